Source: an optimization exercise on an open RTL-to-GDS flow (aim: small area). Production flows keep margins and buffers that such runs may drop. Where RTL was checked, it was by simulation tests only, not by an equivalence proof against the original. Order is by start time. A run may have started before the one above it ended, and the first run may already hold edits. Not every run is shown, and edits may drop behaviour that the tests do not exercise. Function not checked in runs 6 to 10: the RTL went through the layout flow alone. No activity file was given, so power comes from the tool's default toggle rates.

==> design/flow/design.v <==
`timescale 1ns / 1ps
module fma_pipeline #(
    parameter FP = 32,
    parameter FPexp = 8,
    parameter FPfrac = 23
    )(
    input   wire                    clk,
    input   wire                    rst_n,
    input   wire                    valid_in,
    input   wire    [FP - 1 : 0]    A_in, 
    input   wire    [FP - 1 : 0]    B_in,
    input   wire    [FP - 1 : 0]    C_in,
    output  wire                    valid_out,
    output  wire    [FP - 1 : 0]    F_out
    );
    reg valid_s1;
    reg                     signA_s1, signB_s1, signC_s1;
    reg [FPexp - 1 : 0]     expA_s1, expB_s1, expC_s1;
    reg [FPfrac : 0]        fracA_s1, fracB_s1, fracC_s1;    
    wire                        signA_in = A_in[FP - 1];
    wire    [FPexp - 1 : 0]     expA_in = A_in[FPfrac + FPexp - 1 : FPfrac];
    wire    [FPfrac - 1 : 0]    fracA_in = A_in[FPfrac - 1 : 0];
    wire                        signB_in = B_in[FP - 1];
    wire    [FPexp - 1 : 0]     expB_in = B_in[FPfrac + FPexp - 1 : FPfrac];
    wire    [FPfrac - 1 : 0]    fracB_in = B_in[FPfrac - 1 : 0];
    wire                        signC_in = C_in[FP - 1];
    wire    [FPexp - 1 : 0]     expC_in = C_in[FPfrac + FPexp - 1 : FPfrac];
    wire    [FPfrac - 1 : 0]    fracC_in = C_in[FPfrac - 1 : 0];
    always @(posedge clk) begin
        if(!rst_n) begin
            valid_s1 <= 1'b0;
            signA_s1 <= 1'b0; expA_s1 <= {(FPexp){1'b0}}; fracA_s1 <= {(FPfrac + 1){1'b0}};
            signB_s1 <= 1'b0; expB_s1 <= {(FPexp){1'b0}}; fracB_s1 <= {(FPfrac + 1){1'b0}};
            signC_s1 <= 1'b0; expC_s1 <= {(FPexp){1'b0}}; fracC_s1 <= {(FPfrac + 1){1'b0}};
        end
        else begin
            valid_s1 <= valid_in;
            signA_s1 <= signA_in;
            expA_s1 <= expA_in;
            fracA_s1 <= (expA_in == 0) ? {1'b0, fracA_in} : {1'b1, fracA_in};
            signB_s1 <= signB_in;
            expB_s1 <= expB_in;
            fracB_s1 <= (expB_in == 0) ? {1'b0, fracB_in} : {1'b1, fracB_in};
            signC_s1 <= signC_in;
            expC_s1 <= expC_in;
            fracC_s1 <= (expC_in == 0) ? {1'b0, fracC_in} : {1'b1, fracC_in};
        end
    end
    reg valid_s2;
    reg                                 signAB_s2;
    reg [FPexp + 1 : 0]                 expAB_s2;    
    reg [((FPfrac + 1) << 1) - 1 : 0]   prodAB_s2;   
    reg                                 signC_s2;
    reg [FPexp - 1 : 0]                 expC_s2;
    reg [FPfrac : 0]                    fracC_s2;
    always @(posedge clk) begin
        if(!rst_n) begin
            valid_s2 <= 1'b0;
            signAB_s2 <= 1'b0;
            expAB_s2 <= {(FPexp + 2){1'b0}}; prodAB_s2 <= {((FPfrac + 1) << 1){1'b0}};
            signC_s2 <= 1'b0;
            expC_s2 <= {(FPexp){1'b0}};
            fracC_s2 <= {(FPfrac + 1){1'b0}};
        end 
        else begin
            valid_s2 <= valid_s1;
            signAB_s2 <= signA_s1 ^ signB_s1;
            expAB_s2 <= ((&expA_s1) | (&expB_s1)) ? ({(FPexp){1'b1}}) : ({{2'b0}, expA_s1} + {{2'b0}, expB_s1}) - ((1 << (FPexp - 1)) - 1);
            prodAB_s2 <= {{(FPfrac + 1){1'b0}}, fracA_s1} * {{(FPfrac + 1){1'b0}}, fracB_s1};
            signC_s2 <= signC_s1;
            expC_s2 <= expC_s1;
            fracC_s2 <= fracC_s1;
        end
    end
    reg valid_s3;
    reg                                 signAB_s3;
    reg [FPexp + 1 : 0]                 expAB_s3;
    reg [((FPfrac + 1) << 1) - 1 : 0]   prodAB_s3;
    reg                                 signC_s3;
    reg [FPexp + 1 : 0]                 expC_s3;
    reg [((FPfrac + 1) << 1) - 1 : 0]   fracC_s3;
    reg [FPexp + 1 : 0]                 expAB_norm;
    reg [((FPfrac + 1) << 1) - 1 : 0]   prodAB_norm;
    always @(*) begin
        if(prodAB_s2 == 0) begin
            expAB_norm = {(FPexp + 2){1'b0}};
            prodAB_norm = {((FPfrac + 1) << 1){1'b0}};
        end
        else begin
            if(prodAB_s2[((FPfrac + 1) << 1) - 1] == 1'b1) begin
                expAB_norm = expAB_s2 + 1;
                prodAB_norm = prodAB_s2 >> 1;
            end
            else begin
                expAB_norm = expAB_s2;
                prodAB_norm = prodAB_s2;
            end
        end
    end
    always @(posedge clk) begin
        if(!rst_n) begin
            valid_s3 <= 1'b0;
            signAB_s3 <= 1'b0;
            expAB_s3 <= {(FPexp + 2){1'b0}};
            prodAB_s3 <= {((FPfrac + 1) << 1){1'b0}};
        end
        else begin
            valid_s3 <= valid_s2;
            signAB_s3 <= signAB_s2;
            expAB_s3 <= expAB_norm;
            prodAB_s3 <= prodAB_norm;
        end
    end
    reg valid_s4;
    reg                                 sign_s4;
    reg [FPexp + 1 : 0]                 exp_s4;
    reg [((FPfrac + 1) << 1) - 1 : 0]   frac_s4;
    reg                                 sign_big, sign_small;
    reg [FPexp + 1 : 0]                 exp_big, exp_small;
    reg [((FPfrac + 1) << 1) - 1 : 0]   frac_big, frac_small;
    always @(*) begin
        if($signed(expAB_s3) > $signed(expC_s3)) begin
            sign_big = signAB_s3;
            exp_big = expAB_s3;
            frac_big = prodAB_s3;
            sign_small = signC_s3;
            exp_small = expC_s3;
            frac_small = fracC_s3;
        end
        else begin
            sign_big = signC_s3;
            exp_big = expC_s3;
            frac_big = fracC_s3;
            sign_small = signAB_s3;
            exp_small = expAB_s3;
            frac_small = prodAB_s3;
        end
    end
    wire [FPexp + 1 : 0]    exp_diff = exp_big - exp_small;
    wire [((FPfrac + 1) << 1) - 1 : 0]  frac_aligned = frac_small >> exp_diff;
    reg                                 sign_sum;
    reg [((FPfrac + 1) << 1) - 1 : 0]   frac_sum;
    always @(*) begin
        if(sign_big ^ sign_small) begin
            if(frac_big >= frac_aligned) begin
                sign_sum = sign_big;
                frac_sum = frac_big - frac_aligned;
            end
            else begin
                sign_sum = ~sign_big;
                frac_sum = frac_aligned - frac_big;
            end
        end
        else begin
            sign_sum = sign_big;
            frac_sum = frac_big + frac_aligned;
        end
    end
    reg [FPexp + 1 : 0]                 exp_norm;
    reg [((FPfrac + 1) << 1) - 1 : 0]   frac_norm;
    always @(*) begin
        if(frac_sum[((FPfrac + 1) << 1) - 1] == 1'b1) begin
            exp_norm = exp_big + 1;
            frac_norm = frac_sum >> 1;
        end
        else begin
            exp_norm = exp_big;
            frac_norm = frac_sum;
        end
    end
    always @(posedge clk) begin
        if(!rst_n) begin
            valid_s4 <= 1'b0;
            sign_s4 <= 1'b0;
            exp_s4 <= {(FPexp + 2){1'b0}};
            frac_s4 <= {((FPfrac + 1) << 1){1'b0}};
            signC_s3 <= 1'b0;
            expC_s3 <= {(FPexp + 2){1'b0}};
            fracC_s3 <= {((FPfrac + 1) << 1){1'b0}};
        end
        else begin
            valid_s4 <= valid_s3;
            sign_s4 <= sign_sum;
            exp_s4 <= exp_norm;
            frac_s4 <= frac_norm;
            if(valid_s3) begin
                signC_s3 <= sign_sum;
                expC_s3 <= exp_norm;
                fracC_s3 <= frac_norm;
            end
            else begin
                signC_s3 <= signC_s2;
                expC_s3 <= {{2'b0}, expC_s2};
                fracC_s3 <= {{1'b0}, fracC_s2, {(FPfrac){1'b0}}};
            end
        end
    end
    reg                 valid_s5;
    reg [FP - 1 : 0]    out_s5;
    reg [FPexp - 1 : 0]     exp_final;
    reg [FPfrac - 1 : 0]    frac_final;
    always @(*) begin
        if(exp_s4[FPexp + 1]) begin
            exp_final = {(FPexp){1'b0}};
            frac_final = {(FPfrac){1'b0}};
        end
        else if(exp_s4[FPexp] | (&exp_s4[FPexp - 1 : 0])) begin
            exp_final = {(FPexp){1'b1}};
            frac_final = {(FPfrac){1'b0}};
        end
        else begin
            exp_final = exp_s4[FPexp - 1 : 0];
            frac_final = frac_s4[(FPfrac << 1) - 1 : FPfrac];
        end
    end
    always @(posedge clk) begin
        if(!rst_n) begin
            valid_s5 <= 1'b0;
            out_s5 <= {(FP){1'b0}};
        end
        else begin
            valid_s5 <= valid_s4;
            out_s5 <= {sign_s4, exp_final, frac_final};
        end
    end
    assign valid_out = valid_s5;
    assign F_out = out_s5;
endmodule
==> design/flow/run.sh <==
#!/bin/bash
# synth_recipe.tcl (not shown) runs the flow's synth.tcl, then flattens the netlist and writes it again
# the make line also repeats each setting of config.mk as NAME=value (left out here)
make -C /OpenROAD-flow-scripts/flow DESIGN_CONFIG=/design/flow/config.mk WORK_HOME=/design/flow/orfs CLKGATE_MAP_FILE= SYNTH_SCRIPT=/design/flow/synth_recipe.tcl finish
==> design/flow/config.mk <==
export PLATFORM = sky130hd
export DESIGN_NAME = fma_pipeline
export DESIGN_NICKNAME = fma_pipeline
export VERILOG_FILES = /design/flow/design.v
export SDC_FILE = /design/flow/constraint.sdc
export NUM_CORES = 4
export LEC_CHECK = 0
export CAP_MARGIN = 20
export CORE_MARGIN = 2
export CORE_UTILIZATION = 40
export SLEW_MARGIN = 20
==> design/flow/constraint.sdc <==
create_clock -name core_clock -period 10.5 [get_ports {clk}]
set_input_delay 2.1000 -clock core_clock [delete_from_list [all_inputs] [get_ports {clk}]]
set_output_delay 2.1000 -clock core_clock [all_outputs]
set_load 0.01 [all_outputs]
==> results by group, run 1 <==
Status
  – Status: complete, no violations

Worst setup path
  – Worst EP arrival: 10.26 ns
  – WS Path Type: reg2reg
  – Critical Path Fanout Max: 91
  – Worst Setup End Kind: register
  – WP data required: 11.01 ns
  – Worst setup SP type: register

Global routing
  – Global-route wire length before repair: 215 mm
  – Total grt overflow: 0
  – Initial antenna violation count: 1
  – Vias in the first global route: 36.8k
  – Largest net degree at the start of global routing: 102
  – GRT Overall Usage: 24.8%

Power
  – Max VDD drop: 124 uV
  – P_int: 0.00461 W
  – Clock share of power: 17.2%
  – Sw Share: 49.1%
  – Pwr Density: 191 nW/um^2
  – Combinational share of power: 63.4%
  – Net Switching: 0.00444 W
  – Leakage: 21.4 nW
  – Power, Total: 0.00905 W
  – Reg power frac: 19.5%

Logic synthesis
  – Asr flop ratio synth: 0%
  – Yosys warns: 1
  – Sequential area share after synthesis: 17.5%
  – Mapped Avg Cell Area: 8.40 um^2
  – Number of synthesized register bits: 378
  – Commonest register cell after synthesis: dfxtp_1
  – Post-synth EDFFs: 0
  – Post-Syn Nets: 6082
  – Cells after Synth: 5154
  – Unique masters post-synth: 93
  – Mapped Area: 43300 um^2

Clock tree
  – Cts hold-fix bufs: 0
  – H-tree depth: 2
  – CTS Buf Count: 45
  – CTS tree: yes
  – Clock transition at the registers of the reported paths: 0.06 ns
  – Root buf cell: clkbuf_16
  – Clock Latency Late Sink: 0.61 ns
  – Clk sink count: 378
  – Clock Tree Buf Depth: 3

Placement
  – Dpl ws: 0.922 ns
  – DP HPWL: 112 mm
  – IO Port Bufs: 131
  – GP Congestion: 1.02

Layout
  – Most common cell after layout, fill and taps aside: inv_1
  – Layout cells sized above 1: 5.73%
  – Area growth syn-to-layout: 9.75%
  – Antenna Cells: 0
  – Final core occ: 44.3%
  – Commonest cells after routing, fill and taps aside: inv_1 (639), nand2_1 (593), fa_1 (486), and2_1 (397), dfxtp_1 (373)
  – Fin nets: 6065

Route
  – Post-Route WL: 137 mm
  – Routed via count: 36.3k
  – Initial DRT Pass Iterations: 6
  – # DRC: 0
  – DR WL/cell: 20.9 um
  – Post-detailed-route count of antenna-violating nets: 0
  – Vias per cell: 5.52
  – DR iter-0 viols: 3119

Timing
  – Hold Violations, Final: 0
  – Slew headroom: 26.9%
  – Fin. max-slew vios: 0
  – Minimum clock period: 9.76 ns
  – Period utilization: 92.9%
  – RSZ-0062 raised after global routing: false
  – Endpoints failing setup: 0
  – Worst-margin pin slew: 1.10 ns
  – FMAX: 102 MHz
  – Clk_skew: 0.0382 ns
  – Final TNS setup: 0 ns
  – Final WS setup: 0.744 ns

Floorplan
  – Die W: 333 um
  – Initial Util: 40.4%
  – Chip height: 333 um
  – Site Rows: 120
  – Top-Level Pins: 132
  – Die area: 111000 um^2
  – Core Area: 107000 um^2

Worst hold path
  – HP Class: reg2reg

Flow run
  – Total of max-cap violations: 0
-- what timing repair did --
| item | in CTS | in global routing |
|---|---|---|
| setup buffers | 0 | 0 |
| setup endpoints to repair | 0 | 10 |
| gates resized for setup | 0 | 2 |
-- worst paths after layout --
kind,startpoint,endpoint,slack [ns],cells past startpoint
hold / removal,fracC_s1[17],fracC_s2[17],0.43,1
setup reg to reg,expC_s3[9],fracC_s3[33],0.74,27
hold reg to reg,fracC_s1[17],fracC_s2[17],0.43,1
setup / recovery,expC_s3[9],fracC_s3[33],0.74,27
-- final cells by class --
class                   count  area, um^2
well taps                1403        1760
clock inverters            18         181
flip-flops and latches    378        7570
multi-input cells        3843       32200
fillers                 10822       59700
clock buffers              62        1300
inverters                 642        2410
repair buffers            227        2080
-- cell families (layout without fill, tap and decap cells) --
group	Yosys count	after routing	share of synthesized area, %
adders and majority gates	829	829	32.4
buffers and inverters	933	949	8.33
and+or+nand+nor	1725	1725	19.3
xor gates and xnor gates	123	123	2.51
muxes	249	249	6.22
AOI/OAI and AO/OA	917	917	13.8
DFF	378	378	17.5
-- critical path: stages (launching register included) --
cell and delay (ns):
dfxtp_1 0.31, inv_1 0.05, ha_1 0.75, o21ai_0 0.26
o21ba_2 0.29, o211a_1 0.26, o22ai_4 0.56, buf_12 0.46
mux2i_1 0.29, a22oi_1 0.29, a21oi_1 0.12, a21oi_1 0.76
mux2i_1 0.41, nor2_1 0.29, o21ai_0 0.18, ha_1 0.58
and4_1 0.31, nor4b_2 0.34, nand4_1 0.17, a211o_1 0.38
nand3_2 0.17, or2_2 0.52, buf_12 0.26, mux2i_1 0.41
o211ai_1 0.36, xnor2_1 0.41, o211ai_1 0.16, a21oi_1 0.19
-- per-layer routing --
| metal | up-vias | share of wire [%] | global-route usage [%] | wire (um) |
|---|---|---|---|---|
| met5 | - | 0 | 0 | 0 |
| met4 | 0 | 3.9 | 9.11 | 5420 |
| met2 | 1316 | 45 | 39.9 | 61700 |
| li1 | 16903 | - | - | - |
| met1 | 17826 | 44 | 33.3 | 60400 |
| met3 | 223 | 7.3 | 4.36 | 9970 |
-- stage by stage --
step	area (um^2)	hold slack [ns]	instances
floorplan	43300	0.406	5154
global placement	46000	0.415	6493
detailed placement	46000	0.419	6493
CTS	47500	0.433	6573
global route	47500	0.442	6573
finish	47500	0.428	6573
-- cells in the mapped netlist, types with 56 or more instances --
| cell | n | area [um^2] |
|---|---|---|
| mux2_2 | 58 | 653 |
| a21oi_1 | 307 | 1540 |
| xnor2_1 | 87 | 762 |
| clkbuf_1 | 220 | 826 |
| ha_1 | 343 | 4290 |
| o21ai_0 | 141 | 706 |
| nor3_1 | 59 | 295 |
| a21o_1 | 56 | 420 |
| and2_1 | 398 | 2490 |
| nand3_1 | 69 | 345 |
| dfxtp_1 | 378 | 7570 |
| fa_1 | 486 | 9730 |
| nor2_1 | 357 | 1340 |
| inv_1 | 640 | 2400 |
| mux2i_1 | 181 | 1810 |
| nand2_1 | 593 | 2230 |
-- flip-flops by register name, summed over array words and instances (netlist names), 8 cells and up --
| signal | cells |
|---|---|
| expAB_s2 | 10 |
| expAB_s3 | 10 |
| expA_s1 | 8 |
| expB_s1 | 8 |
| expC_s1 | 8 |
| expC_s2 | 8 |
| expC_s3 | 10 |
| exp_s4 | 10 |
| fracA_s1 | 24 |
| fracB_s1 | 24 |
| fracC_s1 | 24 |
| fracC_s2 | 24 |
| fracC_s3 | 47 |
| frac_s4 | 23 |
| out_s5 | 32 |
| prodAB_s2 | 48 |
| prodAB_s3 | 47 |
-- power groups by stage --
stage / Clock, W / Sequential (W) / Combinational (W)
2_1_floorplan: 0 / 0.00171 / 0.00395
3_3_place_gp: 0 / 0.00179 / 0.00561
3_5_place_dp: 0 / 0.00179 / 0.00560
4_1_cts: 0.00161 / 0.00176 / 0.00563
5_1_grt: 0.00166 / 0.00178 / 0.00627
6_report: 0.00156 / 0.00176 / 0.00573
==> run 2: changes to the inputs <==
==> design/flow/design.v (replaced) <==
`timescale 1ns / 1ps
module fma_pipeline #(
    parameter FP = 32,
    parameter FPexp = 8,
    parameter FPfrac = 23
    )(
    input   wire                    clk,
    input   wire                    rst_n,
    input   wire                    valid_in,
    input   wire    [FP - 1 : 0]    A_in,
    input   wire    [FP - 1 : 0]    B_in,
    input   wire    [FP - 1 : 0]    C_in,
    output  wire                    valid_out,
    output  wire    [FP - 1 : 0]    F_out
    );
    wire [7:0]  eA = A_in[30:23];
    wire [7:0]  eB = B_in[30:23];
    wire [23:0] mA = {|eA, A_in[22:0]};
    wire [23:0] mB = {|eB, B_in[22:0]};
    wire [47:0] prod = mA * mB;
    wire        pzero = ~(|A_in[30:0]) | ~(|B_in[30:0]);
    wire        inf   = (&eA) | (&eB);
    wire [9:0]  esum  = {2'b0, eA} + {2'b0, eB} - 10'd127;
    wire [9:0]  e_raw = inf ? 10'd255 : esum;
    wire [9:0]  e_n   = pzero ? 10'd0 : (prod[47] ? e_raw + 10'd1 : e_raw);
    wire [46:0] p_n   = prod[47] ? prod[47:1] : prod[46:0];
    reg         v1;
    reg         s1;
    reg  [9:0]  e1;
    reg  [46:0] p1;
    reg         v2;
    reg         acc_s;
    reg  [9:0]  acc_e;
    reg  [46:0] acc_f;
    wire        ab_big  = $signed(e1) > $signed(acc_e);
    wire        s_big   = ab_big ? s1 : acc_s;
    wire [9:0]  e_big   = ab_big ? e1 : acc_e;
    wire [46:0] f_big   = ab_big ? p1 : acc_f;
    wire [9:0]  e_small = ab_big ? acc_e : e1;
    wire [46:0] f_small = ab_big ? acc_f : p1;
    wire        sub     = s1 ^ acc_s;
    wire [9:0]  diff    = e_big - e_small;
    wire [46:0] f_al    = f_small >> diff;
    wire [47:0] t       = {1'b0, f_big} + ({1'b0, f_al} ^ {48{sub}}) + {47'd0, sub};
    wire        neg     = sub & t[47];
    wire [47:0] mag     = neg ? (~t + 48'd1) : t;
    wire        s_sum   = s_big ^ neg;
    wire        ovf     = ~sub & t[47];
    wire [9:0]  e_sum   = ovf ? e_big + 10'd1 : e_big;
    wire [46:0] f_sum   = ovf ? mag[47:1] : mag[46:0];
    wire [7:0]  e_out = acc_e[9] ? 8'd0 : ((acc_e[8] | (&acc_e[7:0])) ? 8'hff : acc_e[7:0]);
    wire [22:0] f_out = (acc_e[9] | acc_e[8] | (&acc_e[7:0])) ? 23'd0 : acc_f[45:23];
    reg         v3, v4, v5;
    reg  [31:0] o3, o4, o5;
    always @(posedge clk) begin
        if (!rst_n) begin
            v1 <= 1'b0;
            v2 <= 1'b0;
            v3 <= 1'b0;
            v4 <= 1'b0;
            v5 <= 1'b0;
        end
        else begin
            v1 <= valid_in;
            v2 <= v1;
            v3 <= v2;
            v4 <= v3;
            v5 <= v4;
        end
    end
    always @(posedge clk) begin
        s1 <= A_in[31] ^ B_in[31];
        e1 <= e_n;
        p1 <= p_n;
        if (v1) begin
            acc_s <= s_sum;
            acc_e <= e_sum;
            acc_f <= f_sum;
        end
        else begin
            acc_s <= C_in[31];
            acc_e <= {2'b0, C_in[30:23]};
            acc_f <= {|C_in[30:23], C_in[22:0], 23'd0};
        end
        o3 <= {acc_s, e_out, f_out};
        o4 <= o3;
        o5 <= o4;
    end
    assign valid_out = v5;
    assign F_out = o5;
endmodule
==> run 2 against run 1 <==
Count of clock-buffer cells in the layout down 36. Setup slack got worse by 0.24 ns. Flip-flop and latch count is 161 lower. Critical endpoint is now acc_f[44]. Cell area fell by 17%. Global-route usage is 2.4 points lower. Final cell count is 15% lower.
==> results by group, run 2 <==
Worst setup path
  – Worst EP arrival: 10.40 ns
  – Worst setup SP type: register
  – Slowest-stage cell, CP: or3_1
  – Reg-to-Reg Start: acc_e[5]
  – Crit-path most repeated cell: a21o_1
  – WS Path Type: reg2reg
  – Reg2reg path depth: 42
  – WP data required: 10.90 ns
  – Critical Path Fanout Max: 6
  – Slowest Stage Delay on Critical Path: 0.47 ns
  – Worst Setup End Kind: register
  – Reg2reg setup slack: 0.50 ns
  – Reg-to-reg critical path endpoint: acc_f[44]

Worst hold path
  – Beginning of the worst hold path: o4[8]
  – Hold path depth: 0
  – Hold endpoint: o5[8]
  – HP Class: reg2reg

Clock tree
  – H-tree depth: 1
  – Clock Latency Late Sink: 0.55 ns
  – Clk sink count: 217
  – Cts hold-fix bufs: 0
  – CTS Buf Count: 22
  – CTS tree: yes
  – Clock transition at the registers of the reported paths: 0.06 ns
  – Root buf cell: clkbuf_16
  – Clock Tree Buf Depth: 3

Floorplan
  – Die area: 90800 um^2
  – Initial Util: 40.2%
  – Die W: 301 um
  – Chip height: 301 um
  – Site Rows: 109
  – Core Area: 88000 um^2
  – Top-Level Pins: 132

Flow run
  – Total of max-cap violations: 0

Placement
  – IO Port Bufs: 131
  – GP Congestion: 0.977
  – DP HPWL: 86.1 mm
  – Dpl ws: 0.0410 ns

Timing
  – Worst hold slack: 0.310 ns
  – Slew headroom: 30.0%
  – Worst-margin pin slew: 1.05 ns
  – Final WS setup: 0.500 ns
  – FMAX: 100 MHz
  – Clk_skew: 0.0243 ns
  – Period utilization: 95.2%
  – Minimum clock period: 10.00 ns
  – RSZ-0062 raised after global routing: true
  – Endpoints failing setup: 0
  – Hold Violations, Final: 0
  – Fin. max-slew vios: 0

Layout
  – Most common cell after layout, fill and taps aside: nand2_1
  – Multi-input logic area: 28000 um^2
  – Antenna Cells: 0
  – Layout cells sized above 1: 8.07%
  – Seq. cell area: 4350 um^2
  – Fin nets: 5246
  – Commonest cells after routing, fill and taps aside: nand2_1 (718), inv_1 (557), fa_1 (484), nor2_1 (262), ha_1 (250)
  – Fillers: 8798
  – Area growth syn-to-layout: 11.6%
  – Top flop regs: acc_f x47, p1 x47

Status
  – Status: complete, no violations

Global routing
  – GRT Overall Usage: 22.4%
  – Global-route wire length before repair: 163 mm
  – Largest net degree at the start of global routing: 70
  – Total grt overflow: 0
  – Vias in the first global route: 29.5k
  – Initial antenna violation count: 1

Logic synthesis
  – Post-synth EDFFs: 0
  – Asr flop ratio synth: 0%
  – Synth area leaders: fa_1 (27%), dfxtp_1 (12%), ha_1 (8.9%)
  – Top post-synthesis cells by count: nand2_1 (718), inv_1 (557), fa_1 (484)
  – Commonest register cell after synthesis: dfxtp_1
  – Yosys warns: 1
  – Mapped Area: 35400 um^2
  – Yosys top cell area share: 27.4%
  – Unique masters post-synth: 104
  – Mapped Avg Cell Area: 8.22 um^2
  – Sequential area share after synthesis: 12.3%
  – Number of synthesized register bits: 217
  – Post-Syn Nets: 5137
  – Dominant cell type by area after synthesis: fa_1
  – Cells after Synth: 4303
  – Count leader, synth: nand2_1

Route
  – # DRC: 0
  – Post-Route WL: 101 mm
  – Vias per cell: 5.28
  – Routed via count: 29.5k
  – DR WL/cell: 18.1 um
  – DR iter-0 viols: 2084
  – Post-detailed-route count of antenna-violating nets: 0
  – Initial DRT Pass Iterations: 5
[run 2: kinds of logic after synthesis]
kind of cell	after synthesis	synth area share, %
AO/OA/AOI/OAI	616	11.6
XOR/XNOR	192	4.78
adder cells (fa/ha/maj)	735	36.3
AND/OR/NAND/NOR	1554	20.5
multiplexers	184	5.83
flip-flops	217	12.3
buffers and inverters	805	8.77
[run 2: worst max path at each step]
stage          slack [ns]  startpoint  cells past startpoint         to
2_1_floorplan        0.21    acc_e[8]                     47  acc_f[44]
6_report             0.50    acc_e[5]                     42  acc_f[44]
3_5_place_dp         0.04     B_in[0]                     29      e1[9]
4_1_cts              0.45    acc_e[5]                     46  acc_f[34]
5_1_grt             -0.08    acc_e[3]                     44  acc_f[44]
3_3_place_gp         0.13     B_in[0]                     29      e1[9]
[run 2: area by class of cell]
cell class                 instances  area share (%)
clock buffer                      26            1.51
clock inverter                    11           0.291
inverter                         566            5.38
multi-input combinational       3281            70.9
sequential                       217            11.0
tap                             1165            3.69
timing repair buffer             324            7.24
[run 2: what timing repair did]
action	in CTS	in global routing
setup buffers	0	0
resized for setup	0	3
setup endpoints to repair	0	27
[run 2: through the flow]
step | cell area (um^2) | instances | util, % | setup TNS [ns]
after floorplan | 35400 | 4303 | - | 0
after global placement | 38800 | 5553 | 44.1 | 0
after detailed placement | 38800 | 5553 | 44.1 | 0
after CTS | 39500 | 5590 | 44.9 | 0
after global routing | 39500 | 5590 | 44.9 | -0.0819
final | 39500 | 5590 | 44.9 | 0
[run 2: routing by layer]
layer | share of wire (%) | wire length, um | track usage [%]
met2 | 44 | 44800 | 35.8
met1 | 48 | 48400 | 32.7
met5 | 0 | 0 | 0
met4 | 2.3 | 2350 | 5.25
met3 | 5.7 | 5730 | 1.79
[run 2: worst max-delay path, delay by kind of cell, from the launching register on]
kind / cells / cell delay, ns
AOI/OAI and AO/OA: 24 / 4.64
and+or+nand+nor: 9 / 2.85
adders and majority gates: 3 / 0.89
buffers and inverters: 4 / 0.60
DFF: 1 / 0.36
muxes: 1 / 0.30
xor gates and xnor gates: 1 / 0.21
Power of run 2 is left out: the tool's default activity adds up to more than one toggle a clock period on the data nets, which glitch-free logic cannot reach.
--- run 3: outline of the changes from run 2 ---
design/flow/design.v: 91 -> 1686 lines; modules unchanged: 0
  fma_fa: new, 4 lines
  fma_pipeline: edited, 90 -> 1681 lines, shown in part
==> module fma_fa as of run 3 <==
module fma_fa(input a, input b, input c, output s, output co);
    assign s = a ^ b ^ c;
    assign co = (a & b) | (a & c) | (b & c);
endmodule
==> module fma_pipeline, changes in run 3, first 48 of 1596 lines <==
@@ -18,3 +18,1594 @@
     wire [23:0] mB = {|eB, B_in[22:0]};
-    wire [47:0] prod = mA * mB;
+    wire [47:0] nx, ny;
+    wire pp_0_0 = ~(mA[0] & mB[0]);
+    wire pp_0_1 = ~(mA[0] & mB[1]);
+    wire pp_0_2 = ~(mA[0] & mB[2]);
+    wire pp_0_3 = ~(mA[0] & mB[3]);
+    wire pp_0_4 = ~(mA[0] & mB[4]);
+    wire pp_0_5 = ~(mA[0] & mB[5]);
+    wire pp_0_6 = ~(mA[0] & mB[6]);
+    wire pp_0_7 = ~(mA[0] & mB[7]);
+    wire pp_0_8 = ~(mA[0] & mB[8]);
+    wire pp_0_9 = ~(mA[0] & mB[9]);
+    wire pp_0_10 = ~(mA[0] & mB[10]);
+    wire pp_0_11 = ~(mA[0] & mB[11]);
+    wire pp_0_12 = ~(mA[0] & mB[12]);
+    wire pp_0_13 = ~(mA[0] & mB[13]);
+    wire pp_0_14 = ~(mA[0] & mB[14]);
+    wire pp_0_15 = ~(mA[0] & mB[15]);
+    wire pp_0_16 = ~(mA[0] & mB[16]);
+    wire pp_0_17 = ~(mA[0] & mB[17]);
+    wire pp_0_18 = ~(mA[0] & mB[18]);
+    wire pp_0_19 = ~(mA[0] & mB[19]);
+    wire pp_0_20 = ~(mA[0] & mB[20]);
+    wire pp_0_21 = ~(mA[0] & mB[21]);
+    wire pp_0_22 = ~(mA[0] & mB[22]);
+    wire pp_0_23 = ~(mA[0] & mB[23]);
+    wire pp_1_0 = ~(mA[1] & mB[0]);
+    wire pp_1_1 = ~(mA[1] & mB[1]);
+    wire pp_1_2 = ~(mA[1] & mB[2]);
+    wire pp_1_3 = ~(mA[1] & mB[3]);
+    wire pp_1_4 = ~(mA[1] & mB[4]);
+    wire pp_1_5 = ~(mA[1] & mB[5]);
+    wire pp_1_6 = ~(mA[1] & mB[6]);
+    wire pp_1_7 = ~(mA[1] & mB[7]);
+    wire pp_1_8 = ~(mA[1] & mB[8]);
+    wire pp_1_9 = ~(mA[1] & mB[9]);
+    wire pp_1_10 = ~(mA[1] & mB[10]);
+    wire pp_1_11 = ~(mA[1] & mB[11]);
+    wire pp_1_12 = ~(mA[1] & mB[12]);
+    wire pp_1_13 = ~(mA[1] & mB[13]);
+    wire pp_1_14 = ~(mA[1] & mB[14]);
+    wire pp_1_15 = ~(mA[1] & mB[15]);
+    wire pp_1_16 = ~(mA[1] & mB[16]);
+    wire pp_1_17 = ~(mA[1] & mB[17]);
+    wire pp_1_18 = ~(mA[1] & mB[18]);
+    wire pp_1_19 = ~(mA[1] & mB[19]);
--- a/design/flow/config.mk
+++ b/design/flow/config.mk
@@ -11 +11,2 @@
 export SLEW_MARGIN = 20
+export SYNTH_HIERARCHICAL = 1
==> run 3 against run 2 <==
Setup slack improved by 0.33 ns. Cell area fell by 9.9%. Fmax rose by 3.4%. Highest routed layer unchanged. First-iteration DRC count rose by 4.6%. Still clean. Flip-flop and latch count did not move. Global-route usage rose by 2.2 points. Wire length fell by 0.77%.
==> results by group, run 3 <==
Global routing
  – Global-route wire length before repair: 158 mm
  – GRT Overall Usage: 24.6%
  – Largest net degree at the start of global routing: 51
  – Vias in the first global route: 27.5k
  – Initial antenna violation count: 1
  – Total grt overflow: 0

Layout
  – Fillers: 7883
  – Area growth syn-to-layout: 12.4%
  – Commonest cells after routing, fill and taps aside: nand2_1 (1031), fa_1 (486), dfxtp_1 (216), nor2_1 (191), buf_4 (172)
  – Most common cell after layout, fill and taps aside: nand2_1
  – Fin nets: 4537
  – Top flop regs: acc_f x47, p1 x47
  – Layout cells sized above 1: 8.92%

Logic synthesis
  – Unique masters post-synth: 101
  – XOR/XNOR Fraction of Synth Area: 5.65%
  – Synth area leaders: fa_1 (31%), dfxtp_1 (14%), nand2_1 (12%)
  – Mapped Avg Cell Area: 8.50 um^2
  – Post-synth EDFFs: 0
  – Largest family of logic cells by synthesized area: adder cells
  – Asr flop ratio synth: 0%
  – Yosys warns: 7
  – Synth Area in Simple Gates: 20.8%
  – Number of synthesized register bits: 217
  – Mux cell area share after synthesis: 7.65%
  – Cells after Synth: 3722
  – Post-Syn Nets: 4453
  – Yosys top cell area share: 30.7%
  – Mapped Area: 31600 um^2
  – Post-synthesis adder-cell area fraction: 36.5%
  – Synth Area in Compound Gates: 10.6%
  – Commonest register cell after synthesis: dfxtp_1
  – Top post-synthesis cells by count: nand2_1 (1031), fa_1 (486), clkbuf_1 (230)
  – Dominant cell type by area after synthesis: fa_1
  – Sequential area share after synthesis: 13.7%
  – Count leader, synth: nand2_1

Timing
  – Hold Violations, Final: 0
  – Fin. max-slew vios: 0
  – Clk_skew: 0.0276 ns
  – Minimum clock period: 9.67 ns
  – Final TNS setup: 0 ns
  – FMAX: 103 MHz
  – RSZ-0062 raised after global routing: false
  – Period utilization: 92.1%
  – Final WS setup: 0.831 ns
  – Worst hold slack: 0.325 ns
  – Endpoints failing setup: 0
  – Worst-margin pin slew: 1.05 ns
  – Slew headroom: 29.2%

Clock tree
  – Clock Latency Late Sink: 0.55 ns
  – Clock Tree Buf Depth: 3
  – H-tree depth: 1
  – CTS tree: yes
  – Clock transition at the registers of the reported paths: 0.06 ns
  – Clk sink count: 217
  – CTS Buf Count: 22
  – Root buf cell: clkbuf_16

Placement
  – GP Congestion: 0.984
  – IO Port Bufs: 131
  – DP HPWL: 81.5 mm
  – Dpl ws: 0.213 ns

Floorplan
  – Die W: 285 um
  – Core Area: 78600 um^2
  – Site Rows: 103
  – Top-Level Pins: 132
  – Die area: 81400 um^2
  – Initial Util: 40.3%
  – Chip height: 285 um

Worst setup path
  – Worst setup SP type: register
  – Slowest Stage Delay on Critical Path: 0.60 ns
  – Slowest-stage cell, CP: or4_1
  – Worst Setup End Kind: register
  – Worst EP arrival: 10.10 ns
  – WS Path Type: reg2reg
  – WP data required: 10.93 ns
  – Critical Path Fanout Max: 15

Flow run
  – Total of max-cap violations: 0

Route
  – DRT met1 WL: 42.2 mm
  – Vias per cell: 5.53
  – Post-detailed-route count of antenna-violating nets: 0
  – Initial DRT Pass Iterations: 5
  – DR WL/cell: 20.6 um
  – Met3 WL: 6.94 mm
  – Routed via count: 27.0k
  – Top Layer Used: met4
  – DR iter-0 viols: 2179
  – # DRC: 0
  – Post-Route WL: 100 mm
  – DR WL met2: 47.6 mm

Status
  – Status: complete, no violations

Worst hold path
  – HP Class: reg2reg
## run 3: cell count changes after synthesis, sizes merged, moves of 14 or more
cell | previous run | this run
inv | 564 | 158
clkbuf | 201 | 230
ha | 251 | 146
mux4 | 12 | 36
nor2 | 264 | 194
buf | 38 | 21
xnor2 | 146 | 160
o21ai | 158 | 112
nand2b | 44 | 20
mux2 | 52 | 33
and2 | 225 | 43
nand2 | 720 | 1032
## run 3: what timing repair did
item / CTS / global route
resized for setup: 0 / 7
endpoints found under the setup margin: 0 / 21
buffers inserted: 0 / 5
hold buffers: 0 / 0
## run 3: modules after synthesis, one instance, submodules excluded
module | cells inside | times used | flops+latches
fma_pipeline | 3239 | 1 | 217
fma_fa | 1 | 483 | 0
## run 3: area by class of cell
| class | count | area, um^2 | share of cell area (%) |
|---|---|---|---|
| Multi-Input combinational cell | 3094 | 25800 | 72.6 |
| Sequential cell | 217 | 4350 | 12.2 |
| Timing Repair Buffer | 311 | 2760 | 7.76 |
| Tap cell | 1050 | 1310 | 3.69 |
| Inverter | 160 | 601 | 1.69 |
| Clock buffer | 26 | 586 | 1.65 |
| Clock inverter | 14 | 151 | 0.425 |
| Antenna cell | 1 | 2.50 | 0.00703 |
## run 3: cell families (layout without fill, tap and decap cells)
kind of cell	Yosys count	after routing
other	0	1
DFF	217	217
buffers and inverters	411	511
adders and majority gates	632	632
xor gates and xnor gates	202	202
muxes	192	192
and+or+nand+nor	1551	1551
AOI/OAI and AO/OA	517	517
## run 3: metrics by stage
step,util [%],cell area (um^2),cells
after floorplan,-,31600,3722
after global placement,44.2,34800,4827
after detailed placement,44.2,34800,4827
after CTS,45.2,35500,4867
after global routing,45.3,35600,4873
final,45.3,35600,4873
## run 3: final timing paths
kind,depth (start not counted),to,startpoint,slack [ns]
setup reg to reg,38,acc_f[42],acc_e[6],0.83
hold reg to reg,0,o5[25],o4[25],0.33
hold / removal,0,o5[25],o4[25],0.33
setup / recovery,38,acc_f[42],acc_e[6],0.83
## run 3: critical path: cells and delay by family, from the launching register on
kind / cells / cell delay, ns
buf+inv: 5 / 0.93
xor+xnor: 3 / 0.48
mux: 2 / 0.46
fa+ha+maj: 2 / 0.65
simple gates: 9 / 2.63
compound gates: 17 / 4.03
flops: 1 / 0.39
## run 3: layer usage
layer / up-vias / track usage [%]
met2: 1099 / 41.6
met4: 0 / 8.49
met1: 13255 / 32.4
met5: - / 0
li1: 12443 / -
met3: 167 / 3.16
Power of run 3 is left out for the same reason.
==> run 4: changes to the inputs <==
--- a/design/flow/config.mk
+++ b/design/flow/config.mk
@@ -10,2 +10,3 @@
 export CORE_UTILIZATION = 40
+export GPL_TIMING_DRIVEN = 0
 export SLEW_MARGIN = 20
==> run 4 against run 3 <==
Still clean on timing, DRC and antenna. Flip-flop and latch count unchanged. Hold slack worse by 0.0049 ns. Final cell count up 0.60%. Synthesized cell count unchanged. Count of clock-buffer cells in the layout unchanged. Critical path depth up 8. Critical path type unchanged.
==> results by group, run 4 <==
Floorplan
  – Initial Util: 40.3%
  – Die W: 285 um
  – Chip height: 285 um
  – Top-Level Pins: 132
  – Core Area: 78600 um^2
  – Site Rows: 103
  – Die area: 81400 um^2

Layout
  – Fin nets: 4569
  – Top flop regs: acc_f x47, p1 x47
  – Antenna Cells: 0
  – Fin cells: 4902
  – Most common cell after layout, fill and taps aside: nand2_1
  – Area growth syn-to-layout: 10.9%
  – Commonest cells after routing, fill and taps aside: nand2_1 (1029), fa_1 (486), dfxtp_1 (216), clkbuf_1 (199), nor2_1 (189)
  – Layout cells sized above 1: 6.52%
  – Fillers: 7886
  – Final instance area: 35100 um^2

Worst setup path
  – Worst Setup End Kind: register
  – WS Path Type: reg2reg
  – Slowest Stage Delay on Critical Path: 0.42 ns
  – Reg2reg setup slack: 0.46 ns
  – Critical Path Fanout Max: 10
  – Worst EP arrival: 10.47 ns
  – WP data required: 10.93 ns
  – Slowest-stage cell, CP: o41a_1
  – Worst setup SP type: register

Logic synthesis
  – Post-synth EDFFs: 0
  – Count leader, synth: nand2_1
  – Number of synthesized register bits: 217
  – Mapped Area: 31600 um^2
  – Post-Syn Nets: 4453
  – Top post-synthesis cells by count: nand2_1 (1031), fa_1 (486), clkbuf_1 (230)
  – Asr flop ratio synth: 0%
  – Yosys warns: 7
  – Yosys top cell area share: 30.7%
  – Dominant cell type by area after synthesis: fa_1
  – Sequential area share after synthesis: 13.7%
  – Commonest register cell after synthesis: dfxtp_1
  – Mapped Avg Cell Area: 8.50 um^2
  – Cells after Synth: 3722
  – Unique masters post-synth: 101
  – Synth area leaders: fa_1 (31%), dfxtp_1 (14%), nand2_1 (12%)

Status
  – Status: complete, no violations

Global routing
  – Largest net degree at the start of global routing: 17
  – GRT Overall Usage: 27.0%
  – Total grt overflow: 0
  – Vias in the first global route: 28.1k
  – Global-route wire length before repair: 170 mm
  – Initial antenna violation count: 1

Timing
  – Endpoints failing setup: 0
  – Fin. max-slew vios: 0
  – Final TNS setup: 0 ns
  – Hold Violations, Final: 0
  – Slew headroom: 22.5%
  – Worst-margin pin slew: 1.13 ns
  – FMAX: 99.6 MHz
  – Period utilization: 95.6%
  – Clk_skew: 0.0163 ns
  – Minimum clock period: 10.04 ns

Worst hold path
  – HP Class: reg2reg

Flow run
  – Total of max-cap violations: 0

Clock tree
  – Root buf cell: clkbuf_16
  – H-tree depth: 1
  – Cts hold-fix bufs: 0
  – CTS tree: yes
  – Clock transition at the registers of the reported paths: 0.07 ns
  – Clock Tree Buf Depth: 3
  – Clk sink count: 217
  – Clock Latency Late Sink: 0.55 ns
  – CTS Buf Count: 22

Route
  – # DRC: 0
  – Post-Route WL: 111 mm
  – Vias per cell: 5.59
  – Post-detailed-route count of antenna-violating nets: 0
  – Routed via count: 27.4k
  – DR iter-0 viols: 2142
  – DR WL/cell: 22.5 um
  – Initial DRT Pass Iterations: 6

Placement
  – DP HPWL: 91.3 mm
  – Cell Area, Placed: 33800 um^2
  – Placed Cells: 4859
  – IO Port Bufs: 86
  – GP Congestion: 0.995
run 4: worst max-delay path: cells and delay by family (launching register included):
kind,cells,cell delay [ns]
compound gates,20,4.06
buf+inv,10,1.78
fa+ha+maj,4,1.15
mux,3,1.02
simple gates,7,0.96
xor+xnor,2,0.49
flops,1,0.41
run 4: layout make-up:
class                   instances  area, um^2  area share, %
multi-input cells            3094       26100           74.4
flip-flops and latches        217        4350           12.4
well taps                    1050        1310           3.74
plain buffers                 246        1050           2.98
repair buffers                 97         943           2.69
clock buffers                  26         607           1.73
inverters                     160         602           1.72
clock inverters                12         128          0.364
run 4: what timing repair did:
item | CTS | global route
setup buffers | 3 | 7
pin swaps | 4 | 9
resized for setup | 83 | 58
setup endpoints to repair | 114 | 113
endpoints found under the hold margin | 0 | 0
run 4: kinds of logic after synthesis:
kind of cell / Yosys count / synth area share (%)
compound gates: 517 / 10.6
mux: 192 / 7.65
simple gates: 1551 / 20.8
flops: 217 / 13.7
buf+inv: 411 / 5.01
xor+xnor: 202 / 5.65
fa+ha+maj: 632 / 36.5
run 4: metrics by stage:
stage          hold WS (ns)  utilization, %  worst slack [ns]
6_report              0.320            44.6             0.457
5_1_grt               0.329            44.6          -0.00312
4_1_cts               0.323            44.4           0.00808
3_5_place_dp          0.312            43.0             -3.08
3_3_place_gp          0.311            43.0             -3.17
2_1_floorplan         0.310               -             0.773
run 4: per-module statistics from Yosys, one instance, submodules excluded:
module        flip-flops and latches  cells inside  cell area, um^2  copies in the design
fma_pipeline                     217          3239            22000                     1
fma_fa                             0             1             20.0                   483
run 4: path summary, 6_finish.rpt:
path	endpoint	cells past startpoint	from
worst min-delay path	o5[31]	0	o4[31]
worst max register to register	acc_f[26]	46	acc_e[8]
worst max-delay path	acc_f[26]	46	acc_e[8]
worst min register to register	o5[31]	0	o4[31]
run 4: per-layer routing:
metal  vias up  global-route usage (%)  share of wire [%]
met5         -                       0             0.0081
met4         2                    10.6                4.5
met3       212                    3.86                7.4
met2      1138                    44.7                 46
met1     13526                    35.8                 42
li1      12529                       -                  -
Power of run 4 is left out for the same reason.
==> run 5: changes to the inputs <==
--- a/design/flow/config.mk
+++ b/design/flow/config.mk
@@ -7,7 +7,6 @@
 export LEC_CHECK = 0
-export CAP_MARGIN = 20
+export CAP_MARGIN = 0
 export CORE_MARGIN = 2
 export CORE_UTILIZATION = 40
-export GPL_TIMING_DRIVEN = 0
-export SLEW_MARGIN = 20
+export SLEW_MARGIN = 0
 export SYNTH_HIERARCHICAL = 1
==> run 5 against run 4 <==
Critical path depth down 8. Global-route usage down 2.5 points. Area after synthesis unchanged. Synthesized cell count unchanged. Count of clock-buffer cells in the layout unchanged. First-iteration DRC count up 1.7%. Setup slack better by 0.37 ns. Clock skew up 0.011 ns. Non-clock buffer count down 32. Register-to-register slack better by 0.37 ns.
==> results by group, run 5 <==
Status
  – Status: complete, no violations

Clock tree
  – Clock transition at the registers of the reported paths: 0.06 ns
  – Clock Latency Late Sink: 0.55 ns
  – Clock Tree Buf Depth: 3
  – H-tree depth: 1
  – Clk sink count: 217
  – CTS Buf Count: 22
  – Root buf cell: clkbuf_16
  – CTS tree: yes

Route
  – DR WL/cell: 20.6 um
  – Post-Route WL: 100 mm
  – DRT met1 WL: 42.2 mm
  – Met3 WL: 6.94 mm
  – Initial DRT Pass Iterations: 5
  – # DRC: 0
  – Routed via count: 27.0k
  – DR iter-0 viols: 2179
  – Post-detailed-route count of antenna-violating nets: 0
  – DR WL met2: 47.6 mm
  – Top Layer Used: met4
  – Vias per cell: 5.53

Global routing
  – Global-route wire length before repair: 158 mm
  – Largest net degree at the start of global routing: 51
  – Vias in the first global route: 27.5k
  – Initial antenna violation count: 1
  – Total grt overflow: 0
  – GRT Overall Usage: 24.6%

Timing
  – Hold Violations, Final: 0
  – Final TNS setup: 0 ns
  – Worst-margin pin slew: 1.05 ns
  – Period utilization: 92.1%
  – FMAX: 103 MHz
  – Clk_skew: 0.0276 ns
  – Endpoints failing setup: 0
  – Minimum clock period: 9.67 ns
  – Slew headroom: 29.2%
  – RSZ-0062 raised after global routing: false
  – Fin. max-slew vios: 0

Worst setup path
  – WP data required: 10.93 ns
  – Worst Setup End Kind: register
  – WS Path Type: reg2reg
  – Crit path from: acc_e[6]
  – Slowest-stage cell, CP: or4_1
  – Critical Path Sink: acc_f[42]
  – Slowest Stage Delay on Critical Path: 0.60 ns
  – Worst EP arrival: 10.10 ns
  – Reg2reg path depth: 38
  – Reg2reg setup slack: 0.83 ns
  – Worst setup SP type: register
  – Reg-to-Reg Start: acc_e[6]
  – Critical Path Fanout Max: 15
  – Reg-to-reg critical path endpoint: acc_f[42]

Floorplan
  – Die W: 285 um
  – Top-Level Pins: 132
  – Site Rows: 103
  – Core Area: 78600 um^2
  – Initial Util: 40.3%
  – Chip height: 285 um
  – Die area: 81400 um^2

Flow run
  – Total of max-cap violations: 0

Logic synthesis
  – Mapped Area: 31600 um^2
  – Asr flop ratio synth: 0%
  – Yosys top cell area share: 30.7%
  – Count leader, synth: nand2_1
  – Post-synth EDFFs: 0
  – Yosys warns: 7
  – Commonest register cell after synthesis: dfxtp_1
  – Number of synthesized register bits: 217
  – Dominant cell type by area after synthesis: fa_1
  – Top post-synthesis cells by count: nand2_1 (1031), fa_1 (486), clkbuf_1 (230)
  – Unique masters post-synth: 101
  – Mapped Avg Cell Area: 8.50 um^2
  – Synth area leaders: fa_1 (31%), dfxtp_1 (14%), nand2_1 (12%)
  – Cells after Synth: 3722
  – Sequential area share after synthesis: 13.7%
  – Post-Syn Nets: 4453

Placement
  – IO Port Bufs: 131
  – GP Congestion: 0.984
  – DP HPWL: 81.5 mm

Layout
  – Area growth syn-to-layout: 12.4%
  – Most common cell after layout, fill and taps aside: nand2_1
  – Commonest cells after routing, fill and taps aside: nand2_1 (1031), fa_1 (486), dfxtp_1 (216), nor2_1 (191), buf_4 (172)
  – Top flop regs: acc_f x47, p1 x47
  – Layout cells sized above 1: 8.92%
  – Fin nets: 4537

Worst hold path
  – HP Class: reg2reg
  – Hold path depth: 0
-- run 5: logic make-up after synthesis --
| kind of cell | after synthesis | synth area share, % |
|---|---|---|
| buf+inv | 411 | 5.01 |
| simple gates | 1551 | 20.8 |
| compound gates | 517 | 10.6 |
| mux | 192 | 7.65 |
| flops | 217 | 13.7 |
| xor+xnor | 202 | 5.65 |
| fa+ha+maj | 632 | 36.5 |
-- run 5: how the worst min path moves through the flow --
stage               startpoint     end  slack (ns)
global placement        o4[31]  o5[31]        0.31
global route            o4[24]  o5[24]        0.33
CTS                      o3[1]   o4[1]        0.33
floorplan                o3[0]   o4[0]        0.31
detailed placement      o4[14]  o5[14]        0.31
finish                  o4[25]  o5[25]        0.33
-- run 5: timing repair --
item	4_1_cts	5_1_grt
setup buffers	0	5
hold buffers	0	0
resized for setup	0	7
setup endpoints to repair	0	21
-- run 5: per-stage QoR --
stage / util (%) / setup slack (ns) / instance area (um^2) / std cells / hold WS, ns
floorplan: - / 0.773 / 31600 / 3722 / 0.310
global placement: 44.2 / 0.287 / 34800 / 4827 / 0.310
detailed placement: 44.2 / 0.213 / 34800 / 4827 / 0.312
CTS: 45.2 / 0.716 / 35500 / 4867 / 0.327
global route: 45.3 / 0.0319 / 35600 / 4873 / 0.331
finish: 45.3 / 0.831 / 35600 / 4873 / 0.325
-- run 5: modules after synthesis, one instance, submodules excluded --
module,cells inside,cell area (um^2),flip-flops and latches
fma_fa,1,20.0,0
fma_pipeline,3239,22000,217
-- run 5: layout make-up --
class                   instances  area [um^2]
flip-flops and latches        217         4350
inverters                     160          601
repair buffers                311         2760
fillers                      7883        43000
clock buffers                  26          586
diodes                          1         2.50
clock inverters                14          151
well taps                    1050         1310
multi-input cells            3094        25800
-- run 5: per-layer routing --
metal,up-vias,global-route usage [%]
met1,13255,32.4
li1,12443,-
met4,0,8.49
met5,-,0
met2,1099,41.6
met3,167,3.16
-- run 5: worst max-delay path, delay by kind of cell, from the launching register on --
family | cells | cell delay, ns
AOI/OAI and AO/OA | 17 | 4.03
xor gates and xnor gates | 3 | 0.48
adders and majority gates | 2 | 0.65
buffers and inverters | 5 | 0.93
DFF | 1 | 0.39
muxes | 2 | 0.46
and+or+nand+nor | 9 | 2.63
Power of run 5 is left out for the same reason.
==> run 6: changes to the inputs <==
--- a/design/flow/design.v
+++ b/design/flow/design.v
@@ -23,3 +23,2 @@
     wire [23:0] mB = {|eB, B_in[22:0]};
-    wire [47:0] nx, ny;
     wire pp_0_0 = ~(mA[0] & mB[0]);
@@ -1612,5 +1611,137 @@
     fma_fa u_fa482 (.a(pp_22_23), .b(pp_23_22), .c(fc_480), .s(fs_482), .co(fc_482));
-    assign nx = {1'b1, pp_23_23, fs_482, fs_481, fc_476, fs_476, fc_467, fc_461, fs_461, fs_454, fs_446, fc_427, fc_416, fc_404, fc_391, fs_391, fs_377, fc_346, fc_329, fc_311, fc_292, fs_292, hc_22, hc_21, fs_230, hc_19, hc_18, hc_17, hc_16, hc_15, hc_14, fs_104, hc_12, hc_11, hc_10, hc_9, fs_44, hc_7, fs_27, fs_20, fs_14, fs_9, fs_5, hs_2, fs_0, pp_2_0, pp_0_1, pp_0_0};
-    assign ny = {1'b1, fc_482, fc_481, fc_479, fs_479, fc_472, fs_472, fs_467, fc_454, fc_446, fc_437, fs_437, fs_427, fs_416, fs_404, fc_377, fc_362, fs_362, fs_346, fs_329, fs_311, fc_272, fs_272, hs_22, hs_21, hs_20, hs_19, hs_18, hs_17, hs_16, hs_15, hs_14, hs_13, hs_12, hs_11, hs_10, hs_9, hs_8, hs_7, hs_6, hs_5, hs_4, hs_3, fs_2, hs_1, hs_0, pp_1_0, 1'b1};
-    wire [47:0] prod = ~nx + ~ny;
+    wire [47:0] nx = {1'b1, pp_23_23, fs_482, fs_481, fc_476, fs_476, fc_467, fc_461, fs_461, fs_454, fs_446, fc_427, fc_416, fc_404, fc_391, fs_391, fs_377, fc_346, fc_329, fc_311, fc_292, fs_292, hc_22, hc_21, fs_230, hc_19, hc_18, hc_17, hc_16, hc_15, hc_14, fs_104, hc_12, hc_11, hc_10, hc_9, fs_44, hc_7, fs_27, fs_20, fs_14, fs_9, fs_5, hs_2, fs_0, pp_2_0, pp_0_1, pp_0_0};
+    wire [47:0] ny = {1'b1, fc_482, fc_481, fc_479, fs_479, fc_472, fs_472, fs_467, fc_454, fc_446, fc_437, fs_437, fs_427, fs_416, fs_404, fc_377, fc_362, fs_362, fs_346, fs_329, fs_311, fc_272, fs_272, hs_22, hs_21, hs_20, hs_19, hs_18, hs_17, hs_16, hs_15, hs_14, hs_13, hs_12, hs_11, hs_10, hs_9, hs_8, hs_7, hs_6, hs_5, hs_4, hs_3, fs_2, hs_1, hs_0, pp_1_0, 1'b1};
+    wire [47:0] mg = ~(nx | ny);
+    wire [47:0] mp = nx ^ ny;
+    wire mc_g0 = mg[1] | (mp[1] & mg[0]);
+    wire mc_g1 = mg[3] | (mp[3] & mg[2]);
+    wire mc_p1 = mp[3] & mp[2];
+    wire mc_g2 = mg[5] | (mp[5] & mg[4]);
+    wire mc_p2 = mp[5] & mp[4];
+    wire mc_g3 = mg[7] | (mp[7] & mg[6]);
+    wire mc_p3 = mp[7] & mp[6];
+    wire mc_g4 = mg[9] | (mp[9] & mg[8]);
+    wire mc_p4 = mp[9] & mp[8];
+    wire mc_g5 = mg[11] | (mp[11] & mg[10]);
+    wire mc_p5 = mp[11] & mp[10];
+    wire mc_g6 = mg[13] | (mp[13] & mg[12]);
+    wire mc_p6 = mp[13] & mp[12];
+    wire mc_g7 = mg[15] | (mp[15] & mg[14]);
+    wire mc_p7 = mp[15] & mp[14];
+    wire mc_g8 = mg[17] | (mp[17] & mg[16]);
+    wire mc_p8 = mp[17] & mp[16];
+    wire mc_g9 = mg[19] | (mp[19] & mg[18]);
+    wire mc_p9 = mp[19] & mp[18];
+    wire mc_g10 = mg[21] | (mp[21] & mg[20]);
+    wire mc_p10 = mp[21] & mp[20];
+    wire mc_g11 = mg[23] | (mp[23] & mg[22]);
+    wire mc_p11 = mp[23] & mp[22];
+    wire mc_g12 = mg[25] | (mp[25] & mg[24]);
+    wire mc_p12 = mp[25] & mp[24];
+    wire mc_g13 = mg[27] | (mp[27] & mg[26]);
+    wire mc_p13 = mp[27] & mp[26];
+    wire mc_g14 = mg[29] | (mp[29] & mg[28]);
+    wire mc_p14 = mp[29] & mp[28];
+    wire mc_g15 = mg[31] | (mp[31] & mg[30]);
+    wire mc_p15 = mp[31] & mp[30];
+    wire mc_g16 = mg[33] | (mp[33] & mg[32]);
+    wire mc_p16 = mp[33] & mp[32];
+    wire mc_g17 = mg[35] | (mp[35] & mg[34]);
+    wire mc_p17 = mp[35] & mp[34];
+    wire mc_g18 = mg[37] | (mp[37] & mg[36]);
+    wire mc_p18 = mp[37] & mp[36];
+    wire mc_g19 = mg[39] | (mp[39] & mg[38]);
+    wire mc_p19 = mp[39] & mp[38];
+    wire mc_g20 = mg[41] | (mp[41] & mg[40]);
+    wire mc_p20 = mp[41] & mp[40];
+    wire mc_g21 = mg[43] | (mp[43] & mg[42]);
+    wire mc_p21 = mp[43] & mp[42];
+    wire mc_g22 = mg[45] | (mp[45] & mg[44]);
+    wire mc_p22 = mp[45] & mp[44];
+    wire mc_g23 = mg[47] | (mp[47] & mg[46]);
+    wire mc_p23 = mp[47] & mp[46];
+    wire mc_g24 = mc_g1 | (mc_p1 & mc_g0);
+    wire mc_g25 = mc_g3 | (mc_p3 & mc_g2);
+    wire mc_p25 = mc_p3 & mc_p2;
+    wire mc_g26 = mc_g5 | (mc_p5 & mc_g4);
+    wire mc_p26 = mc_p5 & mc_p4;
+    wire mc_g27 = mc_g7 | (mc_p7 & mc_g6);
+    wire mc_p27 = mc_p7 & mc_p6;
+    wire mc_g28 = mc_g9 | (mc_p9 & mc_g8);
+    wire mc_p28 = mc_p9 & mc_p8;
+    wire mc_g29 = mc_g11 | (mc_p11 & mc_g10);
+    wire mc_p29 = mc_p11 & mc_p10;
+    wire mc_g30 = mc_g13 | (mc_p13 & mc_g12);
+    wire mc_p30 = mc_p13 & mc_p12;
+    wire mc_g31 = mc_g15 | (mc_p15 & mc_g14);
+    wire mc_p31 = mc_p15 & mc_p14;
+    wire mc_g32 = mc_g17 | (mc_p17 & mc_g16);
+    wire mc_p32 = mc_p17 & mc_p16;
+    wire mc_g33 = mc_g19 | (mc_p19 & mc_g18);
+    wire mc_p33 = mc_p19 & mc_p18;
+    wire mc_g34 = mc_g21 | (mc_p21 & mc_g20);
+    wire mc_p34 = mc_p21 & mc_p20;
+    wire mc_g35 = mc_g23 | (mc_p23 & mc_g22);
+    wire mc_p35 = mc_p23 & mc_p22;
+    wire mc_g36 = mc_g25 | (mc_p25 & mc_g24);
+    wire mc_g37 = mc_g27 | (mc_p27 & mc_g26);
+    wire mc_p37 = mc_p27 & mc_p26;
+    wire mc_g38 = mc_g29 | (mc_p29 & mc_g28);
+    wire mc_p38 = mc_p29 & mc_p28;
+    wire mc_g39 = mc_g31 | (mc_p31 & mc_g30);
+    wire mc_p39 = mc_p31 & mc_p30;
+    wire mc_g40 = mc_g33 | (mc_p33 & mc_g32);
+    wire mc_p40 = mc_p33 & mc_p32;
+    wire mc_g41 = mc_g35 | (mc_p35 & mc_g34);
+    wire mc_p41 = mc_p35 & mc_p34;
+    wire mc_g42 = mc_g37 | (mc_p37 & mc_g36);
+    wire mc_g43 = mc_g39 | (mc_p39 & mc_g38);
+    wire mc_p43 = mc_p39 & mc_p38;
+    wire mc_g44 = mc_g41 | (mc_p41 & mc_g40);
+    wire mc_p44 = mc_p41 & mc_p40;
+    wire mc_g45 = mc_g43 | (mc_p43 & mc_g42);
+    wire mc_g46 = mc_g44 | (mc_p44 & mc_g45);
+    wire mc_g47 = mc_g38 | (mc_p38 & mc_g42);
+    wire mc_g48 = mc_g40 | (mc_p40 & mc_g45);
+    wire mc_g49 = mc_g26 | (mc_p26 & mc_g36);
+    wire mc_g50 = mc_g28 | (mc_p28 & mc_g42);
+    wire mc_g51 = mc_g30 | (mc_p30 & mc_g47);
+    wire mc_g52 = mc_g32 | (mc_p32 & mc_g45);
+    wire mc_g53 = mc_g34 | (mc_p34 & mc_g48);
+    wire mc_g54 = mc_g2 | (mc_p2 & mc_g24);
+    wire mc_g55 = mc_g4 | (mc_p4 & mc_g36);
+    wire mc_g56 = mc_g6 | (mc_p6 & mc_g49);
+    wire mc_g57 = mc_g8 | (mc_p8 & mc_g42);
+    wire mc_g58 = mc_g10 | (mc_p10 & mc_g50);
+    wire mc_g59 = mc_g12 | (mc_p12 & mc_g47);
+    wire mc_g60 = mc_g14 | (mc_p14 & mc_g51);
+    wire mc_g61 = mc_g16 | (mc_p16 & mc_g45);
+    wire mc_g62 = mc_g18 | (mc_p18 & mc_g52);
+    wire mc_g63 = mc_g20 | (mc_p20 & mc_g48);
+    wire mc_g64 = mc_g22 | (mc_p22 & mc_g53);
+    wire mc_g65 = mg[2] | (mp[2] & mc_g0);
+    wire mc_g66 = mg[4] | (mp[4] & mc_g24);
+    wire mc_g67 = mg[6] | (mp[6] & mc_g54);
+    wire mc_g68 = mg[8] | (mp[8] & mc_g36);
+    wire mc_g69 = mg[10] | (mp[10] & mc_g55);
+    wire mc_g70 = mg[12] | (mp[12] & mc_g49);
+    wire mc_g71 = mg[14] | (mp[14] & mc_g56);
+    wire mc_g72 = mg[16] | (mp[16] & mc_g42);
+    wire mc_g73 = mg[18] | (mp[18] & mc_g57);
+    wire mc_g74 = mg[20] | (mp[20] & mc_g50);
+    wire mc_g75 = mg[22] | (mp[22] & mc_g58);
+    wire mc_g76 = mg[24] | (mp[24] & mc_g47);
+    wire mc_g77 = mg[26] | (mp[26] & mc_g59);
+    wire mc_g78 = mg[28] | (mp[28] & mc_g51);
+    wire mc_g79 = mg[30] | (mp[30] & mc_g60);
+    wire mc_g80 = mg[32] | (mp[32] & mc_g45);
+    wire mc_g81 = mg[34] | (mp[34] & mc_g61);
+    wire mc_g82 = mg[36] | (mp[36] & mc_g52);
+    wire mc_g83 = mg[38] | (mp[38] & mc_g62);
+    wire mc_g84 = mg[40] | (mp[40] & mc_g48);
+    wire mc_g85 = mg[42] | (mp[42] & mc_g63);
+    wire mc_g86 = mg[44] | (mp[44] & mc_g53);
+    wire mc_g87 = mg[46] | (mp[46] & mc_g64);
+    wire [47:0] mcy = {mc_g87, mc_g64, mc_g86, mc_g53, mc_g85, mc_g63, mc_g84, mc_g48, mc_g83, mc_g62, mc_g82, mc_g52, mc_g81, mc_g61, mc_g80, mc_g45, mc_g79, mc_g60, mc_g78, mc_g51, mc_g77, mc_g59, mc_g76, mc_g47, mc_g75, mc_g58, mc_g74, mc_g50, mc_g73, mc_g57, mc_g72, mc_g42, mc_g71, mc_g56, mc_g70, mc_g49, mc_g69, mc_g55, mc_g68, mc_g36, mc_g67, mc_g54, mc_g66, mc_g24, mc_g65, mc_g0, mg[0], 1'b0};
+    wire [47:0] prod = mp ^ mcy;
     wire        pzero = ~(|A_in[30:0]) | ~(|B_in[30:0]);
@@ -1629,3 +1760,6 @@
     reg  [46:0] acc_f;
-    wire        ab_big  = $signed(e1) > $signed(acc_e);
+    wire [10:0] d_ab  = {e1[9], e1} - {acc_e[9], acc_e};
+    wire [10:0] d_acc = {acc_e[9], acc_e} - {e1[9], e1};
+    wire        ab_big = ~d_ab[10] & (|d_ab[9:0]);       
+    wire [9:0]  sh     = ab_big ? d_ab[9:0] : d_acc[9:0];
     wire        s_big   = ab_big ? s1 : acc_s;
@@ -1633,16 +1767,196 @@
     wire [46:0] f_big   = ab_big ? p1 : acc_f;
-    wire [9:0]  e_small = ab_big ? acc_e : e1;
     wire [46:0] f_small = ab_big ? acc_f : p1;
     wire        sub     = s1 ^ acc_s;
-    wire [9:0]  diff    = e_big - e_small;
-    wire [46:0] f_al    = f_small >> diff;
-    wire [47:0] t       = {1'b0, f_big} + ({1'b0, f_al} ^ {48{sub}}) + {47'd0, sub};
-    wire        neg     = sub & t[47];
-    wire [47:0] mag     = neg ? (~t + 48'd1) : t;
-    wire        s_sum   = s_big ^ neg;
-    wire        ovf     = ~sub & t[47];
-    wire [9:0]  e_sum   = ovf ? e_big + 10'd1 : e_big;
-    wire [46:0] f_sum   = ovf ? mag[47:1] : mag[46:0];
-    wire [7:0]  e_out = acc_e[9] ? 8'd0 : ((acc_e[8] | (&acc_e[7:0])) ? 8'hff : acc_e[7:0]);
-    wire [22:0] f_out = (acc_e[9] | acc_e[8] | (&acc_e[7:0])) ? 23'd0 : acc_f[45:23];
+    wire [46:0] al0 = f_small;
+    wire [46:0] al1 = sh[0] ? {1'b0,  al0[46:1]}  : al0;
+    wire [46:0] al2 = sh[1] ? {2'b0,  al1[46:2]}  : al1;
+    wire [46:0] al3 = sh[2] ? {4'b0,  al2[46:4]}  : al2;
+    wire [46:0] al4 = sh[3] ? {8'b0,  al3[46:8]}  : al3;
+    wire [46:0] al5 = sh[4] ? {16'b0, al4[46:16]} : al4;
+    wire [46:0] al6 = sh[5] ? {32'b0, al5[46:32]} : al5;
+    wire [46:0] f_al = (|sh[9:6]) ? 47'd0 : al6;
+    wire [46:0] ab = f_al ^ {47{sub}};
+    wire [46:0] lg = f_big & ab;
+    wire [46:0] lp = f_big ^ ab;
+    wire lc_g0 = lg[1] | (lp[1] & lg[0]);
+    wire lc_p0 = lp[1] & lp[0];
+    wire lc_g1 = lg[3] | (lp[3] & lg[2]);
+    wire lc_p1 = lp[3] & lp[2];
+    wire lc_g2 = lg[5] | (lp[5] & lg[4]);
+    wire lc_p2 = lp[5] & lp[4];
+    wire lc_g3 = lg[7] | (lp[7] & lg[6]);
+    wire lc_p3 = lp[7] & lp[6];
+    wire lc_g4 = lg[9] | (lp[9] & lg[8]);
+    wire lc_p4 = lp[9] & lp[8];
+    wire lc_g5 = lg[11] | (lp[11] & lg[10]);
+    wire lc_p5 = lp[11] & lp[10];
+    wire lc_g6 = lg[13] | (lp[13] & lg[12]);
+    wire lc_p6 = lp[13] & lp[12];
+    wire lc_g7 = lg[15] | (lp[15] & lg[14]);
+    wire lc_p7 = lp[15] & lp[14];
+    wire lc_g8 = lg[17] | (lp[17] & lg[16]);
+    wire lc_p8 = lp[17] & lp[16];
+    wire lc_g9 = lg[19] | (lp[19] & lg[18]);
+    wire lc_p9 = lp[19] & lp[18];
+    wire lc_g10 = lg[21] | (lp[21] & lg[20]);
+    wire lc_p10 = lp[21] & lp[20];
+    wire lc_g11 = lg[23] | (lp[23] & lg[22]);
+    wire lc_p11 = lp[23] & lp[22];
+    wire lc_g12 = lg[25] | (lp[25] & lg[24]);
+    wire lc_p12 = lp[25] & lp[24];
+    wire lc_g13 = lg[27] | (lp[27] & lg[26]);
+    wire lc_p13 = lp[27] & lp[26];
+    wire lc_g14 = lg[29] | (lp[29] & lg[28]);
+    wire lc_p14 = lp[29] & lp[28];
+    wire lc_g15 = lg[31] | (lp[31] & lg[30]);
+    wire lc_p15 = lp[31] & lp[30];
+    wire lc_g16 = lg[33] | (lp[33] & lg[32]);
+    wire lc_p16 = lp[33] & lp[32];
+    wire lc_g17 = lg[35] | (lp[35] & lg[34]);
+    wire lc_p17 = lp[35] & lp[34];
+    wire lc_g18 = lg[37] | (lp[37] & lg[36]);
+    wire lc_p18 = lp[37] & lp[36];
+    wire lc_g19 = lg[39] | (lp[39] & lg[38]);
+    wire lc_p19 = lp[39] & lp[38];
+    wire lc_g20 = lg[41] | (lp[41] & lg[40]);
+    wire lc_p20 = lp[41] & lp[40];
+    wire lc_g21 = lg[43] | (lp[43] & lg[42]);
+    wire lc_p21 = lp[43] & lp[42];
+    wire lc_g22 = lg[45] | (lp[45] & lg[44]);
+    wire lc_p22 = lp[45] & lp[44];
+    wire lc_g23 = lc_g1 | (lc_p1 & lc_g0);
+    wire lc_p23 = lc_p1 & lc_p0;
+    wire lc_g24 = lc_g3 | (lc_p3 & lc_g2);
+    wire lc_p24 = lc_p3 & lc_p2;
+    wire lc_g25 = lc_g5 | (lc_p5 & lc_g4);
+    wire lc_p25 = lc_p5 & lc_p4;
+    wire lc_g26 = lc_g7 | (lc_p7 & lc_g6);
+    wire lc_p26 = lc_p7 & lc_p6;
+    wire lc_g27 = lc_g9 | (lc_p9 & lc_g8);
+    wire lc_p27 = lc_p9 & lc_p8;
+    wire lc_g28 = lc_g11 | (lc_p11 & lc_g10);
+    wire lc_p28 = lc_p11 & lc_p10;
+    wire lc_g29 = lc_g13 | (lc_p13 & lc_g12);
+    wire lc_p29 = lc_p13 & lc_p12;
+    wire lc_g30 = lc_g15 | (lc_p15 & lc_g14);
+    wire lc_p30 = lc_p15 & lc_p14;
+    wire lc_g31 = lc_g17 | (lc_p17 & lc_g16);
+    wire lc_p31 = lc_p17 & lc_p16;
+    wire lc_g32 = lc_g19 | (lc_p19 & lc_g18);
+    wire lc_p32 = lc_p19 & lc_p18;
+    wire lc_g33 = lc_g21 | (lc_p21 & lc_g20);
+    wire lc_p33 = lc_p21 & lc_p20;
+    wire lc_g34 = lc_g24 | (lc_p24 & lc_g23);
+    wire lc_p34 = lc_p24 & lc_p23;
+    wire lc_g35 = lc_g26 | (lc_p26 & lc_g25);
+    wire lc_p35 = lc_p26 & lc_p25;
+    wire lc_g36 = lc_g28 | (lc_p28 & lc_g27);
+    wire lc_p36 = lc_p28 & lc_p27;
+    wire lc_g37 = lc_g30 | (lc_p30 & lc_g29);
+    wire lc_p37 = lc_p30 & lc_p29;
+    wire lc_g38 = lc_g32 | (lc_p32 & lc_g31);
+    wire lc_p38 = lc_p32 & lc_p31;
+    wire lc_g39 = lc_g35 | (lc_p35 & lc_g34);
+    wire lc_p39 = lc_p35 & lc_p34;
+    wire lc_g40 = lc_g37 | (lc_p37 & lc_g36);
+    wire lc_p40 = lc_p37 & lc_p36;
+    wire lc_g41 = lc_g40 | (lc_p40 & lc_g39);
+    wire lc_p41 = lc_p40 & lc_p39;
+    wire lc_g42 = lc_g36 | (lc_p36 & lc_g39);
+    wire lc_p42 = lc_p36 & lc_p39;
+    wire lc_g43 = lc_g38 | (lc_p38 & lc_g41);
+    wire lc_p43 = lc_p38 & lc_p41;
+    wire lc_g44 = lc_g25 | (lc_p25 & lc_g34);
+    wire lc_p44 = lc_p25 & lc_p34;
+    wire lc_g45 = lc_g27 | (lc_p27 & lc_g39);
+    wire lc_p45 = lc_p27 & lc_p39;
+    wire lc_g46 = lc_g29 | (lc_p29 & lc_g42);
+    wire lc_p46 = lc_p29 & lc_p42;
+    wire lc_g47 = lc_g31 | (lc_p31 & lc_g41);
+    wire lc_p47 = lc_p31 & lc_p41;
+    wire lc_g48 = lc_g33 | (lc_p33 & lc_g43);
+    wire lc_p48 = lc_p33 & lc_p43;
+    wire lc_g49 = lc_g2 | (lc_p2 & lc_g23);
+    wire lc_p49 = lc_p2 & lc_p23;
+    wire lc_g50 = lc_g4 | (lc_p4 & lc_g34);
+    wire lc_p50 = lc_p4 & lc_p34;
+    wire lc_g51 = lc_g6 | (lc_p6 & lc_g44);
+    wire lc_p51 = lc_p6 & lc_p44;
+    wire lc_g52 = lc_g8 | (lc_p8 & lc_g39);
+    wire lc_p52 = lc_p8 & lc_p39;
+    wire lc_g53 = lc_g10 | (lc_p10 & lc_g45);
+    wire lc_p53 = lc_p10 & lc_p45;
+    wire lc_g54 = lc_g12 | (lc_p12 & lc_g42);
+    wire lc_p54 = lc_p12 & lc_p42;
+    wire lc_g55 = lc_g14 | (lc_p14 & lc_g46);
+    wire lc_p55 = lc_p14 & lc_p46;
+    wire lc_g56 = lc_g16 | (lc_p16 & lc_g41);
+    wire lc_p56 = lc_p16 & lc_p41;
+    wire lc_g57 = lc_g18 | (lc_p18 & lc_g47);
+    wire lc_p57 = lc_p18 & lc_p47;
+    wire lc_g58 = lc_g20 | (lc_p20 & lc_g43);
+    wire lc_p58 = lc_p20 & lc_p43;
+    wire lc_g59 = lc_g22 | (lc_p22 & lc_g48);
+    wire lc_p59 = lc_p22 & lc_p48;
+    wire lc_g60 = lg[2] | (lp[2] & lc_g0);
+    wire lc_p60 = lp[2] & lc_p0;
+    wire lc_g61 = lg[4] | (lp[4] & lc_g23);
+    wire lc_p61 = lp[4] & lc_p23;
+    wire lc_g62 = lg[6] | (lp[6] & lc_g49);
+    wire lc_p62 = lp[6] & lc_p49;
+    wire lc_g63 = lg[8] | (lp[8] & lc_g34);
+    wire lc_p63 = lp[8] & lc_p34;
+    wire lc_g64 = lg[10] | (lp[10] & lc_g50);
+    wire lc_p64 = lp[10] & lc_p50;
+    wire lc_g65 = lg[12] | (lp[12] & lc_g44);
+    wire lc_p65 = lp[12] & lc_p44;
+    wire lc_g66 = lg[14] | (lp[14] & lc_g51);
+    wire lc_p66 = lp[14] & lc_p51;
+    wire lc_g67 = lg[16] | (lp[16] & lc_g39);
+    wire lc_p67 = lp[16] & lc_p39;
+    wire lc_g68 = lg[18] | (lp[18] & lc_g52);
+    wire lc_p68 = lp[18] & lc_p52;
+    wire lc_g69 = lg[20] | (lp[20] & lc_g45);
+    wire lc_p69 = lp[20] & lc_p45;
+    wire lc_g70 = lg[22] | (lp[22] & lc_g53);
+    wire lc_p70 = lp[22] & lc_p53;
+    wire lc_g71 = lg[24] | (lp[24] & lc_g42);
+    wire lc_p71 = lp[24] & lc_p42;
+    wire lc_g72 = lg[26] | (lp[26] & lc_g54);
+    wire lc_p72 = lp[26] & lc_p54;
+    wire lc_g73 = lg[28] | (lp[28] & lc_g46);
+    wire lc_p73 = lp[28] & lc_p46;
+    wire lc_g74 = lg[30] | (lp[30] & lc_g55);
+    wire lc_p74 = lp[30] & lc_p55;
+    wire lc_g75 = lg[32] | (lp[32] & lc_g41);
+    wire lc_p75 = lp[32] & lc_p41;
+    wire lc_g76 = lg[34] | (lp[34] & lc_g56);
+    wire lc_p76 = lp[34] & lc_p56;
+    wire lc_g77 = lg[36] | (lp[36] & lc_g47);
+    wire lc_p77 = lp[36] & lc_p47;
+    wire lc_g78 = lg[38] | (lp[38] & lc_g57);
+    wire lc_p78 = lp[38] & lc_p57;
+    wire lc_g79 = lg[40] | (lp[40] & lc_g43);
+    wire lc_p79 = lp[40] & lc_p43;
+    wire lc_g80 = lg[42] | (lp[42] & lc_g58);
+    wire lc_p80 = lp[42] & lc_p58;
+    wire lc_g81 = lg[44] | (lp[44] & lc_g48);
+    wire lc_p81 = lp[44] & lc_p48;
+    wire lc_g82 = lg[46] | (lp[46] & lc_g59);
+    wire lc_p82 = lp[46] & lc_p59;
+    wire [46:0] c0 = {lc_g59, lc_g81, lc_g48, lc_g80, lc_g58, lc_g79, lc_g43, lc_g78, lc_g57, lc_g77, lc_g47, lc_g76, lc_g56, lc_g75, lc_g41, lc_g74, lc_g55, lc_g73, lc_g46, lc_g72, lc_g54, lc_g71, lc_g42, lc_g70, lc_g53, lc_g69, lc_g45, lc_g68, lc_g52, lc_g67, lc_g39, lc_g66, lc_g51, lc_g65, lc_g44, lc_g64, lc_g50, lc_g63, lc_g34, lc_g62, lc_g49, lc_g61, lc_g23, lc_g60, lc_g0, lg[0], 1'b0};
+    wire [46:0] c1 = {(lc_g59 | lc_p59), (lc_g81 | lc_p81), (lc_g48 | lc_p48), (lc_g80 | lc_p80), (lc_g58 | lc_p58), (lc_g79 | lc_p79), (lc_g43 | lc_p43), (lc_g78 | lc_p78), (lc_g57 | lc_p57), (lc_g77 | lc_p77), (lc_g47 | lc_p47), (lc_g76 | lc_p76), (lc_g56 | lc_p56), (lc_g75 | lc_p75), (lc_g41 | lc_p41), (lc_g74 | lc_p74), (lc_g55 | lc_p55), (lc_g73 | lc_p73), (lc_g46 | lc_p46), (lc_g72 | lc_p72), (lc_g54 | lc_p54), (lc_g71 | lc_p71), (lc_g42 | lc_p42), (lc_g70 | lc_p70), (lc_g53 | lc_p53), (lc_g69 | lc_p69), (lc_g45 | lc_p45), (lc_g68 | lc_p68), (lc_g52 | lc_p52), (lc_g67 | lc_p67), (lc_g39 | lc_p39), (lc_g66 | lc_p66), (lc_g51 | lc_p51), (lc_g65 | lc_p65), (lc_g44 | lc_p44), (lc_g64 | lc_p64), (lc_g50 | lc_p50), (lc_g63 | lc_p63), (lc_g34 | lc_p34), (lc_g62 | lc_p62), (lc_g49 | lc_p49), (lc_g61 | lc_p61), (lc_g23 | lc_p23), (lc_g60 | lc_p60), (lc_g0 | lc_p0), (lg[0] | lp[0]), 1'b1};
+    wire        cout0 = lc_g82;
+    wire        ge    = lc_g82 | lc_p82;
+    wire [46:0] csel  = sub ? (ge ? c1 : ~c0) : c0;
+    wire [46:0] mag   = lp ^ csel;
+    wire        neg   = sub & ~ge;
+    wire        ovf   = ~sub & cout0;
+    wire        s_sum = s_big ^ neg;
+    wire [9:0]  e_sum = ovf ? e_big + 10'd1 : e_big;
+    wire [46:0] f_sum = ovf ? {1'b1, mag[46:1]} : mag;
+    wire        o_zero = acc_e[9];
+    wire        o_inf  = acc_e[8] | (&acc_e[7:0]);
+    wire [7:0]  e_out = o_zero ? 8'd0 : (o_inf ? 8'hff : acc_e[7:0]);
+    wire [22:0] f_out = (o_zero | o_inf) ? 23'd0 : acc_f[45:23];
     reg         v3, v4, v5;
==> design/flow/flow/run.sh (new file) <==
#!/bin/bash
# Own layout flow: the standard flow, except that the final technology
# mapping in synthesis uses an area-oriented ABC script (area.abc) with a delay
# target. Everything else (synthesis passes, register names, floorplan, power
# grid, placement, CTS, routing) is the standard flow.
set -uo pipefail
HERE=$(pwd)
FLOWDIR=$HERE/flow
ABC_D=$(cat $FLOWDIR/abc_delay_ps)

# synthesis script: the standard flow's, with yosys' abc command wrapped to use our script
cat > $HERE/my_synth.tcl <<EOT
proc abc {args} {
  set out {}
  set i 0
  while {\$i < [llength \$args]} {
    set a [lindex \$args \$i]
    if {\$a eq "-script"} {
      incr i
      lappend out -script $FLOWDIR/area.abc
    } elseif {\$a eq "-D"} {
      incr i
      lappend out -D $ABC_D
    } else {
      lappend out \$a
    }
    incr i
  }
  if {[lsearch -exact \$out -D] < 0} { lappend out -D $ABC_D }
  yosys abc {*}\$out
}
source $HERE/synth_recipe.tcl
EOT

sed -e "s#SYNTH_SCRIPT=[^ ]*#SYNTH_SCRIPT=$HERE/my_synth.tcl#" standard.sh > $HERE/my_standard.sh
bash $HERE/my_standard.sh synth > $HERE/synth.log 2>&1 || { echo "synthesis failed"; tail -20 $HERE/synth.log; exit 1; }
bash standard.sh > $HERE/layout.log 2>&1 || { echo "layout failed"; tail -20 $HERE/layout.log; exit 1; }
==> design/flow/flow/abc_delay_ps (new file) <==
7000
==> design/flow/flow/area.abc (new file) <==
strash
dch
map -D {D}
topo
buffer -c
upsize -c -D {D}
dnsize -c -D {D}
==> design/flow/standard.sh (new file) <==
#!/bin/bash
# synth_recipe.tcl (not shown) runs the flow's synth.tcl, then flattens the netlist and writes it again
# the make line also repeats each setting of config.mk as NAME=value (left out here)
make -C /OpenROAD-flow-scripts/flow DESIGN_CONFIG=/design/flow/config.mk WORK_HOME=/design/flow/orfs CLKGATE_MAP_FILE= SYNTH_SCRIPT=/design/flow/synth_recipe.tcl "${@:-finish}"
--- a/design/flow/config.mk
+++ b/design/flow/config.mk
@@ -7,6 +7,6 @@
 export LEC_CHECK = 0
-export CAP_MARGIN = 0
+export CAP_MARGIN = 20
 export CORE_MARGIN = 2
 export CORE_UTILIZATION = 40
-export SLEW_MARGIN = 0
+export SLEW_MARGIN = 20
 export SYNTH_HIERARCHICAL = 1
removed: design/flow/run.sh
==> run 6 against run 5 <==
The flow now stops in 1_2_yosys.
==> results by group, run 6 <==
Status
  – Last stage: 1_2_yosys
  – Status: aborted with a tool error
  – Run Error: ERROR: ABC script did not complete successfully

Logic synthesis
  – Yosys warns: 1
==> run 7: changes to the inputs <==
==> design/flow/flow/abc_delay_ps (replaced) <==
9000
==> run 7 against run 6 <==
The flow again stops in 1_2_yosys.
==> results by group, run 7 <==
Logic synthesis
  – Yosys warns: 1

Status
  – Last stage: 1_2_yosys
  – Run Error: ERROR: ABC script did not complete successfully
  – Status: aborted with a tool error
==> run 8: changes to the inputs <==
--- a/design/flow/flow/run.sh
+++ b/design/flow/flow/run.sh
@@ -9,2 +9,3 @@
 ABC_D=$(cat $FLOWDIR/abc_delay_ps)
+sed -e "s/{D}/$ABC_D/g" $FLOWDIR/area.abc > $HERE/area_d.abc
 
@@ -19,3 +20,3 @@
       incr i
-      lappend out -script $FLOWDIR/area.abc
+      lappend out -script $HERE/area_d.abc
     } elseif {\$a eq "-D"} {
==> run 8 against run 7 <==
The run now finishes clean.
==> results by group, run 8 <==
Logic synthesis
  – Asr flop ratio synth: 0%
  – Unique masters post-synth: 44
  – Top post-synthesis cells by count: nand2_1 (1013), fa_1 (509), inv_1 (355)
  – Number of synthesized register bits: 217
  – Yosys top cell area share: 35.0%
  – Count leader, synth: nand2_1
  – Yosys warns: 7
  – Commonest register cell after synthesis: dfxtp_1
  – Synth area leaders: fa_1 (35%), dfxtp_1 (15%), nand2_1 (13%)
  – Sequential area share after synthesis: 14.9%
  – Mapped Area: 29100 um^2
  – Post-synth EDFFs: 0
  – Dominant cell type by area after synthesis: fa_1
  – Post-Syn Nets: 4432
  – Cells after Synth: 3671
  – Mapped Avg Cell Area: 7.93 um^2

Worst setup path
  – Slowest Stage Delay on Critical Path: 0.81 ns
  – Worst EP arrival: 10.25 ns
  – Slowest-stage cell, CP: clkdlybuf4s50_1
  – Reg-to-reg critical path endpoint: acc_f[46]
  – Reg2reg setup slack: 0.75 ns
  – WP data required: 10.86 ns
  – Worst setup SP type: primary input
  – WS Path Type: in2reg
  – CP delay by family, top: adder cells
  – Crit-path most repeated cell: fa_1
  – Worst Setup End Kind: register
  – Reg2reg path depth: 47
  – Critical Path Fanout Max: 6
  – Crit path from: A_in[17]
  – Reg-to-Reg Start: e1[0]
  – Crit path buf inv count: 5

Clock tree
  – Clock Tree Buf Depth: 3
  – Root buf cell: clkbuf_16
  – CTS tree: yes
  – CTS Buf Count: 21
  – Clock Latency Late Sink: 0.53 ns
  – Clk sink count: 217
  – H-tree depth: 1
  – Clock transition at the registers of the reported paths: 0.07 ns

Global routing
  – Grt peak-use layer: met2
  – Grt met1 use: 33.0%
  – GRT met3 Usage: 3.62%
  – GRT Overall Usage: 24.4%
  – Initial antenna violation count: 0
  – Vias in the first global route: 25.8k
  – Global Route met2 Usage: 40.8%
  – Global-route wire length before repair: 144 mm
  – Largest net degree at the start of global routing: 51
  – Total grt overflow: 0

Floorplan
  – Core Area: 71700 um^2
  – Site Rows: 98
  – Initial Util: 40.6%
  – Die area: 74900 um^2
  – Top-Level Pins: 132
  – Die W: 274 um
  – Chip height: 274 um

Timing
  – FMAX: 101 MHz
  – Endpoints failing setup: 0
  – Clk_skew: 0.0240 ns
  – Fin. max-slew vios: 0
  – Slew headroom: 35.6%
  – Hold Violations, Final: 0
  – Minimum clock period: 9.89 ns
  – Period utilization: 94.1%
  – Worst-margin pin slew: 0.963 ns

Route
  – DR iter-0 viols: 2106
  – Post-Route WL: 91.2 mm
  – DR WL/cell: 19.3 um
  – # DRC: 0
  – Post-detailed-route count of antenna-violating nets: 0
  – Routed via count: 25.1k
  – Vias per cell: 5.32
  – Initial DRT Pass Iterations: 7

Layout
  – Seq. cell area: 4340 um^2
  – Layout cells sized above 1: 6.56%
  – Commonest cells after routing, fill and taps aside: nand2_1 (1012), fa_1 (508), inv_1 (353), o21ai_0 (285), nor2_1 (242)
  – Antenna Cells: 0
  – Fin nets: 4513
  – Top flop regs: acc_f x47, p1 x47
  – Final core occ: 46.3%
  – Most common cell after layout, fill and taps aside: nand2_1
  – Area growth syn-to-layout: 14.2%
  – Multi-input logic area: 22500 um^2
  – Fillers: 7076

Placement
  – GP Congestion: 1.00
  – DP HPWL: 72.7 mm
  – IO Port Bufs: 131

Worst hold path
  – Beginning of the worst hold path: o4[13]
  – Hold endpoint: o5[13]
  – Hold path depth: 0
  – HP Class: reg2reg

Status
  – Status: complete, no violations

Flow run
  – Total of max-cap violations: 0
-- run 8: kinds of logic after synthesis --
family | Yosys count | synth area share, %
DFF | 217 | 14.9
AOI/OAI and AO/OA | 647 | 12.4
xor gates and xnor gates | 136 | 4.09
and+or+nand+nor | 1383 | 18.6
adders and majority gates | 662 | 41.6
muxes | 13 | 0.447
buffers and inverters | 613 | 7.91
-- run 8: worst register-to-register path, delay by kind of cell (launching register included) --
family | cells | cell delay [ns]
flops | 1 | 0.36
fa+ha+maj | 3 | 1.03
compound gates | 16 | 3.90
xor+xnor | 3 | 1.03
simple gates | 16 | 1.95
buf+inv | 9 | 1.30
-- run 8: final cells by class --
cell class                      instances  area share, %
Sequential cell                       217           13.1
Clock buffer                           25           1.72
Clock inverter                         12          0.414
Inverter                              361           4.10
Timing Repair Buffer                  310           9.24
Multi-Input combinational cell       2841           67.9
Tap cell                              950           3.58
-- run 8: metrics by stage --
stage	worst slack [ns]	instances	area [um^2]	TNS, ns	hold WS [ns]
finish	0.615	4716	33200	0	0.314
global route	-0.0203	4716	33200	-0.0203	0.323
floorplan	0.728	3671	29100	0	0.310
detailed placement	-0.171	4673	32400	-0.495	0.312
CTS	0.265	4714	33100	0	0.318
global placement	-0.117	4673	32400	-0.230	0.311
-- run 8: how the worst max path moves through the flow --
stage | endpoint | slack (ns) | cells past startpoint
final | e1[8] | 0.61 | 37
after global routing | e1[8] | -0.02 | 40
after CTS | acc_f[19] | 0.26 | 50
after detailed placement | e1[8] | -0.17 | 40
after global placement | e1[9] | -0.12 | 38
after floorplan | e1[9] | 0.73 | 37
-- run 8: metal layers --
metal / share of wire (%) / up-vias / wire length (um)
met5: 0 / - / 0
met4: 3.0 / 0 / 2720
met3: 7.6 / 140 / 6940
met2: 47 / 1053 / 42600
met1: 43 / 12122 / 38900
li1: - / 11778 / -
-- run 8: modules after synthesis, one instance, submodules excluded --
module | cell area, um^2 | flip-flops and latches
fma_fa | 20.0 | 0
fma_pipeline | 19400 | 217
-- run 8: what timing repair did --
action                     CTS  global route
hold buffers                 0             0
buffers inserted             4             2
gates resized for setup      0            22
setup endpoints to repair    6            80
pin swaps                    1             2
cloned                       0             0
Power of run 8 is left out for the same reason.
==> run 9: changes to the inputs <==
==> design/flow/flow/abc_delay_ps (replaced) <==
7000
==> run 9 against run 8 <==
Register-to-register slack hardly changed. Via count stayed put. Hold slack stayed put. Global-route usage stayed put. Cell area stayed put. Largest cell class unchanged. Highest routed layer unchanged. Die area stayed put. Area after synthesis stayed put. Clock skew stayed put. Count of clock-buffer cells in the layout stayed put. Final cell count stayed put. Fmax stayed put.
==> results by group, run 9 <==
Logic synthesis
  – Cells after Synth: 3671
  – Number of synthesized register bits: 217
  – Post-synth EDFFs: 0
  – Sequential area share after synthesis: 14.9%
  – Count leader, synth: nand2_1
  – Asr flop ratio synth: 0%
  – Post-synthesis adder-cell area fraction: 41.6%
  – Unique masters post-synth: 44
  – Top post-synthesis cells by count: nand2_1 (1013), fa_1 (509), inv_1 (355)
  – Mux cell area share after synthesis: 0.447%
  – Commonest register cell after synthesis: dfxtp_1
  – XOR/XNOR Fraction of Synth Area: 4.09%
  – Post-Syn Nets: 4432
  – Mapped Avg Cell Area: 7.93 um^2
  – Yosys top cell area share: 35.0%
  – Dominant cell type by area after synthesis: fa_1
  – Synth area leaders: fa_1 (35%), dfxtp_1 (15%), nand2_1 (13%)
  – Synth Area in Simple Gates: 18.6%
  – Yosys warns: 7
  – Largest family of logic cells by synthesized area: adder cells
  – Mapped Area: 29100 um^2
  – Synth Area in Compound Gates: 12.4%

Placement
  – GP Congestion: 1.00
  – DP HPWL: 72.7 mm
  – IO Port Bufs: 131

Worst hold path
  – HP Class: reg2reg

Floorplan
  – Die W: 274 um
  – Die area: 74900 um^2
  – Core Area: 71700 um^2
  – Chip height: 274 um
  – Initial Util: 40.6%
  – Site Rows: 98
  – Top-Level Pins: 132

Route
  – Initial DRT Pass Iterations: 7
  – DR WL/cell: 19.3 um
  – Post-detailed-route count of antenna-violating nets: 0
  – Routed via count: 25.1k
  – Vias per cell: 5.32
  – # DRC: 0
  – DR iter-0 viols: 2106
  – Post-Route WL: 91.2 mm

Clock tree
  – CTS tree: yes
  – Clock Tree Buf Depth: 3
  – H-tree depth: 1
  – CTS Buf Count: 21
  – Clock transition at the registers of the reported paths: 0.07 ns
  – Root buf cell: clkbuf_16
  – Clock Latency Late Sink: 0.53 ns
  – Clk sink count: 217

Worst setup path
  – Worst setup SP type: primary input
  – WP data required: 10.86 ns
  – CP delay by family, top: adder cells
  – Worst EP arrival: 10.25 ns
  – Crit-path most repeated cell: fa_1
  – Slowest Stage Delay on Critical Path: 0.81 ns
  – Crit path buf inv count: 5
  – Critical Path Fanout Max: 6
  – Worst Setup End Kind: register
  – Slowest-stage cell, CP: clkdlybuf4s50_1
  – WS Path Type: in2reg

Layout
  – Fillers: 7076
  – Layout cells sized above 1: 6.56%
  – Top flop regs: acc_f x47, p1 x47
  – Most common cell after layout, fill and taps aside: nand2_1
  – Commonest cells after routing, fill and taps aside: nand2_1 (1012), fa_1 (508), inv_1 (353), o21ai_0 (285), nor2_1 (242)
  – Area growth syn-to-layout: 14.2%
  – Fin nets: 4513
  – Antenna Cells: 0

Global routing
  – Largest net degree at the start of global routing: 51
  – Initial antenna violation count: 0
  – Global-route wire length before repair: 144 mm
  – GRT Overall Usage: 24.4%
  – Total grt overflow: 0
  – Vias in the first global route: 25.8k

Flow run
  – Total of max-cap violations: 0

Timing
  – Worst-margin pin slew: 0.963 ns
  – Clk_skew: 0.0240 ns
  – FMAX: 101 MHz
  – Hold Violations, Final: 0
  – Final TNS setup: 0 ns
  – Fin. max-slew vios: 0
  – Period utilization: 94.1%
  – Minimum clock period: 9.89 ns
  – Endpoints failing setup: 0
  – Slew headroom: 35.6%

Status
  – Status: complete, no violations
-- run 9: cell counts in the layout (fill, tap and decap cells not counted) --
Identical to the previous run, type by type.
-- run 9: path summary, 6_finish.rpt --
path | from | to | slack (ns) | cells after the start
max | A_in[17] | e1[8] | 0.61 | 37
min | o4[13] | o5[13] | 0.31 | 0
max reg2reg | e1[0] | acc_f[46] | 0.75 | 47
min reg2reg | o4[13] | o5[13] | 0.31 | 0
-- run 9: layout make-up --
class / count / area [um^2] / area share, %
inverter: 361 / 1360 / 4.10
multi-input combinational: 2841 / 22500 / 67.9
sequential: 217 / 4340 / 13.1
clock buffer: 25 / 571 / 1.72
tap: 950 / 1190 / 3.58
clock inverter: 12 / 138 / 0.414
timing repair buffer: 310 / 3070 / 9.24
-- run 9: timing repair --
| item | in CTS | in global routing |
|---|---|---|
| hold buffers | 0 | 0 |
| endpoints found under the setup margin | 6 | 80 |
| pin swaps | 1 | 2 |
| setup buffers | 4 | 2 |
| gates resized for setup | 0 | 22 |
-- run 9: per-module statistics from Yosys, one instance, submodules excluded --
module | flops+latches | copies in the design | cell area (um^2)
fma_pipeline | 217 | 1 | 19400
fma_fa | 0 | 483 | 20.0
-- run 9: kinds of logic (layout without fill, tap and decap cells) --
| group | count (synthesis) | in the layout |
|---|---|---|
| simple gates | 1383 | 1383 |
| fa+ha+maj | 662 | 662 |
| compound gates | 647 | 647 |
| buf+inv | 613 | 708 |
| flops | 217 | 217 |
| xor+xnor | 136 | 136 |
| mux | 13 | 13 |
-- run 9: per-layer routing --
layer  global-route usage (%)  part of all wire [%]  routed length [um]  vias to the layer above
li1                         -                     -                   -                    11778
met1                     33.0                    43               38900                    12122
met2                     40.8                    47               42600                     1053
met3                     3.62                   7.6                6940                      140
met4                     6.79                   3.0                2720                        0
met5                        0                     0                   0                        -
-- run 9: metrics by stage --
step	cell area, um^2	worst slack [ns]	std cells	hold slack (ns)	utilization [%]
after global placement	32400	-0.117	4673	0.311	45.1
after global routing	33200	-0.0203	4716	0.323	46.3
after detailed placement	32400	-0.171	4673	0.312	45.1
after CTS	33100	0.265	4714	0.318	46.2
final	33200	0.615	4716	0.314	46.3
after floorplan	29100	0.728	3671	0.310	-
Power of run 9 is left out for the same reason.
==> run 10: changes to the inputs <==
--- a/design/flow/config.mk
+++ b/design/flow/config.mk
@@ -10,2 +10,3 @@
 export CORE_UTILIZATION = 40
+export GPL_TIMING_DRIVEN = 0
 export SLEW_MARGIN = 20
==> run 10 against run 9 <==
Clock skew grew 0.0040 ns. Via count rose by 3.6%. Highest routed layer unchanged. Synthesized cell count did not move. Critical path type unchanged.
==> results by group, run 10 <==
Status
  – Status: complete, no violations

Worst setup path
  – Crit-path most repeated cell: fa_1
  – WS Path Type: in2reg
  – Reg2reg setup slack: 0.69 ns
  – Critical Path Fanout Max: 10
  – Reg-to-Reg Start: e1[0]
  – Reg2reg path depth: 43
  – Slowest-stage cell, CP: clkdlybuf4s50_1
  – Critical Path Sink: e1[8]
  – Slowest Stage Delay on Critical Path: 0.74 ns
  – Crit path from: A_in[1]
  – Worst EP arrival: 10.47 ns
  – WP data required: 10.86 ns
  – Worst setup SP type: primary input
  – Reg-to-reg critical path endpoint: acc_f[9]
  – Worst Setup End Kind: register

Logic synthesis
  – Number of synthesized register bits: 217
  – Unique masters post-synth: 44
  – Sequential area share after synthesis: 14.9%
  – Post-Syn Nets: 4432
  – Commonest register cell after synthesis: dfxtp_1
  – Cells after Synth: 3671
  – Mapped Area: 29100 um^2
  – Dominant cell type by area after synthesis: fa_1
  – Mapped Avg Cell Area: 7.93 um^2
  – Top post-synthesis cells by count: nand2_1 (1013), fa_1 (509), inv_1 (355)
  – Asr flop ratio synth: 0%
  – Yosys warns: 7
  – Post-synth EDFFs: 0
  – Synth area leaders: fa_1 (35%), dfxtp_1 (15%), nand2_1 (13%)
  – Yosys top cell area share: 35.0%
  – Count leader, synth: nand2_1

Layout
  – Fillers: 7313
  – Area growth syn-to-layout: 11.4%
  – Top flop regs: acc_f x47, p1 x47
  – Commonest cells after routing, fill and taps aside: nand2_1 (1010), fa_1 (501), inv_1 (352), o21ai_0 (278), nor2_1 (239)
  – Layout cells sized above 1: 4.91%
  – Multi-input logic area: 22600 um^2
  – Most common cell after layout, fill and taps aside: nand2_1
  – Fin nets: 4555
  – Seq. cell area: 4340 um^2

Global routing
  – Vias in the first global route: 26.4k
  – Initial antenna violation count: 1
  – GRT Overall Usage: 28.2%
  – Total grt overflow: 0
  – Global-route wire length before repair: 160 mm
  – Largest net degree at the start of global routing: 17

Route
  – Routed via count: 26.0k
  – DR iter-0 viols: 2747
  – Post-Route WL: 106 mm
  – Post-detailed-route count of antenna-violating nets: 0
  – Initial DRT Pass Iterations: 6
  – # DRC: 0
  – Vias per cell: 5.46
  – DR WL/cell: 22.3 um

Placement
  – DP HPWL: 87.5 mm
  – IO Port Bufs: 89
  – Dpl ws: -2.08 ns
  – GP Congestion: 1.00

Clock tree
  – CTS Buf Count: 22
  – Root buf cell: clkbuf_16
  – Clock transition at the registers of the reported paths: 0.08 ns
  – CTS tree: yes
  – Clk sink count: 217
  – H-tree depth: 1
  – Clock Tree Buf Depth: 3
  – Clock Latency Late Sink: 0.54 ns

Timing
  – FMAX: 98.9 MHz
  – Worst-margin pin slew: 0.882 ns
  – Slew headroom: 40.8%
  – RSZ-0062 raised after global routing: true
  – Period utilization: 96.3%
  – Final WS setup: 0.389 ns
  – Hold Violations, Final: 0
  – Minimum clock period: 10.11 ns
  – Endpoints failing setup: 0
  – Fin. max-slew vios: 0
  – Clk_skew: 0.0280 ns

Floorplan
  – Chip height: 274 um
  – Core Area: 71700 um^2
  – Die W: 274 um
  – Initial Util: 40.6%
  – Top-Level Pins: 132
  – Site Rows: 98
  – Die area: 74900 um^2

Worst hold path
  – HP Class: reg2reg
  – Beginning of the worst hold path: o4[25]

Flow run
  – Total of max-cap violations: 0
-- run 10: per-stage QoR --
| stage | hold slack, ns | utilization, % | instances | cell area, um^2 | TNS, ns |
|---|---|---|---|---|---|
| floorplan | 0.310 | - | 3671 | 29100 | 0 |
| global placement | 0.310 | 43.5 | 4710 | 31200 | -156.22 |
| detailed placement | 0.312 | 43.5 | 4710 | 31200 | -162.76 |
| CTS | 0.305 | 44.8 | 4754 | 32100 | 0 |
| global route | 0.329 | 45.2 | 4761 | 32400 | -0.0337 |
| finish | 0.315 | 45.2 | 4761 | 32400 | 0 |
-- run 10: final cells by class --
cell class	instances	share of cell area (%)
buffer	250	3.27
clock inverter	11	0.413
clock buffer	29	2.03
multi-input combinational	2841	69.9
antenna	1	0.00772
sequential	217	13.4
inverter	361	4.21
tap	950	3.67
timing repair buffer	101	3.12
-- run 10: routing by layer --
metal	vias up	GRT usage [%]	share of wire, %
met5	-	0	0
met1	12616	37.9	41
li1	11863	-	-
met2	1318	46.6	46
met3	207	3.46	8.7
met4	0	10.6	4.1
-- run 10: cell families after synthesis --
kind of cell               after synthesis  synth area share, %
DFF                                    217                 14.9
and+or+nand+nor                       1383                 18.6
buffers and inverters                  613                 7.91
AOI/OAI and AO/OA                      647                 12.4
adders and majority gates              662                 41.6
xor gates and xnor gates               136                 4.09
muxes                                   13                0.447
-- run 10: how the worst min path moves through the flow --
| stage | to | depth (start not counted) |
|---|---|---|
| after detailed placement | o4[18] | 0 |
| after floorplan | o4[0] | 0 |
| after global routing | o5[31] | 0 |
| final | o5[25] | 0 |
| after global placement | o4[22] | 0 |
| after CTS | o5[25] | 0 |
-- run 10: modules after synthesis (local to each module, per instance) --
module,flops+latches,cells inside,cell area (um^2),copies in the design
fma_pipeline,217,3188,19400,1
fma_fa,0,1,20.0,483
-- run 10: repair_timing --
action / in CTS / in global routing
endpoints found under the hold margin: 0 / 0
setup endpoints to repair: 115 / 101
cloned: 0 / 0
hold buffers: 0 / 0
pin swaps: 3 / 16
setup buffers: 6 / 6
resized for setup: 67 / 144
-- run 10: worst max-delay path: cells and delay by family --
kind / cells / cell delay (ns)
compound gates: 5 / 0.77
fa+ha+maj: 10 / 4.42
buf+inv: 6 / 1.43
simple gates: 17 / 1.72
Power of run 10 is left out for the same reason.
==> run 11: too many edits to list; what changed since run 10 <==
design/flow/design.v: 2000 -> 1380 lines; modules unchanged: 1
  fma_pipeline: edited, 1995 -> 1375 lines, shown in part
==> module fma_pipeline as of run 11, first 38 of 1375 lines <==
module fma_pipeline #(
    parameter FP = 32,
    parameter FPexp = 8,
    parameter FPfrac = 23
    )(
    input   wire                    clk,
    input   wire                    rst_n,
    input   wire                    valid_in,
    input   wire    [FP - 1 : 0]    A_in,
    input   wire    [FP - 1 : 0]    B_in,
    input   wire    [FP - 1 : 0]    C_in,
    output  wire                    valid_out,
    output  wire    [FP - 1 : 0]    F_out
    );
    wire [7:0]  eA = A_in[30:23];
    wire [7:0]  eB = B_in[30:23];
    wire [23:0] mA = {|eA, A_in[22:0]};
    wire [23:0] mB = {|eB, B_in[22:0]};
    wire bo_0 = mB[0] ^ 1'b0;
    wire bt_0 = mB[1] ? ~(mB[0] | 1'b0) : (mB[0] & 1'b0);
    wire bn_0 = mB[1];
    wire pp_0_0 = ~(((bo_0 & mA[0])) ^ bn_0);
    wire pp_0_1 = ~(((bo_0 & mA[1]) | (bt_0 & mA[0])) ^ bn_0);
    wire pp_0_2 = ~(((bo_0 & mA[2]) | (bt_0 & mA[1])) ^ bn_0);
    wire pp_0_3 = ~(((bo_0 & mA[3]) | (bt_0 & mA[2])) ^ bn_0);
    wire pp_0_4 = ~(((bo_0 & mA[4]) | (bt_0 & mA[3])) ^ bn_0);
    wire pp_0_5 = ~(((bo_0 & mA[5]) | (bt_0 & mA[4])) ^ bn_0);
    wire pp_0_6 = ~(((bo_0 & mA[6]) | (bt_0 & mA[5])) ^ bn_0);
    wire pp_0_7 = ~(((bo_0 & mA[7]) | (bt_0 & mA[6])) ^ bn_0);
    wire pp_0_8 = ~(((bo_0 & mA[8]) | (bt_0 & mA[7])) ^ bn_0);
    wire pp_0_9 = ~(((bo_0 & mA[9]) | (bt_0 & mA[8])) ^ bn_0);
    wire pp_0_10 = ~(((bo_0 & mA[10]) | (bt_0 & mA[9])) ^ bn_0);
    wire pp_0_11 = ~(((bo_0 & mA[11]) | (bt_0 & mA[10])) ^ bn_0);
    wire pp_0_12 = ~(((bo_0 & mA[12]) | (bt_0 & mA[11])) ^ bn_0);
    wire pp_0_13 = ~(((bo_0 & mA[13]) | (bt_0 & mA[12])) ^ bn_0);
    wire pp_0_14 = ~(((bo_0 & mA[14]) | (bt_0 & mA[13])) ^ bn_0);
    wire pp_0_15 = ~(((bo_0 & mA[15]) | (bt_0 & mA[14])) ^ bn_0);
    wire pp_0_16 = ~(((bo_0 & mA[16]) | (bt_0 & mA[15])) ^ bn_0);
--- a/design/flow/config.mk
+++ b/design/flow/config.mk
@@ -10,3 +10,2 @@
 export CORE_UTILIZATION = 40
-export GPL_TIMING_DRIVEN = 0
 export SLEW_MARGIN = 20
==> run 11 against run 10 <==
Still clean. Cell area is 1.5% lower. Synthesized cell count is 1.9% lower. Wire length shrank 11%. Clock skew is 0.015 ns lower. Area after synthesis decreased by 4.8%. Critical path type unchanged.
==> results by group, run 11 <==
Status
  – Status: complete, no violations

Worst setup path
  – Reg2reg path depth: 46
  – Slowest Stage Delay on Critical Path: 0.57 ns
  – Worst Setup End Kind: register
  – WP data required: 10.94 ns
  – Slowest-stage cell, CP: clkdlybuf4s50_1
  – Critical Path Fanout Max: 6
  – Crit-path most repeated cell: fa_1
  – WS Path Type: in2reg
  – Worst EP arrival: 10.43 ns
  – Worst setup SP type: primary input
  – Reg2reg setup slack: 0.78 ns

Logic synthesis
  – Sequential area share after synthesis: 15.7%
  – Synth area leaders: fa_1 (21%), dfxtp_1 (16%), xor2_1 (13%)
  – Post-Syn Nets: 4167
  – Mapped Avg Cell Area: 7.69 um^2
  – Synth Area in Compound Gates: 19.5%
  – Yosys warns: 7
  – Largest family of logic cells by synthesized area: adder cells
  – Post-synth EDFFs: 0
  – XOR/XNOR Fraction of Synth Area: 13.6%
  – Synth Area in Simple Gates: 12.5%
  – Cells after Synth: 3603
  – Count leader, synth: nand2_1
  – Dominant cell type by area after synthesis: fa_1
  – Asr flop ratio synth: 0%
  – Post-synthesis adder-cell area fraction: 28.9%
  – Mapped Area: 27700 um^2
  – Commonest register cell after synthesis: dfxtp_1
  – Mux cell area share after synthesis: 0.759%
  – Unique masters post-synth: 40
  – Top post-synthesis cells by count: nand2_1 (481), inv_1 (411), xor2_1 (404)
  – Yosys top cell area share: 21.0%
  – Number of synthesized register bits: 217

Layout
  – Layout cells sized above 1: 7.79%
  – Top flop regs: acc_f x47, p1 x47
  – Commonest cells after routing, fill and taps aside: nand2_1 (478), inv_1 (410), xor2_1 (404), o22ai_1 (329), fa_1 (290)
  – Antenna Cells: 0
  – Most common cell after layout, fill and taps aside: nand2_1
  – Fin nets: 4301
  – Area growth syn-to-layout: 15.3%
  – Final core occ: 46.5%

Timing
  – Endpoints failing setup: 0
  – Hold Violations, Final: 0
  – Period utilization: 95.2%
  – Minimum clock period: 9.99 ns
  – Fin. max-slew vios: 0
  – FMAX: 100 MHz
  – Clk_skew: 0.0129 ns
  – Slew headroom: 35.4%
  – Worst-margin pin slew: 0.959 ns

Global routing
  – GRT Overall Usage: 26.4%
  – Vias in the first global route: 25.4k
  – GRT met3 Usage: 2.39%
  – Largest net degree at the start of global routing: 100
  – Total grt overflow: 0
  – Grt met1 use: 33.1%
  – Global-route wire length before repair: 146 mm
  – Global Route met2 Usage: 45.5%
  – Grt peak-use layer: met2
  – Initial antenna violation count: 0

Floorplan
  – Site Rows: 96
  – Initial Util: 40.4%
  – Die area: 71300 um^2
  – Core Area: 68600 um^2
  – Die W: 267 um
  – Top-Level Pins: 132
  – Chip height: 267 um

Clock tree
  – Clock Tree Buf Depth: 3
  – Clock transition at the registers of the reported paths: 0.07 ns
  – Clk sink count: 217
  – CTS tree: yes
  – Cts hold-fix bufs: 0
  – Clock Latency Late Sink: 0.53 ns
  – CTS Buf Count: 21
  – Root buf cell: clkbuf_16
  – H-tree depth: 1

Route
  – DR iter-0 viols: 1961
  – # DRC: 0
  – Vias per cell: 5.53
  – Initial DRT Pass Iterations: 6
  – Routed via count: 25.9k
  – Post-detailed-route count of antenna-violating nets: 0
  – DR WL/cell: 20.3 um
  – Post-Route WL: 95.0 mm

Placement
  – GP Congestion: 1.01
  – IO Port Bufs: 131
  – DP HPWL: 75.6 mm

Worst hold path
  – HP Class: reg2reg
  – Hold path depth: 0

Flow run
  – Total of max-cap violations: 0
-- run 11: changes by cell type after synthesis, moves of 23 or more --
| cell | previous run | this run |
|---|---|---|
| nand2_1 | 1013 | 481 |
| xor2_1 | 113 | 404 |
| o22ai_1 | 48 | 329 |
| fa_1 | 509 | 290 |
| inv_1 | 355 | 411 |
| clkbuf_1 | 243 | 199 |
| a21oi_1 | 186 | 216 |
| buf_1 | 9 | 38 |
| o21ai_0 | 290 | 263 |
| nor2_1 | 247 | 270 |
-- run 11: critical path: cells and delay by family --
kind                     cells  cell delay [ns]
buffers and inverters        9             1.45
AO/OA/AOI/OAI               11             1.63
XOR/XNOR                     1             0.19
adder cells (fa/ha/maj)      9             3.65
AND/OR/NAND/NOR             14             1.41
-- run 11: routing by layer --
layer	vias up	routed length [um]
li1	12253	-
met1	12331	39000
met2	1059	45100
met3	244	5520
met4	0	5280
met5	-	0
-- run 11: path summary, 6_finish.rpt --
path / startpoint / end
max: B_in[6] / e1[9]
min reg2reg: o3[16] / o4[16]
min: o3[16] / o4[16]
max reg2reg: e1[0] / acc_f[10]
-- run 11: cells by family (layout without fill, tap and decap cells) --
kind of cell,Yosys count,count (layout)
and+or+nand+nor,870,870
DFF,217,217
xor gates and xnor gates,429,429
muxes,21,21
AOI/OAI and AO/OA,934,934
buffers and inverters,667,813
adders and majority gates,465,465
-- run 11: layout make-up --
class / count / area (um^2)
fill: 6970 / 36700
multi-input combinational: 2719 / 21000
sequential: 217 / 4340
timing repair buffer: 348 / 3150
inverter: 430 / 1620
tap: 931 / 1160
clock buffer: 26 / 564
clock inverter: 9 / 113
-- run 11: metrics by stage --
step | instance area, um^2 | setup slack (ns) | std cells | TNS, ns | hold WS (ns)
6_report | 31900 | 0.508 | 4680 | 0 | 0.323
5_1_grt | 31900 | -0.0682 | 4680 | -0.113 | 0.331
4_1_cts | 31800 | 0.411 | 4673 | 0 | 0.326
3_5_place_dp | 31100 | -0.105 | 4638 | -0.205 | 0.312
3_3_place_gp | 31100 | 0.0702 | 4638 | 0 | 0.310
2_1_floorplan | 27700 | 0.143 | 3603 | 0 | 0.310
-- run 11: what timing repair did --
action,CTS,global route
resized for setup,0,13
setup buffers,0,6
setup endpoints to repair,0,56
-- run 11: Yosys stat by module (local to each module, per instance) --
module / times used / cell area, um^2 / cells / flip-flops and latches
fma_fa: 264 / 20.0 / 1 / 0
fma_pipeline: 1 / 22400 / 3339 / 217
Power of run 11 is left out for the same reason.
==> run 12: changes to the inputs <==
--- a/design/flow/config.mk
+++ b/design/flow/config.mk
@@ -10,2 +10,3 @@
 export CORE_UTILIZATION = 40
+export GPL_TIMING_DRIVEN = 0
 export SLEW_MARGIN = 20
==> run 12 against run 11 <==
Still clean on timing, DRC and antenna. Die area unchanged. Setup slack worse by 0.13 ns. Global-route usage up 7.4 points. First-iteration DRC count up 22%. Synthesized cell count unchanged. Wire length up 28%. Flip-flop and latch count unchanged. Register-to-register slack worse by 0.17 ns. Core utilization up 0.46 points. Critical endpoint is now p1[31]. Largest cell class unchanged.
==> results by group, run 12 <==
Timing
  – Period utilization: 96.4%
  – Endpoints failing setup: 0
  – Minimum clock period: 10.12 ns
  – FMAX: 98.8 MHz
  – Fin. max-slew vios: 0
  – Worst-margin pin slew: 1.04 ns
  – Clk_skew: 0.0163 ns
  – Final WS setup: 0.376 ns
  – Slew headroom: 30.1%
  – Hold Violations, Final: 0

Clock tree
  – Clk sink count: 217
  – Cts hold-fix bufs: 0
  – Root buf cell: clkbuf_16
  – Clock transition at the registers of the reported paths: 0.07 ns
  – CTS Buf Count: 23
  – Clock Latency Late Sink: 0.55 ns
  – H-tree depth: 1
  – Clock Tree Buf Depth: 3
  – CTS tree: yes

Route
  – Post-Route WL: 122 mm
  – Vias per cell: 5.66
  – # DRC: 0
  – Post-detailed-route count of antenna-violating nets: 0
  – Routed via count: 26.8k
  – DR WL/cell: 25.7 um
  – Initial DRT Pass Iterations: 6
  – DR iter-0 viols: 2386

Logic synthesis
  – Top post-synthesis cells by count: nand2_1 (481), inv_1 (411), xor2_1 (404)
  – Asr flop ratio synth: 0%
  – Post-Syn Nets: 4167
  – Number of synthesized register bits: 217
  – Commonest register cell after synthesis: dfxtp_1
  – Yosys top cell area share: 21.0%
  – Post-synth EDFFs: 0
  – Count leader, synth: nand2_1
  – Sequential area share after synthesis: 15.7%
  – Cells after Synth: 3603
  – Mapped Avg Cell Area: 7.69 um^2
  – Yosys warns: 7
  – Mapped Area: 27700 um^2
  – Synth area leaders: fa_1 (21%), dfxtp_1 (16%), xor2_1 (13%)
  – Dominant cell type by area after synthesis: fa_1
  – Unique masters post-synth: 40

Floorplan
  – Die area: 71300 um^2
  – Chip height: 267 um
  – Site Rows: 96
  – Die W: 267 um
  – Core Area: 68600 um^2
  – Top-Level Pins: 132
  – Initial Util: 40.4%

Placement
  – IO Port Bufs: 131
  – Placed Cells: 4665
  – Dpl ws: -3.25 ns
  – DP HPWL: 101 mm
  – GP Congestion: 1.08

Global routing
  – Largest net degree at the start of global routing: 17
  – GRT Overall Usage: 33.8%
  – Total grt overflow: 0
  – Initial antenna violation count: 1
  – Vias in the first global route: 27.0k
  – Global-route wire length before repair: 178 mm

Layout
  – Most common cell after layout, fill and taps aside: nand2_1
  – Layout cells sized above 1: 8.50%
  – Fin cells: 4735
  – Final core occ: 47.0%
  – Commonest cells after routing, fill and taps aside: nand2_1 (477), inv_1 (397), xor2_1 (397), o22ai_1 (322), fa_1 (284)
  – Fin nets: 4349
  – Area growth syn-to-layout: 16.4%
  – Top flop regs: acc_f x47, p1 x47

Worst setup path
  – Slowest-stage cell, CP: fa_1
  – WP data required: 10.87 ns
  – WS Path Type: in2reg
  – Slowest Stage Delay on Critical Path: 0.52 ns
  – Worst EP arrival: 10.50 ns
  – Critical Path Fanout Max: 10
  – Crit-path most repeated cell: fa_1
  – Worst setup SP type: primary input
  – Worst Setup End Kind: register

Flow run
  – Total of max-cap violations: 0

Status
  – Status: complete, no violations

Worst hold path
  – HP Class: reg2reg
## run 12: cell type report
| type | count | area (um^2) |
|---|---|---|
| fill | 7046 | 36400 |
| multi-input combinational | 2719 | 21400 |
| sequential | 217 | 4340 |
| inverter | 430 | 1670 |
| timing repair buffer | 164 | 1560 |
| buffer | 230 | 1330 |
| tap | 931 | 1160 |
| clock buffer | 31 | 666 |
| clock inverter | 11 | 123 |
| antenna | 2 | 5.00 |
## run 12: kinds of logic after synthesis
group	synth area share (%)
compound gates	19.5
mux	0.759
fa+ha+maj	28.9
buf+inv	9.04
xor+xnor	13.6
flops	15.7
simple gates	12.5
## run 12: final timing paths
| kind | slack, ns | startpoint | depth (start not counted) | end |
|---|---|---|---|---|
| setup / recovery | 0.38 | A_in[18] | 34 | p1[31] |
| hold / removal | 0.32 | o4[25] | 0 | o5[25] |
| setup reg to reg | 0.61 | e1[2] | 49 | acc_f[10] |
| hold reg to reg | 0.32 | o4[25] | 0 | o5[25] |
## run 12: per-stage QoR
stage	setup TNS [ns]	instance area, um^2	hold WS, ns
CTS	0	31600	0.323
global placement	-256.31	30200	0.310
global route	-0.00740	32200	0.330
finish	0	32200	0.316
detailed placement	-243.33	30200	0.312
floorplan	0	27700	0.310
## run 12: per-module statistics from Yosys, one instance, submodules excluded
module / cells / area [um^2] / flops+latches
fma_fa: 1 / 20.0 / 0
fma_pipeline: 3339 / 22400 / 217
## run 12: timing repair
item,4_1_cts,5_1_grt
pin swaps,6,19
setup buffers,11,21
gates cloned,0,1
gates resized for setup,281,272
setup endpoints to repair,115,113
## run 12: critical path, delay by kind of cell
kind                     cells  cell delay (ns)
adder cells (fa/ha/maj)      8             3.16
buffers and inverters        8             2.00
AND/OR/NAND/NOR             10             1.60
AO/OA/AOI/OAI                7             1.31
XOR/XNOR                     1             0.31
## run 12: metal layers
metal / vias up / routed length [um] / global-route usage (%)
met2: 1310 / 56900 / 57.0
li1: 12347 / - / -
met5: - / 0 / 0
met1: 12781 / 48000 / 40.7
met3: 381 / 7730 / 4.60
met4: 0 / 9240 / 21.3
Power of run 12 is left out for the same reason.
==> run 13: changes to the inputs <==
--- a/design/flow/design.v
+++ b/design/flow/design.v
@@ -5,2 +5,5 @@
 endmodule
+module fma_bpp(input one, input two, input a, input a1, input neg, output npp);
+    assign npp = ~(((one & a) | (two & a1)) ^ neg);
+endmodule
 module fma_pipeline #(
@@ -27,25 +30,48 @@
     wire pp_0_0 = ~(((bo_0 & mA[0])) ^ bn_0);
-    wire pp_0_1 = ~(((bo_0 & mA[1]) | (bt_0 & mA[0])) ^ bn_0);
-    wire pp_0_2 = ~(((bo_0 & mA[2]) | (bt_0 & mA[1])) ^ bn_0);
-    wire pp_0_3 = ~(((bo_0 & mA[3]) | (bt_0 & mA[2])) ^ bn_0);
-    wire pp_0_4 = ~(((bo_0 & mA[4]) | (bt_0 & mA[3])) ^ bn_0);
-    wire pp_0_5 = ~(((bo_0 & mA[5]) | (bt_0 & mA[4])) ^ bn_0);
-    wire pp_0_6 = ~(((bo_0 & mA[6]) | (bt_0 & mA[5])) ^ bn_0);
-    wire pp_0_7 = ~(((bo_0 & mA[7]) | (bt_0 & mA[6])) ^ bn_0);
-    wire pp_0_8 = ~(((bo_0 & mA[8]) | (bt_0 & mA[7])) ^ bn_0);
-    wire pp_0_9 = ~(((bo_0 & mA[9]) | (bt_0 & mA[8])) ^ bn_0);
-    wire pp_0_10 = ~(((bo_0 & mA[10]) | (bt_0 & mA[9])) ^ bn_0);
-    wire pp_0_11 = ~(((bo_0 & mA[11]) | (bt_0 & mA[10])) ^ bn_0);
-    wire pp_0_12 = ~(((bo_0 & mA[12]) | (bt_0 & mA[11])) ^ bn_0);
-    wire pp_0_13 = ~(((bo_0 & mA[13]) | (bt_0 & mA[12])) ^ bn_0);
-    wire pp_0_14 = ~(((bo_0 & mA[14]) | (bt_0 & mA[13])) ^ bn_0);
-    wire pp_0_15 = ~(((bo_0 & mA[15]) | (bt_0 & mA[14])) ^ bn_0);
-    wire pp_0_16 = ~(((bo_0 & mA[16]) | (bt_0 & mA[15])) ^ bn_0);
-    wire pp_0_17 = ~(((bo_0 & mA[17]) | (bt_0 & mA[16])) ^ bn_0);
-    wire pp_0_18 = ~(((bo_0 & mA[18]) | (bt_0 & mA[17])) ^ bn_0);
-    wire pp_0_19 = ~(((bo_0 & mA[19]) | (bt_0 & mA[18])) ^ bn_0);
-    wire pp_0_20 = ~(((bo_0 & mA[20]) | (bt_0 & mA[19])) ^ bn_0);
-    wire pp_0_21 = ~(((bo_0 & mA[21]) | (bt_0 & mA[20])) ^ bn_0);
-    wire pp_0_22 = ~(((bo_0 & mA[22]) | (bt_0 & mA[21])) ^ bn_0);
-    wire pp_0_23 = ~(((bo_0 & mA[23]) | (bt_0 & mA[22])) ^ bn_0);
+    wire pp_0_1;
+    fma_bpp u_bpp0_1 (.one(bo_0), .two(bt_0), .a(mA[1]), .a1(mA[0]), .neg(bn_0), .npp(pp_0_1));
+    wire pp_0_2;
+    fma_bpp u_bpp0_2 (.one(bo_0), .two(bt_0), .a(mA[2]), .a1(mA[1]), .neg(bn_0), .npp(pp_0_2));
+    wire pp_0_3;
+    fma_bpp u_bpp0_3 (.one(bo_0), .two(bt_0), .a(mA[3]), .a1(mA[2]), .neg(bn_0), .npp(pp_0_3));
+    wire pp_0_4;
+    fma_bpp u_bpp0_4 (.one(bo_0), .two(bt_0), .a(mA[4]), .a1(mA[3]), .neg(bn_0), .npp(pp_0_4));
+    wire pp_0_5;
+    fma_bpp u_bpp0_5 (.one(bo_0), .two(bt_0), .a(mA[5]), .a1(mA[4]), .neg(bn_0), .npp(pp_0_5));
+    wire pp_0_6;
+    fma_bpp u_bpp0_6 (.one(bo_0), .two(bt_0), .a(mA[6]), .a1(mA[5]), .neg(bn_0), .npp(pp_0_6));
+    wire pp_0_7;
+    fma_bpp u_bpp0_7 (.one(bo_0), .two(bt_0), .a(mA[7]), .a1(mA[6]), .neg(bn_0), .npp(pp_0_7));
+    wire pp_0_8;
+    fma_bpp u_bpp0_8 (.one(bo_0), .two(bt_0), .a(mA[8]), .a1(mA[7]), .neg(bn_0), .npp(pp_0_8));
+    wire pp_0_9;
+    fma_bpp u_bpp0_9 (.one(bo_0), .two(bt_0), .a(mA[9]), .a1(mA[8]), .neg(bn_0), .npp(pp_0_9));
+    wire pp_0_10;
+    fma_bpp u_bpp0_10 (.one(bo_0), .two(bt_0), .a(mA[10]), .a1(mA[9]), .neg(bn_0), .npp(pp_0_10));
+    wire pp_0_11;
+    fma_bpp u_bpp0_11 (.one(bo_0), .two(bt_0), .a(mA[11]), .a1(mA[10]), .neg(bn_0), .npp(pp_0_11));
+    wire pp_0_12;
+    fma_bpp u_bpp0_12 (.one(bo_0), .two(bt_0), .a(mA[12]), .a1(mA[11]), .neg(bn_0), .npp(pp_0_12));
+    wire pp_0_13;
+    fma_bpp u_bpp0_13 (.one(bo_0), .two(bt_0), .a(mA[13]), .a1(mA[12]), .neg(bn_0), .npp(pp_0_13));
+    wire pp_0_14;
+    fma_bpp u_bpp0_14 (.one(bo_0), .two(bt_0), .a(mA[14]), .a1(mA[13]), .neg(bn_0), .npp(pp_0_14));
+    wire pp_0_15;
+    fma_bpp u_bpp0_15 (.one(bo_0), .two(bt_0), .a(mA[15]), .a1(mA[14]), .neg(bn_0), .npp(pp_0_15));
+    wire pp_0_16;
+    fma_bpp u_bpp0_16 (.one(bo_0), .two(bt_0), .a(mA[16]), .a1(mA[15]), .neg(bn_0), .npp(pp_0_16));
+    wire pp_0_17;
+    fma_bpp u_bpp0_17 (.one(bo_0), .two(bt_0), .a(mA[17]), .a1(mA[16]), .neg(bn_0), .npp(pp_0_17));
+    wire pp_0_18;
+    fma_bpp u_bpp0_18 (.one(bo_0), .two(bt_0), .a(mA[18]), .a1(mA[17]), .neg(bn_0), .npp(pp_0_18));
+    wire pp_0_19;
+    fma_bpp u_bpp0_19 (.one(bo_0), .two(bt_0), .a(mA[19]), .a1(mA[18]), .neg(bn_0), .npp(pp_0_19));
+    wire pp_0_20;
+    fma_bpp u_bpp0_20 (.one(bo_0), .two(bt_0), .a(mA[20]), .a1(mA[19]), .neg(bn_0), .npp(pp_0_20));
+    wire pp_0_21;
+    fma_bpp u_bpp0_21 (.one(bo_0), .two(bt_0), .a(mA[21]), .a1(mA[20]), .neg(bn_0), .npp(pp_0_21));
+    wire pp_0_22;
+    fma_bpp u_bpp0_22 (.one(bo_0), .two(bt_0), .a(mA[22]), .a1(mA[21]), .neg(bn_0), .npp(pp_0_22));
+    wire pp_0_23;
+    fma_bpp u_bpp0_23 (.one(bo_0), .two(bt_0), .a(mA[23]), .a1(mA[22]), .neg(bn_0), .npp(pp_0_23));
     wire pp_0_24 = ~(((bt_0 & mA[23])) ^ bn_0);
@@ -57,25 +83,48 @@
     wire pp_1_0 = ~(((bo_1 & mA[0])) ^ bn_1);
-    wire pp_1_1 = ~(((bo_1 & mA[1]) | (bt_1 & mA[0])) ^ bn_1);
-    wire pp_1_2 = ~(((bo_1 & mA[2]) | (bt_1 & mA[1])) ^ bn_1);
-    wire pp_1_3 = ~(((bo_1 & mA[3]) | (bt_1 & mA[2])) ^ bn_1);
-    wire pp_1_4 = ~(((bo_1 & mA[4]) | (bt_1 & mA[3])) ^ bn_1);
-    wire pp_1_5 = ~(((bo_1 & mA[5]) | (bt_1 & mA[4])) ^ bn_1);
-    wire pp_1_6 = ~(((bo_1 & mA[6]) | (bt_1 & mA[5])) ^ bn_1);
-    wire pp_1_7 = ~(((bo_1 & mA[7]) | (bt_1 & mA[6])) ^ bn_1);
-    wire pp_1_8 = ~(((bo_1 & mA[8]) | (bt_1 & mA[7])) ^ bn_1);
-    wire pp_1_9 = ~(((bo_1 & mA[9]) | (bt_1 & mA[8])) ^ bn_1);
-    wire pp_1_10 = ~(((bo_1 & mA[10]) | (bt_1 & mA[9])) ^ bn_1);
-    wire pp_1_11 = ~(((bo_1 & mA[11]) | (bt_1 & mA[10])) ^ bn_1);
-    wire pp_1_12 = ~(((bo_1 & mA[12]) | (bt_1 & mA[11])) ^ bn_1);
-    wire pp_1_13 = ~(((bo_1 & mA[13]) | (bt_1 & mA[12])) ^ bn_1);
-    wire pp_1_14 = ~(((bo_1 & mA[14]) | (bt_1 & mA[13])) ^ bn_1);
-    wire pp_1_15 = ~(((bo_1 & mA[15]) | (bt_1 & mA[14])) ^ bn_1);
-    wire pp_1_16 = ~(((bo_1 & mA[16]) | (bt_1 & mA[15])) ^ bn_1);
-    wire pp_1_17 = ~(((bo_1 & mA[17]) | (bt_1 & mA[16])) ^ bn_1);
-    wire pp_1_18 = ~(((bo_1 & mA[18]) | (bt_1 & mA[17])) ^ bn_1);
-    wire pp_1_19 = ~(((bo_1 & mA[19]) | (bt_1 & mA[18])) ^ bn_1);
-    wire pp_1_20 = ~(((bo_1 & mA[20]) | (bt_1 & mA[19])) ^ bn_1);
-    wire pp_1_21 = ~(((bo_1 & mA[21]) | (bt_1 & mA[20])) ^ bn_1);
-    wire pp_1_22 = ~(((bo_1 & mA[22]) | (bt_1 & mA[21])) ^ bn_1);
-    wire pp_1_23 = ~(((bo_1 & mA[23]) | (bt_1 & mA[22])) ^ bn_1);
+    wire pp_1_1;
+    fma_bpp u_bpp1_1 (.one(bo_1), .two(bt_1), .a(mA[1]), .a1(mA[0]), .neg(bn_1), .npp(pp_1_1));
+    wire pp_1_2;
+    fma_bpp u_bpp1_2 (.one(bo_1), .two(bt_1), .a(mA[2]), .a1(mA[1]), .neg(bn_1), .npp(pp_1_2));
+    wire pp_1_3;
+    fma_bpp u_bpp1_3 (.one(bo_1), .two(bt_1), .a(mA[3]), .a1(mA[2]), .neg(bn_1), .npp(pp_1_3));
+    wire pp_1_4;
+    fma_bpp u_bpp1_4 (.one(bo_1), .two(bt_1), .a(mA[4]), .a1(mA[3]), .neg(bn_1), .npp(pp_1_4));
+    wire pp_1_5;
+    fma_bpp u_bpp1_5 (.one(bo_1), .two(bt_1), .a(mA[5]), .a1(mA[4]), .neg(bn_1), .npp(pp_1_5));
+    wire pp_1_6;
+    fma_bpp u_bpp1_6 (.one(bo_1), .two(bt_1), .a(mA[6]), .a1(mA[5]), .neg(bn_1), .npp(pp_1_6));
+    wire pp_1_7;
+    fma_bpp u_bpp1_7 (.one(bo_1), .two(bt_1), .a(mA[7]), .a1(mA[6]), .neg(bn_1), .npp(pp_1_7));
+    wire pp_1_8;
+    fma_bpp u_bpp1_8 (.one(bo_1), .two(bt_1), .a(mA[8]), .a1(mA[7]), .neg(bn_1), .npp(pp_1_8));
+    wire pp_1_9;
+    fma_bpp u_bpp1_9 (.one(bo_1), .two(bt_1), .a(mA[9]), .a1(mA[8]), .neg(bn_1), .npp(pp_1_9));
+    wire pp_1_10;
+    fma_bpp u_bpp1_10 (.one(bo_1), .two(bt_1), .a(mA[10]), .a1(mA[9]), .neg(bn_1), .npp(pp_1_10));
+    wire pp_1_11;
+    fma_bpp u_bpp1_11 (.one(bo_1), .two(bt_1), .a(mA[11]), .a1(mA[10]), .neg(bn_1), .npp(pp_1_11));
+    wire pp_1_12;
+    fma_bpp u_bpp1_12 (.one(bo_1), .two(bt_1), .a(mA[12]), .a1(mA[11]), .neg(bn_1), .npp(pp_1_12));
+    wire pp_1_13;
+    fma_bpp u_bpp1_13 (.one(bo_1), .two(bt_1), .a(mA[13]), .a1(mA[12]), .neg(bn_1), .npp(pp_1_13));
+    wire pp_1_14;
+    fma_bpp u_bpp1_14 (.one(bo_1), .two(bt_1), .a(mA[14]), .a1(mA[13]), .neg(bn_1), .npp(pp_1_14));
+    wire pp_1_15;
+    fma_bpp u_bpp1_15 (.one(bo_1), .two(bt_1), .a(mA[15]), .a1(mA[14]), .neg(bn_1), .npp(pp_1_15));
+    wire pp_1_16;
+    fma_bpp u_bpp1_16 (.one(bo_1), .two(bt_1), .a(mA[16]), .a1(mA[15]), .neg(bn_1), .npp(pp_1_16));
+    wire pp_1_17;
+    fma_bpp u_bpp1_17 (.one(bo_1), .two(bt_1), .a(mA[17]), .a1(mA[16]), .neg(bn_1), .npp(pp_1_17));
+    wire pp_1_18;
+    fma_bpp u_bpp1_18 (.one(bo_1), .two(bt_1), .a(mA[18]), .a1(mA[17]), .neg(bn_1), .npp(pp_1_18));
+    wire pp_1_19;
+    fma_bpp u_bpp1_19 (.one(bo_1), .two(bt_1), .a(mA[19]), .a1(mA[18]), .neg(bn_1), .npp(pp_1_19));
+    wire pp_1_20;
+    fma_bpp u_bpp1_20 (.one(bo_1), .two(bt_1), .a(mA[20]), .a1(mA[19]), .neg(bn_1), .npp(pp_1_20));
+    wire pp_1_21;
+    fma_bpp u_bpp1_21 (.one(bo_1), .two(bt_1), .a(mA[21]), .a1(mA[20]), .neg(bn_1), .npp(pp_1_21));
+    wire pp_1_22;
+    fma_bpp u_bpp1_22 (.one(bo_1), .two(bt_1), .a(mA[22]), .a1(mA[21]), .neg(bn_1), .npp(pp_1_22));
+    wire pp_1_23;
+    fma_bpp u_bpp1_23 (.one(bo_1), .two(bt_1), .a(mA[23]), .a1(mA[22]), .neg(bn_1), .npp(pp_1_23));
     wire pp_1_24 = ~(((bt_1 & mA[23])) ^ bn_1);
@@ -87,25 +136,48 @@
     wire pp_2_0 = ~(((bo_2 & mA[0])) ^ bn_2);
-    wire pp_2_1 = ~(((bo_2 & mA[1]) | (bt_2 & mA[0])) ^ bn_2);
-    wire pp_2_2 = ~(((bo_2 & mA[2]) | (bt_2 & mA[1])) ^ bn_2);
-    wire pp_2_3 = ~(((bo_2 & mA[3]) | (bt_2 & mA[2])) ^ bn_2);
-    wire pp_2_4 = ~(((bo_2 & mA[4]) | (bt_2 & mA[3])) ^ bn_2);
-    wire pp_2_5 = ~(((bo_2 & mA[5]) | (bt_2 & mA[4])) ^ bn_2);
-    wire pp_2_6 = ~(((bo_2 & mA[6]) | (bt_2 & mA[5])) ^ bn_2);
-    wire pp_2_7 = ~(((bo_2 & mA[7]) | (bt_2 & mA[6])) ^ bn_2);
-    wire pp_2_8 = ~(((bo_2 & mA[8]) | (bt_2 & mA[7])) ^ bn_2);
-    wire pp_2_9 = ~(((bo_2 & mA[9]) | (bt_2 & mA[8])) ^ bn_2);
-    wire pp_2_10 = ~(((bo_2 & mA[10]) | (bt_2 & mA[9])) ^ bn_2);
-    wire pp_2_11 = ~(((bo_2 & mA[11]) | (bt_2 & mA[10])) ^ bn_2);
-    wire pp_2_12 = ~(((bo_2 & mA[12]) | (bt_2 & mA[11])) ^ bn_2);
-    wire pp_2_13 = ~(((bo_2 & mA[13]) | (bt_2 & mA[12])) ^ bn_2);
-    wire pp_2_14 = ~(((bo_2 & mA[14]) | (bt_2 & mA[13])) ^ bn_2);
-    wire pp_2_15 = ~(((bo_2 & mA[15]) | (bt_2 & mA[14])) ^ bn_2);
-    wire pp_2_16 = ~(((bo_2 & mA[16]) | (bt_2 & mA[15])) ^ bn_2);
-    wire pp_2_17 = ~(((bo_2 & mA[17]) | (bt_2 & mA[16])) ^ bn_2);
-    wire pp_2_18 = ~(((bo_2 & mA[18]) | (bt_2 & mA[17])) ^ bn_2);
-    wire pp_2_19 = ~(((bo_2 & mA[19]) | (bt_2 & mA[18])) ^ bn_2);
-    wire pp_2_20 = ~(((bo_2 & mA[20]) | (bt_2 & mA[19])) ^ bn_2);
-    wire pp_2_21 = ~(((bo_2 & mA[21]) | (bt_2 & mA[20])) ^ bn_2);
-    wire pp_2_22 = ~(((bo_2 & mA[22]) | (bt_2 & mA[21])) ^ bn_2);
-    wire pp_2_23 = ~(((bo_2 & mA[23]) | (bt_2 & mA[22])) ^ bn_2);
+    wire pp_2_1;
+    fma_bpp u_bpp2_1 (.one(bo_2), .two(bt_2), .a(mA[1]), .a1(mA[0]), .neg(bn_2), .npp(pp_2_1));
+    wire pp_2_2;
+    fma_bpp u_bpp2_2 (.one(bo_2), .two(bt_2), .a(mA[2]), .a1(mA[1]), .neg(bn_2), .npp(pp_2_2));
+    wire pp_2_3;
+    fma_bpp u_bpp2_3 (.one(bo_2), .two(bt_2), .a(mA[3]), .a1(mA[2]), .neg(bn_2), .npp(pp_2_3));
+    wire pp_2_4;
+    fma_bpp u_bpp2_4 (.one(bo_2), .two(bt_2), .a(mA[4]), .a1(mA[3]), .neg(bn_2), .npp(pp_2_4));
+    wire pp_2_5;
+    fma_bpp u_bpp2_5 (.one(bo_2), .two(bt_2), .a(mA[5]), .a1(mA[4]), .neg(bn_2), .npp(pp_2_5));
+    wire pp_2_6;
+    fma_bpp u_bpp2_6 (.one(bo_2), .two(bt_2), .a(mA[6]), .a1(mA[5]), .neg(bn_2), .npp(pp_2_6));
+    wire pp_2_7;
+    fma_bpp u_bpp2_7 (.one(bo_2), .two(bt_2), .a(mA[7]), .a1(mA[6]), .neg(bn_2), .npp(pp_2_7));
+    wire pp_2_8;
+    fma_bpp u_bpp2_8 (.one(bo_2), .two(bt_2), .a(mA[8]), .a1(mA[7]), .neg(bn_2), .npp(pp_2_8));
+    wire pp_2_9;
+    fma_bpp u_bpp2_9 (.one(bo_2), .two(bt_2), .a(mA[9]), .a1(mA[8]), .neg(bn_2), .npp(pp_2_9));
+    wire pp_2_10;
+    fma_bpp u_bpp2_10 (.one(bo_2), .two(bt_2), .a(mA[10]), .a1(mA[9]), .neg(bn_2), .npp(pp_2_10));
+    wire pp_2_11;
+    fma_bpp u_bpp2_11 (.one(bo_2), .two(bt_2), .a(mA[11]), .a1(mA[10]), .neg(bn_2), .npp(pp_2_11));
+    wire pp_2_12;
+    fma_bpp u_bpp2_12 (.one(bo_2), .two(bt_2), .a(mA[12]), .a1(mA[11]), .neg(bn_2), .npp(pp_2_12));
+    wire pp_2_13;
+    fma_bpp u_bpp2_13 (.one(bo_2), .two(bt_2), .a(mA[13]), .a1(mA[12]), .neg(bn_2), .npp(pp_2_13));
+    wire pp_2_14;
+    fma_bpp u_bpp2_14 (.one(bo_2), .two(bt_2), .a(mA[14]), .a1(mA[13]), .neg(bn_2), .npp(pp_2_14));
+    wire pp_2_15;
+    fma_bpp u_bpp2_15 (.one(bo_2), .two(bt_2), .a(mA[15]), .a1(mA[14]), .neg(bn_2), .npp(pp_2_15));
+    wire pp_2_16;
+    fma_bpp u_bpp2_16 (.one(bo_2), .two(bt_2), .a(mA[16]), .a1(mA[15]), .neg(bn_2), .npp(pp_2_16));
+    wire pp_2_17;
+    fma_bpp u_bpp2_17 (.one(bo_2), .two(bt_2), .a(mA[17]), .a1(mA[16]), .neg(bn_2), .npp(pp_2_17));
+    wire pp_2_18;
+    fma_bpp u_bpp2_18 (.one(bo_2), .two(bt_2), .a(mA[18]), .a1(mA[17]), .neg(bn_2), .npp(pp_2_18));
+    wire pp_2_19;
+    fma_bpp u_bpp2_19 (.one(bo_2), .two(bt_2), .a(mA[19]), .a1(mA[18]), .neg(bn_2), .npp(pp_2_19));
+    wire pp_2_20;
+    fma_bpp u_bpp2_20 (.one(bo_2), .two(bt_2), .a(mA[20]), .a1(mA[19]), .neg(bn_2), .npp(pp_2_20));
+    wire pp_2_21;
+    fma_bpp u_bpp2_21 (.one(bo_2), .two(bt_2), .a(mA[21]), .a1(mA[20]), .neg(bn_2), .npp(pp_2_21));
+    wire pp_2_22;
+    fma_bpp u_bpp2_22 (.one(bo_2), .two(bt_2), .a(mA[22]), .a1(mA[21]), .neg(bn_2), .npp(pp_2_22));
+    wire pp_2_23;
+    fma_bpp u_bpp2_23 (.one(bo_2), .two(bt_2), .a(mA[23]), .a1(mA[22]), .neg(bn_2), .npp(pp_2_23));
     wire pp_2_24 = ~(((bt_2 & mA[23])) ^ bn_2);
@@ -117,25 +189,48 @@
     wire pp_3_0 = ~(((bo_3 & mA[0])) ^ bn_3);
-    wire pp_3_1 = ~(((bo_3 & mA[1]) | (bt_3 & mA[0])) ^ bn_3);
-    wire pp_3_2 = ~(((bo_3 & mA[2]) | (bt_3 & mA[1])) ^ bn_3);
-    wire pp_3_3 = ~(((bo_3 & mA[3]) | (bt_3 & mA[2])) ^ bn_3);
-    wire pp_3_4 = ~(((bo_3 & mA[4]) | (bt_3 & mA[3])) ^ bn_3);
-    wire pp_3_5 = ~(((bo_3 & mA[5]) | (bt_3 & mA[4])) ^ bn_3);
-    wire pp_3_6 = ~(((bo_3 & mA[6]) | (bt_3 & mA[5])) ^ bn_3);
-    wire pp_3_7 = ~(((bo_3 & mA[7]) | (bt_3 & mA[6])) ^ bn_3);
-    wire pp_3_8 = ~(((bo_3 & mA[8]) | (bt_3 & mA[7])) ^ bn_3);
-    wire pp_3_9 = ~(((bo_3 & mA[9]) | (bt_3 & mA[8])) ^ bn_3);
-    wire pp_3_10 = ~(((bo_3 & mA[10]) | (bt_3 & mA[9])) ^ bn_3);
-    wire pp_3_11 = ~(((bo_3 & mA[11]) | (bt_3 & mA[10])) ^ bn_3);
-    wire pp_3_12 = ~(((bo_3 & mA[12]) | (bt_3 & mA[11])) ^ bn_3);
-    wire pp_3_13 = ~(((bo_3 & mA[13]) | (bt_3 & mA[12])) ^ bn_3);
-    wire pp_3_14 = ~(((bo_3 & mA[14]) | (bt_3 & mA[13])) ^ bn_3);
-    wire pp_3_15 = ~(((bo_3 & mA[15]) | (bt_3 & mA[14])) ^ bn_3);
-    wire pp_3_16 = ~(((bo_3 & mA[16]) | (bt_3 & mA[15])) ^ bn_3);
-    wire pp_3_17 = ~(((bo_3 & mA[17]) | (bt_3 & mA[16])) ^ bn_3);
-    wire pp_3_18 = ~(((bo_3 & mA[18]) | (bt_3 & mA[17])) ^ bn_3);
-    wire pp_3_19 = ~(((bo_3 & mA[19]) | (bt_3 & mA[18])) ^ bn_3);
-    wire pp_3_20 = ~(((bo_3 & mA[20]) | (bt_3 & mA[19])) ^ bn_3);
-    wire pp_3_21 = ~(((bo_3 & mA[21]) | (bt_3 & mA[20])) ^ bn_3);
-    wire pp_3_22 = ~(((bo_3 & mA[22]) | (bt_3 & mA[21])) ^ bn_3);
-    wire pp_3_23 = ~(((bo_3 & mA[23]) | (bt_3 & mA[22])) ^ bn_3);
+    wire pp_3_1;
+    fma_bpp u_bpp3_1 (.one(bo_3), .two(bt_3), .a(mA[1]), .a1(mA[0]), .neg(bn_3), .npp(pp_3_1));
+    wire pp_3_2;
+    fma_bpp u_bpp3_2 (.one(bo_3), .two(bt_3), .a(mA[2]), .a1(mA[1]), .neg(bn_3), .npp(pp_3_2));
+    wire pp_3_3;
+    fma_bpp u_bpp3_3 (.one(bo_3), .two(bt_3), .a(mA[3]), .a1(mA[2]), .neg(bn_3), .npp(pp_3_3));
+    wire pp_3_4;
+    fma_bpp u_bpp3_4 (.one(bo_3), .two(bt_3), .a(mA[4]), .a1(mA[3]), .neg(bn_3), .npp(pp_3_4));
+    wire pp_3_5;
+    fma_bpp u_bpp3_5 (.one(bo_3), .two(bt_3), .a(mA[5]), .a1(mA[4]), .neg(bn_3), .npp(pp_3_5));
+    wire pp_3_6;
+    fma_bpp u_bpp3_6 (.one(bo_3), .two(bt_3), .a(mA[6]), .a1(mA[5]), .neg(bn_3), .npp(pp_3_6));
+    wire pp_3_7;
+    fma_bpp u_bpp3_7 (.one(bo_3), .two(bt_3), .a(mA[7]), .a1(mA[6]), .neg(bn_3), .npp(pp_3_7));
+    wire pp_3_8;
+    fma_bpp u_bpp3_8 (.one(bo_3), .two(bt_3), .a(mA[8]), .a1(mA[7]), .neg(bn_3), .npp(pp_3_8));
+    wire pp_3_9;
+    fma_bpp u_bpp3_9 (.one(bo_3), .two(bt_3), .a(mA[9]), .a1(mA[8]), .neg(bn_3), .npp(pp_3_9));
+    wire pp_3_10;
+    fma_bpp u_bpp3_10 (.one(bo_3), .two(bt_3), .a(mA[10]), .a1(mA[9]), .neg(bn_3), .npp(pp_3_10));
+    wire pp_3_11;
+    fma_bpp u_bpp3_11 (.one(bo_3), .two(bt_3), .a(mA[11]), .a1(mA[10]), .neg(bn_3), .npp(pp_3_11));
+    wire pp_3_12;
+    fma_bpp u_bpp3_12 (.one(bo_3), .two(bt_3), .a(mA[12]), .a1(mA[11]), .neg(bn_3), .npp(pp_3_12));
+    wire pp_3_13;
+    fma_bpp u_bpp3_13 (.one(bo_3), .two(bt_3), .a(mA[13]), .a1(mA[12]), .neg(bn_3), .npp(pp_3_13));
+    wire pp_3_14;
+    fma_bpp u_bpp3_14 (.one(bo_3), .two(bt_3), .a(mA[14]), .a1(mA[13]), .neg(bn_3), .npp(pp_3_14));
+    wire pp_3_15;
+    fma_bpp u_bpp3_15 (.one(bo_3), .two(bt_3), .a(mA[15]), .a1(mA[14]), .neg(bn_3), .npp(pp_3_15));
+    wire pp_3_16;
+    fma_bpp u_bpp3_16 (.one(bo_3), .two(bt_3), .a(mA[16]), .a1(mA[15]), .neg(bn_3), .npp(pp_3_16));
+    wire pp_3_17;
+    fma_bpp u_bpp3_17 (.one(bo_3), .two(bt_3), .a(mA[17]), .a1(mA[16]), .neg(bn_3), .npp(pp_3_17));
+    wire pp_3_18;
+    fma_bpp u_bpp3_18 (.one(bo_3), .two(bt_3), .a(mA[18]), .a1(mA[17]), .neg(bn_3), .npp(pp_3_18));
+    wire pp_3_19;
+    fma_bpp u_bpp3_19 (.one(bo_3), .two(bt_3), .a(mA[19]), .a1(mA[18]), .neg(bn_3), .npp(pp_3_19));
+    wire pp_3_20;
+    fma_bpp u_bpp3_20 (.one(bo_3), .two(bt_3), .a(mA[20]), .a1(mA[19]), .neg(bn_3), .npp(pp_3_20));
+    wire pp_3_21;
+    fma_bpp u_bpp3_21 (.one(bo_3), .two(bt_3), .a(mA[21]), .a1(mA[20]), .neg(bn_3), .npp(pp_3_21));
+    wire pp_3_22;
+    fma_bpp u_bpp3_22 (.one(bo_3), .two(bt_3), .a(mA[22]), .a1(mA[21]), .neg(bn_3), .npp(pp_3_22));
+    wire pp_3_23;
+    fma_bpp u_bpp3_23 (.one(bo_3), .two(bt_3), .a(mA[23]), .a1(mA[22]), .neg(bn_3), .npp(pp_3_23));
     wire pp_3_24 = ~(((bt_3 & mA[23])) ^ bn_3);
@@ -147,25 +242,48 @@
     wire pp_4_0 = ~(((bo_4 & mA[0])) ^ bn_4);
-    wire pp_4_1 = ~(((bo_4 & mA[1]) | (bt_4 & mA[0])) ^ bn_4);
-    wire pp_4_2 = ~(((bo_4 & mA[2]) | (bt_4 & mA[1])) ^ bn_4);
-    wire pp_4_3 = ~(((bo_4 & mA[3]) | (bt_4 & mA[2])) ^ bn_4);
-    wire pp_4_4 = ~(((bo_4 & mA[4]) | (bt_4 & mA[3])) ^ bn_4);
-    wire pp_4_5 = ~(((bo_4 & mA[5]) | (bt_4 & mA[4])) ^ bn_4);
-    wire pp_4_6 = ~(((bo_4 & mA[6]) | (bt_4 & mA[5])) ^ bn_4);
-    wire pp_4_7 = ~(((bo_4 & mA[7]) | (bt_4 & mA[6])) ^ bn_4);
-    wire pp_4_8 = ~(((bo_4 & mA[8]) | (bt_4 & mA[7])) ^ bn_4);
-    wire pp_4_9 = ~(((bo_4 & mA[9]) | (bt_4 & mA[8])) ^ bn_4);
-    wire pp_4_10 = ~(((bo_4 & mA[10]) | (bt_4 & mA[9])) ^ bn_4);
-    wire pp_4_11 = ~(((bo_4 & mA[11]) | (bt_4 & mA[10])) ^ bn_4);
-    wire pp_4_12 = ~(((bo_4 & mA[12]) | (bt_4 & mA[11])) ^ bn_4);
-    wire pp_4_13 = ~(((bo_4 & mA[13]) | (bt_4 & mA[12])) ^ bn_4);
-    wire pp_4_14 = ~(((bo_4 & mA[14]) | (bt_4 & mA[13])) ^ bn_4);
-    wire pp_4_15 = ~(((bo_4 & mA[15]) | (bt_4 & mA[14])) ^ bn_4);
-    wire pp_4_16 = ~(((bo_4 & mA[16]) | (bt_4 & mA[15])) ^ bn_4);
-    wire pp_4_17 = ~(((bo_4 & mA[17]) | (bt_4 & mA[16])) ^ bn_4);
-    wire pp_4_18 = ~(((bo_4 & mA[18]) | (bt_4 & mA[17])) ^ bn_4);
-    wire pp_4_19 = ~(((bo_4 & mA[19]) | (bt_4 & mA[18])) ^ bn_4);
-    wire pp_4_20 = ~(((bo_4 & mA[20]) | (bt_4 & mA[19])) ^ bn_4);
-    wire pp_4_21 = ~(((bo_4 & mA[21]) | (bt_4 & mA[20])) ^ bn_4);
-    wire pp_4_22 = ~(((bo_4 & mA[22]) | (bt_4 & mA[21])) ^ bn_4);
-    wire pp_4_23 = ~(((bo_4 & mA[23]) | (bt_4 & mA[22])) ^ bn_4);
+    wire pp_4_1;
+    fma_bpp u_bpp4_1 (.one(bo_4), .two(bt_4), .a(mA[1]), .a1(mA[0]), .neg(bn_4), .npp(pp_4_1));
+    wire pp_4_2;
+    fma_bpp u_bpp4_2 (.one(bo_4), .two(bt_4), .a(mA[2]), .a1(mA[1]), .neg(bn_4), .npp(pp_4_2));
+    wire pp_4_3;
+    fma_bpp u_bpp4_3 (.one(bo_4), .two(bt_4), .a(mA[3]), .a1(mA[2]), .neg(bn_4), .npp(pp_4_3));
+    wire pp_4_4;
+    fma_bpp u_bpp4_4 (.one(bo_4), .two(bt_4), .a(mA[4]), .a1(mA[3]), .neg(bn_4), .npp(pp_4_4));
+    wire pp_4_5;
+    fma_bpp u_bpp4_5 (.one(bo_4), .two(bt_4), .a(mA[5]), .a1(mA[4]), .neg(bn_4), .npp(pp_4_5));
+    wire pp_4_6;
+    fma_bpp u_bpp4_6 (.one(bo_4), .two(bt_4), .a(mA[6]), .a1(mA[5]), .neg(bn_4), .npp(pp_4_6));
+    wire pp_4_7;
+    fma_bpp u_bpp4_7 (.one(bo_4), .two(bt_4), .a(mA[7]), .a1(mA[6]), .neg(bn_4), .npp(pp_4_7));
+    wire pp_4_8;
+    fma_bpp u_bpp4_8 (.one(bo_4), .two(bt_4), .a(mA[8]), .a1(mA[7]), .neg(bn_4), .npp(pp_4_8));
+    wire pp_4_9;
+    fma_bpp u_bpp4_9 (.one(bo_4), .two(bt_4), .a(mA[9]), .a1(mA[8]), .neg(bn_4), .npp(pp_4_9));
+    wire pp_4_10;
+    fma_bpp u_bpp4_10 (.one(bo_4), .two(bt_4), .a(mA[10]), .a1(mA[9]), .neg(bn_4), .npp(pp_4_10));
+    wire pp_4_11;
+    fma_bpp u_bpp4_11 (.one(bo_4), .two(bt_4), .a(mA[11]), .a1(mA[10]), .neg(bn_4), .npp(pp_4_11));
+    wire pp_4_12;
+    fma_bpp u_bpp4_12 (.one(bo_4), .two(bt_4), .a(mA[12]), .a1(mA[11]), .neg(bn_4), .npp(pp_4_12));
+    wire pp_4_13;
+    fma_bpp u_bpp4_13 (.one(bo_4), .two(bt_4), .a(mA[13]), .a1(mA[12]), .neg(bn_4), .npp(pp_4_13));
+    wire pp_4_14;
+    fma_bpp u_bpp4_14 (.one(bo_4), .two(bt_4), .a(mA[14]), .a1(mA[13]), .neg(bn_4), .npp(pp_4_14));
+    wire pp_4_15;
+    fma_bpp u_bpp4_15 (.one(bo_4), .two(bt_4), .a(mA[15]), .a1(mA[14]), .neg(bn_4), .npp(pp_4_15));
+    wire pp_4_16;
+    fma_bpp u_bpp4_16 (.one(bo_4), .two(bt_4), .a(mA[16]), .a1(mA[15]), .neg(bn_4), .npp(pp_4_16));
+    wire pp_4_17;
+    fma_bpp u_bpp4_17 (.one(bo_4), .two(bt_4), .a(mA[17]), .a1(mA[16]), .neg(bn_4), .npp(pp_4_17));
+    wire pp_4_18;
+    fma_bpp u_bpp4_18 (.one(bo_4), .two(bt_4), .a(mA[18]), .a1(mA[17]), .neg(bn_4), .npp(pp_4_18));
+    wire pp_4_19;
+    fma_bpp u_bpp4_19 (.one(bo_4), .two(bt_4), .a(mA[19]), .a1(mA[18]), .neg(bn_4), .npp(pp_4_19));
+    wire pp_4_20;
+    fma_bpp u_bpp4_20 (.one(bo_4), .two(bt_4), .a(mA[20]), .a1(mA[19]), .neg(bn_4), .npp(pp_4_20));
+    wire pp_4_21;
+    fma_bpp u_bpp4_21 (.one(bo_4), .two(bt_4), .a(mA[21]), .a1(mA[20]), .neg(bn_4), .npp(pp_4_21));
+    wire pp_4_22;
+    fma_bpp u_bpp4_22 (.one(bo_4), .two(bt_4), .a(mA[22]), .a1(mA[21]), .neg(bn_4), .npp(pp_4_22));
+    wire pp_4_23;
+    fma_bpp u_bpp4_23 (.one(bo_4), .two(bt_4), .a(mA[23]), .a1(mA[22]), .neg(bn_4), .npp(pp_4_23));
     wire pp_4_24 = ~(((bt_4 & mA[23])) ^ bn_4);
@@ -177,25 +295,48 @@
     wire pp_5_0 = ~(((bo_5 & mA[0])) ^ bn_5);
-    wire pp_5_1 = ~(((bo_5 & mA[1]) | (bt_5 & mA[0])) ^ bn_5);
-    wire pp_5_2 = ~(((bo_5 & mA[2]) | (bt_5 & mA[1])) ^ bn_5);
-    wire pp_5_3 = ~(((bo_5 & mA[3]) | (bt_5 & mA[2])) ^ bn_5);
-    wire pp_5_4 = ~(((bo_5 & mA[4]) | (bt_5 & mA[3])) ^ bn_5);
-    wire pp_5_5 = ~(((bo_5 & mA[5]) | (bt_5 & mA[4])) ^ bn_5);
-    wire pp_5_6 = ~(((bo_5 & mA[6]) | (bt_5 & mA[5])) ^ bn_5);
-    wire pp_5_7 = ~(((bo_5 & mA[7]) | (bt_5 & mA[6])) ^ bn_5);
-    wire pp_5_8 = ~(((bo_5 & mA[8]) | (bt_5 & mA[7])) ^ bn_5);
-    wire pp_5_9 = ~(((bo_5 & mA[9]) | (bt_5 & mA[8])) ^ bn_5);
-    wire pp_5_10 = ~(((bo_5 & mA[10]) | (bt_5 & mA[9])) ^ bn_5);
-    wire pp_5_11 = ~(((bo_5 & mA[11]) | (bt_5 & mA[10])) ^ bn_5);
-    wire pp_5_12 = ~(((bo_5 & mA[12]) | (bt_5 & mA[11])) ^ bn_5);
-    wire pp_5_13 = ~(((bo_5 & mA[13]) | (bt_5 & mA[12])) ^ bn_5);
-    wire pp_5_14 = ~(((bo_5 & mA[14]) | (bt_5 & mA[13])) ^ bn_5);
-    wire pp_5_15 = ~(((bo_5 & mA[15]) | (bt_5 & mA[14])) ^ bn_5);
-    wire pp_5_16 = ~(((bo_5 & mA[16]) | (bt_5 & mA[15])) ^ bn_5);
-    wire pp_5_17 = ~(((bo_5 & mA[17]) | (bt_5 & mA[16])) ^ bn_5);
-    wire pp_5_18 = ~(((bo_5 & mA[18]) | (bt_5 & mA[17])) ^ bn_5);
-    wire pp_5_19 = ~(((bo_5 & mA[19]) | (bt_5 & mA[18])) ^ bn_5);
-    wire pp_5_20 = ~(((bo_5 & mA[20]) | (bt_5 & mA[19])) ^ bn_5);
-    wire pp_5_21 = ~(((bo_5 & mA[21]) | (bt_5 & mA[20])) ^ bn_5);
-    wire pp_5_22 = ~(((bo_5 & mA[22]) | (bt_5 & mA[21])) ^ bn_5);
-    wire pp_5_23 = ~(((bo_5 & mA[23]) | (bt_5 & mA[22])) ^ bn_5);
+    wire pp_5_1;
+    fma_bpp u_bpp5_1 (.one(bo_5), .two(bt_5), .a(mA[1]), .a1(mA[0]), .neg(bn_5), .npp(pp_5_1));
+    wire pp_5_2;
+    fma_bpp u_bpp5_2 (.one(bo_5), .two(bt_5), .a(mA[2]), .a1(mA[1]), .neg(bn_5), .npp(pp_5_2));
+    wire pp_5_3;
+    fma_bpp u_bpp5_3 (.one(bo_5), .two(bt_5), .a(mA[3]), .a1(mA[2]), .neg(bn_5), .npp(pp_5_3));
+    wire pp_5_4;
+    fma_bpp u_bpp5_4 (.one(bo_5), .two(bt_5), .a(mA[4]), .a1(mA[3]), .neg(bn_5), .npp(pp_5_4));
+    wire pp_5_5;
+    fma_bpp u_bpp5_5 (.one(bo_5), .two(bt_5), .a(mA[5]), .a1(mA[4]), .neg(bn_5), .npp(pp_5_5));
+    wire pp_5_6;
+    fma_bpp u_bpp5_6 (.one(bo_5), .two(bt_5), .a(mA[6]), .a1(mA[5]), .neg(bn_5), .npp(pp_5_6));
+    wire pp_5_7;
+    fma_bpp u_bpp5_7 (.one(bo_5), .two(bt_5), .a(mA[7]), .a1(mA[6]), .neg(bn_5), .npp(pp_5_7));
+    wire pp_5_8;
+    fma_bpp u_bpp5_8 (.one(bo_5), .two(bt_5), .a(mA[8]), .a1(mA[7]), .neg(bn_5), .npp(pp_5_8));
+    wire pp_5_9;
+    fma_bpp u_bpp5_9 (.one(bo_5), .two(bt_5), .a(mA[9]), .a1(mA[8]), .neg(bn_5), .npp(pp_5_9));
+    wire pp_5_10;
+    fma_bpp u_bpp5_10 (.one(bo_5), .two(bt_5), .a(mA[10]), .a1(mA[9]), .neg(bn_5), .npp(pp_5_10));
+    wire pp_5_11;
+    fma_bpp u_bpp5_11 (.one(bo_5), .two(bt_5), .a(mA[11]), .a1(mA[10]), .neg(bn_5), .npp(pp_5_11));
+    wire pp_5_12;
+    fma_bpp u_bpp5_12 (.one(bo_5), .two(bt_5), .a(mA[12]), .a1(mA[11]), .neg(bn_5), .npp(pp_5_12));
+    wire pp_5_13;
+    fma_bpp u_bpp5_13 (.one(bo_5), .two(bt_5), .a(mA[13]), .a1(mA[12]), .neg(bn_5), .npp(pp_5_13));
+    wire pp_5_14;
+    fma_bpp u_bpp5_14 (.one(bo_5), .two(bt_5), .a(mA[14]), .a1(mA[13]), .neg(bn_5), .npp(pp_5_14));
+    wire pp_5_15;
+    fma_bpp u_bpp5_15 (.one(bo_5), .two(bt_5), .a(mA[15]), .a1(mA[14]), .neg(bn_5), .npp(pp_5_15));
+    wire pp_5_16;
+    fma_bpp u_bpp5_16 (.one(bo_5), .two(bt_5), .a(mA[16]), .a1(mA[15]), .neg(bn_5), .npp(pp_5_16));
+    wire pp_5_17;
+    fma_bpp u_bpp5_17 (.one(bo_5), .two(bt_5), .a(mA[17]), .a1(mA[16]), .neg(bn_5), .npp(pp_5_17));
+    wire pp_5_18;
+    fma_bpp u_bpp5_18 (.one(bo_5), .two(bt_5), .a(mA[18]), .a1(mA[17]), .neg(bn_5), .npp(pp_5_18));
+    wire pp_5_19;
+    fma_bpp u_bpp5_19 (.one(bo_5), .two(bt_5), .a(mA[19]), .a1(mA[18]), .neg(bn_5), .npp(pp_5_19));
+    wire pp_5_20;
+    fma_bpp u_bpp5_20 (.one(bo_5), .two(bt_5), .a(mA[20]), .a1(mA[19]), .neg(bn_5), .npp(pp_5_20));
+    wire pp_5_21;
+    fma_bpp u_bpp5_21 (.one(bo_5), .two(bt_5), .a(mA[21]), .a1(mA[20]), .neg(bn_5), .npp(pp_5_21));
+    wire pp_5_22;
+    fma_bpp u_bpp5_22 (.one(bo_5), .two(bt_5), .a(mA[22]), .a1(mA[21]), .neg(bn_5), .npp(pp_5_22));
+    wire pp_5_23;
+    fma_bpp u_bpp5_23 (.one(bo_5), .two(bt_5), .a(mA[23]), .a1(mA[22]), .neg(bn_5), .npp(pp_5_23));
     wire pp_5_24 = ~(((bt_5 & mA[23])) ^ bn_5);
@@ -207,25 +348,48 @@
     wire pp_6_0 = ~(((bo_6 & mA[0])) ^ bn_6);
-    wire pp_6_1 = ~(((bo_6 & mA[1]) | (bt_6 & mA[0])) ^ bn_6);
-    wire pp_6_2 = ~(((bo_6 & mA[2]) | (bt_6 & mA[1])) ^ bn_6);
-    wire pp_6_3 = ~(((bo_6 & mA[3]) | (bt_6 & mA[2])) ^ bn_6);
-    wire pp_6_4 = ~(((bo_6 & mA[4]) | (bt_6 & mA[3])) ^ bn_6);
-    wire pp_6_5 = ~(((bo_6 & mA[5]) | (bt_6 & mA[4])) ^ bn_6);
-    wire pp_6_6 = ~(((bo_6 & mA[6]) | (bt_6 & mA[5])) ^ bn_6);
-    wire pp_6_7 = ~(((bo_6 & mA[7]) | (bt_6 & mA[6])) ^ bn_6);
-    wire pp_6_8 = ~(((bo_6 & mA[8]) | (bt_6 & mA[7])) ^ bn_6);
-    wire pp_6_9 = ~(((bo_6 & mA[9]) | (bt_6 & mA[8])) ^ bn_6);
-    wire pp_6_10 = ~(((bo_6 & mA[10]) | (bt_6 & mA[9])) ^ bn_6);
-    wire pp_6_11 = ~(((bo_6 & mA[11]) | (bt_6 & mA[10])) ^ bn_6);
-    wire pp_6_12 = ~(((bo_6 & mA[12]) | (bt_6 & mA[11])) ^ bn_6);
-    wire pp_6_13 = ~(((bo_6 & mA[13]) | (bt_6 & mA[12])) ^ bn_6);
-    wire pp_6_14 = ~(((bo_6 & mA[14]) | (bt_6 & mA[13])) ^ bn_6);
-    wire pp_6_15 = ~(((bo_6 & mA[15]) | (bt_6 & mA[14])) ^ bn_6);
-    wire pp_6_16 = ~(((bo_6 & mA[16]) | (bt_6 & mA[15])) ^ bn_6);
-    wire pp_6_17 = ~(((bo_6 & mA[17]) | (bt_6 & mA[16])) ^ bn_6);
-    wire pp_6_18 = ~(((bo_6 & mA[18]) | (bt_6 & mA[17])) ^ bn_6);
-    wire pp_6_19 = ~(((bo_6 & mA[19]) | (bt_6 & mA[18])) ^ bn_6);
-    wire pp_6_20 = ~(((bo_6 & mA[20]) | (bt_6 & mA[19])) ^ bn_6);
-    wire pp_6_21 = ~(((bo_6 & mA[21]) | (bt_6 & mA[20])) ^ bn_6);
-    wire pp_6_22 = ~(((bo_6 & mA[22]) | (bt_6 & mA[21])) ^ bn_6);
-    wire pp_6_23 = ~(((bo_6 & mA[23]) | (bt_6 & mA[22])) ^ bn_6);
+    wire pp_6_1;
+    fma_bpp u_bpp6_1 (.one(bo_6), .two(bt_6), .a(mA[1]), .a1(mA[0]), .neg(bn_6), .npp(pp_6_1));
+    wire pp_6_2;
+    fma_bpp u_bpp6_2 (.one(bo_6), .two(bt_6), .a(mA[2]), .a1(mA[1]), .neg(bn_6), .npp(pp_6_2));
+    wire pp_6_3;
+    fma_bpp u_bpp6_3 (.one(bo_6), .two(bt_6), .a(mA[3]), .a1(mA[2]), .neg(bn_6), .npp(pp_6_3));
+    wire pp_6_4;
+    fma_bpp u_bpp6_4 (.one(bo_6), .two(bt_6), .a(mA[4]), .a1(mA[3]), .neg(bn_6), .npp(pp_6_4));
+    wire pp_6_5;
+    fma_bpp u_bpp6_5 (.one(bo_6), .two(bt_6), .a(mA[5]), .a1(mA[4]), .neg(bn_6), .npp(pp_6_5));
+    wire pp_6_6;
+    fma_bpp u_bpp6_6 (.one(bo_6), .two(bt_6), .a(mA[6]), .a1(mA[5]), .neg(bn_6), .npp(pp_6_6));
+    wire pp_6_7;
+    fma_bpp u_bpp6_7 (.one(bo_6), .two(bt_6), .a(mA[7]), .a1(mA[6]), .neg(bn_6), .npp(pp_6_7));
+    wire pp_6_8;
+    fma_bpp u_bpp6_8 (.one(bo_6), .two(bt_6), .a(mA[8]), .a1(mA[7]), .neg(bn_6), .npp(pp_6_8));
+    wire pp_6_9;
+    fma_bpp u_bpp6_9 (.one(bo_6), .two(bt_6), .a(mA[9]), .a1(mA[8]), .neg(bn_6), .npp(pp_6_9));
+    wire pp_6_10;
+    fma_bpp u_bpp6_10 (.one(bo_6), .two(bt_6), .a(mA[10]), .a1(mA[9]), .neg(bn_6), .npp(pp_6_10));
+    wire pp_6_11;
+    fma_bpp u_bpp6_11 (.one(bo_6), .two(bt_6), .a(mA[11]), .a1(mA[10]), .neg(bn_6), .npp(pp_6_11));
+    wire pp_6_12;
+    fma_bpp u_bpp6_12 (.one(bo_6), .two(bt_6), .a(mA[12]), .a1(mA[11]), .neg(bn_6), .npp(pp_6_12));
+    wire pp_6_13;
+    fma_bpp u_bpp6_13 (.one(bo_6), .two(bt_6), .a(mA[13]), .a1(mA[12]), .neg(bn_6), .npp(pp_6_13));
+    wire pp_6_14;
+    fma_bpp u_bpp6_14 (.one(bo_6), .two(bt_6), .a(mA[14]), .a1(mA[13]), .neg(bn_6), .npp(pp_6_14));
+    wire pp_6_15;
+    fma_bpp u_bpp6_15 (.one(bo_6), .two(bt_6), .a(mA[15]), .a1(mA[14]), .neg(bn_6), .npp(pp_6_15));
+    wire pp_6_16;
+    fma_bpp u_bpp6_16 (.one(bo_6), .two(bt_6), .a(mA[16]), .a1(mA[15]), .neg(bn_6), .npp(pp_6_16));
+    wire pp_6_17;
+    fma_bpp u_bpp6_17 (.one(bo_6), .two(bt_6), .a(mA[17]), .a1(mA[16]), .neg(bn_6), .npp(pp_6_17));
+    wire pp_6_18;
+    fma_bpp u_bpp6_18 (.one(bo_6), .two(bt_6), .a(mA[18]), .a1(mA[17]), .neg(bn_6), .npp(pp_6_18));
+    wire pp_6_19;
+    fma_bpp u_bpp6_19 (.one(bo_6), .two(bt_6), .a(mA[19]), .a1(mA[18]), .neg(bn_6), .npp(pp_6_19));
+    wire pp_6_20;
+    fma_bpp u_bpp6_20 (.one(bo_6), .two(bt_6), .a(mA[20]), .a1(mA[19]), .neg(bn_6), .npp(pp_6_20));
+    wire pp_6_21;
+    fma_bpp u_bpp6_21 (.one(bo_6), .two(bt_6), .a(mA[21]), .a1(mA[20]), .neg(bn_6), .npp(pp_6_21));
+    wire pp_6_22;
+    fma_bpp u_bpp6_22 (.one(bo_6), .two(bt_6), .a(mA[22]), .a1(mA[21]), .neg(bn_6), .npp(pp_6_22));
+    wire pp_6_23;
+    fma_bpp u_bpp6_23 (.one(bo_6), .two(bt_6), .a(mA[23]), .a1(mA[22]), .neg(bn_6), .npp(pp_6_23));
     wire pp_6_24 = ~(((bt_6 & mA[23])) ^ bn_6);
@@ -237,25 +401,48 @@
     wire pp_7_0 = ~(((bo_7 & mA[0])) ^ bn_7);
-    wire pp_7_1 = ~(((bo_7 & mA[1]) | (bt_7 & mA[0])) ^ bn_7);
-    wire pp_7_2 = ~(((bo_7 & mA[2]) | (bt_7 & mA[1])) ^ bn_7);
-    wire pp_7_3 = ~(((bo_7 & mA[3]) | (bt_7 & mA[2])) ^ bn_7);
-    wire pp_7_4 = ~(((bo_7 & mA[4]) | (bt_7 & mA[3])) ^ bn_7);
-    wire pp_7_5 = ~(((bo_7 & mA[5]) | (bt_7 & mA[4])) ^ bn_7);
-    wire pp_7_6 = ~(((bo_7 & mA[6]) | (bt_7 & mA[5])) ^ bn_7);
-    wire pp_7_7 = ~(((bo_7 & mA[7]) | (bt_7 & mA[6])) ^ bn_7);
-    wire pp_7_8 = ~(((bo_7 & mA[8]) | (bt_7 & mA[7])) ^ bn_7);
-    wire pp_7_9 = ~(((bo_7 & mA[9]) | (bt_7 & mA[8])) ^ bn_7);
-    wire pp_7_10 = ~(((bo_7 & mA[10]) | (bt_7 & mA[9])) ^ bn_7);
-    wire pp_7_11 = ~(((bo_7 & mA[11]) | (bt_7 & mA[10])) ^ bn_7);
-    wire pp_7_12 = ~(((bo_7 & mA[12]) | (bt_7 & mA[11])) ^ bn_7);
-    wire pp_7_13 = ~(((bo_7 & mA[13]) | (bt_7 & mA[12])) ^ bn_7);
-    wire pp_7_14 = ~(((bo_7 & mA[14]) | (bt_7 & mA[13])) ^ bn_7);
-    wire pp_7_15 = ~(((bo_7 & mA[15]) | (bt_7 & mA[14])) ^ bn_7);
-    wire pp_7_16 = ~(((bo_7 & mA[16]) | (bt_7 & mA[15])) ^ bn_7);
-    wire pp_7_17 = ~(((bo_7 & mA[17]) | (bt_7 & mA[16])) ^ bn_7);
-    wire pp_7_18 = ~(((bo_7 & mA[18]) | (bt_7 & mA[17])) ^ bn_7);
-    wire pp_7_19 = ~(((bo_7 & mA[19]) | (bt_7 & mA[18])) ^ bn_7);
-    wire pp_7_20 = ~(((bo_7 & mA[20]) | (bt_7 & mA[19])) ^ bn_7);
-    wire pp_7_21 = ~(((bo_7 & mA[21]) | (bt_7 & mA[20])) ^ bn_7);
-    wire pp_7_22 = ~(((bo_7 & mA[22]) | (bt_7 & mA[21])) ^ bn_7);
-    wire pp_7_23 = ~(((bo_7 & mA[23]) | (bt_7 & mA[22])) ^ bn_7);
+    wire pp_7_1;
+    fma_bpp u_bpp7_1 (.one(bo_7), .two(bt_7), .a(mA[1]), .a1(mA[0]), .neg(bn_7), .npp(pp_7_1));
+    wire pp_7_2;
+    fma_bpp u_bpp7_2 (.one(bo_7), .two(bt_7), .a(mA[2]), .a1(mA[1]), .neg(bn_7), .npp(pp_7_2));
+    wire pp_7_3;
+    fma_bpp u_bpp7_3 (.one(bo_7), .two(bt_7), .a(mA[3]), .a1(mA[2]), .neg(bn_7), .npp(pp_7_3));
+    wire pp_7_4;
+    fma_bpp u_bpp7_4 (.one(bo_7), .two(bt_7), .a(mA[4]), .a1(mA[3]), .neg(bn_7), .npp(pp_7_4));
+    wire pp_7_5;
+    fma_bpp u_bpp7_5 (.one(bo_7), .two(bt_7), .a(mA[5]), .a1(mA[4]), .neg(bn_7), .npp(pp_7_5));
+    wire pp_7_6;
+    fma_bpp u_bpp7_6 (.one(bo_7), .two(bt_7), .a(mA[6]), .a1(mA[5]), .neg(bn_7), .npp(pp_7_6));
+    wire pp_7_7;
+    fma_bpp u_bpp7_7 (.one(bo_7), .two(bt_7), .a(mA[7]), .a1(mA[6]), .neg(bn_7), .npp(pp_7_7));
+    wire pp_7_8;
+    fma_bpp u_bpp7_8 (.one(bo_7), .two(bt_7), .a(mA[8]), .a1(mA[7]), .neg(bn_7), .npp(pp_7_8));
+    wire pp_7_9;
+    fma_bpp u_bpp7_9 (.one(bo_7), .two(bt_7), .a(mA[9]), .a1(mA[8]), .neg(bn_7), .npp(pp_7_9));
+    wire pp_7_10;
+    fma_bpp u_bpp7_10 (.one(bo_7), .two(bt_7), .a(mA[10]), .a1(mA[9]), .neg(bn_7), .npp(pp_7_10));
+    wire pp_7_11;
+    fma_bpp u_bpp7_11 (.one(bo_7), .two(bt_7), .a(mA[11]), .a1(mA[10]), .neg(bn_7), .npp(pp_7_11));
+    wire pp_7_12;
+    fma_bpp u_bpp7_12 (.one(bo_7), .two(bt_7), .a(mA[12]), .a1(mA[11]), .neg(bn_7), .npp(pp_7_12));
+    wire pp_7_13;
+    fma_bpp u_bpp7_13 (.one(bo_7), .two(bt_7), .a(mA[13]), .a1(mA[12]), .neg(bn_7), .npp(pp_7_13));
+    wire pp_7_14;
+    fma_bpp u_bpp7_14 (.one(bo_7), .two(bt_7), .a(mA[14]), .a1(mA[13]), .neg(bn_7), .npp(pp_7_14));
+    wire pp_7_15;
+    fma_bpp u_bpp7_15 (.one(bo_7), .two(bt_7), .a(mA[15]), .a1(mA[14]), .neg(bn_7), .npp(pp_7_15));
+    wire pp_7_16;
+    fma_bpp u_bpp7_16 (.one(bo_7), .two(bt_7), .a(mA[16]), .a1(mA[15]), .neg(bn_7), .npp(pp_7_16));
+    wire pp_7_17;
+    fma_bpp u_bpp7_17 (.one(bo_7), .two(bt_7), .a(mA[17]), .a1(mA[16]), .neg(bn_7), .npp(pp_7_17));
+    wire pp_7_18;
+    fma_bpp u_bpp7_18 (.one(bo_7), .two(bt_7), .a(mA[18]), .a1(mA[17]), .neg(bn_7), .npp(pp_7_18));
+    wire pp_7_19;
+    fma_bpp u_bpp7_19 (.one(bo_7), .two(bt_7), .a(mA[19]), .a1(mA[18]), .neg(bn_7), .npp(pp_7_19));
+    wire pp_7_20;
+    fma_bpp u_bpp7_20 (.one(bo_7), .two(bt_7), .a(mA[20]), .a1(mA[19]), .neg(bn_7), .npp(pp_7_20));
+    wire pp_7_21;
+    fma_bpp u_bpp7_21 (.one(bo_7), .two(bt_7), .a(mA[21]), .a1(mA[20]), .neg(bn_7), .npp(pp_7_21));
+    wire pp_7_22;
+    fma_bpp u_bpp7_22 (.one(bo_7), .two(bt_7), .a(mA[22]), .a1(mA[21]), .neg(bn_7), .npp(pp_7_22));
+    wire pp_7_23;
+    fma_bpp u_bpp7_23 (.one(bo_7), .two(bt_7), .a(mA[23]), .a1(mA[22]), .neg(bn_7), .npp(pp_7_23));
     wire pp_7_24 = ~(((bt_7 & mA[23])) ^ bn_7);
@@ -267,25 +454,48 @@
     wire pp_8_0 = ~(((bo_8 & mA[0])) ^ bn_8);
-    wire pp_8_1 = ~(((bo_8 & mA[1]) | (bt_8 & mA[0])) ^ bn_8);
-    wire pp_8_2 = ~(((bo_8 & mA[2]) | (bt_8 & mA[1])) ^ bn_8);
-    wire pp_8_3 = ~(((bo_8 & mA[3]) | (bt_8 & mA[2])) ^ bn_8);
-    wire pp_8_4 = ~(((bo_8 & mA[4]) | (bt_8 & mA[3])) ^ bn_8);
-    wire pp_8_5 = ~(((bo_8 & mA[5]) | (bt_8 & mA[4])) ^ bn_8);
-    wire pp_8_6 = ~(((bo_8 & mA[6]) | (bt_8 & mA[5])) ^ bn_8);
-    wire pp_8_7 = ~(((bo_8 & mA[7]) | (bt_8 & mA[6])) ^ bn_8);
-    wire pp_8_8 = ~(((bo_8 & mA[8]) | (bt_8 & mA[7])) ^ bn_8);
-    wire pp_8_9 = ~(((bo_8 & mA[9]) | (bt_8 & mA[8])) ^ bn_8);
-    wire pp_8_10 = ~(((bo_8 & mA[10]) | (bt_8 & mA[9])) ^ bn_8);
-    wire pp_8_11 = ~(((bo_8 & mA[11]) | (bt_8 & mA[10])) ^ bn_8);
-    wire pp_8_12 = ~(((bo_8 & mA[12]) | (bt_8 & mA[11])) ^ bn_8);
-    wire pp_8_13 = ~(((bo_8 & mA[13]) | (bt_8 & mA[12])) ^ bn_8);
-    wire pp_8_14 = ~(((bo_8 & mA[14]) | (bt_8 & mA[13])) ^ bn_8);
-    wire pp_8_15 = ~(((bo_8 & mA[15]) | (bt_8 & mA[14])) ^ bn_8);
-    wire pp_8_16 = ~(((bo_8 & mA[16]) | (bt_8 & mA[15])) ^ bn_8);
-    wire pp_8_17 = ~(((bo_8 & mA[17]) | (bt_8 & mA[16])) ^ bn_8);
-    wire pp_8_18 = ~(((bo_8 & mA[18]) | (bt_8 & mA[17])) ^ bn_8);
-    wire pp_8_19 = ~(((bo_8 & mA[19]) | (bt_8 & mA[18])) ^ bn_8);
-    wire pp_8_20 = ~(((bo_8 & mA[20]) | (bt_8 & mA[19])) ^ bn_8);
-    wire pp_8_21 = ~(((bo_8 & mA[21]) | (bt_8 & mA[20])) ^ bn_8);
-    wire pp_8_22 = ~(((bo_8 & mA[22]) | (bt_8 & mA[21])) ^ bn_8);
-    wire pp_8_23 = ~(((bo_8 & mA[23]) | (bt_8 & mA[22])) ^ bn_8);
+    wire pp_8_1;
+    fma_bpp u_bpp8_1 (.one(bo_8), .two(bt_8), .a(mA[1]), .a1(mA[0]), .neg(bn_8), .npp(pp_8_1));
+    wire pp_8_2;
+    fma_bpp u_bpp8_2 (.one(bo_8), .two(bt_8), .a(mA[2]), .a1(mA[1]), .neg(bn_8), .npp(pp_8_2));
+    wire pp_8_3;
+    fma_bpp u_bpp8_3 (.one(bo_8), .two(bt_8), .a(mA[3]), .a1(mA[2]), .neg(bn_8), .npp(pp_8_3));
+    wire pp_8_4;
+    fma_bpp u_bpp8_4 (.one(bo_8), .two(bt_8), .a(mA[4]), .a1(mA[3]), .neg(bn_8), .npp(pp_8_4));
+    wire pp_8_5;
+    fma_bpp u_bpp8_5 (.one(bo_8), .two(bt_8), .a(mA[5]), .a1(mA[4]), .neg(bn_8), .npp(pp_8_5));
+    wire pp_8_6;
+    fma_bpp u_bpp8_6 (.one(bo_8), .two(bt_8), .a(mA[6]), .a1(mA[5]), .neg(bn_8), .npp(pp_8_6));
+    wire pp_8_7;
+    fma_bpp u_bpp8_7 (.one(bo_8), .two(bt_8), .a(mA[7]), .a1(mA[6]), .neg(bn_8), .npp(pp_8_7));
+    wire pp_8_8;
+    fma_bpp u_bpp8_8 (.one(bo_8), .two(bt_8), .a(mA[8]), .a1(mA[7]), .neg(bn_8), .npp(pp_8_8));
+    wire pp_8_9;
+    fma_bpp u_bpp8_9 (.one(bo_8), .two(bt_8), .a(mA[9]), .a1(mA[8]), .neg(bn_8), .npp(pp_8_9));
+    wire pp_8_10;
+    fma_bpp u_bpp8_10 (.one(bo_8), .two(bt_8), .a(mA[10]), .a1(mA[9]), .neg(bn_8), .npp(pp_8_10));
+    wire pp_8_11;
+    fma_bpp u_bpp8_11 (.one(bo_8), .two(bt_8), .a(mA[11]), .a1(mA[10]), .neg(bn_8), .npp(pp_8_11));
+    wire pp_8_12;
+    fma_bpp u_bpp8_12 (.one(bo_8), .two(bt_8), .a(mA[12]), .a1(mA[11]), .neg(bn_8), .npp(pp_8_12));
+    wire pp_8_13;
+    fma_bpp u_bpp8_13 (.one(bo_8), .two(bt_8), .a(mA[13]), .a1(mA[12]), .neg(bn_8), .npp(pp_8_13));
+    wire pp_8_14;
+    fma_bpp u_bpp8_14 (.one(bo_8), .two(bt_8), .a(mA[14]), .a1(mA[13]), .neg(bn_8), .npp(pp_8_14));
+    wire pp_8_15;
+    fma_bpp u_bpp8_15 (.one(bo_8), .two(bt_8), .a(mA[15]), .a1(mA[14]), .neg(bn_8), .npp(pp_8_15));
+    wire pp_8_16;
+    fma_bpp u_bpp8_16 (.one(bo_8), .two(bt_8), .a(mA[16]), .a1(mA[15]), .neg(bn_8), .npp(pp_8_16));
+    wire pp_8_17;
+    fma_bpp u_bpp8_17 (.one(bo_8), .two(bt_8), .a(mA[17]), .a1(mA[16]), .neg(bn_8), .npp(pp_8_17));
+    wire pp_8_18;
+    fma_bpp u_bpp8_18 (.one(bo_8), .two(bt_8), .a(mA[18]), .a1(mA[17]), .neg(bn_8), .npp(pp_8_18));
+    wire pp_8_19;
+    fma_bpp u_bpp8_19 (.one(bo_8), .two(bt_8), .a(mA[19]), .a1(mA[18]), .neg(bn_8), .npp(pp_8_19));
+    wire pp_8_20;
+    fma_bpp u_bpp8_20 (.one(bo_8), .two(bt_8), .a(mA[20]), .a1(mA[19]), .neg(bn_8), .npp(pp_8_20));
+    wire pp_8_21;
+    fma_bpp u_bpp8_21 (.one(bo_8), .two(bt_8), .a(mA[21]), .a1(mA[20]), .neg(bn_8), .npp(pp_8_21));
+    wire pp_8_22;
+    fma_bpp u_bpp8_22 (.one(bo_8), .two(bt_8), .a(mA[22]), .a1(mA[21]), .neg(bn_8), .npp(pp_8_22));
+    wire pp_8_23;
+    fma_bpp u_bpp8_23 (.one(bo_8), .two(bt_8), .a(mA[23]), .a1(mA[22]), .neg(bn_8), .npp(pp_8_23));
     wire pp_8_24 = ~(((bt_8 & mA[23])) ^ bn_8);
@@ -297,25 +507,48 @@
     wire pp_9_0 = ~(((bo_9 & mA[0])) ^ bn_9);
-    wire pp_9_1 = ~(((bo_9 & mA[1]) | (bt_9 & mA[0])) ^ bn_9);
-    wire pp_9_2 = ~(((bo_9 & mA[2]) | (bt_9 & mA[1])) ^ bn_9);
-    wire pp_9_3 = ~(((bo_9 & mA[3]) | (bt_9 & mA[2])) ^ bn_9);
-    wire pp_9_4 = ~(((bo_9 & mA[4]) | (bt_9 & mA[3])) ^ bn_9);
-    wire pp_9_5 = ~(((bo_9 & mA[5]) | (bt_9 & mA[4])) ^ bn_9);
-    wire pp_9_6 = ~(((bo_9 & mA[6]) | (bt_9 & mA[5])) ^ bn_9);
-    wire pp_9_7 = ~(((bo_9 & mA[7]) | (bt_9 & mA[6])) ^ bn_9);
-    wire pp_9_8 = ~(((bo_9 & mA[8]) | (bt_9 & mA[7])) ^ bn_9);
-    wire pp_9_9 = ~(((bo_9 & mA[9]) | (bt_9 & mA[8])) ^ bn_9);
-    wire pp_9_10 = ~(((bo_9 & mA[10]) | (bt_9 & mA[9])) ^ bn_9);
-    wire pp_9_11 = ~(((bo_9 & mA[11]) | (bt_9 & mA[10])) ^ bn_9);
-    wire pp_9_12 = ~(((bo_9 & mA[12]) | (bt_9 & mA[11])) ^ bn_9);
-    wire pp_9_13 = ~(((bo_9 & mA[13]) | (bt_9 & mA[12])) ^ bn_9);
-    wire pp_9_14 = ~(((bo_9 & mA[14]) | (bt_9 & mA[13])) ^ bn_9);
-    wire pp_9_15 = ~(((bo_9 & mA[15]) | (bt_9 & mA[14])) ^ bn_9);
-    wire pp_9_16 = ~(((bo_9 & mA[16]) | (bt_9 & mA[15])) ^ bn_9);
-    wire pp_9_17 = ~(((bo_9 & mA[17]) | (bt_9 & mA[16])) ^ bn_9);
-    wire pp_9_18 = ~(((bo_9 & mA[18]) | (bt_9 & mA[17])) ^ bn_9);
-    wire pp_9_19 = ~(((bo_9 & mA[19]) | (bt_9 & mA[18])) ^ bn_9);
-    wire pp_9_20 = ~(((bo_9 & mA[20]) | (bt_9 & mA[19])) ^ bn_9);
-    wire pp_9_21 = ~(((bo_9 & mA[21]) | (bt_9 & mA[20])) ^ bn_9);
-    wire pp_9_22 = ~(((bo_9 & mA[22]) | (bt_9 & mA[21])) ^ bn_9);
-    wire pp_9_23 = ~(((bo_9 & mA[23]) | (bt_9 & mA[22])) ^ bn_9);
+    wire pp_9_1;
+    fma_bpp u_bpp9_1 (.one(bo_9), .two(bt_9), .a(mA[1]), .a1(mA[0]), .neg(bn_9), .npp(pp_9_1));
+    wire pp_9_2;
+    fma_bpp u_bpp9_2 (.one(bo_9), .two(bt_9), .a(mA[2]), .a1(mA[1]), .neg(bn_9), .npp(pp_9_2));
+    wire pp_9_3;
+    fma_bpp u_bpp9_3 (.one(bo_9), .two(bt_9), .a(mA[3]), .a1(mA[2]), .neg(bn_9), .npp(pp_9_3));
+    wire pp_9_4;
+    fma_bpp u_bpp9_4 (.one(bo_9), .two(bt_9), .a(mA[4]), .a1(mA[3]), .neg(bn_9), .npp(pp_9_4));
+    wire pp_9_5;
+    fma_bpp u_bpp9_5 (.one(bo_9), .two(bt_9), .a(mA[5]), .a1(mA[4]), .neg(bn_9), .npp(pp_9_5));
+    wire pp_9_6;
+    fma_bpp u_bpp9_6 (.one(bo_9), .two(bt_9), .a(mA[6]), .a1(mA[5]), .neg(bn_9), .npp(pp_9_6));
+    wire pp_9_7;
+    fma_bpp u_bpp9_7 (.one(bo_9), .two(bt_9), .a(mA[7]), .a1(mA[6]), .neg(bn_9), .npp(pp_9_7));
+    wire pp_9_8;
+    fma_bpp u_bpp9_8 (.one(bo_9), .two(bt_9), .a(mA[8]), .a1(mA[7]), .neg(bn_9), .npp(pp_9_8));
+    wire pp_9_9;
+    fma_bpp u_bpp9_9 (.one(bo_9), .two(bt_9), .a(mA[9]), .a1(mA[8]), .neg(bn_9), .npp(pp_9_9));
+    wire pp_9_10;
+    fma_bpp u_bpp9_10 (.one(bo_9), .two(bt_9), .a(mA[10]), .a1(mA[9]), .neg(bn_9), .npp(pp_9_10));
+    wire pp_9_11;
+    fma_bpp u_bpp9_11 (.one(bo_9), .two(bt_9), .a(mA[11]), .a1(mA[10]), .neg(bn_9), .npp(pp_9_11));
+    wire pp_9_12;
+    fma_bpp u_bpp9_12 (.one(bo_9), .two(bt_9), .a(mA[12]), .a1(mA[11]), .neg(bn_9), .npp(pp_9_12));
+    wire pp_9_13;
+    fma_bpp u_bpp9_13 (.one(bo_9), .two(bt_9), .a(mA[13]), .a1(mA[12]), .neg(bn_9), .npp(pp_9_13));
+    wire pp_9_14;
+    fma_bpp u_bpp9_14 (.one(bo_9), .two(bt_9), .a(mA[14]), .a1(mA[13]), .neg(bn_9), .npp(pp_9_14));
+    wire pp_9_15;
+    fma_bpp u_bpp9_15 (.one(bo_9), .two(bt_9), .a(mA[15]), .a1(mA[14]), .neg(bn_9), .npp(pp_9_15));
+    wire pp_9_16;
+    fma_bpp u_bpp9_16 (.one(bo_9), .two(bt_9), .a(mA[16]), .a1(mA[15]), .neg(bn_9), .npp(pp_9_16));
+    wire pp_9_17;
+    fma_bpp u_bpp9_17 (.one(bo_9), .two(bt_9), .a(mA[17]), .a1(mA[16]), .neg(bn_9), .npp(pp_9_17));
+    wire pp_9_18;
+    fma_bpp u_bpp9_18 (.one(bo_9), .two(bt_9), .a(mA[18]), .a1(mA[17]), .neg(bn_9), .npp(pp_9_18));
+    wire pp_9_19;
+    fma_bpp u_bpp9_19 (.one(bo_9), .two(bt_9), .a(mA[19]), .a1(mA[18]), .neg(bn_9), .npp(pp_9_19));
+    wire pp_9_20;
+    fma_bpp u_bpp9_20 (.one(bo_9), .two(bt_9), .a(mA[20]), .a1(mA[19]), .neg(bn_9), .npp(pp_9_20));
+    wire pp_9_21;
+    fma_bpp u_bpp9_21 (.one(bo_9), .two(bt_9), .a(mA[21]), .a1(mA[20]), .neg(bn_9), .npp(pp_9_21));
+    wire pp_9_22;
+    fma_bpp u_bpp9_22 (.one(bo_9), .two(bt_9), .a(mA[22]), .a1(mA[21]), .neg(bn_9), .npp(pp_9_22));
+    wire pp_9_23;
+    fma_bpp u_bpp9_23 (.one(bo_9), .two(bt_9), .a(mA[23]), .a1(mA[22]), .neg(bn_9), .npp(pp_9_23));
     wire pp_9_24 = ~(((bt_9 & mA[23])) ^ bn_9);
@@ -327,25 +560,48 @@
     wire pp_10_0 = ~(((bo_10 & mA[0])) ^ bn_10);
-    wire pp_10_1 = ~(((bo_10 & mA[1]) | (bt_10 & mA[0])) ^ bn_10);
-    wire pp_10_2 = ~(((bo_10 & mA[2]) | (bt_10 & mA[1])) ^ bn_10);
-    wire pp_10_3 = ~(((bo_10 & mA[3]) | (bt_10 & mA[2])) ^ bn_10);
-    wire pp_10_4 = ~(((bo_10 & mA[4]) | (bt_10 & mA[3])) ^ bn_10);
-    wire pp_10_5 = ~(((bo_10 & mA[5]) | (bt_10 & mA[4])) ^ bn_10);
-    wire pp_10_6 = ~(((bo_10 & mA[6]) | (bt_10 & mA[5])) ^ bn_10);
-    wire pp_10_7 = ~(((bo_10 & mA[7]) | (bt_10 & mA[6])) ^ bn_10);
-    wire pp_10_8 = ~(((bo_10 & mA[8]) | (bt_10 & mA[7])) ^ bn_10);
-    wire pp_10_9 = ~(((bo_10 & mA[9]) | (bt_10 & mA[8])) ^ bn_10);
-    wire pp_10_10 = ~(((bo_10 & mA[10]) | (bt_10 & mA[9])) ^ bn_10);
-    wire pp_10_11 = ~(((bo_10 & mA[11]) | (bt_10 & mA[10])) ^ bn_10);
-    wire pp_10_12 = ~(((bo_10 & mA[12]) | (bt_10 & mA[11])) ^ bn_10);
-    wire pp_10_13 = ~(((bo_10 & mA[13]) | (bt_10 & mA[12])) ^ bn_10);
-    wire pp_10_14 = ~(((bo_10 & mA[14]) | (bt_10 & mA[13])) ^ bn_10);
-    wire pp_10_15 = ~(((bo_10 & mA[15]) | (bt_10 & mA[14])) ^ bn_10);
-    wire pp_10_16 = ~(((bo_10 & mA[16]) | (bt_10 & mA[15])) ^ bn_10);
-    wire pp_10_17 = ~(((bo_10 & mA[17]) | (bt_10 & mA[16])) ^ bn_10);
-    wire pp_10_18 = ~(((bo_10 & mA[18]) | (bt_10 & mA[17])) ^ bn_10);
-    wire pp_10_19 = ~(((bo_10 & mA[19]) | (bt_10 & mA[18])) ^ bn_10);
-    wire pp_10_20 = ~(((bo_10 & mA[20]) | (bt_10 & mA[19])) ^ bn_10);
-    wire pp_10_21 = ~(((bo_10 & mA[21]) | (bt_10 & mA[20])) ^ bn_10);
-    wire pp_10_22 = ~(((bo_10 & mA[22]) | (bt_10 & mA[21])) ^ bn_10);
-    wire pp_10_23 = ~(((bo_10 & mA[23]) | (bt_10 & mA[22])) ^ bn_10);
+    wire pp_10_1;
+    fma_bpp u_bpp10_1 (.one(bo_10), .two(bt_10), .a(mA[1]), .a1(mA[0]), .neg(bn_10), .npp(pp_10_1));
+    wire pp_10_2;
+    fma_bpp u_bpp10_2 (.one(bo_10), .two(bt_10), .a(mA[2]), .a1(mA[1]), .neg(bn_10), .npp(pp_10_2));
+    wire pp_10_3;
+    fma_bpp u_bpp10_3 (.one(bo_10), .two(bt_10), .a(mA[3]), .a1(mA[2]), .neg(bn_10), .npp(pp_10_3));
+    wire pp_10_4;
+    fma_bpp u_bpp10_4 (.one(bo_10), .two(bt_10), .a(mA[4]), .a1(mA[3]), .neg(bn_10), .npp(pp_10_4));
+    wire pp_10_5;
+    fma_bpp u_bpp10_5 (.one(bo_10), .two(bt_10), .a(mA[5]), .a1(mA[4]), .neg(bn_10), .npp(pp_10_5));
+    wire pp_10_6;
+    fma_bpp u_bpp10_6 (.one(bo_10), .two(bt_10), .a(mA[6]), .a1(mA[5]), .neg(bn_10), .npp(pp_10_6));
+    wire pp_10_7;
+    fma_bpp u_bpp10_7 (.one(bo_10), .two(bt_10), .a(mA[7]), .a1(mA[6]), .neg(bn_10), .npp(pp_10_7));
+    wire pp_10_8;
+    fma_bpp u_bpp10_8 (.one(bo_10), .two(bt_10), .a(mA[8]), .a1(mA[7]), .neg(bn_10), .npp(pp_10_8));
+    wire pp_10_9;
+    fma_bpp u_bpp10_9 (.one(bo_10), .two(bt_10), .a(mA[9]), .a1(mA[8]), .neg(bn_10), .npp(pp_10_9));
+    wire pp_10_10;
+    fma_bpp u_bpp10_10 (.one(bo_10), .two(bt_10), .a(mA[10]), .a1(mA[9]), .neg(bn_10), .npp(pp_10_10));
+    wire pp_10_11;
+    fma_bpp u_bpp10_11 (.one(bo_10), .two(bt_10), .a(mA[11]), .a1(mA[10]), .neg(bn_10), .npp(pp_10_11));
+    wire pp_10_12;
+    fma_bpp u_bpp10_12 (.one(bo_10), .two(bt_10), .a(mA[12]), .a1(mA[11]), .neg(bn_10), .npp(pp_10_12));
+    wire pp_10_13;
+    fma_bpp u_bpp10_13 (.one(bo_10), .two(bt_10), .a(mA[13]), .a1(mA[12]), .neg(bn_10), .npp(pp_10_13));
+    wire pp_10_14;
+    fma_bpp u_bpp10_14 (.one(bo_10), .two(bt_10), .a(mA[14]), .a1(mA[13]), .neg(bn_10), .npp(pp_10_14));
+    wire pp_10_15;
+    fma_bpp u_bpp10_15 (.one(bo_10), .two(bt_10), .a(mA[15]), .a1(mA[14]), .neg(bn_10), .npp(pp_10_15));
+    wire pp_10_16;
+    fma_bpp u_bpp10_16 (.one(bo_10), .two(bt_10), .a(mA[16]), .a1(mA[15]), .neg(bn_10), .npp(pp_10_16));
+    wire pp_10_17;
+    fma_bpp u_bpp10_17 (.one(bo_10), .two(bt_10), .a(mA[17]), .a1(mA[16]), .neg(bn_10), .npp(pp_10_17));
+    wire pp_10_18;
+    fma_bpp u_bpp10_18 (.one(bo_10), .two(bt_10), .a(mA[18]), .a1(mA[17]), .neg(bn_10), .npp(pp_10_18));
+    wire pp_10_19;
+    fma_bpp u_bpp10_19 (.one(bo_10), .two(bt_10), .a(mA[19]), .a1(mA[18]), .neg(bn_10), .npp(pp_10_19));
+    wire pp_10_20;
+    fma_bpp u_bpp10_20 (.one(bo_10), .two(bt_10), .a(mA[20]), .a1(mA[19]), .neg(bn_10), .npp(pp_10_20));
+    wire pp_10_21;
+    fma_bpp u_bpp10_21 (.one(bo_10), .two(bt_10), .a(mA[21]), .a1(mA[20]), .neg(bn_10), .npp(pp_10_21));
+    wire pp_10_22;
+    fma_bpp u_bpp10_22 (.one(bo_10), .two(bt_10), .a(mA[22]), .a1(mA[21]), .neg(bn_10), .npp(pp_10_22));
+    wire pp_10_23;
+    fma_bpp u_bpp10_23 (.one(bo_10), .two(bt_10), .a(mA[23]), .a1(mA[22]), .neg(bn_10), .npp(pp_10_23));
     wire pp_10_24 = ~(((bt_10 & mA[23])) ^ bn_10);
@@ -357,25 +613,48 @@
     wire pp_11_0 = ~(((bo_11 & mA[0])) ^ bn_11);
-    wire pp_11_1 = ~(((bo_11 & mA[1]) | (bt_11 & mA[0])) ^ bn_11);
-    wire pp_11_2 = ~(((bo_11 & mA[2]) | (bt_11 & mA[1])) ^ bn_11);
-    wire pp_11_3 = ~(((bo_11 & mA[3]) | (bt_11 & mA[2])) ^ bn_11);
-    wire pp_11_4 = ~(((bo_11 & mA[4]) | (bt_11 & mA[3])) ^ bn_11);
-    wire pp_11_5 = ~(((bo_11 & mA[5]) | (bt_11 & mA[4])) ^ bn_11);
-    wire pp_11_6 = ~(((bo_11 & mA[6]) | (bt_11 & mA[5])) ^ bn_11);
-    wire pp_11_7 = ~(((bo_11 & mA[7]) | (bt_11 & mA[6])) ^ bn_11);
-    wire pp_11_8 = ~(((bo_11 & mA[8]) | (bt_11 & mA[7])) ^ bn_11);
-    wire pp_11_9 = ~(((bo_11 & mA[9]) | (bt_11 & mA[8])) ^ bn_11);
-    wire pp_11_10 = ~(((bo_11 & mA[10]) | (bt_11 & mA[9])) ^ bn_11);
-    wire pp_11_11 = ~(((bo_11 & mA[11]) | (bt_11 & mA[10])) ^ bn_11);
-    wire pp_11_12 = ~(((bo_11 & mA[12]) | (bt_11 & mA[11])) ^ bn_11);
-    wire pp_11_13 = ~(((bo_11 & mA[13]) | (bt_11 & mA[12])) ^ bn_11);
-    wire pp_11_14 = ~(((bo_11 & mA[14]) | (bt_11 & mA[13])) ^ bn_11);
-    wire pp_11_15 = ~(((bo_11 & mA[15]) | (bt_11 & mA[14])) ^ bn_11);
-    wire pp_11_16 = ~(((bo_11 & mA[16]) | (bt_11 & mA[15])) ^ bn_11);
-    wire pp_11_17 = ~(((bo_11 & mA[17]) | (bt_11 & mA[16])) ^ bn_11);
-    wire pp_11_18 = ~(((bo_11 & mA[18]) | (bt_11 & mA[17])) ^ bn_11);
-    wire pp_11_19 = ~(((bo_11 & mA[19]) | (bt_11 & mA[18])) ^ bn_11);
-    wire pp_11_20 = ~(((bo_11 & mA[20]) | (bt_11 & mA[19])) ^ bn_11);
-    wire pp_11_21 = ~(((bo_11 & mA[21]) | (bt_11 & mA[20])) ^ bn_11);
-    wire pp_11_22 = ~(((bo_11 & mA[22]) | (bt_11 & mA[21])) ^ bn_11);
-    wire pp_11_23 = ~(((bo_11 & mA[23]) | (bt_11 & mA[22])) ^ bn_11);
+    wire pp_11_1;
+    fma_bpp u_bpp11_1 (.one(bo_11), .two(bt_11), .a(mA[1]), .a1(mA[0]), .neg(bn_11), .npp(pp_11_1));
+    wire pp_11_2;
+    fma_bpp u_bpp11_2 (.one(bo_11), .two(bt_11), .a(mA[2]), .a1(mA[1]), .neg(bn_11), .npp(pp_11_2));
+    wire pp_11_3;
+    fma_bpp u_bpp11_3 (.one(bo_11), .two(bt_11), .a(mA[3]), .a1(mA[2]), .neg(bn_11), .npp(pp_11_3));
+    wire pp_11_4;
+    fma_bpp u_bpp11_4 (.one(bo_11), .two(bt_11), .a(mA[4]), .a1(mA[3]), .neg(bn_11), .npp(pp_11_4));
+    wire pp_11_5;
+    fma_bpp u_bpp11_5 (.one(bo_11), .two(bt_11), .a(mA[5]), .a1(mA[4]), .neg(bn_11), .npp(pp_11_5));
+    wire pp_11_6;
+    fma_bpp u_bpp11_6 (.one(bo_11), .two(bt_11), .a(mA[6]), .a1(mA[5]), .neg(bn_11), .npp(pp_11_6));
+    wire pp_11_7;
+    fma_bpp u_bpp11_7 (.one(bo_11), .two(bt_11), .a(mA[7]), .a1(mA[6]), .neg(bn_11), .npp(pp_11_7));
+    wire pp_11_8;
+    fma_bpp u_bpp11_8 (.one(bo_11), .two(bt_11), .a(mA[8]), .a1(mA[7]), .neg(bn_11), .npp(pp_11_8));
+    wire pp_11_9;
+    fma_bpp u_bpp11_9 (.one(bo_11), .two(bt_11), .a(mA[9]), .a1(mA[8]), .neg(bn_11), .npp(pp_11_9));
+    wire pp_11_10;
+    fma_bpp u_bpp11_10 (.one(bo_11), .two(bt_11), .a(mA[10]), .a1(mA[9]), .neg(bn_11), .npp(pp_11_10));
+    wire pp_11_11;
+    fma_bpp u_bpp11_11 (.one(bo_11), .two(bt_11), .a(mA[11]), .a1(mA[10]), .neg(bn_11), .npp(pp_11_11));
+    wire pp_11_12;
+    fma_bpp u_bpp11_12 (.one(bo_11), .two(bt_11), .a(mA[12]), .a1(mA[11]), .neg(bn_11), .npp(pp_11_12));
+    wire pp_11_13;
+    fma_bpp u_bpp11_13 (.one(bo_11), .two(bt_11), .a(mA[13]), .a1(mA[12]), .neg(bn_11), .npp(pp_11_13));
+    wire pp_11_14;
+    fma_bpp u_bpp11_14 (.one(bo_11), .two(bt_11), .a(mA[14]), .a1(mA[13]), .neg(bn_11), .npp(pp_11_14));
+    wire pp_11_15;
+    fma_bpp u_bpp11_15 (.one(bo_11), .two(bt_11), .a(mA[15]), .a1(mA[14]), .neg(bn_11), .npp(pp_11_15));
+    wire pp_11_16;
+    fma_bpp u_bpp11_16 (.one(bo_11), .two(bt_11), .a(mA[16]), .a1(mA[15]), .neg(bn_11), .npp(pp_11_16));
+    wire pp_11_17;
+    fma_bpp u_bpp11_17 (.one(bo_11), .two(bt_11), .a(mA[17]), .a1(mA[16]), .neg(bn_11), .npp(pp_11_17));
+    wire pp_11_18;
+    fma_bpp u_bpp11_18 (.one(bo_11), .two(bt_11), .a(mA[18]), .a1(mA[17]), .neg(bn_11), .npp(pp_11_18));
+    wire pp_11_19;
+    fma_bpp u_bpp11_19 (.one(bo_11), .two(bt_11), .a(mA[19]), .a1(mA[18]), .neg(bn_11), .npp(pp_11_19));
+    wire pp_11_20;
+    fma_bpp u_bpp11_20 (.one(bo_11), .two(bt_11), .a(mA[20]), .a1(mA[19]), .neg(bn_11), .npp(pp_11_20));
+    wire pp_11_21;
+    fma_bpp u_bpp11_21 (.one(bo_11), .two(bt_11), .a(mA[21]), .a1(mA[20]), .neg(bn_11), .npp(pp_11_21));
+    wire pp_11_22;
+    fma_bpp u_bpp11_22 (.one(bo_11), .two(bt_11), .a(mA[22]), .a1(mA[21]), .neg(bn_11), .npp(pp_11_22));
+    wire pp_11_23;
+    fma_bpp u_bpp11_23 (.one(bo_11), .two(bt_11), .a(mA[23]), .a1(mA[22]), .neg(bn_11), .npp(pp_11_23));
     wire pp_11_24 = ~(((bt_11 & mA[23])) ^ bn_11);
@@ -993,5 +1272,6 @@
     wire [47:0] ny = {fc_262, fc_261, fc_259, fc_257, fs_257, fc_251, fc_247, fs_247, fs_243, fs_238, fc_227, fc_221, fs_221, fs_214, fs_207, fs_199, fs_191, fs_182, fs_173, fs_163, fs_153, fc_131, fs_131, fs_120, hs_21, hs_20, hs_19, hs_18, hs_17, hs_16, hs_15, hs_14, hs_13, hs_12, hs_11, hs_10, hs_9, hs_8, hs_7, hs_6, hs_5, hs_4, hs_3, hs_2, hs_1, hs_0, 1'b1, pp_0_0};
-    wire [47:0] mg = ~(nx | ny);
+    wire [47:0] mg = nx & ny;
     wire [47:0] mp = nx ^ ny;
     wire mc_g0 = mg[1] | (mp[1] & mg[0]);
+    wire mc_p0 = mp[1] & mp[0];
     wire mc_g1 = mg[3] | (mp[3] & mg[2]);
@@ -1043,2 +1323,3 @@
     wire mc_g24 = mc_g1 | (mc_p1 & mc_g0);
+    wire mc_p24 = mc_p1 & mc_p0;
     wire mc_g25 = mc_g3 | (mc_p3 & mc_g2);
@@ -1066,2 +1347,3 @@
     wire mc_g36 = mc_g25 | (mc_p25 & mc_g24);
+    wire mc_p36 = mc_p25 & mc_p24;
     wire mc_g37 = mc_g27 | (mc_p27 & mc_g26);
@@ -1077,2 +1359,3 @@
     wire mc_g42 = mc_g37 | (mc_p37 & mc_g36);
+    wire mc_p42 = mc_p37 & mc_p36;
     wire mc_g43 = mc_g39 | (mc_p39 & mc_g38);
@@ -1082,46 +1365,89 @@
     wire mc_g45 = mc_g43 | (mc_p43 & mc_g42);
+    wire mc_p45 = mc_p43 & mc_p42;
     wire mc_g46 = mc_g44 | (mc_p44 & mc_g45);
+    wire mc_p46 = mc_p44 & mc_p45;
     wire mc_g47 = mc_g38 | (mc_p38 & mc_g42);
+    wire mc_p47 = mc_p38 & mc_p42;
     wire mc_g48 = mc_g40 | (mc_p40 & mc_g45);
+    wire mc_p48 = mc_p40 & mc_p45;
     wire mc_g49 = mc_g26 | (mc_p26 & mc_g36);
+    wire mc_p49 = mc_p26 & mc_p36;
     wire mc_g50 = mc_g28 | (mc_p28 & mc_g42);
+    wire mc_p50 = mc_p28 & mc_p42;
     wire mc_g51 = mc_g30 | (mc_p30 & mc_g47);
+    wire mc_p51 = mc_p30 & mc_p47;
     wire mc_g52 = mc_g32 | (mc_p32 & mc_g45);
+    wire mc_p52 = mc_p32 & mc_p45;
     wire mc_g53 = mc_g34 | (mc_p34 & mc_g48);
+    wire mc_p53 = mc_p34 & mc_p48;
     wire mc_g54 = mc_g2 | (mc_p2 & mc_g24);
+    wire mc_p54 = mc_p2 & mc_p24;
     wire mc_g55 = mc_g4 | (mc_p4 & mc_g36);
+    wire mc_p55 = mc_p4 & mc_p36;
     wire mc_g56 = mc_g6 | (mc_p6 & mc_g49);
+    wire mc_p56 = mc_p6 & mc_p49;
     wire mc_g57 = mc_g8 | (mc_p8 & mc_g42);
+    wire mc_p57 = mc_p8 & mc_p42;
     wire mc_g58 = mc_g10 | (mc_p10 & mc_g50);
+    wire mc_p58 = mc_p10 & mc_p50;
     wire mc_g59 = mc_g12 | (mc_p12 & mc_g47);
+    wire mc_p59 = mc_p12 & mc_p47;
     wire mc_g60 = mc_g14 | (mc_p14 & mc_g51);
+    wire mc_p60 = mc_p14 & mc_p51;
     wire mc_g61 = mc_g16 | (mc_p16 & mc_g45);
+    wire mc_p61 = mc_p16 & mc_p45;
     wire mc_g62 = mc_g18 | (mc_p18 & mc_g52);
+    wire mc_p62 = mc_p18 & mc_p52;
     wire mc_g63 = mc_g20 | (mc_p20 & mc_g48);
+    wire mc_p63 = mc_p20 & mc_p48;
     wire mc_g64 = mc_g22 | (mc_p22 & mc_g53);
+    wire mc_p64 = mc_p22 & mc_p53;
     wire mc_g65 = mg[2] | (mp[2] & mc_g0);
+    wire mc_p65 = mp[2] & mc_p0;
     wire mc_g66 = mg[4] | (mp[4] & mc_g24);
+    wire mc_p66 = mp[4] & mc_p24;
     wire mc_g67 = mg[6] | (mp[6] & mc_g54);
+    wire mc_p67 = mp[6] & mc_p54;
     wire mc_g68 = mg[8] | (mp[8] & mc_g36);
+    wire mc_p68 = mp[8] & mc_p36;
     wire mc_g69 = mg[10] | (mp[10] & mc_g55);
+    wire mc_p69 = mp[10] & mc_p55;
     wire mc_g70 = mg[12] | (mp[12] & mc_g49);
+    wire mc_p70 = mp[12] & mc_p49;
     wire mc_g71 = mg[14] | (mp[14] & mc_g56);
+    wire mc_p71 = mp[14] & mc_p56;
     wire mc_g72 = mg[16] | (mp[16] & mc_g42);
+    wire mc_p72 = mp[16] & mc_p42;
     wire mc_g73 = mg[18] | (mp[18] & mc_g57);
+    wire mc_p73 = mp[18] & mc_p57;
     wire mc_g74 = mg[20] | (mp[20] & mc_g50);
+    wire mc_p74 = mp[20] & mc_p50;
     wire mc_g75 = mg[22] | (mp[22] & mc_g58);
+    wire mc_p75 = mp[22] & mc_p58;
     wire mc_g76 = mg[24] | (mp[24] & mc_g47);
+    wire mc_p76 = mp[24] & mc_p47;
     wire mc_g77 = mg[26] | (mp[26] & mc_g59);
+    wire mc_p77 = mp[26] & mc_p59;
     wire mc_g78 = mg[28] | (mp[28] & mc_g51);
+    wire mc_p78 = mp[28] & mc_p51;
     wire mc_g79 = mg[30] | (mp[30] & mc_g60);
+    wire mc_p79 = mp[30] & mc_p60;
     wire mc_g80 = mg[32] | (mp[32] & mc_g45);
+    wire mc_p80 = mp[32] & mc_p45;
     wire mc_g81 = mg[34] | (mp[34] & mc_g61);
+    wire mc_p81 = mp[34] & mc_p61;
     wire mc_g82 = mg[36] | (mp[36] & mc_g52);
+    wire mc_p82 = mp[36] & mc_p52;
     wire mc_g83 = mg[38] | (mp[38] & mc_g62);
+    wire mc_p83 = mp[38] & mc_p62;
     wire mc_g84 = mg[40] | (mp[40] & mc_g48);
+    wire mc_p84 = mp[40] & mc_p48;
     wire mc_g85 = mg[42] | (mp[42] & mc_g63);
+    wire mc_p85 = mp[42] & mc_p63;
     wire mc_g86 = mg[44] | (mp[44] & mc_g53);
+    wire mc_p86 = mp[44] & mc_p53;
     wire mc_g87 = mg[46] | (mp[46] & mc_g64);
-    wire [47:0] mcy = {mc_g87, mc_g64, mc_g86, mc_g53, mc_g85, mc_g63, mc_g84, mc_g48, mc_g83, mc_g62, mc_g82, mc_g52, mc_g81, mc_g61, mc_g80, mc_g45, mc_g79, mc_g60, mc_g78, mc_g51, mc_g77, mc_g59, mc_g76, mc_g47, mc_g75, mc_g58, mc_g74, mc_g50, mc_g73, mc_g57, mc_g72, mc_g42, mc_g71, mc_g56, mc_g70, mc_g49, mc_g69, mc_g55, mc_g68, mc_g36, mc_g67, mc_g54, mc_g66, mc_g24, mc_g65, mc_g0, mg[0], 1'b0};
-    wire [47:0] prod = mp ^ mcy;
+    wire mc_p87 = mp[46] & mc_p64;
+    wire [47:0] mcy = {(mc_g87 | mc_p87), (mc_g64 | mc_p64), (mc_g86 | mc_p86), (mc_g53 | mc_p53), (mc_g85 | mc_p85), (mc_g63 | mc_p63), (mc_g84 | mc_p84), (mc_g48 | mc_p48), (mc_g83 | mc_p83), (mc_g62 | mc_p62), (mc_g82 | mc_p82), (mc_g52 | mc_p52), (mc_g81 | mc_p81), (mc_g61 | mc_p61), (mc_g80 | mc_p80), (mc_g45 | mc_p45), (mc_g79 | mc_p79), (mc_g60 | mc_p60), (mc_g78 | mc_p78), (mc_g51 | mc_p51), (mc_g77 | mc_p77), (mc_g59 | mc_p59), (mc_g76 | mc_p76), (mc_g47 | mc_p47), (mc_g75 | mc_p75), (mc_g58 | mc_p58), (mc_g74 | mc_p74), (mc_g50 | mc_p50), (mc_g73 | mc_p73), (mc_g57 | mc_p57), (mc_g72 | mc_p72), (mc_g42 | mc_p42), (mc_g71 | mc_p71), (mc_g56 | mc_p56), (mc_g70 | mc_p70), (mc_g49 | mc_p49), (mc_g69 | mc_p69), (mc_g55 | mc_p55), (mc_g68 | mc_p68), (mc_g36 | mc_p36), (mc_g67 | mc_p67), (mc_g54 | mc_p54), (mc_g66 | mc_p66), (mc_g24 | mc_p24), (mc_g65 | mc_p65), (mc_g0 | mc_p0), (mg[0] | mp[0]), 1'b1};
+    wire [47:0] prod = ~(mp ^ mcy);
     wire        pzero = ~(|A_in[30:0]) | ~(|B_in[30:0]);
--- a/design/flow/config.mk
+++ b/design/flow/config.mk
@@ -10,3 +10,2 @@
 export CORE_UTILIZATION = 40
-export GPL_TIMING_DRIVEN = 0
 export SLEW_MARGIN = 20
==> run 13 against run 12 <==
Sequential share of layout area is 0.36 points higher. Final cell count is 3.0% lower. Critical path type unchanged. Still clean. Area after synthesis is 0.68% lower. Clock skew is 0.0019 ns lower. Via count is 4.4% lower. Critical path depth stayed put.
==> results by group, run 13 <==
Layout
  – Antenna Cells: 0
  – Layout cells sized above 1: 5.69%
  – Area growth syn-to-layout: 14.2%
  – Commonest cells after routing, fill and taps aside: nand2_1 (523), xor2_1 (415), inv_1 (383), a22oi_1 (280), nor2_1 (270)
  – Fin nets: 4236
  – Top flop regs: acc_f x47, p1 x47
  – Most common cell after layout, fill and taps aside: nand2_1
  – Final instance area: 31400 um^2

Clock tree
  – CTS Buf Count: 22
  – CTS tree: yes
  – Clock Tree Buf Depth: 3
  – H-tree depth: 1
  – Root buf cell: clkbuf_16
  – Clk sink count: 217
  – Clock transition at the registers of the reported paths: 0.07 ns
  – Clock Latency Late Sink: 0.54 ns

Logic synthesis
  – Number of synthesized register bits: 217
  – Post-synth EDFFs: 0
  – Dominant cell type by area after synthesis: fa_1
  – Count leader, synth: nand2_1
  – Mapped Area: 27500 um^2
  – Mapped Avg Cell Area: 7.83 um^2
  – Unique masters post-synth: 46
  – Synth area leaders: fa_1 (19%), dfxtp_1 (16%), xor2_1 (13%)
  – Yosys top cell area share: 19.4%
  – Cells after Synth: 3511
  – Asr flop ratio synth: 0%
  – Yosys warns: 7
  – Top post-synthesis cells by count: nand2_1 (524), xor2_1 (415), inv_1 (384)
  – Commonest register cell after synthesis: dfxtp_1
  – Post-Syn Nets: 4053
  – Sequential area share after synthesis: 15.8%

Route
  – Routed via count: 25.6k
  – Initial DRT Pass Iterations: 6
  – Post-detailed-route count of antenna-violating nets: 0
  – Vias per cell: 5.58
  – # DRC: 0
  – Post-Route WL: 93.6 mm
  – DR iter-0 viols: 2368
  – DR WL/cell: 20.4 um

Timing
  – Worst-margin pin slew: 0.986 ns
  – RSZ-0062 raised after global routing: false
  – Clk_skew: 0.0144 ns
  – FMAX: 103 MHz
  – Slew headroom: 34.1%
  – Hold Violations, Final: 0
  – Worst hold slack: 0.323 ns
  – Fin. max-slew vios: 0
  – Endpoints failing setup: 0
  – Final WS setup: 0.819 ns
  – Final TNS setup: 0 ns
  – Period utilization: 92.2%
  – Minimum clock period: 9.68 ns

Floorplan
  – Site Rows: 96
  – Die area: 70900 um^2
  – Core Area: 68300 um^2
  – Die W: 266 um
  – Initial Util: 40.2%
  – Chip height: 266 um
  – Top-Level Pins: 132

Worst setup path
  – Reg-to-Reg Start: e1[0]
  – Reg2reg path depth: 51
  – Worst EP arrival: 10.11 ns
  – CP delay by family, top: adder cells
  – Crit-path most repeated cell: nand2_1
  – WP data required: 10.93 ns
  – Crit path buf inv count: 6
  – WS Path Type: in2reg
  – Reg-to-reg critical path endpoint: acc_e[9]
  – Critical Path Fanout Max: 19
  – Reg2reg setup slack: 1.03 ns
  – Slowest Stage Delay on Critical Path: 0.61 ns
  – Worst setup SP type: primary input
  – Worst Setup End Kind: register
  – Slowest-stage cell, CP: or4_1

Global routing
  – Initial antenna violation count: 1
  – Total grt overflow: 0
  – Vias in the first global route: 25.0k
  – Largest net degree at the start of global routing: 65
  – GRT Overall Usage: 26.1%
  – Global-route wire length before repair: 145 mm

Status
  – Status: complete, no violations

Worst hold path
  – Hold endpoint: o5[24]
  – HP Class: reg2reg
  – Beginning of the worst hold path: o4[24]
  – Hold path depth: 0

Flow run
  – Total of max-cap violations: 0

Placement
  – GP Congestion: 0.969
  – IO Port Bufs: 131
  – DP HPWL: 73.9 mm
  – Dpl ws: 0.218 ns
  – Cell Area, Placed: 30600 um^2
## run 13: changes by cell type after synthesis, moves of 7 or more
cell / before / now
clkbuf_1: 199 / 95
inv_1: 411 / 384
buf_1: 38 / 18
xor2_1: 404 / 415
inv_2: 14 / 2
a21o_1: 4 / 18
fa_1: 290 / 267
nor3_1: 30 / 37
a22oi_1: 2 / 280
nand2_1: 481 / 524
a31oi_1: 37 / 29
o22ai_1: 329 / 52
## run 13: routing by layer
metal | wire [um] | GRT usage (%) | vias to the layer above
li1 | - | - | 12220
met3 | 7760 | 3.51 | 173
met5 | 0 | 0 | -
met2 | 42300 | 42.3 | 1055
met1 | 40100 | 35.6 | 12192
met4 | 3390 | 8.82 | 0
## run 13: stage by stage
step / cells / utilization [%]
6_report: 4591 / 45.9
5_1_grt: 4591 / 45.9
4_1_cts: 4588 / 45.9
3_5_place_dp: 4549 / 44.8
3_3_place_gp: 4549 / 44.8
2_1_floorplan: 3511 / -
## run 13: area by class of cell
class / instances / area [um^2]
multi-input cells: 2792 / 21300
well taps: 882 / 1100
repair buffers: 273 / 2420
clock inverters: 11 / 121
flip-flops and latches: 217 / 4340
inverters: 388 / 1460
clock buffers: 28 / 634
fillers: 6927 / 37000
## run 13: modules after synthesis, one instance, submodules excluded
module	area, um^2	times used
fma_fa	20.0	264
fma_bpp	16.3	276
fma_pipeline	17700	1
## run 13: what timing repair did
item                       4_1_cts  5_1_grt
setup buffers                    0        2
setup endpoints to repair        0       48
gates resized for setup          0        1
hold buffers                     0        0
## run 13: kinds of logic after synthesis
kind of cell,synth area share (%)
buffers and inverters,6.86
adder cells (fa/ha/maj),27.4
flip-flops,15.8
XOR/XNOR,14.0
AND/OR/NAND/NOR,13.5
AO/OA/AOI/OAI,21.6
multiplexers,0.764
## run 13: worst max-delay path by stage
| stage | start | endpoint | depth (start not counted) |
|---|---|---|---|
| floorplan | B_in[30] | p1[16] | 29 |
| global placement | B_in[30] | e1[0] | 34 |
| detailed placement | B_in[30] | e1[0] | 34 |
| CTS | B_in[30] | e1[0] | 34 |
| global route | e1[0] | acc_e[9] | 53 |
| finish | B_in[28] | e1[0] | 34 |
Power of run 13 is left out for the same reason.
==> run 14: changes to the inputs <==
==> design/flow/flow/area.abc (replaced) <==
strash
dch
amap
topo
==> run 14 against run 13 <==
Still clean. Sequential share of layout area shrank 0.41 points. Flip-flop and latch count unchanged. Hold slack better by 0.0022 ns. Setup slack got worse by 0.36 ns. Critical endpoint is now e1[9]. Largest cell class unchanged.
==> results by group, run 14 <==
Worst setup path
  – Worst Setup End Kind: register
  – Critical Path Fanout Max: 4
  – Slowest Stage Delay on Critical Path: 0.60 ns
  – Reg2reg path depth: 47
  – WP data required: 10.93 ns
  – Reg-to-reg critical path endpoint: acc_f[4]
  – Worst EP arrival: 10.47 ns
  – WS Path Type: in2reg
  – Critical Path Sink: e1[9]
  – Worst setup SP type: primary input
  – Slowest-stage cell, CP: clkdlybuf4s50_1
  – Crit path from: B_in[20]
  – Reg2reg setup slack: 0.62 ns
  – Crit-path most repeated cell: fa_1
  – Reg-to-Reg Start: e1[0]

Layout
  – Fin cells: 4662
  – Seq. cell area: 4350 um^2
  – Fillers: 6396
  – Most common cell after layout, fill and taps aside: nor2_1
  – Fin nets: 4334
  – Antenna Cells: 0
  – Commonest cells after routing, fill and taps aside: nor2_1 (589), a21oi_1 (508), buf_4 (300), clkinv_1 (280), a22oi_1 (270)
  – Multi-input logic area: 21400 um^2
  – Layout cells sized above 1: 12.9%
  – Top flop regs: acc_f x47, p1 x47
  – Area growth syn-to-layout: 23.8%

Global routing
  – Initial antenna violation count: 4
  – GRT met3 Usage: 3.80%
  – Total grt overflow: 0
  – Global Route met2 Usage: 46.1%
  – GRT Overall Usage: 28.2%
  – Vias in the first global route: 25.7k
  – Grt peak-use layer: met2
  – Global-route wire length before repair: 150 mm
  – Largest net degree at the start of global routing: 76
  – Grt met1 use: 38.3%

Logic synthesis
  – Synth Area in Simple Gates: 14.0%
  – Post-Syn Nets: 3869
  – XOR/XNOR Fraction of Synth Area: 0.100%
  – Mapped Avg Cell Area: 7.86 um^2
  – Mapped Area: 26200 um^2
  – Top post-synthesis cells by count: nor2_1 (597), a21oi_1 (531), clkinv_1 (295)
  – Post-synthesis adder-cell area fraction: 28.9%
  – Count leader, synth: nor2_1
  – Synth Area in Compound Gates: 36.2%
  – Yosys warns: 7
  – Unique masters post-synth: 44
  – Largest family of logic cells by synthesized area: compound AO/OA/AOI/OAI gates
  – Cells after Synth: 3327
  – Commonest register cell after synthesis: dfxtp_1
  – Sequential area share after synthesis: 16.6%
  – Asr flop ratio synth: 0%
  – Post-synth EDFFs: 0
  – Number of synthesized register bits: 217
  – Synth area leaders: fa_1 (20%), dfxtp_1 (17%), a21oi_1 (10%)
  – Yosys top cell area share: 20.4%
  – Dominant cell type by area after synthesis: fa_1
  – Mux cell area share after synthesis: 0%

Status
  – Status: complete, no violations

Placement
  – DP HPWL: 76.9 mm
  – Placed Cells: 4613
  – GP Congestion: 0.966
  – IO Port Bufs: 131

Floorplan
  – Top-Level Pins: 132
  – Site Rows: 93
  – Initial Util: 40.5%
  – Die area: 67500 um^2
  – Die W: 260 um
  – Core Area: 64600 um^2
  – Chip height: 260 um

Timing
  – Endpoints failing setup: 0
  – Slew headroom: 25.6%
  – Minimum clock period: 10.04 ns
  – Clk_skew: 0.0122 ns
  – Worst-margin pin slew: 1.11 ns
  – Period utilization: 95.6%
  – Hold Violations, Final: 0
  – Fin. max-slew vios: 0
  – FMAX: 99.6 MHz

Clock tree
  – Clk sink count: 217
  – Clock Latency Late Sink: 0.52 ns
  – Clock transition at the registers of the reported paths: 0.07 ns
  – Root buf cell: clkbuf_16
  – CTS Buf Count: 21
  – H-tree depth: 1
  – Clock Tree Buf Depth: 3
  – CTS tree: yes
  – Cts hold-fix bufs: 0

Route
  – DR iter-0 viols: 2665
  – DR WL/cell: 20.8 um
  – Routed via count: 27.3k
  – Initial DRT Pass Iterations: 8
  – Vias per cell: 5.87
  – Post-detailed-route count of antenna-violating nets: 0
  – Post-Route WL: 97.1 mm
  – # DRC: 0

Flow run
  – Total of max-cap violations: 0

Worst hold path
  – HP Class: reg2reg
## run 14: cell types whose count changed in the layout (fill, tap and decap cells not counted), sizes merged, moves of 30 or more
cell / previous run / this run
buf: 152 / 320
xor2: 415 / 3
o22ai: 52 / 140
a21oi: 214 / 531
nor2: 272 / 598
nand3: 43 / 13
clkinv: 9 / 300
nand2: 524 / 178
o21ai: 275 / 139
o22a: 0 / 159
inv: 386 / 3
## run 14: layout make-up
type                            instances  area share [%]
Clock inverter                         13           0.417
Clock buffer                           25            1.76
Inverter                              295            3.57
Multi-Input combinational cell       2816            66.1
Tap cell                              855            3.30
Timing Repair Buffer                  441            11.4
Sequential cell                       217            13.4
## run 14: timing repair
action                     CTS  global route
gates resized for setup      0            63
buffers inserted             0             9
setup endpoints to repair    0            96
## run 14: critical path: cells and delay by family
kind / cells / cell delay (ns)
AO/OA/AOI/OAI: 14 / 2.90
AND/OR/NAND/NOR: 9 / 1.31
adder cells (fa/ha/maj): 8 / 3.25
buffers and inverters: 4 / 0.91
## run 14: modules after synthesis, one instance, submodules excluded
module        times used  cells inside  flip-flops and latches
fma_fa               264             1                       0
fma_bpp              276             3                       0
fma_pipeline           1          2235                     217
## run 14: per-stage QoR
stage,instance area (um^2),TNS (ns),setup slack (ns),hold WS [ns],utilization [%]
final,32400,0,0.462,0.325,50.2
after global routing,32400,-0.0679,-0.0679,0.330,50.2
after detailed placement,31400,-8.60,-0.368,0.312,48.5
after CTS,32100,0,0.0911,0.327,49.6
after global placement,31400,-2.19,-0.207,0.310,48.5
after floorplan,26600,-365.61,-6.40,0.310,-
## run 14: cell families after synthesis
family | count (synthesis)
and+or+nand+nor | 901
adders and majority gates | 443
DFF | 217
AOI/OAI and AO/OA | 1468
xor gates and xnor gates | 3
buffers and inverters | 295
## run 14: how the worst min path moves through the flow
stage / slack [ns] / startpoint / end / depth (start not counted)
2_1_floorplan: 0.31 / o3[0] / o4[0] / 0
3_3_place_gp: 0.31 / o3[11] / o4[11] / 0
3_5_place_dp: 0.31 / o4[10] / o5[10] / 0
4_1_cts: 0.33 / o4[31] / o5[31] / 0
5_1_grt: 0.33 / o4[6] / o5[6] / 0
6_report: 0.33 / o4[17] / o5[17] / 0
## run 14: layer usage
metal | routed length, um | up-vias
met5 | 0 | -
met4 | 3910 | 0
met3 | 7120 | 175
met2 | 43800 | 1142
met1 | 42300 | 12611
li1 | - | 13418
Power of run 14 is left out for the same reason.
==> run 15: changes to the inputs <==
==> design/flow/flow/area.abc (replaced) <==
strash
dch
map -a
topo
dnsize -c -D {D}
==> run 15 against run 14 <==
Still clean on timing, DRC and antenna. Area after synthesis up 3.5%. Non-clock buffer count decreased by 121. Synthesized cell count rose by 2.1%. Via count is 5.4% lower. Fmax is 3.0% higher. Cell area decreased by 1.5%. Core utilization is 2.5 points lower. Critical path depth is 4 lower. Final cell count is 0.71% lower. First-iteration DRC count down 7.2%.
==> results by group, run 15 <==
Status
  – Status: complete, no violations

Worst setup path
  – Worst EP arrival: 10.20 ns
  – Slowest-stage cell, CP: or4_1
  – Reg2reg setup slack: 1.12 ns
  – CP delay by family, top: adder cells
  – Worst Setup End Kind: register
  – Crit path buf inv count: 6
  – Critical Path Fanout Max: 80
  – Worst setup SP type: primary input
  – WS Path Type: in2reg
  – Slowest Stage Delay on Critical Path: 0.64 ns
  – WP data required: 10.96 ns
  – Crit-path most repeated cell: fa_1

Layout
  – Multi-input logic area: 21400 um^2
  – Top flop regs: acc_f x47, p1 x47
  – Most common cell after layout, fill and taps aside: nand2_1
  – Seq. cell area: 4350 um^2
  – Antenna Cells: 0
  – Layout cells sized above 1: 7.32%
  – Fin nets: 4283
  – Final instance area: 31900 um^2
  – Fillers: 6673
  – Commonest cells after routing, fill and taps aside: nand2_1 (522), xor2_1 (415), clkinv_1 (379), a22oi_1 (280), nor2_1 (267)
  – Area growth syn-to-layout: 17.9%

Clock tree
  – Post_cts resized: 0
  – Clock Latency Late Sink: 0.54 ns
  – Setup bufs post-CTS: 0
  – Clk sink count: 217
  – Clock transition at the registers of the reported paths: 0.07 ns
  – Root buf cell: clkbuf_16
  – Clock Tree Buf Depth: 3
  – Cts hold-fix bufs: 0
  – CTS tree: yes
  – H-tree depth: 1
  – CTS Buf Count: 22

Logic synthesis
  – Unique masters post-synth: 40
  – Post-Syn Nets: 3939
  – Yosys top cell area share: 19.7%
  – Top post-synthesis cells by count: nand2_1 (524), xor2_1 (415), clkinv_1 (388)
  – Number of synthesized register bits: 217
  – Mapped Area: 27100 um^2
  – Yosys warns: 7
  – Asr flop ratio synth: 0%
  – Sequential area share after synthesis: 16.0%
  – Commonest register cell after synthesis: dfxtp_1
  – Synth area leaders: fa_1 (20%), dfxtp_1 (16%), xor2_1 (13%)
  – Mapped Avg Cell Area: 7.97 um^2
  – Cells after Synth: 3397
  – Post-synth EDFFs: 0
  – Dominant cell type by area after synthesis: fa_1
  – Count leader, synth: nand2_1

Route
  – Routed via count: 25.9k
  – Initial DRT Pass Iterations: 6
  – # DRC: 0
  – Post-detailed-route count of antenna-violating nets: 0
  – DR WL/cell: 19.9 um
  – DR iter-0 viols: 2473
  – Vias per cell: 5.59
  – Post-Route WL: 92.0 mm

Global routing
  – Grt met1 use: 36.4%
  – GRT met3 Usage: 4.07%
  – GRT Overall Usage: 26.0%
  – Grt peak-use layer: met2
  – Global Route met2 Usage: 41.0%
  – Total grt overflow: 0
  – Vias in the first global route: 25.0k
  – Largest net degree at the start of global routing: 151
  – Initial antenna violation count: 0
  – Global-route wire length before repair: 144 mm

Placement
  – DP HPWL: 72.0 mm
  – GP Congestion: 0.954
  – Cell Area, Placed: 31100 um^2
  – Dpl ws: 0.248 ns
  – IO Port Bufs: 131

Timing
  – Hold Violations, Final: 0
  – Period utilization: 92.8%
  – RSZ-0062 raised after global routing: false
  – Minimum clock period: 9.74 ns
  – FMAX: 103 MHz
  – Worst-margin pin slew: 0.960 ns
  – Slew headroom: 35.8%
  – Final WS setup: 0.758 ns
  – Endpoints failing setup: 0
  – Fin. max-slew vios: 0
  – Clk_skew: 0.0354 ns

Floorplan
  – Chip height: 264 um
  – Site Rows: 95
  – Die W: 264 um
  – Top-Level Pins: 132
  – Initial Util: 40.4%
  – Die area: 69800 um^2
  – Core Area: 67000 um^2

Flow run
  – Total of max-cap violations: 0

Worst hold path
  – HP Class: reg2reg
-- run 15: cell count changes after synthesis, moves of 136 or more --
cell	delta
o21ai_0	+136
o22a_1	-159
nor2_1	-325
nand2_1	+346
xor2_1	+412
a21oi_1	-317
-- run 15: per-layer routing --
metal,up-vias,wire [um]
li1,12369,-
met1,12242,41100
met2,1085,40500
met3,168,7370
met4,0,2950
met5,-,0
-- run 15: cell type report --
class | count | share of cell area (%)
Timing Repair Buffer | 320 | 8.80
Tap cell | 873 | 3.42
Multi-Input combinational cell | 2792 | 67.1
Sequential cell | 217 | 13.6
Clock inverter | 10 | 0.463
Inverter | 388 | 4.62
Clock buffer | 29 | 1.93
-- run 15: final timing paths --
path,startpoint,to,depth (start not counted)
worst max-delay path,B_in[30],p1[6],31
worst max register to register,e1[2],acc_f[5],55
worst min register to register,o4[31],o5[31],0
worst min-delay path,o4[31],o5[31],0
-- run 15: metrics by stage --
step | setup TNS [ns] | hold WS, ns | std cells | utilization [%]
2_1_floorplan | -149.28 | 0.310 | 3397 | -
3_3_place_gp | 0 | 0.310 | 4589 | 46.4
3_5_place_dp | 0 | 0.312 | 4589 | 46.4
4_1_cts | 0 | 0.317 | 4628 | 47.6
5_1_grt | 0 | 0.314 | 4629 | 47.6
6_report | 0 | 0.306 | 4629 | 47.6
-- run 15: cells by family (layout without fill, tap and decap cells) --
kind of cell	count (synthesis)	count (layout)	synth area share, %
xor+xnor	441	441	14.3
buf+inv	388	747	5.38
compound gates	959	959	21.9
mux	21	21	0.776
simple gates	928	928	13.7
flops	217	217	16.0
fa+ha+maj	443	443	27.9
-- run 15: worst reg2reg max path: cells and delay by family (launching register included) --
| kind | cells | cell delay, ns |
|---|---|---|
| xor+xnor | 3 | 0.54 |
| fa+ha+maj | 2 | 0.78 |
| flops | 1 | 0.41 |
| simple gates | 23 | 3.09 |
| compound gates | 11 | 2.27 |
| buf+inv | 16 | 2.20 |
-- run 15: per-module statistics from Yosys, one instance, submodules excluded --
| module | copies in the design | cells |
|---|---|---|
| fma_bpp | 276 | 2 |
| fma_pipeline | 1 | 2581 |
| fma_fa | 264 | 1 |
Power of run 15 is left out for the same reason.
==> run 16: changes to the inputs <==
--- a/design/flow/flow/run.sh
+++ b/design/flow/flow/run.sh
@@ -37,2 +37,3 @@
 bash $HERE/my_standard.sh synth > $HERE/synth.log 2>&1 || { echo "synthesis failed"; tail -20 $HERE/synth.log; exit 1; }
+export BUFFER_PORTS_ARGS="-buffer_cell sky130_fd_sc_hd__buf_1"
 bash standard.sh > $HERE/layout.log 2>&1 || { echo "layout failed"; tail -20 $HERE/layout.log; exit 1; }
==> design/flow/flow/area.abc (replaced) <==
strash
dch
map -D {D}
topo
buffer -c
upsize -c -D {D}
dnsize -c -D {D}
==> run 16 against run 15 <==
Clock skew decreased by 0.014 ns. Critical endpoint is now acc_e[8]. Register-to-register slack got worse by 0.30 ns. Die area increased by 1.6%. Global-route usage about the same. Core utilization decreased by 3.1 points. Cell area decreased by 4.7%. Sequential share of layout area increased by 0.67 points.
==> results by group, run 16 <==
Status
  – Status: complete, no violations

Layout
  – Layout cells sized above 1: 5.27%
  – Area growth syn-to-layout: 10.6%
  – Top flop regs: acc_f x47, p1 x47
  – Fillers: 6987
  – Fin nets: 4226
  – Commonest cells after routing, fill and taps aside: nand2_1 (523), xor2_1 (415), inv_1 (383), a22oi_1 (280), nor2_1 (270)
  – Most common cell after layout, fill and taps aside: nand2_1

Clock tree
  – Setup bufs post-CTS: 0
  – Clock transition at the registers of the reported paths: 0.06 ns
  – Clock Latency Late Sink: 0.53 ns
  – CTS Buf Count: 21
  – Clk sink count: 217
  – CTS tree: yes
  – H-tree depth: 1
  – Cts hold-fix bufs: 0
  – Post_cts resized: 0
  – Root buf cell: clkbuf_16
  – Clock Tree Buf Depth: 3

Timing
  – Endpoints failing setup: 0
  – Hold Violations, Final: 0
  – Period utilization: 92.2%
  – Fin. max-slew vios: 0
  – Worst-margin pin slew: 1.12 ns
  – Final WS setup: 0.816 ns
  – FMAX: 103 MHz
  – Slew headroom: 25.1%
  – RSZ-0062 raised after global routing: false
  – Final TNS setup: 0 ns
  – Minimum clock period: 9.68 ns
  – Clk_skew: 0.0219 ns

Worst setup path
  – WS Path Type: reg2reg
  – Critical Path Fanout Max: 75
  – Slowest-stage cell, CP: o21ai_4
  – Worst setup SP type: register
  – Crit path buf inv count: 10
  – Worst Setup End Kind: register
  – Worst EP arrival: 10.11 ns
  – Slowest Stage Delay on Critical Path: 0.51 ns
  – WP data required: 10.93 ns
  – Reg-to-Reg Start: e1[0]
  – CP delay by family, top: compound AO/OA/AOI/OAI gates
  – Crit-path most repeated cell: o21ai_0
  – Crit path from: e1[0]

Logic synthesis
  – Synth Area in Compound Gates: 21.6%
  – Unique masters post-synth: 46
  – Post-synthesis adder-cell area fraction: 27.4%
  – Sequential area share after synthesis: 15.8%
  – Post-Syn Nets: 4053
  – Number of synthesized register bits: 217
  – Post-synth EDFFs: 0
  – Mux cell area share after synthesis: 0.764%
  – Cells after Synth: 3511
  – Yosys warns: 7
  – Mapped Area: 27500 um^2
  – XOR/XNOR Fraction of Synth Area: 14.0%
  – Top post-synthesis cells by count: nand2_1 (524), xor2_1 (415), inv_1 (384)
  – Synth Area in Simple Gates: 13.5%
  – Count leader, synth: nand2_1
  – Synth area leaders: fa_1 (19%), dfxtp_1 (16%), xor2_1 (13%)
  – Largest family of logic cells by synthesized area: adder cells
  – Mapped Avg Cell Area: 7.83 um^2
  – Commonest register cell after synthesis: dfxtp_1
  – Asr flop ratio synth: 0%
  – Yosys top cell area share: 19.4%
  – Dominant cell type by area after synthesis: fa_1

Global routing
  – GRT Overall Usage: 26.0%
  – Largest net degree at the start of global routing: 76
  – Initial antenna violation count: 1
  – Vias in the first global route: 25.0k
  – Global-route wire length before repair: 144 mm
  – Total grt overflow: 0

Floorplan
  – Die area: 70900 um^2
  – Core Area: 68300 um^2
  – Chip height: 266 um
  – Initial Util: 40.2%
  – Die W: 266 um
  – Top-Level Pins: 132
  – Site Rows: 96

Placement
  – IO Port Bufs: 131
  – GP Congestion: 1.00
  – Dpl ws: 0.680 ns
  – DP HPWL: 73.8 mm

Route
  – # DRC: 0
  – Post-Route WL: 93.5 mm
  – Met3 WL: 7.97 mm
  – DR WL/cell: 20.4 um
  – Post-detailed-route count of antenna-violating nets: 0
  – Initial DRT Pass Iterations: 8
  – Vias per cell: 5.59
  – DR WL met2: 43.7 mm
  – DRT met1 WL: 38.9 mm
  – Routed via count: 25.6k
  – Top Layer Used: met4
  – DR iter-0 viols: 2671

Worst hold path
  – Beginning of the worst hold path: o4[29]
  – HP Class: reg2reg

Flow run
  – Total of max-cap violations: 0
run 16: cells by family after synthesis:
kind of cell    after synthesis
compound gates              959
flops                       217
buf+inv                     502
simple gates                928
mux                          21
xor+xnor                    441
fa+ha+maj                   443
run 16: layer usage:
metal  vias to the layer above  track usage, %
li1                      12228               -
met1                     12095            34.2
met2                      1131            43.6
met3                       159            4.22
met4                         0            8.15
met5                         -               0
run 16: area by class of cell:
type	instances	area [um^2]	area share [%]
antenna	2	5.00	0.0165
clock buffer	30	589	1.94
clock inverter	7	72.6	0.239
inverter	388	1460	4.79
multi-input combinational	2792	21300	70.1
sequential	217	4340	14.3
tap	882	1100	3.63
timing repair buffer	264	1530	5.03
run 16: worst paths after layout:
check | cells past startpoint | slack, ns | end
setup reg to reg | 46 | 0.82 | acc_e[8]
hold / removal | 0 | 0.32 | o5[29]
hold reg to reg | 0 | 0.32 | o5[29]
setup / recovery | 46 | 0.82 | acc_e[8]
run 16: Yosys stat by module (local to each module, per instance):
module | flops+latches | cell area (um^2) | cells
fma_fa | 0 | 20.0 | 1
fma_bpp | 0 | 16.3 | 2
fma_pipeline | 217 | 17700 | 2695
run 16: per-stage QoR:
stage / hold slack [ns] / util [%] / cell area [um^2] / std cells
5_1_grt: 0.326 / 44.5 / 30400 / 4581
3_5_place_dp: 0.312 / 43.5 / 29700 / 4543
4_1_cts: 0.324 / 44.5 / 30400 / 4580
3_3_place_gp: 0.310 / 43.5 / 29700 / 4543
2_1_floorplan: 0.310 / - / 27500 / 3511
6_report: 0.322 / 44.5 / 30400 / 4582
Power of run 16 is left out for the same reason.
==> run 17: changes to the inputs <==
--- a/design/flow/config.mk
+++ b/design/flow/config.mk
@@ -10,2 +10,3 @@
 export CORE_UTILIZATION = 40
+export CTS_BUF_LIST = sky130_fd_sc_hd__clkbuf_8
 export SLEW_MARGIN = 20
==> run 17 against run 16 <==
Still clean on timing, DRC and antenna. Register-to-register slack about the same. Core utilization barely moved. Clock skew rose by 0.0095 ns. Flip-flop and latch count did not move. Synthesized cell count unchanged. Wire length is 0.40% higher. Critical path depth unchanged. Final cell count rose by 0.44%. Largest cell class unchanged. Highest routed layer unchanged.
==> results by group, run 17 <==
Status
  – Status: complete, no violations

Route
  – Post-detailed-route count of antenna-violating nets: 0
  – Post-Route WL: 93.9 mm
  – Routed via count: 25.6k
  – DR iter-0 viols: 2613
  – Vias per cell: 5.57
  – DR WL/cell: 20.4 um
  – Initial DRT Pass Iterations: 6
  – # DRC: 0

Logic synthesis
  – Synth Area in Compound Gates: 21.6%
  – Count leader, synth: nand2_1
  – Post-synth EDFFs: 0
  – Mapped Area: 27500 um^2
  – Mapped Avg Cell Area: 7.83 um^2
  – Mux cell area share after synthesis: 0.764%
  – Unique masters post-synth: 46
  – Post-synthesis adder-cell area fraction: 27.4%
  – Number of synthesized register bits: 217
  – Commonest register cell after synthesis: dfxtp_1
  – Asr flop ratio synth: 0%
  – Largest family of logic cells by synthesized area: adder cells
  – Sequential area share after synthesis: 15.8%
  – Synth area leaders: fa_1 (19%), dfxtp_1 (16%), xor2_1 (13%)
  – Top post-synthesis cells by count: nand2_1 (524), xor2_1 (415), inv_1 (384)
  – Yosys top cell area share: 19.4%
  – Dominant cell type by area after synthesis: fa_1
  – Yosys warns: 7
  – Post-Syn Nets: 4053
  – Cells after Synth: 3511
  – XOR/XNOR Fraction of Synth Area: 14.0%
  – Synth Area in Simple Gates: 13.5%

Worst setup path
  – WS Path Type: reg2reg
  – Slowest-stage cell, CP: o21ai_4
  – Crit path buf inv count: 10
  – WP data required: 10.96 ns
  – Worst Setup End Kind: register
  – Crit-path most repeated cell: o21ai_0
  – Worst setup SP type: register
  – Worst EP arrival: 10.14 ns
  – Critical Path Fanout Max: 75
  – CP delay by family, top: compound AO/OA/AOI/OAI gates
  – Slowest Stage Delay on Critical Path: 0.53 ns

Clock tree
  – Clock Latency Late Sink: 0.56 ns
  – Clk sink count: 217
  – Clock Tree Buf Depth: 3
  – CTS tree: yes
  – Setup bufs post-CTS: 0
  – Root buf cell: clkbuf_8
  – H-tree depth: 2
  – Post_cts resized: 0
  – CTS Buf Count: 34
  – Clock transition at the registers of the reported paths: 0.06 ns
  – Cts hold-fix bufs: 0

Global routing
  – Largest net degree at the start of global routing: 76
  – Global-route wire length before repair: 145 mm
  – Vias in the first global route: 25.1k
  – Initial antenna violation count: 2
  – GRT Overall Usage: 26.1%
  – Total grt overflow: 0

Layout
  – Fin cells: 4602
  – Final core occ: 44.5%
  – Area growth syn-to-layout: 10.5%
  – Fin nets: 4239
  – Most common cell after layout, fill and taps aside: nand2_1
  – Layout cells sized above 1: 5.76%
  – Top flop regs: acc_f x47, p1 x47
  – Commonest cells after routing, fill and taps aside: nand2_1 (523), xor2_1 (415), inv_1 (390), a22oi_1 (280), nor2_1 (270)

Timing
  – Minimum clock period: 9.68 ns
  – Fin. max-slew vios: 0
  – Final TNS setup: 0 ns
  – RSZ-0062 raised after global routing: false
  – Slew headroom: 25.9%
  – Endpoints failing setup: 0
  – FMAX: 103 MHz
  – Worst-margin pin slew: 1.11 ns
  – Period utilization: 92.2%
  – Hold Violations, Final: 0
  – Clk_skew: 0.0314 ns

Placement
  – GP Congestion: 1.00
  – DP HPWL: 73.8 mm
  – Placed Cells: 4543
  – IO Port Bufs: 131

Floorplan
  – Initial Util: 40.2%
  – Core Area: 68300 um^2
  – Die W: 266 um
  – Chip height: 266 um
  – Site Rows: 96
  – Top-Level Pins: 132
  – Die area: 70900 um^2

Worst hold path
  – HP Class: reg2reg

Flow run
  – Total of max-cap violations: 0
run 17: cell types whose count changed in the layout (fill, tap and decap cells not counted), sizes merged:
cell | before | now
clkinvlp | 5 | 2
bufinv | 1 | 0
clkinv | 3 | 8
inv | 386 | 393
clkbuf | 41 | 53
run 17: per-stage QoR:
step | setup WS (ns) | hold slack, ns | area [um^2]
CTS | 0.949 | 0.325 | 30400
floorplan | 0.901 | 0.310 | 27500
global placement | 0.711 | 0.310 | 29700
global route | 0.0297 | 0.332 | 30400
detailed placement | 0.680 | 0.312 | 29700
finish | 0.818 | 0.323 | 30400
run 17: path summary, 6_finish.rpt:
| check | from | endpoint | slack, ns | cells past startpoint |
|---|---|---|---|---|
| setup / recovery | e1[0] | acc_e[8] | 0.82 | 46 |
| hold / removal | o4[28] | o5[28] | 0.32 | 0 |
| setup reg to reg | e1[0] | acc_e[8] | 0.82 | 46 |
| hold reg to reg | o4[28] | o5[28] | 0.32 | 0 |
run 17: final cells by class:
cell class,instances,area (um^2)
diodes,2,5.00
fillers,7010,38000
inverters,388,1460
repair buffers,264,1530
well taps,882,1100
multi-input cells,2792,21300
clock buffers,42,578
clock inverters,15,71.3
flip-flops and latches,217,4340
run 17: cells by family (layout without fill, tap and decap cells):
logic type | count (synthesis) | count (layout)
xor+xnor | 441 | 441
buf+inv | 502 | 709
compound gates | 959 | 959
simple gates | 928 | 928
other cells | 0 | 2
fa+ha+maj | 443 | 443
mux | 21 | 21
flops | 217 | 217
run 17: per-module statistics from Yosys, one instance, submodules excluded:
module | flip-flops and latches | times used | area (um^2)
fma_bpp | 0 | 276 | 16.3
fma_fa | 0 | 264 | 20.0
fma_pipeline | 217 | 1 | 17700
run 17: routing by layer:
layer / GRT usage [%] / routed length, um / up-vias
met4: 7.67 / 2760 / 0
li1: - / - / 12265
met1: 34.4 / 39400 / 12122
met5: 0 / 0 / -
met3: 4.24 / 7650 / 146
met2: 44.0 / 44100 / 1115
run 17: worst register-to-register path, delay by kind of cell, from the launching register on:
family / cells / cell delay [ns]
AO/OA/AOI/OAI: 17 / 4.31
AND/OR/NAND/NOR: 15 / 2.42
buffers and inverters: 10 / 1.40
adder cells (fa/ha/maj): 3 / 0.96
flip-flops: 1 / 0.35
XOR/XNOR: 1 / 0.12
Power of run 17 is left out for the same reason.
==> run 18: changes to the inputs <==
--- a/design/flow/config.mk
+++ b/design/flow/config.mk
@@ -9,4 +9,4 @@
 export CORE_MARGIN = 2
-export CORE_UTILIZATION = 40
-export CTS_BUF_LIST = sky130_fd_sc_hd__clkbuf_8
+export CORE_UTILIZATION = 60
+export PLACE_DENSITY = 0.72
 export SLEW_MARGIN = 20
==> run 18 against run 17 <==
Highest routed layer unchanged. Area after synthesis unchanged. Core utilization increased by 22 points. Critical path depth decreased by 13. Flip-flop and latch count unchanged. Global-route usage increased by 13 points. Critical endpoint is now e1[4]. Setup slack got worse by 0.30 ns. Hold slack got worse by 0.0065 ns. Synthesized cell count unchanged. Register-to-register slack improved by 0.03 ns. Still clean on timing, DRC and antenna. Via count increased by 4.2%.
==> results by group, run 18 <==
Worst setup path
  – Worst Setup End Kind: register
  – Slowest-stage cell, CP: or4_1
  – Slowest Stage Delay on Critical Path: 0.63 ns
  – Worst setup SP type: primary input
  – WP data required: 10.88 ns
  – Reg-to-Reg Start: e1[0]
  – WS Path Type: in2reg
  – Crit path from: B_in[30]
  – Worst EP arrival: 10.36 ns
  – Critical Path Fanout Max: 21

Status
  – Status: complete, no violations

Timing
  – Slew headroom: 26.5%
  – Final TNS setup: 0 ns
  – RSZ-0062 raised after global routing: false
  – FMAX: 100 MHz
  – Clk_skew: 0.0323 ns
  – Fin. max-slew vios: 0
  – Endpoints failing setup: 0
  – Minimum clock period: 9.98 ns
  – Hold Violations, Final: 0
  – Worst-margin pin slew: 1.10 ns
  – Period utilization: 95.0%

Layout
  – Top flop regs: acc_f x47, p1 x47
  – Commonest cells after routing, fill and taps aside: nand2_1 (523), xor2_1 (415), inv_1 (382), a22oi_1 (280), nor2_1 (268)
  – Fin nets: 4205
  – Area growth syn-to-layout: 8.90%
  – Most common cell after layout, fill and taps aside: nand2_1
  – Layout cells sized above 1: 4.95%

Logic synthesis
  – Mapped Area: 27500 um^2
  – Commonest register cell after synthesis: dfxtp_1
  – Post-synth EDFFs: 0
  – Sequential area share after synthesis: 15.8%
  – Yosys top cell area share: 19.4%
  – Yosys warns: 7
  – Unique masters post-synth: 46
  – Synth area leaders: fa_1 (19%), dfxtp_1 (16%), xor2_1 (13%)
  – Dominant cell type by area after synthesis: fa_1
  – Count leader, synth: nand2_1
  – Number of synthesized register bits: 217
  – Asr flop ratio synth: 0%
  – Top post-synthesis cells by count: nand2_1 (524), xor2_1 (415), inv_1 (384)
  – Post-Syn Nets: 4053
  – Mapped Avg Cell Area: 7.83 um^2
  – Cells after Synth: 3511

Route
  – Post-Route WL: 93.0 mm
  – Vias per cell: 6.24
  – # DRC: 0
  – Routed via count: 26.7k
  – Initial DRT Pass Iterations: 6
  – DR WL/cell: 21.7 um
  – Post-detailed-route count of antenna-violating nets: 0
  – DR iter-0 viols: 2988

Clock tree
  – CTS Buf Count: 19
  – Root buf cell: clkbuf_16
  – Clock Tree Buf Depth: 3
  – Clock Latency Late Sink: 0.53 ns
  – Clock transition at the registers of the reported paths: 0.08 ns
  – CTS tree: yes
  – H-tree depth: 1
  – Clk sink count: 217

Placement
  – DP HPWL: 71.8 mm
  – IO Port Bufs: 131
  – GP Congestion: 1.05

Floorplan
  – Core Area: 45300 um^2
  – Chip height: 218 um
  – Die W: 218 um
  – Initial Util: 60.7%
  – Top-Level Pins: 132
  – Die area: 47600 um^2
  – Site Rows: 78

Global routing
  – Initial antenna violation count: 3
  – Vias in the first global route: 26.6k
  – Total grt overflow: 0
  – Global-route wire length before repair: 145 mm
  – Largest net degree at the start of global routing: 57
  – GRT Overall Usage: 38.8%

Flow run
  – Total of max-cap violations: 0

Worst hold path
  – HP Class: reg2reg
  – Beginning of the worst hold path: o3[25]
[run 18: logic make-up (layout without fill, tap and decap cells)]
logic type	count (synthesis)	count (layout)	synth area share [%]
adders and majority gates	443	443	27.4
AOI/OAI and AO/OA	959	959	21.6
xor gates and xnor gates	441	441	14.0
other	0	3	0
and+or+nand+nor	928	928	13.5
muxes	21	21	0.764
buffers and inverters	502	667	6.86
DFF	217	217	15.8
[run 18: final timing paths]
kind                to  slack [ns]  cells after the start
max              e1[4]        0.52                     33
min             o4[25]        0.32                      0
max reg2reg  acc_f[42]        0.85                     51
min reg2reg     o4[25]        0.32                      0
[run 18: modules after synthesis (local to each module, per instance)]
| module | copies in the design | flops+latches | cells inside |
|---|---|---|---|
| fma_pipeline | 1 | 217 | 2695 |
| fma_bpp | 276 | 0 | 2 |
| fma_fa | 264 | 0 | 1 |
[run 18: routing by layer]
metal / wire length [um] / vias up / GRT usage, % / share of wire, %
li1: - / 12182 / - / -
met1: 35500 / 12536 / 49.4 / 38
met2: 42300 / 1665 / 62.6 / 45
met3: 9450 / 333 / 6.43 / 10
met4: 5790 / 0 / 22.5 / 6.2
met5: 0 / - / 0 / 0
[run 18: cell type report]
| cell class | instances | area (um^2) |
|---|---|---|
| Inverter | 388 | 1460 |
| Antenna cell | 3 | 7.51 |
| Sequential cell | 217 | 4340 |
| Clock inverter | 8 | 108 |
| Clock buffer | 26 | 562 |
| Timing Repair inverter | 1 | 7.51 |
| Fill cell | 4064 | 15300 |
| Timing Repair Buffer | 244 | 1390 |
| Multi-Input combinational cell | 2792 | 21300 |
| Tap cell | 600 | 751 |
[run 18: critical path: cells and delay by family]
family	cells	cell delay (ns)
buffers and inverters	6	0.89
AO/OA/AOI/OAI	5	1.07
adder cells (fa/ha/maj)	6	2.69
AND/OR/NAND/NOR	15	3.35
XOR/XNOR	1	0.22
[run 18: stage by stage]
step / worst slack (ns) / utilization [%] / area, um^2 / hold WS (ns) / instances
global placement: 0.116 / 64.5 / 29200 / 0.310 / 4236
detailed placement: -0.0389 / 64.5 / 29200 / 0.312 / 4236
floorplan: 0.901 / - / 27500 / 0.310 / 3511
global route: 0.0257 / 66.1 / 30000 / 0.326 / 4279
finish: 0.520 / 66.1 / 30000 / 0.316 / 4279
CTS: 0.478 / 66.0 / 29900 / 0.320 / 4270
[run 18: timing repair]
item / 4_1_cts / 5_1_grt
setup buffers: 0 / 5
hold buffers: 0 / 0
setup endpoints to repair: 0 / 55
resized for setup: 0 / 7
Power of run 18 is left out for the same reason.
==> run 19: changes to the inputs <==
--- a/design/flow/design.v
+++ b/design/flow/design.v
@@ -1466,6 +1466,8 @@
     reg  [46:0] acc_f;
-    wire [10:0] d_ab  = {e1[9], e1} - {acc_e[9], acc_e};
-    wire [10:0] d_acc = {acc_e[9], acc_e} - {e1[9], e1};
+    wire [10:0] d_ab   = {e1[9], e1} - {acc_e[9], acc_e};
     wire        ab_big = ~d_ab[10] & (|d_ab[9:0]);       
-    wire [9:0]  sh     = ab_big ? d_ab[9:0] : d_acc[9:0];
+    wire [5:0]  d_neg  = ~d_ab[5:0] + 6'd1;
+    wire [5:0]  sh     = ab_big ? d_ab[5:0] : d_neg;
+    wire        sh_big = ab_big ? (|d_ab[9:6])
+                                : (d_ab[10] & ~((&d_ab[9:6]) & (|d_ab[5:0])));    
     wire        s_big   = ab_big ? s1 : acc_s;
@@ -1482,3 +1484,3 @@
     wire [46:0] al6 = sh[5] ? {32'b0, al5[46:32]} : al5;
-    wire [46:0] f_al = (|sh[9:6]) ? 47'd0 : al6;
+    wire [46:0] f_al = sh_big ? 47'd0 : al6;
     wire [46:0] ab = f_al ^ {47{sub}};
--- a/design/flow/flow/run.sh
+++ b/design/flow/flow/run.sh
@@ -1,6 +1,8 @@
 #!/bin/bash
-# Own layout flow: the standard flow, except that the final technology
-# mapping in synthesis uses an area-oriented ABC script (area.abc) with a delay
-# target. Everything else (synthesis passes, register names, floorplan, power
-# grid, placement, CTS, routing) is the standard flow.
+# Own layout flow: the standard flow, except that
+#  - the final technology mapping in synthesis uses an area-oriented ABC script
+#    (area.abc) with a delay target, and
+#  - the port buffers that placement inserts are sky130_fd_sc_hd__buf_1.
+# Everything else (synthesis passes, register names, floorplan, power grid,
+# placement, CTS, routing) is the standard flow.
 set -uo pipefail
==> design/flow/flow/area.abc (replaced) <==
strash
&get -n
&dch -f
&nf -R 1000
&put
topo
buffer -c
upsize -c -D {D}
dnsize -c -D {D}
--- a/design/flow/config.mk
+++ b/design/flow/config.mk
@@ -9,4 +9,3 @@
 export CORE_MARGIN = 2
-export CORE_UTILIZATION = 60
-export PLACE_DENSITY = 0.72
+export CORE_UTILIZATION = 40
 export SLEW_MARGIN = 20
==> run 19 against run 18 <==
Non-clock buffer count is 51 higher. Hold slack worse by 0.011 ns. Still clean. Cell area is 1.5% higher. Fmax is 2.4% higher. Register-to-register slack better by 0.14 ns. Area after synthesis is 1.7% lower. Highest routed layer unchanged. Via count is 12% lower.
==> results by group, run 19 <==
Status
  – Status: complete, no violations

Route
  – DRT met1 WL: 39.3 mm
  – DR iter-0 viols: 2190
  – # DRC: 0
  – Post-detailed-route count of antenna-violating nets: 0
  – Met3 WL: 6.75 mm
  – DR WL met2: 39.4 mm
  – Initial DRT Pass Iterations: 6
  – Top Layer Used: met4
  – Routed via count: 23.6k
  – Vias per cell: 5.73
  – DR WL/cell: 21.4 um
  – Post-Route WL: 88.2 mm

Layout
  – Final core occ: 45.3%
  – Top flop regs: acc_f x47, p1 x47
  – Fillers: 6640
  – Seq. cell area: 4350 um^2
  – Area growth syn-to-layout: 12.5%
  – Fin nets: 3764
  – Commonest cells after routing, fill and taps aside: xor2_1 (321), a22oi_1 (289), fa_1 (266), nand2_1 (230), dfxtp_1 (216)
  – Multi-input logic area: 21800 um^2
  – Most common cell after layout, fill and taps aside: xor2_1
  – Layout cells sized above 1: 10.1%

Worst setup path
  – Crit path buf inv count: 3
  – Slowest-stage cell, CP: fa_1
  – Crit path from: B_in[7]
  – Worst Setup End Kind: register
  – Slowest Stage Delay on Critical Path: 0.50 ns
  – CP delay by family, top: adder cells
  – Worst setup SP type: primary input
  – WS Path Type: in2reg
  – Worst EP arrival: 10.18 ns
  – Crit-path most repeated cell: fa_1
  – Reg2reg path depth: 43
  – Critical path depth: 30
  – Critical Path Fanout Max: 23
  – WP data required: 10.94 ns
  – Reg-to-Reg Start: acc_e[0]

Timing
  – Hold Violations, Final: 0
  – Clk_skew: 0.0322 ns
  – Worst-margin pin slew: 1.06 ns
  – Fin. max-slew vios: 0
  – Worst hold slack: 0.306 ns
  – FMAX: 103 MHz
  – Slew headroom: 28.7%
  – RSZ-0062 raised after global routing: false
  – Final TNS setup: 0 ns
  – Period utilization: 92.8%
  – Endpoints failing setup: 0
  – Minimum clock period: 9.75 ns

Placement
  – GP Congestion: 0.966
  – DP HPWL: 68.8 mm
  – IO Port Bufs: 131

Floorplan
  – Chip height: 264 um
  – Core Area: 67000 um^2
  – Top-Level Pins: 132
  – Die area: 69700 um^2
  – Die W: 264 um
  – Initial Util: 40.3%
  – Site Rows: 95

Logic synthesis
  – Synth area leaders: fa_1 (20%), dfxtp_1 (16%), xor2_1 (10%)
  – Mapped Avg Cell Area: 8.97 um^2
  – Synth Area in Compound Gates: 19.3%
  – Top post-synthesis cells by count: xor2_1 (324), a22oi_1 (289), fa_1 (266)
  – Post-synthesis adder-cell area fraction: 27.5%
  – Commonest register cell after synthesis: dfxtp_1
  – Asr flop ratio synth: 0%
  – Sequential area share after synthesis: 16.1%
  – Count leader, synth: xor2_1
  – Mux cell area share after synthesis: 8.69%
  – Largest family of logic cells by synthesized area: adder cells
  – XOR/XNOR Fraction of Synth Area: 14.6%
  – Dominant cell type by area after synthesis: fa_1
  – Number of synthesized register bits: 217
  – Yosys warns: 7
  – Synth Area in Simple Gates: 10.0%
  – Post-synth EDFFs: 0
  – Cells after Synth: 3013
  – Yosys top cell area share: 19.7%
  – Post-Syn Nets: 3546
  – Mapped Area: 27000 um^2
  – Unique masters post-synth: 50

Clock tree
  – Root buf cell: clkbuf_16
  – CTS Buf Count: 22
  – CTS tree: yes
  – Clk sink count: 217
  – H-tree depth: 1
  – Clock transition at the registers of the reported paths: 0.06 ns
  – Clock Latency Late Sink: 0.54 ns
  – Cts hold-fix bufs: 0
  – Clock Tree Buf Depth: 3

Worst hold path
  – Hold path depth: 0
  – HP Class: reg2reg
  – Beginning of the worst hold path: o4[22]

Global routing
  – Largest net degree at the start of global routing: 77
  – Total grt overflow: 0
  – GRT Overall Usage: 24.9%
  – Initial antenna violation count: 1
  – Global-route wire length before repair: 137 mm
  – Vias in the first global route: 23.5k

Flow run
  – Total of max-cap violations: 0
## run 19: cell types whose count changed after synthesis, sizes merged, moves of 21 or more
| cell | change |
|---|---|
| nand2 | -293 |
| mux2 | +67 |
| xor2 | -91 |
| nor2 | -70 |
| o21ai | -140 |
| inv | -208 |
| o221ai | -28 |
| a21oi | -21 |
| xnor2 | +101 |
| and2 | +33 |
| mux2i | +100 |
## run 19: worst reg2reg max path, delay by kind of cell (launching register included)
kind / cells / cell delay (ns)
AO/OA/AOI/OAI: 17 / 3.88
XOR/XNOR: 3 / 0.43
adder cells (fa/ha/maj): 3 / 1.00
buffers and inverters: 7 / 1.35
flip-flops: 1 / 0.44
multiplexers: 2 / 0.89
AND/OR/NAND/NOR: 11 / 1.34
## run 19: final timing paths
check                           slack [ns]         to
worst max-delay path                  0.75     p1[36]
worst min-delay path                  0.31     o5[22]
worst max register to register        0.99  acc_f[23]
worst min register to register        0.31     o5[22]
## run 19: through the flow
| stage | setup slack (ns) | cell area (um^2) | instances |
|---|---|---|---|
| final | 0.752 | 30400 | 4118 |
| after global routing | 0.0729 | 30400 | 4117 |
| after CTS | 0.446 | 30300 | 4111 |
| after detailed placement | 0.157 | 29600 | 4074 |
| after global placement | 0.200 | 29600 | 4074 |
| after floorplan | 0.527 | 27000 | 3013 |
## run 19: final cells by class
type	instances	share of cell area, %
well taps	873	3.59
repair buffers	295	5.96
diodes	1	0.00823
clock inverters	8	0.268
multi-input cells	2516	71.6
clock buffers	29	2.07
flip-flops and latches	217	14.3
inverters	179	2.21
## run 19: cell families (layout without fill, tap and decap cells)
kind of cell,after synthesis,after routing
buffers and inverters,280,511
and+or+nand+nor,616,616
AOI/OAI and AO/OA,810,810
DFF,217,217
other,0,1
xor gates and xnor gates,451,451
muxes,205,205
adders and majority gates,434,434
## run 19: routing by layer
metal,GRT usage (%),vias up
met2,40.0,1000
li1,-,11130
met5,0,-
met1,34.5,11328
met4,7.66,0
met3,3.79,147
## run 19: what timing repair did
item                                    CTS  global route
buffers inserted                          0             6
endpoints found under the setup margin    0            53
resized for setup                         0             3
## run 19: Yosys stat by module (local to each module, per instance)
module,cells,area [um^2],flip-flops and latches,copies in the design
fma_pipeline,2197,17300,217,1
fma_fa,1,20.0,0,264
fma_bpp,2,16.3,0,276
Power of run 19 is left out for the same reason.
==> run 20: changes to the inputs <==
==> design/flow/flow/area.abc (replaced) <==
strash
dch
map -D {D}
topo
buffer -c
upsize -c -D {D}
dnsize -c -D {D}
==> run 20 against run 19 <==
Largest cell class unchanged. Final cell count up 8.4%. Non-clock buffer count down 50. Count of clock-buffer cells in the layout down 1. Core utilization down 0.67 points. Wire length up 2.4%.
==> results by group, run 20 <==
Timing
  – RSZ-0062 raised after global routing: false
  – Hold Violations, Final: 0
  – Fin. max-slew vios: 0
  – Endpoints failing setup: 0
  – FMAX: 103 MHz
  – Slew headroom: 19.6%
  – Final TNS setup: 0 ns
  – Worst-margin pin slew: 1.21 ns
  – Period utilization: 92.1%
  – Clk_skew: 0.0150 ns
  – Minimum clock period: 9.67 ns

Logic synthesis
  – Asr flop ratio synth: 0%
  – Cells after Synth: 3428
  – Mux cell area share after synthesis: 1.25%
  – Synth area leaders: fa_1 (20%), dfxtp_1 (16%), xor2_1 (13%)
  – Post-Syn Nets: 3961
  – Largest family of logic cells by synthesized area: adder cells
  – Yosys top cell area share: 19.6%
  – Number of synthesized register bits: 217
  – Yosys warns: 7
  – Synth Area in Simple Gates: 12.7%
  – Unique masters post-synth: 45
  – Top post-synthesis cells by count: nand2_1 (469), xor2_1 (416), inv_1 (359)
  – Commonest register cell after synthesis: dfxtp_1
  – Post-synthesis adder-cell area fraction: 27.4%
  – Mapped Avg Cell Area: 7.92 um^2
  – Synth Area in Compound Gates: 21.6%
  – Dominant cell type by area after synthesis: fa_1
  – Post-synth EDFFs: 0
  – Mapped Area: 27100 um^2
  – XOR/XNOR Fraction of Synth Area: 14.4%
  – Sequential area share after synthesis: 16.0%
  – Count leader, synth: nand2_1

Clock tree
  – Cts hold-fix bufs: 0
  – Clock Tree Buf Depth: 3
  – Root buf cell: clkbuf_16
  – Clk sink count: 217
  – CTS tree: yes
  – Post_cts resized: 0
  – Setup bufs post-CTS: 0
  – Clock transition at the registers of the reported paths: 0.08 ns
  – CTS Buf Count: 21
  – H-tree depth: 1
  – Clock Latency Late Sink: 0.53 ns

Layout
  – Antenna Cells: 0
  – Layout cells sized above 1: 5.23%
  – Commonest cells after routing, fill and taps aside: nand2_1 (466), xor2_1 (414), inv_1 (358), a22oi_1 (276), fa_1 (266)
  – Top flop regs: acc_f x47, p1 x47
  – Most common cell after layout, fill and taps aside: nand2_1
  – Fin nets: 4111
  – Area growth syn-to-layout: 10.5%
  – Fin cells: 4465

Route
  – Post-Route WL: 90.3 mm
  – DR WL/cell: 20.2 um
  – Vias per cell: 5.56
  – Routed via count: 24.8k
  – Post-detailed-route count of antenna-violating nets: 0
  – # DRC: 0
  – Initial DRT Pass Iterations: 6
  – DR iter-0 viols: 2042

Worst setup path
  – WP data required: 10.91 ns
  – WS Path Type: in2reg
  – CP delay by family, top: adder cells
  – Slowest-stage cell, CP: fa_1
  – Crit-path most repeated cell: inv_1
  – Worst EP arrival: 10.08 ns
  – Crit path buf inv count: 10
  – Slowest Stage Delay on Critical Path: 0.58 ns
  – Reg2reg setup slack: 1.00 ns
  – Worst Setup End Kind: register
  – Worst setup SP type: primary input
  – Critical Path Fanout Max: 18

Floorplan
  – Core Area: 67200 um^2
  – Die W: 264 um
  – Die area: 70000 um^2
  – Site Rows: 95
  – Top-Level Pins: 132
  – Initial Util: 40.4%
  – Chip height: 264 um

Flow run
  – Total of max-cap violations: 0

Global routing
  – GRT Overall Usage: 25.5%
  – Initial antenna violation count: 0
  – Global-route wire length before repair: 141 mm
  – Vias in the first global route: 24.3k
  – Total grt overflow: 0
  – Largest net degree at the start of global routing: 143

Worst hold path
  – HP Class: reg2reg

Placement
  – DP HPWL: 69.6 mm
  – Placed Cells: 4428
  – IO Port Bufs: 131
  – GP Congestion: 0.982

Status
  – Status: complete, no violations
## run 20: cell types whose count changed in the layout (fill, tap and decap cells not counted), moves of 17 or more
cell and change:
nand2_1 +236, inv_1 +180, o21ai_0 +117, xnor2_1 -94, xor2_1 +93, mux2i_1 -87
a21oi_1 +70, mux2_2 -67, nor2_1 +51, buf_4 -48, and2_1 -33, o221ai_1 +26
nand3_1 +20, mux4_2 -17
## run 20: cell type report
| class | instances | area, um^2 |
|---|---|---|
| flip-flops and latches | 217 | 4340 |
| repair buffers | 245 | 1420 |
| multi-input cells | 2728 | 21000 |
| well taps | 873 | 1090 |
| clock buffers | 28 | 602 |
| fillers | 6760 | 37200 |
| inverters | 365 | 1370 |
| clock inverters | 9 | 133 |
## run 20: metrics by stage
stage | area [um^2] | hold slack (ns) | util [%] | worst slack (ns)
final | 30000 | 0.319 | 44.7 | 0.829
after global routing | 30000 | 0.327 | 44.7 | 0.0678
after CTS | 30000 | 0.316 | 44.6 | 0.751
after detailed placement | 29200 | 0.312 | 43.5 | 0.230
after global placement | 29200 | 0.311 | 43.5 | 0.228
after floorplan | 27100 | 0.310 | - | 0.684
## run 20: cells by family after synthesis
logic type                 count (synthesis)
DFF                                      217
xor gates and xnor gates                 445
AOI/OAI and AO/OA                        956
buffers and inverters                    483
and+or+nand+nor                          859
adders and majority gates                434
muxes                                     34
## run 20: final timing paths
| check | cells after the start | end | start |
|---|---|---|---|
| max | 37 | e1[5] | A_in[30] |
| min | 0 | o4[14] | o3[14] |
| max reg2reg | 52 | acc_f[42] | e1[0] |
| min reg2reg | 0 | o4[14] | o3[14] |
## run 20: worst reg2reg max path, delay by kind of cell, from the launching register on
kind / cells / cell delay (ns)
XOR/XNOR: 3 / 0.69
AO/OA/AOI/OAI: 9 / 1.60
flip-flops: 1 / 0.31
buffers and inverters: 12 / 1.59
AND/OR/NAND/NOR: 25 / 4.41
adder cells (fa/ha/maj): 3 / 0.74
## run 20: metal layers
| metal | global-route usage, % | up-vias | part of all wire [%] |
|---|---|---|---|
| met4 | 8.60 | 0 | 3.5 |
| met1 | 35.1 | 11682 | 43 |
| met5 | 0 | - | 0 |
| met3 | 3.77 | 153 | 8.0 |
| met2 | 40.9 | 1066 | 45 |
| li1 | - | 11908 | - |
## run 20: modules after synthesis, one instance, submodules excluded
module	flip-flops and latches	copies in the design	cells	area (um^2)
fma_fa	0	264	1	20.0
fma_bpp	0	276	2	16.3
fma_pipeline	217	1	2612	17400
Power of run 20 is left out for the same reason.
==> run 21: changes to the inputs <==
--- a/design/flow/config.mk
+++ b/design/flow/config.mk
@@ -10,2 +10,4 @@
 export CORE_UTILIZATION = 40
+export CTS_CLUSTER_DIAMETER = 100
+export CTS_CLUSTER_SIZE = 28
 export SLEW_MARGIN = 20
==> run 21 against run 20 <==
Cell area decreased by 1.5%. Flip-flop and latch count unchanged. Fmax about the same. Non-clock buffer count unchanged. Final cell count decreased by 0.56%. Area after synthesis unchanged. Highest routed layer unchanged. Wire length decreased by 0.38%. Sequential share of layout area increased by 0.22 points. Still clean on timing, DRC and antenna. Critical path depth unchanged. Count of clock-buffer cells in the layout decreased by 17. Die area unchanged. Core utilization decreased by 0.67 points.
==> results by group, run 21 <==
Status
  – Status: complete, no violations

Clock tree
  – Cts hold-fix bufs: 0
  – CTS tree: yes
  – H-tree depth: 1
  – Clk sink count: 217
  – Clock Latency Late Sink: 0.50 ns
  – Clock Tree Buf Depth: 3
  – Root buf cell: clkbuf_16
  – CTS Buf Count: 11
  – Clock transition at the registers of the reported paths: 0.11 ns

Floorplan
  – Die area: 70000 um^2
  – Top-Level Pins: 132
  – Chip height: 264 um
  – Initial Util: 40.4%
  – Site Rows: 95
  – Core Area: 67200 um^2
  – Die W: 264 um

Layout
  – Area growth syn-to-layout: 8.87%
  – Layout cells sized above 1: 4.63%
  – Fin nets: 4101
  – Fillers: 6803
  – Most common cell after layout, fill and taps aside: nand2_1
  – Fin cells: 4440
  – Top flop regs: acc_f x47, p1 x47
  – Antenna Cells: 0
  – Commonest cells after routing, fill and taps aside: nand2_1 (466), xor2_1 (414), inv_1 (358), a22oi_1 (276), fa_1 (266)

Placement
  – IO Port Bufs: 131
  – Placed Cells: 4428
  – GP Congestion: 0.982
  – DP HPWL: 69.6 mm

Worst setup path
  – WP data required: 10.86 ns
  – Reg2reg setup slack: 1.02 ns
  – Slowest-stage cell, CP: fa_1
  – Reg2reg path depth: 52
  – Critical Path Fanout Max: 18
  – Crit-path most repeated cell: inv_1
  – Reg-to-reg critical path endpoint: acc_e[8]
  – Worst EP arrival: 10.03 ns
  – Slowest Stage Delay on Critical Path: 0.58 ns
  – Worst setup SP type: primary input
  – Reg-to-Reg Start: e1[0]
  – WS Path Type: in2reg
  – Worst Setup End Kind: register

Flow run
  – Total of max-cap violations: 0

Logic synthesis
  – Asr flop ratio synth: 0%
  – Post-Syn Nets: 3961
  – Sequential area share after synthesis: 16.0%
  – Commonest register cell after synthesis: dfxtp_1
  – Dominant cell type by area after synthesis: fa_1
  – Count leader, synth: nand2_1
  – Unique masters post-synth: 45
  – Top post-synthesis cells by count: nand2_1 (469), xor2_1 (416), inv_1 (359)
  – Number of synthesized register bits: 217
  – Mapped Avg Cell Area: 7.92 um^2
  – Synth area leaders: fa_1 (20%), dfxtp_1 (16%), xor2_1 (13%)
  – Mapped Area: 27100 um^2
  – Yosys warns: 7
  – Yosys top cell area share: 19.6%
  – Cells after Synth: 3428
  – Post-synth EDFFs: 0

Global routing
  – Initial antenna violation count: 0
  – Total grt overflow: 0
  – Vias in the first global route: 24.1k
  – Global-route wire length before repair: 141 mm
  – GRT Overall Usage: 25.5%
  – Largest net degree at the start of global routing: 143

Timing
  – FMAX: 103 MHz
  – Period utilization: 92.2%
  – Worst-margin pin slew: 1.19 ns
  – Fin. max-slew vios: 0
  – Minimum clock period: 9.68 ns
  – Hold Violations, Final: 0
  – Clk_skew: 0.0217 ns
  – Final TNS setup: 0 ns
  – RSZ-0062 raised after global routing: false
  – Slew headroom: 20.6%
  – Endpoints failing setup: 0

Worst hold path
  – Beginning of the worst hold path: o4[5]
  – HP Class: reg2reg
  – Hold path depth: 0
  – Hold endpoint: o5[5]

Route
  – Routed via count: 24.7k
  – Post-Route WL: 89.9 mm
  – DR iter-0 viols: 2070
  – Post-detailed-route count of antenna-violating nets: 0
  – Vias per cell: 5.57
  – # DRC: 0
  – DR WL/cell: 20.3 um
  – Initial DRT Pass Iterations: 8
## run 21: per-layer routing
metal	part of all wire [%]	wire, um	up-vias	GRT usage [%]
met1	44	39500	11653	35.2
met3	7.7	6950	156	3.59
met2	45	40300	1031	40.8
met4	3.5	3170	0	8.60
met5	0	0	-	0
li1	-	-	11886	-
## run 21: per-module statistics from Yosys (local to each module, per instance)
module        flip-flops and latches  cells inside  cell area [um^2]  times used
fma_fa                             0             1              20.0         264
fma_bpp                            0             2              16.3         276
fma_pipeline                     217          2612             17400           1
## run 21: cells by family (layout without fill, tap and decap cells)
kind of cell / count (synthesis) / after routing / share of synthesized area, %
AO/OA/AOI/OAI: 956 / 956 / 21.6
XOR/XNOR: 445 / 445 / 14.4
adder cells (fa/ha/maj): 434 / 434 / 27.4
buffers and inverters: 483 / 622 / 6.68
flip-flops: 217 / 217 / 16.0
multiplexers: 34 / 34 / 1.25
AND/OR/NAND/NOR: 859 / 859 / 12.7
## run 21: worst max-delay path: cells and delay by family
kind	cells	cell delay, ns
adder cells (fa/ha/maj)	6	2.83
AND/OR/NAND/NOR	15	2.51
buffers and inverters	10	1.46
AO/OA/AOI/OAI	6	1.09
## run 21: worst max path at each step
stage	from	end	slack [ns]	cells after the start
2_1_floorplan	B_in[24]	p1[19]	0.68	33
3_3_place_gp	A_in[30]	e1[5]	0.23	37
3_5_place_dp	A_in[30]	e1[3]	0.23	36
4_1_cts	A_in[30]	e1[3]	0.73	36
5_1_grt	e1[0]	acc_e[8]	0.06	51
6_report	A_in[30]	e1[3]	0.82	37
## run 21: cell type report
type,count,area (um^2),share of cell area [%]
multi-input combinational,2728,21000,71.2
clock buffer,11,275,0.931
inverter,365,1370,4.64
sequential,217,4340,14.7
clock inverter,1,8.76,0.0296
timing repair buffer,245,1420,4.80
tap,873,1090,3.70
## run 21: timing repair
item / CTS / global route
buffers inserted: 0 / 0
gates resized for setup: 0 / 8
endpoints found under the setup margin: 0 / 33
## run 21: stage by stage
stage	utilization, %	area (um^2)	hold WS, ns	setup slack (ns)
floorplan	-	27100	0.310	0.684
global placement	43.5	29200	0.311	0.228
detailed placement	43.5	29200	0.312	0.230
CTS	44.0	29500	0.316	0.734
global route	44.0	29600	0.319	0.0573
finish	44.0	29600	0.319	0.824
Power of run 21 is left out for the same reason.
==> run 22: changes to the inputs <==
--- a/design/flow/config.mk
+++ b/design/flow/config.mk
@@ -9,5 +9,6 @@
 export CORE_MARGIN = 2
-export CORE_UTILIZATION = 40
+export CORE_UTILIZATION = 60
 export CTS_CLUSTER_DIAMETER = 100
 export CTS_CLUSTER_SIZE = 28
+export PLACE_DENSITY = 0.72
 export SLEW_MARGIN = 20
==> run 22 against run 21 <==
Still clean. Critical endpoint is now p1[39]. Final cell count shrank 6.4%. Fmax shrank 1.9%. Sequential share of layout area grew 0.17 points. Flip-flop and latch count is the same. Global-route usage grew 13 points. Non-clock buffer count shrank 3.
==> results by group, run 22 <==
Status
  – Status: complete, no violations

Timing
  – Minimum clock period: 9.87 ns
  – Fin. max-slew vios: 0
  – Worst-margin pin slew: 1.27 ns
  – Slew headroom: 15.1%
  – Hold Violations, Final: 0
  – Clk_skew: 0.0195 ns
  – Period utilization: 94.0%
  – Endpoints failing setup: 0
  – FMAX: 101 MHz

Worst setup path
  – Reg-to-Reg Start: e1[0]
  – Slowest-stage cell, CP: ha_1
  – Reg2reg setup slack: 0.78 ns
  – Worst Setup End Kind: register
  – Worst EP arrival: 10.26 ns
  – WS Path Type: in2reg
  – Critical Path Fanout Max: 39
  – Reg-to-reg critical path endpoint: acc_f[43]
  – Crit-path most repeated cell: fa_1
  – Critical Path Sink: p1[39]
  – Slowest Stage Delay on Critical Path: 0.70 ns
  – Worst setup SP type: primary input
  – Reg2reg path depth: 57
  – WP data required: 10.89 ns
  – Crit path from: B_in[9]

Route
  – DR WL/cell: 22.1 um
  – DR iter-0 viols: 3073
  – Post-Route WL: 92.0 mm
  – # DRC: 0
  – Initial DRT Pass Iterations: 7
  – Vias per cell: 6.30
  – Routed via count: 26.2k
  – Post-detailed-route count of antenna-violating nets: 0

Logic synthesis
  – Unique masters post-synth: 45
  – Sequential area share after synthesis: 16.0%
  – Number of synthesized register bits: 217
  – Post-synth EDFFs: 0
  – Post-Syn Nets: 3961
  – Yosys warns: 7
  – Dominant cell type by area after synthesis: fa_1
  – Synth area leaders: fa_1 (20%), dfxtp_1 (16%), xor2_1 (13%)
  – Asr flop ratio synth: 0%
  – Top post-synthesis cells by count: nand2_1 (469), xor2_1 (416), inv_1 (359)
  – Cells after Synth: 3428
  – Yosys top cell area share: 19.6%
  – Commonest register cell after synthesis: dfxtp_1
  – Mapped Area: 27100 um^2
  – Count leader, synth: nand2_1
  – Mapped Avg Cell Area: 7.92 um^2

Floorplan
  – Die W: 217 um
  – Die area: 47000 um^2
  – Chip height: 217 um
  – Top-Level Pins: 132
  – Initial Util: 61.1%
  – Site Rows: 77
  – Core Area: 44400 um^2

Global routing
  – Largest net degree at the start of global routing: 107
  – Total grt overflow: 0
  – Global-route wire length before repair: 144 mm
  – Initial antenna violation count: 0
  – Vias in the first global route: 26.3k
  – GRT Overall Usage: 38.9%

Clock tree
  – Clock Latency Late Sink: 0.49 ns
  – CTS tree: yes
  – Clk sink count: 217
  – H-tree depth: 1
  – Clock Tree Buf Depth: 3
  – Cts hold-fix bufs: 0
  – Clock transition at the registers of the reported paths: 0.11 ns
  – Root buf cell: clkbuf_16
  – CTS Buf Count: 11

Layout
  – Multi-input logic area: 21000 um^2
  – Top flop regs: acc_f x47, p1 x47
  – Area growth syn-to-layout: 7.62%
  – Fillers: 3947
  – Seq. cell area: 4340 um^2
  – Layout cells sized above 1: 4.54%
  – Most common cell after layout, fill and taps aside: nand2_1
  – Commonest cells after routing, fill and taps aside: nand2_1 (467), xor2_1 (415), inv_1 (357), a22oi_1 (276), fa_1 (266)
  – Final instance area: 29200 um^2
  – Antenna Cells: 0
  – Fin nets: 4099

Worst hold path
  – Hold path depth: 0
  – HP Class: reg2reg

Placement
  – DP HPWL: 70.0 mm
  – IO Port Bufs: 131
  – Cell Area, Placed: 28900 um^2
  – GP Congestion: 1.01

Flow run
  – Total of max-cap violations: 0
==> run 22: cell counts after synthesis <==
Identical to the previous run, type by type.
==> run 22: cells by family after synthesis <==
group / Yosys count / synth area share [%]
AO/OA/AOI/OAI: 956 / 21.6
XOR/XNOR: 445 / 14.4
adder cells (fa/ha/maj): 434 / 27.4
buffers and inverters: 483 / 6.68
flip-flops: 217 / 16.0
multiplexers: 34 / 1.25
AND/OR/NAND/NOR: 859 / 12.7
==> run 22: metrics by stage <==
stage               worst slack, ns  setup TNS [ns]  hold slack [ns]  instances  util, %
finish                        0.634               0            0.325       4157     65.8
floorplan                     0.684               0            0.310       3428        -
detailed placement            0.219               0            0.312       4142     65.0
global route                -0.0119         -0.0119            0.335       4157     65.8
global placement              0.367               0            0.310       4142     65.0
CTS                           0.690               0            0.335       4154     65.6
==> run 22: worst min-delay path by stage <==
| stage | to | startpoint | slack [ns] |
|---|---|---|---|
| 4_1_cts | o5[22] | o4[22] | 0.33 |
| 5_1_grt | o5[9] | o4[9] | 0.34 |
| 6_report | o5[9] | o4[9] | 0.32 |
| 3_3_place_gp | o5[6] | o4[6] | 0.31 |
| 2_1_floorplan | o4[0] | o3[0] | 0.31 |
| 3_5_place_dp | o5[22] | o4[22] | 0.31 |
==> run 22: critical path, delay by kind of cell <==
kind	cells	cell delay, ns
XOR/XNOR	1	0.24
adder cells (fa/ha/maj)	8	3.82
AO/OA/AOI/OAI	3	0.85
buffers and inverters	7	1.39
multiplexers	1	0.29
AND/OR/NAND/NOR	12	1.53
==> run 22: cell type report <==
class	count	area share [%]
inverters	365	4.72
clock inverters	1	0.0300
flip-flops and latches	217	14.9
multi-input cells	2728	72.0
repair inverters	1	0.0257
clock buffers	11	0.942
well taps	592	2.54
repair buffers	242	4.89
==> run 22: what timing repair did <==
item                                   4_1_cts  5_1_grt
gates resized for setup                      0        9
endpoints found under the hold margin        0        0
setup endpoints to repair                    0       49
buffers inserted                             0        1
==> run 22: per-module statistics from Yosys (local to each module, per instance) <==
module	times used	flops+latches	cells inside
fma_pipeline	1	217	2612
fma_fa	264	0	1
fma_bpp	276	0	2
==> run 22: layer usage <==
metal  vias up  global-route usage, %  share of wire (%)
li1      11873                      -                  -
met1     12396                   47.8                 38
met2      1538                   64.8                 46
met3       363                   6.92                9.6
met4         0                   21.3                6.1
met5         -                      0                  0
Power of run 22 is left out for the same reason.
==> run 23: changes to the inputs <==
--- a/design/flow/config.mk
+++ b/design/flow/config.mk
@@ -9,6 +9,6 @@
 export CORE_MARGIN = 2
-export CORE_UTILIZATION = 60
+export CORE_UTILIZATION = 40
 export CTS_CLUSTER_DIAMETER = 100
 export CTS_CLUSTER_SIZE = 28
-export PLACE_DENSITY = 0.72
+export GPL_TIMING_DRIVEN = 0
 export SLEW_MARGIN = 20
==> run 23 against run 22 <==
Sequential share of layout area down 0.22 points. Cell area up 1.5%. Count of clock-buffer cells in the layout stayed put. Fmax down 2.0%. Clock skew rose by 0.00082 ns. Critical path depth grew 3. Still clean on timing, DRC and antenna. Global-route usage decreased by 10 points. Synthesized cell count unchanged. Hold slack worse by 0.0019 ns. Final cell count grew 7.3%. Core utilization shrank 22 points. Die area grew 49%.
==> results by group, run 23 <==
Logic synthesis
  – Top post-synthesis cells by count: nand2_1 (469), xor2_1 (416), inv_1 (359)
  – Sequential area share after synthesis: 16.0%
  – Count leader, synth: nand2_1
  – Post-Syn Nets: 3961
  – Cells after Synth: 3428
  – Mapped Avg Cell Area: 7.92 um^2
  – Number of synthesized register bits: 217
  – Synth Area in Compound Gates: 21.6%
  – Mapped Area: 27100 um^2
  – Asr flop ratio synth: 0%
  – Dominant cell type by area after synthesis: fa_1
  – Post-synthesis adder-cell area fraction: 27.4%
  – Mux cell area share after synthesis: 1.25%
  – Synth Area in Simple Gates: 12.7%
  – Largest family of logic cells by synthesized area: adder cells
  – Synth area leaders: fa_1 (20%), dfxtp_1 (16%), xor2_1 (13%)
  – Unique masters post-synth: 45
  – Yosys top cell area share: 19.6%
  – XOR/XNOR Fraction of Synth Area: 14.4%
  – Commonest register cell after synthesis: dfxtp_1
  – Post-synth EDFFs: 0
  – Yosys warns: 7

Route
  – Post-Route WL: 102 mm
  – Post-detailed-route count of antenna-violating nets: 0
  – # DRC: 0
  – Routed via count: 25.5k
  – Vias per cell: 5.73
  – DR WL/cell: 22.8 um
  – Initial DRT Pass Iterations: 8
  – DR iter-0 viols: 2198

Floorplan
  – Die W: 264 um
  – Initial Util: 40.4%
  – Site Rows: 95
  – Die area: 70000 um^2
  – Top-Level Pins: 132
  – Chip height: 264 um
  – Core Area: 67200 um^2

Timing
  – Endpoints failing setup: 0
  – Hold Violations, Final: 0
  – Period utilization: 95.9%
  – Clk_skew: 0.0203 ns
  – FMAX: 99.3 MHz
  – Final TNS setup: 0 ns
  – RSZ-0062 raised after global routing: false
  – Worst-margin pin slew: 1.11 ns
  – Slew headroom: 25.3%
  – Minimum clock period: 10.07 ns
  – Fin. max-slew vios: 0

Worst setup path
  – WS Path Type: in2reg
  – WP data required: 10.91 ns
  – Slowest-stage cell, CP: ha_2
  – Worst EP arrival: 10.47 ns
  – Worst setup SP type: primary input
  – Reg2reg setup slack: 0.67 ns
  – Reg-to-Reg Start: acc_e[3]
  – Reg-to-reg critical path endpoint: acc_f[12]
  – Crit path from: B_in[9]
  – Slowest Stage Delay on Critical Path: 0.82 ns
  – Reg2reg path depth: 49
  – Critical Path Fanout Max: 24
  – Worst Setup End Kind: register

Layout
  – Area growth syn-to-layout: 9.25%
  – Top flop regs: acc_f x47, p1 x47
  – Most common cell after layout, fill and taps aside: nand2_1
  – Final instance area: 29700 um^2
  – Fin cells: 4459
  – Fillers: 6875
  – Seq. cell area: 4340 um^2
  – Multi-input logic area: 21200 um^2
  – Layout cells sized above 1: 4.68%
  – Commonest cells after routing, fill and taps aside: nand2_1 (459), xor2_1 (413), inv_1 (357), a22oi_1 (276), fa_1 (266)
  – Fin nets: 4119
  – Antenna Cells: 0
  – Final core occ: 44.2%

Placement
  – DP HPWL: 77.7 mm
  – Placed Cells: 4447
  – GP Congestion: 1.02
  – IO Port Bufs: 131
  – Cell Area, Placed: 29100 um^2

Clock tree
  – Clk sink count: 217
  – CTS Buf Count: 11
  – Root buf cell: clkbuf_16
  – Clock Latency Late Sink: 0.50 ns
  – Clock Tree Buf Depth: 3
  – CTS tree: yes
  – H-tree depth: 1
  – Clock transition at the registers of the reported paths: 0.11 ns

Flow run
  – Total of max-cap violations: 0

Worst hold path
  – Beginning of the worst hold path: o4[22]
  – Hold path depth: 0
  – Hold endpoint: o5[22]
  – HP Class: reg2reg

Status
  – Status: complete, no violations

Global routing
  – Largest net degree at the start of global routing: 29
  – Initial antenna violation count: 0
  – Vias in the first global route: 25.4k
  – Total grt overflow: 0
  – GRT Overall Usage: 28.8%
  – Global-route wire length before repair: 156 mm
==> run 23: cell counts after synthesis <==
No cell type changed its count.
==> run 23: kinds of logic after synthesis <==
family,Yosys count
compound gates,956
xor+xnor,445
fa+ha+maj,434
buf+inv,483
flops,217
mux,34
simple gates,859
==> run 23: layout make-up <==
type | count | share of cell area, %
sequential | 217 | 14.6
multi-input combinational | 2728 | 71.5
clock buffer | 11 | 0.928
clock inverter | 2 | 0.118
timing repair buffer | 147 | 2.82
inverter | 365 | 4.62
tap | 873 | 3.68
buffer | 116 | 1.73
==> run 23: worst max-delay path by stage <==
| stage | endpoint | depth (start not counted) |
|---|---|---|
| floorplan | p1[19] | 33 |
| global placement | p1[39] | 34 |
| detailed placement | acc_f[45] | 55 |
| CTS | p1[9] | 36 |
| global route | p1[1] | 37 |
| finish | p1[3] | 35 |
==> run 23: metal layers <==
layer,share of wire [%],vias to the layer above,global-route usage (%)
met5,0,-,0
met4,4.6,0,12.6
met3,7.9,239,3.78
met2,45,1293,46.8
met1,42,12080,38.2
li1,-,11926,-
==> run 23: worst max-delay path, delay by kind of cell <==
kind	cells	cell delay, ns
compound gates	4	0.85
xor+xnor	1	0.21
fa+ha+maj	8	3.94
buf+inv	9	1.80
simple gates	13	1.53
==> run 23: per-module statistics from Yosys (local to each module, per instance) <==
module	flops+latches	copies in the design	cell area [um^2]
fma_pipeline	217	1	17400
fma_fa	0	264	20.0
fma_bpp	0	276	16.3
==> run 23: stage by stage <==
stage          hold slack, ns  setup slack, ns
2_1_floorplan           0.310            0.684
3_3_place_gp            0.310            -3.22
3_5_place_dp            0.312            -1.68
4_1_cts                 0.324           0.0162
5_1_grt                 0.335          0.00194
6_report                0.323            0.434
==> run 23: timing repair <==
| action | 4_1_cts | 5_1_grt |
|---|---|---|
| resized for setup | 66 | 66 |
| endpoints found under the setup margin | 112 | 114 |
| pin swaps | 0 | 2 |
| hold endpoints to repair | 0 | 0 |
| hold buffers | 0 | 0 |
| setup buffers | 0 | 1 |
Power of run 23 is left out for the same reason.
==> run 24: changes to the inputs <==
==> design/flow/flow/area.abc (replaced) <==
strash
dch
map -D {D}
topo
upsize -c -D {D}
dnsize -c -D {D}
==> run 24 against run 23 <==
Still clean on timing, DRC and antenna. First-iteration DRC count grew 13%. Flip-flop and latch count did not move. Highest routed layer unchanged. Global-route usage decreased by 3.1 points.
==> results by group, run 24 <==
Status
  – Status: complete, no violations

Floorplan
  – Core Area: 66000 um^2
  – Chip height: 262 um
  – Die W: 262 um
  – Initial Util: 40.5%
  – Die area: 68900 um^2
  – Top-Level Pins: 132
  – Site Rows: 94

Worst hold path
  – Beginning of the worst hold path: o3[1]
  – Hold endpoint: o4[1]
  – Hold path depth: 0
  – HP Class: reg2reg

Flow run
  – Total of max-cap violations: 0

Worst setup path
  – Crit-path most repeated cell: fa_1
  – Reg2reg path depth: 46
  – Slowest Stage Delay on Critical Path: 0.51 ns
  – Critical Path Fanout Max: 23
  – Worst Setup End Kind: register
  – Reg-to-Reg Start: acc_e[0]
  – Reg2reg setup slack: 0.62 ns
  – Worst EP arrival: 10.27 ns
  – Worst setup SP type: primary input
  – Slowest-stage cell, CP: fa_1
  – Reg-to-reg critical path endpoint: acc_f[11]
  – WP data required: 10.88 ns
  – WS Path Type: in2reg

Layout
  – Most common cell after layout, fill and taps aside: nand2_1
  – Fin nets: 4032
  – Layout cells sized above 1: 5.95%
  – Top flop regs: acc_f x47, p1 x47
  – Commonest cells after routing, fill and taps aside: nand2_1 (452), xor2_1 (413), clkinv_1 (331), a22oi_1 (276), fa_1 (265)
  – Area growth syn-to-layout: 12.1%
  – Antenna Cells: 0

Logic synthesis
  – Cells after Synth: 3310
  – Post-synth EDFFs: 0
  – Synth area leaders: fa_1 (20%), dfxtp_1 (16%), xor2_1 (14%)
  – Unique masters post-synth: 45
  – Mapped Avg Cell Area: 8.07 um^2
  – Yosys top cell area share: 19.9%
  – Count leader, synth: nand2_1
  – Top post-synthesis cells by count: nand2_1 (468), xor2_1 (416), clkinv_1 (364)
  – Post-Syn Nets: 3843
  – Asr flop ratio synth: 0%
  – Yosys warns: 7
  – Commonest register cell after synthesis: dfxtp_1
  – Number of synthesized register bits: 217
  – Sequential area share after synthesis: 16.3%
  – Mapped Area: 26700 um^2
  – Dominant cell type by area after synthesis: fa_1

Route
  – # DRC: 0
  – Initial DRT Pass Iterations: 6
  – Vias per cell: 5.66
  – Post-detailed-route count of antenna-violating nets: 0
  – DR WL/cell: 21.1 um
  – Routed via count: 24.7k
  – DR iter-0 viols: 2491
  – Post-Route WL: 92.1 mm

Clock tree
  – Clk sink count: 217
  – Clock Tree Buf Depth: 3
  – H-tree depth: 1
  – Root buf cell: clkbuf_16
  – Clock transition at the registers of the reported paths: 0.12 ns
  – CTS tree: yes
  – CTS Buf Count: 11
  – Cts hold-fix bufs: 0
  – Clock Latency Late Sink: 0.50 ns

Timing
  – Period utilization: 94.2%
  – Endpoints failing setup: 0
  – Clk_skew: 0.0237 ns
  – Minimum clock period: 9.89 ns
  – Fin. max-slew vios: 0
  – Slew headroom: 29.5%
  – Hold Violations, Final: 0
  – FMAX: 101 MHz
  – Worst-margin pin slew: 1.06 ns
  – Final TNS setup: 0 ns
  – Final WS setup: 0.609 ns

Global routing
  – Global-route wire length before repair: 140 mm
  – GRT Overall Usage: 25.6%
  – Initial antenna violation count: 0
  – Largest net degree at the start of global routing: 105
  – Total grt overflow: 0
  – Vias in the first global route: 23.9k

Placement
  – Dpl ws: -1.94 ns
  – GP Congestion: 0.960
  – IO Port Bufs: 131
  – DP HPWL: 62.7 mm
[run 24: cell types whose count changed after synthesis, sizes merged]
cell / previous run / this run
inv: 363 / 1
clkinv: 2 / 364
clkbuf: 108 / 0
buf: 10 / 0
[run 24: stage by stage]
stage / hold WS, ns / utilization, % / instance area (um^2) / std cells
finish: 0.316 / 45.4 / 29900 / 4362
global route: 0.329 / 45.4 / 29900 / 4362
CTS: 0.324 / 44.8 / 29600 / 4344
detailed placement: 0.312 / 43.9 / 29000 / 4321
global placement: 0.310 / 43.2 / 28500 / 4305
floorplan: 0.310 / - / 26900 / 3310
[run 24: timing repair]
action | CTS | global route
cloned | 7 | 4
pin swaps | 4 | 4
setup endpoints to repair | 115 | 85
endpoints found under the hold margin | 0 | 0
buffers inserted | 4 | 14
gates resized for setup | 50 | 56
[run 24: worst max-delay path, delay by kind of cell]
| kind | cells | cell delay (ns) |
|---|---|---|
| AOI/OAI and AO/OA | 3 | 0.74 |
| xor gates and xnor gates | 1 | 0.23 |
| adders and majority gates | 8 | 3.29 |
| buffers and inverters | 9 | 1.46 |
| and+or+nand+nor | 17 | 2.38 |
[run 24: logic make-up after synthesis]
logic type      synth area share [%]
compound gates                  21.9
xor+xnor                        14.7
fa+ha+maj                       27.8
buf+inv                         5.13
flops                           16.3
mux                             1.27
simple gates                    13.0
[run 24: Yosys stat by module, one instance, submodules excluded]
module,cells,area (um^2)
fma_pipeline,2494,17000
fma_fa,1,20.0
fma_bpp,2,16.3
[run 24: worst max-delay path by stage]
| stage | cells past startpoint | end | start |
|---|---|---|---|
| floorplan | 53 | acc_f[18] | e1[0] |
| global placement | 33 | acc_f[46] | acc_s |
| detailed placement | 52 | acc_f[46] | acc_e[2] |
| CTS | 37 | e1[5] | B_in[7] |
| global route | 38 | e1[5] | B_in[3] |
| finish | 38 | e1[5] | B_in[9] |
[run 24: area by class of cell]
class,count,area [um^2]
Inverter,365,1500
Timing Repair Buffer,165,1060
Multi-Input combinational cell,2739,21700
Tap cell,864,1080
Clock buffer,11,275
Fill cell,6634,36000
Sequential cell,217,4350
Clock inverter,1,8.76
[run 24: per-layer routing]
layer | part of all wire, % | GRT usage [%] | wire [um]
met5 | 0 | 0 | 0
met1 | 42 | 34.3 | 39100
met3 | 8.3 | 4.15 | 7610
met4 | 3.2 | 8.43 | 2980
met2 | 46 | 42.2 | 42400
Power of run 24 is left out for the same reason.
==> run 25: changes to the inputs <==
==> design/flow/flow/abc_delay_ps (replaced) <==
5000
==> design/flow/flow/area.abc (replaced) <==
strash
dch
map -D {D}
topo
buffer -c
upsize -c -D {D}
dnsize -c -D {D}
--- a/design/flow/config.mk
+++ b/design/flow/config.mk
@@ -12,3 +12,2 @@
 export CTS_CLUSTER_SIZE = 28
-export GPL_TIMING_DRIVEN = 0
 export SLEW_MARGIN = 20
==> run 25 against run 24 <==
Register-to-register slack better by 0.40 ns. Non-clock buffer count rose by 80. Setup slack better by 0.22 ns. Highest routed layer unchanged. Flip-flop and latch count stayed put. Die area up 1.5%. Global-route usage down 0.18 points. Largest cell class unchanged. Wire length shrank 2.4%. Cell area fell by 1.3%. First-iteration DRC count fell by 17%. Fmax is 2.2% higher. Area after synthesis is 1.6% higher.
==> results by group, run 25 <==
Logic synthesis
  – Yosys top cell area share: 19.6%
  – Synth area leaders: fa_1 (20%), dfxtp_1 (16%), xor2_1 (13%)
  – Post-Syn Nets: 3961
  – Top post-synthesis cells by count: nand2_1 (469), xor2_1 (416), inv_1 (359)
  – Mapped Avg Cell Area: 7.92 um^2
  – Commonest register cell after synthesis: dfxtp_1
  – Cells after Synth: 3428
  – Unique masters post-synth: 45
  – Mapped Area: 27100 um^2
  – Sequential area share after synthesis: 16.0%
  – Count leader, synth: nand2_1
  – Post-synth EDFFs: 0
  – Yosys warns: 7
  – Dominant cell type by area after synthesis: fa_1
  – Asr flop ratio synth: 0%
  – Number of synthesized register bits: 217

Floorplan
  – Die area: 70000 um^2
  – Site Rows: 95
  – Chip height: 264 um
  – Core Area: 67200 um^2
  – Die W: 264 um
  – Top-Level Pins: 132
  – Initial Util: 40.4%

Layout
  – Multi-input logic area: 21000 um^2
  – Fillers: 6803
  – Seq. cell area: 4340 um^2
  – Commonest cells after routing, fill and taps aside: nand2_1 (466), xor2_1 (414), inv_1 (358), a22oi_1 (276), fa_1 (266)
  – Antenna Cells: 0
  – Layout cells sized above 1: 4.63%
  – Final core occ: 44.0%
  – Area growth syn-to-layout: 8.87%
  – Fin nets: 4101
  – Most common cell after layout, fill and taps aside: nand2_1
  – Top flop regs: acc_f x47, p1 x47

Route
  – DR WL/cell: 20.3 um
  – DR iter-0 viols: 2070
  – # DRC: 0
  – Initial DRT Pass Iterations: 8
  – Routed via count: 24.7k
  – Post-detailed-route count of antenna-violating nets: 0
  – Post-Route WL: 89.9 mm
  – Vias per cell: 5.57

Placement
  – DP HPWL: 69.6 mm
  – Dpl ws: 0.230 ns
  – IO Port Bufs: 131
  – GP Congestion: 0.982

Worst setup path
  – Worst setup SP type: primary input
  – WS Path Type: in2reg
  – Slowest-stage cell, CP: fa_1
  – Slowest Stage Delay on Critical Path: 0.58 ns
  – Crit-path most repeated cell: inv_1
  – WP data required: 10.86 ns
  – Worst EP arrival: 10.03 ns
  – Worst Setup End Kind: register
  – Critical Path Fanout Max: 18

Status
  – Status: complete, no violations

Timing
  – Period utilization: 92.2%
  – RSZ-0062 raised after global routing: false
  – Fin. max-slew vios: 0
  – Slew headroom: 20.6%
  – Minimum clock period: 9.68 ns
  – Hold Violations, Final: 0
  – Worst-margin pin slew: 1.19 ns
  – Endpoints failing setup: 0
  – Final TNS setup: 0 ns
  – FMAX: 103 MHz
  – Clk_skew: 0.0217 ns
  – Worst hold slack: 0.319 ns
  – Final WS setup: 0.824 ns

Clock tree
  – Post_cts resized: 0
  – Clock Tree Buf Depth: 3
  – Clock transition at the registers of the reported paths: 0.11 ns
  – H-tree depth: 1
  – CTS tree: yes
  – Clk sink count: 217
  – CTS Buf Count: 11
  – Cts hold-fix bufs: 0
  – Setup bufs post-CTS: 0
  – Clock Latency Late Sink: 0.50 ns
  – Root buf cell: clkbuf_16

Global routing
  – Largest net degree at the start of global routing: 143
  – Global-route wire length before repair: 141 mm
  – Vias in the first global route: 24.1k
  – Total grt overflow: 0
  – GRT Overall Usage: 25.5%
  – Initial antenna violation count: 0

Worst hold path
  – HP Class: reg2reg

Flow run
  – Total of max-cap violations: 0
-- run 25: layer usage --
| metal | up-vias | share of wire (%) | track usage, % |
|---|---|---|---|
| met3 | 156 | 7.7 | 3.59 |
| met1 | 11653 | 44 | 35.2 |
| li1 | 11886 | - | - |
| met5 | - | 0 | 0 |
| met4 | 0 | 3.5 | 8.60 |
| met2 | 1031 | 45 | 40.8 |
-- run 25: cell type report --
cell class / instances / share of cell area [%]
inverter: 365 / 4.64
clock inverter: 1 / 0.0296
sequential: 217 / 14.7
clock buffer: 11 / 0.931
multi-input combinational: 2728 / 71.2
timing repair buffer: 245 / 4.80
tap: 873 / 3.70
-- run 25: Yosys stat by module (local to each module, per instance) --
| module | times used | flops+latches |
|---|---|---|
| fma_fa | 264 | 0 |
| fma_bpp | 276 | 0 |
| fma_pipeline | 1 | 217 |
-- run 25: cells by family after synthesis --
| family | synth area share [%] |
|---|---|
| AOI/OAI and AO/OA | 21.6 |
| xor gates and xnor gates | 14.4 |
| adders and majority gates | 27.4 |
| buffers and inverters | 6.68 |
| DFF | 16.0 |
| muxes | 1.25 |
| and+or+nand+nor | 12.7 |
-- run 25: worst max-delay path: cells and delay by family --
family,cells,cell delay (ns)
compound gates,6,1.09
buf+inv,10,1.46
simple gates,15,2.51
fa+ha+maj,6,2.83
-- run 25: path summary, 6_finish.rpt --
| check | startpoint | endpoint | slack [ns] | depth (start not counted) |
|---|---|---|---|---|
| setup / recovery | A_in[30] | e1[3] | 0.82 | 37 |
| hold / removal | o4[5] | o5[5] | 0.32 | 0 |
| setup reg to reg | e1[0] | acc_e[8] | 1.02 | 52 |
| hold reg to reg | o4[5] | o5[5] | 0.32 | 0 |
-- run 25: stage by stage --
| step | std cells | cell area [um^2] |
|---|---|---|
| 2_1_floorplan | 3428 | 27100 |
| 3_3_place_gp | 4428 | 29200 |
| 3_5_place_dp | 4428 | 29200 |
| 4_1_cts | 4440 | 29500 |
| 5_1_grt | 4440 | 29600 |
| 6_report | 4440 | 29600 |
Power of run 25 is left out for the same reason.
==> run 26: changes to the inputs <==
==> design/flow/flow/abc_delay_ps (replaced) <==
6000
==> run 26 against run 25 <==
Still clean on timing, DRC and antenna. Core utilization unchanged. Synthesized cell count unchanged. Setup slack unchanged. Critical endpoint unchanged.
==> results by group, run 26 <==
Logic synthesis
  – Top post-synthesis cells by count: nand2_1 (469), xor2_1 (416), inv_1 (359)
  – Post-synth EDFFs: 0
  – Yosys warns: 7
  – Synth area leaders: fa_1 (20%), dfxtp_1 (16%), xor2_1 (13%)
  – Sequential area share after synthesis: 16.0%
  – Mapped Avg Cell Area: 7.92 um^2
  – Count leader, synth: nand2_1
  – Unique masters post-synth: 45
  – Asr flop ratio synth: 0%
  – Dominant cell type by area after synthesis: fa_1
  – Yosys top cell area share: 19.6%
  – Cells after Synth: 3428
  – Post-Syn Nets: 3961
  – Mapped Area: 27100 um^2
  – Commonest register cell after synthesis: dfxtp_1
  – Number of synthesized register bits: 217

Route
  – DR WL/cell: 20.3 um
  – Routed via count: 24.7k
  – # DRC: 0
  – Initial DRT Pass Iterations: 8
  – DR iter-0 viols: 2070
  – Vias per cell: 5.57
  – Post-detailed-route count of antenna-violating nets: 0
  – Post-Route WL: 89.9 mm

Timing
  – Endpoints failing setup: 0
  – Final TNS setup: 0 ns
  – Slew headroom: 20.6%
  – Minimum clock period: 9.68 ns
  – Hold Violations, Final: 0
  – RSZ-0062 raised after global routing: false
  – Clk_skew: 0.0217 ns
  – Worst-margin pin slew: 1.19 ns
  – Fin. max-slew vios: 0
  – FMAX: 103 MHz
  – Period utilization: 92.2%

Layout
  – Layout cells sized above 1: 4.63%
  – Most common cell after layout, fill and taps aside: nand2_1
  – Area growth syn-to-layout: 8.87%
  – Antenna Cells: 0
  – Top flop regs: acc_f x47, p1 x47
  – Fin nets: 4101
  – Commonest cells after routing, fill and taps aside: nand2_1 (466), xor2_1 (414), inv_1 (358), a22oi_1 (276), fa_1 (266)

Worst setup path
  – Slowest Stage Delay on Critical Path: 0.58 ns
  – Worst Setup End Kind: register
  – WP data required: 10.86 ns
  – WS Path Type: in2reg
  – Worst EP arrival: 10.03 ns
  – Critical Path Fanout Max: 18
  – Crit-path most repeated cell: inv_1
  – Reg-to-Reg Start: e1[0]
  – Worst setup SP type: primary input
  – Crit path from: A_in[30]
  – Slowest-stage cell, CP: fa_1

Global routing
  – Total grt overflow: 0
  – GRT met3 Usage: 3.59%
  – Largest net degree at the start of global routing: 143
  – Global-route wire length before repair: 141 mm
  – Grt peak-use layer: met2
  – Vias in the first global route: 24.1k
  – GRT Overall Usage: 25.5%
  – Grt met1 use: 35.2%
  – Initial antenna violation count: 0
  – Global Route met2 Usage: 40.8%

Floorplan
  – Chip height: 264 um
  – Site Rows: 95
  – Die W: 264 um
  – Initial Util: 40.4%
  – Die area: 70000 um^2
  – Top-Level Pins: 132
  – Core Area: 67200 um^2

Clock tree
  – Root buf cell: clkbuf_16
  – H-tree depth: 1
  – Clock Latency Late Sink: 0.50 ns
  – Clk sink count: 217
  – CTS tree: yes
  – Setup bufs post-CTS: 0
  – CTS Buf Count: 11
  – Clock Tree Buf Depth: 3
  – Clock transition at the registers of the reported paths: 0.11 ns

Worst hold path
  – HP Class: reg2reg
  – Beginning of the worst hold path: o4[5]

Status
  – Status: complete, no violations

Placement
  – IO Port Bufs: 131
  – DP HPWL: 69.6 mm
  – GP Congestion: 0.982

Flow run
  – Total of max-cap violations: 0
-- run 26: modules after synthesis, one instance, submodules excluded --
module        times used  area [um^2]
fma_bpp              276         16.3
fma_fa               264         20.0
fma_pipeline           1        17400
-- run 26: cell families (layout without fill, tap and decap cells) --
family | Yosys count | after routing | synth area share [%]
XOR/XNOR | 445 | 445 | 14.4
AND/OR/NAND/NOR | 859 | 859 | 12.7
buffers and inverters | 483 | 622 | 6.68
AO/OA/AOI/OAI | 956 | 956 | 21.6
flip-flops | 217 | 217 | 16.0
adder cells (fa/ha/maj) | 434 | 434 | 27.4
multiplexers | 34 | 34 | 1.25
-- run 26: critical path: cells and delay by family --
kind | cells | cell delay [ns]
fa+ha+maj | 6 | 2.83
simple gates | 15 | 2.51
buf+inv | 10 | 1.46
compound gates | 6 | 1.09
-- run 26: worst paths after layout --
| kind | end | slack, ns | depth (start not counted) |
|---|---|---|---|
| max | e1[3] | 0.82 | 37 |
| min | o5[5] | 0.32 | 0 |
| max reg2reg | acc_e[8] | 1.02 | 52 |
| min reg2reg | o5[5] | 0.32 | 0 |
-- run 26: through the flow --
stage | cells | worst slack, ns | instance area [um^2] | hold slack (ns) | utilization (%)
3_5_place_dp | 4428 | 0.230 | 29200 | 0.312 | 43.5
6_report | 4440 | 0.824 | 29600 | 0.319 | 44.0
4_1_cts | 4440 | 0.734 | 29500 | 0.316 | 44.0
5_1_grt | 4440 | 0.0573 | 29600 | 0.319 | 44.0
2_1_floorplan | 3428 | 0.684 | 27100 | 0.310 | -
3_3_place_gp | 4428 | 0.228 | 29200 | 0.311 | 43.5
-- run 26: layer usage --
layer / vias to the layer above / wire, um
met5: - / 0
met4: 0 / 3170
met3: 156 / 6950
met2: 1031 / 40300
met1: 11653 / 39500
li1: 11886 / -
-- run 26: area by class of cell --
class | count | area [um^2]
inverter | 365 | 1370
fill | 6803 | 37600
timing repair buffer | 245 | 1420
tap | 873 | 1090
multi-input combinational | 2728 | 21000
clock inverter | 1 | 8.76
clock buffer | 11 | 275
sequential | 217 | 4340
-- run 26: repair_timing --
item | in CTS | in global routing
gates resized for setup | 0 | 8
setup endpoints to repair | 0 | 33
hold buffers | 0 | 0
Power of run 26 is left out for the same reason.
==> run 27: changes to the inputs <==
==> design/flow/flow/abc_delay_ps (replaced) <==
7000
==> design/flow/flow/area.abc (replaced) <==
strash
dc2
balance
rewrite
refactor
balance
rewrite
rewrite -z
balance
refactor -z
rewrite -z
balance
dc2
dch
map -D {D}
topo
buffer -c
upsize -c -D {D}
dnsize -c -D {D}
==> run 27 against run 26 <==
The layout now fails its checks (setup timing). Non-clock buffer count increased by 727. Final cell count increased by 12%. Clock skew decreased by 0.0020 ns. Flip-flop and latch count unchanged. Synthesized cell count decreased by 5.4%. Global-route usage increased by 1.5 points.
==> results by group, run 27 <==
Timing
  – Hold Violations, Final: 0
  – Slew headroom: 31.6%
  – FMAX: 80.0 MHz
  – Worst hold slack: 0.331 ns
  – Fin. max-slew vios: 0
  – Final TNS setup: -125.01 ns
  – Clk_skew: 0.0197 ns
  – Period utilization: 119%
  – Minimum clock period: 12.50 ns
  – Worst-margin pin slew: 1.03 ns
  – Final WS setup: -2.00 ns
  – RSZ-0062 raised after global routing: true
  – Endpoints failing setup: 115

Route
  – Routed via count: 27.0k
  – Vias per cell: 5.42
  – Post-detailed-route count of antenna-violating nets: 0
  – Initial DRT Pass Iterations: 7
  – DR WL/cell: 19.7 um
  – Post-Route WL: 98.5 mm
  – # DRC: 0
  – DR iter-0 viols: 2426

Placement
  – GP Congestion: 0.966
  – IO Port Bufs: 131
  – DP HPWL: 72.2 mm

Floorplan
  – Chip height: 261 um
  – Site Rows: 94
  – Top-Level Pins: 132
  – Initial Util: 40.4%
  – Core Area: 65600 um^2
  – Die area: 68300 um^2
  – Die W: 261 um

Worst setup path
  – Critical Path Fanout Max: 7
  – WS Path Type: reg2reg
  – Worst Setup End Kind: register
  – Slowest-stage cell, CP: ha_1
  – Reg2reg setup slack: -2.00 ns
  – Worst setup SP type: register
  – Crit path buf inv count: 61
  – Reg-to-reg critical path endpoint: acc_f[6]
  – Reg-to-Reg Start: e1[0]
  – Worst EP arrival: 12.91 ns
  – Slowest Stage Delay on Critical Path: 0.34 ns
  – Reg2reg path depth: 97
  – CP delay by family, top: buffers and inverters
  – Crit-path most repeated cell: buf_4
  – WP data required: 10.91 ns

Clock tree
  – CTS Buf Count: 12
  – Clock Latency Late Sink: 0.52 ns
  – Clock transition at the registers of the reported paths: 0.11 ns
  – Clk sink count: 217
  – Clock Tree Buf Depth: 3
  – H-tree depth: 1
  – Root buf cell: clkbuf_16
  – CTS tree: yes

Global routing
  – GRT Overall Usage: 26.9%
  – Vias in the first global route: 25.5k
  – Global-route wire length before repair: 145 mm
  – Total grt overflow: 0
  – Largest net degree at the start of global routing: 57
  – Initial antenna violation count: 1

Worst hold path
  – Hold endpoint: o4[28]
  – Hold path depth: 0
  – Beginning of the worst hold path: o3[28]
  – HP Class: reg2reg

Logic synthesis
  – Mapped Area: 26500 um^2
  – Post-synth EDFFs: 0
  – Top post-synthesis cells by count: nand2_1 (453), xor2_1 (411), a22oi_1 (302)
  – Number of synthesized register bits: 217
  – Cells after Synth: 3243
  – Unique masters post-synth: 55
  – Sequential area share after synthesis: 16.4%
  – Post-Syn Nets: 3776
  – Yosys warns: 7
  – Count leader, synth: nand2_1
  – Yosys top cell area share: 20.1%
  – Synth area leaders: fa_1 (20%), dfxtp_1 (16%), xor2_1 (14%)
  – Dominant cell type by area after synthesis: fa_1
  – Commonest register cell after synthesis: dfxtp_1
  – Mapped Avg Cell Area: 8.17 um^2
  – Asr flop ratio synth: 0%

Status
  – Status: failed layout checks
  – Failed Checks: setup timing

Flow run
  – Total of max-cap violations: 0

Layout
  – Layout cells sized above 1: 29.1%
  – Antenna Cells: 0
  – Top flop regs: acc_f x47, p1 x47
  – Most common cell after layout, fill and taps aside: buf_4
  – Commonest cells after routing, fill and taps aside: buf_4 (750), nand2_1 (417), xor2_1 (398), a22oi_1 (289), inv_1 (285)
  – Area growth syn-to-layout: 39.2%
  – Fin nets: 4658
run 27: cell count changes after synthesis, sizes merged, moves of 14 or more:
| cell | previous run | this run |
|---|---|---|
| a21oi | 260 | 206 |
| mux2i | 34 | 17 |
| a21o | 16 | 35 |
| o221ai | 26 | 2 |
| a22oi | 276 | 302 |
| nor2 | 255 | 240 |
| clkbuf | 108 | 79 |
| nand3 | 48 | 29 |
| inv | 363 | 305 |
| buf | 10 | 32 |
| o21ai | 254 | 240 |
run 27: worst register-to-register path: cells and delay by family (launching register included):
kind | cells | cell delay (ns)
AOI/OAI and AO/OA | 11 | 1.31
buffers and inverters | 61 | 7.36
and+or+nand+nor | 19 | 2.06
DFF | 1 | 0.33
adders and majority gates | 3 | 0.80
xor gates and xnor gates | 3 | 0.52
run 27: per-stage QoR:
step	cell area [um^2]	util [%]	cells	setup WS [ns]
floorplan	26900	-	3243	-1.02
global placement	33000	50.3	4762	-1.35
detailed placement	33000	50.3	4762	-1.51
CTS	34600	52.7	4903	-1.26
global route	36900	56.2	4990	-2.53
finish	36900	56.2	4990	-2.00
run 27: kinds of logic after synthesis:
family          synth area share (%)
compound gates                  21.8
simple gates                    12.3
xor+xnor                        14.7
fa+ha+maj                       28.0
buf+inv                         6.15
flops                           16.4
mux                            0.642
run 27: metal layers:
metal  vias to the layer above  track usage (%)  wire length, um
met5                         -                0               13
met2                      1065             45.4            46800
met1                     13003             36.2            41400
li1                      12788                -                -
met4                         2             7.51             3430
met3                       186             3.54             6830
run 27: cell type report:
cell class	count	area (um^2)
inverter	307	1200
fill	6002	28700
timing repair buffer	972	7690
sequential	217	4350
clock buffer	12	300
timing repair inverter	1	11.3
multi-input combinational	2614	22200
tap	864	1080
clock inverter	3	56.3
run 27: worst max-delay path by stage:
stage / start / end / slack [ns] / cells after the start
final: e1[0] / acc_f[6] / -2.00 / 97
after detailed placement: e1[0] / acc_f[22] / -1.51 / 86
after floorplan: e1[0] / acc_f[23] / -1.02 / 89
after global placement: e1[0] / acc_f[14] / -1.35 / 86
after global routing: e1[0] / acc_f[7] / -2.53 / 87
after CTS: e1[0] / acc_f[12] / -1.26 / 86
run 27: per-module statistics from Yosys, one instance, submodules excluded:
module	times used	area, um^2
fma_bpp	276	16.3
fma_fa	264	20.0
fma_pipeline	1	16700
run 27: what timing repair did:
item | 4_1_cts | 5_1_grt
buffers inserted | 122 | 77
pin swaps | 17 | 113
hold endpoints to repair | 0 | 0
cloned | 4 | 19
gates resized for setup | 94 | 341
endpoints found under the setup margin | 115 | 115
hold buffers | 0 | 0
Power of run 27 is left out for the same reason.
==> run 28: changes to the inputs <==
==> design/flow/flow/area.abc (replaced) <==
strash
dc2
dch
map -D {D}
topo
buffer -c
upsize -c -D {D}
dnsize -c -D {D}
==> run 28 against run 27 <==
Still fails the layout checks on setup timing. Flip-flop and latch count did not move. Core utilization rose by 1.8 points. Non-clock buffer count rose by 89. Hold slack improved by 0.0016 ns. Setup slack improved by 0.32 ns. Count of clock-buffer cells in the layout did not move. Sequential share of layout area fell by 0.40 points. Area after synthesis rose by 0.74%. First-iteration DRC count fell by 6.7%. Final cell count rose by 2.6%. Global-route usage rose by 0.17 points. Fmax rose by 2.6%. Critical path type unchanged.
==> results by group, run 28 <==
Worst setup path
  – Worst EP arrival: 12.57 ns
  – Crit-path most repeated cell: a21oi_2
  – Worst Setup End Kind: register
  – Worst setup SP type: register
  – Critical Path Fanout Max: 8
  – WP data required: 10.89 ns
  – Slowest-stage cell, CP: dfxtp_2
  – WS Path Type: reg2reg
  – Slowest Stage Delay on Critical Path: 0.34 ns

Clock tree
  – H-tree depth: 1
  – CTS tree: yes
  – Root buf cell: clkbuf_16
  – Clk sink count: 217
  – Clock transition at the registers of the reported paths: 0.12 ns
  – Clock Latency Late Sink: 0.50 ns
  – Clock Tree Buf Depth: 3
  – CTS Buf Count: 11

Timing
  – RSZ-0062 raised after global routing: true
  – Minimum clock period: 12.18 ns
  – Worst-margin pin slew: 0.853 ns
  – Hold Violations, Final: 0
  – FMAX: 82.1 MHz
  – Slew headroom: 42.5%
  – Clk_skew: 0.0281 ns
  – Endpoints failing setup: 115
  – Final WS setup: -1.68 ns
  – Fin. max-slew vios: 0
  – Final TNS setup: -106.62 ns
  – Period utilization: 116%

Layout
  – Commonest cells after routing, fill and taps aside: buf_4 (835), nand2_1 (468), xor2_1 (396), inv_1 (309), a22oi_1 (274)
  – Area growth syn-to-layout: 43.1%
  – Top flop regs: acc_f x47, p1 x47
  – Final core occ: 58.0%
  – Antenna Cells: 0
  – Fin nets: 4790
  – Fillers: 5861
  – Final instance area: 38200 um^2
  – Most common cell after layout, fill and taps aside: buf_4
  – Layout cells sized above 1: 31.7%

Logic synthesis
  – Commonest register cell after synthesis: dfxtp_1
  – Post-Syn Nets: 3825
  – XOR/XNOR Fraction of Synth Area: 14.5%
  – Synth Area in Simple Gates: 12.5%
  – Asr flop ratio synth: 0%
  – Synth Area in Compound Gates: 21.6%
  – Post-synthesis adder-cell area fraction: 27.8%
  – Cells after Synth: 3292
  – Post-synth EDFFs: 0
  – Largest family of logic cells by synthesized area: adder cells
  – Mapped Area: 26700 um^2
  – Count leader, synth: nand2_1
  – Unique masters post-synth: 57
  – Sequential area share after synthesis: 16.3%
  – Yosys warns: 7
  – Yosys top cell area share: 20.0%
  – Number of synthesized register bits: 217
  – Mux cell area share after synthesis: 0.675%
  – Dominant cell type by area after synthesis: fa_1
  – Top post-synthesis cells by count: nand2_1 (509), xor2_1 (415), inv_1 (324)
  – Mapped Avg Cell Area: 8.11 um^2
  – Synth area leaders: fa_1 (20%), dfxtp_1 (16%), xor2_1 (14%)

Floorplan
  – Chip height: 262 um
  – Core Area: 65900 um^2
  – Die W: 262 um
  – Top-Level Pins: 132
  – Site Rows: 94
  – Die area: 68800 um^2
  – Initial Util: 40.5%

Worst hold path
  – HP Class: reg2reg

Route
  – Post-detailed-route count of antenna-violating nets: 0
  – Routed via count: 27.8k
  – DR WL/cell: 19.6 um
  – # DRC: 0
  – Vias per cell: 5.43
  – Post-Route WL: 100 mm
  – Initial DRT Pass Iterations: 7
  – DR iter-0 viols: 2264

Flow run
  – Total of max-cap violations: 0

Placement
  – DP HPWL: 72.7 mm
  – GP Congestion: 0.949
  – Cell Area, Placed: 33300 um^2
  – IO Port Bufs: 131

Status
  – Status: failed layout checks
  – Failed Checks: setup timing

Global routing
  – Largest net degree at the start of global routing: 50
  – Total grt overflow: 0
  – Global-route wire length before repair: 150 mm
  – Initial antenna violation count: 0
  – GRT Overall Usage: 27.1%
  – Vias in the first global route: 26.5k
run 28: what timing repair did:
item,4_1_cts,5_1_grt
buffers inserted,204,60
hold buffers,0,0
gates cloned,11,13
setup endpoints to repair,115,115
pin swaps,44,124
resized for setup,180,365
run 28: modules after synthesis (local to each module, per instance):
| module | flip-flops and latches | cell area, um^2 | times used |
|---|---|---|---|
| fma_fa | 0 | 20.0 | 264 |
| fma_bpp | 0 | 16.3 | 276 |
| fma_pipeline | 217 | 16900 | 1 |
run 28: layout make-up:
type | count | area (um^2) | area share [%]
Clock inverter | 1 | 7.51 | 0.0197
Multi-Input combinational cell | 2628 | 22600 | 59.1
Sequential cell | 217 | 4350 | 11.4
Clock buffer | 12 | 289 | 0.757
Timing Repair Buffer | 1061 | 8550 | 22.4
Tap cell | 864 | 1080 | 2.83
Timing Repair inverter | 2 | 31.3 | 0.0819
Inverter | 336 | 1310 | 3.42
run 28: worst max-delay path, delay by kind of cell, from the launching register on:
family / cells / cell delay (ns)
simple gates: 28 / 2.72
fa+ha+maj: 3 / 0.63
flops: 1 / 0.34
buf+inv: 19 / 2.07
xor+xnor: 3 / 0.73
compound gates: 38 / 5.57
run 28: logic make-up (layout without fill, tap and decap cells):
logic type / after synthesis / count (layout)
multiplexers: 18 / 18
buffers and inverters: 449 / 1412
adder cells (fa/ha/maj): 434 / 434
AO/OA/AOI/OAI: 913 / 913
AND/OR/NAND/NOR: 818 / 820
XOR/XNOR: 443 / 443
flip-flops: 217 / 217
run 28: layer usage:
metal  track usage (%)  share of wire, %  vias up
met5                 0                 0        -
li1                  -                 -    13085
met3              3.31               7.2      198
met4              7.57               3.4        0
met1              37.6                43    13340
met2              44.3                46     1204
run 28: worst paths after layout:
check        cells past startpoint  slack, ns    from        end
min reg2reg                      0       0.33  o3[13]     o4[13]
max reg2reg                     91      -1.68   e1[0]  acc_f[12]
max                             91      -1.68   e1[0]  acc_f[12]
min                              0       0.33  o3[13]     o4[13]
run 28: per-stage QoR:
step	setup WS (ns)	hold WS (ns)	instances
3_5_place_dp	-1.42	0.312	4823
4_1_cts	-0.857	0.335	5051
5_1_grt	-2.51	0.336	5121
3_3_place_gp	-1.06	0.310	4823
6_report	-1.68	0.333	5121
2_1_floorplan	-0.733	0.310	3292
Power of run 28 is left out for the same reason.
==> run 29: changes to the inputs <==
--- a/design/flow/design.v
+++ b/design/flow/design.v
@@ -22,2 +22,30 @@
     );
+    function automatic [9:0] inc10(input [9:0] x);
+        integer i;
+        reg c;
+        begin
+            c = 1'b1;
+            for (i = 0; i < 10; i = i + 1) begin
+                inc10[i] = x[i] ^ c;
+                c = c & x[i];
+            end
+        end
+    endfunction
+    function automatic [9:0] ebias(input [7:0] a, input [7:0] b);
+        integer i;
+        reg c;
+        reg [8:0] s;
+        begin
+            c = 1'b1;
+            for (i = 0; i < 8; i = i + 1) begin
+                s[i] = a[i] ^ b[i] ^ c;
+                c = (a[i] & b[i]) | (a[i] & c) | (b[i] & c);
+            end
+            s[8] = c;
+            ebias[6:0] = s[6:0];
+            ebias[7]   = ~s[7];
+            ebias[8]   = s[8] ^ ~s[7];
+            ebias[9]   = ~s[8] & ~s[7];
+        end
+    endfunction
     wire [7:0]  eA = A_in[30:23];
@@ -1454,5 +1482,5 @@
     wire        inf   = (&eA) | (&eB);
-    wire [9:0]  esum  = {2'b0, eA} + {2'b0, eB} - 10'd127;
+    wire [9:0]  esum  = ebias(eA, eB);
     wire [9:0]  e_raw = inf ? 10'd255 : esum;
-    wire [9:0]  e_n   = pzero ? 10'd0 : (prod[47] ? e_raw + 10'd1 : e_raw);
+    wire [9:0]  e_n   = pzero ? 10'd0 : (prod[47] ? inc10(e_raw) : e_raw);
     wire [46:0] p_n   = prod[47] ? prod[47:1] : prod[46:0];
@@ -1663,3 +1691,3 @@
     wire        s_sum = s_big ^ neg;
-    wire [9:0]  e_sum = ovf ? e_big + 10'd1 : e_big;
+    wire [9:0]  e_sum = ovf ? inc10(e_big) : e_big;
     wire [46:0] f_sum = ovf ? {1'b1, mag[46:1]} : mag;
==> design/flow/flow/area.abc (replaced) <==
strash
dch
map -D {D}
topo
buffer -c
upsize -c -D {D}
dnsize -c -D {D}
==> run 29 against run 28 <==
Now clean on timing, DRC and antenna. Sequential share of layout area up 3.3 points. Cell area fell by 23%. Core utilization is 14 points lower. Clock skew decreased by 0.015 ns. Via count decreased by 10%. Fmax rose by 25%. Count of clock-buffer cells in the layout stayed put. Wire length is 7.3% lower. Global-route usage is 0.83 points lower. Critical endpoint is now acc_f[23]. Highest routed layer is now met5.
==> results by group, run 29 <==
Status
  – Status: complete, no violations

Worst setup path
  – Worst setup SP type: register
  – WS Path Type: reg2reg
  – Worst EP arrival: 10.10 ns
  – Crit-path most repeated cell: inv_1
  – Slowest Stage Delay on Critical Path: 0.37 ns
  – Critical path depth: 56
  – Reg2reg path depth: 56
  – Worst Setup End Kind: register
  – CP delay by family, top: compound AO/OA/AOI/OAI gates
  – Critical Path Fanout Max: 58
  – Crit path buf inv count: 16
  – Slowest-stage cell, CP: ha_1
  – WP data required: 10.86 ns

Logic synthesis
  – Sequential area share after synthesis: 16.1%
  – Yosys warns: 7
  – Count leader, synth: nand2_1
  – Synth area leaders: fa_1 (20%), dfxtp_1 (16%), xor2_1 (13%)
  – Asr flop ratio synth: 0%
  – Number of synthesized register bits: 217
  – Post-Syn Nets: 3941
  – Unique masters post-synth: 40
  – Post-synth EDFFs: 0
  – Mapped Avg Cell Area: 7.94 um^2
  – Dominant cell type by area after synthesis: fa_1
  – Top post-synthesis cells by count: nand2_1 (498), xor2_1 (410), inv_1 (347)
  – Commonest register cell after synthesis: dfxtp_1
  – Yosys top cell area share: 20.2%
  – Cells after Synth: 3401
  – Mapped Area: 27000 um^2

Floorplan
  – Chip height: 264 um
  – Die area: 69600 um^2
  – Initial Util: 40.3%
  – Die W: 264 um
  – Site Rows: 95
  – Top-Level Pins: 132
  – Core Area: 67000 um^2

Clock tree
  – Clock Tree Buf Depth: 3
  – CTS tree: yes
  – H-tree depth: 1
  – Clk sink count: 217
  – Clock Latency Late Sink: 0.49 ns
  – CTS Buf Count: 11
  – Clock transition at the registers of the reported paths: 0.11 ns
  – Root buf cell: clkbuf_16
  – Cts hold-fix bufs: 0

Route
  – Routed via count: 25.0k
  – Initial DRT Pass Iterations: 6
  – DR WL/cell: 21.1 um
  – DR iter-0 viols: 2597
  – Vias per cell: 5.65
  – Post-Route WL: 93.1 mm
  – Post-detailed-route count of antenna-violating nets: 0
  – # DRC: 0

Global routing
  – GRT Overall Usage: 26.3%
  – Global-route wire length before repair: 144 mm
  – Vias in the first global route: 24.4k
  – Total grt overflow: 0
  – Largest net degree at the start of global routing: 59
  – Initial antenna violation count: 1

Placement
  – DP HPWL: 71.8 mm
  – GP Congestion: 0.972
  – IO Port Bufs: 131
  – Cell Area, Placed: 29100 um^2

Layout
  – Most common cell after layout, fill and taps aside: nand2_1
  – Area growth syn-to-layout: 9.25%
  – Antenna Cells: 0
  – Layout cells sized above 1: 5.05%
  – Fin nets: 4085
  – Top flop regs: acc_f x47, p1 x47
  – Final core occ: 44.0%
  – Final instance area: 29500 um^2
  – Commonest cells after routing, fill and taps aside: nand2_1 (495), xor2_1 (408), inv_1 (344), a22oi_1 (281), fa_1 (272)

Timing
  – Endpoints failing setup: 0
  – Period utilization: 92.7%
  – Final TNS setup: 0 ns
  – Slew headroom: 20.4%
  – Clk_skew: 0.0133 ns
  – Fin. max-slew vios: 0
  – Worst hold slack: 0.326 ns
  – Worst-margin pin slew: 1.19 ns
  – FMAX: 103 MHz
  – Minimum clock period: 9.74 ns
  – Hold Violations, Final: 0

Flow run
  – Total of max-cap violations: 0

Worst hold path
  – Hold path depth: 0
  – HP Class: reg2reg
-- run 29: cell count changes in the layout (fill, tap and decap cells not counted), sizes merged, moves of 6 or more --
cell / previous run / this run
a21o: 30 / 16
nor2: 190 / 266
a21oi: 137 / 226
o221ai: 4 / 31
o211ai: 19 / 13
nand2: 524 / 498
buf: 1043 / 234
o22ai: 54 / 60
o21ai: 301 / 231
inv: 330 / 349
a22oi: 299 / 281
nand3: 34 / 40
fa: 266 / 272
or2: 3 / 15
-- run 29: path summary, 6_finish.rpt --
check / startpoint / end / slack [ns]
worst max-delay path: acc_e[2] / acc_f[23] / 0.76
worst max register to register: acc_e[2] / acc_f[23] / 0.76
worst min register to register: o4[11] / o5[11] / 0.33
worst min-delay path: o4[11] / o5[11] / 0.33
-- run 29: layer usage --
metal	part of all wire, %	vias up	wire length [um]	GRT usage, %
li1	-	11789	-	-
met1	42	11774	38700	35.1
met2	46	1205	42500	43.3
met3	9.2	182	8560	4.33
met4	3.5	2	3270	8.51
met5	0.0086	-	8	0
-- run 29: area by class of cell --
cell class / instances / area [um^2]
clock buffers: 12 / 279
clock inverters: 1 / 8.76
fillers: 6939 / 37500
inverters: 357 / 1350
multi-input cells: 2710 / 21000
flip-flops and latches: 217 / 4340
well taps: 873 / 1090
repair buffers: 248 / 1480
-- run 29: through the flow --
step,setup slack [ns],instances
finish,0.765,4418
global route,-0.00379,4418
CTS,0.619,4414
detailed placement,0.261,4401
global placement,0.412,4401
floorplan,0.797,3401
-- run 29: logic make-up (layout without fill, tap and decap cells) --
| logic type | after synthesis | after routing | share of synthesized area, % |
|---|---|---|---|
| multiplexers | 21 | 21 | 0.778 |
| XOR/XNOR | 436 | 436 | 14.1 |
| AO/OA/AOI/OAI | 925 | 925 | 21.3 |
| adder cells (fa/ha/maj) | 441 | 441 | 28.0 |
| buffers and inverters | 474 | 618 | 6.59 |
| AND/OR/NAND/NOR | 887 | 887 | 13.1 |
| flip-flops | 217 | 217 | 16.1 |
-- run 29: timing repair --
| action | in CTS | in global routing |
|---|---|---|
| setup buffers | 0 | 4 |
| resized for setup | 0 | 11 |
| hold endpoints to repair | 0 | 0 |
| setup endpoints to repair | 0 | 51 |
-- run 29: worst register-to-register path: cells and delay by family (launching register included) --
kind,cells,cell delay (ns)
flops,1,0.35
xor+xnor,2,0.53
fa+ha+maj,2,0.70
compound gates,16,3.27
buf+inv,16,2.37
simple gates,20,2.38
-- run 29: modules after synthesis (local to each module, per instance) --
module / flops+latches / cells
fma_bpp: 0 / 2
fma_fa: 0 / 1
fma_pipeline: 217 / 2585
Power of run 29 is left out for the same reason.

[static timing again, ports no longer ideal]
The flow's constraints put no driver on any port. The routed layouts listed below were extracted and timed again, unchanged, in two steps.
Step 1: set_driving_cell puts a clkbuf_16 on clk and a buf_2 on each other input, an assumption about the parent block.
Step 2 times the ports against the registers' clock, not the clock port: input delays grow and output delays shrink by t, the midpoint of the rising clock arrivals with the driver on.
Three values: ideal ports, drivers, drivers and shift; two values: the first two.
| run | shift t [ns] | setup slack, ns | worst hold slack (ns) | worst setup path after step 2 | worst slew at a driven data input, ns |
|---|---|---|---|---|---|
| run 1 | 0.657 | 0.744 / 0.744 / 0.744 | 0.428 / 0.428 / 0.428 | register to register | 0.05 |
| run 2 | 0.589 | 0.500 / 0.500 / 0.112 | 0.310 / 0.310 / 0.310 | input to register | 0.07 |
| run 3 | 0.582 | 0.831 / 0.831 / 0.275 | 0.325 / 0.325 / 0.325 | input to register | 0.07 |
| run 4 | 0.591 | 0.457 / 0.457 / -0.086 | 0.320 / 0.320 / 0.320 | input to register | 0.14 |
| run 5 | 0.582 | 0.831 / 0.831 / 0.275 | 0.325 / 0.325 / 0.325 | input to register | 0.07 |
| run 8 | 0.571 | 0.615 / 0.641 / 0.070 | 0.314 / 0.314 / 0.314 | input to register | 0.06 |
| run 9 | 0.571 | 0.615 / 0.641 / 0.070 | 0.314 / 0.314 / 0.314 | input to register | 0.06 |
| run 10 | 0.578 | 0.389 / 0.420 / -0.158 | 0.315 / 0.315 / 0.315 | input to register | 0.07 |
| run 11 | 0.583 | 0.508 / 0.535 / -0.048 | 0.323 / 0.323 / 0.323 | input to register | 0.06 |
| run 12 | 0.599 | 0.376 / 0.408 / -0.190 | 0.316 / 0.316 / 0.316 | input to register | 0.05 |
| run 13 | 0.579 | 0.819 / 0.849 / 0.270 | 0.323 / 0.323 / 0.323 | input to register | 0.08 |
| run 14 | 0.568 | 0.462 / 0.489 / -0.079 | 0.325 / 0.325 / 0.325 | input to register | 0.12 |
| run 15 | 0.582 | 0.758 / 0.792 / 0.210 | 0.306 / 0.306 / 0.306 | input to register | 0.07 |
| run 16 | 0.572 | 0.816 / 0.816 / 0.575 | 0.322 / 0.322 / 0.322 | input to register | 0.15 |
| run 17 | 0.597 | 0.818 / 0.818 / 0.582 | 0.323 / 0.323 / 0.323 | input to register | 0.16 |
| run 18 | 0.564 | 0.520 / 0.550 / -0.014 | 0.316 / 0.316 / 0.316 | input to register | 0.14 |
| run 19 | 0.581 | 0.752 / 0.773 / 0.192 | 0.306 / 0.306 / 0.306 | input to register | 0.11 |
| run 20 | 0.569 | 0.829 / 0.852 / 0.283 | 0.319 / 0.319 / 0.319 | input to register | 0.05 |
| run 21 | 0.539 | 0.824 / 0.849 / 0.310 | 0.319 / 0.319 / 0.319 | input to register | 0.05 |
| run 22 | 0.528 | 0.634 / 0.650 / 0.122 | 0.325 / 0.325 / 0.325 | input to register | 0.05 |
| run 23 | 0.539 | 0.434 / 0.460 / -0.079 | 0.323 / 0.323 / 0.323 | input to register | 0.04 |
| run 24 | 0.541 | 0.609 / 0.619 / 0.085 | 0.316 / 0.316 / 0.316 | input to register | 0.04 |
| run 25 | 0.539 | 0.824 / 0.849 / 0.310 | 0.319 / 0.319 / 0.319 | input to register | 0.05 |
| run 26 | 0.539 | 0.824 / 0.849 / 0.310 | 0.319 / 0.319 / 0.319 | input to register | 0.05 |
| run 27 | 0.559 | -1.999 / -1.999 / -1.999 | 0.331 / 0.331 / 0.331 | register to register | 0.07 |
| run 28 | 0.534 | -1.681 / -1.681 / -1.681 | 0.333 / 0.333 / 0.333 | register to register | 0.06 |
| run 29 | 0.536 | 0.765 / 0.765 / 0.305 | 0.326 / 0.326 / 0.326 | input to register | 0.15 |
With both steps, setup timing fails in 7 of these runs, where it was met with ideal ports. The setup slack of run 12, which loses most, moves by +0.032 ns with the drivers and by -0.566 ns with both steps.
